Source: an optimization exercise on an open RTL-to-GDS flow (aim: small area, a short achievable clock period and few clock cycles per item). Production flows keep margins and buffers that such runs may drop.
Where RTL was checked, it was by simulation tests only, not by an equivalence proof against the original.
The runs stand in the order in which they began. Some may have run side by side, so a run need not build on the results above it, and the first need not be the original design.
Some runs may be left out. An edit can pass the tests and still lose a function that they never use.
Function not checked in runs 2 to 6, 12 to 16, 24, 33 and 35: the RTL went through the layout flow alone.
Power and IR drop assume default switching activity.

==> flow/design.v <==
module CPU(
				clk,
			  rst_n,
		   IO_stall,
         awid_m_inf,
       awaddr_m_inf,
       awsize_m_inf,
      awburst_m_inf,
        awlen_m_inf,
      awvalid_m_inf,
      awready_m_inf,
        wdata_m_inf,
        wlast_m_inf,
       wvalid_m_inf,
       wready_m_inf,
          bid_m_inf,
        bresp_m_inf,
       bvalid_m_inf,
       bready_m_inf,
         arid_m_inf,
       araddr_m_inf,
        arlen_m_inf,
       arsize_m_inf,
      arburst_m_inf,
      arvalid_m_inf,
      arready_m_inf, 
          rid_m_inf,
        rdata_m_inf,
        rresp_m_inf,
        rlast_m_inf,
       rvalid_m_inf,
       rready_m_inf 
);
input  wire clk, rst_n;
output reg  IO_stall;
parameter ID_WIDTH = 4, ADDR_WIDTH = 32, DATA_WIDTH = 16, DRAM_NUMBER = 2, WRIT_NUMBER = 1;
output wire [WRIT_NUMBER * ID_WIDTH-1:0]      awid_m_inf;
output wire [WRIT_NUMBER * ADDR_WIDTH-1:0]  awaddr_m_inf;
output wire [WRIT_NUMBER * 3 -1:0]          awsize_m_inf;
output wire [WRIT_NUMBER * 2 -1:0]         awburst_m_inf;
output wire [WRIT_NUMBER * 7 -1:0]           awlen_m_inf;
output wire [WRIT_NUMBER-1:0]              awvalid_m_inf;
input  wire [WRIT_NUMBER-1:0]              awready_m_inf;
output wire [WRIT_NUMBER * DATA_WIDTH-1:0]   wdata_m_inf;
output wire [WRIT_NUMBER-1:0]                wlast_m_inf;
output wire [WRIT_NUMBER-1:0]               wvalid_m_inf;
input  wire [WRIT_NUMBER-1:0]               wready_m_inf;
input  wire [WRIT_NUMBER * ID_WIDTH-1:0]       bid_m_inf;
input  wire [WRIT_NUMBER * 2 -1:0]           bresp_m_inf;
input  wire [WRIT_NUMBER-1:0]               bvalid_m_inf;
output wire [WRIT_NUMBER-1:0]               bready_m_inf;
output wire [DRAM_NUMBER * ID_WIDTH-1:0]      arid_m_inf;
output wire [DRAM_NUMBER * ADDR_WIDTH-1:0]  araddr_m_inf;
output wire [DRAM_NUMBER * 7 -1:0]           arlen_m_inf;
output wire [DRAM_NUMBER * 3 -1:0]          arsize_m_inf;
output wire [DRAM_NUMBER * 2 -1:0]         arburst_m_inf;
output wire [DRAM_NUMBER-1:0]              arvalid_m_inf;
input  wire [DRAM_NUMBER-1:0]              arready_m_inf;
input  wire [DRAM_NUMBER * ID_WIDTH-1:0]       rid_m_inf;
input  wire [DRAM_NUMBER * DATA_WIDTH-1:0]   rdata_m_inf;
input  wire [DRAM_NUMBER * 2 -1:0]           rresp_m_inf;
input  wire [DRAM_NUMBER-1:0]                rlast_m_inf;
input  wire [DRAM_NUMBER-1:0]               rvalid_m_inf;
output wire [DRAM_NUMBER-1:0]               rready_m_inf;
assign awid_m_inf    = 4'd0;
assign awsize_m_inf  = 3'd1;
assign awburst_m_inf = 2'd1;
assign awlen_m_inf   = 7'd0;
assign wlast_m_inf   = 1'b1;       
assign bready_m_inf  = 1'b1;
assign arid_m_inf    = 8'd0;
assign arsize_m_inf  = {3'd1, 3'd1};
assign arburst_m_inf = {2'd1, 2'd1};
reg  [255:0] rfv;
reg  [15:0]  rv;
wire [15:0]  wb_en;                
wire [15:0]  wb_data;
genvar gi;
generate for (gi = 0; gi < 16; gi = gi + 1) begin : g_rf
    always @(posedge clk) if (wb_en[gi]) rfv[16*gi +: 16] <= wb_data;
end endgenerate
always @(posedge clk or negedge rst_n)
    if (!rst_n) rv <= 16'd0;
    else        rv <= rv | wb_en;
reg  [3:0]  ra_idx, rb_idx;
reg  [15:0] ra_val, rb_val;
integer ri;
always @(*) begin
    ra_val = 16'd0;
    rb_val = 16'd0;
    for (ri = 0; ri < 16; ri = ri + 1) begin
        ra_val = ra_val | ({16{(ra_idx == ri[3:0]) & rv[ri]}} & rfv[16*ri +: 16]);
        rb_val = rb_val | ({16{(rb_idx == ri[3:0]) & rv[ri]}} & rfv[16*ri +: 16]);
    end
end
reg         i_arvalid;
reg  [10:0] i_araddr;
reg  [6:0]  i_arlen;
reg         i_rready;
reg  [7:0]  f_rem;         
reg  [7:0]  f_drop;        
reg         f_drain;       
reg  [10:0] f_addr;        
reg  [10:0] nb;            
reg         q0v, q1v;
reg  [15:0] q0, q1;
reg  [10:0] ipc;           
wire [15:0] i_rdata  = rdata_m_inf[31:16];
wire        i_beat   = rvalid_m_inf[1] & i_rready;
assign arlen_m_inf   = {i_arlen, 7'd0};
assign rready_m_inf  = {i_rready, 1'b1};
wire [2:0]  op    = q0[15:13];
wire [3:0]  f_rs  = q0[12:9];
wire [3:0]  f_rt  = q0[8:5];
wire [3:0]  f_rd  = q0[4:1];
wire        f_fn  = q0[0];
wire [4:0]  f_imm = q0[4:0];
wire is_alu  = (op == 3'd0) | (op == 3'd1 & ~f_fn);
wire is_mul  = (op == 3'd1) & f_fn;
wire is_ld   = (op == 3'd2);
wire is_st   = (op == 3'd3);
wire is_br   = (op == 3'd4);
wire is_det  = (op == 3'd7);
wire is_nop  = (op == 3'd5) | (op == 3'd6);
reg  [15:0] busy;
wire bz_rs = busy[f_rs];
wire bz_rt = busy[f_rt];
wire bz_rd = busy[f_rd];
wire        alu_sub = f_fn | (op == 3'd1);
wire [15:0] alu_sum = ra_val + (rb_val ^ {16{alu_sub}}) + {15'd0, alu_sub};
wire        alu_lt  = (ra_val[15] != rb_val[15]) ? ra_val[15] : alu_sum[15];
wire [15:0] alu_res = (op == 3'd1) ? {15'd0, alu_lt} : alu_sum;
wire        br_eq   = (ra_val == rb_val);
wire [10:0] ls_addr = ra_val[10:0] + {{6{f_imm[4]}}, f_imm};
wire [10:0] br_tgt  = ipc + 11'd1 + {{6{f_imm[4]}}, f_imm};
reg  [16:0] ma, mb;
reg  [33:0] ms, mc;
reg  [33:0] mp;
wire [33:0] bs, bc;
booth17 u_mul (.a(ma), .b(mb), .s(bs), .c(bc));
reg         a_v, s_v, p_v;
reg  [1:0]  a_kind, s_kind, p_kind;
reg         a_first, s_first, p_first;
reg  [1:0]  a_sh, s_sh, p_sh;
reg         a_buf, s_buf, p_buf;
reg  [3:0]  a_tag, s_tag, p_tag;
wire        p_mulwb = p_v & (p_kind == 2'd3);    
reg         dt_on;         
reg  [2:0]  dt_ph;         
reg  [5:0]  dt_slot;
reg  [3:0]  dt_cnt;
reg  [3:0]  dt_ra, dt_rb;
reg  [1:0]  dt_kind, dt_sh;
reg         dt_first, dt_ha, dt_hb, dt_buf;
always @(*) begin
    dt_ra = 4'd0; dt_rb = 4'd0; dt_kind = 2'd0; dt_first = 1'b0;
    dt_ha = 1'b0; dt_hb = 1'b0; dt_sh = 2'd0; dt_buf = 1'b0;
    case (dt_slot)
        6'd0: begin dt_ra = 4'd0; dt_rb = 4'd5; dt_kind = 2'd0; dt_first = 1'b1; dt_ha = 1'b0; dt_hb = 1'b0; dt_sh = 2'd0; dt_buf = 1'b0; end
        6'd1: begin dt_ra = 4'd1; dt_rb = 4'd4; dt_kind = 2'd0; dt_first = 1'b0; dt_ha = 1'b0; dt_hb = 1'b0; dt_sh = 2'd0; dt_buf = 1'b0; end
        6'd2: begin dt_ra = 4'd10; dt_rb = 4'd15; dt_kind = 2'd1; dt_first = 1'b1; dt_ha = 1'b0; dt_hb = 1'b0; dt_sh = 2'd0; dt_buf = 1'b0; end
        6'd3: begin dt_ra = 4'd11; dt_rb = 4'd14; dt_kind = 2'd1; dt_first = 1'b0; dt_ha = 1'b0; dt_hb = 1'b0; dt_sh = 2'd0; dt_buf = 1'b0; end
        6'd4: begin dt_ra = 4'd0; dt_rb = 4'd6; dt_kind = 2'd0; dt_first = 1'b1; dt_ha = 1'b0; dt_hb = 1'b0; dt_sh = 2'd0; dt_buf = 1'b1; end
        6'd5: begin dt_ra = 4'd2; dt_rb = 4'd4; dt_kind = 2'd0; dt_first = 1'b0; dt_ha = 1'b0; dt_hb = 1'b0; dt_sh = 2'd0; dt_buf = 1'b1; end
        6'd6: begin dt_ra = 4'd11; dt_rb = 4'd13; dt_kind = 2'd1; dt_first = 1'b1; dt_ha = 1'b0; dt_hb = 1'b0; dt_sh = 2'd0; dt_buf = 1'b1; end
        6'd7: begin dt_ra = 4'd9; dt_rb = 4'd15; dt_kind = 2'd1; dt_first = 1'b0; dt_ha = 1'b0; dt_hb = 1'b0; dt_sh = 2'd0; dt_buf = 1'b1; end
        6'd8: begin dt_ra = 4'd0; dt_rb = 4'd0; dt_kind = 2'd2; dt_first = 1'b0; dt_ha = 1'b0; dt_hb = 1'b0; dt_sh = 2'd0; dt_buf = 1'b0; end
        6'd9: begin dt_ra = 4'd0; dt_rb = 4'd0; dt_kind = 2'd2; dt_first = 1'b0; dt_ha = 1'b1; dt_hb = 1'b0; dt_sh = 2'd1; dt_buf = 1'b0; end
        6'd10: begin dt_ra = 4'd0; dt_rb = 4'd0; dt_kind = 2'd2; dt_first = 1'b0; dt_ha = 1'b0; dt_hb = 1'b1; dt_sh = 2'd1; dt_buf = 1'b0; end
        6'd11: begin dt_ra = 4'd0; dt_rb = 4'd0; dt_kind = 2'd2; dt_first = 1'b0; dt_ha = 1'b1; dt_hb = 1'b1; dt_sh = 2'd2; dt_buf = 1'b0; end
        6'd12: begin dt_ra = 4'd0; dt_rb = 4'd7; dt_kind = 2'd0; dt_first = 1'b1; dt_ha = 1'b0; dt_hb = 1'b0; dt_sh = 2'd0; dt_buf = 1'b0; end
        6'd13: begin dt_ra = 4'd3; dt_rb = 4'd4; dt_kind = 2'd0; dt_first = 1'b0; dt_ha = 1'b0; dt_hb = 1'b0; dt_sh = 2'd0; dt_buf = 1'b0; end
        6'd14: begin dt_ra = 4'd9; dt_rb = 4'd14; dt_kind = 2'd1; dt_first = 1'b1; dt_ha = 1'b0; dt_hb = 1'b0; dt_sh = 2'd0; dt_buf = 1'b0; end
        6'd15: begin dt_ra = 4'd10; dt_rb = 4'd13; dt_kind = 2'd1; dt_first = 1'b0; dt_ha = 1'b0; dt_hb = 1'b0; dt_sh = 2'd0; dt_buf = 1'b0; end
        6'd16: begin dt_ra = 4'd0; dt_rb = 4'd0; dt_kind = 2'd2; dt_first = 1'b0; dt_ha = 1'b0; dt_hb = 1'b0; dt_sh = 2'd0; dt_buf = 1'b1; end
        6'd17: begin dt_ra = 4'd0; dt_rb = 4'd0; dt_kind = 2'd2; dt_first = 1'b0; dt_ha = 1'b1; dt_hb = 1'b0; dt_sh = 2'd1; dt_buf = 1'b1; end
        6'd18: begin dt_ra = 4'd0; dt_rb = 4'd0; dt_kind = 2'd2; dt_first = 1'b0; dt_ha = 1'b0; dt_hb = 1'b1; dt_sh = 2'd1; dt_buf = 1'b1; end
        6'd19: begin dt_ra = 4'd0; dt_rb = 4'd0; dt_kind = 2'd2; dt_first = 1'b0; dt_ha = 1'b1; dt_hb = 1'b1; dt_sh = 2'd2; dt_buf = 1'b1; end
        6'd20: begin dt_ra = 4'd1; dt_rb = 4'd6; dt_kind = 2'd0; dt_first = 1'b1; dt_ha = 1'b0; dt_hb = 1'b0; dt_sh = 2'd0; dt_buf = 1'b1; end
        6'd21: begin dt_ra = 4'd2; dt_rb = 4'd5; dt_kind = 2'd0; dt_first = 1'b0; dt_ha = 1'b0; dt_hb = 1'b0; dt_sh = 2'd0; dt_buf = 1'b1; end
        6'd22: begin dt_ra = 4'd8; dt_rb = 4'd15; dt_kind = 2'd1; dt_first = 1'b1; dt_ha = 1'b0; dt_hb = 1'b0; dt_sh = 2'd0; dt_buf = 1'b1; end
        6'd23: begin dt_ra = 4'd11; dt_rb = 4'd12; dt_kind = 2'd1; dt_first = 1'b0; dt_ha = 1'b0; dt_hb = 1'b0; dt_sh = 2'd0; dt_buf = 1'b1; end
        6'd24: begin dt_ra = 4'd0; dt_rb = 4'd0; dt_kind = 2'd2; dt_first = 1'b0; dt_ha = 1'b0; dt_hb = 1'b0; dt_sh = 2'd0; dt_buf = 1'b0; end
        6'd25: begin dt_ra = 4'd0; dt_rb = 4'd0; dt_kind = 2'd2; dt_first = 1'b0; dt_ha = 1'b1; dt_hb = 1'b0; dt_sh = 2'd1; dt_buf = 1'b0; end
        6'd26: begin dt_ra = 4'd0; dt_rb = 4'd0; dt_kind = 2'd2; dt_first = 1'b0; dt_ha = 1'b0; dt_hb = 1'b1; dt_sh = 2'd1; dt_buf = 1'b0; end
        6'd27: begin dt_ra = 4'd0; dt_rb = 4'd0; dt_kind = 2'd2; dt_first = 1'b0; dt_ha = 1'b1; dt_hb = 1'b1; dt_sh = 2'd2; dt_buf = 1'b0; end
        6'd28: begin dt_ra = 4'd1; dt_rb = 4'd7; dt_kind = 2'd0; dt_first = 1'b1; dt_ha = 1'b0; dt_hb = 1'b0; dt_sh = 2'd0; dt_buf = 1'b0; end
        6'd29: begin dt_ra = 4'd3; dt_rb = 4'd5; dt_kind = 2'd0; dt_first = 1'b0; dt_ha = 1'b0; dt_hb = 1'b0; dt_sh = 2'd0; dt_buf = 1'b0; end
        6'd30: begin dt_ra = 4'd10; dt_rb = 4'd12; dt_kind = 2'd1; dt_first = 1'b1; dt_ha = 1'b0; dt_hb = 1'b0; dt_sh = 2'd0; dt_buf = 1'b0; end
        6'd31: begin dt_ra = 4'd8; dt_rb = 4'd14; dt_kind = 2'd1; dt_first = 1'b0; dt_ha = 1'b0; dt_hb = 1'b0; dt_sh = 2'd0; dt_buf = 1'b0; end
        6'd32: begin dt_ra = 4'd0; dt_rb = 4'd0; dt_kind = 2'd2; dt_first = 1'b0; dt_ha = 1'b0; dt_hb = 1'b0; dt_sh = 2'd0; dt_buf = 1'b1; end
        6'd33: begin dt_ra = 4'd0; dt_rb = 4'd0; dt_kind = 2'd2; dt_first = 1'b0; dt_ha = 1'b1; dt_hb = 1'b0; dt_sh = 2'd1; dt_buf = 1'b1; end
        6'd34: begin dt_ra = 4'd0; dt_rb = 4'd0; dt_kind = 2'd2; dt_first = 1'b0; dt_ha = 1'b0; dt_hb = 1'b1; dt_sh = 2'd1; dt_buf = 1'b1; end
        6'd35: begin dt_ra = 4'd0; dt_rb = 4'd0; dt_kind = 2'd2; dt_first = 1'b0; dt_ha = 1'b1; dt_hb = 1'b1; dt_sh = 2'd2; dt_buf = 1'b1; end
        6'd36: begin dt_ra = 4'd2; dt_rb = 4'd7; dt_kind = 2'd0; dt_first = 1'b1; dt_ha = 1'b0; dt_hb = 1'b0; dt_sh = 2'd0; dt_buf = 1'b1; end
        6'd37: begin dt_ra = 4'd3; dt_rb = 4'd6; dt_kind = 2'd0; dt_first = 1'b0; dt_ha = 1'b0; dt_hb = 1'b0; dt_sh = 2'd0; dt_buf = 1'b1; end
        6'd38: begin dt_ra = 4'd8; dt_rb = 4'd13; dt_kind = 2'd1; dt_first = 1'b1; dt_ha = 1'b0; dt_hb = 1'b0; dt_sh = 2'd0; dt_buf = 1'b1; end
        6'd39: begin dt_ra = 4'd9; dt_rb = 4'd12; dt_kind = 2'd1; dt_first = 1'b0; dt_ha = 1'b0; dt_hb = 1'b0; dt_sh = 2'd0; dt_buf = 1'b1; end
        6'd40: begin dt_ra = 4'd0; dt_rb = 4'd0; dt_kind = 2'd2; dt_first = 1'b0; dt_ha = 1'b0; dt_hb = 1'b0; dt_sh = 2'd0; dt_buf = 1'b0; end
        6'd41: begin dt_ra = 4'd0; dt_rb = 4'd0; dt_kind = 2'd2; dt_first = 1'b0; dt_ha = 1'b1; dt_hb = 1'b0; dt_sh = 2'd1; dt_buf = 1'b0; end
        6'd42: begin dt_ra = 4'd0; dt_rb = 4'd0; dt_kind = 2'd2; dt_first = 1'b0; dt_ha = 1'b0; dt_hb = 1'b1; dt_sh = 2'd1; dt_buf = 1'b0; end
        6'd43: begin dt_ra = 4'd0; dt_rb = 4'd0; dt_kind = 2'd2; dt_first = 1'b0; dt_ha = 1'b1; dt_hb = 1'b1; dt_sh = 2'd2; dt_buf = 1'b0; end
        6'd44: begin dt_ra = 4'd0; dt_rb = 4'd0; dt_kind = 2'd2; dt_first = 1'b0; dt_ha = 1'b0; dt_hb = 1'b0; dt_sh = 2'd0; dt_buf = 1'b1; end
        6'd45: begin dt_ra = 4'd0; dt_rb = 4'd0; dt_kind = 2'd2; dt_first = 1'b0; dt_ha = 1'b1; dt_hb = 1'b0; dt_sh = 2'd1; dt_buf = 1'b1; end
        6'd46: begin dt_ra = 4'd0; dt_rb = 4'd0; dt_kind = 2'd2; dt_first = 1'b0; dt_ha = 1'b0; dt_hb = 1'b1; dt_sh = 2'd1; dt_buf = 1'b1; end
        6'd47: begin dt_ra = 4'd0; dt_rb = 4'd0; dt_kind = 2'd2; dt_first = 1'b0; dt_ha = 1'b1; dt_hb = 1'b1; dt_sh = 2'd2; dt_buf = 1'b1; end
        default: ;
    endcase
end
reg  [32:0] t0, b0, t1, b1;      
reg  [66:0] acc;
wire [32:0] t_sel = dt_buf ? t1 : t0;
wire [32:0] b_sel = dt_buf ? b1 : b0;
wire [16:0] ch_a  = dt_ha ? t_sel[32:16] : {1'b0, t_sel[15:0]};
wire [16:0] ch_b  = dt_hb ? b_sel[32:16] : {1'b0, b_sel[15:0]};
wire dt_issue = dt_on & (dt_ph == 3'd0);
wire [32:0] x_old  = p_buf ? (p_kind[0] ? b1 : t1) : (p_kind[0] ? b0 : t0);
wire [32:0] x_new  = p_first ? mp[32:0] : (x_old - mp[32:0]);
wire [66:0] p_ext  = {{33{mp[33]}}, mp};
reg  [66:0] acc_add;
always @(*) begin
    case (p_sh)
        2'd0:    acc_add = p_ext;
        2'd1:    acc_add = {p_ext[50:0], 16'd0};
        default: acc_add = {p_ext[34:0], 32'd0};
    endcase
    if (dt_ph == 3'd3) acc_add = {58'd0, q0[8:0]};
end
wire [66:0] acc_sum = acc + acc_add;
wire        sat_ok  = (&acc[66:15]) | ~(|acc[66:15]);
wire [15:0] det_res = sat_ok ? acc[15:0] : (acc[66] ? 16'h8000 : 16'h7fff);
reg  [10:0] dm_addr;
reg         d_arvalid;
reg         ld_busy;       
reg  [3:0]  ld_tag;
reg         md_v;          
reg  [15:0] md;
reg  [3:0]  md_tag;
reg         d_awvalid, d_wvalid;
reg  [1:0]  st_ph;         
reg  [15:0] wd;
assign awaddr_m_inf  = {20'd1, dm_addr, 1'b0};
assign arvalid_m_inf = {i_arvalid, d_arvalid};
assign araddr_m_inf  = {20'd1, i_araddr, 1'b0, 20'd1, dm_addr, 1'b0};
assign awvalid_m_inf = d_awvalid;
assign wdata_m_inf   = wd;
assign wvalid_m_inf  = d_wvalid;
wire d_beat = rvalid_m_inf[0];
wire hz_alu = bz_rs | bz_rt | bz_rd | p_mulwb;
wire hz_mul = bz_rs | bz_rt | bz_rd;
wire hz_ld  = bz_rs | bz_rt | ld_busy | md_v;
wire hz_st  = bz_rs | bz_rt | ld_busy;
wire hz_br  = bz_rs | bz_rt;
wire go_alu = q0v & is_alu & ~hz_alu;
wire go_mul = q0v & is_mul & ~hz_mul;
wire go_ld  = q0v & is_ld  & ~hz_ld;
wire go_st  = q0v & is_st  & ~hz_st & (st_ph == 2'd0);
wire go_br  = q0v & is_br  & ~hz_br;
wire go_nop = q0v & is_nop;
wire go_det = q0v & is_det & ~dt_on & (busy == 16'd0);
wire st_done = (st_ph == 2'd3) & bvalid_m_inf;
wire dt_done = dt_on & (dt_ph == 3'd4);
wire pop   = go_alu | go_mul | go_ld | go_br | go_nop | st_done | dt_done;
wire taken = go_br & br_eq & (f_imm != 5'd0);
always @(*) begin
    if (dt_issue) begin ra_idx = dt_ra; rb_idx = dt_rb; end
    else          begin ra_idx = f_rs;  rb_idx = f_rt;  end
end
wire md_wb = md_v & ~p_mulwb & ~go_alu & ~dt_done;
wire [3:0] wb_idx = p_mulwb ? p_tag : go_alu ? f_rd : dt_done ? 4'd0 : md_tag;
wire       wb_any = p_mulwb | go_alu | dt_done | md_wb;
assign wb_data = p_mulwb ? mp[15:0] : go_alu ? alu_res : dt_done ? det_res : md;
generate for (gi = 0; gi < 16; gi = gi + 1) begin : g_we
    assign wb_en[gi] = wb_any & (wb_idx == gi);
end endgenerate
wire [15:0] set_mul = go_mul ? (16'd1 << f_rd) : 16'd0;
wire [15:0] set_ld  = go_ld  ? (16'd1 << f_rt) : 16'd0;
wire [15:0] clr_mul = p_mulwb ? (16'd1 << p_tag) : 16'd0;
wire [15:0] clr_md  = md_wb ? (16'd1 << md_tag) : 16'd0;
always @(posedge clk or negedge rst_n)
    if (!rst_n) busy <= 16'd0;
    else        busy <= (busy & ~clr_mul & ~clr_md) | set_mul | set_ld;
always @(posedge clk or negedge rst_n)
    if (!rst_n) IO_stall <= 1'b1;
    else        IO_stall <= ~pop;
wire [10:0] d0      = br_tgt - f_addr;
wire        in_brst = (f_rem != 8'd0) & ({1'b0, d0} < {4'd0, f_rem});
wire        push    = i_beat & (f_drop == 8'd0);
always @(posedge clk or negedge rst_n) begin
    if (!rst_n) begin
        i_arvalid <= 1'b0;
        i_araddr  <= 11'd0;
        i_arlen   <= 7'd0;
        i_rready  <= 1'b0;
        f_rem     <= 8'd0;
        f_drop    <= 8'd0;
        f_drain   <= 1'b0;
        f_addr    <= 11'd0;
        nb        <= 11'd0;
        q0v       <= 1'b0;
        q1v       <= 1'b0;
        ipc       <= 11'd0;
    end else begin : fetch
        reg [7:0]  rem_n, drop_n;
        reg        q0v_n, q1v_n, drain_n;
        rem_n   = f_rem - {7'd0, i_beat};
        drop_n  = f_drop - {7'd0, i_beat & (f_drop != 8'd0)};
        drain_n = f_drain;
        q0v_n   = q0v;
        q1v_n   = q1v;
        if (i_beat) f_addr <= f_addr + 11'd1;
        if (i_beat & ~f_drain) nb <= f_addr + 11'd1;
        if (taken) begin
            ipc   <= br_tgt;
            q1v_n = 1'b0;
            q0v_n = 1'b0;
            if (in_brst) begin
                if (i_beat) begin
                    if (d0 == 11'd0) begin q0v_n = 1'b1; q0 <= i_rdata; drop_n = 8'd0; end
                    else drop_n = {1'b0, d0[6:0]} - 8'd1;
                end else drop_n = {1'b0, d0[6:0]};
            end else begin
                drop_n  = rem_n;
                drain_n = 1'b1;
                nb      <= br_tgt;
            end
        end else begin
            if (pop) ipc <= ipc + 11'd1;
            if (pop) begin
                if (q1v) begin
                    q0 <= q1; q0v_n = 1'b1;
                    q1v_n = push;
                    if (push) q1 <= i_rdata;
                end else begin
                    q0v_n = push;
                    if (push) q0 <= i_rdata;
                    q1v_n = 1'b0;
                end
            end else if (push) begin
                if (!q0v) begin q0 <= i_rdata; q0v_n = 1'b1; end
                else      begin q1 <= i_rdata; q1v_n = 1'b1; end
            end
        end
        if (i_arvalid & arready_m_inf[1]) i_arvalid <= 1'b0;
        if (rem_n == 8'd0) begin : newburst
            reg [10:0] sa;
            reg [6:0]  ln;
            sa = drain_n ? (taken ? br_tgt : nb) : (i_beat ? f_addr + 11'd1 : nb);
            ln = (sa[10:7] == 4'hf) ? ~sa[6:0] : 7'd127;
            i_arvalid <= 1'b1;
            i_araddr  <= sa;
            i_arlen   <= ln;
            f_addr    <= sa;
            rem_n     = {1'b0, ln} + 8'd1;
            drain_n   = 1'b0;
        end
        f_rem   <= rem_n;
        f_drop  <= drop_n;
        f_drain <= drain_n;
        q0v     <= q0v_n;
        q1v     <= q1v_n;
        i_rready <= (drop_n != 8'd0) | ~(q0v_n & q1v_n);
    end
end
always @(posedge clk) begin
    if (dt_issue) begin
        ma <= (dt_kind == 2'd2) ? ch_a : {ra_val[15], ra_val};
        mb <= (dt_kind == 2'd2) ? ch_b : {rb_val[15], rb_val};
    end else begin
        ma <= {ra_val[15], ra_val};
        mb <= {rb_val[15], rb_val};
    end
    ms <= bs;
    mc <= bc;
    mp <= ms + mc;
    a_kind <= dt_issue ? dt_kind : 2'd3;
    a_first <= dt_first; a_sh <= dt_sh; a_buf <= dt_buf; a_tag <= f_rd;
    s_kind <= a_kind; s_first <= a_first; s_sh <= a_sh; s_buf <= a_buf; s_tag <= a_tag;
    p_kind <= s_kind; p_first <= s_first; p_sh <= s_sh; p_buf <= s_buf; p_tag <= s_tag;
end
always @(posedge clk or negedge rst_n)
    if (!rst_n) begin a_v <= 1'b0; s_v <= 1'b0; p_v <= 1'b0; end
    else        begin a_v <= go_mul | dt_issue; s_v <= a_v; p_v <= s_v; end
always @(posedge clk) begin
    if (p_v & (p_kind[1] == 1'b0)) begin
        case ({p_buf, p_kind[0]})
            2'b00: t0 <= x_new;
            2'b01: b0 <= x_new;
            2'b10: t1 <= x_new;
            2'b11: b1 <= x_new;
        endcase
    end
    if (go_det)                                acc <= 67'd0;
    else if (p_v & (p_kind == 2'd2))           acc <= acc_sum;
    else if (dt_on & (dt_ph == 3'd2) & (dt_cnt != 4'd0))
                                               acc <= {acc[66], acc[66], acc[66:2]};
    else if (dt_on & (dt_ph == 3'd3))          acc <= acc_sum;
end
always @(posedge clk or negedge rst_n) begin
    if (!rst_n) begin
        dt_on   <= 1'b0;
        dt_ph   <= 3'd0;
        dt_slot <= 6'd0;
        dt_cnt  <= 4'd0;
    end else begin
        if (go_det) begin
            dt_on   <= 1'b1;
            dt_ph   <= 3'd0;
            dt_slot <= 6'd0;
        end else if (dt_on) begin
            case (dt_ph)
                3'd0: begin
                    dt_slot <= dt_slot + 6'd1;
                    if (dt_slot == 6'd47) begin dt_ph <= 3'd1; dt_cnt <= 4'd2; end
                end
                3'd1: begin        
                    dt_cnt <= dt_cnt - 4'd1;
                    if (dt_cnt == 4'd0) begin dt_ph <= 3'd2; dt_cnt <= q0[12:9]; end
                end
                3'd2: begin        
                    dt_cnt <= dt_cnt - 4'd1;
                    if (dt_cnt == 4'd0) dt_ph <= 3'd3;
                end
                3'd3: dt_ph <= 3'd4;
                default: begin dt_on <= 1'b0; dt_ph <= 3'd0; end
            endcase
        end
    end
end
always @(posedge clk) begin
    if (go_ld | go_st) dm_addr <= ls_addr;
    if (go_st)         wd <= rb_val;
    if (d_beat)        md <= rdata_m_inf[15:0];
    if (d_beat)        md_tag <= ld_tag;
    if (go_ld)         ld_tag <= f_rt;
end
always @(posedge clk or negedge rst_n) begin
    if (!rst_n) begin
        d_arvalid <= 1'b0;
        ld_busy   <= 1'b0;
        md_v      <= 1'b0;
        d_awvalid <= 1'b0;
        d_wvalid  <= 1'b0;
        st_ph     <= 2'd0;
    end else begin
        if (go_ld) begin d_arvalid <= 1'b1; ld_busy <= 1'b1; end
        else if (d_arvalid & arready_m_inf[0]) d_arvalid <= 1'b0;
        if (d_beat) begin ld_busy <= 1'b0; md_v <= 1'b1; end
        else if (md_wb) md_v <= 1'b0;
        case (st_ph)
            2'd0: if (go_st) begin d_awvalid <= 1'b1; st_ph <= 2'd1; end
            2'd1: if (awready_m_inf) begin d_awvalid <= 1'b0; d_wvalid <= 1'b1; st_ph <= 2'd2; end
            2'd2: if (wready_m_inf) begin d_wvalid <= 1'b0; st_ph <= 2'd3; end
            2'd3: if (bvalid_m_inf) st_ph <= 2'd0;
        endcase
    end
end
endmodule
module booth17 (
    input  wire [16:0] a,
    input  wire [16:0] b,
    output wire [33:0] s,
    output wire [33:0] c
);
wire [17:0] bx = {b[16], b};
wire [18:0] ax = {{2{a[16]}}, a};
wire d0_one = bx[0] ^ 1'b0;
wire d0_two = (bx[1] & ~bx[0] & ~1'b0) | (~bx[1] & bx[0] & 1'b0);
wire d0_neg = bx[1];
wire [18:0] pp0;
assign pp0[0] = (d0_one & ax[0]) ^ d0_neg;
genvar g0;
generate for (g0 = 1; g0 < 19; g0 = g0 + 1) begin : gp0
    assign pp0[g0] = ((d0_one & ax[g0]) | (d0_two & ax[g0-1])) ^ d0_neg;
end endgenerate
wire d1_one = bx[2] ^ bx[1];
wire d1_two = (bx[3] & ~bx[2] & ~bx[1]) | (~bx[3] & bx[2] & bx[1]);
wire d1_neg = bx[3];
wire [18:0] pp1;
assign pp1[0] = (d1_one & ax[0]) ^ d1_neg;
genvar g1;
generate for (g1 = 1; g1 < 19; g1 = g1 + 1) begin : gp1
    assign pp1[g1] = ((d1_one & ax[g1]) | (d1_two & ax[g1-1])) ^ d1_neg;
end endgenerate
wire d2_one = bx[4] ^ bx[3];
wire d2_two = (bx[5] & ~bx[4] & ~bx[3]) | (~bx[5] & bx[4] & bx[3]);
wire d2_neg = bx[5];
wire [18:0] pp2;
assign pp2[0] = (d2_one & ax[0]) ^ d2_neg;
genvar g2;
generate for (g2 = 1; g2 < 19; g2 = g2 + 1) begin : gp2
    assign pp2[g2] = ((d2_one & ax[g2]) | (d2_two & ax[g2-1])) ^ d2_neg;
end endgenerate
wire d3_one = bx[6] ^ bx[5];
wire d3_two = (bx[7] & ~bx[6] & ~bx[5]) | (~bx[7] & bx[6] & bx[5]);
wire d3_neg = bx[7];
wire [18:0] pp3;
assign pp3[0] = (d3_one & ax[0]) ^ d3_neg;
genvar g3;
generate for (g3 = 1; g3 < 19; g3 = g3 + 1) begin : gp3
    assign pp3[g3] = ((d3_one & ax[g3]) | (d3_two & ax[g3-1])) ^ d3_neg;
end endgenerate
wire d4_one = bx[8] ^ bx[7];
wire d4_two = (bx[9] & ~bx[8] & ~bx[7]) | (~bx[9] & bx[8] & bx[7]);
wire d4_neg = bx[9];
wire [18:0] pp4;
assign pp4[0] = (d4_one & ax[0]) ^ d4_neg;
genvar g4;
generate for (g4 = 1; g4 < 19; g4 = g4 + 1) begin : gp4
    assign pp4[g4] = ((d4_one & ax[g4]) | (d4_two & ax[g4-1])) ^ d4_neg;
end endgenerate
wire d5_one = bx[10] ^ bx[9];
wire d5_two = (bx[11] & ~bx[10] & ~bx[9]) | (~bx[11] & bx[10] & bx[9]);
wire d5_neg = bx[11];
wire [18:0] pp5;
assign pp5[0] = (d5_one & ax[0]) ^ d5_neg;
genvar g5;
generate for (g5 = 1; g5 < 19; g5 = g5 + 1) begin : gp5
    assign pp5[g5] = ((d5_one & ax[g5]) | (d5_two & ax[g5-1])) ^ d5_neg;
end endgenerate
wire d6_one = bx[12] ^ bx[11];
wire d6_two = (bx[13] & ~bx[12] & ~bx[11]) | (~bx[13] & bx[12] & bx[11]);
wire d6_neg = bx[13];
wire [18:0] pp6;
assign pp6[0] = (d6_one & ax[0]) ^ d6_neg;
genvar g6;
generate for (g6 = 1; g6 < 19; g6 = g6 + 1) begin : gp6
    assign pp6[g6] = ((d6_one & ax[g6]) | (d6_two & ax[g6-1])) ^ d6_neg;
end endgenerate
wire d7_one = bx[14] ^ bx[13];
wire d7_two = (bx[15] & ~bx[14] & ~bx[13]) | (~bx[15] & bx[14] & bx[13]);
wire d7_neg = bx[15];
wire [18:0] pp7;
assign pp7[0] = (d7_one & ax[0]) ^ d7_neg;
genvar g7;
generate for (g7 = 1; g7 < 19; g7 = g7 + 1) begin : gp7
    assign pp7[g7] = ((d7_one & ax[g7]) | (d7_two & ax[g7-1])) ^ d7_neg;
end endgenerate
wire d8_one = bx[16] ^ bx[15];
wire d8_two = (bx[17] & ~bx[16] & ~bx[15]) | (~bx[17] & bx[16] & bx[15]);
wire d8_neg = bx[17];
wire [18:0] pp8;
assign pp8[0] = (d8_one & ax[0]) ^ d8_neg;
genvar g8;
generate for (g8 = 1; g8 < 19; g8 = g8 + 1) begin : gp8
    assign pp8[g8] = ((d8_one & ax[g8]) | (d8_two & ax[g8-1])) ^ d8_neg;
end endgenerate
wire t1 = pp0[16] ^ pp1[14];
wire t2 = pp0[16] & pp1[14];
wire t3 = pp0[17] ^ pp1[15];
wire t4 = pp0[17] & pp1[15];
wire t5 = ~pp0[18] ^ pp1[16] ^ pp2[14];
wire t6 = (~pp0[18] & pp1[16]) | (~pp0[18] & pp2[14]) | (pp1[16] & pp2[14]);
wire t7 = pp1[17] ^ pp2[15];
wire t8 = pp1[17] & pp2[15];
wire t9 = pp0[10] ^ pp1[8];
wire t10 = pp0[10] & pp1[8];
wire t11 = pp0[11] ^ pp1[9];
wire t12 = pp0[11] & pp1[9];
wire t13 = pp0[12] ^ pp1[10] ^ pp2[8];
wire t14 = (pp0[12] & pp1[10]) | (pp0[12] & pp2[8]) | (pp1[10] & pp2[8]);
wire t15 = pp3[6] ^ pp4[4];
wire t16 = pp3[6] & pp4[4];
wire t17 = pp0[13] ^ pp1[11] ^ pp2[9];
wire t18 = (pp0[13] & pp1[11]) | (pp0[13] & pp2[9]) | (pp1[11] & pp2[9]);
wire t19 = pp3[7] ^ pp4[5];
wire t20 = pp3[7] & pp4[5];
wire t21 = pp0[14] ^ pp1[12] ^ pp2[10];
wire t22 = (pp0[14] & pp1[12]) | (pp0[14] & pp2[10]) | (pp1[12] & pp2[10]);
wire t23 = pp3[8] ^ pp4[6] ^ pp5[4];
wire t24 = (pp3[8] & pp4[6]) | (pp3[8] & pp5[4]) | (pp4[6] & pp5[4]);
wire t25 = pp6[2] ^ pp7[0];
wire t26 = pp6[2] & pp7[0];
wire t27 = pp0[15] ^ pp1[13] ^ pp2[11];
wire t28 = (pp0[15] & pp1[13]) | (pp0[15] & pp2[11]) | (pp1[13] & pp2[11]);
wire t29 = pp3[9] ^ pp4[7] ^ pp5[5];
wire t30 = (pp3[9] & pp4[7]) | (pp3[9] & pp5[5]) | (pp4[7] & pp5[5]);
wire t31 = pp6[3] ^ pp7[1];
wire t32 = pp6[3] & pp7[1];
wire t33 = t1 ^ pp2[12] ^ pp3[10];
wire t34 = (t1 & pp2[12]) | (t1 & pp3[10]) | (pp2[12] & pp3[10]);
wire t35 = pp4[8] ^ pp5[6] ^ pp6[4];
wire t36 = (pp4[8] & pp5[6]) | (pp4[8] & pp6[4]) | (pp5[6] & pp6[4]);
wire t37 = pp7[2] ^ pp8[0] ^ d8_neg;
wire t38 = (pp7[2] & pp8[0]) | (pp7[2] & d8_neg) | (pp8[0] & d8_neg);
wire t39 = t2 ^ t3 ^ pp2[13];
wire t40 = (t2 & t3) | (t2 & pp2[13]) | (t3 & pp2[13]);
wire t41 = pp3[11] ^ pp4[9] ^ pp5[7];
wire t42 = (pp3[11] & pp4[9]) | (pp3[11] & pp5[7]) | (pp4[9] & pp5[7]);
wire t43 = pp6[5] ^ pp7[3] ^ pp8[1];
wire t44 = (pp6[5] & pp7[3]) | (pp6[5] & pp8[1]) | (pp7[3] & pp8[1]);
wire t45 = t4 ^ t5 ^ pp3[12];
wire t46 = (t4 & t5) | (t4 & pp3[12]) | (t5 & pp3[12]);
wire t47 = pp4[10] ^ pp5[8] ^ pp6[6];
wire t48 = (pp4[10] & pp5[8]) | (pp4[10] & pp6[6]) | (pp5[8] & pp6[6]);
wire t49 = pp7[4] ^ pp8[2] ^ 1'b1;
wire t50 = (pp7[4] & pp8[2]) | (pp7[4] & 1'b1) | (pp8[2] & 1'b1);
wire t51 = t6 ^ t7 ^ pp3[13];
wire t52 = (t6 & t7) | (t6 & pp3[13]) | (t7 & pp3[13]);
wire t53 = pp4[11] ^ pp5[9] ^ pp6[7];
wire t54 = (pp4[11] & pp5[9]) | (pp4[11] & pp6[7]) | (pp5[9] & pp6[7]);
wire t55 = pp7[5] ^ pp8[3] ^ 1'b1;
wire t56 = (pp7[5] & pp8[3]) | (pp7[5] & 1'b1) | (pp8[3] & 1'b1);
wire t57 = t8 ^ ~pp1[18] ^ pp2[16];
wire t58 = (t8 & ~pp1[18]) | (t8 & pp2[16]) | (~pp1[18] & pp2[16]);
wire t59 = pp3[14] ^ pp4[12] ^ pp5[10];
wire t60 = (pp3[14] & pp4[12]) | (pp3[14] & pp5[10]) | (pp4[12] & pp5[10]);
wire t61 = pp6[8] ^ pp7[6] ^ pp8[4];
wire t62 = (pp6[8] & pp7[6]) | (pp6[8] & pp8[4]) | (pp7[6] & pp8[4]);
wire t63 = pp2[17] ^ pp3[15] ^ pp4[13];
wire t64 = (pp2[17] & pp3[15]) | (pp2[17] & pp4[13]) | (pp3[15] & pp4[13]);
wire t65 = pp5[11] ^ pp6[9] ^ pp7[7];
wire t66 = (pp5[11] & pp6[9]) | (pp5[11] & pp7[7]) | (pp6[9] & pp7[7]);
wire t67 = pp8[5] ^ 1'b1;
wire t68 = pp8[5] & 1'b1;
wire t69 = ~pp2[18] ^ pp3[16] ^ pp4[14];
wire t70 = (~pp2[18] & pp3[16]) | (~pp2[18] & pp4[14]) | (pp3[16] & pp4[14]);
wire t71 = pp5[12] ^ pp6[10] ^ pp7[8];
wire t72 = (pp5[12] & pp6[10]) | (pp5[12] & pp7[8]) | (pp6[10] & pp7[8]);
wire t73 = pp3[17] ^ pp4[15] ^ pp5[13];
wire t74 = (pp3[17] & pp4[15]) | (pp3[17] & pp5[13]) | (pp4[15] & pp5[13]);
wire t75 = pp6[11] ^ pp7[9];
wire t76 = pp6[11] & pp7[9];
wire t77 = ~pp3[18] ^ pp4[16] ^ pp5[14];
wire t78 = (~pp3[18] & pp4[16]) | (~pp3[18] & pp5[14]) | (pp4[16] & pp5[14]);
wire t79 = pp4[17] ^ pp5[15];
wire t80 = pp4[17] & pp5[15];
wire t81 = pp0[6] ^ pp1[4];
wire t82 = pp0[6] & pp1[4];
wire t83 = pp0[7] ^ pp1[5];
wire t84 = pp0[7] & pp1[5];
wire t85 = pp0[8] ^ pp1[6] ^ pp2[4];
wire t86 = (pp0[8] & pp1[6]) | (pp0[8] & pp2[4]) | (pp1[6] & pp2[4]);
wire t87 = pp3[2] ^ pp4[0];
wire t88 = pp3[2] & pp4[0];
wire t89 = pp0[9] ^ pp1[7] ^ pp2[5];
wire t90 = (pp0[9] & pp1[7]) | (pp0[9] & pp2[5]) | (pp1[7] & pp2[5]);
wire t91 = pp3[3] ^ pp4[1];
wire t92 = pp3[3] & pp4[1];
wire t93 = t9 ^ pp2[6] ^ pp3[4];
wire t94 = (t9 & pp2[6]) | (t9 & pp3[4]) | (pp2[6] & pp3[4]);
wire t95 = pp4[2] ^ pp5[0] ^ d5_neg;
wire t96 = (pp4[2] & pp5[0]) | (pp4[2] & d5_neg) | (pp5[0] & d5_neg);
wire t97 = t10 ^ t11 ^ pp2[7];
wire t98 = (t10 & t11) | (t10 & pp2[7]) | (t11 & pp2[7]);
wire t99 = pp3[5] ^ pp4[3] ^ pp5[1];
wire t100 = (pp3[5] & pp4[3]) | (pp3[5] & pp5[1]) | (pp4[3] & pp5[1]);
wire t101 = t12 ^ t13 ^ t15;
wire t102 = (t12 & t13) | (t12 & t15) | (t13 & t15);
wire t103 = pp5[2] ^ pp6[0] ^ d6_neg;
wire t104 = (pp5[2] & pp6[0]) | (pp5[2] & d6_neg) | (pp6[0] & d6_neg);
wire t105 = t14 ^ t16 ^ t17;
wire t106 = (t14 & t16) | (t14 & t17) | (t16 & t17);
wire t107 = t19 ^ pp5[3] ^ pp6[1];
wire t108 = (t19 & pp5[3]) | (t19 & pp6[1]) | (pp5[3] & pp6[1]);
wire t109 = t18 ^ t20 ^ t21;
wire t110 = (t18 & t20) | (t18 & t21) | (t20 & t21);
wire t111 = t23 ^ t25 ^ d7_neg;
wire t112 = (t23 & t25) | (t23 & d7_neg) | (t25 & d7_neg);
wire t113 = t22 ^ t24 ^ t26;
wire t114 = (t22 & t24) | (t22 & t26) | (t24 & t26);
wire t115 = t27 ^ t29 ^ t31;
wire t116 = (t27 & t29) | (t27 & t31) | (t29 & t31);
wire t117 = t28 ^ t30 ^ t32;
wire t118 = (t28 & t30) | (t28 & t32) | (t30 & t32);
wire t119 = t33 ^ t35 ^ t37;
wire t120 = (t33 & t35) | (t33 & t37) | (t35 & t37);
wire t121 = t34 ^ t36 ^ t38;
wire t122 = (t34 & t36) | (t34 & t38) | (t36 & t38);
wire t123 = t39 ^ t41 ^ t43;
wire t124 = (t39 & t41) | (t39 & t43) | (t41 & t43);
wire t125 = t40 ^ t42 ^ t44;
wire t126 = (t40 & t42) | (t40 & t44) | (t42 & t44);
wire t127 = t45 ^ t47 ^ t49;
wire t128 = (t45 & t47) | (t45 & t49) | (t47 & t49);
wire t129 = t46 ^ t48 ^ t50;
wire t130 = (t46 & t48) | (t46 & t50) | (t48 & t50);
wire t131 = t51 ^ t53 ^ t55;
wire t132 = (t51 & t53) | (t51 & t55) | (t53 & t55);
wire t133 = t52 ^ t54 ^ t56;
wire t134 = (t52 & t54) | (t52 & t56) | (t54 & t56);
wire t135 = t57 ^ t59 ^ t61;
wire t136 = (t57 & t59) | (t57 & t61) | (t59 & t61);
wire t137 = t58 ^ t60 ^ t62;
wire t138 = (t58 & t60) | (t58 & t62) | (t60 & t62);
wire t139 = t63 ^ t65 ^ t67;
wire t140 = (t63 & t65) | (t63 & t67) | (t65 & t67);
wire t141 = t64 ^ t66 ^ t68;
wire t142 = (t64 & t66) | (t64 & t68) | (t66 & t68);
wire t143 = t69 ^ t71 ^ pp8[6];
wire t144 = (t69 & t71) | (t69 & pp8[6]) | (t71 & pp8[6]);
wire t145 = t70 ^ t72 ^ t73;
wire t146 = (t70 & t72) | (t70 & t73) | (t72 & t73);
wire t147 = t75 ^ pp8[7] ^ 1'b1;
wire t148 = (t75 & pp8[7]) | (t75 & 1'b1) | (pp8[7] & 1'b1);
wire t149 = t74 ^ t76 ^ t77;
wire t150 = (t74 & t76) | (t74 & t77) | (t76 & t77);
wire t151 = pp6[12] ^ pp7[10] ^ pp8[8];
wire t152 = (pp6[12] & pp7[10]) | (pp6[12] & pp8[8]) | (pp7[10] & pp8[8]);
wire t153 = t78 ^ t79 ^ pp6[13];
wire t154 = (t78 & t79) | (t78 & pp6[13]) | (t79 & pp6[13]);
wire t155 = pp7[11] ^ pp8[9] ^ 1'b1;
wire t156 = (pp7[11] & pp8[9]) | (pp7[11] & 1'b1) | (pp8[9] & 1'b1);
wire t157 = t80 ^ ~pp4[18] ^ pp5[16];
wire t158 = (t80 & ~pp4[18]) | (t80 & pp5[16]) | (~pp4[18] & pp5[16]);
wire t159 = pp6[14] ^ pp7[12] ^ pp8[10];
wire t160 = (pp6[14] & pp7[12]) | (pp6[14] & pp8[10]) | (pp7[12] & pp8[10]);
wire t161 = pp5[17] ^ pp6[15] ^ pp7[13];
wire t162 = (pp5[17] & pp6[15]) | (pp5[17] & pp7[13]) | (pp6[15] & pp7[13]);
wire t163 = pp8[11] ^ 1'b1;
wire t164 = pp8[11] & 1'b1;
wire t165 = ~pp5[18] ^ pp6[16] ^ pp7[14];
wire t166 = (~pp5[18] & pp6[16]) | (~pp5[18] & pp7[14]) | (pp6[16] & pp7[14]);
wire t167 = pp6[17] ^ pp7[15];
wire t168 = pp6[17] & pp7[15];
wire t169 = pp0[4] ^ pp1[2];
wire t170 = pp0[4] & pp1[2];
wire t171 = pp0[5] ^ pp1[3];
wire t172 = pp0[5] & pp1[3];
wire t173 = t81 ^ pp2[2] ^ pp3[0];
wire t174 = (t81 & pp2[2]) | (t81 & pp3[0]) | (pp2[2] & pp3[0]);
wire t175 = t82 ^ t83 ^ pp2[3];
wire t176 = (t82 & t83) | (t82 & pp2[3]) | (t83 & pp2[3]);
wire t177 = t84 ^ t85 ^ t87;
wire t178 = (t84 & t85) | (t84 & t87) | (t85 & t87);
wire t179 = t86 ^ t88 ^ t89;
wire t180 = (t86 & t88) | (t86 & t89) | (t88 & t89);
wire t181 = t90 ^ t92 ^ t93;
wire t182 = (t90 & t92) | (t90 & t93) | (t92 & t93);
wire t183 = t94 ^ t96 ^ t97;
wire t184 = (t94 & t96) | (t94 & t97) | (t96 & t97);
wire t185 = t98 ^ t100 ^ t101;
wire t186 = (t98 & t100) | (t98 & t101) | (t100 & t101);
wire t187 = t102 ^ t104 ^ t105;
wire t188 = (t102 & t104) | (t102 & t105) | (t104 & t105);
wire t189 = t106 ^ t108 ^ t109;
wire t190 = (t106 & t108) | (t106 & t109) | (t108 & t109);
wire t191 = t110 ^ t112 ^ t113;
wire t192 = (t110 & t112) | (t110 & t113) | (t112 & t113);
wire t193 = t114 ^ t116 ^ t117;
wire t194 = (t114 & t116) | (t114 & t117) | (t116 & t117);
wire t195 = t118 ^ t120 ^ t121;
wire t196 = (t118 & t120) | (t118 & t121) | (t120 & t121);
wire t197 = t122 ^ t124 ^ t125;
wire t198 = (t122 & t124) | (t122 & t125) | (t124 & t125);
wire t199 = t126 ^ t128 ^ t129;
wire t200 = (t126 & t128) | (t126 & t129) | (t128 & t129);
wire t201 = t130 ^ t132 ^ t133;
wire t202 = (t130 & t132) | (t130 & t133) | (t132 & t133);
wire t203 = t134 ^ t136 ^ t137;
wire t204 = (t134 & t136) | (t134 & t137) | (t136 & t137);
wire t205 = t138 ^ t140 ^ t141;
wire t206 = (t138 & t140) | (t138 & t141) | (t140 & t141);
wire t207 = t142 ^ t144 ^ t145;
wire t208 = (t142 & t144) | (t142 & t145) | (t144 & t145);
wire t209 = t146 ^ t148 ^ t149;
wire t210 = (t146 & t148) | (t146 & t149) | (t148 & t149);
wire t211 = t150 ^ t152 ^ t153;
wire t212 = (t150 & t152) | (t150 & t153) | (t152 & t153);
wire t213 = t154 ^ t156 ^ t157;
wire t214 = (t154 & t156) | (t154 & t157) | (t156 & t157);
wire t215 = t158 ^ t160 ^ t161;
wire t216 = (t158 & t160) | (t158 & t161) | (t160 & t161);
wire t217 = t162 ^ t164 ^ t165;
wire t218 = (t162 & t164) | (t162 & t165) | (t164 & t165);
wire t219 = t166 ^ t167 ^ pp8[13];
wire t220 = (t166 & t167) | (t166 & pp8[13]) | (t167 & pp8[13]);
wire t221 = t168 ^ ~pp6[18] ^ pp7[16];
wire t222 = (t168 & ~pp6[18]) | (t168 & pp7[16]) | (~pp6[18] & pp7[16]);
wire t223 = pp7[17] ^ pp8[15];
wire t224 = pp7[17] & pp8[15];
wire t225 = pp0[2] ^ pp1[0];
wire t226 = pp0[2] & pp1[0];
wire t227 = pp0[3] ^ pp1[1];
wire t228 = pp0[3] & pp1[1];
wire t229 = t169 ^ pp2[0] ^ d2_neg;
wire t230 = (t169 & pp2[0]) | (t169 & d2_neg) | (pp2[0] & d2_neg);
wire t231 = t170 ^ t171 ^ pp2[1];
wire t232 = (t170 & t171) | (t170 & pp2[1]) | (t171 & pp2[1]);
wire t233 = t172 ^ t173 ^ d3_neg;
wire t234 = (t172 & t173) | (t172 & d3_neg) | (t173 & d3_neg);
wire t235 = t174 ^ t175 ^ pp3[1];
wire t236 = (t174 & t175) | (t174 & pp3[1]) | (t175 & pp3[1]);
wire t237 = t176 ^ t177 ^ d4_neg;
wire t238 = (t176 & t177) | (t176 & d4_neg) | (t177 & d4_neg);
wire t239 = t178 ^ t179 ^ t91;
wire t240 = (t178 & t179) | (t178 & t91) | (t179 & t91);
wire t241 = t180 ^ t181 ^ t95;
wire t242 = (t180 & t181) | (t180 & t95) | (t181 & t95);
wire t243 = t182 ^ t183 ^ t99;
wire t244 = (t182 & t183) | (t182 & t99) | (t183 & t99);
wire t245 = t184 ^ t185 ^ t103;
wire t246 = (t184 & t185) | (t184 & t103) | (t185 & t103);
wire t247 = t186 ^ t187 ^ t107;
wire t248 = (t186 & t187) | (t186 & t107) | (t187 & t107);
wire t249 = t188 ^ t189 ^ t111;
wire t250 = (t188 & t189) | (t188 & t111) | (t189 & t111);
wire t251 = t190 ^ t191 ^ t115;
wire t252 = (t190 & t191) | (t190 & t115) | (t191 & t115);
wire t253 = t192 ^ t193 ^ t119;
wire t254 = (t192 & t193) | (t192 & t119) | (t193 & t119);
wire t255 = t194 ^ t195 ^ t123;
wire t256 = (t194 & t195) | (t194 & t123) | (t195 & t123);
wire t257 = t196 ^ t197 ^ t127;
wire t258 = (t196 & t197) | (t196 & t127) | (t197 & t127);
wire t259 = t198 ^ t199 ^ t131;
wire t260 = (t198 & t199) | (t198 & t131) | (t199 & t131);
wire t261 = t200 ^ t201 ^ t135;
wire t262 = (t200 & t201) | (t200 & t135) | (t201 & t135);
wire t263 = t202 ^ t203 ^ t139;
wire t264 = (t202 & t203) | (t202 & t139) | (t203 & t139);
wire t265 = t204 ^ t205 ^ t143;
wire t266 = (t204 & t205) | (t204 & t143) | (t205 & t143);
wire t267 = t206 ^ t207 ^ t147;
wire t268 = (t206 & t207) | (t206 & t147) | (t207 & t147);
wire t269 = t208 ^ t209 ^ t151;
wire t270 = (t208 & t209) | (t208 & t151) | (t209 & t151);
wire t271 = t210 ^ t211 ^ t155;
wire t272 = (t210 & t211) | (t210 & t155) | (t211 & t155);
wire t273 = t212 ^ t213 ^ t159;
wire t274 = (t212 & t213) | (t212 & t159) | (t213 & t159);
wire t275 = t214 ^ t215 ^ t163;
wire t276 = (t214 & t215) | (t214 & t163) | (t215 & t163);
wire t277 = t216 ^ t217 ^ pp8[12];
wire t278 = (t216 & t217) | (t216 & pp8[12]) | (t217 & pp8[12]);
wire t279 = t218 ^ t219 ^ 1'b1;
wire t280 = (t218 & t219) | (t218 & 1'b1) | (t219 & 1'b1);
wire t281 = t220 ^ t221 ^ pp8[14];
wire t282 = (t220 & t221) | (t220 & pp8[14]) | (t221 & pp8[14]);
wire t283 = t222 ^ t223 ^ 1'b1;
wire t284 = (t222 & t223) | (t222 & 1'b1) | (t223 & 1'b1);
wire t285 = t224 ^ ~pp7[18] ^ pp8[16];
wire t286 = (t224 & ~pp7[18]) | (t224 & pp8[16]) | (~pp7[18] & pp8[16]);
wire t287 = pp8[17] ^ 1'b1;
wire t288 = pp8[17] & 1'b1;
assign s[0] = pp0[0];
assign c[0] = d0_neg;
assign s[1] = pp0[1];
assign c[1] = 1'b0;
assign s[2] = t225;
assign c[2] = d1_neg;
assign s[3] = t226;
assign c[3] = t227;
assign s[4] = t228;
assign c[4] = t229;
assign s[5] = t230;
assign c[5] = t231;
assign s[6] = t232;
assign c[6] = t233;
assign s[7] = t234;
assign c[7] = t235;
assign s[8] = t236;
assign c[8] = t237;
assign s[9] = t238;
assign c[9] = t239;
assign s[10] = t240;
assign c[10] = t241;
assign s[11] = t242;
assign c[11] = t243;
assign s[12] = t244;
assign c[12] = t245;
assign s[13] = t246;
assign c[13] = t247;
assign s[14] = t248;
assign c[14] = t249;
assign s[15] = t250;
assign c[15] = t251;
assign s[16] = t252;
assign c[16] = t253;
assign s[17] = t254;
assign c[17] = t255;
assign s[18] = t256;
assign c[18] = t257;
assign s[19] = t258;
assign c[19] = t259;
assign s[20] = t260;
assign c[20] = t261;
assign s[21] = t262;
assign c[21] = t263;
assign s[22] = t264;
assign c[22] = t265;
assign s[23] = t266;
assign c[23] = t267;
assign s[24] = t268;
assign c[24] = t269;
assign s[25] = t270;
assign c[25] = t271;
assign s[26] = t272;
assign c[26] = t273;
assign s[27] = t274;
assign c[27] = t275;
assign s[28] = t276;
assign c[28] = t277;
assign s[29] = t278;
assign c[29] = t279;
assign s[30] = t280;
assign c[30] = t281;
assign s[31] = t282;
assign c[31] = t283;
assign s[32] = t284;
assign c[32] = t285;
assign s[33] = t286;
assign c[33] = t287;
endmodule
==> flow/run.sh <==
#!/bin/bash
# synth_recipe.tcl (not shown) runs the flow's synth.tcl, then flattens the netlist and writes it again
# the make line also repeats each setting of config.mk as NAME=value (left out here)
make -C /OpenROAD-flow-scripts/flow DESIGN_CONFIG=/design/flow/config.mk WORK_HOME=/design/flow/orfs CLKGATE_MAP_FILE= SYNTH_SCRIPT=/design/flow/synth_recipe.tcl finish
==> flow/config.mk <==
export PLATFORM = sky130hd
export DESIGN_NAME = CPU
export DESIGN_NICKNAME = CPU
export VERILOG_FILES = /design/flow/design.v
export SDC_FILE = /design/flow/constraint.sdc
export NUM_CORES = 8
export LEC_CHECK = 0
export CAP_MARGIN = 20
export CORE_MARGIN = 2
export CORE_UTILIZATION = 55.0
export SLEW_MARGIN = 20
==> flow/constraint.sdc <==
create_clock -name core_clock -period 10.0 [get_ports {clk}]
set_input_delay 2.0000 -clock core_clock [delete_from_list [all_inputs] [get_ports {clk}]]
set_output_delay 2.0000 -clock core_clock [all_outputs]
set_load 0.01 [all_outputs]
==> out/results.md, run 1 <==
- timing/DRC/antenna clean — run status
- 7 — drt pass-1 iters
- 0 — Finish-stage setup viols
- 0.9937 — global placement routability congestion
- 137000 um — HPWL after detailed placement
- 116 — Site Rows
- 0.1550 — proportion of synthesized flip-flops having asynchronous set or reset
- 1.226 ns — transition time at the pin with the least slew margin
- 0 — number of violations of the max-capacitance limit
- 6100 — drt initial violations
- 0.3267 ns — final hold slack
- 115.5 MHz — fmax
- 0.06 ns — register clock-pin slew on the reported worst setup and hold paths
- 0.1036 sq mm — die area
- 0.09178 — fraction of layout instances using a drive strength above 1
- 194900 um — wire length after detailed routing
- 832 — # clock sinks
- 1 — total number of yosys warnings
- 1.34 ns — worst reg-to-reg setup slack
- inv_1 -> ha_1 -> nand2b_1 -> nor2_1 -> o21ai_1 -> a21o_1 -> buf_4 -> mux2_2 -> and4b_1 -> nand4_1 -> xnor2_1 -> a2111oi_2 -> nand4_4 -> nor3_4 -> o21bai_1 -> a221o_1 -> or4_1 -> or2_1 -> ha_1 -> nand2_1 -> mux2i_1 -> a221o_1 — cell-by-cell trace of the critical path
- 0.5551 — Initial Utilization
- 0 — number of cells upsized or downsized after cts
- 230 — Top Ports
- 91 — number of buffers added by the clock tree synthesis step
- 0 — hold violation count in the final report
- 0.8657 — Final Cycle Share
- 0 — residual overflow from global routing
- 1.343 ns — Worst Slack Setup Final
- 0.3960 — share of the yosys chip area belonging to registers
- 0.3687 — global-route usage over all layers
- 0.05559 sq mm — Netlist Area Pre-Place
- 0.72 ns — insertion delay to the later sink of the worst-skew pair
- 0.1799 — Slew headroom
- 9.334 sq um — mean post-synth cell area
- register to register — Crit Path Class
- 0 — Routed Antenna Nets
- 48050 — total via count in the routed design
- false — RSZ-0062 raised after global routing
- 110 — Synth cell types
- 286000 um — first-pass GRT wire length
- 82 — maximum number of pins on one net before global-route repair
- 321.9 um — overall die height
- 0.1001 sq mm — area of the core
- 3 — Max Buffers Root-to-Sink
- 0 — total of hold buffers inserted after clock tree synthesis
- register to register — HP Class
- 5956 — Syn Inst Count
- 4 — initial antenna violation count
- 8612 — fill cell instance count of the final layout
- 832 — number of flip-flops and latches in the synthesized netlist
- 0.05648 ns — clock tree skew after final layout
- 6.609 — via/cell ratio
- 0 — number of buffers inserted to repair setup after CTS
- 102 — quantity of I/O buffers inserted on ports
- 26.81 um — post-DR wirelength/cell
- nor3_4 — cell with the biggest individual delay on the critical path
- 8.657 ns — shortest clock period the worst path allows after layout
- 1.638 ns — setup slack at placement
- 6297 — number of nets at the end of the flow
- 9.23 ns — Critical Path AT
- clkbuf_16 — library cell used as clock root buffer
- 321.9 um — die width
- register — type of element launching the critical path
- 0 — final max-slew violation count
- 10.58 ns — CP required
- 0 ns — Setup TNS
- done — CTS tree
- edfxtp_1 — most used flip-flop cell after synthesis
- 9.198% — synth-to-layout area growth
- 3 — number of levels the H-tree was split into
- 17 — critical path fanouts, max
- register — type of element capturing the critical path
- 0 — drt drc
- 0.71 ns — slowest stage delay, CP
- 43940 — via count of the first global-routing pass
- 471 — number of enable flip-flop cells after synthesis
-- metrics by stage --
step / cell area (sq um) / util / cells
global route: 60700 / 0.6061 / 7269
detailed placement: 57580 / 0.5750 / 7098
finish: 60710 / 0.6062 / 7271
CTS: 60700 / 0.6061 / 7269
global placement: 57580 / 0.5749 / 7098
floorplan: 55990 / - / 6061
-- cell families (layout without fill, tap and decap cells) --
kind of cell               count (synthesis)  count (layout)  share of synthesized area
xor gates and xnor gates                 248             248                    0.03907
muxes                                    150             150                    0.04224
other                                      2             109                  0.0001351
adders and majority gates                389             389                     0.1006
and+or+nand+nor                         1825            1825                     0.1556
DFF                                      832             832                     0.3960
buffers and inverters                    841             751                    0.06682
AOI/OAI and AO/OA                       1669            1669                     0.1995
-- worst max-delay path, delay by kind of cell (launching register included) --
kind | cells | cell delay, ns
and+or+nand+nor | 9 | 3.15
AOI/OAI and AO/OA | 6 | 2.51
adders and majority gates | 2 | 0.72
DFF | 1 | 0.64
buffers and inverters | 2 | 0.62
muxes | 2 | 0.47
xor gates and xnor gates | 1 | 0.38
-- synthesized netlist by cell type, drive strengths merged (161+ instances only) --
| cell | instances | share of area |
|---|---|---|
| a21oi | 438 | 0.040 |
| buf | 214 | 0.024 |
| clkbuf | 313 | 0.021 |
| dfxtp | 232 | 0.084 |
| edfxtp | 471 | 0.25 |
| ha | 231 | 0.052 |
| inv | 303 | 0.020 |
| nand2 | 590 | 0.040 |
| nand3 | 200 | 0.018 |
| nor2 | 510 | 0.035 |
| o21ai | 348 | 0.031 |
| xnor2 | 161 | 0.025 |
-- final cells by class --
class                           count  area [sq um]  area share
Timing Repair Buffer              266          2253     0.03712
Multi-Input combinational cell   4388         30490      0.5023
Tap cell                         1298          1624     0.02675
Inverter                          314          1179     0.01942
Clock buffer                      117          2445     0.04027
Clock inverter                     54         673.1     0.01109
Antenna cell                        2         5.005  0.00008244
Sequential cell                   832         22040      0.3630
-- sequential cells by signal, indices dropped and copies added, names as in the netlist, 33 cells and up --
signal	cells
ms	34
t0	33
rfv	256
acc	67
b1	33
b0	33
mc	33
mp	34
t1	33
-- placed cells by master (no fill, tap or decap), types with 37 or more instances in the layout --
master	count
nor3_1	62
o21ai_0	336
a21o_1	73
nor4_1	44
mux2i_1	49
dfrtp_1	128
xor2_1	87
and3_1	69
ha_1	231
o211ai_1	56
nor2_1	488
edfxtp_1	471
fa_1	112
nand2b_1	54
dfxtp_1	219
clkbuf_16	91
a31oi_1	45
buf_4	164
nand2_1	589
mux4_2	64
a21oi_1	436
clkdlybuf4s50_1	101
o221ai_1	37
a211oi_1	119
nor2b_1	42
o22ai_1	47
a22oi_1	67
nand4_1	61
xnor2_1	161
nand3_1	200
conb_1	107
a221oi_1	63
mux2_2	37
a311oi_1	52
maj3_1	46
inv_1	303
-- per-layer routing --
layer  wire (um)  vias up  GRT usage
met3       22490      551    0.09922
met4        9632        4     0.1576
li1            -    21540          -
met2       82940     2763     0.5432
met5          22        -          0
met1       79850    23200     0.5108
-- worst paths after layout --
check | end | start | cells past startpoint
setup / recovery | f_rem[4] | dt_slot[1] | 22
hold / removal | p_tag[0] | s_tag[0] | 0
setup reg to reg | f_rem[4] | dt_slot[1] | 22
hold reg to reg | p_tag[0] | s_tag[0] | 0
max in group asynchronous | rv[14] | rst_n | 2
min in group asynchronous | f_drop[2] | rst_n | 1
Testbench counts, summed over its fixed seeds: cycles 47,571, instructions 12,000.
Power of run 1 is not shown: the default activity estimate is doubtful for this run.
==> inputs of run 2 (changes only) <==
--- a/flow/design.v
+++ b/flow/design.v
@@ -108,7 +108,7 @@
 wire [15:0] i_rdata  = rdata_m_inf[31:16];
 wire        i_beat   = rvalid_m_inf[1] & i_rready;
 assign arlen_m_inf   = {i_arlen, 7'd0};
-assign rready_m_inf  = {i_rready, 1'b1};
+assign rready_m_inf  = {i_rready, d_rready};
 wire [2:0]  op    = q0[15:13];
 wire [3:0]  f_rs  = q0[12:9];
 wire [3:0]  f_rt  = q0[8:5];
@@ -149,61 +149,62 @@
 reg  [2:0]  dt_ph;         
 reg  [5:0]  dt_slot;
 reg  [3:0]  dt_cnt;
-reg  [3:0]  dt_ra, dt_rb;
-reg  [1:0]  dt_kind, dt_sh;
-reg         dt_first, dt_ha, dt_hb, dt_buf;
+reg  [3:0]  dt_ra, dt_rb, nx_ra, nx_rb;
+reg  [1:0]  dt_kind, dt_sh, nx_kind, nx_sh;
+reg         dt_first, dt_ha, dt_hb, dt_buf, nx_first, nx_ha, nx_hb, nx_buf;
+wire [5:0]  dt_nslot;        
 always @(*) begin
-    dt_ra = 4'd0; dt_rb = 4'd0; dt_kind = 2'd0; dt_first = 1'b0;
-    dt_ha = 1'b0; dt_hb = 1'b0; dt_sh = 2'd0; dt_buf = 1'b0;
-    case (dt_slot)
-        6'd0: begin dt_ra = 4'd0; dt_rb = 4'd5; dt_kind = 2'd0; dt_first = 1'b1; dt_ha = 1'b0; dt_hb = 1'b0; dt_sh = 2'd0; dt_buf = 1'b0; end
-        6'd1: begin dt_ra = 4'd1; dt_rb = 4'd4; dt_kind = 2'd0; dt_first = 1'b0; dt_ha = 1'b0; dt_hb = 1'b0; dt_sh = 2'd0; dt_buf = 1'b0; end
-        6'd2: begin dt_ra = 4'd10; dt_rb = 4'd15; dt_kind = 2'd1; dt_first = 1'b1; dt_ha = 1'b0; dt_hb = 1'b0; dt_sh = 2'd0; dt_buf = 1'b0; end
-        6'd3: begin dt_ra = 4'd11; dt_rb = 4'd14; dt_kind = 2'd1; dt_first = 1'b0; dt_ha = 1'b0; dt_hb = 1'b0; dt_sh = 2'd0; dt_buf = 1'b0; end
-        6'd4: begin dt_ra = 4'd0; dt_rb = 4'd6; dt_kind = 2'd0; dt_first = 1'b1; dt_ha = 1'b0; dt_hb = 1'b0; dt_sh = 2'd0; dt_buf = 1'b1; end
-        6'd5: begin dt_ra = 4'd2; dt_rb = 4'd4; dt_kind = 2'd0; dt_first = 1'b0; dt_ha = 1'b0; dt_hb = 1'b0; dt_sh = 2'd0; dt_buf = 1'b1; end
-        6'd6: begin dt_ra = 4'd11; dt_rb = 4'd13; dt_kind = 2'd1; dt_first = 1'b1; dt_ha = 1'b0; dt_hb = 1'b0; dt_sh = 2'd0; dt_buf = 1'b1; end
-        6'd7: begin dt_ra = 4'd9; dt_rb = 4'd15; dt_kind = 2'd1; dt_first = 1'b0; dt_ha = 1'b0; dt_hb = 1'b0; dt_sh = 2'd0; dt_buf = 1'b1; end
-        6'd8: begin dt_ra = 4'd0; dt_rb = 4'd0; dt_kind = 2'd2; dt_first = 1'b0; dt_ha = 1'b0; dt_hb = 1'b0; dt_sh = 2'd0; dt_buf = 1'b0; end
-        6'd9: begin dt_ra = 4'd0; dt_rb = 4'd0; dt_kind = 2'd2; dt_first = 1'b0; dt_ha = 1'b1; dt_hb = 1'b0; dt_sh = 2'd1; dt_buf = 1'b0; end
-        6'd10: begin dt_ra = 4'd0; dt_rb = 4'd0; dt_kind = 2'd2; dt_first = 1'b0; dt_ha = 1'b0; dt_hb = 1'b1; dt_sh = 2'd1; dt_buf = 1'b0; end
-        6'd11: begin dt_ra = 4'd0; dt_rb = 4'd0; dt_kind = 2'd2; dt_first = 1'b0; dt_ha = 1'b1; dt_hb = 1'b1; dt_sh = 2'd2; dt_buf = 1'b0; end
-        6'd12: begin dt_ra = 4'd0; dt_rb = 4'd7; dt_kind = 2'd0; dt_first = 1'b1; dt_ha = 1'b0; dt_hb = 1'b0; dt_sh = 2'd0; dt_buf = 1'b0; end
-        6'd13: begin dt_ra = 4'd3; dt_rb = 4'd4; dt_kind = 2'd0; dt_first = 1'b0; dt_ha = 1'b0; dt_hb = 1'b0; dt_sh = 2'd0; dt_buf = 1'b0; end
-        6'd14: begin dt_ra = 4'd9; dt_rb = 4'd14; dt_kind = 2'd1; dt_first = 1'b1; dt_ha = 1'b0; dt_hb = 1'b0; dt_sh = 2'd0; dt_buf = 1'b0; end
-        6'd15: begin dt_ra = 4'd10; dt_rb = 4'd13; dt_kind = 2'd1; dt_first = 1'b0; dt_ha = 1'b0; dt_hb = 1'b0; dt_sh = 2'd0; dt_buf = 1'b0; end
-        6'd16: begin dt_ra = 4'd0; dt_rb = 4'd0; dt_kind = 2'd2; dt_first = 1'b0; dt_ha = 1'b0; dt_hb = 1'b0; dt_sh = 2'd0; dt_buf = 1'b1; end
-        6'd17: begin dt_ra = 4'd0; dt_rb = 4'd0; dt_kind = 2'd2; dt_first = 1'b0; dt_ha = 1'b1; dt_hb = 1'b0; dt_sh = 2'd1; dt_buf = 1'b1; end
-        6'd18: begin dt_ra = 4'd0; dt_rb = 4'd0; dt_kind = 2'd2; dt_first = 1'b0; dt_ha = 1'b0; dt_hb = 1'b1; dt_sh = 2'd1; dt_buf = 1'b1; end
-        6'd19: begin dt_ra = 4'd0; dt_rb = 4'd0; dt_kind = 2'd2; dt_first = 1'b0; dt_ha = 1'b1; dt_hb = 1'b1; dt_sh = 2'd2; dt_buf = 1'b1; end
-        6'd20: begin dt_ra = 4'd1; dt_rb = 4'd6; dt_kind = 2'd0; dt_first = 1'b1; dt_ha = 1'b0; dt_hb = 1'b0; dt_sh = 2'd0; dt_buf = 1'b1; end
-        6'd21: begin dt_ra = 4'd2; dt_rb = 4'd5; dt_kind = 2'd0; dt_first = 1'b0; dt_ha = 1'b0; dt_hb = 1'b0; dt_sh = 2'd0; dt_buf = 1'b1; end
-        6'd22: begin dt_ra = 4'd8; dt_rb = 4'd15; dt_kind = 2'd1; dt_first = 1'b1; dt_ha = 1'b0; dt_hb = 1'b0; dt_sh = 2'd0; dt_buf = 1'b1; end
-        6'd23: begin dt_ra = 4'd11; dt_rb = 4'd12; dt_kind = 2'd1; dt_first = 1'b0; dt_ha = 1'b0; dt_hb = 1'b0; dt_sh = 2'd0; dt_buf = 1'b1; end
-        6'd24: begin dt_ra = 4'd0; dt_rb = 4'd0; dt_kind = 2'd2; dt_first = 1'b0; dt_ha = 1'b0; dt_hb = 1'b0; dt_sh = 2'd0; dt_buf = 1'b0; end
-        6'd25: begin dt_ra = 4'd0; dt_rb = 4'd0; dt_kind = 2'd2; dt_first = 1'b0; dt_ha = 1'b1; dt_hb = 1'b0; dt_sh = 2'd1; dt_buf = 1'b0; end
-        6'd26: begin dt_ra = 4'd0; dt_rb = 4'd0; dt_kind = 2'd2; dt_first = 1'b0; dt_ha = 1'b0; dt_hb = 1'b1; dt_sh = 2'd1; dt_buf = 1'b0; end
-        6'd27: begin dt_ra = 4'd0; dt_rb = 4'd0; dt_kind = 2'd2; dt_first = 1'b0; dt_ha = 1'b1; dt_hb = 1'b1; dt_sh = 2'd2; dt_buf = 1'b0; end
-        6'd28: begin dt_ra = 4'd1; dt_rb = 4'd7; dt_kind = 2'd0; dt_first = 1'b1; dt_ha = 1'b0; dt_hb = 1'b0; dt_sh = 2'd0; dt_buf = 1'b0; end
-        6'd29: begin dt_ra = 4'd3; dt_rb = 4'd5; dt_kind = 2'd0; dt_first = 1'b0; dt_ha = 1'b0; dt_hb = 1'b0; dt_sh = 2'd0; dt_buf = 1'b0; end
-        6'd30: begin dt_ra = 4'd10; dt_rb = 4'd12; dt_kind = 2'd1; dt_first = 1'b1; dt_ha = 1'b0; dt_hb = 1'b0; dt_sh = 2'd0; dt_buf = 1'b0; end
-        6'd31: begin dt_ra = 4'd8; dt_rb = 4'd14; dt_kind = 2'd1; dt_first = 1'b0; dt_ha = 1'b0; dt_hb = 1'b0; dt_sh = 2'd0; dt_buf = 1'b0; end
-        6'd32: begin dt_ra = 4'd0; dt_rb = 4'd0; dt_kind = 2'd2; dt_first = 1'b0; dt_ha = 1'b0; dt_hb = 1'b0; dt_sh = 2'd0; dt_buf = 1'b1; end
-        6'd33: begin dt_ra = 4'd0; dt_rb = 4'd0; dt_kind = 2'd2; dt_first = 1'b0; dt_ha = 1'b1; dt_hb = 1'b0; dt_sh = 2'd1; dt_buf = 1'b1; end
-        6'd34: begin dt_ra = 4'd0; dt_rb = 4'd0; dt_kind = 2'd2; dt_first = 1'b0; dt_ha = 1'b0; dt_hb = 1'b1; dt_sh = 2'd1; dt_buf = 1'b1; end
-        6'd35: begin dt_ra = 4'd0; dt_rb = 4'd0; dt_kind = 2'd2; dt_first = 1'b0; dt_ha = 1'b1; dt_hb = 1'b1; dt_sh = 2'd2; dt_buf = 1'b1; end
-        6'd36: begin dt_ra = 4'd2; dt_rb = 4'd7; dt_kind = 2'd0; dt_first = 1'b1; dt_ha = 1'b0; dt_hb = 1'b0; dt_sh = 2'd0; dt_buf = 1'b1; end
-        6'd37: begin dt_ra = 4'd3; dt_rb = 4'd6; dt_kind = 2'd0; dt_first = 1'b0; dt_ha = 1'b0; dt_hb = 1'b0; dt_sh = 2'd0; dt_buf = 1'b1; end
-        6'd38: begin dt_ra = 4'd8; dt_rb = 4'd13; dt_kind = 2'd1; dt_first = 1'b1; dt_ha = 1'b0; dt_hb = 1'b0; dt_sh = 2'd0; dt_buf = 1'b1; end
-        6'd39: begin dt_ra = 4'd9; dt_rb = 4'd12; dt_kind = 2'd1; dt_first = 1'b0; dt_ha = 1'b0; dt_hb = 1'b0; dt_sh = 2'd0; dt_buf = 1'b1; end
-        6'd40: begin dt_ra = 4'd0; dt_rb = 4'd0; dt_kind = 2'd2; dt_first = 1'b0; dt_ha = 1'b0; dt_hb = 1'b0; dt_sh = 2'd0; dt_buf = 1'b0; end
-        6'd41: begin dt_ra = 4'd0; dt_rb = 4'd0; dt_kind = 2'd2; dt_first = 1'b0; dt_ha = 1'b1; dt_hb = 1'b0; dt_sh = 2'd1; dt_buf = 1'b0; end
-        6'd42: begin dt_ra = 4'd0; dt_rb = 4'd0; dt_kind = 2'd2; dt_first = 1'b0; dt_ha = 1'b0; dt_hb = 1'b1; dt_sh = 2'd1; dt_buf = 1'b0; end
-        6'd43: begin dt_ra = 4'd0; dt_rb = 4'd0; dt_kind = 2'd2; dt_first = 1'b0; dt_ha = 1'b1; dt_hb = 1'b1; dt_sh = 2'd2; dt_buf = 1'b0; end
-        6'd44: begin dt_ra = 4'd0; dt_rb = 4'd0; dt_kind = 2'd2; dt_first = 1'b0; dt_ha = 1'b0; dt_hb = 1'b0; dt_sh = 2'd0; dt_buf = 1'b1; end
-        6'd45: begin dt_ra = 4'd0; dt_rb = 4'd0; dt_kind = 2'd2; dt_first = 1'b0; dt_ha = 1'b1; dt_hb = 1'b0; dt_sh = 2'd1; dt_buf = 1'b1; end
-        6'd46: begin dt_ra = 4'd0; dt_rb = 4'd0; dt_kind = 2'd2; dt_first = 1'b0; dt_ha = 1'b0; dt_hb = 1'b1; dt_sh = 2'd1; dt_buf = 1'b1; end
-        6'd47: begin dt_ra = 4'd0; dt_rb = 4'd0; dt_kind = 2'd2; dt_first = 1'b0; dt_ha = 1'b1; dt_hb = 1'b1; dt_sh = 2'd2; dt_buf = 1'b1; end
+    nx_ra = 4'd0; nx_rb = 4'd0; nx_kind = 2'd0; nx_first = 1'b0;
+    nx_ha = 1'b0; nx_hb = 1'b0; nx_sh = 2'd0; nx_buf = 1'b0;
+    case (dt_nslot)
+        6'd0: begin nx_ra = 4'd0; nx_rb = 4'd5; nx_kind = 2'd0; nx_first = 1'b1; nx_ha = 1'b0; nx_hb = 1'b0; nx_sh = 2'd0; nx_buf = 1'b0; end
+        6'd1: begin nx_ra = 4'd1; nx_rb = 4'd4; nx_kind = 2'd0; nx_first = 1'b0; nx_ha = 1'b0; nx_hb = 1'b0; nx_sh = 2'd0; nx_buf = 1'b0; end
+        6'd2: begin nx_ra = 4'd10; nx_rb = 4'd15; nx_kind = 2'd1; nx_first = 1'b1; nx_ha = 1'b0; nx_hb = 1'b0; nx_sh = 2'd0; nx_buf = 1'b0; end
+        6'd3: begin nx_ra = 4'd11; nx_rb = 4'd14; nx_kind = 2'd1; nx_first = 1'b0; nx_ha = 1'b0; nx_hb = 1'b0; nx_sh = 2'd0; nx_buf = 1'b0; end
+        6'd4: begin nx_ra = 4'd0; nx_rb = 4'd6; nx_kind = 2'd0; nx_first = 1'b1; nx_ha = 1'b0; nx_hb = 1'b0; nx_sh = 2'd0; nx_buf = 1'b1; end
+        6'd5: begin nx_ra = 4'd2; nx_rb = 4'd4; nx_kind = 2'd0; nx_first = 1'b0; nx_ha = 1'b0; nx_hb = 1'b0; nx_sh = 2'd0; nx_buf = 1'b1; end
+        6'd6: begin nx_ra = 4'd11; nx_rb = 4'd13; nx_kind = 2'd1; nx_first = 1'b1; nx_ha = 1'b0; nx_hb = 1'b0; nx_sh = 2'd0; nx_buf = 1'b1; end
+        6'd7: begin nx_ra = 4'd9; nx_rb = 4'd15; nx_kind = 2'd1; nx_first = 1'b0; nx_ha = 1'b0; nx_hb = 1'b0; nx_sh = 2'd0; nx_buf = 1'b1; end
+        6'd8: begin nx_ra = 4'd0; nx_rb = 4'd0; nx_kind = 2'd2; nx_first = 1'b0; nx_ha = 1'b0; nx_hb = 1'b0; nx_sh = 2'd0; nx_buf = 1'b0; end
+        6'd9: begin nx_ra = 4'd0; nx_rb = 4'd0; nx_kind = 2'd2; nx_first = 1'b0; nx_ha = 1'b1; nx_hb = 1'b0; nx_sh = 2'd1; nx_buf = 1'b0; end
+        6'd10: begin nx_ra = 4'd0; nx_rb = 4'd0; nx_kind = 2'd2; nx_first = 1'b0; nx_ha = 1'b0; nx_hb = 1'b1; nx_sh = 2'd1; nx_buf = 1'b0; end
+        6'd11: begin nx_ra = 4'd0; nx_rb = 4'd0; nx_kind = 2'd2; nx_first = 1'b0; nx_ha = 1'b1; nx_hb = 1'b1; nx_sh = 2'd2; nx_buf = 1'b0; end
+        6'd12: begin nx_ra = 4'd0; nx_rb = 4'd7; nx_kind = 2'd0; nx_first = 1'b1; nx_ha = 1'b0; nx_hb = 1'b0; nx_sh = 2'd0; nx_buf = 1'b0; end
+        6'd13: begin nx_ra = 4'd3; nx_rb = 4'd4; nx_kind = 2'd0; nx_first = 1'b0; nx_ha = 1'b0; nx_hb = 1'b0; nx_sh = 2'd0; nx_buf = 1'b0; end
+        6'd14: begin nx_ra = 4'd9; nx_rb = 4'd14; nx_kind = 2'd1; nx_first = 1'b1; nx_ha = 1'b0; nx_hb = 1'b0; nx_sh = 2'd0; nx_buf = 1'b0; end
+        6'd15: begin nx_ra = 4'd10; nx_rb = 4'd13; nx_kind = 2'd1; nx_first = 1'b0; nx_ha = 1'b0; nx_hb = 1'b0; nx_sh = 2'd0; nx_buf = 1'b0; end
+        6'd16: begin nx_ra = 4'd0; nx_rb = 4'd0; nx_kind = 2'd2; nx_first = 1'b0; nx_ha = 1'b0; nx_hb = 1'b0; nx_sh = 2'd0; nx_buf = 1'b1; end
+        6'd17: begin nx_ra = 4'd0; nx_rb = 4'd0; nx_kind = 2'd2; nx_first = 1'b0; nx_ha = 1'b1; nx_hb = 1'b0; nx_sh = 2'd1; nx_buf = 1'b1; end
+        6'd18: begin nx_ra = 4'd0; nx_rb = 4'd0; nx_kind = 2'd2; nx_first = 1'b0; nx_ha = 1'b0; nx_hb = 1'b1; nx_sh = 2'd1; nx_buf = 1'b1; end
+        6'd19: begin nx_ra = 4'd0; nx_rb = 4'd0; nx_kind = 2'd2; nx_first = 1'b0; nx_ha = 1'b1; nx_hb = 1'b1; nx_sh = 2'd2; nx_buf = 1'b1; end
+        6'd20: begin nx_ra = 4'd1; nx_rb = 4'd6; nx_kind = 2'd0; nx_first = 1'b1; nx_ha = 1'b0; nx_hb = 1'b0; nx_sh = 2'd0; nx_buf = 1'b1; end
+        6'd21: begin nx_ra = 4'd2; nx_rb = 4'd5; nx_kind = 2'd0; nx_first = 1'b0; nx_ha = 1'b0; nx_hb = 1'b0; nx_sh = 2'd0; nx_buf = 1'b1; end
+        6'd22: begin nx_ra = 4'd8; nx_rb = 4'd15; nx_kind = 2'd1; nx_first = 1'b1; nx_ha = 1'b0; nx_hb = 1'b0; nx_sh = 2'd0; nx_buf = 1'b1; end
+        6'd23: begin nx_ra = 4'd11; nx_rb = 4'd12; nx_kind = 2'd1; nx_first = 1'b0; nx_ha = 1'b0; nx_hb = 1'b0; nx_sh = 2'd0; nx_buf = 1'b1; end
+        6'd24: begin nx_ra = 4'd0; nx_rb = 4'd0; nx_kind = 2'd2; nx_first = 1'b0; nx_ha = 1'b0; nx_hb = 1'b0; nx_sh = 2'd0; nx_buf = 1'b0; end
+        6'd25: begin nx_ra = 4'd0; nx_rb = 4'd0; nx_kind = 2'd2; nx_first = 1'b0; nx_ha = 1'b1; nx_hb = 1'b0; nx_sh = 2'd1; nx_buf = 1'b0; end
+        6'd26: begin nx_ra = 4'd0; nx_rb = 4'd0; nx_kind = 2'd2; nx_first = 1'b0; nx_ha = 1'b0; nx_hb = 1'b1; nx_sh = 2'd1; nx_buf = 1'b0; end
+        6'd27: begin nx_ra = 4'd0; nx_rb = 4'd0; nx_kind = 2'd2; nx_first = 1'b0; nx_ha = 1'b1; nx_hb = 1'b1; nx_sh = 2'd2; nx_buf = 1'b0; end
+        6'd28: begin nx_ra = 4'd1; nx_rb = 4'd7; nx_kind = 2'd0; nx_first = 1'b1; nx_ha = 1'b0; nx_hb = 1'b0; nx_sh = 2'd0; nx_buf = 1'b0; end
+        6'd29: begin nx_ra = 4'd3; nx_rb = 4'd5; nx_kind = 2'd0; nx_first = 1'b0; nx_ha = 1'b0; nx_hb = 1'b0; nx_sh = 2'd0; nx_buf = 1'b0; end
+        6'd30: begin nx_ra = 4'd10; nx_rb = 4'd12; nx_kind = 2'd1; nx_first = 1'b1; nx_ha = 1'b0; nx_hb = 1'b0; nx_sh = 2'd0; nx_buf = 1'b0; end
+        6'd31: begin nx_ra = 4'd8; nx_rb = 4'd14; nx_kind = 2'd1; nx_first = 1'b0; nx_ha = 1'b0; nx_hb = 1'b0; nx_sh = 2'd0; nx_buf = 1'b0; end
+        6'd32: begin nx_ra = 4'd0; nx_rb = 4'd0; nx_kind = 2'd2; nx_first = 1'b0; nx_ha = 1'b0; nx_hb = 1'b0; nx_sh = 2'd0; nx_buf = 1'b1; end
+        6'd33: begin nx_ra = 4'd0; nx_rb = 4'd0; nx_kind = 2'd2; nx_first = 1'b0; nx_ha = 1'b1; nx_hb = 1'b0; nx_sh = 2'd1; nx_buf = 1'b1; end
+        6'd34: begin nx_ra = 4'd0; nx_rb = 4'd0; nx_kind = 2'd2; nx_first = 1'b0; nx_ha = 1'b0; nx_hb = 1'b1; nx_sh = 2'd1; nx_buf = 1'b1; end
+        6'd35: begin nx_ra = 4'd0; nx_rb = 4'd0; nx_kind = 2'd2; nx_first = 1'b0; nx_ha = 1'b1; nx_hb = 1'b1; nx_sh = 2'd2; nx_buf = 1'b1; end
+        6'd36: begin nx_ra = 4'd2; nx_rb = 4'd7; nx_kind = 2'd0; nx_first = 1'b1; nx_ha = 1'b0; nx_hb = 1'b0; nx_sh = 2'd0; nx_buf = 1'b1; end
+        6'd37: begin nx_ra = 4'd3; nx_rb = 4'd6; nx_kind = 2'd0; nx_first = 1'b0; nx_ha = 1'b0; nx_hb = 1'b0; nx_sh = 2'd0; nx_buf = 1'b1; end
+        6'd38: begin nx_ra = 4'd8; nx_rb = 4'd13; nx_kind = 2'd1; nx_first = 1'b1; nx_ha = 1'b0; nx_hb = 1'b0; nx_sh = 2'd0; nx_buf = 1'b1; end
+        6'd39: begin nx_ra = 4'd9; nx_rb = 4'd12; nx_kind = 2'd1; nx_first = 1'b0; nx_ha = 1'b0; nx_hb = 1'b0; nx_sh = 2'd0; nx_buf = 1'b1; end
+        6'd40: begin nx_ra = 4'd0; nx_rb = 4'd0; nx_kind = 2'd2; nx_first = 1'b0; nx_ha = 1'b0; nx_hb = 1'b0; nx_sh = 2'd0; nx_buf = 1'b0; end
+        6'd41: begin nx_ra = 4'd0; nx_rb = 4'd0; nx_kind = 2'd2; nx_first = 1'b0; nx_ha = 1'b1; nx_hb = 1'b0; nx_sh = 2'd1; nx_buf = 1'b0; end
+        6'd42: begin nx_ra = 4'd0; nx_rb = 4'd0; nx_kind = 2'd2; nx_first = 1'b0; nx_ha = 1'b0; nx_hb = 1'b1; nx_sh = 2'd1; nx_buf = 1'b0; end
+        6'd43: begin nx_ra = 4'd0; nx_rb = 4'd0; nx_kind = 2'd2; nx_first = 1'b0; nx_ha = 1'b1; nx_hb = 1'b1; nx_sh = 2'd2; nx_buf = 1'b0; end
+        6'd44: begin nx_ra = 4'd0; nx_rb = 4'd0; nx_kind = 2'd2; nx_first = 1'b0; nx_ha = 1'b0; nx_hb = 1'b0; nx_sh = 2'd0; nx_buf = 1'b1; end
+        6'd45: begin nx_ra = 4'd0; nx_rb = 4'd0; nx_kind = 2'd2; nx_first = 1'b0; nx_ha = 1'b1; nx_hb = 1'b0; nx_sh = 2'd1; nx_buf = 1'b1; end
+        6'd46: begin nx_ra = 4'd0; nx_rb = 4'd0; nx_kind = 2'd2; nx_first = 1'b0; nx_ha = 1'b0; nx_hb = 1'b1; nx_sh = 2'd1; nx_buf = 1'b1; end
+        6'd47: begin nx_ra = 4'd0; nx_rb = 4'd0; nx_kind = 2'd2; nx_first = 1'b0; nx_ha = 1'b1; nx_hb = 1'b1; nx_sh = 2'd2; nx_buf = 1'b1; end
         default: ;
     endcase
 end
@@ -229,27 +230,31 @@
 wire [66:0] acc_sum = acc + acc_add;
 wire        sat_ok  = (&acc[66:15]) | ~(|acc[66:15]);
 wire [15:0] det_res = sat_ok ? acc[15:0] : (acc[66] ? 16'h8000 : 16'h7fff);
-reg  [10:0] dm_addr;
+reg  [10:0] dm_addr;       
 reg         d_arvalid;
-reg         ld_busy;       
-reg  [3:0]  ld_tag;
+reg         la1_v;         
+reg  [10:0] la1;
+reg  [1:0]  ld_cnt;        
+reg  [3:0]  ld_tag0, ld_tag1;
 reg         md_v;          
 reg  [15:0] md;
 reg  [3:0]  md_tag;
+reg         d_rready;
 reg         d_awvalid, d_wvalid;
 reg  [1:0]  st_ph;         
+reg  [10:0] st_addr;
 reg  [15:0] wd;
-assign awaddr_m_inf  = {20'd1, dm_addr, 1'b0};
+assign awaddr_m_inf  = {20'd1, st_addr, 1'b0};
 assign arvalid_m_inf = {i_arvalid, d_arvalid};
 assign araddr_m_inf  = {20'd1, i_araddr, 1'b0, 20'd1, dm_addr, 1'b0};
 assign awvalid_m_inf = d_awvalid;
 assign wdata_m_inf   = wd;
 assign wvalid_m_inf  = d_wvalid;
-wire d_beat = rvalid_m_inf[0];
+wire d_beat = rvalid_m_inf[0] & d_rready;
 wire hz_alu = bz_rs | bz_rt | bz_rd | p_mulwb;
 wire hz_mul = bz_rs | bz_rt | bz_rd;
-wire hz_ld  = bz_rs | bz_rt | ld_busy | md_v;
-wire hz_st  = bz_rs | bz_rt | ld_busy;
+wire hz_ld  = bz_rs | bz_rt | ld_cnt[1];
+wire hz_st  = bz_rs | bz_rt;
 wire hz_br  = bz_rs | bz_rt;
 wire go_alu = q0v & is_alu & ~hz_alu;
 wire go_mul = q0v & is_mul & ~hz_mul;
@@ -266,10 +271,12 @@
     if (dt_issue) begin ra_idx = dt_ra; rb_idx = dt_rb; end
     else          begin ra_idx = f_rs;  rb_idx = f_rt;  end
 end
-wire md_wb = md_v & ~p_mulwb & ~go_alu & ~dt_done;
-wire [3:0] wb_idx = p_mulwb ? p_tag : go_alu ? f_rd : dt_done ? 4'd0 : md_tag;
-wire       wb_any = p_mulwb | go_alu | dt_done | md_wb;
-assign wb_data = p_mulwb ? mp[15:0] : go_alu ? alu_res : dt_done ? det_res : md;
+wire wb_busy = p_mulwb | go_alu | dt_done;
+wire md_wb   = md_v & ~wb_busy;
+wire rd_wb   = d_beat & ~md_v & ~wb_busy;
+wire [3:0] wb_idx = p_mulwb ? p_tag : go_alu ? f_rd : dt_done ? 4'd0 : md_v ? md_tag : ld_tag0;
+wire       wb_any = wb_busy | md_wb | rd_wb;
+assign wb_data = p_mulwb ? mp[15:0] : go_alu ? alu_res : dt_done ? det_res : md_v ? md : rdata_m_inf[15:0];
 generate for (gi = 0; gi < 16; gi = gi + 1) begin : g_we
     assign wb_en[gi] = wb_any & (wb_idx == gi);
 end endgenerate
@@ -277,15 +284,73 @@
 wire [15:0] set_ld  = go_ld  ? (16'd1 << f_rt) : 16'd0;
 wire [15:0] clr_mul = p_mulwb ? (16'd1 << p_tag) : 16'd0;
 wire [15:0] clr_md  = md_wb ? (16'd1 << md_tag) : 16'd0;
+wire [15:0] clr_rd  = rd_wb ? (16'd1 << ld_tag0) : 16'd0;
 always @(posedge clk or negedge rst_n)
     if (!rst_n) busy <= 16'd0;
-    else        busy <= (busy & ~clr_mul & ~clr_md) | set_mul | set_ld;
+    else        busy <= (busy & ~clr_mul & ~clr_md & ~clr_rd) | set_mul | set_ld;
 always @(posedge clk or negedge rst_n)
     if (!rst_n) IO_stall <= 1'b1;
     else        IO_stall <= ~pop;
-wire [10:0] d0      = br_tgt - f_addr;
-wire        in_brst = (f_rem != 8'd0) & ({1'b0, d0} < {4'd0, f_rem});
-wire        push    = i_beat & (f_drop == 8'd0);
+wire [10:0] d0     = br_tgt - f_addr;
+wire        rem_z  = (f_rem == 8'd0);
+wire        rem_1  = (f_rem == 8'd1);
+wire        drop_z = (f_drop == 8'd0);
+wire        in_brst = ~rem_z & ({1'b0, d0} < {4'd0, f_rem});
+wire        d0_z   = (d0 == 11'd0);
+wire        push   = i_beat & drop_z;
+wire [7:0]  rem_n  = f_rem - {7'd0, i_beat};
+wire        end_n  = rem_z | (rem_1 & i_beat);    
+wire [10:0] f_addr_1 = f_addr + 11'd1;
+reg  [7:0]  nt_drop;
+reg         nt_q0v, nt_q1v, nt_drain, nt_q0_beat, nt_q0_q1, nt_q1_beat;
+reg  [10:0] nt_sa;
+always @(*) begin
+    nt_drop    = f_drop - {7'd0, i_beat & ~drop_z};
+    nt_drain   = f_drain;
+    nt_q0v     = q0v;
+    nt_q1v     = q1v;
+    nt_q0_beat = 1'b0;
+    nt_q0_q1   = 1'b0;
+    nt_q1_beat = 1'b0;
+    if (pop) begin
+        if (q1v) begin nt_q0_q1 = 1'b1; nt_q0v = 1'b1; nt_q1v = push; nt_q1_beat = push; end
+        else     begin nt_q0v = push; nt_q0_beat = push; nt_q1v = 1'b0; end
+    end else if (push) begin
+        if (!q0v) begin nt_q0_beat = 1'b1; nt_q0v = 1'b1; end
+        else      begin nt_q1_beat = 1'b1; nt_q1v = 1'b1; end
+    end
+    nt_sa = f_drain ? nb : (i_beat ? f_addr_1 : nb);
+    if (end_n) nt_drain = 1'b0;
+end
+reg  [7:0]  tk_drop;
+reg         tk_q0v, tk_drain;
+reg  [10:0] tk_sa;
+always @(*) begin
+    tk_q0v   = 1'b0;
+    tk_drain = 1'b0;
+    if (in_brst) begin
+        if (i_beat) begin
+            if (d0_z) begin tk_q0v = 1'b1; tk_drop = 8'd0; end
+            else tk_drop = {1'b0, d0[6:0]} - 8'd1;
+        end else tk_drop = {1'b0, d0[6:0]};
+        tk_sa = i_beat ? f_addr_1 : nb;
+    end else begin
+        tk_drop  = rem_n;
+        tk_drain = ~end_n;
+        tk_sa    = br_tgt;
+    end
+end
+wire [7:0]  drop_n  = taken ? tk_drop : nt_drop;
+wire        drain_n = taken ? tk_drain : nt_drain;
+wire        q0v_n   = taken ? tk_q0v : nt_q0v;
+wire        q1v_n   = taken ? 1'b0 : nt_q1v;
+wire [10:0] sa      = taken ? tk_sa : nt_sa;
+wire [6:0]  sa_len  = (sa[10:7] == 4'hf) ? ~sa[6:0] : 7'd127;
+always @(posedge clk) begin
+    if (taken ? tk_q0v : nt_q0_beat) q0 <= i_rdata;
+    else if (~taken & nt_q0_q1)      q0 <= q1;
+    if (~taken & nt_q1_beat)         q1 <= i_rdata;
+end
 always @(posedge clk or negedge rst_n) begin
     if (!rst_n) begin
         i_arvalid <= 1'b0;
@@ -300,65 +365,27 @@
         q0v       <= 1'b0;
         q1v       <= 1'b0;
         ipc       <= 11'd0;
-    end else begin : fetch
-        reg [7:0]  rem_n, drop_n;
-        reg        q0v_n, q1v_n, drain_n;
-        rem_n   = f_rem - {7'd0, i_beat};
-        drop_n  = f_drop - {7'd0, i_beat & (f_drop != 8'd0)};
-        drain_n = f_drain;
-        q0v_n   = q0v;
-        q1v_n   = q1v;
-        if (i_beat) f_addr <= f_addr + 11'd1;
-        if (i_beat & ~f_drain) nb <= f_addr + 11'd1;
-        if (taken) begin
-            ipc   <= br_tgt;
-            q1v_n = 1'b0;
-            q0v_n = 1'b0;
-            if (in_brst) begin
-                if (i_beat) begin
-                    if (d0 == 11'd0) begin q0v_n = 1'b1; q0 <= i_rdata; drop_n = 8'd0; end
-                    else drop_n = {1'b0, d0[6:0]} - 8'd1;
-                end else drop_n = {1'b0, d0[6:0]};
-            end else begin
-                drop_n  = rem_n;
-                drain_n = 1'b1;
-                nb      <= br_tgt;
-            end
-        end else begin
-            if (pop) ipc <= ipc + 11'd1;
-            if (pop) begin
-                if (q1v) begin
-                    q0 <= q1; q0v_n = 1'b1;
-                    q1v_n = push;
-                    if (push) q1 <= i_rdata;
-                end else begin
-                    q0v_n = push;
-                    if (push) q0 <= i_rdata;
-                    q1v_n = 1'b0;
-                end
-            end else if (push) begin
-                if (!q0v) begin q0 <= i_rdata; q0v_n = 1'b1; end
-                else      begin q1 <= i_rdata; q1v_n = 1'b1; end
-            end
-        end
+    end else begin
+        if (taken)    ipc <= br_tgt;
+        else if (pop) ipc <= ipc + 11'd1;
+        if (taken & ~in_brst)              nb <= br_tgt;
+        else if (i_beat & ~f_drain)        nb <= f_addr_1;
         if (i_arvalid & arready_m_inf[1]) i_arvalid <= 1'b0;
-        if (rem_n == 8'd0) begin : newburst
-            reg [10:0] sa;
-            reg [6:0]  ln;
-            sa = drain_n ? (taken ? br_tgt : nb) : (i_beat ? f_addr + 11'd1 : nb);
-            ln = (sa[10:7] == 4'hf) ? ~sa[6:0] : 7'd127;
+        if (end_n) begin                    
             i_arvalid <= 1'b1;
             i_araddr  <= sa;
-            i_arlen   <= ln;
+            i_arlen   <= sa_len;
             f_addr    <= sa;
-            rem_n     = {1'b0, ln} + 8'd1;
-            drain_n   = 1'b0;
+            f_rem     <= {1'b0, sa_len} + 8'd1;
+            f_drain   <= 1'b0;
+        end else begin
+            if (i_beat) f_addr <= f_addr_1;
+            f_rem   <= rem_n;
+            f_drain <= drain_n;
         end
-        f_rem   <= rem_n;
-        f_drop  <= drop_n;
-        f_drain <= drain_n;
-        q0v     <= q0v_n;
-        q1v     <= q1v_n;
+        f_drop   <= drop_n;
+        q0v      <= q0v_n;
+        q1v      <= q1v_n;
         i_rready <= (drop_n != 8'd0) | ~(q0v_n & q1v_n);
     end
 end
@@ -396,6 +423,13 @@
                                                acc <= {acc[66], acc[66], acc[66:2]};
     else if (dt_on & (dt_ph == 3'd3))          acc <= acc_sum;
 end
+assign dt_nslot = go_det ? 6'd0 : dt_slot + 6'd1;
+always @(posedge clk) begin
+    if (go_det | dt_issue) begin
+        dt_ra <= nx_ra; dt_rb <= nx_rb; dt_kind <= nx_kind; dt_first <= nx_first;
+        dt_ha <= nx_ha; dt_hb <= nx_hb; dt_sh <= nx_sh; dt_buf <= nx_buf;
+    end
+end
 always @(posedge clk or negedge rst_n) begin
     if (!rst_n) begin
         dt_on   <= 1'b0;
@@ -427,30 +461,55 @@
         end
     end
 end
+wire d_arhs = d_arvalid & arready_m_inf[0];
+wire [1:0] ld_cnt_n = ld_cnt + {1'b0, go_ld} - {1'b0, d_beat};
 always @(posedge clk) begin
-    if (go_ld | go_st) dm_addr <= ls_addr;
-    if (go_st)         wd <= rb_val;
-    if (d_beat)        md <= rdata_m_inf[15:0];
-    if (d_beat)        md_tag <= ld_tag;
-    if (go_ld)         ld_tag <= f_rt;
+    if (go_st) st_addr <= ls_addr;
+    if (go_st) wd <= rb_val;
+    if (d_beat & ~rd_wb) begin md <= rdata_m_inf[15:0]; md_tag <= ld_tag0; end
+    if (go_ld & ~la1_v & (~d_arvalid | d_arhs)) dm_addr <= ls_addr;
+    else if (d_arhs & la1_v)                    dm_addr <= la1;
+    if (go_ld & d_arvalid & ~d_arhs)            la1 <= ls_addr;
+    if (d_beat) begin
+        ld_tag0 <= (go_ld & (ld_cnt == 2'd1)) ? f_rt : ld_tag1;
+        ld_tag1 <= f_rt;
+    end else if (go_ld) begin
+        if (ld_cnt == 2'd0) ld_tag0 <= f_rt;
+        else                ld_tag1 <= f_rt;
+    end
 end
 always @(posedge clk or negedge rst_n) begin
     if (!rst_n) begin
         d_arvalid <= 1'b0;
-        ld_busy   <= 1'b0;
+        la1_v     <= 1'b0;
+        ld_cnt    <= 2'd0;
         md_v      <= 1'b0;
+        d_rready  <= 1'b0;
         d_awvalid <= 1'b0;
         d_wvalid  <= 1'b0;
         st_ph     <= 2'd0;
-    end else begin
-        if (go_ld) begin d_arvalid <= 1'b1; ld_busy <= 1'b1; end
-        else if (d_arvalid & arready_m_inf[0]) d_arvalid <= 1'b0;
-        if (d_beat) begin ld_busy <= 1'b0; md_v <= 1'b1; end
-        else if (md_wb) md_v <= 1'b0;
+    end else begin : dport
+        reg md_v_n;
+        if (go_ld) begin
+            if (d_arvalid & ~d_arhs) la1_v <= 1'b1;
+            d_arvalid <= 1'b1;
+        end else if (d_arhs) begin
+            d_arvalid <= la1_v;
+            la1_v     <= 1'b0;
+        end
+        ld_cnt <= ld_cnt_n;
+        md_v_n = (md_v & ~md_wb) | (d_beat & ~rd_wb);
+        md_v     <= md_v_n;
+        d_rready <= ~md_v_n;
         case (st_ph)
             2'd0: if (go_st) begin d_awvalid <= 1'b1; st_ph <= 2'd1; end
-            2'd1: if (awready_m_inf) begin d_awvalid <= 1'b0; d_wvalid <= 1'b1; st_ph <= 2'd2; end
-            2'd2: if (wready_m_inf) begin d_wvalid <= 1'b0; st_ph <= 2'd3; end
+            2'd1: if (awready_m_inf) begin
+                      d_awvalid <= 1'b0; st_ph <= 2'd2;
+                      d_wvalid  <= (ld_cnt_n == 2'd0);
+                  end
+            2'd2: if (d_wvalid) begin
+                      if (wready_m_inf) begin d_wvalid <= 1'b0; st_ph <= 2'd3; end
+                  end else if (ld_cnt_n == 2'd0) d_wvalid <= 1'b1;
             2'd3: if (bvalid_m_inf) st_ph <= 2'd0;
         endcase
     end
--- a/flow/config.mk
+++ b/flow/config.mk
@@ -5,7 +5,9 @@
 export SDC_FILE = /design/flow/constraint.sdc
 export NUM_CORES = 8
 export LEC_CHECK = 0
+export ABC_CLOCK_PERIOD_IN_PS = 2500
 export CAP_MARGIN = 20
 export CORE_MARGIN = 2
 export CORE_UTILIZATION = 55.0
+export SETUP_SLACK_MARGIN = 5
 export SLEW_MARGIN = 20
==> run 2 against run 1 <==
- highest routed layer unchanged
- synthesized cell count grew 1.9%
- wire length increased by 6.8%
- die area grew 3.2%
- register-to-register slack gained 2.6 ns
- flip-flop and latch count rose by 42
- maximum frequency is 43% higher
- via count grew 5.8%
- clock skew fell by 0.0058 ns
- first-iteration DRC count up 4.5%
- non-clock buffer count increased by 294
- core utilization rose by 5.8 points
- setup slack better by 2.6 ns
==> out/results.md, run 2 <==
- 7284 — count of placed standard cells including taps
- 7 — WP buf/inv
- 0.1510 — proportion of synthesized flip-flops having asynchronous set or reset
- 510 — number of enable flip-flop cells after synthesis
- rfv: 256 flops, acc: 67 flops — biggest registers after layout
- 6 — drt pass-1 iters
- 0.05065 ns — clock tree skew after final layout
- 0.05740 sq mm — Netlist Area Pre-Place
- 0.1736 — Slew headroom
- 0 — hold violation count in the final report
- 0.2992 ns — final hold slack
- 0.6061 — Final Cycle Share
- 256 — flip-flop count of the largest register, all copies and words added
- nand2_1, edfxtp_1, nor2_1 — most common library cells after synthesis
- 0.3752 — global-route usage over all layers
- 0.2590 mV — VDD IR max
- or4b_4 -> buf_12 -> buf_16 -> mux2i_4 -> buf_12 -> buf_4 -> buf_6 -> o22ai_1 -> a31oi_1 -> nand2_1 -> xnor2_1 -> ha_1 -> and3_4 -> a31o_4 -> o211ai_1 -> o22ai_2 -> buf_4 -> or3_1 -> a311oi_2 -> a21oi_2 -> buf_6 — cell-by-cell trace of the critical path
- 874 — # clock sinks
- 0 — number of violations of the max-capacitance limit
- 10.43 ns — CP required
- done — CTS tree
- 303400 um — first-pass GRT wire length
- rfv — register with the highest flop count
- 8246 — fill cell instance count of the final layout
- nand2_1 — most frequently used cell type in the post-synthesis netlist
- 26.74 um — post-DR wirelength/cell
- 4 — initial antenna violation count
- 19.79% — synth-to-layout area growth
- 136500 um — HPWL after detailed placement
- 3.939 ns — Worst Slack Setup Final
- 6725 — number of nets at the end of the flow
- 6.49 ns — Critical Path AT
- 0.06 ns — register clock-pin slew on the reported worst setup and hold paths
- 230 — Top Ports
- nand2_1 — most common cell after layout, fill and taps aside
- 8 — critical path fanouts, max
- 0.1070 sq mm — die area
- 3 — number of levels the H-tree was split into
- 0 — final max-slew violation count
- register to register — Crit Path Class
- 47070 — via count of the first global-routing pass
- 0.1809 — fraction of layout instances using a drive strength above 1
- 6377 — drt initial violations
- 0.9470 — global placement routability congestion
- 26.97 nW — leakage power
- edfxtp_1, dfxtp_1, dfrtp_1 — largest cells by area after synthesis
- 0.4053 — share of the yosys chip area belonging to registers
- 0.2668 — proportion of netlist area held by the largest area contributor
- 0.73 ns — insertion delay to the later sink of the worst-skew pair
- 874 — number of flip-flops and latches in the synthesized netlist
- 0 — drt drc
- 208200 um — wire length after detailed routing
- register to register — HP Class
- 0.70 ns — slowest stage delay, CP
- 3 — Max Buffers Root-to-Sink
- 0 — total of hold buffers inserted after clock tree synthesis
- 1 — total number of yosys warnings
- 102 — Synth cell types
- 118 — Site Rows
- clkbuf_16 — library cell used as clock root buffer
- 165.0 MHz — fmax
- 0 — Finish-stage setup viols
- simple AND/OR/NAND/NOR gates — dominant delay contributor by cell family on the critical path
- nand2_1, edfxtp_1, nor2_1, a21oi_1, o21ai_0 — most used cells in the layout excluding fill and tap cells
- true — RSZ-0062 raised after global routing
- 289.3 mW/mm^2 — power per cell area
- 6.061 ns — shortest clock period the worst path allows after layout
- 99 — maximum number of pins on one net before global-route repair
- 2.011 ns — setup slack at placement
- timing/DRC/antenna clean — run status
- 0 — Routed Antenna Nets
- 327.1 um — die width
- 97 — number of buffers added by the clock tree synthesis step
- 7785 — count of placed standard cells in the final layout, fillers left out
- 1.237 ns — transition time at the pin with the least slew margin
- or4b_4 — cell with the biggest individual delay on the critical path
- 9.458 sq um — mean post-synth cell area
- edfxtp_1 — most used flip-flop cell after synthesis
- 103 — quantity of I/O buffers inserted on ports
- register — type of element capturing the critical path
- 327.1 um — overall die height
- 0.5546 — Initial Utilization
- 0 — residual overflow from global routing
- edfxtp_1 — most area-hungry cell type in the Yosys netlist
- 6069 — Syn Inst Count
- 0.1035 sq mm — area of the core
- 6.528 — via/cell ratio
- 0 ns — Setup TNS
- 50820 — total via count in the routed design
- register — type of element launching the critical path
run 2: cell types whose count changed after synthesis, sizes merged, moves of 39 or more:
cell,before,now
nor2,510,444
nand2,590,656
nand3,200,161
o21ai,348,393
edfxtp,471,510
o22ai,47,157
run 2: kinds of logic (layout without fill, tap and decap cells):
kind of cell | after synthesis | count (layout) | synth area share
AND/OR/NAND/NOR | 1807 | 1810 | 0.1488
AO/OA/AOI/OAI | 1683 | 1684 | 0.1858
flip-flops | 874 | 874 | 0.4053
buffers and inverters | 829 | 1055 | 0.06302
adder cells (fa/ha/maj) | 388 | 388 | 0.09726
XOR/XNOR | 263 | 263 | 0.04013
multiplexers | 223 | 223 | 0.05958
other | 2 | 108 | 0.0001308
run 2: final timing paths:
kind	end	slack [ns]	from	cells past startpoint
min reg2reg	s_first	0.30	a_first	0
min in group asynchronous	i_araddr[0]	1.35	rst_n	1
max reg2reg	rfv[93]	3.94	dt_ph[0]	21
max	rfv[93]	3.94	dt_ph[0]	21
min	s_first	0.30	a_first	0
max in group asynchronous	ipc[10]	7.26	rst_n	2
run 2: worst reg2reg max path, cell delays in order (launching register included):
cell and delay (ns):
dfrtp_2 0.43, or4b_4 0.70, buf_12 0.22, buf_16 0.14, mux2i_4 0.18, buf_12 0.16
buf_4 0.16, buf_6 0.17, o22ai_1 0.10, a31oi_1 0.40, nand2_1 0.48, xnor2_1 0.38
ha_1 0.31, and3_4 0.18, a31o_4 0.22, o211ai_1 0.28, o22ai_2 0.15, buf_4 0.15
or3_1 0.32, a311oi_2 0.30, a21oi_2 0.15, buf_6 0.21
run 2: cell type report:
cell class / count / area [sq um] / share of cell area
Antenna cell: 2 / 5.005 / 0.00007279
Clock buffer: 129 / 2768 / 0.04025
Timing Repair Buffer: 560 / 5633 / 0.08192
Inverter: 314 / 1179 / 0.01714
Clock inverter: 52 / 689.4 / 0.01003
Tap cell: 1380 / 1727 / 0.02511
Multi-Input combinational cell: 4474 / 33470 / 0.4868
Sequential cell: 874 / 23290 / 0.3387
run 2: through the flow:
| step | cell area, sq um | utilization | power, mW |
|---|---|---|---|
| after global placement | 59580 | 0.5756 | 14.47 |
| after floorplan | 58130 | - | 11.64 |
| final | 68760 | 0.6644 | 19.89 |
| after CTS | 67420 | 0.6515 | 19.31 |
| after detailed placement | 59590 | 0.5757 | 14.70 |
| after global routing | 68750 | 0.6643 | 21.10 |
run 2: where the power goes:
| part | internal (mW) | switching [mW] |
|---|---|---|
| combinational | 4.28 | 6.47 |
| clock | 2.25 | 1.58 |
| sequential | 4.66 | 0.647 |
run 2: repair_timing:
item,CTS,global route
setup endpoints to repair,757,643
gates cloned,15,4
setup buffers,245,52
gates resized for setup,421,181
pin swaps,107,75
run 2: routing by layer:
layer / global-route usage / wire length, um / vias to the layer above
met5: 0 / 24 / -
met4: 0.1540 / 9983 / 4
met3: 0.08387 / 23540 / 593
met2: 0.5549 / 89930 / 3038
met1: 0.5340 / 84730 / 24660
li1: - / - / 22520
==> inputs of run 3 (changes only) <==
--- a/flow/config.mk
+++ b/flow/config.mk
@@ -5,7 +5,7 @@
 export SDC_FILE = /design/flow/constraint.sdc
 export NUM_CORES = 8
 export LEC_CHECK = 0
-export ABC_CLOCK_PERIOD_IN_PS = 2500
+export ABC_CLOCK_PERIOD_IN_PS = 4000
 export CAP_MARGIN = 20
 export CORE_MARGIN = 2
 export CORE_UTILIZATION = 55.0
==> run 3 against run 2 <==
- total power is the same
- flip-flop and latch count is the same
- count of clock-buffer cells in the layout is the same
- register-to-register slack is essentially flat
- maximum frequency is the same
- wire length is the same
- largest power group unchanged
- highest routed layer unchanged
==> out/results.md, run 3 <==
- timing/DRC/antenna clean — run status
- 208200 um — wire length after detailed routing
- 6.49 ns — Critical Path AT
- 0.540 — Comb power frac
- register — type of element capturing the critical path
- 0 — drt drc
- rfv[93] — Reg-to-Reg End
- true — RSZ-0062 raised after global routing
- 6069 — Syn Inst Count
- 0.9470 — global placement routability congestion
- 327.1 um — die width
- 0.6061 — Final Cycle Share
- 0.1809 — fraction of layout instances using a drive strength above 1
- 2.011 ns — setup slack at placement
- 8.703 mW — Switching Power
- 0.06876 sq mm — finished layout cell area
- 289.3 mW/mm^2 — power per cell area
- done — CTS tree
- 0 — final max-slew violation count
- 0.2590 mV — VDD IR max
- 0.06 ns — register clock-pin slew on the reported worst setup and hold paths
- 0.09726 — Post-Synth Adder-Cell Area
- 0.5546 — Initial Utilization
- 26.74 um — post-DR wirelength/cell
- register to register — Crit Path Class
- 3.939 ns — Worst Slack Setup Final
- edfxtp_1, dfxtp_1, dfrtp_1 — largest cells by area after synthesis
- 0.6644 — Layout Utilization
- simple AND/OR/NAND/NOR gates — dominant delay contributor by cell family on the critical path
- register — type of element launching the critical path
- 0.4375 — switching fraction of total power
- 874 — # clock sinks
- 6.061 ns — shortest clock period the worst path allows after layout
- 103 — quantity of I/O buffers inserted on ports
- 165.0 MHz — fmax
- 0.193 — Clock power frac
- 0.1858 — Synth Area in Compound Gates
- edfxtp_1 — most used flip-flop cell after synthesis
- 510 — number of enable flip-flop cells after synthesis
- 7 — WP buf/inv
- 874 — number of flip-flops and latches in the synthesized netlist
- 0.05065 ns — clock tree skew after final layout
- 21 — cells on worst reg2reg path
- 0.70 ns — slowest stage delay, CP
- 3 — number of levels the H-tree was split into
- 50820 — total via count in the routed design
- 11.19 mW — Internal
- rfv — register with the highest flop count
- 0.73 ns — insertion delay to the later sink of the worst-skew pair
- nand2_1, edfxtp_1, nor2_1 — most common library cells after synthesis
- 0 — Finish-stage setup viols
- 0.1510 — proportion of synthesized flip-flops having asynchronous set or reset
- 6725 — number of nets at the end of the flow
- edfxtp_1 — most area-hungry cell type in the Yosys netlist
- 9.458 sq um — mean post-synth cell area
- 0 — hold violation count in the final report
- 0.05740 sq mm — Netlist Area Pre-Place
- 327.1 um — overall die height
- nand2_1 — most frequently used cell type in the post-synthesis netlist
- 0.1035 sq mm — area of the core
- 26.97 nW — leakage power
- 118 — Site Rows
- 0.1070 sq mm — die area
- 6 — drt pass-1 iters
- 3 — Max Buffers Root-to-Sink
- 0.04013 — area share of xor/xnor cells in the synthesized design
- 1 — total number of yosys warnings
- 256 — flip-flop count of the largest register, all copies and words added
- 19.79% — synth-to-layout area growth
- 303400 um — first-pass GRT wire length
- or4b_4 — cell with the biggest individual delay on the critical path
- 4 — initial antenna violation count
- 6377 — drt initial violations
- rfv: 256 flops, acc: 67 flops — biggest registers after layout
- 0 ns — Setup TNS
- 102 — Synth cell types
- 0.1488 — simple-gate area share of the yosys netlist
- 0 — number of violations of the max-capacitance limit
- 0.267 — sequential share of power
- a_first — source of the worst hold timing path
- 19.89 mW — total power
- compound AO/OA/AOI/OAI gates — largest family of logic cells by synthesized area
- register to register — HP Class
- 0.1736 — Slew headroom
- 10.43 ns — CP required
- clkbuf_16 — library cell used as clock root buffer
- 0 — residual overflow from global routing
- dt_ph[0] — Worst setup startpoint
- nand2_1, edfxtp_1, nor2_1, a21oi_1, o21ai_0 — most used cells in the layout excluding fill and tap cells
- 99 — maximum number of pins on one net before global-route repair
- 0.4053 — share of the yosys chip area belonging to registers
- 3.94 ns — worst reg-to-reg setup slack
- s_first — end point of the most critical hold path
- 6.528 — via/cell ratio
- 0.3752 — global-route usage over all layers
- 0.05957 — post-synthesis mux area share
- 8 — critical path fanouts, max
- or4b_4 -> buf_12 -> buf_16 -> mux2i_4 -> buf_12 -> buf_4 -> buf_6 -> o22ai_1 -> a31oi_1 -> nand2_1 -> xnor2_1 -> ha_1 -> and3_4 -> a31o_4 -> o211ai_1 -> o22ai_2 -> buf_4 -> or3_1 -> a311oi_2 -> a21oi_2 -> buf_6 — cell-by-cell trace of the critical path
- 0.05959 sq mm — Cell Area, Placed
- 1.237 ns — transition time at the pin with the least slew margin
- 136500 um — HPWL after detailed placement
- 0.2668 — proportion of netlist area held by the largest area contributor
- 0 — Routed Antenna Nets
- dt_ph[0] — Reg-to-Reg Start
- 8246 — fill cell instance count of the final layout
- 47070 — via count of the first global-routing pass
- nand2_1 — most common cell after layout, fill and taps aside
- 0 — Hold Path Stages
- 97 — number of buffers added by the clock tree synthesis step
- 230 — Top Ports
-- run 3: cell counts after synthesis --
Identical to the previous run, type by type.
-- run 3: per-stage QoR --
| stage | cells | hold slack (ns) |
|---|---|---|
| after floorplan | 6173 | 0.3096 |
| after global placement | 7284 | 0.3109 |
| after detailed placement | 7284 | 0.3121 |
| after CTS | 7725 | 0.3093 |
| after global routing | 7783 | 0.3229 |
| final | 7785 | 0.2992 |
-- run 3: kinds of logic (layout without fill, tap and decap cells) --
logic type / Yosys count / after routing
other: 2 / 108
AOI/OAI and AO/OA: 1683 / 1684
muxes: 223 / 223
and+or+nand+nor: 1807 / 1810
xor gates and xnor gates: 263 / 263
adders and majority gates: 388 / 388
DFF: 874 / 874
buffers and inverters: 829 / 1055
-- run 3: layout make-up --
cell class	count	area, sq um	share of cell area
timing repair buffer	560	5633	0.08192
multi-input combinational	4474	33470	0.4868
clock inverter	52	689.4	0.01003
clock buffer	129	2768	0.04025
sequential	874	23290	0.3387
tap	1380	1727	0.02511
antenna	2	5.005	0.00007279
inverter	314	1179	0.01714
-- run 3: worst max path at each step --
stage                    end  cells past startpoint  slack (ns)
detailed placement   rfv[14]                     24        2.01
floorplan           rfv[110]                     26        4.79
CTS                  rfv[46]                     27        4.24
global route        rfv[142]                     25        3.88
global placement     rfv[30]                     24        2.02
finish               rfv[93]                     21        3.94
-- run 3: what timing repair did --
| action | CTS | global route |
|---|---|---|
| pin swaps | 107 | 75 |
| hold endpoints to repair | 0 | 0 |
| endpoints found under the setup margin | 757 | 643 |
| hold buffers | 0 | 0 |
| gates cloned | 15 | 4 |
| gates resized for setup | 421 | 181 |
| setup buffers | 245 | 52 |
-- run 3: layer usage --
layer | global-route usage | wire length, um | vias to the layer above
li1 | - | - | 22520
met1 | 0.5340 | 84730 | 24660
met2 | 0.5549 | 89930 | 3038
met3 | 0.08387 | 23540 | 593
met4 | 0.1540 | 9983 | 4
met5 | 0 | 24 | -
-- run 3: power by group through the flow --
stage / Combinational [mW] / Sequential [mW] / Clock (mW)
finish: 10.7 / 5.31 / 3.84
global route: 11.8 / 5.32 / 4.00
CTS: 10.2 / 5.26 / 3.87
detailed placement: 9.36 / 5.34 / 0
global placement: 9.15 / 5.33 / 0
floorplan: 6.66 / 4.98 / 0
==> run 4: too many edits to list; what changed since run 3 <==
flow/design.v: 963 -> 1017 lines; modules unchanged: 1
  CPU: edited, 517 -> 571 lines, shown in part
==> module CPU, changes in run 4, first 53 of 420 lines <==
@@ -73,8 +73,9 @@
 assign arburst_m_inf = {2'd1, 2'd1};
 reg  [255:0] rfv;
 reg  [15:0]  rv;
-wire [15:0]  wb_en;                
-wire [15:0]  wb_data;
+reg  [15:0]  wb_en;                
+reg  [15:0]  wb_data;
+reg  [15:0]  ra_sel, rb_sel, rd_sel;
 genvar gi;
 generate for (gi = 0; gi < 16; gi = gi + 1) begin : g_rf
     always @(posedge clk) if (wb_en[gi]) rfv[16*gi +: 16] <= wb_data;
@@ -82,17 +83,18 @@
 always @(posedge clk or negedge rst_n)
     if (!rst_n) rv <= 16'd0;
     else        rv <= rv | wb_en;
-reg  [3:0]  ra_idx, rb_idx;
-reg  [15:0] ra_val, rb_val;
+reg  [15:0] ra_raw, rb_raw;
 integer ri;
 always @(*) begin
-    ra_val = 16'd0;
-    rb_val = 16'd0;
+    ra_raw = 16'd0;
+    rb_raw = 16'd0;
     for (ri = 0; ri < 16; ri = ri + 1) begin
-        ra_val = ra_val | ({16{(ra_idx == ri[3:0]) & rv[ri]}} & rfv[16*ri +: 16]);
-        rb_val = rb_val | ({16{(rb_idx == ri[3:0]) & rv[ri]}} & rfv[16*ri +: 16]);
+        ra_raw = ra_raw | ({16{ra_sel[ri]}} & rfv[16*ri +: 16]);
+        rb_raw = rb_raw | ({16{rb_sel[ri]}} & rfv[16*ri +: 16]);
     end
 end
+wire [15:0] ra_val = ra_raw & {16{|(ra_sel & rv)}};
+wire [15:0] rb_val = rb_raw & {16{|(rb_sel & rv)}};
 reg         i_arvalid;
 reg  [10:0] i_araddr;
 reg  [6:0]  i_arlen;
@@ -107,10 +109,7 @@
 reg  [10:0] ipc;           
 wire [15:0] i_rdata  = rdata_m_inf[31:16];
 wire        i_beat   = rvalid_m_inf[1] & i_rready;
-assign arlen_m_inf   = {i_arlen, 7'd0};
-assign rready_m_inf  = {i_rready, d_rready};
 wire [2:0]  op    = q0[15:13];
-wire [3:0]  f_rs  = q0[12:9];
 wire [3:0]  f_rt  = q0[8:5];
 wire [3:0]  f_rd  = q0[4:1];
 wire        f_fn  = q0[0];
@@ -123,9 +122,9 @@
 wire is_det  = (op == 3'd7);
 wire is_nop  = (op == 3'd5) | (op == 3'd6);
 reg  [15:0] busy;
-wire bz_rs = busy[f_rs];
--- a/flow/config.mk
+++ b/flow/config.mk
@@ -5,7 +5,6 @@
 export SDC_FILE = /design/flow/constraint.sdc
 export NUM_CORES = 8
 export LEC_CHECK = 0
-export ABC_CLOCK_PERIOD_IN_PS = 4000
 export CAP_MARGIN = 20
 export CORE_MARGIN = 2
 export CORE_UTILIZATION = 55.0
==> run 4 against run 3 <==
- flip-flop and latch count is 79 higher
- core utilization is 2.7 points lower
- count of clock-buffer cells in the layout is 5 higher
- still clean on timing, DRC and antenna
- cell area is 0.78% lower
- setup slack better by 0.42 ns
==> out/results.md, run 4 <==
- timing/DRC/antenna clean — run status
- 26 — cells on worst reg2reg path
- 0.5297 — GR Util met2
- 199900 um — wire length after detailed routing
- 554 — number of enable flip-flop cells after synthesis
- register to register — HP Class
- 8685 — fill cell instance count of the final layout
- 120 — Site Rows
- 14.94% — synth-to-layout area growth
- 95 — maximum number of pins on one net before global-route repair
- 4.36 ns — worst reg-to-reg setup slack
- 0 — total of hold buffers inserted after clock tree synthesis
- register to register — Crit Path Class
- ipc[0] — Reg-to-Reg Start
- register — type of element launching the critical path
- 332.5 um — die width
- 198.9 mW/mm^2 — power per cell area
- 0 — final max-slew violation count
- 103 — quantity of I/O buffers inserted on ports
- 0.72 ns — insertion delay to the later sink of the worst-skew pair
- edfxtp_1 — most common cell after layout, fill and taps aside
- 0 — Finish-stage setup viols
- 6.19 ns — Critical Path AT
- 0.1421 — fraction of layout instances using a drive strength above 1
- 3 — number of levels the H-tree was split into
- edfxtp_1 — most used flip-flop cell after synthesis
- edfxtp_1 — most area-hungry cell type in the Yosys netlist
- 0.5545 — Initial Utilization
- 177.3 MHz — fmax
- 4.359 ns — Worst Slack Setup Final
- 3 — Max Buffers Root-to-Sink
- 133300 um — HPWL after detailed placement
- 0.5641 — Final Cycle Share
- 46760 — via count of the first global-routing pass
- s_tag[2] — end point of the most critical hold path
- 0 — Hold Path Stages
- 103 — number of buffers added by the clock tree synthesis step
- 50280 — total via count in the routed design
- 953 — number of flip-flops and latches in the synthesized netlist
- 230 — Top Ports
- 0.1071 sq mm — area of the core
- edfxtp_1 — most frequently used cell type in the post-synthesis netlist
- 26.01 um — post-DR wirelength/cell
- edfxtp_1, dfxtp_1, dfrtp_1 — largest cells by area after synthesis
- 6610 — number of nets at the end of the flow
- 0.09889 — Slew headroom
- 0.06 ns — register clock-pin slew on the reported worst setup and hold paths
- edfxtp_1, nand2_1, nor2_1 — most common library cells after synthesis
- 6.542 — via/cell ratio
- 0.4264 — share of the yosys chip area belonging to registers
- 0.3519 — global-route usage over all layers
- 5 — critical path fanouts, max
- f_rem[6] — Reg-to-Reg End
- 4 — initial antenna violation count
- 0.06448 — met3 usage
- 0 — hold violation count in the final report
- 0 ns — Setup TNS
- 6 — drt pass-1 iters
- 256 — flip-flop count of the largest register, all copies and words added
- 296000 um — first-pass GRT wire length
- 10.55 ns — CP required
- 953 — # clock sinks
- 0.5114 — met1 track demand over resource in global routing
- rfv — register with the highest flop count
- done — CTS tree
- 0.6373 — Layout Utilization
- met2 — most crowded layer after global routing
- 0.03624 ns — clock tree skew after final layout
- edfxtp_1, nand2_1, nor2_1, a21oi_1, o21ai_0 — most used cells in the layout excluding fill and tap cells
- clkbuf_16 — library cell used as clock root buffer
- rfv: 256 flops, acc: 67 flops, mp: 66 flops — biggest registers after layout
- 0 — number of violations of the max-capacitance limit
- 3.055 ns — setup slack at placement
- 0.3158 ns — final hold slack
- 0 — drt drc
- 0 — Routed Antenna Nets
- 1.352 ns — transition time at the pin with the least slew margin
- 0.2803 — proportion of netlist area held by the largest area contributor
- 0.1911 mV — VDD IR max
- 0 — residual overflow from global routing
- 332.5 um — overall die height
- 6059 — drt initial violations
- 0.06166 sq mm — Cell Area, Placed
- 0.05936 sq mm — Netlist Area Pre-Place
- 5.641 ns — shortest clock period the worst path allows after layout
- 95 — Synth cell types
- register — type of element capturing the critical path
- true — RSZ-0062 raised after global routing
- 1 — total number of yosys warnings
- 0.9308 — global placement routability congestion
- 6069 — Syn Inst Count
- 0.1438 — proportion of synthesized flip-flops having asynchronous set or reset
- a_tag[2] — source of the worst hold timing path
- 0.06822 sq mm — finished layout cell area
- 0.1106 sq mm — die area
- 27.02 nW — leakage power
- 9.780 sq um — mean post-synth cell area
-- run 4: changes by cell type in the layout (fill, tap and decap cells not counted), sizes merged, moves of 44 or more --
cell / delta
a221oi: +92
a22o: +102
a21o: +48
nand2: -104
a211oi: -47
edfxtp: +44
buf: -154
a22oi: +47
o22ai: -107
-- run 4: repair_timing --
action,4_1_cts,5_1_grt
setup buffers,90,44
cloned,13,2
gates resized for setup,218,152
pin swaps,56,60
setup endpoints to repair,315,324
-- run 4: worst max path at each step --
stage / startpoint / endpoint / slack [ns] / depth (start not counted)
global placement: q0[0] / f_rem[6] / 3.17 / 27
floorplan: ipc[1] / rb_sel[12] / 4.60 / 27
finish: ipc[0] / f_rem[6] / 4.36 / 26
global route: ipc[2] / f_rem[6] / 4.15 / 26
detailed placement: q0[0] / f_rem[6] / 3.05 / 27
CTS: ipc[0] / f_rem[6] / 4.49 / 29
-- run 4: area by class of cell --
| cell class | instances | area [sq um] | share of cell area |
|---|---|---|---|
| Tap cell | 1403 | 1755 | 0.02573 |
| Multi-Input combinational cell | 4420 | 32470 | 0.4759 |
| Timing Repair Buffer | 410 | 4011 | 0.05880 |
| Antenna cell | 5 | 12.51 | 0.0001834 |
| Clock buffer | 134 | 2815 | 0.04126 |
| Inverter | 299 | 1129 | 0.01654 |
| Clock inverter | 62 | 704.4 | 0.01033 |
| Sequential cell | 953 | 25330 | 0.3713 |
-- run 4: logic make-up (layout without fill, tap and decap cells) --
kind of cell             Yosys count  after routing  synth area share
other                              2            111         0.0001265
multiplexers                     200            200           0.04899
AO/OA/AOI/OAI                   1832           1832            0.2043
XOR/XNOR                         273            273           0.04028
buffers and inverters            807            905           0.05883
flip-flops                       953            953            0.4264
adder cells (fa/ha/maj)          408            408           0.09836
AND/OR/NAND/NOR                 1594           1601            0.1227
-- run 4: power by group --
group / internal [mW] / switching, mW / leakage [nW]
registers: 4.66 / 0.394 / 8.78
logic: 1.82 / 2.71 / 16.5
clock network: 2.29 / 1.69 / 1.71
-- run 4: worst max-delay path, stage by stage (launching register included) --
cell and delay (ns):
dfrtp_1 0.43, and3_4 0.23, xor2_1 0.14, ha_1 0.41, nand2_1 0.13, o21ai_2 0.18, buf_4 0.14, xor2_2 0.29
ha_1 0.33, o21ai_2 0.09, o21ba_2 0.22, o31ai_4 0.22, a21boi_4 0.24, ha_1 0.24, nor3_1 0.18, nor2_1 0.08
nand2_2 0.15, nand3_4 0.14, mux2i_1 0.15, mux2i_1 0.21, nand2_1 0.15, nor3b_4 0.34, nand2_2 0.11, ha_4 0.18
mux2_2 0.28, o22ai_2 0.14, o21ai_1 0.07
-- run 4: per-layer routing --
layer	wire length, um	part of all wire	vias to the layer above
li1	-	-	22430
met1	83460	0.42	24500
met2	87500	0.44	2871
met3	21070	0.11	473
met4	7848	0.039	4
met5	25	0.00013	-
-- run 4: through the flow --
step                total power, mW  std cells
global placement              8.925       7336
global route                  14.18       7681
finish                        13.57       7686
CTS                           13.28       7635
detailed placement            8.971       7336
floorplan                     7.763       6173
==> inputs of run 5 (changes only) <==
==> flow/flow/run.sh (new file) <==
#!/bin/bash
# Standard layout, with timing repair aiming for a larger setup margin.
set -euo pipefail
bash standard.sh SETUP_SLACK_MARGIN=6.5 finish > standard_flow.log 2>&1
==> flow/standard.sh (new file) <==
#!/bin/bash
# synth_recipe.tcl (not shown) runs the flow's synth.tcl, then flattens the netlist and writes it again
# the make line also repeats each setting of config.mk as NAME=value (left out here)
make -C /OpenROAD-flow-scripts/flow DESIGN_CONFIG=/design/flow/config.mk WORK_HOME=/design/flow/orfs CLKGATE_MAP_FILE= SYNTH_SCRIPT=/design/flow/synth_recipe.tcl "${@:-finish}"
removed: flow/run.sh
==> run 5 against run 4 <==
- sequential power rose by 1%
- still clean
- via count rose by 9.8%
- highest routed layer unchanged
- largest power group is now combinational logic
- largest cell class unchanged
- flip-flop and latch count did not move
==> out/results.md, run 5 <==
- 1 — total number of yosys warnings
- 0 ns — Setup TNS
- true — RSZ-0062 raised after global routing
- 28.51 um — post-DR wirelength/cell
- 0.7469 — Layout Utilization
- 0.334 — sequential share of power
- 0.1106 sq mm — die area
- 3 — number of levels the H-tree was split into
- dfrtp_1 — cell with the biggest individual delay on the critical path
- register to register — HP Class
- 95 — Synth cell types
- 953 — # clock sinks
- 0 — final max-slew violation count
- 0.2022 — Slew headroom
- edfxtp_1, nand2_1, nor2_1 — most common library cells after synthesis
- edfxtp_1, nand2_1, buf_4, nor2_1, a21oi_1 — most used cells in the layout excluding fill and tap cells
- 0.3212 — fraction of layout instances using a drive strength above 1
- 0.3605 — switching fraction of total power
- edfxtp_1 — most used flip-flop cell after synthesis
- rfv — register with the highest flop count
- 0.5778 — GR Util met2
- 0 — number of violations of the max-capacitance limit
- 0.07 ns — register clock-pin slew on the reported worst setup and hold paths
- 103 — quantity of I/O buffers inserted on ports
- 6069 — Syn Inst Count
- 5.720 ns — shortest clock period the worst path allows after layout
- 234300 um — wire length after detailed routing
- 0.1282 — met3 usage
- 0.1071 sq mm — area of the core
- edfxtp_1 — most frequently used cell type in the post-synthesis netlist
- 554 — number of enable flip-flop cells after synthesis
- 0.4264 — share of the yosys chip area belonging to registers
- 7300 — count of placed standard cells including taps
- 55230 — total via count in the routed design
- 6.29 ns — Critical Path AT
- rfv: 256 flops, acc: 67 flops, mp: 66 flops — biggest registers after layout
- 34.72% — synth-to-layout area growth
- 2.900 ns — setup slack at placement
- 0.5545 — Initial Utilization
- 0.1438 — proportion of synthesized flip-flops having asynchronous set or reset
- 0.07996 sq mm — finished layout cell area
- 0.06187 sq mm — Cell Area, Placed
- 0.9233 — global placement routability congestion
- 10 — drt pass-1 iters
- register to register — Crit Path Class
- 6 — initial antenna violation count
- 0.280 — Clock power frac
- 50460 — via count of the first global-routing pass
- 9.780 sq um — mean post-synth cell area
- 0 — hold violation count in the final report
- 0.08717 ns — clock tree skew after final layout
- done — CTS tree
- 191.0 mW/mm^2 — power per cell area
- 0.75 ns — insertion delay to the later sink of the worst-skew pair
- 104 — number of buffers added by the clock tree synthesis step
- 7143 — number of nets at the end of the flow
- 332.5 um — die width
- 133800 um — HPWL after detailed placement
- 4.280 ns — Worst Slack Setup Final
- 1.192 ns — transition time at the pin with the least slew margin
- 0 — Routed Antenna Nets
- timing/DRC/antenna clean — run status
- 0.3970 — global-route usage over all layers
- 5.506 mW — Switching Power
- 6.722 — via/cell ratio
- 256 — flip-flop count of the largest register, all copies and words added
- 0.2257 mV — VDD IR max
- edfxtp_1 — most common cell after layout, fill and taps aside
- 329800 um — first-pass GRT wire length
- 953 — number of flip-flops and latches in the synthesized netlist
- 0 — Finish-stage setup viols
- 0.5575 — met1 track demand over resource in global routing
- register — type of element launching the critical path
- 8217 — count of placed standard cells in the final layout, fillers left out
- register — type of element capturing the critical path
- 0 — total of hold buffers inserted after clock tree synthesis
- 230 — Top Ports
- 7917 — drt initial violations
- clkbuf_16 — library cell used as clock root buffer
- 3 — Max Buffers Root-to-Sink
- 9.767 mW — Internal
- 0.2803 — proportion of netlist area held by the largest area contributor
- edfxtp_1 — most area-hungry cell type in the Yosys netlist
- 174.8 MHz — fmax
- ha_4 -> and3_4 -> xor2_4 -> ha_4 -> a21oi_4 -> o21ai_2 -> buf_4 -> buf_4 -> xor2_4 -> ha_1 -> o21ai_4 -> o21ai_1 -> a2111oi_2 -> a311o_1 -> xnor2_2 -> nand2_2 -> nor4_4 -> and4_4 -> a21oi_4 -> buf_6 -> mux2_4 -> o22a_4 -> or2_4 -> nor2_1 — cell-by-cell trace of the critical path
- 0.42 ns — slowest stage delay, CP
- 120 — Site Rows
- edfxtp_1, dfxtp_1, dfrtp_1 — largest cells by area after synthesis
- 31.67 nW — leakage power
- 4 — critical path fanouts, max
- 10.57 ns — CP required
- 7232 — fill cell instance count of the final layout
- 0 — drt drc
- met2 — most crowded layer after global routing
- 0.05936 sq mm — Netlist Area Pre-Place
- 0.5720 — Final Cycle Share
- 0.386 — Comb power frac
- 0 — residual overflow from global routing
- 95 — maximum number of pins on one net before global-route repair
- 332.5 um — overall die height
==> run 5: routing by layer <==
layer | vias to the layer above | part of all wire
met2 | 3998 | 0.42
met1 | 26840 | 0.38
met5 | - | 0.00083
li1 | 23570 | -
met3 | 807 | 0.15
met4 | 14 | 0.044
==> run 5: cells by family after synthesis <==
kind of cell | after synthesis | share of synthesized area
buffers and inverters | 807 | 0.05883
adders and majority gates | 408 | 0.09836
DFF | 953 | 0.4264
and+or+nand+nor | 1594 | 0.1227
xor gates and xnor gates | 273 | 0.04028
other | 2 | 0.0001265
muxes | 200 | 0.04899
AOI/OAI and AO/OA | 1832 | 0.2043
==> run 5: critical path, delay by kind of cell (launching register included) <==
family | cells | cell delay (ns)
AO/OA/AOI/OAI | 8 | 1.65
XOR/XNOR | 3 | 0.57
adder cells (fa/ha/maj) | 3 | 0.80
buffers and inverters | 3 | 0.45
flip-flops | 1 | 0.42
multiplexers | 1 | 0.30
AND/OR/NAND/NOR | 6 | 1.36
==> run 5: area by class of cell <==
cell class / instances / area (sq um) / share of cell area
inverter: 299 / 1236 / 0.01546
clock inverter: 66 / 982.2 / 0.01228
multi-input combinational: 4434 / 36930 / 0.4618
tap: 1403 / 1755 / 0.02195
clock buffer: 132 / 2854 / 0.03569
timing repair buffer: 928 / 10630 / 0.1330
sequential: 953 / 25570 / 0.3197
antenna: 2 / 5.005 / 0.00006259
==> run 5: per-stage QoR <==
| stage | hold WS [ns] | total power [mW] |
|---|---|---|
| 2_1_floorplan | 0.3096 | 7.851 |
| 3_3_place_gp | 0.3100 | 8.995 |
| 3_5_place_dp | 0.3120 | 9.045 |
| 4_1_cts | 0.3249 | 14.29 |
| 5_1_grt | 0.3299 | 15.87 |
| 6_report | 0.3241 | 15.27 |
==> run 5: final timing paths <==
check / depth (start not counted) / end / slack [ns] / from
setup / recovery: 24 / rb_sel[8] / 4.28 / ipc[1]
hold / removal: 0 / p_kind[0] / 0.32 / s_kind[0]
setup reg to reg: 24 / rb_sel[8] / 4.28 / ipc[1]
hold reg to reg: 0 / p_kind[0] / 0.32 / s_kind[0]
max in group asynchronous: 2 / busy[4] / 7.12 / rst_n
min in group asynchronous: 1 / i_arlen[5] / 1.28 / rst_n
==> run 5: repair_timing <==
item / in CTS / in global routing
pin swaps: 275 / 265
resized for setup: 1197 / 635
setup buffers: 446 / 196
cloned: 57 / 18
setup endpoints to repair: 1122 / 971
==> run 5: power by group through the flow <==
| stage | logic (mW) | registers, mW | clock network (mW) |
|---|---|---|---|
| 2_1_floorplan | 2.92 | 4.93 | 0 |
| 5_1_grt | 6.28 | 5.14 | 4.46 |
| 4_1_cts | 4.93 | 5.07 | 4.29 |
| 3_5_place_dp | 3.92 | 5.12 | 0 |
| 6_report | 5.89 | 5.11 | 4.28 |
| 3_3_place_gp | 3.88 | 5.12 | 0 |
==> inputs of run 6 (changes only) <==
--- a/flow/design.v
+++ b/flow/design.v
@@ -107,11 +107,12 @@
 reg         q0v, q1v;
 reg  [15:0] q0, q1;
 reg  [10:0] ipc;           
+reg         rdr;           
+reg  [10:0] rdr_tgt;
 wire [15:0] i_rdata  = rdata_m_inf[31:16];
 wire        i_beat   = rvalid_m_inf[1] & i_rready;
 wire [2:0]  op    = q0[15:13];
 wire [3:0]  f_rt  = q0[8:5];
-wire [3:0]  f_rd  = q0[4:1];
 wire        f_fn  = q0[0];
 wire [4:0]  f_imm = q0[4:0];
 wire is_alu  = (op == 3'd0) | (op == 3'd1 & ~f_fn);
@@ -126,17 +127,22 @@
 wire bz_rt = |(busy & rb_sel);
 wire bz_rd = |(busy & rd_sel);
 wire        alu_sub = f_fn | (op == 3'd1);
-wire [15:0] alu_sum = ra_val + (rb_val ^ {16{alu_sub}}) + {15'd0, alu_sub};
+wire [15:0] alu_sum;
+ksadd #(16) u_alu (.a(ra_val), .b(rb_val ^ {16{alu_sub}}), .ci(alu_sub), .s(alu_sum));
 wire        alu_lt  = (ra_val[15] != rb_val[15]) ? ra_val[15] : alu_sum[15];
 wire [15:0] alu_res = (op == 3'd1) ? {15'd0, alu_lt} : alu_sum;
 wire        br_eq   = (ra_val == rb_val);
-wire [10:0] ls_addr = ra_val[10:0] + {{6{f_imm[4]}}, f_imm};
+wire [10:0] ls_addr;
+ksadd #(11) u_lsa (.a(ra_val[10:0]), .b({{6{f_imm[4]}}, f_imm}), .ci(1'b0), .s(ls_addr));
 wire [10:0] br_tgt  = ipc + 11'd1 + {{6{f_imm[4]}}, f_imm};
 reg  [16:0] ma, mb;
 reg  [33:0] ms, mc;
 reg  [66:0] mp;
+reg  [32:0] mq;            
 wire [33:0] bs, bc;
 booth17 u_mul (.a(ma), .b(mb), .s(bs), .c(bc));
+wire [33:0] prod;
+ksadd #(34) u_prod (.a(ms), .b(mc), .ci(1'b0), .s(prod));
 reg         a_v, s_v, p_v;
 reg  [1:0]  a_kind, s_kind, p_kind;
 reg         a_first, s_first, p_first;
@@ -241,9 +247,10 @@
 wire [16:0] ch_a  = dt_ha ? t_sel[32:16] : {1'b0, t_sel[15:0]};
 wire [16:0] ch_b  = dt_hb ? b_sel[32:16] : {1'b0, b_sel[15:0]};
 wire dt_issue = dt_on & (dt_ph == 3'd0);
-wire [32:0] x_old  = p_buf ? (p_kind[0] ? b1 : t1) : (p_kind[0] ? b0 : t0);
-wire [32:0] x_new  = p_first ? mp[32:0] : (x_old - mp[32:0]);
-wire [66:0] acc_sum = acc + mp;
+wire [32:0] x_new;
+ksadd #(33) u_minor (.a(mq), .b(~mp[32:0]), .ci(1'b1), .s(x_new));
+wire [66:0] acc_sum;
+ksadd #(67) u_acc (.a(acc), .b(mp), .ci(1'b0), .s(acc_sum));
 wire        sat_ok  = (&acc[66:15]) | ~(|acc[66:15]);
 wire [15:0] det_res = sat_ok ? acc[15:0] : (acc[66] ? 16'h8000 : 16'h7fff);
 reg  [10:0] dm_addr;       
@@ -276,17 +283,20 @@
 wire hz_br  = bz_rs | bz_rt;
 reg  [3:0] rc;
 wire       rc_full = (rc == 4'd15);
-wire       q0ok    = q0v & ~rc_full;
+wire       q0ok    = q0v & ~rc_full & ~rdr;
+wire st_wpend = st_ph[0] | (st_ph == 2'd2);
 wire go_alu = q0ok & is_alu & ~hz_alu;
 wire go_mul = q0ok & is_mul & ~hz_mul;
-wire go_ld  = q0ok & is_ld  & ~hz_ld & ~st_ph[0] & ~(st_ph == 2'd2);    
+wire go_ld  = q0ok & is_ld  & ~hz_ld & ~(st_wpend & (ls_addr == st_addr));
 wire go_st  = q0ok & is_st  & ~hz_st & (st_ph == 2'd0) & (rc == 4'd0);
 wire go_br  = q0ok & is_br  & ~hz_br;
 wire go_nop = q0ok & is_nop;
-wire go_det = q0ok & is_det & ~dt_on & (busy == 16'd0) & ~a_v & ~s_v & ~p_v;
+wire go_det = q0ok & is_det & ~dt_on;
+wire dt_pause = dt_v & (dt_kind != 2'd2) & (bz_rs | bz_rt);
+wire dt_adv   = dt_issue & ~dt_pause;
 wire st_done = (st_ph == 2'd3) & bvalid_m_inf;
 wire dt_early = dt_issue & (dt_slot == 7'd35) & ~((&acc[66:51]) | ~(|acc[66:51]));
-wire dt_done = dt_on & ((dt_ph == 3'd4) | dt_early);
+wire dt_done = dt_on & ((dt_ph == 3'd4) | dt_early) & ~p_mulwb & ~busy[0];
 wire pop   = go_alu | go_mul | go_ld | go_br | go_nop | go_st | dt_done;
 wire taken = go_br & br_eq & (f_imm != 5'd0);
 wire inc   = go_alu | go_mul | go_ld | go_br | go_nop | dt_done;
@@ -298,11 +308,11 @@
 wire [15:0] dec_md   = 16'd1 << md_tag;
 wire [15:0] dec_ld0  = 16'd1 << ld_tag0;
 always @(*) begin
-    if (p_mulwb)     begin wb_en = dec_ptag; wb_data = mp[15:0]; end
-    else if (go_alu) begin wb_en = rd_sel;   wb_data = alu_res;  end
-    else if (dt_done) begin wb_en = 16'd1;   wb_data = det_res;  end
-    else if (md_v)   begin wb_en = md_wb ? dec_md : 16'd0; wb_data = md; end
-    else             begin wb_en = rd_wb ? dec_ld0 : 16'd0; wb_data = rdata_m_inf[15:0]; end
+    if (p_mulwb)      begin wb_en = dec_ptag; wb_data = mp[15:0]; end
+    else if (go_alu)  begin wb_en = rd_sel;   wb_data = alu_res;  end
+    else if (dt_done) begin wb_en = 16'd1;    wb_data = det_res;  end
+    else if (md_v)    begin wb_en = md_wb ? dec_md : 16'd0; wb_data = md; end
+    else              begin wb_en = rd_wb ? dec_ld0 : 16'd0; wb_data = rdata_m_inf[15:0]; end
 end
 wire [15:0] set_mul = go_mul ? rd_sel : 16'd0;
 wire [15:0] set_ld  = go_ld  ? rb_sel : 16'd0;
@@ -320,65 +330,65 @@
         IO_stall <= ~ret;
         rc       <= rc + {3'd0, inc} - {3'd0, ret & (st_ph == 2'd0)};
     end
-wire [10:0] d0     = br_tgt - f_addr;
-wire        rem_z  = (f_rem == 8'd0);
-wire        rem_1  = (f_rem == 8'd1);
-wire        drop_z = (f_drop == 8'd0);
-wire        in_brst = ~rem_z & ({1'b0, d0} < {4'd0, f_rem});
-wire        d0_z   = (d0 == 11'd0);
-wire        push   = i_beat & drop_z;
-wire [7:0]  rem_n  = f_rem - {7'd0, i_beat};
-wire        end_n  = rem_z | (rem_1 & i_beat);    
+wire        rem_z   = (f_rem == 8'd0);
+wire        rem_1   = (f_rem == 8'd1);
+wire        drop_z  = (f_drop == 8'd0);
+wire        push    = i_beat & drop_z;
+wire [7:0]  rem_n   = f_rem - {7'd0, i_beat};
+wire        end_n   = rem_z | (rem_1 & i_beat);    
 wire [10:0] f_addr_1 = f_addr + 11'd1;
-reg  [7:0]  nt_drop;
-reg         nt_q0v, nt_q1v, nt_drain, nt_q0_beat, nt_q0_q1, nt_q1_beat;
-reg  [10:0] nt_sa;
+wire [10:0] ipc_1   = ipc + 11'd1;
+wire [10:0] rd_d    = rdr_tgt - f_addr;
+wire        rd_inb  = ~rem_z & ({1'b0, rd_d} < {4'd0, f_rem});
+wire        rd_q1   = q1v & (rdr_tgt == ipc_1);      
+wire        hold_ar = q0v & is_br;
+reg  [7:0]  drop_n;
+reg         q0v_n, q1v_n, drain_n, q0_beat, q0_q1, q1_beat, new_ar;
+reg  [10:0] sa, ipc_n, nb_n;
 always @(*) begin
-    nt_drop    = f_drop - {7'd0, i_beat & ~drop_z};
-    nt_drain   = f_drain;
-    nt_q0v     = q0v;
-    nt_q1v     = q1v;
-    nt_q0_beat = 1'b0;
-    nt_q0_q1   = 1'b0;
-    nt_q1_beat = 1'b0;
-    if (pop) begin
-        if (q1v) begin nt_q0_q1 = 1'b1; nt_q0v = 1'b1; nt_q1v = push; nt_q1_beat = push; end
-        else     begin nt_q0v = push; nt_q0_beat = push; nt_q1v = 1'b0; end
+    drop_n  = f_drop - {7'd0, i_beat & ~drop_z};
+    drain_n = f_drain;
+    q0v_n   = q0v;
+    q1v_n   = q1v;
+    q0_beat = 1'b0;
+    q0_q1   = 1'b0;
+    q1_beat = 1'b0;
+    ipc_n   = ipc;
+    nb_n    = (i_beat & ~f_drain) ? f_addr_1 : nb;
+    sa      = f_drain ? nb : (i_beat ? f_addr_1 : nb);
+    new_ar  = end_n & ~hold_ar;
+    if (rdr & ~rd_q1) begin
+        q0v_n = 1'b0;
+        q1v_n = 1'b0;
+        ipc_n = rdr_tgt;
+        new_ar = end_n;
+        if (rd_inb) begin
+            if (i_beat) begin
+                if (rd_d == 11'd0) begin q0v_n = 1'b1; q0_beat = 1'b1; drop_n = 8'd0; end
+                else drop_n = {1'b0, rd_d[6:0]} - 8'd1;
+            end else drop_n = {1'b0, rd_d[6:0]};
+        end else begin
+            drop_n  = rem_n;
+            drain_n = 1'b1;
+            nb_n    = rdr_tgt;
+            sa      = rdr_tgt;
+        end
+    end else if (pop | rdr) begin
+        ipc_n = ipc_1;
+        if (q1v) begin q0_q1 = 1'b1; q0v_n = 1'b1; q1v_n = push; q1_beat = push; end
+        else     begin q0v_n = push; q0_beat = push; q1v_n = 1'b0; end
     end else if (push) begin
-        if (!q0v) begin nt_q0_beat = 1'b1; nt_q0v = 1'b1; end
-        else      begin nt_q1_beat = 1'b1; nt_q1v = 1'b1; end
-    end
-    nt_sa = f_drain ? nb : (i_beat ? f_addr_1 : nb);
-    if (end_n) nt_drain = 1'b0;
-end
-reg  [7:0]  tk_drop;
-reg         tk_q0v, tk_drain;
-reg  [10:0] tk_sa;
-always @(*) begin
-    tk_q0v   = 1'b0;
-    tk_drain = 1'b0;
-    if (in_brst) begin
-        if (i_beat) begin
-            if (d0_z) begin tk_q0v = 1'b1; tk_drop = 8'd0; end
-            else tk_drop = {1'b0, d0[6:0]} - 8'd1;
-        end else tk_drop = {1'b0, d0[6:0]};
-        tk_sa = i_beat ? f_addr_1 : nb;
-    end else begin
-        tk_drop  = rem_n;
-        tk_drain = ~end_n;
-        tk_sa    = br_tgt;
+        if (!q0v) begin q0_beat = 1'b1; q0v_n = 1'b1; end
+        else      begin q1_beat = 1'b1; q1v_n = 1'b1; end
     end
+    if (new_ar) drain_n = 1'b0;
 end
-wire [7:0]  drop_n  = taken ? tk_drop : nt_drop;
-wire        drain_n = taken ? tk_drain : nt_drain;
-wire        q0v_n   = taken ? tk_q0v : nt_q0v;
-wire        q1v_n   = taken ? 1'b0 : nt_q1v;
-wire [10:0] sa      = taken ? tk_sa : nt_sa;
 wire [6:0]  sa_len  = (sa[10:7] == 4'hf) ? ~sa[6:0] : 7'd127;
 always @(posedge clk) begin
-    if (taken ? tk_q0v : nt_q0_beat) q0 <= i_rdata;
-    else if (~taken & nt_q0_q1)      q0 <= q1;
-    if (~taken & nt_q1_beat)         q1 <= i_rdata;
+    if (q0_beat)     q0 <= i_rdata;
+    else if (q0_q1)  q0 <= q1;
+    if (q1_beat)     q1 <= i_rdata;
+    if (taken)       rdr_tgt <= br_tgt;
 end
 always @(posedge clk or negedge rst_n) begin
     if (!rst_n) begin
@@ -394,50 +404,46 @@
         q0v       <= 1'b0;
         q1v       <= 1'b0;
         ipc       <= 11'd0;
+        rdr       <= 1'b0;
     end else begin
-        if (taken)    ipc <= br_tgt;
-        else if (pop) ipc <= ipc + 11'd1;
-        if (taken & ~in_brst)              nb <= br_tgt;
-        else if (i_beat & ~f_drain)        nb <= f_addr_1;
+        rdr <= taken;
+        ipc <= ipc_n;
+        nb  <= nb_n;
         if (i_arvalid & arready_m_inf[1]) i_arvalid <= 1'b0;
-        if (end_n) begin                    
+        if (new_ar) begin                   
             i_arvalid <= 1'b1;
             i_araddr  <= sa;
             i_arlen   <= sa_len;
             f_addr    <= sa;
             f_rem     <= {1'b0, sa_len} + 8'd1;
-            f_drain   <= 1'b0;
         end else begin
             if (i_beat) f_addr <= f_addr_1;
             f_rem   <= rem_n;
-            f_drain <= drain_n;
         end
+        f_drain  <= drain_n;
         f_drop   <= drop_n;
         q0v      <= q0v_n;
         q1v      <= q1v_n;
         i_rready <= (drop_n != 8'd0) | ~(q0v_n & q1v_n);
     end
 end
-wire q0_ld_beat = taken ? tk_q0v : nt_q0_beat;
-wire q0_ld_q1   = ~taken & nt_q0_q1;
-wire dt_issue_n = go_det | (dt_issue & (dt_slot != 7'd73) & ~dt_early);
+wire dt_issue_n = go_det | (dt_adv & (dt_slot != 7'd73) & ~dt_early);
 always @(posedge clk) begin
     if (dt_issue_n) begin
         ra_sel <= 16'd1 << nx_ra;
         rb_sel <= 16'd1 << nx_rb;
-    end else if (q0_ld_beat) begin
+    end else if (q0_beat) begin
         ra_sel <= 16'd1 << i_rdata[12:9];
         rb_sel <= 16'd1 << i_rdata[8:5];
-    end else if (q0_ld_q1) begin
+    end else if (q0_q1) begin
         ra_sel <= 16'd1 << q1[12:9];
         rb_sel <= 16'd1 << q1[8:5];
     end
-    if (q0_ld_beat)    rd_sel <= 16'd1 << i_rdata[4:1];
-    else if (q0_ld_q1) rd_sel <= 16'd1 << q1[4:1];
+    if (q0_beat)    rd_sel <= 16'd1 << i_rdata[4:1];
+    else if (q0_q1) rd_sel <= 16'd1 << q1[4:1];
 end
-wire [33:0] prod = ms + mc;
 always @(posedge clk) begin
-    if (dt_issue & (dt_kind == 2'd2)) begin
+    if (dt_adv & (dt_kind == 2'd2)) begin
         ma <= ch_a;
         mb <= ch_b;
     end else begin
@@ -452,16 +458,20 @@
         2'd1:    mp <= {{17{prod[33]}}, prod, 16'd0};
         default: mp <= {prod[33], prod, 32'd0};
     endcase
-    a_kind <= dt_issue ? dt_kind : 2'd3;
-    a_first <= dt_first; a_sh <= dt_sh; a_buf <= dt_buf; a_tag <= f_rd;
+    a_kind  <= dt_adv ? dt_kind : 2'd3;
+    a_first <= dt_adv & dt_first;
+    a_sh    <= dt_adv ? dt_sh : 2'd0;
+    a_buf   <= dt_buf;
+    a_tag   <= q0[4:1];
     s_kind <= a_kind; s_first <= a_first; s_sh <= a_sh; s_buf <= a_buf; s_tag <= a_tag;
     p_kind <= s_kind; p_first <= s_first; p_buf <= s_buf; p_tag <= s_tag;
 end
 always @(posedge clk or negedge rst_n)
     if (!rst_n) begin a_v <= 1'b0; s_v <= 1'b0; p_v <= 1'b0; end
-    else        begin a_v <= go_mul | (dt_issue & dt_v); s_v <= a_v; p_v <= s_v; end
+    else        begin a_v <= go_mul | (dt_adv & dt_v); s_v <= a_v; p_v <= s_v; end
 always @(posedge clk) begin
-    if (p_v & (p_kind[1] == 1'b0)) begin
+    if (p_v & p_first) mq <= mp[32:0];
+    if (p_v & ~p_first & (p_kind[1] == 1'b0)) begin
         case ({p_buf, p_kind[0]})
             2'b00: t0 <= x_new;
             2'b01: b0 <= x_new;
@@ -477,7 +487,7 @@
 end
 assign dt_nslot = go_det ? 7'd0 : dt_slot + 7'd1;
 always @(posedge clk) begin
-    if (go_det | dt_issue) begin
+    if (go_det | dt_adv) begin
         dt_kind <= nx_kind; dt_first <= nx_first;
         dt_ha <= nx_ha; dt_hb <= nx_hb; dt_sh <= nx_sh; dt_buf <= nx_buf; dt_v <= nx_v;
     end
@@ -493,11 +503,12 @@
             dt_on   <= 1'b1;
             dt_ph   <= 3'd0;
             dt_slot <= 7'd0;
-        end else if (dt_early) begin
-            dt_on <= 1'b0;
+        end else if (dt_done) begin
+            dt_on   <= 1'b0;
+            dt_ph   <= 3'd0;
         end else if (dt_on) begin
             case (dt_ph)
-                3'd0: begin
+                3'd0: if (dt_adv) begin
                     dt_slot <= dt_slot + 7'd1;
                     if (dt_slot == 7'd73) begin dt_ph <= 3'd1; dt_cnt <= 4'd2; end
                 end
@@ -510,13 +521,15 @@
                     if (dt_cnt == 4'd0) dt_ph <= 3'd3;
                 end
                 3'd3: dt_ph <= 3'd4;
-                default: begin dt_on <= 1'b0; dt_ph <= 3'd0; end
+                default: ;         
             endcase
         end
     end
 end
 wire d_arhs = d_arvalid & arready_m_inf[0];
 wire [1:0] ld_cnt_n = ld_cnt + {1'b0, go_ld} - {1'b0, d_beat};
+reg  [1:0] st_lw;
+wire [1:0] st_lw_n = st_lw - {1'b0, d_beat & (st_lw != 2'd0)};
 always @(posedge clk) begin
     if (go_st) st_addr <= ls_addr;
     if (go_st) wd <= rb_val;
@@ -542,6 +555,7 @@
         d_awvalid <= 1'b0;
         d_wvalid  <= 1'b0;
         st_ph     <= 2'd0;
+        st_lw     <= 2'd0;
     end else begin : dport
         reg md_v_n;
         if (go_ld) begin
@@ -552,6 +566,7 @@
             la1_v     <= 1'b0;
         end
         ld_cnt <= ld_cnt_n;
+        st_lw  <= go_st ? (ld_cnt - {1'b0, d_beat}) : st_lw_n;
         md_v_n = (md_v & ~md_wb) | (d_beat & ~rd_wb);
         md_v     <= md_v_n;
         d_rready <= ~md_v_n;
@@ -559,16 +574,43 @@
             2'd0: if (go_st) begin d_awvalid <= 1'b1; st_ph <= 2'd1; end
             2'd1: if (awready_m_inf) begin
                       d_awvalid <= 1'b0; st_ph <= 2'd2;
-                      d_wvalid  <= (ld_cnt_n == 2'd0);
+                      d_wvalid  <= (st_lw_n == 2'd0);
                   end
             2'd2: if (d_wvalid) begin
                       if (wready_m_inf) begin d_wvalid <= 1'b0; st_ph <= 2'd3; end
-                  end else if (ld_cnt_n == 2'd0) d_wvalid <= 1'b1;
+                  end else if (st_lw_n == 2'd0) d_wvalid <= 1'b1;
             2'd3: if (bvalid_m_inf) st_ph <= 2'd0;
         endcase
     end
 end
 endmodule
+module ksadd #(parameter W = 16) (
+    input  wire [W-1:0] a,
+    input  wire [W-1:0] b,
+    input  wire         ci,
+    output wire [W-1:0] s
+);
+    localparam L = $clog2(W + 1);
+    wire [W:0] g [0:L];
+    wire [W:0] p [0:L];
+    assign g[0] = {a & b, ci};
+    assign p[0] = {a ^ b, 1'b0};
+    genvar k, j;
+    generate
+        for (k = 0; k < L; k = k + 1) begin : lv
+            for (j = 0; j <= W; j = j + 1) begin : bt
+                if (j >= (1 << k)) begin : cmb
+                    assign g[k+1][j] = g[k][j] | (p[k][j] & g[k][j - (1 << k)]);
+                    assign p[k+1][j] = p[k][j] & p[k][j - (1 << k)];
+                end else begin : pas
+                    assign g[k+1][j] = g[k][j];
+                    assign p[k+1][j] = p[k][j];
+                end
+            end
+        end
+    endgenerate
+    assign s = (a ^ b) ^ g[L][W-1:0];
+endmodule
 module booth17 (
     input  wire [16:0] a,
     input  wire [16:0] b,
==> flow/flow/run.sh (replaced) <==
#!/bin/bash
# Standard layout, with timing repair aiming for a larger setup margin.
set -euo pipefail
bash standard.sh SETUP_SLACK_MARGIN=6 finish > standard_flow.log 2>&1
==> run 6 against run 5 <==
- setup slack improved by 0.23 ns
- wire length decreased by 5.1%
- area after synthesis increased by 1.9%
- critical path depth unchanged
- flip-flop and latch count increased by 47
- core utilization decreased by 6.2 points
- still clean on timing, DRC and antenna
- sequential share of layout area increased by 3.9 points
- clock skew decreased by 0.042 ns
- non-clock buffer count decreased by 278
- register-to-register slack improved by 0.23 ns
- cell area decreased by 6.7%
- hold slack got worse by 0.0013 ns
==> out/results.md, run 6 <==
- edfxtp_1, a21oi_1, nor2_1 — most common library cells after synthesis
- 0.02674 sq mm — sequential cell area
- buf_12 -> a22o_1 -> a221oi_2 -> nand4_1 -> and2_4 -> ha_4 -> inv_2 -> fa_2 -> xnor2_1 -> nor3_1 -> nand3_1 -> a311oi_1 -> nand3_1 -> nor4_4 -> a31oi_4 -> buf_6 -> o31ai_4 -> o32ai_4 -> buf_12 -> buf_12 -> mux2_4 -> mux2i_4 -> nand2b_4 -> nor2_2 — cell-by-cell trace of the critical path
- 320500 um — first-pass GRT wire length
- 7403 — count of placed standard cells including taps
- edfxtp_1 — most area-hungry cell type in the Yosys netlist
- 0.07463 sq mm — finished layout cell area
- 0.1090 sq mm — area of the core
- clkbuf_16 — library cell used as clock root buffer
- 6.586 — via/cell ratio
- 0.72 ns — insertion delay to the later sink of the worst-skew pair
- edfxtp_1, a21oi_1, nand2_1, nor2_1, inv_1 — most used cells in the layout excluding fill and tap cells
- 0.06286 sq mm — Cell Area, Placed
- 109 — Synth cell types
- 0.03364 sq mm — combined area of the multi-input logic cells
- 0.06047 sq mm — Netlist Area Pre-Place
- 52780 — total via count in the routed design
- 5.94 ns — Critical Path AT
- 230 — Top Ports
- edfxtp_1, dfxtp_1, dfrtp_1 — largest cells by area after synthesis
- 1000 — # clock sinks
- register to register — Crit Path Class
- 10.45 ns — CP required
- 0 — hold violation count in the final report
- 0.3821 — global-route usage over all layers
- done — CTS tree
- 0.45 ns — slowest stage delay, CP
- 121 — Site Rows
- 48760 — via count of the first global-routing pass
- 0.1235 — Slew headroom
- 8013 — count of placed standard cells in the final layout, fillers left out
- 6927 — number of nets at the end of the flow
- 9.864 sq um — mean post-synth cell area
- 0.5494 — Final Cycle Share
- 0.5547 — Initial Utilization
- rb_sel[4] — Reg-to-Reg End
- 0 — final max-slew violation count
- 27.74 um — post-DR wirelength/cell
- true — RSZ-0062 raised after global routing
- rfv: 256 flops, acc: 67 flops, mp: 66 flops — biggest registers after layout
- 23.41% — synth-to-layout area growth
- 3 — number of levels the H-tree was split into
- 0.1126 sq mm — die area
- 5 — critical path fanouts, max
- 24 — cells on worst reg2reg path
- 0.9111 — global placement routability congestion
- edfxtp_1 — most common cell after layout, fill and taps aside
- 0.5435 — met1 track demand over resource in global routing
- 0.1958 — fraction of layout instances using a drive strength above 1
- 6 — total number of yosys warnings
- timing/DRC/antenna clean — run status
- 0.1400 — proportion of synthesized flip-flops having asynchronous set or reset
- 0.06 ns — register clock-pin slew on the reported worst setup and hold paths
- 4.51 ns — worst reg-to-reg setup slack
- 182.0 MHz — fmax
- fa_2 — cell with the biggest individual delay on the critical path
- 108 — number of buffers added by the clock tree synthesis step
- 1.310 ns — transition time at the pin with the least slew margin
- 9 — initial antenna violation count
- 0 — Hold Path Stages
- edfxtp_1 — most used flip-flop cell after synthesis
- 1000 — number of flip-flops and latches in the synthesized netlist
- 0 ns — Setup TNS
- 335.6 um — overall die height
- 3 — Max Buffers Root-to-Sink
- 85 — maximum number of pins on one net before global-route repair
- buf_12 — most prevalent standard cell on the critical path
- rfv — register with the highest flop count
- 0 — number of violations of the max-capacitance limit
- 0.04472 ns — clock tree skew after final layout
- 0.4417 — share of the yosys chip area belonging to registers
- 103 — quantity of I/O buffers inserted on ports
- 5.494 ns — shortest clock period the worst path allows after layout
- 256 — flip-flop count of the largest register, all copies and words added
- met1 — most crowded layer after global routing
- 0 — drt drc
- 335.6 um — die width
- ra_sel[6] — Reg-to-Reg Start
- 7132 — drt initial violations
- 0 — Finish-stage setup viols
- register to register — HP Class
- register — type of element launching the critical path
- p_tag[2] — end point of the most critical hold path
- edfxtp_1 — most frequently used cell type in the post-synthesis netlist
- 0.2970 — proportion of netlist area held by the largest area contributor
- register — type of element capturing the critical path
- 8202 — fill cell instance count of the final layout
- 0 — Routed Antenna Nets
- 0 — residual overflow from global routing
- 6130 — Syn Inst Count
- 0.1086 — met3 usage
- 0.5416 — GR Util met2
- 598 — number of enable flip-flop cells after synthesis
- s_tag[2] — source of the worst hold timing path
- 134700 um — HPWL after detailed placement
- 7 — drt pass-1 iters
- 0 — total of hold buffers inserted after clock tree synthesis
- 222200 um — wire length after detailed routing
==> run 6: cell count changes in the layout (fill, tap and decap cells not counted), moves of 45 or more <==
| cell | before | now |
|---|---|---|
| buf_4 | 451 | 275 |
| a21oi_2 | 82 | 30 |
| fa_2 | 51 | 5 |
| dfxtp_1 | 168 | 249 |
| ha_1 | 179 | 234 |
| dlygate4sd2_1 | 55 | 0 |
| xnor2_1 | 133 | 178 |
| a21oi_1 | 322 | 508 |
| dfxtp_4 | 49 | 4 |
| nor2_1 | 396 | 443 |
| clkdlybuf4s50_1 | 39 | 102 |
| inv_1 | 230 | 302 |
==> run 6: timing repair <==
item                                    4_1_cts  5_1_grt
pin swaps                                   138      117
resized for setup                           651      284
buffers inserted                            268       84
endpoints found under the setup margin      931      910
cloned                                       43        5
==> run 6: worst max-delay path by stage <==
stage | start | endpoint | slack (ns) | depth (start not counted)
after floorplan | ra_sel[4] | ra_sel[0] | 5.16 | 21
after global placement | ra_sel[0] | ra_sel[14] | 3.23 | 20
after detailed placement | ra_sel[1] | ra_sel[3] | 3.14 | 23
after CTS | ra_sel[1] | ra_sel[3] | 4.59 | 24
after global routing | ra_sel[1] | ra_sel[11] | 4.28 | 23
final | ra_sel[6] | rb_sel[4] | 4.51 | 24
==> run 6: layout make-up <==
class,instances,area share
clock inverter,53,0.007679
sequential,1000,0.3583
timing repair buffer,650,0.1000
clock buffer,150,0.04178
multi-input combinational,4411,0.4508
inverter,330,0.01752
tap,1414,0.02371
antenna,5,0.0001677
==> run 6: cells by family after synthesis <==
group | count (synthesis) | synth area share
buffers and inverters | 833 | 0.05947
AND/OR/NAND/NOR | 1534 | 0.1166
multiplexers | 154 | 0.03396
adder cells (fa/ha/maj) | 408 | 0.09642
XOR/XNOR | 313 | 0.04687
AO/OA/AOI/OAI | 1886 | 0.2049
other | 2 | 0.0001242
flip-flops | 1000 | 0.4417
==> run 6: worst max-delay path, delay by kind of cell, from the launching register on <==
kind	cells	cell delay, ns
buf+inv	5	0.70
simple gates	8	1.51
xor+xnor	1	0.14
compound gates	6	1.25
flops	1	0.42
mux	2	0.57
fa+ha+maj	2	0.62
==> run 6: stage by stage <==
stage               worst slack [ns]  hold slack, ns  utilization
floorplan                      5.161          0.3096            -
global placement               3.227          0.3101       0.5764
detailed placement             3.141          0.3121       0.5767
CTS                            4.590          0.3245       0.6665
global route                   4.284          0.3289       0.6845
finish                         4.506          0.3229       0.6846
==> run 6: per-layer routing <==
layer,part of all wire,up-vias
li1,-,23130
met1,0.41,25520
met2,0.41,3433
met3,0.13,683
met4,0.053,6
met5,0.00026,-
Power of run 6 is not shown: the default activity estimate is doubtful for this run.
==> inputs of run 7 (changes only) <==
--- a/flow/design.v
+++ b/flow/design.v
@@ -128,12 +128,12 @@
 wire bz_rd = |(busy & rd_sel);
 wire        alu_sub = f_fn | (op == 3'd1);
 wire [15:0] alu_sum;
-ksadd #(16) u_alu (.a(ra_val), .b(rb_val ^ {16{alu_sub}}), .ci(alu_sub), .s(alu_sum));
+ksadd #(16, 5) u_alu (.a(ra_val), .b(rb_val ^ {16{alu_sub}}), .ci(alu_sub), .s(alu_sum));
 wire        alu_lt  = (ra_val[15] != rb_val[15]) ? ra_val[15] : alu_sum[15];
 wire [15:0] alu_res = (op == 3'd1) ? {15'd0, alu_lt} : alu_sum;
 wire        br_eq   = (ra_val == rb_val);
 wire [10:0] ls_addr;
-ksadd #(11) u_lsa (.a(ra_val[10:0]), .b({{6{f_imm[4]}}, f_imm}), .ci(1'b0), .s(ls_addr));
+ksadd #(11, 4) u_lsa (.a(ra_val[10:0]), .b({{6{f_imm[4]}}, f_imm}), .ci(1'b0), .s(ls_addr));
 wire [10:0] br_tgt  = ipc + 11'd1 + {{6{f_imm[4]}}, f_imm};
 reg  [16:0] ma, mb;
 reg  [33:0] ms, mc;
@@ -142,7 +142,7 @@
 wire [33:0] bs, bc;
 booth17 u_mul (.a(ma), .b(mb), .s(bs), .c(bc));
 wire [33:0] prod;
-ksadd #(34) u_prod (.a(ms), .b(mc), .ci(1'b0), .s(prod));
+ksadd #(34, 6) u_prod (.a(ms), .b(mc), .ci(1'b0), .s(prod));
 reg         a_v, s_v, p_v;
 reg  [1:0]  a_kind, s_kind, p_kind;
 reg         a_first, s_first, p_first;
@@ -248,9 +248,9 @@
 wire [16:0] ch_b  = dt_hb ? b_sel[32:16] : {1'b0, b_sel[15:0]};
 wire dt_issue = dt_on & (dt_ph == 3'd0);
 wire [32:0] x_new;
-ksadd #(33) u_minor (.a(mq), .b(~mp[32:0]), .ci(1'b1), .s(x_new));
+ksadd #(33, 6) u_minor (.a(mq), .b(~mp[32:0]), .ci(1'b1), .s(x_new));
 wire [66:0] acc_sum;
-ksadd #(67) u_acc (.a(acc), .b(mp), .ci(1'b0), .s(acc_sum));
+ksadd #(67, 7) u_acc (.a(acc), .b(mp), .ci(1'b0), .s(acc_sum));
 wire        sat_ok  = (&acc[66:15]) | ~(|acc[66:15]);
 wire [15:0] det_res = sat_ok ? acc[15:0] : (acc[66] ? 16'h8000 : 16'h7fff);
 reg  [10:0] dm_addr;       
@@ -584,13 +584,12 @@
     end
 end
 endmodule
-module ksadd #(parameter W = 16) (
+module ksadd #(parameter W = 16, parameter L = 5) (
     input  wire [W-1:0] a,
     input  wire [W-1:0] b,
     input  wire         ci,
     output wire [W-1:0] s
 );
-    localparam L = $clog2(W + 1);
     wire [W:0] g [0:L];
     wire [W:0] p [0:L];
     assign g[0] = {a & b, ci};
==> flow/run.sh (new file) <==
#!/bin/bash
# synth_recipe.tcl (not shown) runs the flow's synth.tcl, then flattens the netlist and writes it again
# the make line also repeats each setting of config.mk as NAME=value (left out here)
make -C /OpenROAD-flow-scripts/flow DESIGN_CONFIG=/design/flow/config.mk WORK_HOME=/design/flow/orfs CLKGATE_MAP_FILE= SYNTH_SCRIPT=/design/flow/synth_recipe.tcl finish
removed: flow/flow/run.sh
removed: flow/standard.sh
==> run 7 against run 6 <==
- non-clock buffer count down 255
- first-iteration DRC count fell by 13%
- via count decreased by 4.8%
- largest cell class unchanged
==> out/results.md, run 7 <==
- 5.83 ns — Critical Path AT
- 121 — Site Rows
- 6 — critical path fanouts, max
- 0 — drt drc
- 0.5398 — Final Cycle Share
- true — RSZ-0062 raised after global routing
- 0.09642 — Post-Synth Adder-Cell Area
- rfv — register with the highest flop count
- 0.04687 — area share of xor/xnor cells in the synthesized design
- 0.1126 sq mm — die area
- 0.1090 sq mm — area of the core
- 0 — Finish-stage setup viols
- 3 — Max Buffers Root-to-Sink
- edfxtp_1 — most frequently used cell type in the post-synthesis netlist
- 0.1166 — simple-gate area share of the yosys netlist
- 0.2970 — proportion of netlist area held by the largest area contributor
- 335.6 um — die width
- 0 — Hold Path Stages
- 0.1244 — fraction of layout instances using a drive strength above 1
- 5.398 ns — shortest clock period the worst path allows after layout
- 0.4417 — share of the yosys chip area belonging to registers
- register — type of element capturing the critical path
- register to register — HP Class
- 256 — flip-flop count of the largest register, all copies and words added
- edfxtp_1 — most common cell after layout, fill and taps aside
- 300000 um — first-pass GRT wire length
- 0.2049 — Synth Area in Compound Gates
- edfxtp_1 — most used flip-flop cell after synthesis
- 185.2 MHz — fmax
- 1000 — number of flip-flops and latches in the synthesized netlist
- edfxtp_1, a21oi_1, nor2_1 — most common library cells after synthesis
- 105 — number of buffers added by the clock tree synthesis step
- 7 — drt pass-1 iters
- 135100 um — HPWL after detailed placement
- 103 — quantity of I/O buffers inserted on ports
- 335.6 um — overall die height
- 8940 — fill cell instance count of the final layout
- 0.1400 — proportion of synthesized flip-flops having asynchronous set or reset
- 0.03396 — post-synthesis mux area share
- 9.864 sq um — mean post-synth cell area
- 598 — number of enable flip-flop cells after synthesis
- done — CTS tree
- 10.43 ns — CP required
- 13.96% — synth-to-layout area growth
- 0 — residual overflow from global routing
- 0 — number of violations of the max-capacitance limit
- 26.53 um — post-DR wirelength/cell
- 24 — cells on worst reg2reg path
- 0.06047 sq mm — Netlist Area Pre-Place
- 0 — hold violation count in the final report
- 0.03957 ns — clock tree skew after final layout
- 0 — Routed Antenna Nets
- 85 — maximum number of pins on one net before global-route repair
- register — type of element launching the critical path
- 0.1527 — Slew headroom
- rfv: 256 flops, acc: 67 flops, mp: 66 flops — biggest registers after layout
- edfxtp_1, dfxtp_1, dfrtp_1 — largest cells by area after synthesis
- 0.02673 sq mm — sequential cell area
- 6 — total number of yosys warnings
- 1000 — # clock sinks
- 1.267 ns — transition time at the pin with the least slew margin
- 230 — Top Ports
- 0.71 ns — insertion delay to the later sink of the worst-skew pair
- 6192 — drt initial violations
- 50230 — total via count in the routed design
- compound AO/OA/AOI/OAI gates — largest family of logic cells by synthesized area
- timing/DRC/antenna clean — run status
- 3 — number of levels the H-tree was split into
- 0 — total of hold buffers inserted after clock tree synthesis
- edfxtp_1 — most area-hungry cell type in the Yosys netlist
- 6.490 — via/cell ratio
- 109 — Synth cell types
- 0.3561 — global-route usage over all layers
- clkbuf_16 — library cell used as clock root buffer
- register to register — Crit Path Class
- 0.9437 — global placement routability congestion
- 0.06 ns — register clock-pin slew on the reported worst setup and hold paths
- 6661 — number of nets at the end of the flow
- 0 ns — Setup TNS
- 0 — final max-slew violation count
- 0.5547 — Initial Utilization
- 6130 — Syn Inst Count
- edfxtp_1, a21oi_1, nand2_1, nor2_1, o21ai_0 — most used cells in the layout excluding fill and tap cells
- 0.03174 sq mm — combined area of the multi-input logic cells
- 45970 — via count of the first global-routing pass
- 7 — initial antenna violation count
- 205300 um — wire length after detailed routing
[run 7: cell counts after synthesis]
Identical to the previous run, type by type.
[run 7: cell families (layout without fill, tap and decap cells)]
family,after synthesis,count (layout)
multiplexers,154,154
XOR/XNOR,313,313
AND/OR/NAND/NOR,1534,1536
AO/OA/AOI/OAI,1886,1886
adder cells (fa/ha/maj),408,408
other,2,107
flip-flops,1000,1000
buffers and inverters,833,921
[run 7: path summary, 6_finish.rpt]
check / from / to / slack [ns]
setup / recovery: ra_sel[0] / ra_sel[6] / 4.60
hold / removal: s_tag[3] / p_tag[3] / 0.33
setup reg to reg: ra_sel[0] / ra_sel[6] / 4.60
hold reg to reg: s_tag[3] / p_tag[3] / 0.33
max in group asynchronous: rst_n / dt_slot[0] / 7.09
min in group asynchronous: rst_n / f_rem[4] / 1.33
[run 7: critical path: stages, from the launching register on]
cell      delay (ns)
edfxtp_1        0.55
a22o_1          0.27
a221oi_1        0.23
nand4_1         0.19
and2_4          0.24
ha_4            0.17
inv_2           0.05
fa_2            0.46
xnor2_2         0.15
nor3_2          0.19
nand3_1         0.09
a311oi_1        0.20
nand3_1         0.16
nor4_4          0.36
a31oi_4         0.14
buf_12          0.17
inv_12          0.05
a41oi_4         0.13
o32ai_4         0.15
buf_12          0.19
buf_12          0.14
mux2_4          0.32
o21ai_4         0.23
nand2b_4        0.23
nor2_1          0.05
[run 7: area by class of cell]
cell class	instances	share of cell area
Inverter	330	0.01821
Sequential cell	1000	0.3879
Tap cell	1414	0.02567
Antenna cell	1	0.00003631
Timing Repair Buffer	395	0.05643
Clock inverter	51	0.008098
Multi-Input combinational cell	4403	0.4606
Clock buffer	145	0.04312
[run 7: per-layer routing]
layer,track usage,routed length (um),vias to the layer above
met5,0,54,-
met4,0.1283,8009,4
met3,0.08674,23830,468
met2,0.5106,85880,2941
met1,0.5220,87570,24310
li1,-,-,22510
[run 7: through the flow]
stage / cell area (sq um) / utilization / setup slack [ns] / cells / hold slack (ns)
after floorplan: 60920 / - / 5.036 / 6234 / 0.3096
after global placement: 62680 / 0.5750 / 3.394 / 7407 / 0.3107
after detailed placement: 62740 / 0.5756 / 3.350 / 7410 / 0.3121
after CTS: 67670 / 0.6208 / 4.684 / 7670 / 0.3269
after global routing: 68910 / 0.6321 / 4.464 / 7738 / 0.3341
final: 68910 / 0.6322 / 4.602 / 7739 / 0.3268
[run 7: timing repair]
item	CTS	global route
cloned	5	0
setup endpoints to repair	597	524
resized for setup	164	145
pin swaps	42	57
buffers inserted	59	66
Testbench counts for the RTL of run 7, summed over its fixed seeds: cycles 38,156, instructions 12,000.
Power of run 7 is not shown: the default activity estimate is doubtful for this run.
==> inputs of run 8 (changes only) <==
--- a/flow/design.v
+++ b/flow/design.v
@@ -122,20 +122,27 @@
 wire is_br   = (op == 3'd4);
 wire is_det  = (op == 3'd7);
 wire is_nop  = (op == 3'd5) | (op == 3'd6);
-reg  [15:0] busy;
-wire bz_rs = |(busy & ra_sel);
-wire bz_rt = |(busy & rb_sel);
-wire bz_rd = |(busy & rd_sel);
-wire        alu_sub = f_fn | (op == 3'd1);
+reg  [15:0] busy, kill;
+wire [15:0] busy_rd = busy & ~kill;
+wire bz_rs  = |(busy_rd & ra_sel);
+wire bz_rt  = |(busy_rd & rb_sel);
+wire bzw_rt = |(busy & rb_sel);
+wire bz_rd  = |(busy & rd_sel);
+reg         x_alu, x_sub, x_slt;
+reg  [15:0] x_rd;
+reg  [16:0] ma, mb;
 wire [15:0] alu_sum;
-ksadd #(16, 5) u_alu (.a(ra_val), .b(rb_val ^ {16{alu_sub}}), .ci(alu_sub), .s(alu_sum));
-wire        alu_lt  = (ra_val[15] != rb_val[15]) ? ra_val[15] : alu_sum[15];
-wire [15:0] alu_res = (op == 3'd1) ? {15'd0, alu_lt} : alu_sum;
+ksadd #(16, 5) u_alu (.a(ma[15:0]), .b(mb[15:0] ^ {16{x_sub}}), .ci(x_sub), .s(alu_sum));
+wire        alu_lt  = (ma[15] != mb[15]) ? ma[15] : alu_sum[15];
+wire [15:0] alu_res = x_slt ? {15'd0, alu_lt} : alu_sum;
+wire        xw_rs   = x_alu & |(x_rd & ra_sel);
+wire        xw_rt   = x_alu & |(x_rd & rb_sel);
+wire [15:0] ra_fwd  = xw_rs ? alu_res : ra_val;
+wire [15:0] rb_fwd  = xw_rt ? alu_res : rb_val;
 wire        br_eq   = (ra_val == rb_val);
 wire [10:0] ls_addr;
 ksadd #(11, 4) u_lsa (.a(ra_val[10:0]), .b({{6{f_imm[4]}}, f_imm}), .ci(1'b0), .s(ls_addr));
 wire [10:0] br_tgt  = ipc + 11'd1 + {{6{f_imm[4]}}, f_imm};
-reg  [16:0] ma, mb;
 reg  [33:0] ms, mc;
 reg  [66:0] mp;
 reg  [32:0] mq;            
@@ -149,7 +156,10 @@
 reg  [1:0]  a_sh, s_sh;
 reg         a_buf, s_buf, p_buf;
 reg  [3:0]  a_tag, s_tag, p_tag;
-wire        p_mulwb = p_v & (p_kind == 2'd3);    
+wire        p_mul   = p_v & (p_kind == 2'd3);    
+wire [15:0] dec_ptag = 16'd1 << p_tag;
+wire        k_mul    = |(dec_ptag & kill);
+wire        p_mulwb = p_mul & ~k_mul;          
 reg         dt_on;         
 reg  [2:0]  dt_ph;         
 reg  [6:0]  dt_slot;
@@ -276,18 +286,19 @@
 assign wdata_m_inf   = wd;
 assign wvalid_m_inf  = d_wvalid;
 wire d_beat = rvalid_m_inf[0] & d_rready;
-wire hz_alu = bz_rs | bz_rt | bz_rd | p_mulwb;
+wire s_mul  = s_v & (s_kind == 2'd3);      
+wire hz_alu = bz_rs | bz_rt | s_mul;
 wire hz_mul = bz_rs | bz_rt | bz_rd;
-wire hz_ld  = bz_rs | bz_rt | ld_cnt[1];
-wire hz_st  = bz_rs | bz_rt;
-wire hz_br  = bz_rs | bz_rt;
+wire hz_ld  = bz_rs | bzw_rt | ld_cnt[1] | xw_rs;
+wire hz_st  = bz_rs | bz_rt | xw_rs;
+wire hz_br  = bz_rs | bz_rt | xw_rs | xw_rt;
 reg  [3:0] rc;
 wire       rc_full = (rc == 4'd15);
 wire       q0ok    = q0v & ~rc_full & ~rdr;
 wire st_wpend = st_ph[0] | (st_ph == 2'd2);
 wire go_alu = q0ok & is_alu & ~hz_alu;
 wire go_mul = q0ok & is_mul & ~hz_mul;
-wire go_ld  = q0ok & is_ld  & ~hz_ld & ~(st_wpend & (ls_addr == st_addr));
+wire go_ld  = q0ok & is_ld  & ~hz_ld;
 wire go_st  = q0ok & is_st  & ~hz_st & (st_ph == 2'd0) & (rc == 4'd0);
 wire go_br  = q0ok & is_br  & ~hz_br;
 wire go_nop = q0ok & is_nop;
@@ -296,32 +307,41 @@
 wire dt_adv   = dt_issue & ~dt_pause;
 wire st_done = (st_ph == 2'd3) & bvalid_m_inf;
 wire dt_early = dt_issue & (dt_slot == 7'd35) & ~((&acc[66:51]) | ~(|acc[66:51]));
-wire dt_done = dt_on & ((dt_ph == 3'd4) | dt_early) & ~p_mulwb & ~busy[0];
+wire dt_done = dt_on & ((dt_ph == 3'd4) | dt_early) & ~p_mulwb & ~busy_rd[0];
 wire pop   = go_alu | go_mul | go_ld | go_br | go_nop | go_st | dt_done;
 wire taken = go_br & br_eq & (f_imm != 5'd0);
 wire inc   = go_alu | go_mul | go_ld | go_br | go_nop | dt_done;
 wire ret   = (st_ph == 2'd0) ? ((rc != 4'd0) | inc) : st_done;
-wire wb_busy = p_mulwb | go_alu | dt_done;
-wire md_wb   = md_v & ~wb_busy;
-wire rd_wb   = d_beat & ~md_v & ~wb_busy;
-wire [15:0] dec_ptag = 16'd1 << p_tag;
 wire [15:0] dec_md   = 16'd1 << md_tag;
 wire [15:0] dec_ld0  = 16'd1 << ld_tag0;
+wire        k_md     = |(dec_md & kill);
+wire        k_ld0    = |(dec_ld0 & kill);
+wire wb_busy = p_mulwb | x_alu | dt_done;
+wire md_wb   = md_v & ~wb_busy & ~k_md;
+wire rd_wb   = d_beat & ~md_v & ~wb_busy & ~k_ld0;
+wire md_kl   = md_v & k_md;
+wire rd_kl   = d_beat & ~md_v & k_ld0;
 always @(*) begin
     if (p_mulwb)      begin wb_en = dec_ptag; wb_data = mp[15:0]; end
-    else if (go_alu)  begin wb_en = rd_sel;   wb_data = alu_res;  end
+    else if (x_alu)   begin wb_en = x_rd;     wb_data = alu_res;  end
     else if (dt_done) begin wb_en = 16'd1;    wb_data = det_res;  end
     else if (md_v)    begin wb_en = md_wb ? dec_md : 16'd0; wb_data = md; end
     else              begin wb_en = rd_wb ? dec_ld0 : 16'd0; wb_data = rdata_m_inf[15:0]; end
 end
 wire [15:0] set_mul = go_mul ? rd_sel : 16'd0;
 wire [15:0] set_ld  = go_ld  ? rb_sel : 16'd0;
-wire [15:0] clr_mul = p_mulwb ? dec_ptag : 16'd0;
-wire [15:0] clr_md  = md_wb ? dec_md : 16'd0;
-wire [15:0] clr_rd  = rd_wb ? dec_ld0 : 16'd0;
+wire [15:0] clr_mul = p_mul ? dec_ptag : 16'd0;
+wire [15:0] clr_md  = (md_wb | md_kl) ? dec_md : 16'd0;
+wire [15:0] clr_rd  = (rd_wb | rd_kl) ? dec_ld0 : 16'd0;
+wire [15:0] set_kl  = go_alu ? (rd_sel & busy & ~clr_mul & ~clr_md & ~clr_rd) : 16'd0;
 always @(posedge clk or negedge rst_n)
-    if (!rst_n) busy <= 16'd0;
-    else        busy <= (busy & ~clr_mul & ~clr_md & ~clr_rd) | set_mul | set_ld;
+    if (!rst_n) begin
+        busy <= 16'd0;
+        kill <= 16'd0;
+    end else begin
+        busy <= (busy & ~clr_mul & ~clr_md & ~clr_rd) | set_mul | set_ld;
+        kill <= ((kill & ~clr_mul & ~clr_md & ~clr_rd) | set_kl) & ~set_mul & ~set_ld;
+    end
 always @(posedge clk or negedge rst_n)
     if (!rst_n) begin
         IO_stall <= 1'b1;
@@ -447,9 +467,12 @@
         ma <= ch_a;
         mb <= ch_b;
     end else begin
-        ma <= {ra_val[15], ra_val};
-        mb <= {rb_val[15], rb_val};
+        ma <= {ra_fwd[15], ra_fwd};
+        mb <= {rb_fwd[15], rb_fwd};
     end
+    x_rd  <= rd_sel;
+    x_sub <= f_fn | (op == 3'd1);
+    x_slt <= (op == 3'd1);
     ms <= bs;
     mc <= bc;
     if (dt_on & (dt_ph == 3'd2)) mp <= {58'd0, q0[8:0]};       
@@ -467,8 +490,8 @@
     p_kind <= s_kind; p_first <= s_first; p_buf <= s_buf; p_tag <= s_tag;
 end
 always @(posedge clk or negedge rst_n)
-    if (!rst_n) begin a_v <= 1'b0; s_v <= 1'b0; p_v <= 1'b0; end
-    else        begin a_v <= go_mul | (dt_adv & dt_v); s_v <= a_v; p_v <= s_v; end
+    if (!rst_n) begin a_v <= 1'b0; s_v <= 1'b0; p_v <= 1'b0; x_alu <= 1'b0; end
+    else        begin a_v <= go_mul | (dt_adv & dt_v); s_v <= a_v; p_v <= s_v; x_alu <= go_alu; end
 always @(posedge clk) begin
     if (p_v & p_first) mq <= mp[32:0];
     if (p_v & ~p_first & (p_kind[1] == 1'b0)) begin
@@ -527,16 +550,20 @@
     end
 end
 wire d_arhs = d_arvalid & arready_m_inf[0];
+reg  d_arq, d_arh, la1_h;
+wire a_free = ~d_arq | d_arhs;
 wire [1:0] ld_cnt_n = ld_cnt + {1'b0, go_ld} - {1'b0, d_beat};
 reg  [1:0] st_lw;
 wire [1:0] st_lw_n = st_lw - {1'b0, d_beat & (st_lw != 2'd0)};
 always @(posedge clk) begin
     if (go_st) st_addr <= ls_addr;
-    if (go_st) wd <= rb_val;
-    if (d_beat & ~rd_wb) begin md <= rdata_m_inf[15:0]; md_tag <= ld_tag0; end
-    if (go_ld & ~la1_v & (~d_arvalid | d_arhs)) dm_addr <= ls_addr;
-    else if (d_arhs & la1_v)                    dm_addr <= la1;
-    if (go_ld & d_arvalid & ~d_arhs)            la1 <= ls_addr;
+    if (go_st) wd <= rb_fwd;
+    if (d_beat & ~rd_wb & ~rd_kl) begin md <= rdata_m_inf[15:0]; md_tag <= ld_tag0; end
+    if (a_free) begin
+        if (la1_v)      dm_addr <= la1;
+        else if (go_ld) dm_addr <= ls_addr;
+    end
+    if (go_ld & ~(a_free & ~la1_v)) la1 <= ls_addr;
     if (d_beat) begin
         ld_tag0 <= (go_ld & (ld_cnt == 2'd1)) ? f_rt : ld_tag1;
         ld_tag1 <= f_rt;
@@ -548,7 +575,10 @@
 always @(posedge clk or negedge rst_n) begin
     if (!rst_n) begin
         d_arvalid <= 1'b0;
+        d_arq     <= 1'b0;
+        d_arh     <= 1'b0;
         la1_v     <= 1'b0;
+        la1_h     <= 1'b0;
         ld_cnt    <= 2'd0;
         md_v      <= 1'b0;
         d_rready  <= 1'b0;
@@ -557,17 +587,27 @@
         st_ph     <= 2'd0;
         st_lw     <= 2'd0;
     end else begin : dport
-        reg md_v_n;
-        if (go_ld) begin
-            if (d_arvalid & ~d_arhs) la1_v <= 1'b1;
-            d_arvalid <= 1'b1;
-        end else if (d_arhs) begin
-            d_arvalid <= la1_v;
-            la1_v     <= 1'b0;
+        reg md_v_n, arq_n, arh_n;
+        if (a_free) begin
+            if (la1_v) begin
+                arq_n = 1'b1; arh_n = la1_h & st_wpend;
+                la1_v <= go_ld; la1_h <= st_wpend;
+            end else if (go_ld) begin
+                arq_n = 1'b1; arh_n = st_wpend;
+            end else begin
+                arq_n = 1'b0; arh_n = 1'b0;
+            end
+        end else begin
+            arq_n = 1'b1; arh_n = d_arh & st_wpend;
+            if (go_ld) begin la1_v <= 1'b1; la1_h <= st_wpend; end
+            else la1_h <= la1_h & st_wpend;
         end
+        d_arq     <= arq_n;
+        d_arh     <= arh_n;
+        d_arvalid <= arq_n & ~arh_n;
         ld_cnt <= ld_cnt_n;
         st_lw  <= go_st ? (ld_cnt - {1'b0, d_beat}) : st_lw_n;
-        md_v_n = (md_v & ~md_wb) | (d_beat & ~rd_wb);
+        md_v_n = (md_v & ~md_wb & ~md_kl) | (d_beat & ~rd_wb & ~rd_kl);
         md_v     <= md_v_n;
         d_rready <= ~md_v_n;
         case (st_ph)
==> run 8 against run 7 <==
- critical path depth decreased by 12
- maximum frequency increased by 10%
- non-clock buffer count decreased by 123
- via count increased by 3.5%
- sequential share of layout area increased by 1.3 points
- register-to-register slack improved by 0.50 ns
- final cell count increased by 2.6%
- critical path type unchanged
- largest cell class unchanged
==> out/results.md, run 8 <==
- rfv[154] — Reg-to-Reg End
- 0.08552 — fraction of layout instances using a drive strength above 1
- 0.1541 — proportion of synthesized flip-flops having asynchronous set or reset
- 598 — number of enable flip-flop cells after synthesis
- 0 — final max-slew violation count
- rfv — register with the highest flop count
- 6.546 — via/cell ratio
- 9 — drt pass-1 iters
- 100 — maximum number of pins on one net before global-route repair
- nor2_1, edfxtp_1, nand2_1, a21oi_1, o21ai_0 — most used cells in the layout excluding fill and tap cells
- 102 — Synth cell types
- 0.9624 — global placement routability congestion
- done — CTS tree
- register — type of element capturing the critical path
- 0.1158 sq mm — die area
- 1038 — number of flip-flops and latches in the synthesized netlist
- 7199 — drt initial violations
- 9544 — fill cell instance count of the final layout
- nor2_1 — most frequently used cell type in the post-synthesis netlist
- 0 — hold violation count in the final report
- 0 — residual overflow from global routing
- 103 — quantity of I/O buffers inserted on ports
- acc[66] — Reg-to-Reg Start
- 0.3572 — global-route usage over all layers
- 0 ns — Setup TNS
- register to register — Crit Path Class
- 0.5537 — Initial Utilization
- 5.10 ns — worst reg-to-reg setup slack
- 51990 — total via count in the routed design
- 6 — total number of yosys warnings
- 2 — initial antenna violation count
- 0 — number of violations of the max-capacitance limit
- 256 — flip-flop count of the largest register, all copies and words added
- 123 — Site Rows
- 340.3 um — die width
- 0 — Ant. Diodes
- 144500 um — HPWL after detailed placement
- 1.127 ns — transition time at the pin with the least slew margin
- 0.06221 sq mm — Netlist Area Pre-Place
- 0.04667 ns — clock tree skew after final layout
- edfxtp_1 — most used flip-flop cell after synthesis
- 0.1123 sq mm — area of the core
- nor2_1 — most common cell after layout, fill and taps aside
- a_buf — source of the worst hold timing path
- clkbuf_16 — library cell used as clock root buffer
- 6772 — number of nets at the end of the flow
- true — RSZ-0062 raised after global routing
- 15 — critical path fanouts, max
- 10.56% — synth-to-layout area growth
- 6393 — Syn Inst Count
- 230 — Top Ports
- 9.731 sq um — mean post-synth cell area
- 204.0 MHz — fmax
- 340.3 um — overall die height
- 5.31 ns — Critical Path AT
- 0.2887 — proportion of netlist area held by the largest area contributor
- rfv: 256 flops, acc: 67 flops, mp: 66 flops — biggest registers after layout
- register to register — HP Class
- register — type of element launching the critical path
- timing/DRC/antenna clean — run status
- nor2_1, edfxtp_1, nand2_1 — most common library cells after synthesis
- s_buf — end point of the most critical hold path
- edfxtp_1, dfxtp_1, dfrtp_1 — largest cells by area after synthesis
- 47540 — via count of the first global-routing pass
- 0.4903 — Final Cycle Share
- 1038 — # clock sinks
- 0 — drt drc
- 4.903 ns — shortest clock period the worst path allows after layout
- 0.74 ns — insertion delay to the later sink of the worst-skew pair
- 0.2485 — Slew headroom
- 0.06 ns — register clock-pin slew on the reported worst setup and hold paths
- 3 — Max Buffers Root-to-Sink
- 0 — Routed Antenna Nets
- 0 — Finish-stage setup viols
- 10.41 ns — CP required
- 0.4431 — share of the yosys chip area belonging to registers
- 12 — cells on worst reg2reg path
- 26.64 um — post-DR wirelength/cell
- 0 — Hold Path Stages
- 312700 um — first-pass GRT wire length
- 3 — number of levels the H-tree was split into
- 110 — number of buffers added by the clock tree synthesis step
- 0 — total of hold buffers inserted after clock tree synthesis
- edfxtp_1 — most area-hungry cell type in the Yosys netlist
- 211600 um — wire length after detailed routing
[run 8: cell count changes in the layout (fill, tap and decap cells not counted), sizes merged, moves of 37 or more]
cell | before | now
buf | 292 | 170
nor2 | 498 | 617
a22oi | 94 | 145
a21oi | 559 | 509
mux2i | 58 | 96
a221oi | 141 | 178
[run 8: cell type report]
cell class | count | area (sq um) | area share
Multi-Input combinational cell | 4597 | 31750 | 0.4616
Sequential cell | 1038 | 27580 | 0.4009
Clock buffer | 153 | 3163 | 0.04599
Timing Repair Buffer | 272 | 2486 | 0.03615
Tap cell | 1500 | 1877 | 0.02729
Inverter | 328 | 1235 | 0.01795
Clock inverter | 55 | 695.7 | 0.01011
[run 8: kinds of logic (layout without fill, tap and decap cells)]
family | after synthesis | in the layout | share of synthesized area
AO/OA/AOI/OAI | 1928 | 1930 | 0.2053
adder cells (fa/ha/maj) | 373 | 373 | 0.08805
XOR/XNOR | 287 | 287 | 0.04099
multiplexers | 177 | 177 | 0.03590
flip-flops | 1038 | 1038 | 0.4431
other | 2 | 106 | 0.0001207
buffers and inverters | 864 | 808 | 0.05941
AND/OR/NAND/NOR | 1724 | 1724 | 0.1271
[run 8: timing repair]
action                     CTS  global route
gates cloned                 1             1
pin swaps                    2             6
setup buffers                3            20
setup endpoints to repair  376           256
resized for setup           16            29
[run 8: layer usage]
| metal | vias to the layer above | GRT usage | routed length [um] |
|---|---|---|---|
| met5 | - | 0 | 56 |
| met4 | 8 | 0.1147 | 7911 |
| met1 | 25150 | 0.5429 | 91940 |
| li1 | 23190 | - | - |
| met2 | 3147 | 0.5094 | 87780 |
| met3 | 491 | 0.07121 | 23880 |
[run 8: how the worst max path moves through the flow]
stage                           from   endpoint
after floorplan           rdr_tgt[0]  ra_sel[0]
after global placement       acc[66]  rb_sel[6]
after detailed placement     acc[66]  rb_sel[6]
after CTS                   p_tag[1]  rb_sel[6]
after global routing        p_tag[0]  rb_sel[6]
final                        acc[66]   rfv[154]
[run 8: through the flow]
stage	std cells	cell area [sq um]	worst slack, ns	hold WS (ns)	utilization
after floorplan	6497	62600	5.013	0.3096	-
after global placement	7709	64380	4.211	0.3104	0.5731
after detailed placement	7709	64380	4.073	0.3121	0.5731
after CTS	7921	68340	4.917	0.3151	0.6083
after global routing	7943	68780	4.963	0.3277	0.6122
final	7943	68780	5.097	0.3146	0.6122
[run 8: critical path: stages, from the launching register on]
cell,delay (ns)
dfxtp_1,0.48
nand4_1,0.15
nor4_2,0.64
nor3b_1,0.20
o221ai_2,0.54
nand2b_1,0.37
and2_0,0.17
buf_4,0.23
nor3b_1,0.47
and2_1,0.22
a211oi_1,0.16
nor2_2,0.59
buf_4,0.35
Testbench counts for the RTL of run 8, summed over its fixed seeds: cycles 38,608, instructions 12,000.
Power of run 8 is not shown: the default activity estimate is doubtful for this run.
==> inputs of run 9 (changes only) <==
==> flow/flow/run.sh (new file) <==
#!/bin/bash
# Standard layout, with timing repair aiming for a larger setup margin.
set -euo pipefail
bash standard.sh SETUP_SLACK_MARGIN=6 finish > standard_flow.log 2>&1
==> flow/standard.sh (new file) <==
#!/bin/bash
# synth_recipe.tcl (not shown) runs the flow's synth.tcl, then flattens the netlist and writes it again
# the make line also repeats each setting of config.mk as NAME=value (left out here)
make -C /OpenROAD-flow-scripts/flow DESIGN_CONFIG=/design/flow/config.mk WORK_HOME=/design/flow/orfs CLKGATE_MAP_FILE= SYNTH_SCRIPT=/design/flow/synth_recipe.tcl "${@:-finish}"
removed: flow/run.sh
==> run 9 against run 8 <==
- non-clock buffer count grew 119
- cell area grew 4.5%
- still clean
- first-iteration DRC count grew 4.6%
- die area is the same
- via count grew 2.4%
- clock skew grew 0.0049 ns
- critical path depth grew 7
- sequential share of layout area shrank 1.7 points
- register-to-register slack gained 0.65 ns
- maximum frequency grew 15%
- final cell count grew 1.7%
- critical endpoint is now rb_sel[1]
==> out/results.md, run 9 <==
- timing/DRC/antenna clean — run status
- 598 — number of enable flip-flop cells after synthesis
- 9188 — fill cell instance count of the final layout
- edfxtp_1 — most common cell after layout, fill and taps aside
- 3.837 ns — setup slack at placement
- register to register — Crit Path Class
- rfv: 256 flops, acc: 67 flops, mp: 66 flops — biggest registers after layout
- 144900 um — HPWL after detailed placement
- 6898 — number of nets at the end of the flow
- 323000 um — first-pass GRT wire length
- 0.1541 — proportion of synthesized flip-flops having asynchronous set or reset
- done — CTS tree
- 123 — Site Rows
- edfxtp_1 — most used flip-flop cell after synthesis
- 219100 um — wire length after detailed routing
- 76 — maximum number of pins on one net before global-route repair
- 0.5484 — met1 track demand over resource in global routing
- 0.09054 — met3 usage
- true — RSZ-0062 raised after global routing
- 15.49% — synth-to-layout area growth
- 0.2887 — proportion of netlist area held by the largest area contributor
- 3 — number of levels the H-tree was split into
- 0 — residual overflow from global routing
- 0.74 ns — insertion delay to the later sink of the worst-skew pair
- clkbuf_16 — library cell used as clock root buffer
- 102 — Synth cell types
- 0.1158 sq mm — die area
- edfxtp_1 — most area-hungry cell type in the Yosys netlist
- 9.731 sq um — mean post-synth cell area
- 8 — drt pass-1 iters
- 1038 — number of flip-flops and latches in the synthesized netlist
- 4.256 ns — shortest clock period the worst path allows after layout
- nor2_1, edfxtp_1, nand2_1 — most common library cells after synthesis
- 6393 — Syn Inst Count
- 0 — number of violations of the max-capacitance limit
- 0 — total of hold buffers inserted after clock tree synthesis
- register to register — HP Class
- 0 — final max-slew violation count
- 0.1123 sq mm — area of the core
- edfxtp_1, nor2_1, nand2_1, a21oi_1 — most used cells in the layout excluding fill and tap cells
- 4.71 ns — Critical Path AT
- 0.06 ns — register clock-pin slew on the reported worst setup and hold paths
- 0.2447 — Slew headroom
- register — type of element launching the critical path
- met1 — most crowded layer after global routing
- 0.5267 — GR Util met2
- 1.133 ns — transition time at the pin with the least slew margin
- 0 — Routed Antenna Nets
- 0.05160 ns — clock tree skew after final layout
- 5.744 ns — Worst Slack Setup Final
- 3 — Max Buffers Root-to-Sink
- 10.46 ns — CP required
- 6 — critical path fanouts, max
- 6.593 — via/cell ratio
- 256 — flip-flop count of the largest register, all copies and words added
- 0 — drt drc
- 0 — Hold Path Stages
- 8 — initial antenna violation count
- 49210 — via count of the first global-routing pass
- 0.3699 — global-route usage over all layers
- 6 — total number of yosys warnings
- 112 — number of buffers added by the clock tree synthesis step
- 27.13 um — post-DR wirelength/cell
- 0 — hold violation count in the final report
- rfv — register with the highest flop count
- 0 ns — Setup TNS
- 0.9886 — global placement routability congestion
- 7530 — drt initial violations
- 0.06221 sq mm — Netlist Area Pre-Place
- 19 — cells on worst reg2reg path
- 1038 — # clock sinks
- 340.3 um — overall die height
- nor2_1 — most frequently used cell type in the post-synthesis netlist
- 0.4431 — share of the yosys chip area belonging to registers
- 0 — Finish-stage setup viols
- 0.4256 — Final Cycle Share
- 103 — quantity of I/O buffers inserted on ports
- register — type of element capturing the critical path
- edfxtp_1, dfxtp_1, dfrtp_1 — largest cells by area after synthesis
- 0.1406 — fraction of layout instances using a drive strength above 1
- 230 — Top Ports
- 235.0 MHz — fmax
- 340.3 um — die width
- 0.5537 — Initial Utilization
- 53250 — total via count in the routed design
==> run 9: cells by family (layout without fill, tap and decap cells) <==
| group | Yosys count | after routing | synth area share |
|---|---|---|---|
| xor gates and xnor gates | 287 | 287 | 0.04099 |
| and+or+nand+nor | 1724 | 1731 | 0.1271 |
| buffers and inverters | 864 | 933 | 0.05941 |
| adders and majority gates | 373 | 373 | 0.08805 |
| DFF | 1038 | 1038 | 0.4431 |
| AOI/OAI and AO/OA | 1928 | 1928 | 0.2053 |
| other | 2 | 109 | 0.0001207 |
| muxes | 177 | 177 | 0.03590 |
==> run 9: metrics by stage <==
stage	hold WS, ns	area (sq um)	cells	util
floorplan	0.3096	62710	6497	-
global route	0.3292	71840	8073	0.6394
finish	0.3260	71850	8076	0.6395
global placement	0.3096	64420	7702	0.5734
detailed placement	0.3128	64430	7703	0.5735
CTS	0.3270	70730	8034	0.6296
==> run 9: worst paths after layout <==
kind	from	endpoint	slack (ns)
max in group asynchronous	rst_n	kill[0]	6.85
worst max register to register	rdr_tgt[1]	rb_sel[1]	5.74
min in group asynchronous	rst_n	i_arlen[5]	1.26
worst max-delay path	rdr_tgt[1]	rb_sel[1]	5.74
worst min-delay path	a_buf	s_buf	0.33
worst min register to register	a_buf	s_buf	0.33
==> run 9: routing by layer <==
metal | vias up | share of wire | wire, um
met2 | 3327 | 0.41 | 90800
met3 | 534 | 0.12 | 27080
li1 | 23490 | - | -
met4 | 4 | 0.040 | 8798
met5 | - | 0.00012 | 27
met1 | 25900 | 0.42 | 92370
==> run 9: worst max-delay path: stages (launching register included) <==
cell	delay, ns
edfxtp_1	0.52
ha_4	0.27
nor2b_4	0.13
o2111ai_2	0.24
nand3_2	0.14
a311oi_2	0.34
nor2_2	0.10
ha_2	0.18
o21bai_4	0.18
o41ai_4	0.34
nand2_2	0.12
o31ai_4	0.22
buf_12	0.16
o211ai_4	0.09
buf_12	0.18
buf_12	0.16
mux2i_4	0.21
a21o_1	0.23
nand2_4	0.12
nor2_1	0.05
==> run 9: repair_timing <==
item,CTS,global route
cloned,12,3
buffers inserted,105,35
pin swaps,63,54
resized for setup,270,188
setup endpoints to repair,851,670
==> run 9: final cells by class <==
cell class | count | area [sq um] | area share
antenna | 3 | 7.507 | 0.0001045
clock inverter | 63 | 745.7 | 0.01038
clock buffer | 151 | 3092 | 0.04303
tap | 1500 | 1877 | 0.02612
multi-input combinational | 4602 | 33270 | 0.4630
inverter | 328 | 1250 | 0.01740
sequential | 1038 | 27610 | 0.3843
timing repair buffer | 391 | 3995 | 0.05561
Power of run 9 is not shown: the default activity estimate is doubtful for this run.
==> run 10: too many edits to list; what changed since run 9 <==
flow/design.v: 1098 -> 1636 lines; modules unchanged: 2
  CPU: edited, 626 -> 634 lines, not shown
  bkadd67: new, 266 lines, shown in part
  bkadd34: new, 133 lines, not shown
  bkadd33: new, 131 lines, not shown
==> module bkadd67 as of run 10, first 51 of 266 lines <==
module bkadd67 (input wire [66:0] a, input wire [66:0] b, input wire ci, output wire [66:0] s);
wire [67:0] g0 = {a & b, ci};
wire [67:0] p0 = {a ^ b, 1'b0};
wire gg1 = g0[1] | (p0[1] & g0[0]);
wire pp1 = p0[1] & p0[0];
wire gg2 = g0[3] | (p0[3] & g0[2]);
wire pp2 = p0[3] & p0[2];
wire gg3 = g0[5] | (p0[5] & g0[4]);
wire pp3 = p0[5] & p0[4];
wire gg4 = g0[7] | (p0[7] & g0[6]);
wire pp4 = p0[7] & p0[6];
wire gg5 = g0[9] | (p0[9] & g0[8]);
wire pp5 = p0[9] & p0[8];
wire gg6 = g0[11] | (p0[11] & g0[10]);
wire pp6 = p0[11] & p0[10];
wire gg7 = g0[13] | (p0[13] & g0[12]);
wire pp7 = p0[13] & p0[12];
wire gg8 = g0[15] | (p0[15] & g0[14]);
wire pp8 = p0[15] & p0[14];
wire gg9 = g0[17] | (p0[17] & g0[16]);
wire pp9 = p0[17] & p0[16];
wire gg10 = g0[19] | (p0[19] & g0[18]);
wire pp10 = p0[19] & p0[18];
wire gg11 = g0[21] | (p0[21] & g0[20]);
wire pp11 = p0[21] & p0[20];
wire gg12 = g0[23] | (p0[23] & g0[22]);
wire pp12 = p0[23] & p0[22];
wire gg13 = g0[25] | (p0[25] & g0[24]);
wire pp13 = p0[25] & p0[24];
wire gg14 = g0[27] | (p0[27] & g0[26]);
wire pp14 = p0[27] & p0[26];
wire gg15 = g0[29] | (p0[29] & g0[28]);
wire pp15 = p0[29] & p0[28];
wire gg16 = g0[31] | (p0[31] & g0[30]);
wire pp16 = p0[31] & p0[30];
wire gg17 = g0[33] | (p0[33] & g0[32]);
wire pp17 = p0[33] & p0[32];
wire gg18 = g0[35] | (p0[35] & g0[34]);
wire pp18 = p0[35] & p0[34];
wire gg19 = g0[37] | (p0[37] & g0[36]);
wire pp19 = p0[37] & p0[36];
wire gg20 = g0[39] | (p0[39] & g0[38]);
wire pp20 = p0[39] & p0[38];
wire gg21 = g0[41] | (p0[41] & g0[40]);
wire pp21 = p0[41] & p0[40];
wire gg22 = g0[43] | (p0[43] & g0[42]);
wire pp22 = p0[43] & p0[42];
wire gg23 = g0[45] | (p0[45] & g0[44]);
wire pp23 = p0[45] & p0[44];
wire gg24 = g0[47] | (p0[47] & g0[46]);
wire pp24 = p0[47] & p0[46];
==> flow/flow/run.sh (replaced) <==
#!/bin/bash
# Standard layout, with timing repair aiming for a larger setup margin.
set -euo pipefail
bash standard.sh SETUP_SLACK_MARGIN=6.5 finish > standard_flow.log 2>&1
==> run 10 against run 9 <==
- core utilization grew 8.8 points
- critical path depth grew 3
- cell area grew 12%
- sequential share of layout area shrank 3.6 points
- maximum frequency grew 4.3%
- flip-flop and latch count grew 12
- setup slack gained 0.18 ns
- die area shrank 0.82%
- register-to-register slack gained 0.18 ns
- critical path type unchanged
- largest cell class unchanged
==> out/results.md, run 10 <==
- 4.079 ns — shortest clock period the worst path allows after layout
- rfv — register with the highest flop count
- true — RSZ-0062 raised after global routing
- 0.4527 — share of the yosys chip area belonging to registers
- 0.1149 sq mm — die area
- 0 — Finish-stage setup viols
- 1050 — number of flip-flops and latches in the synthesized netlist
- register to register — Crit Path Class
- 7927 — drt initial violations
- 1050 — # clock sinks
- 245.1 MHz — fmax
- 9 — initial antenna violation count
- 338.9 um — overall die height
- 0.1110 sq mm — area of the core
- register — type of element capturing the critical path
- 0.04353 ns — clock tree skew after final layout
- 3 — Max Buffers Root-to-Sink
- register to register — HP Class
- compound AO/OA/AOI/OAI gates — dominant delay contributor by cell family on the critical path
- 1.165 ns — transition time at the pin with the least slew margin
- 0.4079 — Final Cycle Share
- 0.7271 — Layout Utilization
- 122 — Site Rows
- 0.06169 sq mm — Netlist Area Pre-Place
- 328300 um — first-pass GRT wire length
- 338.9 um — die width
- edfxtp_1 — most area-hungry cell type in the Yosys netlist
- 22 — number of cells on the critical path
- 0.5559 — Initial Utilization
- 0.9565 — global placement routability congestion
- 0 — number of violations of the max-capacitance limit
- 0 — residual overflow from global routing
- 610 — number of enable flip-flop cells after synthesis
- 28.78 um — post-DR wirelength/cell
- 0 — Routed Antenna Nets
- 3 — number of levels the H-tree was split into
- 101 — Synth cell types
- 0.06 ns — register clock-pin slew on the reported worst setup and hold paths
- 256 — flip-flop count of the largest register, all copies and words added
- 0.3815 — global-route usage over all layers
- 0.3134 ns — final hold slack
- timing/DRC/antenna clean — run status
- 103 — quantity of I/O buffers inserted on ports
- 97 — maximum number of pins on one net before global-route repair
- 0.2969 — proportion of netlist area held by the largest area contributor
- 3 — total number of yosys warnings
- 0 — final max-slew violation count
- 49050 — via count of the first global-routing pass
- 6 — WP buf/inv
- 7092 — number of nets at the end of the flow
- 10.46 ns — CP required
- rfv: 256 flops, acc: 67 flops, mp: 66 flops — biggest registers after layout
- 7 — drt pass-1 iters
- 0.1524 — proportion of synthesized flip-flops having asynchronous set or reset
- 0 — total of hold buffers inserted after clock tree synthesis
- 0 — Hold Path Stages
- 0 — hold violation count in the final report
- 0.39 ns — slowest stage delay, CP
- 4.54 ns — Critical Path AT
- edfxtp_1 — most common cell after layout, fill and taps aside
- 141300 um — HPWL after detailed placement
- 0 — drt drc
- 230 — Top Ports
- clkbuf_16 — library cell used as clock root buffer
- 32.03 nW — leakage power
- 0.08069 sq mm — finished layout cell area
- 0.2236 — Slew headroom
- 3 — critical path fanouts, max
- 0.3317 mV — VDD IR max
- edfxtp_1 — most used flip-flop cell after synthesis
- 113 — number of buffers added by the clock tree synthesis step
- done — CTS tree
- 6065 — Syn Inst Count
- 6.613 — via/cell ratio
- edfxtp_1, nand2_1, nor2_1, buf_4, inv_1 — most used cells in the layout excluding fill and tap cells
- 22 — cells on worst reg2reg path
- edfxtp_1, dfxtp_1, dfrtp_1 — largest cells by area after synthesis
- 30.78% — synth-to-layout area growth
- 235900 um — wire length after detailed routing
- 0 ns — Setup TNS
- register — type of element launching the critical path
- 0.06443 sq mm — Cell Area, Placed
- buf_6 -> buf_12 -> a22o_1 -> a221oi_2 -> nand3_1 -> nor2_4 -> buf_6 -> buf_6 -> buf_6 -> a31oi_4 -> buf_6 -> ha_4 -> a21o_1 -> a21oi_4 -> o21ai_2 -> a21oi_2 -> o21ai_2 -> a21oi_2 -> o21ai_2 -> a21oi_2 -> xnor2_2 -> mux2_2 — cell-by-cell trace of the critical path
- 0.75 ns — insertion delay to the later sink of the worst-skew pair
- 10.17 sq um — mean post-synth cell area
- edfxtp_1 — cell with the biggest individual delay on the critical path
- 4.258 ns — setup slack at placement
- edfxtp_1 — most frequently used cell type in the post-synthesis netlist
- edfxtp_1, nor2_1, nand2_1 — most common library cells after synthesis
- 54220 — total via count in the routed design
- buf_6 — most prevalent standard cell on the critical path
- 328.7 mW/mm^2 — power per cell area
- 5.921 ns — Worst Slack Setup Final
- 0.2823 — fraction of layout instances using a drive strength above 1
## run 10: routing by layer
| layer | global-route usage | share of wire | up-vias | routed length [um] |
|---|---|---|---|---|
| met4 | 0.1702 | 0.059 | 8 | 13940 |
| met1 | 0.5456 | 0.39 | 26440 | 91390 |
| met2 | 0.5489 | 0.42 | 3702 | 99880 |
| li1 | - | - | 23200 | - |
| met5 | 0 | 0.00021 | - | 49 |
| met3 | 0.09264 | 0.13 | 863 | 30660 |
## run 10: per-stage QoR
stage,total power [mW],std cells
2_1_floorplan,14.01,6169
3_3_place_gp,17.96,7381
3_5_place_dp,18.01,7381
4_1_cts,24.33,7935
5_1_grt,27.84,8194
6_report,26.53,8198
## run 10: final timing paths
kind	startpoint	slack, ns	end
hold reg to reg	s_tag[2]	0.31	p_tag[2]
hold / removal	s_tag[2]	0.31	p_tag[2]
setup / recovery	ra_sel[1]	5.92	dm_addr[9]
setup reg to reg	ra_sel[1]	5.92	dm_addr[9]
min in group asynchronous	rst_n	1.23	i_araddr[5]
max in group asynchronous	rst_n	6.99	x_alu
## run 10: final cells by class
cell class	instances	area (sq um)
inverters	389	1496
diodes	4	10.01
repair buffers	818	9084
fillers	7794	30290
well taps	1488	1862
clock buffers	149	3144
flip-flops and latches	1050	28140
multi-input cells	4234	36250
clock inverters	66	693.2
## run 10: what timing repair did
action                                  in CTS  in global routing
endpoints found under the setup margin    1215                910
gates cloned                                40                 28
gates resized for setup                    854                644
setup buffers                              299                230
pin swaps                                  241                337
## run 10: power by group
| part | internal [mW] | switching, mW | leakage [nW] |
|---|---|---|---|
| sequential | 6.03 | 0.871 | 9.82 |
| combinational | 6.34 | 8.93 | 20.3 |
| clock | 2.50 | 1.85 | 1.90 |
## run 10: logic make-up after synthesis
group                      share of synthesized area
muxes                                        0.03683
DFF                                           0.4527
and+or+nand+nor                               0.1232
buffers and inverters                        0.06208
other                                      0.0001217
xor gates and xnor gates                     0.03273
AOI/OAI and AO/OA                             0.1834
adders and majority gates                     0.1090
Testbench counts for the RTL of run 10, summed over its fixed seeds: cycles 38,608, instructions 12,000.
==> inputs of run 11 (changes only) <==
==> flow/flow/run.sh (replaced) <==
#!/bin/bash
# Standard layout, with timing repair aiming for a larger setup margin.
set -euo pipefail
bash standard.sh SETUP_SLACK_MARGIN=6 finish > standard_flow.log 2>&1
==> run 11 against run 10 <==
- count of clock-buffer cells in the layout is 5 lower
- register-to-register slack better by 0.05 ns
- global-route usage is 2.7 points lower
- clock skew is 0.0088 ns higher
- largest power group unchanged
- combinational power is 18% lower
- setup slack better by 0.052 ns
- sequential power hardly changed
- die area stayed put
- area after synthesis stayed put
- flip-flop and latch count stayed put
- clock power hardly changed
- via count is 7.1% lower
- largest cell class unchanged
==> out/results.md, run 11 <==
- 3 — Max Buffers Root-to-Sink
- rdr_imm1 — Reg-to-Reg End
- edfxtp_1, dfxtp_1, dfrtp_1 — largest cells by area after synthesis
- 4.39 ns — Critical Path AT
- 248.3 MHz — fmax
- 103 — quantity of I/O buffers inserted on ports
- 209400 um — wire length after detailed routing
- 0 ns — Setup TNS
- 8975 — fill cell instance count of the final layout
- 12 — cells on worst reg2reg path
- register to register — Crit Path Class
- 46960 — via count of the first global-routing pass
- edfxtp_1 — most area-hungry cell type in the Yosys netlist
- 140100 um — HPWL after detailed placement
- 6640 — number of nets at the end of the flow
- 0.06 ns — register clock-pin slew on the reported worst setup and hold paths
- 27.04 um — post-DR wirelength/cell
- 0.06169 sq mm — Netlist Area Pre-Place
- 0.2969 — proportion of netlist area held by the largest area contributor
- 0.1527 — fraction of layout instances using a drive strength above 1
- 6.507 — via/cell ratio
- rfv — register with the highest flop count
- edfxtp_1 — most frequently used cell type in the post-synthesis netlist
- rfv: 256 flops, acc: 67 flops, mp: 66 flops — biggest registers after layout
- timing/DRC/antenna clean — run status
- 10.36 ns — CP required
- 0.05232 ns — clock tree skew after final layout
- 23.74 mW — total power
- 0.1149 sq mm — die area
- 15.59% — synth-to-layout area growth
- 0.3541 — global-route usage over all layers
- 7743 — count of placed standard cells in the final layout, fillers left out
- 7382 — count of placed standard cells including taps
- 0.1110 sq mm — area of the core
- 4.379 ns — setup slack at placement
- 0.75 ns — insertion delay to the later sink of the worst-skew pair
- rb_sel[0] — Reg-to-Reg Start
- register — type of element launching the critical path
- true — RSZ-0062 raised after global routing
- 0.1612 — Slew headroom
- 0 — final max-slew violation count
- 6065 — Syn Inst Count
- 0 — residual overflow from global routing
- 122 — Site Rows
- 5.973 ns — Worst Slack Setup Final
- 1.249 ns — transition time at the pin with the least slew margin
- 332.9 mW/mm^2 — power per cell area
- 6 — drt pass-1 iters
- 3 — number of levels the H-tree was split into
- clkbuf_16 — library cell used as clock root buffer
- 10.17 sq um — mean post-synth cell area
- 3 — total number of yosys warnings
- 306800 um — first-pass GRT wire length
- done — CTS tree
- 0 — hold violation count in the final report
- 112 — number of buffers added by the clock tree synthesis step
- 0.06405 sq mm — Cell Area, Placed
- 0.9693 — global placement routability congestion
- 8 — initial antenna violation count
- 338.9 um — overall die height
- 6603 — drt initial violations
- 0.1524 — proportion of synthesized flip-flops having asynchronous set or reset
- 1050 — number of flip-flops and latches in the synthesized netlist
- 0.02805 sq mm — sequential cell area
- a_first — source of the worst hold timing path
- 0 — drt drc
- 0 — Hold Path Stages
- 4.027 ns — shortest clock period the worst path allows after layout
- 256 — flip-flop count of the largest register, all copies and words added
- 0 — number of violations of the max-capacitance limit
- 610 — number of enable flip-flop cells after synthesis
- 0.5559 — Initial Utilization
- 5.97 ns — worst reg-to-reg setup slack
- 0.3046 mV — VDD IR max
- 28.17 nW — leakage power
- edfxtp_1, nand2_1, nor2_1, inv_1, a21oi_1 — most used cells in the layout excluding fill and tap cells
- 0.03234 sq mm — combined area of the multi-input logic cells
- 0.07131 sq mm — finished layout cell area
- 50380 — total via count in the routed design
- 24 — critical path fanouts, max
- 101 — Synth cell types
- 338.9 um — die width
- 0 — Finish-stage setup viols
- 0.4527 — share of the yosys chip area belonging to registers
- 0 — Routed Antenna Nets
- s_first — end point of the most critical hold path
- 230 — Top Ports
- 0 — total of hold buffers inserted after clock tree synthesis
- edfxtp_1 — most used flip-flop cell after synthesis
- 92 — maximum number of pins on one net before global-route repair
- 1050 — # clock sinks
- 0.4027 — Final Cycle Share
- register to register — HP Class
- edfxtp_1 — most common cell after layout, fill and taps aside
- register — type of element capturing the critical path
- edfxtp_1, nor2_1, nand2_1 — most common library cells after synthesis
run 11: cell count changes in the layout (fill, tap and decap cells not counted), moves of 59 or more:
cell             before  now
buf_4               426  210
buf_6               124   37
clkdlybuf4s50_1      37  101
dlygate4sd2_1        59    0
buf_12              100   19
nor2_1              433  499
run 11: power breakdown:
part / total [mW] / internal (mW) / switching [mW]
registers: 6.88 / 6.02 / 0.861
clock network: 4.39 / 2.55 / 1.84
logic: 12.5 / 4.66 / 7.81
total: 23.7 / 13.2 / 10.5
run 11: kinds of logic after synthesis:
kind of cell | synth area share
multiplexers | 0.03683
AO/OA/AOI/OAI | 0.1834
adder cells (fa/ha/maj) | 0.1090
flip-flops | 0.4527
buffers and inverters | 0.06208
AND/OR/NAND/NOR | 0.1232
XOR/XNOR | 0.03273
other | 0.0001217
run 11: worst max-delay path, stage by stage (launching register included):
cell and delay, ns:
edfxtp_1 0.40, buf_4 0.46, a22o_1 0.23, a221oi_1 0.04, nand3_1 0.10, nor2_1 0.05, buf_4 0.23, a31oi_1 0.80
xor2_1 0.14, nor4_1 0.32, nand3_1 0.21, nor4_4 0.19, buf_4 0.39
run 11: how the worst max path moves through the flow:
stage	start	endpoint	slack, ns
after floorplan	rvalid_m_inf[1]	ra_sel[0]	5.92
after global placement	rvalid_m_inf[1]	f_rem[4]	4.48
after detailed placement	rvalid_m_inf[1]	f_rem[4]	4.38
after CTS	mb[0]	rfv[44]	5.81
after global routing	q0[1]	rd_d[10]	5.82
final	rb_sel[0]	rdr_imm1	5.97
run 11: what timing repair did:
action,4_1_cts,5_1_grt
gates cloned,5,5
setup buffers,62,73
gates resized for setup,255,241
pin swaps,43,70
endpoints found under the setup margin,861,667
run 11: cell type report:
cell class	count	area share
flip-flops and latches	1050	0.3933
clock inverters	70	0.01151
well taps	1488	0.02611
inverters	389	0.02077
diodes	1	0.00003509
clock buffers	144	0.04309
repair buffers	383	0.05169
multi-input cells	4218	0.4535
run 11: stage by stage:
| step | hold slack (ns) | util |
|---|---|---|
| 2_1_floorplan | 0.3096 | - |
| 3_3_place_gp | 0.3100 | 0.5771 |
| 3_5_place_dp | 0.3121 | 0.5771 |
| 4_1_cts | 0.3258 | 0.6273 |
| 5_1_grt | 0.3303 | 0.6426 |
| 6_report | 0.3261 | 0.6426 |
run 11: routing by layer:
layer  global-route usage  share of wire  vias to the layer above
met2               0.5145           0.43                     2785
li1                     -              -                    22240
met3              0.08171           0.11                      457
met5                    0       0.000081                        -
met1               0.5211           0.42                    24900
met4               0.1179          0.038                        2
==> inputs of run 12 (changes only) <==
--- a/flow/design.v
+++ b/flow/design.v
@@ -144,10 +144,11 @@
 ksadd #(11, 4) u_lsa (.a(ra_val[10:0]), .b({{6{f_imm[4]}}, f_imm}), .ci(1'b0), .s(ls_addr));
 wire [10:0] br_tgt  = ipc + 11'd1 + {{6{f_imm[4]}}, f_imm};
 reg  [33:0] ms, mc;
+reg  [8:0]  bd_one, bd_two, bd_neg;    
 reg  [66:0] mp;
 reg  [32:0] mq;            
 wire [33:0] bs, bc;
-booth17 u_mul (.a(ma), .b(mb), .s(bs), .c(bc));
+booth17e u_mul (.a(ma), .d_one(bd_one), .d_two(bd_two), .d_neg(bd_neg), .s(bs), .c(bc));
 wire [33:0] prod;
 bkadd34 u_prod (.a(ms), .b(mc), .ci(1'b0), .s(prod));
 reg         a_v, s_v, p_v;
@@ -158,8 +159,10 @@
 reg  [3:0]  a_tag, s_tag, p_tag;
 wire        p_mul   = p_v & (p_kind == 2'd3);    
 wire [15:0] dec_ptag = 16'd1 << p_tag;
-wire        k_mul    = |(dec_ptag & kill);
-wire        p_mulwb = p_mul & ~k_mul;          
+wire        p_mulwb = p_mul;                   
+wire [15:0] mul_pend = ((a_v & (a_kind == 2'd3)) ? (16'd1 << a_tag) : 16'd0)
+                     | ((s_v & (s_kind == 2'd3)) ? (16'd1 << s_tag) : 16'd0)
+                     | (p_mul ? dec_ptag : 16'd0);
 reg         dt_on;         
 reg  [2:0]  dt_ph;         
 reg  [6:0]  dt_slot;
@@ -287,19 +290,19 @@
 assign wvalid_m_inf  = d_wvalid;
 wire d_beat = rvalid_m_inf[0] & d_rready;
 wire s_mul  = s_v & (s_kind == 2'd3);      
-wire hz_alu = bz_rs | bz_rt | s_mul;
+wire hz_alu = bz_rs | bz_rt | s_mul | |(mul_pend & rd_sel);
 wire hz_mul = bz_rs | bz_rt | bz_rd;
 wire hz_ld  = bz_rs | bzw_rt | ld_cnt[1] | xw_rs;
 wire hz_st  = bz_rs | bz_rt | xw_rs;
 wire hz_br  = bz_rs | bz_rt | xw_rs | xw_rt;
 reg  [3:0] rc;
-wire       rc_full = (rc == 4'd15);
+reg        rc_full, rc_z;      
 wire       q0ok    = q0v & ~rc_full & ~rdr;
 wire st_wpend = st_ph[0] | (st_ph == 2'd2);
 wire go_alu = q0ok & is_alu & ~hz_alu;
 wire go_mul = q0ok & is_mul & ~hz_mul;
 wire go_ld  = q0ok & is_ld  & ~hz_ld;
-wire go_st  = q0ok & is_st  & ~hz_st & (st_ph == 2'd0) & (rc == 4'd0);
+wire go_st  = q0ok & is_st  & ~hz_st & (st_ph == 2'd0) & rc_z;
 wire go_br  = q0ok & is_br  & ~hz_br;
 wire go_nop = q0ok & is_nop;
 wire go_det = q0ok & is_det & ~dt_on;
@@ -311,7 +314,8 @@
 wire pop   = go_alu | go_mul | go_ld | go_br | go_nop | go_st | dt_done;
 wire taken = go_br & br_eq & (f_imm != 5'd0);
 wire inc   = go_alu | go_mul | go_ld | go_br | go_nop | dt_done;
-wire ret   = (st_ph == 2'd0) ? ((rc != 4'd0) | inc) : st_done;
+wire ret   = (st_ph == 2'd0) ? (~rc_z | inc) : st_done;
+wire [3:0] rc_n = rc + {3'd0, inc} - {3'd0, ret & (st_ph == 2'd0)};
 wire [15:0] dec_md   = 16'd1 << md_tag;
 wire [15:0] dec_ld0  = 16'd1 << ld_tag0;
 wire        k_md     = |(dec_md & kill);
@@ -346,9 +350,13 @@
     if (!rst_n) begin
         IO_stall <= 1'b1;
         rc       <= 4'd0;
+        rc_full  <= 1'b0;
+        rc_z     <= 1'b1;
     end else begin
         IO_stall <= ~ret;
-        rc       <= rc + {3'd0, inc} - {3'd0, ret & (st_ph == 2'd0)};
+        rc       <= rc_n;
+        rc_full  <= (rc_n == 4'd15);
+        rc_z     <= (rc_n == 4'd0);
     end
 wire        rem_z   = (f_rem == 8'd0);
 wire        rem_1   = (f_rem == 8'd1);
@@ -470,13 +478,18 @@
     if (q0_beat)    rd_sel <= 16'd1 << i_rdata[4:1];
     else if (q0_q1) rd_sel <= 16'd1 << q1[4:1];
 end
+wire [8:0] chb_one, chb_two, chb_neg, rbf_one, rbf_two, rbf_neg;
+booth17enc u_enc_ch (.b(ch_b), .d_one(chb_one), .d_two(chb_two), .d_neg(chb_neg));
+booth17enc u_enc_rb (.b({rb_fwd[15], rb_fwd}), .d_one(rbf_one), .d_two(rbf_two), .d_neg(rbf_neg));
 always @(posedge clk) begin
     if (dt_adv & (dt_kind == 2'd2)) begin
         ma <= ch_a;
         mb <= ch_b;
+        bd_one <= chb_one; bd_two <= chb_two; bd_neg <= chb_neg;
     end else begin
         ma <= {ra_fwd[15], ra_fwd};
         mb <= {rb_fwd[15], rb_fwd};
+        bd_one <= rbf_one; bd_two <= rbf_two; bd_neg <= rbf_neg;
     end
     x_rd  <= rd_sel;
     x_sub <= f_fn | (op == 3'd1);
@@ -658,89 +671,90 @@
     endgenerate
     assign s = (a ^ b) ^ g[L][W-1:0];
 endmodule
-module booth17 (
+module booth17e (
     input  wire [16:0] a,
-    input  wire [16:0] b,
+    input  wire [8:0]  d_one,       
+    input  wire [8:0]  d_two,
+    input  wire [8:0]  d_neg,
     output wire [33:0] s,
     output wire [33:0] c
 );
-wire [17:0] bx = {b[16], b};
 wire [18:0] ax = {{2{a[16]}}, a};
-wire d0_one = bx[0] ^ 1'b0;
-wire d0_two = (bx[1] & ~bx[0] & ~1'b0) | (~bx[1] & bx[0] & 1'b0);
-wire d0_neg = bx[1];
+wire d0_one = d_one[0];
+wire d0_two = d_two[0];
+wire d0_neg = d_neg[0];
 wire [18:0] pp0;
 assign pp0[0] = (d0_one & ax[0]) ^ d0_neg;
 genvar g0;
 generate for (g0 = 1; g0 < 19; g0 = g0 + 1) begin : gp0
     assign pp0[g0] = ((d0_one & ax[g0]) | (d0_two & ax[g0-1])) ^ d0_neg;
 end endgenerate
-wire d1_one = bx[2] ^ bx[1];
-wire d1_two = (bx[3] & ~bx[2] & ~bx[1]) | (~bx[3] & bx[2] & bx[1]);
-wire d1_neg = bx[3];
+wire d1_one = d_one[1];
+wire d1_two = d_two[1];
+wire d1_neg = d_neg[1];
 wire [18:0] pp1;
 assign pp1[0] = (d1_one & ax[0]) ^ d1_neg;
 genvar g1;
 generate for (g1 = 1; g1 < 19; g1 = g1 + 1) begin : gp1
     assign pp1[g1] = ((d1_one & ax[g1]) | (d1_two & ax[g1-1])) ^ d1_neg;
 end endgenerate
-wire d2_one = bx[4] ^ bx[3];
-wire d2_two = (bx[5] & ~bx[4] & ~bx[3]) | (~bx[5] & bx[4] & bx[3]);
-wire d2_neg = bx[5];
+wire d2_one = d_one[2];
+wire d2_two = d_two[2];
+wire d2_neg = d_neg[2];
 wire [18:0] pp2;
 assign pp2[0] = (d2_one & ax[0]) ^ d2_neg;
 genvar g2;
 generate for (g2 = 1; g2 < 19; g2 = g2 + 1) begin : gp2
     assign pp2[g2] = ((d2_one & ax[g2]) | (d2_two & ax[g2-1])) ^ d2_neg;
 end endgenerate
-wire d3_one = bx[6] ^ bx[5];
-wire d3_two = (bx[7] & ~bx[6] & ~bx[5]) | (~bx[7] & bx[6] & bx[5]);
-wire d3_neg = bx[7];
+wire d3_one = d_one[3];
+wire d3_two = d_two[3];
+wire d3_neg = d_neg[3];
 wire [18:0] pp3;
 assign pp3[0] = (d3_one & ax[0]) ^ d3_neg;
 genvar g3;
 generate for (g3 = 1; g3 < 19; g3 = g3 + 1) begin : gp3
     assign pp3[g3] = ((d3_one & ax[g3]) | (d3_two & ax[g3-1])) ^ d3_neg;
 end endgenerate
-wire d4_one = bx[8] ^ bx[7];
-wire d4_two = (bx[9] & ~bx[8] & ~bx[7]) | (~bx[9] & bx[8] & bx[7]);
-wire d4_neg = bx[9];
+wire d4_one = d_one[4];
+wire d4_two = d_two[4];
+wire d4_neg = d_neg[4];
 wire [18:0] pp4;
 assign pp4[0] = (d4_one & ax[0]) ^ d4_neg;
 genvar g4;
 generate for (g4 = 1; g4 < 19; g4 = g4 + 1) begin : gp4
     assign pp4[g4] = ((d4_one & ax[g4]) | (d4_two & ax[g4-1])) ^ d4_neg;
 end endgenerate
-wire d5_one = bx[10] ^ bx[9];
-wire d5_two = (bx[11] & ~bx[10] & ~bx[9]) | (~bx[11] & bx[10] & bx[9]);
-wire d5_neg = bx[11];
+wire d5_one = d_one[5];
+wire d5_two = d_two[5];
+wire d5_neg = d_neg[5];
 wire [18:0] pp5;
 assign pp5[0] = (d5_one & ax[0]) ^ d5_neg;
 genvar g5;
 generate for (g5 = 1; g5 < 19; g5 = g5 + 1) begin : gp5
     assign pp5[g5] = ((d5_one & ax[g5]) | (d5_two & ax[g5-1])) ^ d5_neg;
 end endgenerate
-wire d6_one = bx[12] ^ bx[11];
-wire d6_two = (bx[13] & ~bx[12] & ~bx[11]) | (~bx[13] & bx[12] & bx[11]);
-wire d6_neg = bx[13];
+wire d6_one = d_one[6];
+wire d6_two = d_two[6];
+wire d6_neg = d_neg[6];
 wire [18:0] pp6;
 assign pp6[0] = (d6_one & ax[0]) ^ d6_neg;
 genvar g6;
 generate for (g6 = 1; g6 < 19; g6 = g6 + 1) begin : gp6
     assign pp6[g6] = ((d6_one & ax[g6]) | (d6_two & ax[g6-1])) ^ d6_neg;
 end endgenerate
-wire d7_one = bx[14] ^ bx[13];
-wire d7_two = (bx[15] & ~bx[14] & ~bx[13]) | (~bx[15] & bx[14] & bx[13]);
-wire d7_neg = bx[15];
+wire d7_one = d_one[7];
+wire d7_two = d_two[7];
+wire d7_neg = d_neg[7];
 wire [18:0] pp7;
 assign pp7[0] = (d7_one & ax[0]) ^ d7_neg;
 genvar g7;
 generate for (g7 = 1; g7 < 19; g7 = g7 + 1) begin : gp7
     assign pp7[g7] = ((d7_one & ax[g7]) | (d7_two & ax[g7-1])) ^ d7_neg;
 end endgenerate
-wire d8_one = bx[16] ^ bx[15];
-wire d8_two = (bx[17] & ~bx[16] & ~bx[15]) | (~bx[17] & bx[16] & bx[15]);
-wire d8_neg = bx[17];
+wire d8_one = d_one[8];
+wire d8_two = d_two[8];
+wire d8_neg = d_neg[8];
 wire [18:0] pp8;
 assign pp8[0] = (d8_one & ax[0]) ^ d8_neg;
 genvar g8;
@@ -1104,6 +1118,20 @@
 assign s[33] = t286;
 assign c[33] = t287;
 endmodule
+module booth17enc (
+    input  wire [16:0] b,
+    output wire [8:0]  d_one,
+    output wire [8:0]  d_two,
+    output wire [8:0]  d_neg
+);
+wire [18:0] bx = {b[16], b, 1'b0};
+genvar gd;
+generate for (gd = 0; gd < 9; gd = gd + 1) begin : gdig
+    assign d_one[gd] = bx[2*gd+1] ^ bx[2*gd];
+    assign d_two[gd] = (bx[2*gd+2] & ~bx[2*gd+1] & ~bx[2*gd]) | (~bx[2*gd+2] & bx[2*gd+1] & bx[2*gd]);
+    assign d_neg[gd] = bx[2*gd+2];
+end endgenerate
+endmodule
 module bkadd67 (input wire [66:0] a, input wire [66:0] b, input wire ci, output wire [66:0] s);
 wire [67:0] g0 = {a & b, ci};
 wire [67:0] p0 = {a ^ b, 1'b0};
==> flow/flow/run.sh (replaced) <==
#!/bin/bash
# Standard layout, with timing repair aiming for a larger setup margin.
set -euo pipefail
bash standard.sh SETUP_SLACK_MARGIN=6.3 finish > standard_flow.log 2>&1
==> run 12 against run 11 <==
- still clean
- first-iteration DRC count shrank 4.6%
- non-clock buffer count up 168
- flip-flop and latch count rose by 18
- largest cell class unchanged
- highest routed layer unchanged
==> out/results.md, run 12 <==
- 256 — flip-flop count of the largest register, all copies and words added
- 5667 — Syn Inst Count
- register — type of element launching the critical path
- 0.1136 sq mm — die area
- 0.05409 — area share of xor/xnor cells in the synthesized design
- 0 — Ant. Diodes
- 3.874 ns — shortest clock period the worst path allows after layout
- 0.06100 sq mm — Netlist Area Pre-Place
- 0.2503 — Slew headroom
- 103 — quantity of I/O buffers inserted on ports
- 22.03% — synth-to-layout area growth
- 337.0 um — overall die height
- edfxtp_1 — cell with the biggest individual delay on the critical path
- 0 — Routed Antenna Nets
- register to register — HP Class
- 0 ns — Setup TNS
- timing/DRC/antenna clean — run status
- 0.06 ns — register clock-pin slew on the reported worst setup and hold paths
- 46330 — via count of the first global-routing pass
- 0 — number of violations of the max-capacitance limit
- rfv — register with the highest flop count
- 6299 — drt initial violations
- 6.13 ns — worst reg-to-reg setup slack
- 610 — number of enable flip-flop cells after synthesis
- compound AO/OA/AOI/OAI gates — dominant delay contributor by cell family on the critical path
- 49340 — total via count in the routed design
- 28.92 nW — leakage power
- 1.120 ns — transition time at the pin with the least slew margin
- 97 — Synth cell types
- edfxtp_1, inv_1, nand2_1 — most common library cells after synthesis
- 3 — number of levels the H-tree was split into
- 0.03555 — post-synthesis mux area share
- edfxtp_1, inv_1, nand2_1, buf_4, nor2_1 — most used cells in the layout excluding fill and tap cells
- 1068 — number of flip-flops and latches in the synthesized netlist
- 230 — Top Ports
- 139300 um — HPWL after detailed placement
- 4.35 ns — Critical Path AT
- 10.47 ns — CP required
- 216300 um — wire length after detailed routing
- 286.1 mW/mm^2 — power per cell area
- 0.1088 — Post-Synth Adder-Cell Area
- 7598 — count of placed standard cells in the final layout, fillers left out
- 258.2 MHz — fmax
- 28.47 um — post-DR wirelength/cell
- 0.3003 — proportion of netlist area held by the largest area contributor
- edfxtp_1 — most common cell after layout, fill and taps aside
- 0 — final max-slew violation count
- 0 — hold violation count in the final report
- 0.2154 — fraction of layout instances using a drive strength above 1
- 0.1976 mV — VDD IR max
- register to register — Crit Path Class
- edfxtp_1 — most used flip-flop cell after synthesis
- 0.3702 — global-route usage over all layers
- 0.42 ns — slowest stage delay, CP
- 0.5527 — Initial Utilization
- 0 — drt drc
- 0.3874 — Final Cycle Share
- 7057 — count of placed standard cells including taps
- 101 — maximum number of pins on one net before global-route repair
- true — RSZ-0062 raised after global routing
- 310000 um — first-pass GRT wire length
- buf_12 -> a22o_1 -> a221oi_2 -> nand3_1 -> nor2_4 -> buf_6 -> buf_4 -> a31oi_4 -> ha_1 -> a21o_1 -> a21oi_2 -> o21bai_1 -> a21oi_2 -> o21bai_1 -> a21oi_2 -> o21bai_1 -> a21oi_1 -> xnor2_1 -> mux2_4 — cell-by-cell trace of the critical path
- 0.9408 — global placement routability congestion
- 337.0 um — die width
- edfxtp_1, dfxtp_1, dfrtp_1 — largest cells by area after synthesis
- 1068 — # clock sinks
- 116 — number of buffers added by the clock tree synthesis step
- 0.1696 — Synth Area in Compound Gates
- 6 — drt pass-1 iters
- 10.76 sq um — mean post-synth cell area
- 3 — WP buf/inv
- 3 — total number of yosys warnings
- rfv: 256 flops, acc: 67 flops, mp: 66 flops — biggest registers after layout
- 6.494 — via/cell ratio
- 122 — Site Rows
- 0 — residual overflow from global routing
- 3 — Max Buffers Root-to-Sink
- 0.1517 — proportion of synthesized flip-flops having asynchronous set or reset
- 6491 — number of nets at the end of the flow
- 6 — initial antenna violation count
- 0.75 ns — insertion delay to the later sink of the worst-skew pair
- 5 — critical path fanouts, max
- 0.1091 — simple-gate area share of the yosys netlist
- 0.04166 ns — clock tree skew after final layout
- 0.1104 sq mm — area of the core
- edfxtp_1 — most frequently used cell type in the post-synthesis netlist
- 0 — Finish-stage setup viols
- done — CTS tree
- 0.4640 — share of the yosys chip area belonging to registers
- edfxtp_1 — most area-hungry cell type in the Yosys netlist
- clkbuf_16 — library cell used as clock root buffer
- compound AO/OA/AOI/OAI gates — largest family of logic cells by synthesized area
- register — type of element capturing the critical path
## run 12: layer usage
layer  vias to the layer above  wire length [um]  GRT usage
met4                         4             11190     0.1592
li1                      21450                 -          -
met2                      2783             93480     0.5435
met1                     24500             88150     0.5267
met3                       601             23450    0.08357
met5                         -                27          0
## run 12: kinds of logic (layout without fill, tap and decap cells)
group | after synthesis | count (layout)
flip-flops | 1068 | 1068
AO/OA/AOI/OAI | 1473 | 1476
multiplexers | 166 | 166
other | 2 | 106
adder cells (fa/ha/maj) | 427 | 427
XOR/XNOR | 375 | 375
AND/OR/NAND/NOR | 1336 | 1340
buffers and inverters | 820 | 1152
## run 12: area by class of cell
class	count	area, sq um
fill	8435	35930
multi-input combinational	3890	32990
sequential	1068	28480
timing repair buffer	551	5518
clock buffer	145	3124
tap	1488	1862
inverter	379	1465
clock inverter	76	983.4
timing repair inverter	1	11.26
## run 12: path summary, 6_finish.rpt
path	startpoint	end	cells past startpoint
min in group asynchronous	rst_n	i_arvalid	1
max	ra_sel[2]	dm_addr[10]	19
max reg2reg	ra_sel[2]	dm_addr[10]	19
min reg2reg	a_first	s_first	0
min	a_first	s_first	0
max in group asynchronous	rst_n	d_rready	3
## run 12: power breakdown
group	internal [mW]	switching (mW)	total, mW
clock network	2.67	1.92	4.59
logic	4.06	6.30	10.4
registers	5.71	0.632	6.34
total	12.4	8.85	21.3
## run 12: through the flow
step	hold WS, ns	worst slack, ns	instance area, sq um	util	power, mW
3_3_place_gp	0.3112	4.279	63660	0.5769	14.85
3_5_place_dp	0.3121	4.233	63660	0.5769	14.96
6_report	0.3067	6.126	74440	0.6745	21.30
5_1_grt	0.3181	5.980	74440	0.6745	22.48
2_1_floorplan	0.3096	5.842	61880	-	11.77
4_1_cts	0.3077	6.161	71240	0.6455	20.36
## run 12: worst register-to-register path, stage by stage, from the launching register on
cell and delay (ns):
edfxtp_1 0.42, buf_12 0.16, a22o_1 0.22, a221oi_2 0.18
nand3_1 0.16, nor2_4 0.13, buf_6 0.13, buf_4 0.12
a31oi_4 0.06, ha_1 0.41, a21o_1 0.22, a21oi_2 0.19
o21bai_1 0.11, a21oi_2 0.16, o21bai_1 0.12, a21oi_2 0.16
o21bai_1 0.08, a21oi_1 0.15, xnor2_1 0.13, mux2_4 0.28
## run 12: what timing repair did
item	4_1_cts	5_1_grt
gates cloned	15	8
hold buffers	0	0
setup buffers	147	149
setup endpoints to repair	1033	628
resized for setup	430	394
pin swaps	100	197
==> inputs of run 13 (changes only) <==
--- a/flow/config.mk
+++ b/flow/config.mk
@@ -7,6 +7,6 @@
 export LEC_CHECK = 0
 export CAP_MARGIN = 20
 export CORE_MARGIN = 2
-export CORE_UTILIZATION = 55.0
+export CORE_UTILIZATION = 80
 export SETUP_SLACK_MARGIN = 5
 export SLEW_MARGIN = 20
==> run 13 against run 12 <==
- the run now fails in 5_1_grt
- synthesized cell count did not move
- area after synthesis unchanged
==> out/results.md, run 13 <==
- stopped before the end — run status
- 5_1_grt — terminating stage of the flow
- [ERROR GRT-0232] Routing congestion too high. Check the congestion heatmap in the GUI. — First Error
- 0.4640 — share of the yosys chip area belonging to registers
- 97 — Synth cell types
- 1068 — number of flip-flops and latches in the synthesized netlist
- 280.1 um — overall die height
- clkbuf_16 — library cell used as clock root buffer
- 0.1517 — proportion of synthesized flip-flops having asynchronous set or reset
- 0.8058 — Initial Utilization
- 1068 — # clock sinks
- 0 — total of hold buffers inserted after clock tree synthesis
- 10.76 sq um — mean post-synth cell area
- 17 — residual overflow from global routing
- 101 — maximum number of pins on one net before global-route repair
- edfxtp_1 — most used flip-flop cell after synthesis
- edfxtp_1 — most area-hungry cell type in the Yosys netlist
- 1.057 — global placement routability congestion
- 3 — total number of yosys warnings
- 230 — Top Ports
- 139200 um — HPWL after detailed placement
- 280.1 um — die width
- 0.3003 — proportion of netlist area held by the largest area contributor
- 101 — Site Rows
- edfxtp_1 — most frequently used cell type in the post-synthesis netlist
- 3 — Max Buffers Root-to-Sink
- 103 — quantity of I/O buffers inserted on ports
- 3 — number of levels the H-tree was split into
- 5667 — Syn Inst Count
- 0.8044 — global-route usage over all layers
- edfxtp_1, inv_1, nand2_1 — most common library cells after synthesis
- 104 — number of buffers added by the clock tree synthesis step
- 0.06100 sq mm — Netlist Area Pre-Place
- 610 — number of enable flip-flop cells after synthesis
- edfxtp_1, dfxtp_1, dfrtp_1 — largest cells by area after synthesis
## run 13: cell counts after synthesis
No cell type changed its count.
## run 13: worst max-delay path by stage
stage | cells past startpoint | slack, ns | to
floorplan | 9 | 5.84 | ra_sel[0]
global placement | 10 | 4.36 | ra_sel[2]
detailed placement | 10 | 4.23 | ra_sel[2]
CTS | 19 | 6.19 | rd_d[10]
## run 13: routing by layer
layer / overflow / GRT usage
met1: 1 / 0.8062
met2: 4 / 0.9414
met3: 3 / 0.6844
met4: 9 / 0.7766
met5: 0 / 0.4622
## run 13: through the flow
step / utilization / hold slack (ns) / cell area [sq um] / setup slack, ns / std cells
floorplan: - / 0.3096 / 61880 / 5.842 / 5771
CTS: 0.9331 / 0.3247 / 70630 / 6.187 / 6898
detailed placement: 0.8314 / 0.3121 / 62930 / 4.228 / 6537
global placement: 0.8312 / 0.3102 / 62920 / 4.361 / 6537
## run 13: kinds of logic after synthesis
logic type | after synthesis | synth area share
buffers and inverters | 820 | 0.05871
adders and majority gates | 427 | 0.1088
AOI/OAI and AO/OA | 1473 | 0.1696
other | 2 | 0.0001231
and+or+nand+nor | 1336 | 0.1091
DFF | 1068 | 0.4640
muxes | 166 | 0.03555
xor gates and xnor gates | 375 | 0.05409
## run 13: repair_timing
action	in CTS
resized for setup	529
pin swaps	142
cloned	12
endpoints found under the setup margin	1051
setup buffers	151
==> inputs of run 14 (changes only) <==
--- a/flow/config.mk
+++ b/flow/config.mk
@@ -5,8 +5,9 @@
 export SDC_FILE = /design/flow/constraint.sdc
 export NUM_CORES = 8
 export LEC_CHECK = 0
+export ABC_CLOCK_PERIOD_IN_PS = 3000
 export CAP_MARGIN = 20
 export CORE_MARGIN = 2
-export CORE_UTILIZATION = 80
+export CORE_UTILIZATION = 55.0
 export SETUP_SLACK_MARGIN = 5
 export SLEW_MARGIN = 20
==> run 14 against run 13 <==
- now clean on timing, DRC and antenna
- synthesized cell count did not move
- area after synthesis unchanged
==> out/results.md, run 14 <==
- timing/DRC/antenna clean — run status
- 46330 — via count of the first global-routing pass
- 8435 — fill cell instance count of the final layout
- edfxtp_1, inv_1, nand2_1 — most common library cells after synthesis
- 256 — flip-flop count of the largest register, all copies and words added
- 4.35 ns — Critical Path AT
- 6.13 ns — worst reg-to-reg setup slack
- 310000 um — first-pass GRT wire length
- 122 — Site Rows
- 0 — number of violations of the max-capacitance limit
- 3 — number of levels the H-tree was split into
- 337.0 um — overall die height
- 0.3874 — Final Cycle Share
- 3 — total number of yosys warnings
- edfxtp_1 — most frequently used cell type in the post-synthesis netlist
- 0 — residual overflow from global routing
- dm_addr[10] — Reg-to-Reg End
- 286.1 mW/mm^2 — power per cell area
- 0 — hold violation count in the final report
- 1068 — number of flip-flops and latches in the synthesized netlist
- 230 — Top Ports
- register to register — HP Class
- 6299 — drt initial violations
- 0.1976 mV — VDD IR max
- 0.06100 sq mm — Netlist Area Pre-Place
- 4.233 ns — setup slack at placement
- 49340 — total via count in the routed design
- 0.2154 — fraction of layout instances using a drive strength above 1
- done — CTS tree
- 258.2 MHz — fmax
- 0.75 ns — insertion delay to the later sink of the worst-skew pair
- 5 — critical path fanouts, max
- register — type of element capturing the critical path
- 139300 um — HPWL after detailed placement
- 6 — initial antenna violation count
- 0 — Ant. Diodes
- 0.04166 ns — clock tree skew after final layout
- 0.3003 — proportion of netlist area held by the largest area contributor
- 28.47 um — post-DR wirelength/cell
- 97 — Synth cell types
- 0 — drt drc
- 0 — total of hold buffers inserted after clock tree synthesis
- edfxtp_1 — most common cell after layout, fill and taps aside
- 0 — Finish-stage setup viols
- edfxtp_1, dfxtp_1, dfrtp_1 — largest cells by area after synthesis
- clkbuf_16 — library cell used as clock root buffer
- true — RSZ-0062 raised after global routing
- 610 — number of enable flip-flop cells after synthesis
- 0.2503 — Slew headroom
- 0.9408 — global placement routability congestion
- 0.1104 sq mm — area of the core
- 6.494 — via/cell ratio
- 3.874 ns — shortest clock period the worst path allows after layout
- 0.06 ns — register clock-pin slew on the reported worst setup and hold paths
- 0.03299 sq mm — combined area of the multi-input logic cells
- edfxtp_1 — most used flip-flop cell after synthesis
- 0.02848 sq mm — sequential cell area
- dm_addr[10] — destination of the critical timing path
- 0.1136 sq mm — die area
- 1.120 ns — transition time at the pin with the least slew margin
- edfxtp_1, inv_1, nand2_1, buf_4, nor2_1 — most used cells in the layout excluding fill and tap cells
- 6 — drt pass-1 iters
- rfv: 256 flops, acc: 67 flops, mp: 66 flops — biggest registers after layout
- 10.76 sq um — mean post-synth cell area
- 101 — maximum number of pins on one net before global-route repair
- 0.4640 — share of the yosys chip area belonging to registers
- ra_sel[2] — Worst setup startpoint
- 0 — final max-slew violation count
- 0.1517 — proportion of synthesized flip-flops having asynchronous set or reset
- 0 ns — Setup TNS
- 5667 — Syn Inst Count
- 10.47 ns — CP required
- 22.03% — synth-to-layout area growth
- 216300 um — wire length after detailed routing
- register to register — Crit Path Class
- 6491 — number of nets at the end of the flow
- 3 — Max Buffers Root-to-Sink
- ra_sel[2] — Reg-to-Reg Start
- 6.126 ns — Worst Slack Setup Final
- 0.3702 — global-route usage over all layers
- rfv — register with the highest flop count
- edfxtp_1 — most area-hungry cell type in the Yosys netlist
- register — type of element launching the critical path
- 0.5527 — Initial Utilization
- 0 — Routed Antenna Nets
- 28.92 nW — leakage power
- 116 — number of buffers added by the clock tree synthesis step
- 1068 — # clock sinks
- 337.0 um — die width
- 0.6745 — Layout Utilization
- 103 — quantity of I/O buffers inserted on ports
- 19 — cells on worst reg2reg path
run 14: worst min path at each step:
stage	cells after the start	slack (ns)	endpoint	start
after floorplan	0	0.31	p_buf	s_buf
after global placement	0	0.31	s_buf	a_buf
after detailed placement	0	0.31	s_buf	a_buf
after CTS	0	0.31	s_first	a_first
after global routing	0	0.32	s_first	a_first
final	0	0.31	s_first	a_first
run 14: critical path: stages (launching register included):
cell      delay (ns)
edfxtp_1        0.42
buf_12          0.16
a22o_1          0.22
a221oi_2        0.18
nand3_1         0.16
nor2_4          0.13
buf_6           0.13
buf_4           0.12
a31oi_4         0.06
ha_1            0.41
a21o_1          0.22
a21oi_2         0.19
o21bai_1        0.11
a21oi_2         0.16
o21bai_1        0.12
a21oi_2         0.16
o21bai_1        0.08
a21oi_1         0.15
xnor2_1         0.13
mux2_4          0.28
run 14: where the power goes:
part,total [mW],switching [mW],internal [mW]
logic,10.4,6.30,4.06
registers,6.34,0.632,5.71
clock network,4.59,1.92,2.67
run 14: per-stage QoR:
stage               instance area [sq um]  power, mW  hold slack (ns)  cells
floorplan                           61880      11.77           0.3096   5771
global placement                    63660      14.85           0.3112   7057
detailed placement                  63660      14.96           0.3121   7057
CTS                                 71240      20.36           0.3077   7440
global route                        74440      22.48           0.3181   7598
finish                              74440      21.30           0.3067   7598
run 14: logic make-up after synthesis:
group / after synthesis / share of synthesized area
xor+xnor: 375 / 0.05409
buf+inv: 820 / 0.05871
compound gates: 1473 / 0.1696
flops: 1068 / 0.4640
other cells: 2 / 0.0001231
simple gates: 1336 / 0.1091
mux: 166 / 0.03555
fa+ha+maj: 427 / 0.1088
run 14: area by class of cell:
type,count,share of cell area
well taps,1488,0.02501
flip-flops and latches,1068,0.3826
clock inverters,76,0.01321
multi-input cells,3890,0.4433
repair inverters,1,0.0001513
inverters,379,0.01968
clock buffers,145,0.04197
repair buffers,551,0.07413
run 14: timing repair:
item / in CTS / in global routing
setup buffers: 147 / 149
pin swaps: 100 / 197
cloned: 15 / 8
gates resized for setup: 430 / 394
endpoints found under the setup margin: 1033 / 628
run 14: layer usage:
metal  global-route usage  wire [um]  up-vias
met5                    0         27        -
met4               0.1592      11190        4
met3              0.08357      23450      601
met2               0.5435      93480     2783
met1               0.5267      88150    24500
li1                     -          -    21450
==> inputs of run 15 (changes only) <==
--- a/flow/design.v
+++ b/flow/design.v
@@ -96,14 +96,12 @@
 wire [15:0] ra_val = ra_raw & {16{|(ra_sel & rv)}};
 wire [15:0] rb_val = rb_raw & {16{|(rb_sel & rv)}};
 reg         i_arvalid;
-reg  [10:0] i_araddr;
 reg  [6:0]  i_arlen;
 reg         i_rready;
 reg  [7:0]  f_rem;         
 reg  [7:0]  f_drop;        
 reg         f_drain;       
 reg  [10:0] f_addr;        
-reg  [10:0] nb;            
 reg         q0v, q1v;
 reg  [15:0] q0, q1;
 reg  [10:0] ipc;           
@@ -205,51 +203,49 @@
         7'd26: begin nx_ra = 4'd8; nx_rb = 4'd13; nx_kind = 2'd1; nx_first = 1'b1; nx_ha = 1'b0; nx_hb = 1'b0; nx_sh = 2'd0; nx_buf = 1'b1; end
         7'd27: begin nx_ra = 4'd9; nx_rb = 4'd12; nx_kind = 2'd1; nx_first = 1'b0; nx_ha = 1'b0; nx_hb = 1'b0; nx_sh = 2'd0; nx_buf = 1'b1; end
         7'd28: begin nx_ra = 4'd0; nx_rb = 4'd0; nx_kind = 2'd2; nx_first = 1'b0; nx_ha = 1'b1; nx_hb = 1'b1; nx_sh = 2'd2; nx_buf = 1'b0; end
-        7'd29: nx_v = 1'b0;
-        7'd30: nx_v = 1'b0;
+        7'd29: begin nx_ra = 4'd0; nx_rb = 4'd5; nx_kind = 2'd0; nx_first = 1'b1; nx_ha = 1'b0; nx_hb = 1'b0; nx_sh = 2'd0; nx_buf = 1'b0; end
+        7'd30: begin nx_ra = 4'd1; nx_rb = 4'd4; nx_kind = 2'd0; nx_first = 1'b0; nx_ha = 1'b0; nx_hb = 1'b0; nx_sh = 2'd0; nx_buf = 1'b0; end
         7'd31: begin nx_ra = 4'd0; nx_rb = 4'd0; nx_kind = 2'd2; nx_first = 1'b0; nx_ha = 1'b1; nx_hb = 1'b1; nx_sh = 2'd2; nx_buf = 1'b1; end
-        7'd32: begin nx_ra = 4'd0; nx_rb = 4'd5; nx_kind = 2'd0; nx_first = 1'b1; nx_ha = 1'b0; nx_hb = 1'b0; nx_sh = 2'd0; nx_buf = 1'b0; end
-        7'd33: begin nx_ra = 4'd1; nx_rb = 4'd4; nx_kind = 2'd0; nx_first = 1'b0; nx_ha = 1'b0; nx_hb = 1'b0; nx_sh = 2'd0; nx_buf = 1'b0; end
-        7'd34: begin nx_ra = 4'd10; nx_rb = 4'd15; nx_kind = 2'd1; nx_first = 1'b1; nx_ha = 1'b0; nx_hb = 1'b0; nx_sh = 2'd0; nx_buf = 1'b0; end
-        7'd35: begin nx_ra = 4'd11; nx_rb = 4'd14; nx_kind = 2'd1; nx_first = 1'b0; nx_ha = 1'b0; nx_hb = 1'b0; nx_sh = 2'd0; nx_buf = 1'b0; end
-        7'd36: begin nx_ra = 4'd0; nx_rb = 4'd6; nx_kind = 2'd0; nx_first = 1'b1; nx_ha = 1'b0; nx_hb = 1'b0; nx_sh = 2'd0; nx_buf = 1'b1; end
-        7'd37: begin nx_ra = 4'd2; nx_rb = 4'd4; nx_kind = 2'd0; nx_first = 1'b0; nx_ha = 1'b0; nx_hb = 1'b0; nx_sh = 2'd0; nx_buf = 1'b1; end
-        7'd38: begin nx_ra = 4'd11; nx_rb = 4'd13; nx_kind = 2'd1; nx_first = 1'b1; nx_ha = 1'b0; nx_hb = 1'b0; nx_sh = 2'd0; nx_buf = 1'b1; end
-        7'd39: begin nx_ra = 4'd9; nx_rb = 4'd15; nx_kind = 2'd1; nx_first = 1'b0; nx_ha = 1'b0; nx_hb = 1'b0; nx_sh = 2'd0; nx_buf = 1'b1; end
-        7'd40: begin nx_ra = 4'd0; nx_rb = 4'd0; nx_kind = 2'd2; nx_first = 1'b0; nx_ha = 1'b0; nx_hb = 1'b0; nx_sh = 2'd0; nx_buf = 1'b0; end
-        7'd41: begin nx_ra = 4'd0; nx_rb = 4'd0; nx_kind = 2'd2; nx_first = 1'b0; nx_ha = 1'b1; nx_hb = 1'b0; nx_sh = 2'd1; nx_buf = 1'b0; end
-        7'd42: begin nx_ra = 4'd0; nx_rb = 4'd0; nx_kind = 2'd2; nx_first = 1'b0; nx_ha = 1'b0; nx_hb = 1'b1; nx_sh = 2'd1; nx_buf = 1'b0; end
-        7'd43: begin nx_ra = 4'd0; nx_rb = 4'd7; nx_kind = 2'd0; nx_first = 1'b1; nx_ha = 1'b0; nx_hb = 1'b0; nx_sh = 2'd0; nx_buf = 1'b0; end
-        7'd44: begin nx_ra = 4'd3; nx_rb = 4'd4; nx_kind = 2'd0; nx_first = 1'b0; nx_ha = 1'b0; nx_hb = 1'b0; nx_sh = 2'd0; nx_buf = 1'b0; end
-        7'd45: begin nx_ra = 4'd9; nx_rb = 4'd14; nx_kind = 2'd1; nx_first = 1'b1; nx_ha = 1'b0; nx_hb = 1'b0; nx_sh = 2'd0; nx_buf = 1'b0; end
-        7'd46: begin nx_ra = 4'd10; nx_rb = 4'd13; nx_kind = 2'd1; nx_first = 1'b0; nx_ha = 1'b0; nx_hb = 1'b0; nx_sh = 2'd0; nx_buf = 1'b0; end
-        7'd47: begin nx_ra = 4'd0; nx_rb = 4'd0; nx_kind = 2'd2; nx_first = 1'b0; nx_ha = 1'b0; nx_hb = 1'b0; nx_sh = 2'd0; nx_buf = 1'b1; end
-        7'd48: begin nx_ra = 4'd0; nx_rb = 4'd0; nx_kind = 2'd2; nx_first = 1'b0; nx_ha = 1'b1; nx_hb = 1'b0; nx_sh = 2'd1; nx_buf = 1'b1; end
-        7'd49: begin nx_ra = 4'd0; nx_rb = 4'd0; nx_kind = 2'd2; nx_first = 1'b0; nx_ha = 1'b0; nx_hb = 1'b1; nx_sh = 2'd1; nx_buf = 1'b1; end
-        7'd50: begin nx_ra = 4'd1; nx_rb = 4'd6; nx_kind = 2'd0; nx_first = 1'b1; nx_ha = 1'b0; nx_hb = 1'b0; nx_sh = 2'd0; nx_buf = 1'b1; end
-        7'd51: begin nx_ra = 4'd2; nx_rb = 4'd5; nx_kind = 2'd0; nx_first = 1'b0; nx_ha = 1'b0; nx_hb = 1'b0; nx_sh = 2'd0; nx_buf = 1'b1; end
-        7'd52: begin nx_ra = 4'd8; nx_rb = 4'd15; nx_kind = 2'd1; nx_first = 1'b1; nx_ha = 1'b0; nx_hb = 1'b0; nx_sh = 2'd0; nx_buf = 1'b1; end
-        7'd53: begin nx_ra = 4'd11; nx_rb = 4'd12; nx_kind = 2'd1; nx_first = 1'b0; nx_ha = 1'b0; nx_hb = 1'b0; nx_sh = 2'd0; nx_buf = 1'b1; end
-        7'd54: begin nx_ra = 4'd0; nx_rb = 4'd0; nx_kind = 2'd2; nx_first = 1'b0; nx_ha = 1'b0; nx_hb = 1'b0; nx_sh = 2'd0; nx_buf = 1'b0; end
-        7'd55: begin nx_ra = 4'd0; nx_rb = 4'd0; nx_kind = 2'd2; nx_first = 1'b0; nx_ha = 1'b1; nx_hb = 1'b0; nx_sh = 2'd1; nx_buf = 1'b0; end
-        7'd56: begin nx_ra = 4'd0; nx_rb = 4'd0; nx_kind = 2'd2; nx_first = 1'b0; nx_ha = 1'b0; nx_hb = 1'b1; nx_sh = 2'd1; nx_buf = 1'b0; end
-        7'd57: begin nx_ra = 4'd1; nx_rb = 4'd7; nx_kind = 2'd0; nx_first = 1'b1; nx_ha = 1'b0; nx_hb = 1'b0; nx_sh = 2'd0; nx_buf = 1'b0; end
-        7'd58: begin nx_ra = 4'd3; nx_rb = 4'd5; nx_kind = 2'd0; nx_first = 1'b0; nx_ha = 1'b0; nx_hb = 1'b0; nx_sh = 2'd0; nx_buf = 1'b0; end
-        7'd59: begin nx_ra = 4'd10; nx_rb = 4'd12; nx_kind = 2'd1; nx_first = 1'b1; nx_ha = 1'b0; nx_hb = 1'b0; nx_sh = 2'd0; nx_buf = 1'b0; end
-        7'd60: begin nx_ra = 4'd8; nx_rb = 4'd14; nx_kind = 2'd1; nx_first = 1'b0; nx_ha = 1'b0; nx_hb = 1'b0; nx_sh = 2'd0; nx_buf = 1'b0; end
-        7'd61: begin nx_ra = 4'd0; nx_rb = 4'd0; nx_kind = 2'd2; nx_first = 1'b0; nx_ha = 1'b0; nx_hb = 1'b0; nx_sh = 2'd0; nx_buf = 1'b1; end
-        7'd62: begin nx_ra = 4'd0; nx_rb = 4'd0; nx_kind = 2'd2; nx_first = 1'b0; nx_ha = 1'b1; nx_hb = 1'b0; nx_sh = 2'd1; nx_buf = 1'b1; end
-        7'd63: begin nx_ra = 4'd0; nx_rb = 4'd0; nx_kind = 2'd2; nx_first = 1'b0; nx_ha = 1'b0; nx_hb = 1'b1; nx_sh = 2'd1; nx_buf = 1'b1; end
-        7'd64: begin nx_ra = 4'd2; nx_rb = 4'd7; nx_kind = 2'd0; nx_first = 1'b1; nx_ha = 1'b0; nx_hb = 1'b0; nx_sh = 2'd0; nx_buf = 1'b1; end
-        7'd65: begin nx_ra = 4'd3; nx_rb = 4'd6; nx_kind = 2'd0; nx_first = 1'b0; nx_ha = 1'b0; nx_hb = 1'b0; nx_sh = 2'd0; nx_buf = 1'b1; end
-        7'd66: begin nx_ra = 4'd8; nx_rb = 4'd13; nx_kind = 2'd1; nx_first = 1'b1; nx_ha = 1'b0; nx_hb = 1'b0; nx_sh = 2'd0; nx_buf = 1'b1; end
-        7'd67: begin nx_ra = 4'd9; nx_rb = 4'd12; nx_kind = 2'd1; nx_first = 1'b0; nx_ha = 1'b0; nx_hb = 1'b0; nx_sh = 2'd0; nx_buf = 1'b1; end
-        7'd68: begin nx_ra = 4'd0; nx_rb = 4'd0; nx_kind = 2'd2; nx_first = 1'b0; nx_ha = 1'b0; nx_hb = 1'b0; nx_sh = 2'd0; nx_buf = 1'b0; end
-        7'd69: begin nx_ra = 4'd0; nx_rb = 4'd0; nx_kind = 2'd2; nx_first = 1'b0; nx_ha = 1'b1; nx_hb = 1'b0; nx_sh = 2'd1; nx_buf = 1'b0; end
-        7'd70: begin nx_ra = 4'd0; nx_rb = 4'd0; nx_kind = 2'd2; nx_first = 1'b0; nx_ha = 1'b0; nx_hb = 1'b1; nx_sh = 2'd1; nx_buf = 1'b0; end
-        7'd71: begin nx_ra = 4'd0; nx_rb = 4'd0; nx_kind = 2'd2; nx_first = 1'b0; nx_ha = 1'b0; nx_hb = 1'b0; nx_sh = 2'd0; nx_buf = 1'b1; end
-        7'd72: begin nx_ra = 4'd0; nx_rb = 4'd0; nx_kind = 2'd2; nx_first = 1'b0; nx_ha = 1'b1; nx_hb = 1'b0; nx_sh = 2'd1; nx_buf = 1'b1; end
-        7'd73: begin nx_ra = 4'd0; nx_rb = 4'd0; nx_kind = 2'd2; nx_first = 1'b0; nx_ha = 1'b0; nx_hb = 1'b1; nx_sh = 2'd1; nx_buf = 1'b1; end
+        7'd32: begin nx_ra = 4'd10; nx_rb = 4'd15; nx_kind = 2'd1; nx_first = 1'b1; nx_ha = 1'b0; nx_hb = 1'b0; nx_sh = 2'd0; nx_buf = 1'b0; end
+        7'd33: begin nx_ra = 4'd11; nx_rb = 4'd14; nx_kind = 2'd1; nx_first = 1'b0; nx_ha = 1'b0; nx_hb = 1'b0; nx_sh = 2'd0; nx_buf = 1'b0; end
+        7'd34: begin nx_ra = 4'd0; nx_rb = 4'd6; nx_kind = 2'd0; nx_first = 1'b1; nx_ha = 1'b0; nx_hb = 1'b0; nx_sh = 2'd0; nx_buf = 1'b1; end
+        7'd35: begin nx_ra = 4'd2; nx_rb = 4'd4; nx_kind = 2'd0; nx_first = 1'b0; nx_ha = 1'b0; nx_hb = 1'b0; nx_sh = 2'd0; nx_buf = 1'b1; end
+        7'd36: begin nx_ra = 4'd11; nx_rb = 4'd13; nx_kind = 2'd1; nx_first = 1'b1; nx_ha = 1'b0; nx_hb = 1'b0; nx_sh = 2'd0; nx_buf = 1'b1; end
+        7'd37: begin nx_ra = 4'd9; nx_rb = 4'd15; nx_kind = 2'd1; nx_first = 1'b0; nx_ha = 1'b0; nx_hb = 1'b0; nx_sh = 2'd0; nx_buf = 1'b1; end
+        7'd38: begin nx_ra = 4'd0; nx_rb = 4'd0; nx_kind = 2'd2; nx_first = 1'b0; nx_ha = 1'b0; nx_hb = 1'b0; nx_sh = 2'd0; nx_buf = 1'b0; end
+        7'd39: begin nx_ra = 4'd0; nx_rb = 4'd0; nx_kind = 2'd2; nx_first = 1'b0; nx_ha = 1'b1; nx_hb = 1'b0; nx_sh = 2'd1; nx_buf = 1'b0; end
+        7'd40: begin nx_ra = 4'd0; nx_rb = 4'd0; nx_kind = 2'd2; nx_first = 1'b0; nx_ha = 1'b0; nx_hb = 1'b1; nx_sh = 2'd1; nx_buf = 1'b0; end
+        7'd41: begin nx_ra = 4'd0; nx_rb = 4'd7; nx_kind = 2'd0; nx_first = 1'b1; nx_ha = 1'b0; nx_hb = 1'b0; nx_sh = 2'd0; nx_buf = 1'b0; end
+        7'd42: begin nx_ra = 4'd3; nx_rb = 4'd4; nx_kind = 2'd0; nx_first = 1'b0; nx_ha = 1'b0; nx_hb = 1'b0; nx_sh = 2'd0; nx_buf = 1'b0; end
+        7'd43: begin nx_ra = 4'd9; nx_rb = 4'd14; nx_kind = 2'd1; nx_first = 1'b1; nx_ha = 1'b0; nx_hb = 1'b0; nx_sh = 2'd0; nx_buf = 1'b0; end
+        7'd44: begin nx_ra = 4'd10; nx_rb = 4'd13; nx_kind = 2'd1; nx_first = 1'b0; nx_ha = 1'b0; nx_hb = 1'b0; nx_sh = 2'd0; nx_buf = 1'b0; end
+        7'd45: begin nx_ra = 4'd0; nx_rb = 4'd0; nx_kind = 2'd2; nx_first = 1'b0; nx_ha = 1'b0; nx_hb = 1'b0; nx_sh = 2'd0; nx_buf = 1'b1; end
+        7'd46: begin nx_ra = 4'd0; nx_rb = 4'd0; nx_kind = 2'd2; nx_first = 1'b0; nx_ha = 1'b1; nx_hb = 1'b0; nx_sh = 2'd1; nx_buf = 1'b1; end
+        7'd47: begin nx_ra = 4'd0; nx_rb = 4'd0; nx_kind = 2'd2; nx_first = 1'b0; nx_ha = 1'b0; nx_hb = 1'b1; nx_sh = 2'd1; nx_buf = 1'b1; end
+        7'd48: begin nx_ra = 4'd1; nx_rb = 4'd6; nx_kind = 2'd0; nx_first = 1'b1; nx_ha = 1'b0; nx_hb = 1'b0; nx_sh = 2'd0; nx_buf = 1'b1; end
+        7'd49: begin nx_ra = 4'd2; nx_rb = 4'd5; nx_kind = 2'd0; nx_first = 1'b0; nx_ha = 1'b0; nx_hb = 1'b0; nx_sh = 2'd0; nx_buf = 1'b1; end
+        7'd50: begin nx_ra = 4'd8; nx_rb = 4'd15; nx_kind = 2'd1; nx_first = 1'b1; nx_ha = 1'b0; nx_hb = 1'b0; nx_sh = 2'd0; nx_buf = 1'b1; end
+        7'd51: begin nx_ra = 4'd11; nx_rb = 4'd12; nx_kind = 2'd1; nx_first = 1'b0; nx_ha = 1'b0; nx_hb = 1'b0; nx_sh = 2'd0; nx_buf = 1'b1; end
+        7'd52: begin nx_ra = 4'd0; nx_rb = 4'd0; nx_kind = 2'd2; nx_first = 1'b0; nx_ha = 1'b0; nx_hb = 1'b0; nx_sh = 2'd0; nx_buf = 1'b0; end
+        7'd53: begin nx_ra = 4'd0; nx_rb = 4'd0; nx_kind = 2'd2; nx_first = 1'b0; nx_ha = 1'b1; nx_hb = 1'b0; nx_sh = 2'd1; nx_buf = 1'b0; end
+        7'd54: begin nx_ra = 4'd0; nx_rb = 4'd0; nx_kind = 2'd2; nx_first = 1'b0; nx_ha = 1'b0; nx_hb = 1'b1; nx_sh = 2'd1; nx_buf = 1'b0; end
+        7'd55: begin nx_ra = 4'd1; nx_rb = 4'd7; nx_kind = 2'd0; nx_first = 1'b1; nx_ha = 1'b0; nx_hb = 1'b0; nx_sh = 2'd0; nx_buf = 1'b0; end
+        7'd56: begin nx_ra = 4'd3; nx_rb = 4'd5; nx_kind = 2'd0; nx_first = 1'b0; nx_ha = 1'b0; nx_hb = 1'b0; nx_sh = 2'd0; nx_buf = 1'b0; end
+        7'd57: begin nx_ra = 4'd10; nx_rb = 4'd12; nx_kind = 2'd1; nx_first = 1'b1; nx_ha = 1'b0; nx_hb = 1'b0; nx_sh = 2'd0; nx_buf = 1'b0; end
+        7'd58: begin nx_ra = 4'd8; nx_rb = 4'd14; nx_kind = 2'd1; nx_first = 1'b0; nx_ha = 1'b0; nx_hb = 1'b0; nx_sh = 2'd0; nx_buf = 1'b0; end
+        7'd59: begin nx_ra = 4'd0; nx_rb = 4'd0; nx_kind = 2'd2; nx_first = 1'b0; nx_ha = 1'b0; nx_hb = 1'b0; nx_sh = 2'd0; nx_buf = 1'b1; end
+        7'd60: begin nx_ra = 4'd0; nx_rb = 4'd0; nx_kind = 2'd2; nx_first = 1'b0; nx_ha = 1'b1; nx_hb = 1'b0; nx_sh = 2'd1; nx_buf = 1'b1; end
+        7'd61: begin nx_ra = 4'd0; nx_rb = 4'd0; nx_kind = 2'd2; nx_first = 1'b0; nx_ha = 1'b0; nx_hb = 1'b1; nx_sh = 2'd1; nx_buf = 1'b1; end
+        7'd62: begin nx_ra = 4'd2; nx_rb = 4'd7; nx_kind = 2'd0; nx_first = 1'b1; nx_ha = 1'b0; nx_hb = 1'b0; nx_sh = 2'd0; nx_buf = 1'b1; end
+        7'd63: begin nx_ra = 4'd3; nx_rb = 4'd6; nx_kind = 2'd0; nx_first = 1'b0; nx_ha = 1'b0; nx_hb = 1'b0; nx_sh = 2'd0; nx_buf = 1'b1; end
+        7'd64: begin nx_ra = 4'd8; nx_rb = 4'd13; nx_kind = 2'd1; nx_first = 1'b1; nx_ha = 1'b0; nx_hb = 1'b0; nx_sh = 2'd0; nx_buf = 1'b1; end
+        7'd65: begin nx_ra = 4'd9; nx_rb = 4'd12; nx_kind = 2'd1; nx_first = 1'b0; nx_ha = 1'b0; nx_hb = 1'b0; nx_sh = 2'd0; nx_buf = 1'b1; end
+        7'd66: begin nx_ra = 4'd0; nx_rb = 4'd0; nx_kind = 2'd2; nx_first = 1'b0; nx_ha = 1'b0; nx_hb = 1'b0; nx_sh = 2'd0; nx_buf = 1'b0; end
+        7'd67: begin nx_ra = 4'd0; nx_rb = 4'd0; nx_kind = 2'd2; nx_first = 1'b0; nx_ha = 1'b1; nx_hb = 1'b0; nx_sh = 2'd1; nx_buf = 1'b0; end
+        7'd68: begin nx_ra = 4'd0; nx_rb = 4'd0; nx_kind = 2'd2; nx_first = 1'b0; nx_ha = 1'b0; nx_hb = 1'b1; nx_sh = 2'd1; nx_buf = 1'b0; end
+        7'd69: begin nx_ra = 4'd0; nx_rb = 4'd0; nx_kind = 2'd2; nx_first = 1'b0; nx_ha = 1'b0; nx_hb = 1'b0; nx_sh = 2'd0; nx_buf = 1'b1; end
+        7'd70: begin nx_ra = 4'd0; nx_rb = 4'd0; nx_kind = 2'd2; nx_first = 1'b0; nx_ha = 1'b1; nx_hb = 1'b0; nx_sh = 2'd1; nx_buf = 1'b1; end
+        7'd71: begin nx_ra = 4'd0; nx_rb = 4'd0; nx_kind = 2'd2; nx_first = 1'b0; nx_ha = 1'b0; nx_hb = 1'b1; nx_sh = 2'd1; nx_buf = 1'b1; end
         default: ;
     endcase
 end
@@ -282,7 +278,7 @@
 reg  [15:0] wd;
 assign awaddr_m_inf  = {20'd1, st_addr, 1'b0};
 assign arvalid_m_inf = {i_arvalid, d_arvalid};
-assign araddr_m_inf  = {20'd1, i_araddr, 1'b0, 20'd1, dm_addr, 1'b0};
+assign araddr_m_inf  = {20'd1, f_addr, 1'b0, 20'd1, dm_addr, 1'b0};
 assign arlen_m_inf   = {i_arlen, 7'd0};
 assign rready_m_inf  = {i_rready, d_rready};
 assign awvalid_m_inf = d_awvalid;
@@ -380,7 +376,7 @@
 wire        hold_ar = q0v & is_br;
 reg  [7:0]  drop_n;
 reg         q0v_n, q1v_n, drain_n, q0_beat, q0_q1, q1_beat, new_ar;
-reg  [10:0] sa, ipc_n, nb_n;
+reg  [10:0] sa, ipc_n;
 always @(*) begin
     drop_n  = f_drop - {7'd0, i_beat & ~drop_z};
     drain_n = f_drain;
@@ -390,8 +386,7 @@
     q0_q1   = 1'b0;
     q1_beat = 1'b0;
     ipc_n   = ipc;
-    nb_n    = (i_beat & ~f_drain) ? f_addr_1 : nb;
-    sa      = f_drain ? nb : (i_beat ? f_addr_1 : nb);
+    sa      = f_drain ? rdr_tgt : (i_beat ? f_addr_1 : f_addr);
     new_ar  = end_n & ~hold_ar;
     if (rdr & ~rd_q1) begin
         q0v_n = 1'b0;
@@ -406,7 +401,6 @@
         end else begin
             drop_n  = rem_n;
             drain_n = 1'b1;
-            nb_n    = rdr_tgt;
             sa      = rdr_tgt;
         end
     end else if (pop | rdr) begin
@@ -429,14 +423,12 @@
 always @(posedge clk or negedge rst_n) begin
     if (!rst_n) begin
         i_arvalid <= 1'b0;
-        i_araddr  <= 11'd0;
         i_arlen   <= 7'd0;
         i_rready  <= 1'b0;
         f_rem     <= 8'd0;
         f_drop    <= 8'd0;
         f_drain   <= 1'b0;
         f_addr    <= 11'd0;
-        nb        <= 11'd0;
         q0v       <= 1'b0;
         q1v       <= 1'b0;
         ipc       <= 11'd0;
@@ -444,11 +436,9 @@
     end else begin
         rdr <= taken;
         ipc <= ipc_n;
-        nb  <= nb_n;
         if (i_arvalid & arready_m_inf[1]) i_arvalid <= 1'b0;
         if (new_ar) begin                   
             i_arvalid <= 1'b1;
-            i_araddr  <= sa;
             i_arlen   <= sa_len;
             f_addr    <= sa;
             f_rem     <= {1'b0, sa_len} + 8'd1;
@@ -463,7 +453,7 @@
         i_rready <= (drop_n != 8'd0) | ~(q0v_n & q1v_n);
     end
 end
-wire dt_issue_n = go_det | (dt_adv & (dt_slot != 7'd73) & ~dt_early);
+wire dt_issue_n = go_det | (dt_adv & (dt_slot != 7'd71) & ~dt_early);
 always @(posedge clk) begin
     if (dt_issue_n) begin
         ra_sel <= 16'd1 << nx_ra;
@@ -554,7 +544,7 @@
             case (dt_ph)
                 3'd0: if (dt_adv) begin
                     dt_slot <= dt_slot + 7'd1;
-                    if (dt_slot == 7'd73) begin dt_ph <= 3'd1; dt_cnt <= 4'd2; end
+                    if (dt_slot == 7'd71) begin dt_ph <= 3'd1; dt_cnt <= 4'd2; end
                 end
                 3'd1: begin        
                     dt_cnt <= dt_cnt - 4'd1;
==> flow/flow/run.sh (replaced) <==
#!/bin/bash
# Standard layout, with timing repair aiming for a larger setup margin.
set -euo pipefail
bash standard.sh SETUP_SLACK_MARGIN=6 finish > standard_flow.log 2>&1
--- a/flow/config.mk
+++ b/flow/config.mk
@@ -5,7 +5,6 @@
 export SDC_FILE = /design/flow/constraint.sdc
 export NUM_CORES = 8
 export LEC_CHECK = 0
-export ABC_CLOCK_PERIOD_IN_PS = 3000
 export CAP_MARGIN = 20
 export CORE_MARGIN = 2
 export CORE_UTILIZATION = 55.0
==> run 15 against run 14 <==
- still clean on timing, DRC and antenna
- setup slack worse by 0.39 ns
- sequential share of layout area up 1.7 points
- hold slack better by 0.010 ns
- first-iteration DRC count shrank 4.2%
- via count down 5.4%
- non-clock buffer count fell by 137
- wire length is 7.2% lower
- count of clock-buffer cells in the layout increased by 21
- die area shrank 2.7%
- final cell count shrank 5.1%
- cell area decreased by 6.4%
- global-route usage decreased by 1.5 points
- critical path type unchanged
- critical endpoint is now ra_sel[15]
==> out/results.md, run 15 <==
- 0 ns — Setup TNS
- edfxtp_1 — most frequently used cell type in the post-synthesis netlist
- 0.1666 — Synth Area in Compound Gates
- 0.3553 — global-route usage over all layers
- a_sh[0] — source of the worst hold timing path
- 1045 — # clock sinks
- register to register — HP Class
- 0.06 ns — register clock-pin slew on the reported worst setup and hold paths
- register — type of element launching the critical path
- 9 — critical path fanouts, max
- 0.3083 — proportion of netlist area held by the largest area contributor
- 1045 — number of flip-flops and latches in the synthesized netlist
- 0 — Finish-stage setup viols
- 8525 — fill cell instance count of the final layout
- 332.4 um — die width
- 115 — number of buffers added by the clock tree synthesis step
- 4.269 ns — shortest clock period the worst path allows after layout
- 86 — Synth cell types
- 6033 — drt initial violations
- 0.1340 — proportion of synthesized flip-flops having asynchronous set or reset
- 5.73 ns — worst reg-to-reg setup slack
- 0.4673 — share of the yosys chip area belonging to registers
- 0.03922 — post-synthesis mux area share
- 3 — number of levels the H-tree was split into
- 0.03029 sq mm — combined area of the multi-input logic cells
- 44210 — via count of the first global-routing pass
- 0 — Hold Path Stages
- 0 — hold violation count in the final report
- 5493 — Syn Inst Count
- 46690 — total via count in the routed design
- 0.06964 sq mm — finished layout cell area
- 292500 um — first-pass GRT wire length
- 234.3 MHz — fmax
- 0 — Routed Antenna Nets
- 200800 um — wire length after detailed routing
- 0.1105 sq mm — die area
- p_tag[1] — Reg-to-Reg Start
- 17.41% — synth-to-layout area growth
- edfxtp_1 — most used flip-flop cell after synthesis
- 1.194 ns — transition time at the pin with the least slew margin
- 0 — drt drc
- edfxtp_1, dfxtp_1, fa_1 — largest cells by area after synthesis
- 0.09938 — simple-gate area share of the yosys netlist
- 129000 um — HPWL after detailed placement
- 6 — drt pass-1 iters
- 120 — Site Rows
- s_sh[0] — end point of the most critical hold path
- 3 — total number of yosys warnings
- 0.05656 — area share of xor/xnor cells in the synthesized design
- rfv: 256 flops, acc: 67 flops, mp: 66 flops — biggest registers after layout
- 609 — number of enable flip-flop cells after synthesis
- 0.75 ns — insertion delay to the later sink of the worst-skew pair
- 10.80 sq um — mean post-synth cell area
- timing/DRC/antenna clean — run status
- edfxtp_1 — most area-hungry cell type in the Yosys netlist
- true — RSZ-0062 raised after global routing
- compound AO/OA/AOI/OAI gates — largest family of logic cells by synthesized area
- p_tag[1] — Worst setup startpoint
- 14 — cells on worst reg2reg path
- edfxtp_1, inv_1, nand2_1, nor2_1, dfxtp_1 — most used cells in the layout excluding fill and tap cells
- 103 — quantity of I/O buffers inserted on ports
- 0 — number of violations of the max-capacitance limit
- 0.06394 ns — clock tree skew after final layout
- 27.85 um — post-DR wirelength/cell
- 101 — maximum number of pins on one net before global-route repair
- 230 — Top Ports
- 0.1979 — Slew headroom
- 0 — final max-slew violation count
- 332.4 um — overall die height
- 0 — residual overflow from global routing
- rfv — register with the highest flop count
- 6 — initial antenna violation count
- register to register — Crit Path Class
- 0.05931 sq mm — Netlist Area Pre-Place
- 0.5540 — Initial Utilization
- 0.9404 — global placement routability congestion
- edfxtp_1 — most common cell after layout, fill and taps aside
- 0.02783 sq mm — sequential cell area
- 10.51 ns — CP required
- 0.1071 sq mm — area of the core
- 0.1120 — Post-Synth Adder-Cell Area
- 3 — Max Buffers Root-to-Sink
- register — type of element capturing the critical path
- 0.1620 — fraction of layout instances using a drive strength above 1
- 0.06161 sq mm — Cell Area, Placed
- 6.476 — via/cell ratio
- clkbuf_16 — library cell used as clock root buffer
- 0.4269 — Final Cycle Share
- ra_sel[15] — Reg-to-Reg End
- 4.77 ns — Critical Path AT
- edfxtp_1, inv_1, nand2_1 — most common library cells after synthesis
- done — CTS tree
- 256 — flip-flop count of the largest register, all copies and words added
- 6188 — number of nets at the end of the flow
[run 15: cell count changes after synthesis, sizes merged, moves of 14 or more]
cell	previous run	this run
o21ai	216	160
nor4	103	49
nor2	302	354
nand3	99	70
mux2	35	59
dfrtp	160	138
xor2	133	153
a21oi	228	246
and2	29	12
nor2b	39	23
o221ai	15	30
a211oi	80	66
a31oi	95	81
nand4	58	44
[run 15: final cells by class]
cell class              instances  share of cell area
diodes                          2          0.00007187
well taps                    1403             0.02521
clock buffers                 166             0.04745
repair buffers                414             0.06367
flip-flops and latches       1045              0.3996
multi-input cells            3747              0.4350
clock inverters                52            0.008247
inverters                     380             0.02077
[run 15: what timing repair did]
item	in CTS	in global routing
resized for setup	289	212
cloned	19	4
setup buffers	117	54
hold buffers	0	0
setup endpoints to repair	803	598
pin swaps	63	77
[run 15: logic make-up (layout without fill, tap and decap cells)]
family | Yosys count | in the layout
AOI/OAI and AO/OA | 1399 | 1400
xor gates and xnor gates | 383 | 383
adders and majority gates | 427 | 427
buffers and inverters | 812 | 1012
DFF | 1045 | 1045
muxes | 185 | 185
other | 2 | 108
and+or+nand+nor | 1240 | 1246
[run 15: metrics by stage]
stage	setup slack [ns]	hold slack (ns)	util	cells
finish	5.731	0.3171	0.6505	7209
global route	5.660	0.3296	0.6505	7207
CTS	5.757	0.3186	0.6369	7149
detailed placement	4.342	0.3121	0.5755	6795
global placement	4.381	0.3101	0.5755	6795
floorplan	5.912	0.3096	-	5597
[run 15: worst max path at each step]
| stage | end | slack, ns |
|---|---|---|
| finish | ra_sel[15] | 5.73 |
| global route | ra_sel[15] | 5.66 |
| CTS | acc[66] | 5.76 |
| detailed placement | ra_sel[14] | 4.34 |
| global placement | ra_sel[14] | 4.38 |
| floorplan | f_rem[4] | 5.91 |
[run 15: critical path, stage by stage, from the launching register on]
cell and delay (ns):
dfxtp_1 0.57, nand2_1 0.22, nor3_1 0.79, o21ai_0 0.20, nand4_1 0.18, nor4_4 0.07, buf_6 0.13, or3_4 0.40
a221oi_4 0.37, buf_6 0.17, buf_16 0.13, mux2i_4 0.37, mux2i_4 0.17, nand2_2 0.20, nor2_2 0.06
[run 15: metal layers]
metal / GRT usage / vias to the layer above / part of all wire
li1: - / 20390 / -
met1: 0.5134 / 22960 / 0.41
met2: 0.5230 / 2787 / 0.43
met3: 0.07912 / 549 / 0.11
met4: 0.1344 / 6 / 0.045
met5: 0 / - / 0.00020
Power of run 15 is not shown: the default activity estimate is doubtful for this run.
==> inputs of run 16 (changes only) <==
==> flow/flow/run.sh (replaced) <==
#!/bin/bash
# Standard layout, with timing repair aiming for a larger setup margin.
set -euo pipefail
bash standard.sh SETUP_SLACK_MARGIN=6.3 finish > standard_flow.log 2>&1
==> run 16 against run 15 <==
- count of clock-buffer cells in the layout decreased by 28
- cell area increased by 4.2%
- sequential share of layout area shrank 1.6 points
- register-to-register slack improved by 0.03 ns
- setup slack improved by 0.027 ns
- hold slack got worse by 0.022 ns
- core utilization is 2.8 points higher
- critical path type unchanged
- flip-flop and latch count unchanged
==> out/results.md, run 16 <==
- 0.2120 — Slew headroom
- 0.2082 — fraction of layout instances using a drive strength above 1
- 5493 — Syn Inst Count
- 230 — Top Ports
- register — type of element capturing the critical path
- 27.94 um — post-DR wirelength/cell
- 0.06 ns — register clock-pin slew on the reported worst setup and hold paths
- 0.1666 — Synth Area in Compound Gates
- 0.3083 — proportion of netlist area held by the largest area contributor
- edfxtp_1, dfxtp_1, fa_1 — largest cells by area after synthesis
- 0.06180 sq mm — Cell Area, Placed
- 0 — drt drc
- 0.4242 — Final Cycle Share
- 21 — critical path fanouts, max
- 0.09938 — simple-gate area share of the yosys netlist
- 15 — cells on worst reg2reg path
- 129100 um — HPWL after detailed placement
- clkbuf_16 — library cell used as clock root buffer
- 0 — number of violations of the max-capacitance limit
- edfxtp_1, inv_1, nand2_1 — most common library cells after synthesis
- rfv: 256 flops, acc: 67 flops, mp: 66 flops — biggest registers after layout
- 7 — drt pass-1 iters
- edfxtp_1 — most area-hungry cell type in the Yosys netlist
- 0.07258 sq mm — finished layout cell area
- 10.80 sq um — mean post-synth cell area
- 295600 um — first-pass GRT wire length
- edfxtp_1 — most common cell after layout, fill and taps aside
- 0.1071 sq mm — area of the core
- rb_sel[14] — destination of the critical timing path
- 5919 — drt initial violations
- 0 — hold violation count in the final report
- register to register — HP Class
- 3 — number of levels the H-tree was split into
- 0 — Routed Antenna Nets
- 103 — quantity of I/O buffers inserted on ports
- register to register — Crit Path Class
- 114 — number of buffers added by the clock tree synthesis step
- 0.05143 ns — clock tree skew after final layout
- 4.242 ns — shortest clock period the worst path allows after layout
- 6326 — number of nets at the end of the flow
- rfv — register with the highest flop count
- 235.8 MHz — fmax
- rb_sel[3] — Worst setup startpoint
- 86 — Synth cell types
- compound AO/OA/AOI/OAI gates — largest family of logic cells by synthesized area
- 22.38% — synth-to-layout area growth
- 0 — final max-slew violation count
- 0.1105 sq mm — die area
- 1.178 ns — transition time at the pin with the least slew margin
- 0.9495 — global placement routability congestion
- 332.4 um — overall die height
- 0.3586 — global-route usage over all layers
- 0.05656 — area share of xor/xnor cells in the synthesized design
- 1045 — number of flip-flops and latches in the synthesized netlist
- 609 — number of enable flip-flop cells after synthesis
- 0 — residual overflow from global routing
- 4.152 ns — setup slack at placement
- 4 — initial antenna violation count
- 0.5540 — Initial Utilization
- 0.4673 — share of the yosys chip area belonging to registers
- true — RSZ-0062 raised after global routing
- 0 — Finish-stage setup viols
- 0.1340 — proportion of synthesized flip-flops having asynchronous set or reset
- rb_sel[14] — Reg-to-Reg End
- 0.03922 — post-synthesis mux area share
- done — CTS tree
- 94 — maximum number of pins on one net before global-route repair
- s_first — source of the worst hold timing path
- 256 — flip-flop count of the largest register, all copies and words added
- 0 — total of hold buffers inserted after clock tree synthesis
- 8036 — fill cell instance count of the final layout
- 5.76 ns — worst reg-to-reg setup slack
- 5.758 ns — Worst Slack Setup Final
- timing/DRC/antenna clean — run status
- 3 — Max Buffers Root-to-Sink
- 120 — Site Rows
- 3 — total number of yosys warnings
- 6.466 — via/cell ratio
- rb_sel[3] — Reg-to-Reg Start
- 1045 — # clock sinks
- 0 ns — Setup TNS
- 332.4 um — die width
- 44990 — via count of the first global-routing pass
- 47510 — total via count in the routed design
- edfxtp_1 — most frequently used cell type in the post-synthesis netlist
- 0.05931 sq mm — Netlist Area Pre-Place
- 10.48 ns — CP required
- register — type of element launching the critical path
- edfxtp_1 — most used flip-flop cell after synthesis
- 205300 um — wire length after detailed routing
- 4.72 ns — Critical Path AT
- 0.76 ns — insertion delay to the later sink of the worst-skew pair
- 0.1120 — Post-Synth Adder-Cell Area
- edfxtp_1, inv_1, nand2_1, nor2_1, buf_4 — most used cells in the layout excluding fill and tap cells
## run 16: changes by cell type in the layout (fill, tap and decap cells not counted), moves of 10 or more
cell,delta
xnor2_2,+16
dlygate4sd2_1,+10
clkbuf_1,-15
buf_6,+50
buf_12,+23
ha_1,-13
clkdlybuf4s50_1,-11
a31oi_4,+17
xnor2_1,-18
dfxtp_1,-15
buf_4,+54
a31oi_1,-13
## run 16: per-layer routing
| metal | track usage | wire (um) |
|---|---|---|
| met3 | 0.08495 | 23510 |
| met2 | 0.5264 | 88230 |
| met1 | 0.5101 | 84130 |
| met4 | 0.1514 | 9422 |
| met5 | 0 | 0 |
## run 16: per-stage QoR
step	std cells	utilization	hold slack (ns)
finish	7347	0.6780	0.2956
global route	7344	0.6780	0.3095
CTS	7221	0.6543	0.3025
detailed placement	6796	0.5773	0.3121
global placement	6796	0.5772	0.3099
floorplan	5597	-	0.3096
## run 16: how the worst min path moves through the flow
stage,to,depth (start not counted)
2_1_floorplan,p_buf,0
3_3_place_gp,s_buf,0
3_5_place_dp,s_sh[0],0
4_1_cts,p_first,0
5_1_grt,p_first,0
6_report,p_first,0
## run 16: cell families after synthesis
kind of cell	Yosys count
AOI/OAI and AO/OA	1399
and+or+nand+nor	1240
DFF	1045
buffers and inverters	812
adders and majority gates	427
xor gates and xnor gates	383
muxes	185
other	2
## run 16: critical path, stage by stage, from the launching register on
cell      delay (ns)
edfxtp_1        0.36
buf_8           0.28
a22o_1          0.20
a221oi_1        0.05
and4_1          0.27
a21oi_2         0.27
o21bai_1        0.11
a2111o_1        0.51
or3_4           0.43
a221oi_4        0.32
buf_12          0.18
buf_8           0.10
mux2_4          0.32
o21ai_4         0.25
nand2b_4        0.22
nor2_1          0.06
## run 16: layout make-up
cell class | count | area (sq um) | area share
Clock buffer | 138 | 3024 | 0.04166
Tap cell | 1403 | 1755 | 0.02418
Inverter | 380 | 1459 | 0.02010
Timing Repair Buffer | 549 | 6028 | 0.08305
Multi-Input combinational cell | 3750 | 31500 | 0.4340
Antenna cell | 3 | 7.507 | 0.0001034
Sequential cell | 1045 | 27870 | 0.3840
Timing Repair inverter | 1 | 8.758 | 0.0001207
Clock inverter | 78 | 928.4 | 0.01279
## run 16: repair_timing
action,in CTS,in global routing
endpoints found under the setup margin,966,837
gates cloned,22,11
pin swaps,160,187
gates resized for setup,473,323
setup buffers,187,112
Power of run 16 is not shown: the default activity estimate is doubtful for this run.
==> inputs of run 17 (changes only) <==
--- a/flow/design.v
+++ b/flow/design.v
@@ -102,8 +102,8 @@
 reg  [7:0]  f_drop;        
 reg         f_drain;       
 reg  [10:0] f_addr;        
-reg         q0v, q1v;
-reg  [15:0] q0, q1;
+reg         q0v;
+reg  [15:0] q0;
 reg  [10:0] ipc;           
 reg         rdr;           
 reg  [10:0] rdr_tgt;
@@ -162,6 +162,7 @@
                      | ((s_v & (s_kind == 2'd3)) ? (16'd1 << s_tag) : 16'd0)
                      | (p_mul ? dec_ptag : 16'd0);
 reg         dt_on;         
+reg         dt_sat;        
 reg  [2:0]  dt_ph;         
 reg  [6:0]  dt_slot;
 reg  [3:0]  dt_cnt;
@@ -255,11 +256,11 @@
 wire [32:0] b_sel = dt_buf ? b1 : b0;
 wire [16:0] ch_a  = dt_ha ? t_sel[32:16] : {1'b0, t_sel[15:0]};
 wire [16:0] ch_b  = dt_hb ? b_sel[32:16] : {1'b0, b_sel[15:0]};
-wire dt_issue = dt_on & (dt_ph == 3'd0);
+wire dt_issue = dt_on & (dt_ph == 3'd0) & ~dt_sat;
 wire [32:0] x_new;
 bkadd33 u_minor (.a(mq), .b(~mp[32:0]), .ci(1'b1), .s(x_new));
 wire [66:0] acc_sum;
-bkadd67 u_acc (.a(acc), .b(mp), .ci(1'b0), .s(acc_sum));
+ksadd #(67, 7) u_acc (.a(acc), .b(mp), .ci(1'b0), .s(acc_sum));
 wire        sat_ok  = (&acc[66:15]) | ~(|acc[66:15]);
 wire [15:0] det_res = sat_ok ? acc[15:0] : (acc[66] ? 16'h8000 : 16'h7fff);
 reg  [10:0] dm_addr;       
@@ -306,7 +307,7 @@
 wire dt_adv   = dt_issue & ~dt_pause;
 wire st_done = (st_ph == 2'd3) & bvalid_m_inf;
 wire dt_early = dt_issue & (dt_slot == 7'd35) & ~((&acc[66:51]) | ~(|acc[66:51]));
-wire dt_done = dt_on & ((dt_ph == 3'd4) | dt_early) & ~p_mulwb & ~busy_rd[0];
+wire dt_done = dt_on & ((dt_ph == 3'd4) | dt_sat) & ~p_mulwb & ~busy_rd[0];
 wire pop   = go_alu | go_mul | go_ld | go_br | go_nop | go_st | dt_done;
 wire taken = go_br & br_eq & (f_imm != 5'd0);
 wire inc   = go_alu | go_mul | go_ld | go_br | go_nop | dt_done;
@@ -354,6 +355,9 @@
         rc_full  <= (rc_n == 4'd15);
         rc_z     <= (rc_n == 4'd0);
     end
+reg  [15:0] ib0, ib1, ib2, ib3;
+reg  [1:0]  ib_rp;
+reg  [2:0]  ib_cnt;
 wire        rem_z   = (f_rem == 8'd0);
 wire        rem_1   = (f_rem == 8'd1);
 wire        drop_z  = (f_drop == 8'd0);
@@ -361,36 +365,50 @@
 wire [7:0]  rem_n   = f_rem - {7'd0, i_beat};
 wire        end_n   = rem_z | (rem_1 & i_beat);    
 wire [10:0] f_addr_1 = f_addr + 11'd1;
-wire [10:0] ipc_1   = ipc + 11'd1;
 reg  [10:0] rd_d;
-reg         rdr_imm1;
+reg  [4:0]  rdr_k;
 wire        rd_inb  = ~rem_z & ({1'b0, rd_d} < {4'd0, f_rem});
-wire        rd_q1   = q1v & rdr_imm1;
+wire        rd_jmp  = q0v & (rdr_k[4:3] == 2'd0) & (rdr_k[2:0] != 3'd0) & (rdr_k[2:0] <= ib_cnt);
 wire [10:0] tgt_d   = br_tgt - f_addr;
 always @(posedge clk) begin
     if (taken) begin
-        rd_d     <= i_beat ? tgt_d - 11'd1 : tgt_d;
-        rdr_imm1 <= (f_imm == 5'd1);
+        rd_d  <= i_beat ? tgt_d - 11'd1 : tgt_d;
+        rdr_k <= f_imm;
     end
 end
 wire        hold_ar = q0v & is_br;
+wire        q_adv   = (pop & ~rdr) | (rdr & rd_jmp);
+wire [2:0]  adv     = rdr ? rdr_k[2:0] : 3'd1;
+wire [1:0]  rd_idx  = ib_rp + adv[1:0] - 2'd1;
+reg  [15:0] ib_rd;
+always @(*) begin
+    case (rd_idx)
+        2'd0: ib_rd = ib0;
+        2'd1: ib_rd = ib1;
+        2'd2: ib_rd = ib2;
+        default: ib_rd = ib3;
+    endcase
+end
 reg  [7:0]  drop_n;
-reg         q0v_n, q1v_n, drain_n, q0_beat, q0_q1, q1_beat, new_ar;
+reg  [2:0]  cnt_n;
+reg  [1:0]  rp_n;
+reg         q0v_n, drain_n, q0_beat, q0_ib, ib_push, new_ar;
 reg  [10:0] sa, ipc_n;
 always @(*) begin
     drop_n  = f_drop - {7'd0, i_beat & ~drop_z};
     drain_n = f_drain;
     q0v_n   = q0v;
-    q1v_n   = q1v;
+    cnt_n   = ib_cnt;
+    rp_n    = ib_rp;
     q0_beat = 1'b0;
-    q0_q1   = 1'b0;
-    q1_beat = 1'b0;
+    q0_ib   = 1'b0;
+    ib_push = 1'b0;
     ipc_n   = ipc;
     sa      = f_drain ? rdr_tgt : (i_beat ? f_addr_1 : f_addr);
     new_ar  = end_n & ~hold_ar;
-    if (rdr & ~rd_q1) begin
+    if (rdr & ~rd_jmp) begin
         q0v_n = 1'b0;
-        q1v_n = 1'b0;
+        cnt_n = 3'd0;
         ipc_n = rdr_tgt;
         new_ar = end_n;
         if (rd_inb) begin
@@ -403,21 +421,34 @@
             drain_n = 1'b1;
             sa      = rdr_tgt;
         end
-    end else if (pop | rdr) begin
-        ipc_n = ipc_1;
-        if (q1v) begin q0_q1 = 1'b1; q0v_n = 1'b1; q1v_n = push; q1_beat = push; end
-        else     begin q0v_n = push; q0_beat = push; q1v_n = 1'b0; end
+    end else if (q_adv) begin
+        ipc_n = ipc + {8'd0, adv};
+        if (ib_cnt >= adv) begin
+            q0_ib  = 1'b1;
+            q0v_n  = 1'b1;
+            rp_n   = ib_rp + adv[1:0];
+            cnt_n  = ib_cnt - adv + {2'd0, push};
+            ib_push = push;
+        end else begin                       
+            q0v_n  = push;
+            q0_beat = push;
+            cnt_n  = 3'd0;
+        end
     end else if (push) begin
         if (!q0v) begin q0_beat = 1'b1; q0v_n = 1'b1; end
-        else      begin q1_beat = 1'b1; q1v_n = 1'b1; end
+        else      begin ib_push = 1'b1; cnt_n = ib_cnt + 3'd1; end
     end
     if (new_ar) drain_n = 1'b0;
 end
 wire [6:0]  sa_len  = (sa[10:7] == 4'hf) ? ~sa[6:0] : 7'd127;
+wire [1:0]  ib_wp   = ib_rp + ib_cnt[1:0];
 always @(posedge clk) begin
     if (q0_beat)     q0 <= i_rdata;
-    else if (q0_q1)  q0 <= q1;
-    if (q1_beat)     q1 <= i_rdata;
+    else if (q0_ib)  q0 <= ib_rd;
+    if (ib_push & (ib_wp == 2'd0)) ib0 <= i_rdata;
+    if (ib_push & (ib_wp == 2'd1)) ib1 <= i_rdata;
+    if (ib_push & (ib_wp == 2'd2)) ib2 <= i_rdata;
+    if (ib_push & (ib_wp == 2'd3)) ib3 <= i_rdata;
     if (taken)       rdr_tgt <= br_tgt;
 end
 always @(posedge clk or negedge rst_n) begin
@@ -430,7 +461,8 @@
         f_drain   <= 1'b0;
         f_addr    <= 11'd0;
         q0v       <= 1'b0;
-        q1v       <= 1'b0;
+        ib_cnt    <= 3'd0;
+        ib_rp     <= 2'd0;
         ipc       <= 11'd0;
         rdr       <= 1'b0;
     end else begin
@@ -449,11 +481,12 @@
         f_drain  <= drain_n;
         f_drop   <= drop_n;
         q0v      <= q0v_n;
-        q1v      <= q1v_n;
-        i_rready <= (drop_n != 8'd0) | ~(q0v_n & q1v_n);
+        ib_cnt   <= cnt_n;
+        ib_rp    <= rp_n;
+        i_rready <= (drop_n != 8'd0) | ~(q0v_n & (cnt_n == 3'd4));
     end
 end
-wire dt_issue_n = go_det | (dt_adv & (dt_slot != 7'd71) & ~dt_early);
+wire dt_issue_n = go_det | (dt_adv & (dt_slot != 7'd71) & ~dt_done);
 always @(posedge clk) begin
     if (dt_issue_n) begin
         ra_sel <= 16'd1 << nx_ra;
@@ -461,12 +494,12 @@
     end else if (q0_beat) begin
         ra_sel <= 16'd1 << i_rdata[12:9];
         rb_sel <= 16'd1 << i_rdata[8:5];
-    end else if (q0_q1) begin
-        ra_sel <= 16'd1 << q1[12:9];
-        rb_sel <= 16'd1 << q1[8:5];
+    end else if (q0_ib) begin
+        ra_sel <= 16'd1 << ib_rd[12:9];
+        rb_sel <= 16'd1 << ib_rd[8:5];
     end
     if (q0_beat)    rd_sel <= 16'd1 << i_rdata[4:1];
-    else if (q0_q1) rd_sel <= 16'd1 << q1[4:1];
+    else if (q0_ib) rd_sel <= 16'd1 << ib_rd[4:1];
 end
 wire [8:0] chb_one, chb_two, chb_neg, rbf_one, rbf_two, rbf_neg;
 booth17enc u_enc_ch (.b(ch_b), .d_one(chb_one), .d_two(chb_two), .d_neg(chb_neg));
@@ -532,7 +565,9 @@
         dt_ph   <= 3'd0;
         dt_slot <= 7'd0;
         dt_cnt  <= 4'd0;
+        dt_sat  <= 1'b0;
     end else begin
+        dt_sat <= ~go_det & ~dt_done & (dt_sat | dt_early);
         if (go_det) begin
             dt_on   <= 1'b1;
             dt_ph   <= 3'd0;
==> run 17 against run 16 <==
- first-iteration DRC count is 11% higher
- cell area is 5.0% higher
- register-to-register slack better by 0.30 ns
- hold slack better by 0.032 ns
- maximum frequency is 7.5% higher
- global-route usage is 0.19 points higher
- non-clock buffer count is 11 lower
- via count is 8.7% higher
- wire length is 7.0% higher
- count of clock-buffer cells in the layout is 14 higher
- critical path depth is 3 lower
- die area is 6.2% higher
- critical path type unchanged
==> out/results.md, run 17 <==
- 0.3149 — proportion of netlist area held by the largest area contributor
- rd_d[1] — Reg-to-Reg End
- 6.544 — via/cell ratio
- 0.09856 — Post-Synth Adder-Cell Area
- 12 — cells on worst reg2reg path
- register — type of element capturing the critical path
- 0 — number of violations of the max-capacitance limit
- 6.055 ns — Worst Slack Setup Final
- 3 — Max Buffers Root-to-Sink
- 124 — Site Rows
- 4.160 ns — setup slack at placement
- 101 — Synth cell types
- 6741 — number of nets at the end of the flow
- done — CTS tree
- 0.06304 sq mm — Netlist Area Pre-Place
- 4.41 ns — Critical Path AT
- 0.3945 — Final Cycle Share
- 27.84 um — post-DR wirelength/cell
- 1102 — # clock sinks
- 0.07620 sq mm — finished layout cell area
- rfv — register with the highest flop count
- 20.87% — synth-to-layout area growth
- true — RSZ-0062 raised after global routing
- 51630 — total via count in the routed design
- edfxtp_1, nand2_1, inv_1, nor2_1, buf_4 — most used cells in the layout excluding fill and tap cells
- 3 — number of levels the H-tree was split into
- 0 — residual overflow from global routing
- 10.47 ns — CP required
- 0 — total of hold buffers inserted after clock tree synthesis
- edfxtp_1 — most frequently used cell type in the post-synthesis netlist
- 5958 — Syn Inst Count
- 0.1316 — proportion of synthesized flip-flops having asynchronous set or reset
- edfxtp_1 — most used flip-flop cell after synthesis
- timing/DRC/antenna clean — run status
- 0.78 ns — insertion delay to the later sink of the worst-skew pair
- 77 — maximum number of pins on one net before global-route repair
- 0.1173 sq mm — die area
- 118 — number of buffers added by the clock tree synthesis step
- 0.1140 sq mm — area of the core
- 0 — drt drc
- 0.02951 sq mm — sequential cell area
- edfxtp_1, nand2_1, nor2_1 — most common library cells after synthesis
- 0.06553 sq mm — Cell Area, Placed
- 0 — Finish-stage setup viols
- 342.6 um — die width
- edfxtp_1, dfxtp_1, dfrtp_1 — largest cells by area after synthesis
- 3.945 ns — shortest clock period the worst path allows after layout
- 0.4665 — share of the yosys chip area belonging to registers
- 0.1808 — Slew headroom
- 103 — quantity of I/O buffers inserted on ports
- ra_sel[10] — Reg-to-Reg Start
- compound AO/OA/AOI/OAI gates — largest family of logic cells by synthesized area
- 342.6 um — overall die height
- 0 ns — Setup TNS
- 141800 um — HPWL after detailed placement
- edfxtp_1 — most common cell after layout, fill and taps aside
- 0 — hold violation count in the final report
- 0 — Routed Antenna Nets
- register to register — Crit Path Class
- 4 — total number of yosys warnings
- 10.58 sq um — mean post-synth cell area
- 661 — number of enable flip-flop cells after synthesis
- rfv: 256 flops, acc: 67 flops, mp: 66 flops — biggest registers after layout
- 6554 — drt initial violations
- 219700 um — wire length after detailed routing
- clkbuf_16 — library cell used as clock root buffer
- 253.5 MHz — fmax
- 12 — critical path fanouts, max
- 0.06 ns — register clock-pin slew on the reported worst setup and hold paths
- 256 — flip-flop count of the largest register, all copies and words added
- 0.5528 — Initial Utilization
- 1102 — number of flip-flops and latches in the synthesized netlist
- 48550 — via count of the first global-routing pass
- 0.03704 — post-synthesis mux area share
- 6.05 ns — worst reg-to-reg setup slack
- 0.3606 — global-route usage over all layers
- 0.1758 — Synth Area in Compound Gates
- register to register — HP Class
- 7 — initial antenna violation count
- 0 — Ant. Diodes
- 0.03340 sq mm — combined area of the multi-input logic cells
- 8711 — fill cell instance count of the final layout
- 0.1099 — simple-gate area share of the yosys netlist
- 0.05488 — area share of xor/xnor cells in the synthesized design
- edfxtp_1 — most area-hungry cell type in the Yosys netlist
- 230 — Top Ports
- 0 — Hold Path Stages
- 315400 um — first-pass GRT wire length
- 1.223 ns — transition time at the pin with the least slew margin
- ra_sel[10] — Worst setup startpoint
- rd_d[1] — destination of the critical timing path
- 0 — final max-slew violation count
- 0.1970 — fraction of layout instances using a drive strength above 1
- register — type of element launching the critical path
- 7 — drt pass-1 iters
- 0.04292 ns — clock tree skew after final layout
- 0.9649 — global placement routability congestion
==> run 17: cell types whose count changed after synthesis, sizes merged, moves of 27 or more <==
cell,previous run,this run
nor2,354,401
a21oi,246,284
o211ai,62,25
fa,174,145
o21ai,160,260
nand2,364,420
a31oi,81,108
a211oi,66,107
edfxtp,609,661
==> run 17: area by class of cell <==
type                       count  area share
inverter                     385     0.02018
sequential                  1102      0.3873
multi-input combinational   4126      0.4384
clock inverter                73     0.01144
timing repair buffer         538     0.07535
tap                         1512     0.02483
timing repair inverter         1  0.00009852
clock buffer                 152     0.04246
==> run 17: logic make-up (layout without fill, tap and decap cells) <==
family | Yosys count | in the layout
flops | 1102 | 1102
mux | 167 | 167
xor+xnor | 395 | 395
buf+inv | 843 | 1149
simple gates | 1435 | 1444
compound gates | 1604 | 1604
fa+ha+maj | 410 | 410
other cells | 2 | 106
==> run 17: worst min path at each step <==
stage,from,to,slack (ns)
after global placement,s_buf,p_buf,0.31
after detailed placement,s_first,p_first,0.31
after CTS,a_sh[1],s_sh[1],0.33
after floorplan,s_buf,p_buf,0.31
final,a_sh[1],s_sh[1],0.33
after global routing,s_buf,p_buf,0.34
==> run 17: per-stage QoR <==
step | utilization | hold slack [ns] | std cells
CTS | 0.6465 | 0.3288 | 7780
detailed placement | 0.5747 | 0.3121 | 7329
global placement | 0.5746 | 0.3107 | 7329
finish | 0.6682 | 0.3277 | 7889
floorplan | - | 0.3096 | 6062
global route | 0.6682 | 0.3404 | 7889
==> run 17: what timing repair did <==
item,in CTS,in global routing
pin swaps,153,157
endpoints found under the setup margin,1022,695
resized for setup,461,318
buffers inserted,214,93
cloned,12,14
==> run 17: critical path, cell delays in order (launching register included) <==
cell,delay (ns)
edfxtp_1,0.45
buf_12,0.18
buf_4,0.22
a22o_1,0.22
a221oi_1,0.35
a31oi_4,0.24
xor2_1,0.22
nor4_4,0.50
nand4_1,0.45
nor4_4,0.33
buf_12,0.20
buf_12,0.13
buf_16,0.12
==> run 17: per-layer routing <==
| layer | routed length, um | GRT usage | up-vias |
|---|---|---|---|
| li1 | - | - | 22440 |
| met2 | 96350 | 0.5440 | 3109 |
| met3 | 23200 | 0.07358 | 648 |
| met4 | 10780 | 0.1462 | 6 |
| met5 | 39 | 0 | - |
| met1 | 89290 | 0.5099 | 25420 |
Testbench counts for the RTL of run 17, summed over its fixed seeds: cycles 37,599, instructions 12,000.
Power of run 17 is not shown: the default activity estimate is doubtful for this run.
==> inputs of run 18 (changes only) <==
==> flow/flow/run.sh (replaced) <==
#!/bin/bash
# Standard layout, with timing repair aiming for a larger setup margin.
set -euo pipefail
bash standard.sh SETUP_SLACK_MARGIN=6 finish > standard_flow.log 2>&1
==> run 18 against run 17 <==
- still clean
- cell area fell by 4.3%
- area after synthesis did not move
- register-to-register slack got worse by 0.099 ns
- hold slack got worse by 0.0047 ns
- via count fell by 3.3%
- setup slack got worse by 0.099 ns
- die area did not move
- maximum frequency fell by 2.4%
- critical path depth fell by 1
- sequential share of layout area rose by 1.7 points
==> out/results.md, run 18 <==
- timing/DRC/antenna clean — run status
- buf_12 -> buf_4 -> a22o_1 -> a221oi_1 -> a31oi_4 -> xor2_2 -> nor4_4 -> nand4_1 -> nor4_4 -> buf_6 -> buf_12 — cell-by-cell trace of the critical path
- 0.07 ns — register clock-pin slew on the reported worst setup and hold paths
- clkbuf_16 — library cell used as clock root buffer
- 91 — maximum number of pins on one net before global-route repair
- 5958 — Syn Inst Count
- 0.4044 — Final Cycle Share
- 0 — total of hold buffers inserted after clock tree synthesis
- 4 — total number of yosys warnings
- 0.1140 sq mm — area of the core
- 0.53 ns — slowest stage delay, CP
- 11 — cells on worst reg2reg path
- s_sh[1] — end point of the most critical hold path
- 247.3 MHz — fmax
- 1102 — number of flip-flops and latches in the synthesized netlist
- 6 — drt pass-1 iters
- rfv — register with the highest flop count
- 304800 um — first-pass GRT wire length
- 6.466 — via/cell ratio
- 0.9546 — global placement routability congestion
- 0 — number of violations of the max-capacitance limit
- 0 — Routed Antenna Nets
- 119 — number of buffers added by the clock tree synthesis step
- 15.62% — synth-to-layout area growth
- 5.96 ns — worst reg-to-reg setup slack
- 22830 um — met3 layer wire length in the routed design
- done — CTS tree
- 6020 — drt initial violations
- true — RSZ-0062 raised after global routing
- 49940 — total via count in the routed design
- 0.02944 sq mm — sequential cell area
- 0.07288 sq mm — finished layout cell area
- simple AND/OR/NAND/NOR gates — dominant delay contributor by cell family on the critical path
- register — type of element launching the critical path
- edfxtp_1 — most common cell after layout, fill and taps aside
- a_sh[1] — source of the worst hold timing path
- 1.094 ns — transition time at the pin with the least slew margin
- rd_d[6] — Reg-to-Reg End
- register to register — Crit Path Class
- 0 — drt drc
- 101 — Synth cell types
- 0 — hold violation count in the final report
- 0.03210 sq mm — combined area of the multi-input logic cells
- 342.6 um — overall die height
- 3 — Max Buffers Root-to-Sink
- 0.5528 — Initial Utilization
- 10.43 ns — CP required
- 0.3474 — global-route usage over all layers
- 661 — number of enable flip-flop cells after synthesis
- 0.3149 — proportion of netlist area held by the largest area contributor
- 0.06557 sq mm — Cell Area, Placed
- register to register — HP Class
- 7723 — count of placed standard cells in the final layout, fillers left out
- 7342 — count of placed standard cells including taps
- 342.6 um — die width
- 1102 — # clock sinks
- 0 — residual overflow from global routing
- met5 — highest metal used
- 0.05216 ns — clock tree skew after final layout
- edfxtp_1 — most used flip-flop cell after synthesis
- 4 — WP buf/inv
- 211600 um — wire length after detailed routing
- 9114 — fill cell instance count of the final layout
- rfv: 256 flops, acc: 67 flops, mp: 66 flops — biggest registers after layout
- 142300 um — HPWL after detailed placement
- 0.1425 — fraction of layout instances using a drive strength above 1
- edfxtp_1 — most frequently used cell type in the post-synthesis netlist
- 47170 — via count of the first global-routing pass
- edfxtp_1, dfxtp_1, dfrtp_1 — largest cells by area after synthesis
- edfxtp_1, nand2_1, nor2_1 — most common library cells after synthesis
- 0 — final max-slew violation count
- 0 — Finish-stage setup viols
- edfxtp_1, nand2_1, nor2_1, inv_1, dfxtp_1 — most used cells in the layout excluding fill and tap cells
- 0.76 ns — insertion delay to the later sink of the worst-skew pair
- 3 — number of levels the H-tree was split into
- 0 ns — Setup TNS
- 256 — flip-flop count of the largest register, all copies and words added
- 87510 um — sum of routed wire segments on met1
- ra_sel[14] — Reg-to-Reg Start
- 0.1316 — proportion of synthesized flip-flops having asynchronous set or reset
- 4.47 ns — Critical Path AT
- 4.044 ns — shortest clock period the worst path allows after layout
- 0.06304 sq mm — Netlist Area Pre-Place
- 27.39 um — post-DR wirelength/cell
- register — type of element capturing the critical path
- 103 — quantity of I/O buffers inserted on ports
- nor4_4 — cell with the biggest individual delay on the critical path
- 6571 — number of nets at the end of the flow
- 0.1173 sq mm — die area
- 230 — Top Ports
- 0.6391 — Layout Utilization
- 0.2705 — Slew headroom
- 5 — initial antenna violation count
- 91860 um — met2 routed WL
- 0 — Hold Path Stages
- 124 — Site Rows
- 0.4665 — share of the yosys chip area belonging to registers
- 10.58 sq um — mean post-synth cell area
- edfxtp_1 — most area-hungry cell type in the Yosys netlist
- 14 — critical path fanouts, max
run 18: cell families (layout without fill, tap and decap cells):
logic type | Yosys count | in the layout | synth area share
other | 2 | 108 | 0.0001191
xor gates and xnor gates | 395 | 395 | 0.05488
adders and majority gates | 410 | 410 | 0.09856
AOI/OAI and AO/OA | 1604 | 1604 | 0.1759
muxes | 167 | 167 | 0.03704
and+or+nand+nor | 1435 | 1439 | 0.1099
buffers and inverters | 843 | 986 | 0.05724
DFF | 1102 | 1102 | 0.4665
run 18: per-layer routing:
metal	track usage	vias up
met3	0.07768	553
met1	0.4921	24390
met5	0	-
met2	0.5188	2898
li1	-	22080
met4	0.1393	6
run 18: timing repair:
item | in CTS | in global routing
endpoints found under the setup margin | 645 | 563
setup buffers | 60 | 76
pin swaps | 41 | 74
resized for setup | 184 | 205
cloned | 5 | 10
run 18: through the flow:
step / hold WS (ns) / setup WS, ns
final: 0.3230 / 5.956
after detailed placement: 0.3121 / 4.364
after floorplan: 0.3096 / 5.721
after CTS: 0.3220 / 5.999
after global placement: 0.3112 / 4.316
after global routing: 0.3303 / 5.767
run 18: worst register-to-register path, cell delays in order (launching register included):
cell and delay, ns:
edfxtp_1 0.42, buf_12 0.16, buf_4 0.23, a22o_1 0.24
a221oi_1 0.38, a31oi_4 0.22, xor2_2 0.21, nor4_4 0.53
nand4_1 0.52, nor4_4 0.36, buf_6 0.25, buf_12 0.18
run 18: final cells by class:
cell class | count | share of cell area
multi-input cells | 4121 | 0.4405
flip-flops and latches | 1102 | 0.4040
repair buffers | 372 | 0.05268
clock buffers | 140 | 0.04395
well taps | 1512 | 0.02596
inverters | 385 | 0.02041
clock inverters | 88 | 0.01241
repair inverters | 1 | 0.00006867
diodes | 2 | 0.00006867
run 18: worst max path at each step:
stage / startpoint / end / slack [ns] / depth (start not counted)
after floorplan: rvalid_m_inf[1] / ra_sel[0] / 5.72 / 10
after global placement: ms[2] / mp[48] / 4.32 / 13
after detailed placement: ms[2] / mp[48] / 4.36 / 13
after CTS: x_sub / bd_two[0] / 6.00 / 14
after global routing: mp[23] / acc[61] / 5.77 / 12
final: ra_sel[14] / rd_d[6] / 5.96 / 11
Power of run 18 is not shown: the default activity estimate is doubtful for this run.
==> inputs of run 19 (changes only) <==
--- a/flow/design.v
+++ b/flow/design.v
@@ -102,8 +102,8 @@
 reg  [7:0]  f_drop;        
 reg         f_drain;       
 reg  [10:0] f_addr;        
-reg         q0v;
-reg  [15:0] q0;
+reg         q0v, q1v;
+reg  [15:0] q0, q1;
 reg  [10:0] ipc;           
 reg         rdr;           
 reg  [10:0] rdr_tgt;
@@ -135,8 +135,6 @@
 wire [15:0] alu_res = x_slt ? {15'd0, alu_lt} : alu_sum;
 wire        xw_rs   = x_alu & |(x_rd & ra_sel);
 wire        xw_rt   = x_alu & |(x_rd & rb_sel);
-wire [15:0] ra_fwd  = xw_rs ? alu_res : ra_val;
-wire [15:0] rb_fwd  = xw_rt ? alu_res : rb_val;
 wire        br_eq   = (ra_val == rb_val);
 wire [10:0] ls_addr;
 ksadd #(11, 4) u_lsa (.a(ra_val[10:0]), .b({{6{f_imm[4]}}, f_imm}), .ci(1'b0), .s(ls_addr));
@@ -156,6 +154,14 @@
 reg         a_buf, s_buf, p_buf;
 reg  [3:0]  a_tag, s_tag, p_tag;
 wire        p_mul   = p_v & (p_kind == 2'd3);    
+wire [15:0] p_oh    = 16'd1 << p_tag;
+wire [15:0] pmask   = p_mul ? p_oh : 16'd0;
+wire        pw_rs   = p_mul & |(p_oh & ra_sel);
+wire        pw_rt   = p_mul & |(p_oh & rb_sel);
+wire [15:0] ra_fwd  = xw_rs ? alu_res : pw_rs ? mp[15:0] : ra_val;
+wire [15:0] rb_fwd  = xw_rt ? alu_res : pw_rt ? mp[15:0] : rb_val;
+wire bzd_rs = |(busy_rd & ~pmask & ra_sel);
+wire bzd_rt = |(busy_rd & ~pmask & rb_sel);
 wire [15:0] dec_ptag = 16'd1 << p_tag;
 wire        p_mulwb = p_mul;                   
 wire [15:0] mul_pend = ((a_v & (a_kind == 2'd3)) ? (16'd1 << a_tag) : 16'd0)
@@ -287,10 +293,10 @@
 assign wvalid_m_inf  = d_wvalid;
 wire d_beat = rvalid_m_inf[0] & d_rready;
 wire s_mul  = s_v & (s_kind == 2'd3);      
-wire hz_alu = bz_rs | bz_rt | s_mul | |(mul_pend & rd_sel);
-wire hz_mul = bz_rs | bz_rt | bz_rd;
+wire hz_alu = bzd_rs | bzd_rt | s_mul | |(mul_pend & rd_sel);
+wire hz_mul = bzd_rs | bzd_rt | bz_rd;
 wire hz_ld  = bz_rs | bzw_rt | ld_cnt[1] | xw_rs;
-wire hz_st  = bz_rs | bz_rt | xw_rs;
+wire hz_st  = bz_rs | bzd_rt | xw_rs;
 wire hz_br  = bz_rs | bz_rt | xw_rs | xw_rt;
 reg  [3:0] rc;
 reg        rc_full, rc_z;      
@@ -303,7 +309,7 @@
 wire go_br  = q0ok & is_br  & ~hz_br;
 wire go_nop = q0ok & is_nop;
 wire go_det = q0ok & is_det & ~dt_on;
-wire dt_pause = dt_v & (dt_kind != 2'd2) & (bz_rs | bz_rt);
+wire dt_pause = dt_v & (dt_kind != 2'd2) & (bzd_rs | bzd_rt);
 wire dt_adv   = dt_issue & ~dt_pause;
 wire st_done = (st_ph == 2'd3) & bvalid_m_inf;
 wire dt_early = dt_issue & (dt_slot == 7'd35) & ~((&acc[66:51]) | ~(|acc[66:51]));
@@ -355,9 +361,6 @@
         rc_full  <= (rc_n == 4'd15);
         rc_z     <= (rc_n == 4'd0);
     end
-reg  [15:0] ib0, ib1, ib2, ib3;
-reg  [1:0]  ib_rp;
-reg  [2:0]  ib_cnt;
 wire        rem_z   = (f_rem == 8'd0);
 wire        rem_1   = (f_rem == 8'd1);
 wire        drop_z  = (f_drop == 8'd0);
@@ -365,50 +368,36 @@
 wire [7:0]  rem_n   = f_rem - {7'd0, i_beat};
 wire        end_n   = rem_z | (rem_1 & i_beat);    
 wire [10:0] f_addr_1 = f_addr + 11'd1;
+wire [10:0] ipc_1   = ipc + 11'd1;
 reg  [10:0] rd_d;
-reg  [4:0]  rdr_k;
+reg         rdr_imm1;
 wire        rd_inb  = ~rem_z & ({1'b0, rd_d} < {4'd0, f_rem});
-wire        rd_jmp  = q0v & (rdr_k[4:3] == 2'd0) & (rdr_k[2:0] != 3'd0) & (rdr_k[2:0] <= ib_cnt);
+wire        rd_q1   = q1v & rdr_imm1;
 wire [10:0] tgt_d   = br_tgt - f_addr;
 always @(posedge clk) begin
     if (taken) begin
-        rd_d  <= i_beat ? tgt_d - 11'd1 : tgt_d;
-        rdr_k <= f_imm;
+        rd_d     <= i_beat ? tgt_d - 11'd1 : tgt_d;
+        rdr_imm1 <= (f_imm == 5'd1);
     end
 end
 wire        hold_ar = q0v & is_br;
-wire        q_adv   = (pop & ~rdr) | (rdr & rd_jmp);
-wire [2:0]  adv     = rdr ? rdr_k[2:0] : 3'd1;
-wire [1:0]  rd_idx  = ib_rp + adv[1:0] - 2'd1;
-reg  [15:0] ib_rd;
-always @(*) begin
-    case (rd_idx)
-        2'd0: ib_rd = ib0;
-        2'd1: ib_rd = ib1;
-        2'd2: ib_rd = ib2;
-        default: ib_rd = ib3;
-    endcase
-end
 reg  [7:0]  drop_n;
-reg  [2:0]  cnt_n;
-reg  [1:0]  rp_n;
-reg         q0v_n, drain_n, q0_beat, q0_ib, ib_push, new_ar;
+reg         q0v_n, q1v_n, drain_n, q0_beat, q0_q1, q1_beat, new_ar;
 reg  [10:0] sa, ipc_n;
 always @(*) begin
     drop_n  = f_drop - {7'd0, i_beat & ~drop_z};
     drain_n = f_drain;
     q0v_n   = q0v;
-    cnt_n   = ib_cnt;
-    rp_n    = ib_rp;
+    q1v_n   = q1v;
     q0_beat = 1'b0;
-    q0_ib   = 1'b0;
-    ib_push = 1'b0;
+    q0_q1   = 1'b0;
+    q1_beat = 1'b0;
     ipc_n   = ipc;
     sa      = f_drain ? rdr_tgt : (i_beat ? f_addr_1 : f_addr);
     new_ar  = end_n & ~hold_ar;
-    if (rdr & ~rd_jmp) begin
+    if (rdr & ~rd_q1) begin
         q0v_n = 1'b0;
-        cnt_n = 3'd0;
+        q1v_n = 1'b0;
         ipc_n = rdr_tgt;
         new_ar = end_n;
         if (rd_inb) begin
@@ -421,34 +410,21 @@
             drain_n = 1'b1;
             sa      = rdr_tgt;
         end
-    end else if (q_adv) begin
-        ipc_n = ipc + {8'd0, adv};
-        if (ib_cnt >= adv) begin
-            q0_ib  = 1'b1;
-            q0v_n  = 1'b1;
-            rp_n   = ib_rp + adv[1:0];
-            cnt_n  = ib_cnt - adv + {2'd0, push};
-            ib_push = push;
-        end else begin                       
-            q0v_n  = push;
-            q0_beat = push;
-            cnt_n  = 3'd0;
-        end
+    end else if (pop | rdr) begin
+        ipc_n = ipc_1;
+        if (q1v) begin q0_q1 = 1'b1; q0v_n = 1'b1; q1v_n = push; q1_beat = push; end
+        else     begin q0v_n = push; q0_beat = push; q1v_n = 1'b0; end
     end else if (push) begin
         if (!q0v) begin q0_beat = 1'b1; q0v_n = 1'b1; end
-        else      begin ib_push = 1'b1; cnt_n = ib_cnt + 3'd1; end
+        else      begin q1_beat = 1'b1; q1v_n = 1'b1; end
     end
     if (new_ar) drain_n = 1'b0;
 end
 wire [6:0]  sa_len  = (sa[10:7] == 4'hf) ? ~sa[6:0] : 7'd127;
-wire [1:0]  ib_wp   = ib_rp + ib_cnt[1:0];
 always @(posedge clk) begin
     if (q0_beat)     q0 <= i_rdata;
-    else if (q0_ib)  q0 <= ib_rd;
-    if (ib_push & (ib_wp == 2'd0)) ib0 <= i_rdata;
-    if (ib_push & (ib_wp == 2'd1)) ib1 <= i_rdata;
-    if (ib_push & (ib_wp == 2'd2)) ib2 <= i_rdata;
-    if (ib_push & (ib_wp == 2'd3)) ib3 <= i_rdata;
+    else if (q0_q1)  q0 <= q1;
+    if (q1_beat)     q1 <= i_rdata;
     if (taken)       rdr_tgt <= br_tgt;
 end
 always @(posedge clk or negedge rst_n) begin
@@ -461,8 +437,7 @@
         f_drain   <= 1'b0;
         f_addr    <= 11'd0;
         q0v       <= 1'b0;
-        ib_cnt    <= 3'd0;
-        ib_rp     <= 2'd0;
+        q1v       <= 1'b0;
         ipc       <= 11'd0;
         rdr       <= 1'b0;
     end else begin
@@ -481,9 +456,8 @@
         f_drain  <= drain_n;
         f_drop   <= drop_n;
         q0v      <= q0v_n;
-        ib_cnt   <= cnt_n;
-        ib_rp    <= rp_n;
-        i_rready <= (drop_n != 8'd0) | ~(q0v_n & (cnt_n == 3'd4));
+        q1v      <= q1v_n;
+        i_rready <= (drop_n != 8'd0) | ~(q0v_n & q1v_n);
     end
 end
 wire dt_issue_n = go_det | (dt_adv & (dt_slot != 7'd71) & ~dt_done);
@@ -494,12 +468,12 @@
     end else if (q0_beat) begin
         ra_sel <= 16'd1 << i_rdata[12:9];
         rb_sel <= 16'd1 << i_rdata[8:5];
-    end else if (q0_ib) begin
-        ra_sel <= 16'd1 << ib_rd[12:9];
-        rb_sel <= 16'd1 << ib_rd[8:5];
+    end else if (q0_q1) begin
+        ra_sel <= 16'd1 << q1[12:9];
+        rb_sel <= 16'd1 << q1[8:5];
     end
     if (q0_beat)    rd_sel <= 16'd1 << i_rdata[4:1];
-    else if (q0_ib) rd_sel <= 16'd1 << ib_rd[4:1];
+    else if (q0_q1) rd_sel <= 16'd1 << q1[4:1];
 end
 wire [8:0] chb_one, chb_two, chb_neg, rbf_one, rbf_two, rbf_neg;
 booth17enc u_enc_ch (.b(ch_b), .d_one(chb_one), .d_two(chb_two), .d_neg(chb_neg));
==> run 19 against run 18 <==
- wire length rose by 0.33%
- critical endpoint is now dm_addr[10]
- core utilization rose by 0.19 points
- flip-flop and latch count fell by 56
- final cell count fell by 0.89%
- global-route usage rose by 1.5 points
==> out/results.md, run 19 <==
- timing/DRC/antenna clean — run status
- 20 — critical path fanouts, max
- 1046 — # clock sinks
- done — CTS tree
- 0.1105 sq mm — area of the core
- 230 — Top Ports
- 0.4016 — Final Cycle Share
- 4.335 ns — setup slack at placement
- 10.32 sq um — mean post-synth cell area
- 0 — drt drc
- 0.06116 sq mm — Netlist Area Pre-Place
- 7654 — count of placed standard cells in the final layout, fillers left out
- 46880 — via count of the first global-routing pass
- 6609 — drt initial violations
- register — type of element launching the critical path
- 4.50 ns — Critical Path AT
- 8 — drt pass-1 iters
- 0.08822 — met3 usage
- 337.5 um — overall die height
- 1.092 ns — transition time at the pin with the least slew margin
- 0 — residual overflow from global routing
- 306400 um — first-pass GRT wire length
- edfxtp_1, nand2_1, nor2_1 — most common library cells after synthesis
- 5.984 ns — Worst Slack Setup Final
- 0 — Routed Antenna Nets
- 15.83% — synth-to-layout area growth
- 0 ns — Setup TNS
- 3 — Max Buffers Root-to-Sink
- 0 — Finish-stage setup viols
- rfv: 256 flops, acc: 67 flops, mp: 66 flops — biggest registers after layout
- 0.06 ns — register clock-pin slew on the reported worst setup and hold paths
- 256 — flip-flop count of the largest register, all copies and words added
- 0.5534 — Initial Utilization
- register — type of element capturing the critical path
- 140400 um — HPWL after detailed placement
- 0.2628 — Slew headroom
- 4 — total number of yosys warnings
- 0.1348 — proportion of synthesized flip-flops having asynchronous set or reset
- 0.1139 sq mm — die area
- 27.73 um — post-DR wirelength/cell
- 8871 — fill cell instance count of the final layout
- 0.4536 — share of the yosys chip area belonging to registers
- 6.503 — via/cell ratio
- 1046 — number of flip-flops and latches in the synthesized netlist
- edfxtp_1 — most used flip-flop cell after synthesis
- rfv — register with the highest flop count
- 0.3243 ns — final hold slack
- edfxtp_1 — most frequently used cell type in the post-synthesis netlist
- 212200 um — wire length after detailed routing
- edfxtp_1, dfxtp_1, dfrtp_1 — largest cells by area after synthesis
- 0.5261 — GR Util met2
- 10.49 ns — CP required
- 5927 — Syn Inst Count
- edfxtp_1, nand2_1, nor2_1, inv_1, a21oi_1 — most used cells in the layout excluding fill and tap cells
- 6520 — number of nets at the end of the flow
- clkbuf_16 — library cell used as clock root buffer
- 3 — number of levels the H-tree was split into
- edfxtp_1 — most common cell after layout, fill and taps aside
- 0.03182 ns — clock tree skew after final layout
- 107 — Synth cell types
- register to register — HP Class
- 0 — hold violation count in the final report
- 0.5242 — met1 track demand over resource in global routing
- edfxtp_1 — most area-hungry cell type in the Yosys netlist
- 7265 — count of placed standard cells including taps
- 103 — quantity of I/O buffers inserted on ports
- 0.3621 — global-route usage over all layers
- 609 — number of enable flip-flop cells after synthesis
- 0 — number of violations of the max-capacitance limit
- 0.2990 — proportion of netlist area held by the largest area contributor
- 8 — initial antenna violation count
- 337.5 um — die width
- 249.0 MHz — fmax
- register to register — Crit Path Class
- 0.1476 — fraction of layout instances using a drive strength above 1
- 49780 — total via count in the routed design
- true — RSZ-0062 raised after global routing
- 0.9562 — global placement routability congestion
- 0 — final max-slew violation count
- 122 — Site Rows
- met2 — most crowded layer after global routing
- 4.016 ns — shortest clock period the worst path allows after layout
- 0.74 ns — insertion delay to the later sink of the worst-skew pair
- 112 — number of buffers added by the clock tree synthesis step
- 72 — maximum number of pins on one net before global-route repair
- 0 — total of hold buffers inserted after clock tree synthesis
[run 19: final cells by class]
| cell class | instances | area, sq um | area share |
|---|---|---|---|
| flip-flops and latches | 1046 | 27840 | 0.3929 |
| well taps | 1488 | 1862 | 0.02628 |
| clock buffers | 150 | 3138 | 0.04430 |
| clock inverters | 63 | 769.5 | 0.01086 |
| diodes | 1 | 2.502 | 0.00003532 |
| multi-input cells | 4132 | 31900 | 0.4503 |
| inverters | 383 | 1471 | 0.02077 |
| repair buffers | 391 | 3865 | 0.05456 |
[run 19: routing by layer]
layer / up-vias / share of wire
met5: - / 0.00034
met4: 6 / 0.043
met3: 566 / 0.12
met2: 3059 / 0.42
met1: 24330 / 0.42
li1: 21820 / -
[run 19: logic make-up (layout without fill, tap and decap cells)]
family | count (synthesis) | count (layout) | synth area share
other | 2 | 107 | 0.0001228
flip-flops | 1046 | 1046 | 0.4536
multiplexers | 127 | 127 | 0.02858
XOR/XNOR | 402 | 402 | 0.05757
AO/OA/AOI/OAI | 1637 | 1638 | 0.1832
adder cells (fa/ha/maj) | 397 | 397 | 0.09849
buffers and inverters | 855 | 987 | 0.06017
AND/OR/NAND/NOR | 1461 | 1462 | 0.1182
[run 19: per-stage QoR]
stage,util,instance area [sq um]
6_report,0.6410,70840
3_5_place_dp,0.5738,63420
3_3_place_gp,0.5738,63410
4_1_cts,0.6262,69200
5_1_grt,0.6410,70840
2_1_floorplan,-,61720
[run 19: final timing paths]
| path | slack (ns) | cells past startpoint | end | startpoint |
|---|---|---|---|---|
| max | 5.98 | 17 | dm_addr[10] | ra_sel[2] |
| min | 0.32 | 0 | p_first | s_first |
| max reg2reg | 5.98 | 17 | dm_addr[10] | ra_sel[2] |
| min reg2reg | 0.32 | 0 | p_first | s_first |
| max in group asynchronous | 7.49 | 2 | d_arh | rst_n |
| min in group asynchronous | 1.28 | 1 | f_addr[10] | rst_n |
[run 19: worst max-delay path: stages (launching register included)]
cell      delay, ns
edfxtp_1       0.36
buf_4          0.29
a22o_1         0.26
a221oi_1       0.20
and3_1         0.24
a31oi_4        0.15
ha_2           0.25
fa_2           0.35
a21o_1         0.20
a21oi_2        0.19
o21bai_1       0.12
a21oi_2        0.16
o21bai_1       0.11
a21oi_2        0.19
o21bai_1       0.11
a21oi_2        0.19
xnor2_2        0.11
mux2_2         0.27
[run 19: timing repair]
item                       in CTS  in global routing
setup endpoints to repair     798                408
buffers inserted               85                 78
gates resized for setup       243                192
pin swaps                      46                 89
gates cloned                    4                  6
Testbench counts for the RTL of run 19, summed over its fixed seeds: cycles 38,604, instructions 12,000.
Power of run 19 is not shown: the default activity estimate is doubtful for this run.
==> inputs of run 20 (changes only) <==
==> flow/flow/run.sh (replaced) <==
#!/bin/bash
# Standard layout, with timing repair aiming for a larger setup margin.
set -euo pipefail
bash standard.sh SETUP_SLACK_MARGIN=5.75 finish > standard_flow.log 2>&1
==> run 20 against run 19 <==
- still clean on timing, DRC and antenna
- via count shrank 1.2%
- clock skew is 0.029 ns higher
- critical path depth is 9 lower
- cell area fell by 2.7%
- register-to-register slack lost 0.15 ns
==> out/results.md, run 20 <==
- 0.5534 — Initial Utilization
- edfxtp_1 — most used flip-flop cell after synthesis
- edfxtp_1 — most frequently used cell type in the post-synthesis netlist
- 0.75 ns — insertion delay to the later sink of the worst-skew pair
- 337.5 um — die width
- 7 — initial antenna violation count
- register — type of element capturing the critical path
- 6.504 — via/cell ratio
- 1046 — # clock sinks
- done — CTS tree
- 0.2351 — Slew headroom
- 0 — total of hold buffers inserted after clock tree synthesis
- ra_sel[0] — Reg-to-Reg Start
- 3 — number of levels the H-tree was split into
- 12 — critical path fanouts, max
- 12.75% — synth-to-layout area growth
- 0.1832 — Synth Area in Compound Gates
- 8 — drt pass-1 iters
- 0 — Routed Antenna Nets
- 4.202 ns — shortest clock period the worst path allows after layout
- 107 — Synth cell types
- input pin — type of element launching the critical path
- edfxtp_1 — most common cell after layout, fill and taps aside
- 49170 — total via count in the routed design
- timing/DRC/antenna clean — run status
- register to register — HP Class
- 0.1105 sq mm — area of the core
- 122 — Site Rows
- edfxtp_1, nand2_1, nor2_1, inv_1, a21oi_1 — most used cells in the layout excluding fill and tap cells
- 5.83 ns — worst reg-to-reg setup slack
- 0 — hold violation count in the final report
- 0 — Hold Path Stages
- 6424 — number of nets at the end of the flow
- 0.06116 sq mm — Netlist Area Pre-Place
- 1046 — number of flip-flops and latches in the synthesized netlist
- 140000 um — HPWL after detailed placement
- p_buf — end point of the most critical hold path
- 256 — flip-flop count of the largest register, all copies and words added
- 230 — Top Ports
- 109 — number of buffers added by the clock tree synthesis step
- rfv: 256 flops, acc: 67 flops, mp: 66 flops — biggest registers after layout
- 0.3610 — global-route usage over all layers
- clkbuf_16 — library cell used as clock root buffer
- 4.60 ns — Critical Path AT
- true — RSZ-0062 raised after global routing
- 208400 um — wire length after detailed routing
- 83 — maximum number of pins on one net before global-route repair
- 0.4536 — share of the yosys chip area belonging to registers
- 6383 — drt initial violations
- 0.06 ns — register clock-pin slew on the reported worst setup and hold paths
- dm_addr[10] — Reg-to-Reg End
- 0.06062 ns — clock tree skew after final layout
- 337.5 um — overall die height
- 0.1155 — fraction of layout instances using a drive strength above 1
- 0 ns — Setup TNS
- 304700 um — first-pass GRT wire length
- 238.0 MHz — fmax
- 5927 — Syn Inst Count
- 27.56 um — post-DR wirelength/cell
- 1.140 ns — transition time at the pin with the least slew margin
- edfxtp_1, dfxtp_1, dfrtp_1 — largest cells by area after synthesis
- 0 — number of violations of the max-capacitance limit
- 0.4202 — Final Cycle Share
- 0 — final max-slew violation count
- 1.000 — global placement routability congestion
- 0.1139 sq mm — die area
- s_buf — source of the worst hold timing path
- 103 — quantity of I/O buffers inserted on ports
- 3 — Max Buffers Root-to-Sink
- 0.05757 — area share of xor/xnor cells in the synthesized design
- 0 — drt drc
- 10.40 ns — CP required
- 0.02858 — post-synthesis mux area share
- 0.09849 — Post-Synth Adder-Cell Area
- edfxtp_1, nand2_1, nor2_1 — most common library cells after synthesis
- 0.1348 — proportion of synthesized flip-flops having asynchronous set or reset
- 0 — Finish-stage setup viols
- 0.1182 — simple-gate area share of the yosys netlist
- compound AO/OA/AOI/OAI gates — largest family of logic cells by synthesized area
- 10.32 sq um — mean post-synth cell area
- 19 — cells on worst reg2reg path
- 609 — number of enable flip-flop cells after synthesis
- edfxtp_1 — most area-hungry cell type in the Yosys netlist
- 0.2990 — proportion of netlist area held by the largest area contributor
- 4 — total number of yosys warnings
- 46330 — via count of the first global-routing pass
- input pin to register — Crit Path Class
- 0 — residual overflow from global routing
- rfv — register with the highest flop count
## run 20: cell counts after synthesis
No cell type changed its count.
## run 20: kinds of logic (layout without fill, tap and decap cells)
logic type / Yosys count / in the layout
compound gates: 1637 / 1638
xor+xnor: 402 / 402
fa+ha+maj: 397 / 397
buf+inv: 855 / 890
flops: 1046 / 1046
mux: 127 / 127
other cells: 2 / 111
simple gates: 1461 / 1461
## run 20: timing repair
action / in CTS / in global routing
cloned: 0 / 3
hold endpoints to repair: 0 / 0
resized for setup: 129 / 143
setup endpoints to repair: 662 / 275
pin swaps: 28 / 34
setup buffers: 49 / 29
## run 20: area by class of cell
cell class	instances	area, sq um
well taps	1488	1862
fillers	9159	41560
flip-flops and latches	1046	27790
diodes	5	12.51
clock inverters	58	610.6
repair buffers	299	2930
multi-input cells	4131	31290
inverters	383	1453
clock buffers	150	3014
## run 20: how the worst max path moves through the flow
stage	start	endpoint	slack [ns]	depth (start not counted)
final	rvalid_m_inf[0]	rfv[195]	5.80	8
after global routing	ra_sel[8]	dm_addr[10]	5.56	19
after CTS	bd_neg[0]	rfv[64]	5.70	14
after detailed placement	rvalid_m_inf[1]	ra_sel[9]	3.90	11
after global placement	rvalid_m_inf[1]	ra_sel[11]	4.05	11
after floorplan	rvalid_m_inf[1]	f_rem[6]	5.64	15
## run 20: metrics by stage
stage          hold WS (ns)    util  std cells  setup WS (ns)  area (sq um)
2_1_floorplan        0.3096       -       6031          5.645         61600
3_3_place_gp         0.3104  0.5732       7264          4.052         63350
3_5_place_dp         0.3146  0.5732       7264          3.904         63350
4_1_cts              0.3267  0.6155       7521          5.698         68030
5_1_grt              0.3310  0.6239       7555          5.557         68950
6_report             0.3260  0.6240       7560          5.798         68960
## run 20: critical path, cell delays in order
cell and delay (ns):
clkdlybuf4s50_1 0.45, nand2_1 0.37, nor4_4 0.50, nand2_1 0.19, o22ai_1 0.20, a221oi_1 0.14, nor2_4 0.36, buf_4 0.36
## run 20: routing by layer
metal | routed length, um | part of all wire | vias up | GRT usage
met4 | 8787 | 0.042 | 2 | 0.1402
met1 | 86980 | 0.42 | 24100 | 0.5189
met3 | 24460 | 0.12 | 505 | 0.08948
met2 | 88120 | 0.42 | 2924 | 0.5244
met5 | 8 | 0.000038 | - | 0
li1 | - | - | 21640 | -
Power of run 20 is not shown: the default activity estimate is doubtful for this run.
==> inputs of run 21 (changes only) <==
==> flow/flow/run.sh (replaced) <==
#!/bin/bash
# Standard layout, with timing repair aiming for a larger setup margin.
set -euo pipefail
bash standard.sh SETUP_SLACK_MARGIN=5.5 finish > standard_flow.log 2>&1
==> run 21 against run 20 <==
- maximum frequency fell by 7.3%
- via count fell by 0.89%
- hold slack improved by 0.0021 ns
- die area did not move
- sequential share of layout area rose by 0.42 points
- synthesized cell count did not move
- still clean
- critical endpoint is now rc_full
==> out/results.md, run 21 <==
- timing/DRC/antenna clean — run status
- register — type of element launching the critical path
- 0 ns — Setup TNS
- 3 — Max Buffers Root-to-Sink
- 0.52 ns — slowest stage delay, CP
- buf_4 — cell with the biggest individual delay on the critical path
- 11.51% — synth-to-layout area growth
- met5 — highest metal used
- 0 — number of violations of the max-capacitance limit
- 0.74 ns — insertion delay to the later sink of the worst-skew pair
- 0.06820 sq mm — finished layout cell area
- 337.5 um — overall die height
- 0.1105 sq mm — area of the core
- 0.1348 — proportion of synthesized flip-flops having asynchronous set or reset
- 4.532 ns — shortest clock period the worst path allows after layout
- 0.1035 — fraction of layout instances using a drive strength above 1
- 7528 — count of placed standard cells in the final layout, fillers left out
- 0.06116 sq mm — Netlist Area Pre-Place
- 6328 — drt initial violations
- 205700 um — wire length after detailed routing
- edfxtp_1 — most frequently used cell type in the post-synthesis netlist
- 46070 — via count of the first global-routing pass
- 4 — total number of yosys warnings
- 1046 — number of flip-flops and latches in the synthesized netlist
- 337.5 um — die width
- 0 — residual overflow from global routing
- 139200 um — HPWL after detailed placement
- 0.2990 — proportion of netlist area held by the largest area contributor
- 6395 — number of nets at the end of the flow
- 1046 — # clock sinks
- 27.33 um — post-DR wirelength/cell
- 5.17 ns — Critical Path AT
- edfxtp_1, dfxtp_1, dfrtp_1 — largest cells by area after synthesis
- 122 — Site Rows
- register — type of element capturing the critical path
- 0.1139 sq mm — die area
- 76 — maximum number of pins on one net before global-route repair
- 301200 um — first-pass GRT wire length
- 220.6 MHz — fmax
- 5.47 ns — worst reg-to-reg setup slack
- 0.6171 — Layout Utilization
- 256 — flip-flop count of the largest register, all copies and words added
- true — RSZ-0062 raised after global routing
- edfxtp_1, nand2_1, nor2_1 — most common library cells after synthesis
- edfxtp_1, nand2_1, nor2_1, inv_1, a21oi_1 — most used cells in the layout excluding fill and tap cells
- rfv — register with the highest flop count
- 0.5534 — Initial Utilization
- 0 — hold violation count in the final report
- 6 — drt pass-1 iters
- 0.3564 — global-route usage over all layers
- 0.04185 ns — clock tree skew after final layout
- 111 — number of buffers added by the clock tree synthesis step
- 103 — quantity of I/O buffers inserted on ports
- 0.06333 sq mm — Cell Area, Placed
- 1.199 ns — transition time at the pin with the least slew margin
- 7266 — count of placed standard cells including taps
- 0.4532 — Final Cycle Share
- 88150 um — sum of routed wire segments on met1
- 0 — drt drc
- 0.06 ns — register clock-pin slew on the reported worst setup and hold paths
- 0 — final max-slew violation count
- rfv: 256 flops, acc: 67 flops, mp: 66 flops — biggest registers after layout
- 22620 um — met3 layer wire length in the routed design
- clkbuf_16 — library cell used as clock root buffer
- 8 — initial antenna violation count
- 6.473 — via/cell ratio
- 3 — number of levels the H-tree was split into
- edfxtp_1 — most used flip-flop cell after synthesis
- edfxtp_1 — most area-hungry cell type in the Yosys netlist
- 86560 um — met2 routed WL
- 48730 — total via count in the routed design
- 10.32 sq um — mean post-synth cell area
- 0 — Finish-stage setup viols
- 0 — Routed Antenna Nets
- register to register — HP Class
- 10.64 ns — CP required
- buf_4 -> a221oi_1 -> a31oi_4 -> buf_4 -> o31ai_2 -> a21oi_1 -> nor3b_2 -> a21oi_2 -> ha_1 -> inv_1 -> ha_1 -> inv_1 -> fa_1 -> xnor2_2 -> and4_1 — cell-by-cell trace of the critical path
- register to register — Crit Path Class
- done — CTS tree
- 107 — Synth cell types
- 609 — number of enable flip-flop cells after synthesis
- 230 — Top Ports
- 0.9638 — global placement routability congestion
- 0.4536 — share of the yosys chip area belonging to registers
- 0.1907 — Slew headroom
- 0 — total of hold buffers inserted after clock tree synthesis
- 5927 — Syn Inst Count
- 28 — critical path fanouts, max
- edfxtp_1 — most common cell after layout, fill and taps aside
## run 21: cell count changes in the layout (fill, tap and decap cells not counted), moves of 5 or more
cell,delta
o21ai_1,-7
a21oi_1,+6
nand2_1,+8
clkinv_2,+12
dfxtp_1,+8
o21ai_0,+11
dfxtp_2,-5
clkbuf_1,-18
nand2_2,-5
buf_6,-18
## run 21: repair_timing
action | in CTS | in global routing
endpoints found under the setup margin | 412 | 197
cloned | 1 | 0
resized for setup | 71 | 73
pin swaps | 14 | 10
buffers inserted | 29 | 18
## run 21: cells by family (layout without fill, tap and decap cells)
group                      count (synthesis)  in the layout  synth area share
AOI/OAI and AO/OA                       1637           1637            0.1832
xor gates and xnor gates                 402            402           0.05757
adders and majority gates                397            397           0.09849
buffers and inverters                    855            860           0.06017
DFF                                     1046           1046            0.4536
muxes                                    127            127           0.02858
other                                      2            109         0.0001228
and+or+nand+nor                         1461           1462            0.1182
## run 21: worst paths after layout
| check | from | to | cells past startpoint |
|---|---|---|---|
| hold reg to reg | a_sh[0] | s_sh[0] | 0 |
| hold / removal | a_sh[0] | s_sh[0] | 0 |
| setup / recovery | rb_sel[8] | rc_full | 15 |
| setup reg to reg | rb_sel[8] | rc_full | 15 |
| max in group asynchronous | rst_n | dt_ph[1] | 2 |
| min in group asynchronous | rst_n | f_addr[9] | 1 |
## run 21: layout make-up
| type | count | area, sq um |
|---|---|---|
| fillers | 9235 | 42320 |
| multi-input cells | 4131 | 30900 |
| flip-flops and latches | 1046 | 27770 |
| clock buffers | 139 | 3104 |
| repair buffers | 268 | 2492 |
| well taps | 1488 | 1862 |
| inverters | 383 | 1449 |
| clock inverters | 70 | 611.8 |
| diodes | 3 | 7.507 |
## run 21: worst max-delay path: cells and delay by family (launching register included)
| kind | cells | cell delay (ns) |
|---|---|---|
| xor gates and xnor gates | 1 | 0.25 |
| adders and majority gates | 3 | 0.91 |
| AOI/OAI and AO/OA | 5 | 1.12 |
| and+or+nand+nor | 2 | 0.67 |
| DFF | 1 | 0.48 |
| buffers and inverters | 4 | 1.03 |
## run 21: per-layer routing
metal / track usage / vias to the layer above
li1: - / 21590
met1: 0.5222 / 23810
met2: 0.5185 / 2819
met3: 0.07956 / 512
met4: 0.1267 / 2
met5: 0 / -
## run 21: per-stage QoR
step | hold slack, ns | worst slack [ns]
6_report | 0.3282 | 5.468
5_1_grt | 0.3334 | 5.373
4_1_cts | 0.3268 | 5.458
3_5_place_dp | 0.3121 | 3.962
3_3_place_gp | 0.3109 | 4.021
2_1_floorplan | 0.3096 | 5.415
Power of run 21 is not shown: the default activity estimate is doubtful for this run.
==> inputs of run 22 (changes only) <==
==> flow/flow/run.sh (replaced) <==
#!/bin/bash
# Standard layout, with timing repair aiming for a larger setup margin.
set -euo pipefail
bash standard.sh SETUP_SLACK_MARGIN=6 finish > standard_flow.log 2>&1
--- a/flow/config.mk
+++ b/flow/config.mk
@@ -10,3 +10,4 @@
 export CORE_UTILIZATION = 55.0
 export SETUP_SLACK_MARGIN = 5
 export SLEW_MARGIN = 20
+export TNS_END_PERCENT = 10
==> run 22 against run 21 <==
- flip-flop and latch count is the same
- count of clock-buffer cells in the layout grew 7
- cell area grew 1.7%
- core utilization grew 1.0 points
- largest cell class unchanged
- still clean
- highest routed layer unchanged
- sequential share of layout area shrank 0.64 points
- non-clock buffer count grew 28
==> out/results.md, run 22 <==
- edfxtp_1, dfxtp_1, dfrtp_1 — largest cells by area after synthesis
- 138600 um — HPWL after detailed placement
- 3 — Max Buffers Root-to-Sink
- 0.1105 sq mm — area of the core
- register — type of element launching the critical path
- 1046 — number of flip-flops and latches in the synthesized netlist
- 0.73 ns — insertion delay to the later sink of the worst-skew pair
- 0.4251 — Final Cycle Share
- 4.67 ns — Critical Path AT
- 0.9990 — global placement routability congestion
- 0.06116 sq mm — Netlist Area Pre-Place
- 46220 — via count of the first global-routing pass
- 113 — number of buffers added by the clock tree synthesis step
- 303000 um — first-pass GRT wire length
- 256 — flip-flop count of the largest register, all copies and words added
- 6.511 — via/cell ratio
- edfxtp_1 — most area-hungry cell type in the Yosys netlist
- 5927 — Syn Inst Count
- 207700 um — wire length after detailed routing
- 85 — maximum number of pins on one net before global-route repair
- 0 ns — Setup TNS
- edfxtp_1 — most used flip-flop cell after synthesis
- 230 — Top Ports
- 0.1563 — Slew headroom
- 0.5534 — Initial Utilization
- 0 — Routed Antenna Nets
- 9 — drt pass-1 iters
- 3 — initial antenna violation count
- rfv — register with the highest flop count
- timing/DRC/antenna clean — run status
- 0 — final max-slew violation count
- register — type of element capturing the critical path
- 10.42 ns — CP required
- true — RSZ-0062 raised after global routing
- 0.2990 — proportion of netlist area held by the largest area contributor
- 0 — residual overflow from global routing
- 235.3 MHz — fmax
- 27.48 um — post-DR wirelength/cell
- edfxtp_1, nand2_1, nor2_1 — most common library cells after synthesis
- 4 — total number of yosys warnings
- 0 — total of hold buffers inserted after clock tree synthesis
- 6424 — number of nets at the end of the flow
- 337.5 um — overall die height
- 6576 — drt initial violations
- 5.749 ns — Worst Slack Setup Final
- 122 — Site Rows
- 609 — number of enable flip-flop cells after synthesis
- register to register — HP Class
- done — CTS tree
- 107 — Synth cell types
- register to register — Crit Path Class
- 337.5 um — die width
- edfxtp_1 — most frequently used cell type in the post-synthesis netlist
- 0.1208 — fraction of layout instances using a drive strength above 1
- 1046 — # clock sinks
- 0.06 ns — register clock-pin slew on the reported worst setup and hold paths
- 0 — number of violations of the max-capacitance limit
- 0.03405 ns — clock tree skew after final layout
- edfxtp_1, nand2_1, nor2_1, inv_1, a21oi_1 — most used cells in the layout excluding fill and tap cells
- 20 — critical path fanouts, max
- 49220 — total via count in the routed design
- 1.258 ns — transition time at the pin with the least slew margin
- clkbuf_16 — library cell used as clock root buffer
- 3 — number of levels the H-tree was split into
- 13.38% — synth-to-layout area growth
- 0 — Finish-stage setup viols
- 10.32 sq um — mean post-synth cell area
- 0.3592 — global-route usage over all layers
- 4.307 ns — setup slack at placement
- 0.1139 sq mm — die area
- 0 — hold violation count in the final report
- edfxtp_1 — most common cell after layout, fill and taps aside
- 0.1348 — proportion of synthesized flip-flops having asynchronous set or reset
- 103 — quantity of I/O buffers inserted on ports
- 0 — drt drc
- 9240 — fill cell instance count of the final layout
- rfv: 256 flops, acc: 67 flops, mp: 66 flops — biggest registers after layout
- 4.251 ns — shortest clock period the worst path allows after layout
- 0.4536 — share of the yosys chip area belonging to registers
==> run 22: cell count changes in the layout (fill, tap and decap cells not counted), sizes merged, moves of 2 or more <==
cell,before,now
buf,166,190
bufbuf,0,2
bufinv,7,11
clkbuf,139,149
clkinv,54,42
inv,385,391
==> run 22: worst paths after layout <==
check / start / endpoint / slack [ns] / cells past startpoint
max: bd_neg[1] / rfv[224] / 5.75 / 14
min: a_sh[0] / s_sh[0] / 0.33 / 0
max reg2reg: bd_neg[1] / rfv[224] / 5.75 / 14
min reg2reg: a_sh[0] / s_sh[0] / 0.33 / 0
max in group asynchronous: rst_n / rc_full / 7.28 / 2
min in group asynchronous: rst_n / f_rem[3] / 1.40 / 1
==> run 22: kinds of logic (layout without fill, tap and decap cells) <==
family          count (synthesis)  count (layout)  share of synthesized area
simple gates                 1461            1461                     0.1182
flops                        1046            1046                     0.4536
fa+ha+maj                     397             397                    0.09849
xor+xnor                      402             402                    0.05757
buf+inv                       855             894                    0.06017
mux                           127             127                    0.02858
compound gates               1637            1637                     0.1832
other cells                     2             108                  0.0001228
==> run 22: layout make-up <==
cell class | instances | area (sq um) | area share
timing repair buffer | 296 | 2947 | 0.04249
clock buffer | 146 | 3166 | 0.04565
tap | 1488 | 1862 | 0.02685
sequential | 1046 | 27800 | 0.4008
multi-input combinational | 4130 | 31360 | 0.4522
clock inverter | 69 | 752.0 | 0.01084
antenna | 2 | 5.005 | 0.00007217
inverter | 383 | 1460 | 0.02106
==> run 22: per-layer routing <==
metal	track usage	vias to the layer above	wire (um)
met5	0	-	83
met3	0.08466	515	23300
met4	0.1329	2	8174
li1	-	21630	-
met1	0.5224	24090	87810
met2	0.5213	2981	88360
==> run 22: per-stage QoR <==
step                cells  instance area, sq um  hold WS, ns    util
global route         7558                 69340       0.3335  0.6274
detailed placement   7265                 63380       0.3121  0.5735
CTS                  7517                 68460       0.3268  0.6195
finish               7560                 69340       0.3277  0.6275
floorplan            6031                 61640       0.3096       -
global placement     7265                 63380       0.3115  0.5735
==> run 22: critical path, stage by stage, from the launching register on <==
cell and delay, ns:
dfxtp_1 0.34, buf_8 0.23, xor2_1 0.18, ha_1 0.31, and3_1 0.20, a221oi_2 0.31
o21ai_0 0.19, o41ai_2 0.41, o311ai_0 0.19, a21oi_1 0.22, xnor2_1 0.12, maj3_1 0.45
a21oi_4 0.30, a221oi_1 0.14, a21o_2 0.35
==> run 22: timing repair <==
item                                   in CTS  in global routing
resized for setup                         197                 90
setup endpoints to repair                 751                770
gates cloned                                2                  2
pin swaps                                  21                 40
endpoints found under the hold margin       0                  0
setup buffers                              35                 37
Power of run 22 is not shown: the default activity estimate is doubtful for this run.
==> inputs of run 23 (changes only) <==
--- a/flow/config.mk
+++ b/flow/config.mk
@@ -8,6 +8,6 @@
 export CAP_MARGIN = 20
 export CORE_MARGIN = 2
 export CORE_UTILIZATION = 55.0
+export PLACE_DENSITY = 0.5
 export SETUP_SLACK_MARGIN = 5
 export SLEW_MARGIN = 20
-export TNS_END_PERCENT = 10
==> run 23 against run 22 <==
- critical path depth is 3 higher
- critical path type unchanged
- count of clock-buffer cells in the layout is 4 higher
- critical endpoint is now dm_addr[10]
- still clean on timing, DRC and antenna
- synthesized cell count stayed put
- largest cell class unchanged
==> out/results.md, run 23 <==
- 5.984 ns — Worst Slack Setup Final
- compound AO/OA/AOI/OAI gates — dominant delay contributor by cell family on the critical path
- 4.335 ns — setup slack at placement
- 0.4016 — Final Cycle Share
- 46880 — via count of the first global-routing pass
- 4.016 ns — shortest clock period the worst path allows after layout
- edfxtp_1 — most used flip-flop cell after synthesis
- 0 — drt drc
- 0.06342 sq mm — Cell Area, Placed
- 0 — residual overflow from global routing
- 0 — number of violations of the max-capacitance limit
- 140400 um — HPWL after detailed placement
- 49780 — total via count in the routed design
- 6520 — number of nets at the end of the flow
- 1046 — number of flip-flops and latches in the synthesized netlist
- edfxtp_1, nand2_1, nor2_1, inv_1, a21oi_1 — most used cells in the layout excluding fill and tap cells
- 0 — total of hold buffers inserted after clock tree synthesis
- 256 — flip-flop count of the largest register, all copies and words added
- register to register — Crit Path Class
- 10.49 ns — CP required
- 0.06116 sq mm — Netlist Area Pre-Place
- 7265 — count of placed standard cells including taps
- 0.1476 — fraction of layout instances using a drive strength above 1
- register to register — HP Class
- 6.503 — via/cell ratio
- 17 — number of cells on the critical path
- true — RSZ-0062 raised after global routing
- register — type of element launching the critical path
- 72 — maximum number of pins on one net before global-route repair
- 337.5 um — die width
- 230 — Top Ports
- 107 — Synth cell types
- 6609 — drt initial violations
- 10.32 sq um — mean post-synth cell area
- 0.08822 — met3 usage
- 7654 — count of placed standard cells in the final layout, fillers left out
- 337.5 um — overall die height
- 306400 um — first-pass GRT wire length
- 0.9562 — global placement routability congestion
- 17 — cells on worst reg2reg path
- 0.2990 — proportion of netlist area held by the largest area contributor
- 0.5242 — met1 track demand over resource in global routing
- 0.07084 sq mm — finished layout cell area
- clkbuf_16 — library cell used as clock root buffer
- 3 — number of levels the H-tree was split into
- rfv: 256 flops, acc: 67 flops, mp: 66 flops — biggest registers after layout
- 0.06 ns — register clock-pin slew on the reported worst setup and hold paths
- 1.092 ns — transition time at the pin with the least slew margin
- buf_4 -> a22o_1 -> a221oi_1 -> and3_1 -> a31oi_4 -> ha_2 -> fa_2 -> a21o_1 -> a21oi_2 -> o21bai_1 -> a21oi_2 -> o21bai_1 -> a21oi_2 -> o21bai_1 -> a21oi_2 -> xnor2_2 -> mux2_2 — cell-by-cell trace of the critical path
- 122 — Site Rows
- register — type of element capturing the critical path
- 27.73 um — post-DR wirelength/cell
- 112 — number of buffers added by the clock tree synthesis step
- 8 — initial antenna violation count
- 0 — Routed Antenna Nets
- 0.5261 — GR Util met2
- 0.5534 — Initial Utilization
- 0.1348 — proportion of synthesized flip-flops having asynchronous set or reset
- 212200 um — wire length after detailed routing
- edfxtp_1 — most common cell after layout, fill and taps aside
- 0.1105 sq mm — area of the core
- edfxtp_1 — most frequently used cell type in the post-synthesis netlist
- edfxtp_1, nand2_1, nor2_1 — most common library cells after synthesis
- 1046 — # clock sinks
- 0.03182 ns — clock tree skew after final layout
- 0.74 ns — insertion delay to the later sink of the worst-skew pair
- 0.36 ns — slowest stage delay, CP
- 4 — total number of yosys warnings
- rfv — register with the highest flop count
- 0.3621 — global-route usage over all layers
- a21oi_2 — most prevalent standard cell on the critical path
- done — CTS tree
- 15.83% — synth-to-layout area growth
- 0 — final max-slew violation count
- 3 — Max Buffers Root-to-Sink
- timing/DRC/antenna clean — run status
- 249.0 MHz — fmax
- 0 ns — Setup TNS
- 20 — critical path fanouts, max
- 1 — WP buf/inv
- edfxtp_1, dfxtp_1, dfrtp_1 — largest cells by area after synthesis
- 0 — hold violation count in the final report
- met2 — most crowded layer after global routing
- 8 — drt pass-1 iters
- 4.50 ns — Critical Path AT
- 0.1139 sq mm — die area
- 609 — number of enable flip-flop cells after synthesis
- 5927 — Syn Inst Count
- edfxtp_1 — most area-hungry cell type in the Yosys netlist
- 0.2628 — Slew headroom
- edfxtp_1 — cell with the biggest individual delay on the critical path
- 0 — Finish-stage setup viols
- 103 — quantity of I/O buffers inserted on ports
- 0 — Hold Path Stages
- 0.4536 — share of the yosys chip area belonging to registers
[run 23: final timing paths]
kind | endpoint | start | slack, ns
max | dm_addr[10] | ra_sel[2] | 5.98
min | p_first | s_first | 0.32
max reg2reg | dm_addr[10] | ra_sel[2] | 5.98
min reg2reg | p_first | s_first | 0.32
max in group asynchronous | d_arh | rst_n | 7.49
min in group asynchronous | f_addr[10] | rst_n | 1.28
[run 23: metrics by stage]
| step | utilization | hold slack, ns |
|---|---|---|
| after floorplan | - | 0.3096 |
| after global placement | 0.5738 | 0.3101 |
| after detailed placement | 0.5738 | 0.3121 |
| after CTS | 0.6262 | 0.3270 |
| after global routing | 0.6410 | 0.3350 |
| final | 0.6410 | 0.3243 |
[run 23: worst register-to-register path, delay by kind of cell (launching register included)]
family,cells,cell delay (ns)
buffers and inverters,1,0.29
AND/OR/NAND/NOR,1,0.24
XOR/XNOR,1,0.11
AO/OA/AOI/OAI,11,1.90
adder cells (fa/ha/maj),2,0.60
flip-flops,1,0.36
multiplexers,1,0.27
[run 23: area by class of cell]
class	count	area, sq um
Antenna cell	1	2.502
Timing Repair Buffer	391	3865
Fill cell	8871	39670
Clock buffer	150	3138
Tap cell	1488	1862
Sequential cell	1046	27840
Inverter	383	1471
Clock inverter	63	769.5
Multi-Input combinational cell	4132	31900
[run 23: metal layers]
| metal | up-vias | part of all wire |
|---|---|---|
| met5 | - | 0.00034 |
| met4 | 6 | 0.043 |
| met3 | 566 | 0.12 |
| met2 | 3059 | 0.42 |
| met1 | 24330 | 0.42 |
| li1 | 21820 | - |
[run 23: repair_timing]
action                     in CTS  in global routing
setup endpoints to repair     798                408
gates cloned                    4                  6
gates resized for setup       243                192
pin swaps                      46                 89
setup buffers                  85                 78
[run 23: kinds of logic (layout without fill, tap and decap cells)]
kind of cell | count (synthesis) | after routing | synth area share
flip-flops | 1046 | 1046 | 0.4536
adder cells (fa/ha/maj) | 397 | 397 | 0.09849
AO/OA/AOI/OAI | 1637 | 1638 | 0.1832
multiplexers | 127 | 127 | 0.02858
XOR/XNOR | 402 | 402 | 0.05757
AND/OR/NAND/NOR | 1461 | 1462 | 0.1182
buffers and inverters | 855 | 987 | 0.06017
other | 2 | 107 | 0.0001228
Power of run 23 is not shown: the default activity estimate is doubtful for this run.
==> inputs of run 24 (changes only) <==
--- a/flow/design.v
+++ b/flow/design.v
@@ -328,12 +328,12 @@
 wire rd_wb   = d_beat & ~md_v & ~wb_busy & ~k_ld0;
 wire md_kl   = md_v & k_md;
 wire rd_kl   = d_beat & ~md_v & k_ld0;
+wire [15:0] wb_oth  = p_mulwb ? mp[15:0] : dt_done ? det_res : md;
+wire [15:0] wb_en_e = p_mulwb ? dec_ptag : x_alu ? x_rd : dt_done ? 16'd1 : md_wb ? dec_md : 16'd0;
+wire        rd_ok   = d_rready & ~md_v & ~wb_busy & ~k_ld0;
 always @(*) begin
-    if (p_mulwb)      begin wb_en = dec_ptag; wb_data = mp[15:0]; end
-    else if (x_alu)   begin wb_en = x_rd;     wb_data = alu_res;  end
-    else if (dt_done) begin wb_en = 16'd1;    wb_data = det_res;  end
-    else if (md_v)    begin wb_en = md_wb ? dec_md : 16'd0; wb_data = md; end
-    else              begin wb_en = rd_wb ? dec_ld0 : 16'd0; wb_data = rdata_m_inf[15:0]; end
+    wb_data = x_alu ? alu_res : (p_mulwb | dt_done | md_v) ? wb_oth : rdata_m_inf[15:0];
+    wb_en   = wb_en_e | ((rd_ok & rvalid_m_inf[0]) ? dec_ld0 : 16'd0);
 end
 wire [15:0] set_mul = go_mul ? rd_sel : 16'd0;
 wire [15:0] set_ld  = go_ld  ? rb_sel : 16'd0;
@@ -364,9 +364,6 @@
 wire        rem_z   = (f_rem == 8'd0);
 wire        rem_1   = (f_rem == 8'd1);
 wire        drop_z  = (f_drop == 8'd0);
-wire        push    = i_beat & drop_z;
-wire [7:0]  rem_n   = f_rem - {7'd0, i_beat};
-wire        end_n   = rem_z | (rem_1 & i_beat);    
 wire [10:0] f_addr_1 = f_addr + 11'd1;
 wire [10:0] ipc_1   = ipc + 11'd1;
 reg  [10:0] rd_d;
@@ -381,46 +378,105 @@
     end
 end
 wire        hold_ar = q0v & is_br;
-reg  [7:0]  drop_n;
-reg         q0v_n, q1v_n, drain_n, q0_beat, q0_q1, q1_beat, new_ar;
-reg  [10:0] sa, ipc_n;
+wire        push_1  = drop_z;
+wire        push_0  = 1'b0;
+wire [7:0]  rem_n_1 = f_rem - 8'd1;
+wire [7:0]  rem_n_0 = f_rem;
+wire        end_n_1 = rem_z | rem_1;
+wire        end_n_0 = rem_z;
+reg  [7:0]  drop_n_1, drop_n_0;
+reg         q0v_n_1, q1v_n_1, drain_n_1, q0_beat_1, q0_q1_1, q1_beat_1, new_ar_1;
+reg         q0v_n_0, q1v_n_0, drain_n_0, q0_beat_0, q0_q1_0, q1_beat_0, new_ar_0;
+reg  [10:0] sa_1, ipc_n_1, sa_0, ipc_n_0;
 always @(*) begin
-    drop_n  = f_drop - {7'd0, i_beat & ~drop_z};
-    drain_n = f_drain;
-    q0v_n   = q0v;
-    q1v_n   = q1v;
-    q0_beat = 1'b0;
-    q0_q1   = 1'b0;
-    q1_beat = 1'b0;
-    ipc_n   = ipc;
-    sa      = f_drain ? rdr_tgt : (i_beat ? f_addr_1 : f_addr);
-    new_ar  = end_n & ~hold_ar;
+    drop_n_1  = f_drop - {7'd0, 1'b1 & ~drop_z};
+    drain_n_1 = f_drain;
+    q0v_n_1   = q0v;
+    q1v_n_1   = q1v;
+    q0_beat_1 = 1'b0;
+    q0_q1_1   = 1'b0;
+    q1_beat_1 = 1'b0;
+    ipc_n_1   = ipc;
+    sa_1      = f_drain ? rdr_tgt : (1'b1 ? f_addr_1 : f_addr);
+    new_ar_1  = end_n_1 & ~hold_ar;
     if (rdr & ~rd_q1) begin
-        q0v_n = 1'b0;
-        q1v_n = 1'b0;
-        ipc_n = rdr_tgt;
-        new_ar = end_n;
+        q0v_n_1 = 1'b0;
+        q1v_n_1 = 1'b0;
+        ipc_n_1 = rdr_tgt;
+        new_ar_1 = end_n_1;
         if (rd_inb) begin
-            if (i_beat) begin
-                if (rd_d == 11'd0) begin q0v_n = 1'b1; q0_beat = 1'b1; drop_n = 8'd0; end
-                else drop_n = {1'b0, rd_d[6:0]} - 8'd1;
-            end else drop_n = {1'b0, rd_d[6:0]};
+            if (1'b1) begin
+                if (rd_d == 11'd0) begin q0v_n_1 = 1'b1; q0_beat_1 = 1'b1; drop_n_1 = 8'd0; end
+                else drop_n_1 = {1'b0, rd_d[6:0]} - 8'd1;
+            end else drop_n_1 = {1'b0, rd_d[6:0]};
         end else begin
-            drop_n  = rem_n;
-            drain_n = 1'b1;
-            sa      = rdr_tgt;
+            drop_n_1  = rem_n_1;
+            drain_n_1 = 1'b1;
+            sa_1      = rdr_tgt;
         end
     end else if (pop | rdr) begin
-        ipc_n = ipc_1;
-        if (q1v) begin q0_q1 = 1'b1; q0v_n = 1'b1; q1v_n = push; q1_beat = push; end
-        else     begin q0v_n = push; q0_beat = push; q1v_n = 1'b0; end
-    end else if (push) begin
-        if (!q0v) begin q0_beat = 1'b1; q0v_n = 1'b1; end
-        else      begin q1_beat = 1'b1; q1v_n = 1'b1; end
+        ipc_n_1 = ipc_1;
+        if (q1v) begin q0_q1_1 = 1'b1; q0v_n_1 = 1'b1; q1v_n_1 = push_1; q1_beat_1 = push_1; end
+        else     begin q0v_n_1 = push_1; q0_beat_1 = push_1; q1v_n_1 = 1'b0; end
+    end else if (push_1) begin
+        if (!q0v) begin q0_beat_1 = 1'b1; q0v_n_1 = 1'b1; end
+        else      begin q1_beat_1 = 1'b1; q1v_n_1 = 1'b1; end
     end
-    if (new_ar) drain_n = 1'b0;
+    if (new_ar_1) drain_n_1 = 1'b0;
 end
-wire [6:0]  sa_len  = (sa[10:7] == 4'hf) ? ~sa[6:0] : 7'd127;
+always @(*) begin
+    drop_n_0  = f_drop - {7'd0, 1'b0 & ~drop_z};
+    drain_n_0 = f_drain;
+    q0v_n_0   = q0v;
+    q1v_n_0   = q1v;
+    q0_beat_0 = 1'b0;
+    q0_q1_0   = 1'b0;
+    q1_beat_0 = 1'b0;
+    ipc_n_0   = ipc;
+    sa_0      = f_drain ? rdr_tgt : (1'b0 ? f_addr_1 : f_addr);
+    new_ar_0  = end_n_0 & ~hold_ar;
+    if (rdr & ~rd_q1) begin
+        q0v_n_0 = 1'b0;
+        q1v_n_0 = 1'b0;
+        ipc_n_0 = rdr_tgt;
+        new_ar_0 = end_n_0;
+        if (rd_inb) begin
+            if (1'b0) begin
+                if (rd_d == 11'd0) begin q0v_n_0 = 1'b1; q0_beat_0 = 1'b1; drop_n_0 = 8'd0; end
+                else drop_n_0 = {1'b0, rd_d[6:0]} - 8'd1;
+            end else drop_n_0 = {1'b0, rd_d[6:0]};
+        end else begin
+            drop_n_0  = rem_n_0;
+            drain_n_0 = 1'b1;
+            sa_0      = rdr_tgt;
+        end
+    end else if (pop | rdr) begin
+        ipc_n_0 = ipc_1;
+        if (q1v) begin q0_q1_0 = 1'b1; q0v_n_0 = 1'b1; q1v_n_0 = push_0; q1_beat_0 = push_0; end
+        else     begin q0v_n_0 = push_0; q0_beat_0 = push_0; q1v_n_0 = 1'b0; end
+    end else if (push_0) begin
+        if (!q0v) begin q0_beat_0 = 1'b1; q0v_n_0 = 1'b1; end
+        else      begin q1_beat_0 = 1'b1; q1v_n_0 = 1'b1; end
+    end
+    if (new_ar_0) drain_n_0 = 1'b0;
+end
+wire [6:0]  sa_len_1 = (sa_1[10:7] == 4'hf) ? ~sa_1[6:0] : 7'd127;
+wire [6:0]  sa_len_0 = (sa_0[10:7] == 4'hf) ? ~sa_0[6:0] : 7'd127;
+wire        rdy_1    = (drop_n_1 != 8'd0) | ~(q0v_n_1 & q1v_n_1);
+wire        rdy_0    = (drop_n_0 != 8'd0) | ~(q0v_n_0 & q1v_n_0);
+wire [7:0]  drop_n  = i_beat ? drop_n_1  : drop_n_0;
+wire        q0v_n   = i_beat ? q0v_n_1   : q0v_n_0;
+wire        q1v_n   = i_beat ? q1v_n_1   : q1v_n_0;
+wire        drain_n = i_beat ? drain_n_1 : drain_n_0;
+wire        q0_beat = i_beat & q0_beat_1;
+wire        q0_q1   = i_beat ? q0_q1_1   : q0_q1_0;
+wire        q1_beat = i_beat & q1_beat_1;
+wire        new_ar  = i_beat ? new_ar_1  : new_ar_0;
+wire [10:0] sa      = i_beat ? sa_1      : sa_0;
+wire [6:0]  sa_len  = i_beat ? sa_len_1  : sa_len_0;
+wire [10:0] ipc_n   = ipc_n_0;
+wire [7:0]  rem_n   = i_beat ? rem_n_1   : rem_n_0;
+wire        rdy_n   = i_beat ? rdy_1     : rdy_0;
 always @(posedge clk) begin
     if (q0_beat)     q0 <= i_rdata;
     else if (q0_q1)  q0 <= q1;
@@ -457,7 +513,7 @@
         f_drop   <= drop_n;
         q0v      <= q0v_n;
         q1v      <= q1v_n;
-        i_rready <= (drop_n != 8'd0) | ~(q0v_n & q1v_n);
+        i_rready <= rdy_n;
     end
 end
 wire dt_issue_n = go_det | (dt_adv & (dt_slot != 7'd71) & ~dt_done);
--- a/flow/config.mk
+++ b/flow/config.mk
@@ -8,6 +8,5 @@
 export CAP_MARGIN = 20
 export CORE_MARGIN = 2
 export CORE_UTILIZATION = 55.0
-export PLACE_DENSITY = 0.5
 export SETUP_SLACK_MARGIN = 5
 export SLEW_MARGIN = 20
==> run 24 against run 23 <==
- final cell count rose by 3.1%
- count of clock-buffer cells in the layout decreased by 10
- critical path depth decreased by 1
- area after synthesis up 1.7%
- wire length is 3.4% higher
- setup slack lost 0.025 ns
- critical path type unchanged
==> out/results.md, run 24 <==
- edfxtp_1 — most common cell after layout, fill and taps aside
- 1046 — # clock sinks
- 6741 — number of nets at the end of the flow
- rfv: 256 flops, acc: 67 flops, mp: 66 flops — biggest registers after layout
- 0 — final max-slew violation count
- timing/DRC/antenna clean — run status
- 6.576 — via/cell ratio
- register — type of element capturing the critical path
- 0.4406 — switching fraction of total power
- 340.2 um — overall die height
- 4.424 ns — setup slack at placement
- 5 — critical path fanouts, max
- register — type of element launching the critical path
- 0 ns — Setup TNS
- edfxtp_1 — most area-hungry cell type in the Yosys netlist
- 0 — total of hold buffers inserted after clock tree synthesis
- edfxtp_1 — most frequently used cell type in the post-synthesis netlist
- 0 — hold violation count in the final report
- 10.48 ns — CP required
- 0.195 — Clock power frac
- rfv — register with the highest flop count
- 103 — Synth cell types
- 103 — quantity of I/O buffers inserted on ports
- 0.1123 sq mm — area of the core
- 144000 um — HPWL after detailed placement
- 0.1348 — proportion of synthesized flip-flops having asynchronous set or reset
- 256 — flip-flop count of the largest register, all copies and words added
- 0.9782 — global placement routability congestion
- 49100 — via count of the first global-routing pass
- 0.3264 ns — final hold slack
- 0 — number of violations of the max-capacitance limit
- clkbuf_16 — library cell used as clock root buffer
- q0[2] — Reg-to-Reg Start
- 9106 — fill cell instance count of the final layout
- 10.13 sq um — mean post-synth cell area
- 0.06 ns — register clock-pin slew on the reported worst setup and hold paths
- edfxtp_1, dfxtp_1, dfrtp_1 — largest cells by area after synthesis
- 1.152 ns — transition time at the pin with the least slew margin
- 340.2 um — die width
- 0.3696 — global-route usage over all layers
- 0.5535 — Initial Utilization
- 0.78 ns — slowest stage delay, CP
- 0.520 — Comb power frac
- edfxtp_1, nand2_1, a21oi_1, nor2_1, inv_1 — most common library cells after synthesis
- 0.1158 sq mm — die area
- true — RSZ-0062 raised after global routing
- 322.9 mW/mm^2 — power per cell area
- edfxtp_1 — cell with the biggest individual delay on the critical path
- ha_1 -> nor2b_1 -> o21ai_1 -> nand2_1 -> nor2_1 -> nor2_2 -> ha_1 -> a21boi_0 -> o21ai_1 -> a21boi_1 -> o21a_1 -> o21ai_2 -> or4b_4 -> o311ai_2 -> xnor2_1 -> xnor2_1 — cell-by-cell trace of the critical path
- 0.06218 sq mm — Netlist Area Pre-Place
- register to register — Crit Path Class
- 51900 — total via count in the routed design
- 4.52 ns — Critical Path AT
- 0.2941 — proportion of netlist area held by the largest area contributor
- 6814 — drt initial violations
- 247.4 MHz — fmax
- 10.19 mW — Switching Power
- register to register — HP Class
- edfxtp_1, nand2_1, nor2_1, inv_1, a21oi_1 — most used cells in the layout excluding fill and tap cells
- 0 — drt drc
- edfxtp_1 — most used flip-flop cell after synthesis
- q0[2] — Worst setup startpoint
- 1046 — number of flip-flops and latches in the synthesized netlist
- 12.93 mW — Internal
- 123 — Site Rows
- 609 — number of enable flip-flop cells after synthesis
- 27.97 nW — leakage power
- a_sh[1] — source of the worst hold timing path
- 7 — drt pass-1 iters
- 3 — number of levels the H-tree was split into
- 0 — residual overflow from global routing
- 27.79 um — post-DR wirelength/cell
- done — CTS tree
- 88 — maximum number of pins on one net before global-route repair
- 5.959 ns — Worst Slack Setup Final
- 4 — initial antenna violation count
- 0.285 — sequential share of power
- 15.14% — synth-to-layout area growth
- 0.75 ns — insertion delay to the later sink of the worst-skew pair
- 114 — number of buffers added by the clock tree synthesis step
- 0 — Routed Antenna Nets
- 4 — total number of yosys warnings
- 230 — Top Ports
- 4.041 ns — shortest clock period the worst path allows after layout
- 3 — Max Buffers Root-to-Sink
- 0 — Finish-stage setup viols
- 321200 um — first-pass GRT wire length
- 219400 um — wire length after detailed routing
- 0.2267 — Slew headroom
- 0.4041 — Final Cycle Share
- 0.1365 — fraction of layout instances using a drive strength above 1
- 6139 — Syn Inst Count
- 0.2563 mV — VDD IR max
- 0.4462 — share of the yosys chip area belonging to registers
- 0.05649 ns — clock tree skew after final layout
-- run 24: cell types whose count changed after synthesis, moves of 15 or more --
cell,change
nor3_1,+65
xnor2_1,-15
and2_1,+38
a211oi_1,+19
a21o_1,-22
nand2_1,+16
o31ai_1,+22
a21oi_1,+84
-- run 24: area by class of cell --
cell class	instances	area, sq um	share of cell area
tap	1500	1877	0.02621
antenna	4	10.01	0.0001398
inverter	377	1434	0.02003
clock buffer	140	3083	0.04306
multi-input combinational	4350	32680	0.4565
clock inverter	77	909.6	0.01271
timing repair buffer	399	3827	0.05346
sequential	1046	27770	0.3879
-- run 24: per-stage QoR --
step | cell area, sq um | power (mW) | util | cells
after floorplan | 62630 | 13.88 | - | 6243
after global placement | 64550 | 17.70 | 0.5746 | 7506
after detailed placement | 64560 | 17.76 | 0.5747 | 7506
after CTS | 70280 | 22.71 | 0.6256 | 7807
after global routing | 71580 | 24.82 | 0.6372 | 7889
final | 71590 | 23.12 | 0.6373 | 7893
-- run 24: worst max-delay path, delay by kind of cell, from the launching register on --
kind | cells | cell delay [ns]
adder cells (fa/ha/maj) | 2 | 0.72
XOR/XNOR | 2 | 0.31
AO/OA/AOI/OAI | 7 | 1.07
AND/OR/NAND/NOR | 5 | 0.90
flip-flops | 1 | 0.78
-- run 24: final timing paths --
kind	to	slack, ns	cells after the start
hold / removal	s_sh[1]	0.33	0
min in group asynchronous	i_arlen[2]	1.31	1
setup / recovery	rd_d[10]	5.96	16
setup reg to reg	rd_d[10]	5.96	16
hold reg to reg	s_sh[1]	0.33	0
max in group asynchronous	d_arvalid	7.17	2
-- run 24: cell families after synthesis --
kind of cell / after synthesis / share of synthesized area
xor+xnor: 389 / 0.05479
fa+ha+maj: 394 / 0.09634
buf+inv: 853 / 0.05894
simple gates: 1582 / 0.1248
compound gates: 1755 / 0.1918
flops: 1046 / 0.4462
other cells: 2 / 0.0001208
mux: 118 / 0.02704
-- run 24: power groups by stage --
stage | Combinational, mW | Sequential [mW] | Clock (mW)
2_1_floorplan | 7.70 | 6.18 | 0
3_3_place_gp | 11.1 | 6.61 | 0
3_5_place_dp | 11.1 | 6.62 | 0
4_1_cts | 11.6 | 6.54 | 4.53
5_1_grt | 13.5 | 6.64 | 4.71
6_report | 12.0 | 6.59 | 4.51
-- run 24: repair_timing --
action                                  4_1_cts  5_1_grt
pin swaps                                    52       64
setup buffers                                78       75
endpoints found under the setup margin      811      348
cloned                                        6        6
gates resized for setup                     200      145
-- run 24: layer usage --
layer / GRT usage / routed length (um)
met1: 0.5278 / 90260
met2: 0.5423 / 93050
met3: 0.08713 / 25170
met4: 0.1490 / 10880
met5: 0 / 0
==> inputs of run 25 (changes only) <==
==> flow/design.v: back to that of run 19 <==
--- a/flow/config.mk
+++ b/flow/config.mk
@@ -8,5 +8,6 @@
 export CAP_MARGIN = 20
 export CORE_MARGIN = 2
 export CORE_UTILIZATION = 55.0
+export PLACE_DENSITY = 0.8
 export SETUP_SLACK_MARGIN = 5
 export SLEW_MARGIN = 20
==> run 25 against run 24 <==
- count of clock-buffer cells in the layout up 11
- die area down 1.6%
- non-clock buffer count down 11
==> out/results.md, run 25 <==
- timing/DRC/antenna clean — run status
- 0.1348 — proportion of synthesized flip-flops having asynchronous set or reset
- true — RSZ-0062 raised after global routing
- edfxtp_1, dfxtp_1, dfrtp_1 — largest cells by area after synthesis
- 3 — Max Buffers Root-to-Sink
- edfxtp_1, nand2_1, inv_1, nor2_1, a21oi_1 — most used cells in the layout excluding fill and tap cells
- 0.9995 — global placement routability congestion
- 6.792 — via/cell ratio
- 107 — Synth cell types
- register to register — Crit Path Class
- 13 — cells on worst reg2reg path
- 133000 um — HPWL after detailed placement
- 0.07062 sq mm — finished layout cell area
- 0 — hold violation count in the final report
- rd_d[10] — destination of the critical timing path
- done — CTS tree
- 0.76 ns — insertion delay to the later sink of the worst-skew pair
- 0.05757 — area share of xor/xnor cells in the synthesized design
- 302100 um — first-pass GRT wire length
- 4 — total number of yosys warnings
- 0 — Finish-stage setup viols
- 337.5 um — die width
- 0.5534 — Initial Utilization
- 51990 — total via count in the routed design
- 10.37 ns — CP required
- 75 — maximum number of pins on one net before global-route repair
- 0.2990 — proportion of netlist area held by the largest area contributor
- register — type of element launching the critical path
- 337.5 um — overall die height
- 0.1832 — Synth Area in Compound Gates
- rfv: 256 flops, acc: 67 flops, mp: 66 flops — biggest registers after layout
- 5.62 ns — worst reg-to-reg setup slack
- 1046 — # clock sinks
- 0.1139 sq mm — die area
- edfxtp_1 — most used flip-flop cell after synthesis
- 15.47% — synth-to-layout area growth
- 8147 — fill cell instance count of the final layout
- 0 — residual overflow from global routing
- 49200 — via count of the first global-routing pass
- register — type of element capturing the critical path
- 22 — drt pass-1 iters
- 24 — critical path fanouts, max
- 230 — Top Ports
- 0 — Routed Antenna Nets
- 8373 — drt initial violations
- 0.06 ns — register clock-pin slew on the reported worst setup and hold paths
- 256 — flip-flop count of the largest register, all copies and words added
- 609 — number of enable flip-flop cells after synthesis
- 0 — drt drc
- 0 ns — Setup TNS
- 228.5 MHz — fmax
- 0.06325 sq mm — Cell Area, Placed
- 0.1624 — Slew headroom
- 0.06116 sq mm — Netlist Area Pre-Place
- 5927 — Syn Inst Count
- 108 — number of buffers added by the clock tree synthesis step
- 5.624 ns — Worst Slack Setup Final
- edfxtp_1 — most common cell after layout, fill and taps aside
- 0.3511 — global-route usage over all layers
- register to register — HP Class
- 17 — initial antenna violation count
- edfxtp_1 — most area-hungry cell type in the Yosys netlist
- 0.2695 ns — final hold slack
- 0.09849 — Post-Synth Adder-Cell Area
- compound AO/OA/AOI/OAI gates — largest family of logic cells by synthesized area
- 4.74 ns — Critical Path AT
- 27.60 um — post-DR wirelength/cell
- 0.4536 — share of the yosys chip area belonging to registers
- 0.1105 sq mm — area of the core
- 3 — number of levels the H-tree was split into
- edfxtp_1 — most frequently used cell type in the post-synthesis netlist
- rfv — register with the highest flop count
- rb_sel[7] — Reg-to-Reg Start
- rb_sel[7] — Worst setup startpoint
- 122 — Site Rows
- edfxtp_1, nand2_1, nor2_1 — most common library cells after synthesis
- 1046 — number of flip-flops and latches in the synthesized netlist
- 4.275 ns — setup slack at placement
- 0 — number of violations of the max-capacitance limit
- 4.376 ns — shortest clock period the worst path allows after layout
- 6514 — number of nets at the end of the flow
- 211200 um — wire length after detailed routing
- 0.1182 — simple-gate area share of the yosys netlist
- 103 — quantity of I/O buffers inserted on ports
- 10.32 sq um — mean post-synth cell area
- 0 — final max-slew violation count
- rd_d[10] — Reg-to-Reg End
- 0.07208 ns — clock tree skew after final layout
- 0.4376 — Final Cycle Share
- 0.1496 — fraction of layout instances using a drive strength above 1
- 1.256 ns — transition time at the pin with the least slew margin
- 0.02858 — post-synthesis mux area share
- clkbuf_16 — library cell used as clock root buffer
## run 25: changes by cell type in the layout (fill, tap and decap cells not counted), moves of 32 or more
| cell | change |
|---|---|
| nor3_1 | -60 |
| nand2_1 | -34 |
| and2_1 | -32 |
| a21oi_1 | -85 |
| dfxtp_1 | -32 |
## run 25: worst max-delay path: stages, from the launching register on
cell and delay, ns:
edfxtp_1 0.41, buf_6 0.26, a22o_1 0.24, a221oi_1 0.22
nand3_1 0.15, nor2_2 0.13, buf_4 0.34, a31oi_1 0.17
xnor2_1 0.32, nand2_1 0.22, nor4_1 0.24, o2111ai_1 0.52
nor3_4 0.33, buf_4 0.39
## run 25: per-layer routing
layer  vias to the layer above  global-route usage  share of wire
met5                         -            0.009362         0.0034
met4                        30              0.1658          0.064
met3                      1084              0.1190           0.15
met2                      4178              0.5329           0.43
met1                     24870              0.4518           0.35
li1                      21820                   -              -
## run 25: worst min-delay path by stage
| stage | from | endpoint | slack, ns | cells past startpoint |
|---|---|---|---|---|
| after floorplan | s_buf | p_buf | 0.31 | 0 |
| after global placement | a_sh[0] | s_sh[0] | 0.31 | 0 |
| after detailed placement | a_buf | s_buf | 0.31 | 0 |
| after CTS | a_buf | s_buf | 0.27 | 0 |
| after global routing | a_buf | s_buf | 0.29 | 0 |
| final | a_buf | s_buf | 0.27 | 0 |
## run 25: what timing repair did
item | 4_1_cts | 5_1_grt
gates cloned | 5 | 12
pin swaps | 45 | 94
setup buffers | 64 | 105
hold buffers | 0 | 0
setup endpoints to repair | 895 | 496
resized for setup | 245 | 246
## run 25: cell type report
class / count / area (sq um) / area share
tap: 1488 / 1862 / 0.02636
multi-input combinational: 4133 / 32030 / 0.4536
antenna: 10 / 25.02 / 0.0003544
sequential: 1046 / 27860 / 0.3945
timing repair buffer: 388 / 3846 / 0.05446
inverter: 383 / 1463 / 0.02071
clock buffer: 151 / 2934 / 0.04155
clock inverter: 55 / 599.3 / 0.008487
## run 25: cell families after synthesis
group	count (synthesis)
AO/OA/AOI/OAI	1637
AND/OR/NAND/NOR	1461
flip-flops	1046
buffers and inverters	855
XOR/XNOR	402
adder cells (fa/ha/maj)	397
multiplexers	127
other	2
## run 25: stage by stage
step	util	cells
floorplan	-	6031
global placement	0.5722	7251
detailed placement	0.5723	7251
CTS	0.6193	7526
global route	0.6389	7649
finish	0.6390	7654
Testbench counts for the RTL of run 25, summed over its fixed seeds: cycles 38,604, instructions 12,000.
Power of run 25 is not shown: the default activity estimate is doubtful for this run.
==> inputs of run 26 (changes only) <==
--- a/flow/config.mk
+++ b/flow/config.mk
@@ -8,6 +8,6 @@
 export CAP_MARGIN = 20
 export CORE_MARGIN = 2
 export CORE_UTILIZATION = 55.0
-export PLACE_DENSITY = 0.8
+export PLACE_DENSITY = 0.75
 export SETUP_SLACK_MARGIN = 5
 export SLEW_MARGIN = 20
==> run 26 against run 25 <==
- critical path depth grew 3
- final cell count shrank 0.50%
- first-iteration DRC count shrank 8.4%
- clock skew shrank 0.017 ns
- non-clock buffer count shrank 27
- maximum frequency grew 8.2%
- count of clock-buffer cells in the layout shrank 9
- setup slack gained 0.33 ns
- global-route usage shrank 0.17 points
- wire length shrank 2.7%
- via count shrank 2.3%
- area after synthesis is the same
- critical endpoint is now bd_two[7]
- largest cell class unchanged
==> out/results.md, run 26 <==
- rfv — register with the highest flop count
- 0 — Finish-stage setup viols
- 3 — Max Buffers Root-to-Sink
- 247.4 MHz — fmax
- 10.32 sq um — mean post-synth cell area
- 0.1182 — simple-gate area share of the yosys netlist
- 337.5 um — overall die height
- 6486 — number of nets at the end of the flow
- register — type of element capturing the critical path
- 0.3495 — global-route usage over all layers
- 0.4042 — Final Cycle Share
- 0 ns — Setup TNS
- 50800 — total via count in the routed design
- 4.62 ns — Critical Path AT
- 5927 — Syn Inst Count
- edfxtp_1 — most area-hungry cell type in the Yosys netlist
- 4.289 ns — setup slack at placement
- register to register — HP Class
- 0.1348 — proportion of synthesized flip-flops having asynchronous set or reset
- 2 — WP buf/inv
- 107 — Synth cell types
- 0.2370 — Slew headroom
- 0.1469 — fraction of layout instances using a drive strength above 1
- 0.1832 — Synth Area in Compound Gates
- 0 — number of violations of the max-capacitance limit
- 0.39 ns — slowest stage delay, CP
- 0 — total of hold buffers inserted after clock tree synthesis
- buf_12 -> xor2_1 -> ha_1 -> and3_1 -> a221oi_2 -> o21ai_2 -> o41ai_2 -> buf_4 -> o311ai_0 -> a21oi_1 -> xnor2_2 -> xnor2_2 -> nor2_2 -> or3_1 -> o31a_1 -> a311oi_2 — cell-by-cell trace of the critical path
- 7668 — drt initial violations
- edfxtp_1, dfxtp_1, dfrtp_1 — largest cells by area after synthesis
- timing/DRC/antenna clean — run status
- 107 — number of buffers added by the clock tree synthesis step
- 609 — number of enable flip-flop cells after synthesis
- 0 — Routed Antenna Nets
- 0.75 ns — insertion delay to the later sink of the worst-skew pair
- 4 — critical path fanouts, max
- 4 — total number of yosys warnings
- 0.09849 — Post-Synth Adder-Cell Area
- edfxtp_1 — most frequently used cell type in the post-synthesis netlist
- a311oi_2 — cell with the biggest individual delay on the critical path
- 26.99 um — post-DR wirelength/cell
- compound AO/OA/AOI/OAI gates — largest family of logic cells by synthesized area
- compound AO/OA/AOI/OAI gates — dominant delay contributor by cell family on the critical path
- 48000 — via count of the first global-routing pass
- edfxtp_1 — most common cell after layout, fill and taps aside
- 4.042 ns — shortest clock period the worst path allows after layout
- 0 — drt drc
- register to register — Crit Path Class
- edfxtp_1, nand2_1, inv_1, nor2_1, a21oi_1 — most used cells in the layout excluding fill and tap cells
- xnor2_2 — most prevalent standard cell on the critical path
- 337.5 um — die width
- 0.1139 sq mm — die area
- 3 — number of levels the H-tree was split into
- 9 — drt pass-1 iters
- 0.05757 — area share of xor/xnor cells in the synthesized design
- 1046 — number of flip-flops and latches in the synthesized netlist
- 0.06 ns — register clock-pin slew on the reported worst setup and hold paths
- 0.9856 — global placement routability congestion
- edfxtp_1 — most used flip-flop cell after synthesis
- 122 — Site Rows
- 0.06116 sq mm — Netlist Area Pre-Place
- 0.5534 — Initial Utilization
- 256 — flip-flop count of the largest register, all copies and words added
- 0.6370 — Layout Utilization
- 133800 um — HPWL after detailed placement
- 1046 — # clock sinks
- 0.05494 ns — clock tree skew after final layout
- 4 — initial antenna violation count
- 5.958 ns — Worst Slack Setup Final
- 299100 um — first-pass GRT wire length
- 0.2990 — proportion of netlist area held by the largest area contributor
- 0.02858 — post-synthesis mux area share
- 0 — final max-slew violation count
- 1.138 ns — transition time at the pin with the least slew margin
- 90 — maximum number of pins on one net before global-route repair
- 230 — Top Ports
- 0.1105 sq mm — area of the core
- 0.3024 ns — final hold slack
- 0 — hold violation count in the final report
- 10.58 ns — CP required
- 103 — quantity of I/O buffers inserted on ports
- done — CTS tree
- clkbuf_16 — library cell used as clock root buffer
- edfxtp_1, nand2_1, nor2_1 — most common library cells after synthesis
- 8401 — fill cell instance count of the final layout
- 205500 um — wire length after detailed routing
- 0.4536 — share of the yosys chip area belonging to registers
- 6.671 — via/cell ratio
- 15.11% — synth-to-layout area growth
- register — type of element launching the critical path
- true — RSZ-0062 raised after global routing
- 0 — residual overflow from global routing
- rfv: 256 flops, acc: 67 flops, mp: 66 flops — biggest registers after layout
[run 26: cell counts after synthesis]
No cell type changed its count.
[run 26: kinds of logic (layout without fill, tap and decap cells)]
group                    count (synthesis)  after routing
XOR/XNOR                               402            402
other                                    2            107
adder cells (fa/ha/maj)                397            397
multiplexers                           127            127
AO/OA/AOI/OAI                         1637           1639
buffers and inverters                  855            948
flip-flops                            1046           1046
AND/OR/NAND/NOR                       1461           1462
[run 26: final timing paths]
check                      slack, ns         to  cells past startpoint  startpoint
setup reg to reg                5.96  bd_two[7]                     16   bd_neg[1]
hold / removal                  0.30      p_buf                      0       s_buf
setup / recovery                5.96  bd_two[7]                     16   bd_neg[1]
min in group asynchronous       1.38  f_addr[9]                      1       rst_n
max in group asynchronous       7.13        s_v                      2       rst_n
hold reg to reg                 0.30      p_buf                      0       s_buf
[run 26: metrics by stage]
step | area, sq um | instances
after floorplan | 61720 | 6031
after global placement | 63330 | 7262
after detailed placement | 63360 | 7265
after CTS | 68580 | 7531
after global routing | 70400 | 7615
final | 70400 | 7616
[run 26: routing by layer]
| metal | global-route usage | wire (um) | vias up |
|---|---|---|---|
| met5 | 0.009787 | 315 | - |
| met4 | 0.1609 | 10980 | 11 |
| met3 | 0.1100 | 28490 | 759 |
| met2 | 0.5155 | 88350 | 3728 |
| met1 | 0.4697 | 77410 | 24540 |
| li1 | - | - | 21770 |
[run 26: layout make-up]
type,instances,area (sq um),area share
Clock inverter,62,807.0,0.01146
Antenna cell,1,2.502,0.00003554
Clock buffer,142,2940,0.04176
Timing Repair Buffer,361,3465,0.04921
Inverter,383,1460,0.02074
Multi-Input combinational cell,4133,32020,0.4548
Sequential cell,1046,27850,0.3955
Tap cell,1488,1862,0.02644
[run 26: what timing repair did]
item                                    CTS  global route
endpoints found under the setup margin  873           407
cloned                                    4             5
pin swaps                                37            89
buffers inserted                         58            78
gates resized for setup                 223           239
Power of run 26 is not shown: the default activity estimate is doubtful for this run.
==> inputs of run 27 (changes only) <==
--- a/flow/config.mk
+++ b/flow/config.mk
@@ -8,6 +8,6 @@
 export CAP_MARGIN = 20
 export CORE_MARGIN = 2
 export CORE_UTILIZATION = 55.0
-export PLACE_DENSITY = 0.75
+export PLACE_DENSITY = 0.7
 export SETUP_SLACK_MARGIN = 5
 export SLEW_MARGIN = 20
==> run 27 against run 26 <==
- clock skew up 0.00080 ns
- flip-flop and latch count unchanged
- final cell count up 0.22%
- maximum frequency up 0.22%
- first-iteration DRC count down 13%
- via count down 1.0%
- critical path depth down 1
- global-route usage up 0.29 points
- area after synthesis unchanged
- hold slack better by 0.018 ns
- largest cell class unchanged
==> out/results.md, run 27 <==
- clkbuf_16 — library cell used as clock root buffer
- 0.05574 ns — clock tree skew after final layout
- 50270 — total via count in the routed design
- 4.033 ns — shortest clock period the worst path allows after layout
- or4_4 — cell with the biggest individual delay on the critical path
- 0 ns — Setup TNS
- 5.967 ns — Worst Slack Setup Final
- 4 — total number of yosys warnings
- 0.1105 sq mm — area of the core
- rfv: 256 flops, acc: 67 flops, mp: 66 flops — biggest registers after layout
- 0 — number of violations of the max-capacitance limit
- true — RSZ-0062 raised after global routing
- 103 — quantity of I/O buffers inserted on ports
- 6498 — number of nets at the end of the flow
- 0 — Finish-stage setup viols
- 300200 um — first-pass GRT wire length
- 0.1410 — fraction of layout instances using a drive strength above 1
- 0 — final max-slew violation count
- met5 — highest metal used
- 0.2224 — Slew headroom
- 8 — initial antenna violation count
- 0 — total of hold buffers inserted after clock tree synthesis
- 337.5 um — overall die height
- 0.5534 — Initial Utilization
- 4.59 ns — Critical Path AT
- edfxtp_1 — most common cell after layout, fill and taps aside
- 26.93 um — post-DR wirelength/cell
- 0.06 ns — register clock-pin slew on the reported worst setup and hold paths
- 0.61 ns — slowest stage delay, CP
- 230 — Top Ports
- 6.586 — via/cell ratio
- register — type of element capturing the critical path
- 79560 um — sum of routed wire segments on met1
- 1.156 ns — transition time at the pin with the least slew margin
- edfxtp_1, dfxtp_1, dfrtp_1 — largest cells by area after synthesis
- 28520 um — met3 layer wire length in the routed design
- 5.97 ns — worst reg-to-reg setup slack
- register — type of element launching the critical path
- 6693 — drt initial violations
- 91 — maximum number of pins on one net before global-route repair
- 0 — drt drc
- 0 — hold violation count in the final report
- done — CTS tree
- 122 — Site Rows
- 10.32 sq um — mean post-synth cell area
- 0.1139 sq mm — die area
- 0.1348 — proportion of synthesized flip-flops having asynchronous set or reset
- 5927 — Syn Inst Count
- 0.6344 — Layout Utilization
- 135300 um — HPWL after detailed placement
- 3 — number of levels the H-tree was split into
- timing/DRC/antenna clean — run status
- 0.06116 sq mm — Netlist Area Pre-Place
- 87800 um — met2 routed WL
- 256 — flip-flop count of the largest register, all copies and words added
- 0.9847 — global placement routability congestion
- 0.3523 — global-route usage over all layers
- 10.55 ns — CP required
- 107 — Synth cell types
- 4.315 ns — setup slack at placement
- 110 — number of buffers added by the clock tree synthesis step
- edfxtp_1 — most frequently used cell type in the post-synthesis netlist
- 0.2990 — proportion of netlist area held by the largest area contributor
- edfxtp_1 — most used flip-flop cell after synthesis
- 0.74 ns — insertion delay to the later sink of the worst-skew pair
- buf_12 -> a22o_1 -> a221oi_1 -> and3_1 -> a31oi_4 -> buf_12 -> o31ai_4 -> a21oi_2 -> nand4bb_4 -> buf_12 -> mux2_4 -> nand3_2 -> a31oi_4 -> or4_4 -> nor4_4 — cell-by-cell trace of the critical path
- 609 — number of enable flip-flop cells after synthesis
- 1046 — number of flip-flops and latches in the synthesized netlist
- 0 — residual overflow from global routing
- buf_12 — most prevalent standard cell on the critical path
- 1046 — # clock sinks
- 205500 um — wire length after detailed routing
- 14.63% — synth-to-layout area growth
- 0 — Routed Antenna Nets
- register to register — Crit Path Class
- 28 — critical path fanouts, max
- 337.5 um — die width
- register to register — HP Class
- edfxtp_1 — most area-hungry cell type in the Yosys netlist
- 8 — drt pass-1 iters
- 247.9 MHz — fmax
- edfxtp_1, nand2_1, nor2_1 — most common library cells after synthesis
- 0.4536 — share of the yosys chip area belonging to registers
- 47470 — via count of the first global-routing pass
- edfxtp_1, nand2_1, nor2_1, inv_1, a21oi_1 — most used cells in the layout excluding fill and tap cells
- rfv — register with the highest flop count
- 0.4033 — Final Cycle Share
- 3 — Max Buffers Root-to-Sink
run 27: cell counts after synthesis:
No cell type changed its count.
run 27: timing repair:
action | 4_1_cts | 5_1_grt
pin swaps | 45 | 73
resized for setup | 198 | 202
endpoints found under the setup margin | 826 | 580
setup buffers | 77 | 63
hold endpoints to repair | 0 | 0
gates cloned | 5 | 2
run 27: logic make-up after synthesis:
family	count (synthesis)	share of synthesized area
buf+inv	855	0.06017
mux	127	0.02858
xor+xnor	402	0.05757
compound gates	1637	0.1832
fa+ha+maj	397	0.09849
other cells	2	0.0001228
flops	1046	0.4536
simple gates	1461	0.1182
run 27: critical path: cells and delay by family (launching register included):
| kind | cells | cell delay (ns) |
|---|---|---|
| muxes | 1 | 0.34 |
| and+or+nand+nor | 5 | 1.40 |
| AOI/OAI and AO/OA | 6 | 1.12 |
| DFF | 1 | 0.41 |
| buffers and inverters | 3 | 0.53 |
run 27: final timing paths:
path	startpoint	cells past startpoint	to
setup / recovery	rb_sel[5]	15	ra_sel[14]
hold / removal	a_first	0	s_first
setup reg to reg	rb_sel[5]	15	ra_sel[14]
hold reg to reg	a_first	0	s_first
max in group asynchronous	rst_n	2	p_v
min in group asynchronous	rst_n	1	f_addr[10]
run 27: final cells by class:
cell class | count | area [sq um]
Fill cell | 8714 | 40410
Multi-Input combinational cell | 4132 | 31770
Sequential cell | 1046 | 27810
Timing Repair Buffer | 371 | 3528
Clock buffer | 148 | 3037
Tap cell | 1488 | 1862
Inverter | 383 | 1460
Clock inverter | 61 | 623.1
Antenna cell | 4 | 10.01
run 27: layer usage:
layer | global-route usage | vias up
met5 | 0 | -
met4 | 0.1515 | 8
met1 | 0.4882 | 24230
met3 | 0.1036 | 691
met2 | 0.5146 | 3536
li1 | - | 21810
run 27: stage by stage:
step | hold WS (ns) | cells | instance area (sq um)
finish | 0.3206 | 7633 | 70110
global route | 0.3323 | 7629 | 70100
CTS | 0.3223 | 7560 | 68630
detailed placement | 0.3144 | 7269 | 63410
global placement | 0.3117 | 7269 | 63390
floorplan | 0.3096 | 6031 | 61720
Power of run 27 is not shown: the default activity estimate is doubtful for this run.
==> inputs of run 28 (changes only) <==
--- a/flow/config.mk
+++ b/flow/config.mk
@@ -8,6 +8,8 @@
 export CAP_MARGIN = 20
 export CORE_MARGIN = 2
 export CORE_UTILIZATION = 55.0
+export CTS_CLUSTER_DIAMETER = 120
+export CTS_CLUSTER_SIZE = 30
 export PLACE_DENSITY = 0.7
 export SETUP_SLACK_MARGIN = 5
 export SLEW_MARGIN = 20
==> run 28 against run 27 <==
- still clean on timing, DRC and antenna
- cell area is 2.9% lower
- global-route usage down 0.46 points
- core utilization down 1.9 points
- wire length fell by 0.89%
- hold slack improved by 0.019 ns
- clock skew is 0.0052 ns lower
- first-iteration DRC count fell by 0.64%
- critical endpoint is now ra_sel[10]
- largest cell class unchanged
- highest routed layer unchanged
==> out/results.md, run 28 <==
- 0.4536 — share of the yosys chip area belonging to registers
- edfxtp_1, dfxtp_1, dfrtp_1 — largest cells by area after synthesis
- 0 — Finish-stage setup viols
- edfxtp_1, nand2_1, nor2_1 — most common library cells after synthesis
- 246.5 MHz — fmax
- ra_sel[10] — Reg-to-Reg End
- register — type of element capturing the critical path
- 103 — quantity of I/O buffers inserted on ports
- rfv — register with the highest flop count
- 256 — flip-flop count of the largest register, all copies and words added
- 0.64 ns — slowest stage delay, CP
- 0.5534 — Initial Utilization
- 9026 — fill cell instance count of the final layout
- 296300 um — first-pass GRT wire length
- 91 — maximum number of pins on one net before global-route repair
- 10.32 sq um — mean post-synth cell area
- 1.192 ns — transition time at the pin with the least slew margin
- 0.1105 sq mm — area of the core
- edfxtp_1 — most frequently used cell type in the post-synthesis netlist
- 0.05049 ns — clock tree skew after final layout
- 0.3477 — global-route usage over all layers
- 203700 um — wire length after detailed routing
- done — CTS tree
- 43 — number of buffers added by the clock tree synthesis step
- 0 — number of violations of the max-capacitance limit
- 0.06341 sq mm — Cell Area, Placed
- 11.26% — synth-to-layout area growth
- simple AND/OR/NAND/NOR gates — dominant delay contributor by cell family on the critical path
- 49660 — total via count in the routed design
- clkbuf_16 — library cell used as clock root buffer
- 2 — number of levels the H-tree was split into
- edfxtp_1 — most common cell after layout, fill and taps aside
- 27.08 um — post-DR wirelength/cell
- 0.2990 — proportion of netlist area held by the largest area contributor
- 4.315 ns — setup slack at placement
- 5927 — Syn Inst Count
- 0 ns — Setup TNS
- edfxtp_1 — most area-hungry cell type in the Yosys netlist
- 337.5 um — overall die height
- p_tag[1] — Worst setup startpoint
- a_first — source of the worst hold timing path
- 3 — Max Buffers Root-to-Sink
- true — RSZ-0062 raised after global routing
- 4.056 ns — shortest clock period the worst path allows after layout
- 16 — number of cells on the critical path
- 4.58 ns — Critical Path AT
- 0 — hold violation count in the final report
- edfxtp_1 — most used flip-flop cell after synthesis
- 0 — drt drc
- 6.602 — via/cell ratio
- 6 — initial antenna violation count
- 4 — WP buf/inv
- 1046 — # clock sinks
- or4_4 — cell with the biggest individual delay on the critical path
- 1046 — number of flip-flops and latches in the synthesized netlist
- ra_sel[10] — destination of the critical timing path
- 6650 — drt initial violations
- 0.4056 — Final Cycle Share
- 5.94 ns — worst reg-to-reg setup slack
- 0.06116 sq mm — Netlist Area Pre-Place
- 10.52 ns — CP required
- 0.6157 — Layout Utilization
- rfv: 256 flops, acc: 67 flops, mp: 66 flops — biggest registers after layout
- 609 — number of enable flip-flop cells after synthesis
- 0.12 ns — register clock-pin slew on the reported worst setup and hold paths
- 122 — Site Rows
- buf_8 -> buf_4 -> nor4b_4 -> o22ai_1 -> nor2_1 -> nand4_2 -> nor4_4 -> buf_6 -> o21ai_4 -> nand4bb_4 -> buf_12 -> mux2_4 -> nand3_2 -> a31oi_4 -> or4_4 -> nor3b_2 — cell-by-cell trace of the critical path
- 0 — residual overflow from global routing
- 0.06805 sq mm — finished layout cell area
- 0.9847 — global placement routability congestion
- timing/DRC/antenna clean — run status
- register — type of element launching the critical path
- 230 — Top Ports
- 8 — drt pass-1 iters
- 0 — Routed Antenna Nets
- register to register — Crit Path Class
- 0.2003 — Slew headroom
- 16 — cells on worst reg2reg path
- 107 — Synth cell types
- 135300 um — HPWL after detailed placement
- 0 — final max-slew violation count
- 5.944 ns — Worst Slack Setup Final
- 0.1139 sq mm — die area
- 4 — total number of yosys warnings
- 0.70 ns — insertion delay to the later sink of the worst-skew pair
- register to register — HP Class
- edfxtp_1, nand2_1, nor2_1, inv_1, a21oi_1 — most used cells in the layout excluding fill and tap cells
- 46430 — via count of the first global-routing pass
- 0.1278 — fraction of layout instances using a drive strength above 1
- 0.1348 — proportion of synthesized flip-flops having asynchronous set or reset
- 6453 — number of nets at the end of the flow
- 8 — critical path fanouts, max
- 0 — Ant. Diodes
- p_tag[1] — Reg-to-Reg Start
- 337.5 um — die width
## run 28: cell types whose count changed in the layout (fill, tap and decap cells not counted), moves of 6 or more
cell	change
clkbuf_8	-12
bufinv_16	-7
clkinvlp_4	-7
buf_4	+11
buf_6	+6
clkinv_2	-20
clkbuf_16	-65
clkinv_1	-10
## run 28: metal layers
metal	global-route usage	part of all wire	vias up
li1	-	-	21630
met1	0.4909	0.40	24120
met2	0.5150	0.43	3315
met3	0.08925	0.13	591
met4	0.1326	0.045	6
met5	0	0.00028	-
## run 28: final cells by class
cell class | count | area (sq um) | share of cell area
clock buffers | 72 | 1262 | 0.01855
inverters | 383 | 1468 | 0.02157
well taps | 1488 | 1862 | 0.02736
flip-flops and latches | 1046 | 27820 | 0.4088
repair buffers | 392 | 3730 | 0.05481
clock inverters | 8 | 127.6 | 0.001875
multi-input cells | 4133 | 31780 | 0.4671
## run 28: per-stage QoR
stage | instances | hold slack (ns)
after global placement | 7269 | 0.3117
after global routing | 7522 | 0.3497
after detailed placement | 7269 | 0.3144
after floorplan | 6031 | 0.3096
after CTS | 7421 | 0.3419
final | 7522 | 0.3392
## run 28: worst min path at each step
stage	end	cells past startpoint	slack [ns]
2_1_floorplan	p_buf	0	0.31
3_3_place_gp	s_buf	0	0.31
6_report	s_first	0	0.34
4_1_cts	p_buf	0	0.34
3_5_place_dp	s_first	0	0.31
5_1_grt	s_first	0	0.35
## run 28: repair_timing
item                                    in CTS  in global routing
cloned                                       4                  4
pin swaps                                   42                 87
endpoints found under the setup margin     823                605
hold buffers                                 0                  0
setup buffers                               68                 93
resized for setup                          195                208
## run 28: logic make-up (layout without fill, tap and decap cells)
kind of cell,count (synthesis),in the layout,share of synthesized area
adder cells (fa/ha/maj),397,397,0.09849
AND/OR/NAND/NOR,1461,1463,0.1182
multiplexers,127,127,0.02858
AO/OA/AOI/OAI,1637,1638,0.1832
flip-flops,1046,1046,0.4536
other,2,106,0.0001228
buffers and inverters,855,855,0.06017
XOR/XNOR,402,402,0.05757
Power of run 28 is not shown: the default activity estimate is doubtful for this run.
==> inputs of run 29 (changes only) <==
--- a/flow/config.mk
+++ b/flow/config.mk
@@ -9,7 +9,7 @@
 export CORE_MARGIN = 2
 export CORE_UTILIZATION = 55.0
 export CTS_CLUSTER_DIAMETER = 120
-export CTS_CLUSTER_SIZE = 30
+export CTS_CLUSTER_SIZE = 24
 export PLACE_DENSITY = 0.7
 export SETUP_SLACK_MARGIN = 5
 export SLEW_MARGIN = 20
==> run 29 against run 28 <==
- setup slack improved by 0.0036 ns
- hold slack got worse by 0.0040 ns
- first-iteration DRC count rose by 0.38%
- global-route usage barely moved
- non-clock buffer count fell by 27
- sequential share of layout area rose by 0.064 points
- register-to-register slack barely moved
- critical path type unchanged
- critical endpoint unchanged
- largest cell class unchanged
==> out/results.md, run 29 <==
- rfv — register with the highest flop count
- 5927 — Syn Inst Count
- 609 — number of enable flip-flop cells after synthesis
- 230 — Top Ports
- 50 — number of buffers added by the clock tree synthesis step
- 0.3476 — global-route usage over all layers
- s_v — Worst setup startpoint
- 202700 um — wire length after detailed routing
- 10.32 sq um — mean post-synth cell area
- edfxtp_1, nand2_1, nor2_1, inv_1, a21oi_1 — most used cells in the layout excluding fill and tap cells
- register — type of element launching the critical path
- 8 — initial antenna violation count
- 107 — Synth cell types
- edfxtp_1, dfxtp_1, dfrtp_1 — largest cells by area after synthesis
- 135300 um — HPWL after detailed placement
- 9 — drt pass-1 iters
- register to register — Crit Path Class
- 337.5 um — overall die height
- 0 — Routed Antenna Nets
- 0.4053 — Final Cycle Share
- 296100 um — first-pass GRT wire length
- 6.608 — via/cell ratio
- 14 — cells on worst reg2reg path
- 0 — total of hold buffers inserted after clock tree synthesis
- ra_sel[10] — destination of the critical timing path
- rfv: 256 flops, acc: 67 flops, mp: 66 flops — biggest registers after layout
- 0.1348 — proportion of synthesized flip-flops having asynchronous set or reset
- 46460 — via count of the first global-routing pass
- 1046 — number of flip-flops and latches in the synthesized netlist
- 5.95 ns — worst reg-to-reg setup slack
- 0.2129 — Slew headroom
- 1.170 ns — transition time at the pin with the least slew margin
- 10.56 ns — CP required
- 0 — residual overflow from global routing
- 4.61 ns — Critical Path AT
- 0 — Finish-stage setup viols
- 8 — critical path fanouts, max
- 0 — hold violation count in the final report
- 0 — final max-slew violation count
- 0.1253 — fraction of layout instances using a drive strength above 1
- 49610 — total via count in the routed design
- edfxtp_1 — most area-hungry cell type in the Yosys netlist
- register — type of element capturing the critical path
- 6675 — drt initial violations
- 1046 — # clock sinks
- 0.1105 sq mm — area of the core
- timing/DRC/antenna clean — run status
- s_v — Reg-to-Reg Start
- 0 — number of violations of the max-capacitance limit
- 6431 — number of nets at the end of the flow
- register to register — HP Class
- edfxtp_1 — most common cell after layout, fill and taps aside
- edfxtp_1 — most used flip-flop cell after synthesis
- 246.8 MHz — fmax
- edfxtp_1, nand2_1, nor2_1 — most common library cells after synthesis
- clkbuf_16 — library cell used as clock root buffer
- 337.5 um — die width
- true — RSZ-0062 raised after global routing
- 0 ns — Setup TNS
- 3 — Max Buffers Root-to-Sink
- 91 — maximum number of pins on one net before global-route repair
- 0.10 ns — register clock-pin slew on the reported worst setup and hold paths
- 0.06063 ns — clock tree skew after final layout
- 0.2990 — proportion of netlist area held by the largest area contributor
- ra_sel[10] — Reg-to-Reg End
- 0.9847 — global placement routability congestion
- 4.053 ns — shortest clock period the worst path allows after layout
- 0.4536 — share of the yosys chip area belonging to registers
- 4 — total number of yosys warnings
- 0.75 ns — insertion delay to the later sink of the worst-skew pair
- 103 — quantity of I/O buffers inserted on ports
- 256 — flip-flop count of the largest register, all copies and words added
- done — CTS tree
- 27.00 um — post-DR wirelength/cell
- 0.06116 sq mm — Netlist Area Pre-Place
- 0.1139 sq mm — die area
- 0.5534 — Initial Utilization
- 0 — drt drc
- 2 — number of levels the H-tree was split into
- 122 — Site Rows
- 11.09% — synth-to-layout area growth
- edfxtp_1 — most frequently used cell type in the post-synthesis netlist
==> run 29: worst min path at each step <==
| stage | startpoint | endpoint | slack [ns] | depth (start not counted) |
|---|---|---|---|---|
| 2_1_floorplan | s_buf | p_buf | 0.31 | 0 |
| 3_3_place_gp | a_buf | s_buf | 0.31 | 0 |
| 3_5_place_dp | a_first | s_first | 0.31 | 0 |
| 4_1_cts | a_first | s_first | 0.34 | 0 |
| 5_1_grt | a_first | s_first | 0.35 | 0 |
| 6_report | a_first | s_first | 0.34 | 0 |
==> run 29: routing by layer <==
metal	routed length, um	GRT usage
met5	68	0
met1	80070	0.4879
met2	86180	0.5135
met4	9657	0.1390
met3	26720	0.09126
==> run 29: cells by family after synthesis <==
family	share of synthesized area
other	0.0001228
flip-flops	0.4536
AO/OA/AOI/OAI	0.1832
multiplexers	0.02858
buffers and inverters	0.06017
AND/OR/NAND/NOR	0.1182
XOR/XNOR	0.05757
adder cells (fa/ha/maj)	0.09849
==> run 29: worst max-delay path, stage by stage, from the launching register on <==
cell       delay [ns]
dfrtp_1          0.43
nand4_1          0.31
or4_1            0.54
a31oi_1          0.21
a2111oi_0        0.07
and4_2           0.28
o21ai_4          0.20
nand4bb_4        0.16
buf_12           0.17
mux2i_4          0.18
buf_6            0.14
nor2_8           0.25
nor3_1           0.15
or4_4            0.62
nor3b_2          0.19
==> run 29: area by class of cell <==
cell class,count,area [sq um]
inverter,383,1468
clock inverter,6,97.59
fill,9029,42570
antenna,1,2.502
sequential,1046,27820
clock buffer,87,1390
tap,1488,1862
timing repair buffer,365,3491
multi-input combinational,4131,31820
==> run 29: timing repair <==
| action | CTS | global route |
|---|---|---|
| hold endpoints to repair | 0 | 0 |
| gates cloned | 3 | 3 |
| gates resized for setup | 181 | 231 |
| pin swaps | 43 | 80 |
| buffers inserted | 72 | 63 |
| setup endpoints to repair | 813 | 592 |
==> run 29: through the flow <==
step           utilization  hold WS [ns]  worst slack (ns)  instance area (sq um)  std cells
5_1_grt             0.6148        0.3466             5.845                  67940       7506
6_report            0.6148        0.3352             5.947                  67940       7507
3_5_place_dp        0.5737        0.3144             4.315                  63410       7269
2_1_floorplan            -        0.3096             5.693                  61720       6031
4_1_cts             0.5999        0.3371             5.998                  66300       7437
3_3_place_gp        0.5736        0.3117             4.407                  63390       7269
Power of run 29 is not shown: the default activity estimate is doubtful for this run.
==> inputs of run 30 (changes only) <==
--- a/flow/config.mk
+++ b/flow/config.mk
@@ -9,7 +9,7 @@
 export CORE_MARGIN = 2
 export CORE_UTILIZATION = 55.0
 export CTS_CLUSTER_DIAMETER = 120
-export CTS_CLUSTER_SIZE = 24
+export CTS_CLUSTER_SIZE = 20
 export PLACE_DENSITY = 0.7
 export SETUP_SLACK_MARGIN = 5
 export SLEW_MARGIN = 20
==> run 30 against run 29 <==
- still clean on timing, DRC and antenna
- first-iteration DRC count is 2.0% lower
- count of clock-buffer cells in the layout up 16
- clock skew down 0.015 ns
- maximum frequency hardly changed
- largest cell class unchanged
==> out/results.md, run 30 <==
- 4.44 ns — Critical Path AT
- 4.315 ns — setup slack at placement
- 0.5153 — GR Util met2
- 230 — Top Ports
- 46570 — via count of the first global-routing pass
- edfxtp_1, nand2_1, nor2_1, inv_1, a21oi_1 — most used cells in the layout excluding fill and tap cells
- 0.1348 — proportion of synthesized flip-flops having asynchronous set or reset
- rfv: 256 flops, acc: 67 flops, mp: 66 flops — biggest registers after layout
- 4 — total number of yosys warnings
- 0.4887 — met1 track demand over resource in global routing
- 0 — total of hold buffers inserted after clock tree synthesis
- 0.06341 sq mm — Cell Area, Placed
- 0.1105 sq mm — area of the core
- 135300 um — HPWL after detailed placement
- 0 — residual overflow from global routing
- 10.38 ns — CP required
- 0.4054 — Final Cycle Share
- edfxtp_1 — most used flip-flop cell after synthesis
- ra_sel[6] — Worst setup startpoint
- ra_sel[6] — Reg-to-Reg Start
- buf_4 -> a22oi_1 -> nand4_1 -> nor2_1 -> buf_6 -> buf_4 -> buf_4 -> a31oi_2 -> xnor2_2 -> nand2_1 -> nor4_1 -> o2111ai_2 -> nor3_4 -> buf_6 — cell-by-cell trace of the critical path
- 6.603 — via/cell ratio
- edfxtp_1 — most area-hungry cell type in the Yosys netlist
- register — type of element capturing the critical path
- 337.5 um — overall die height
- s_sh[1] — end point of the most critical hold path
- 14 — number of cells on the critical path
- 0.1223 — fraction of layout instances using a drive strength above 1
- 0.09 ns — register clock-pin slew on the reported worst setup and hold paths
- 49590 — total via count in the routed design
- 107 — Synth cell types
- 24 — critical path fanouts, max
- edfxtp_1, dfxtp_1, dfrtp_1 — largest cells by area after synthesis
- 0.74 ns — insertion delay to the later sink of the worst-skew pair
- 0 — number of violations of the max-capacitance limit
- 103 — quantity of I/O buffers inserted on ports
- 0.06116 sq mm — Netlist Area Pre-Place
- 10.32 sq um — mean post-synth cell area
- register — type of element launching the critical path
- met2 — most crowded layer after global routing
- a_sh[1] — source of the worst hold timing path
- 2 — number of levels the H-tree was split into
- 202300 um — wire length after detailed routing
- 337.5 um — die width
- 0 — drt drc
- rfv — register with the highest flop count
- 3 — initial antenna violation count
- 0 — final max-slew violation count
- 11.23% — synth-to-layout area growth
- 609 — number of enable flip-flop cells after synthesis
- 0.4536 — share of the yosys chip area belonging to registers
- 0 — Hold Path Stages
- 0 — Finish-stage setup viols
- 0.04581 ns — clock tree skew after final layout
- 0.06803 sq mm — finished layout cell area
- 122 — Site Rows
- 6423 — number of nets at the end of the flow
- 5.95 ns — worst reg-to-reg setup slack
- 0.2990 — proportion of netlist area held by the largest area contributor
- 5927 — Syn Inst Count
- 3 — Max Buffers Root-to-Sink
- register to register — HP Class
- a31oi_2 — cell with the biggest individual delay on the critical path
- timing/DRC/antenna clean — run status
- 4.054 ns — shortest clock period the worst path allows after layout
- edfxtp_1 — most frequently used cell type in the post-synthesis netlist
- rdr_tgt[8] — Reg-to-Reg End
- edfxtp_1, nand2_1, nor2_1 — most common library cells after synthesis
- 256 — flip-flop count of the largest register, all copies and words added
- 91 — maximum number of pins on one net before global-route repair
- 297000 um — first-pass GRT wire length
- 0 — hold violation count in the final report
- 0.5534 — Initial Utilization
- 5.946 ns — Worst Slack Setup Final
- 246.6 MHz — fmax
- 0.9847 — global placement routability congestion
- register to register — Crit Path Class
- 0 — Routed Antenna Nets
- true — RSZ-0062 raised after global routing
- 0.09407 — met3 usage
- 6544 — drt initial violations
- 0.1407 — Slew headroom
- 0.3481 — global-route usage over all layers
- buffers and inverters — dominant delay contributor by cell family on the critical path
- 1046 — number of flip-flops and latches in the synthesized netlist
- 1046 — # clock sinks
- 14 — cells on worst reg2reg path
- 5 — WP buf/inv
- 9 — drt pass-1 iters
- edfxtp_1 — most common cell after layout, fill and taps aside
- buf_4 — most prevalent standard cell on the critical path
- clkbuf_16 — library cell used as clock root buffer
- 0.1139 sq mm — die area
- 1.281 ns — transition time at the pin with the least slew margin
- 59 — number of buffers added by the clock tree synthesis step
- done — CTS tree
- 0 ns — Setup TNS
- 0.55 ns — slowest stage delay, CP
- 26.93 um — post-DR wirelength/cell
run 30: cell counts after synthesis:
Identical to the previous run, type by type.
run 30: per-layer routing:
metal / wire [um] / up-vias
met4: 9496 / 2
met5: 13 / -
li1: - / 21590
met3: 26060 / 629
met1: 80560 / 24090
met2: 86120 / 3279
run 30: area by class of cell:
| type | count | area, sq um |
|---|---|---|
| diodes | 4 | 10.01 |
| clock buffers | 103 | 1642 |
| clock inverters | 7 | 146.4 |
| fillers | 8986 | 42490 |
| inverters | 383 | 1456 |
| multi-input cells | 4133 | 31810 |
| flip-flops and latches | 1046 | 27810 |
| well taps | 1488 | 1862 |
| repair buffers | 346 | 3288 |
run 30: kinds of logic (layout without fill, tap and decap cells):
logic type | Yosys count | after routing | synth area share
xor+xnor | 402 | 402 | 0.05757
simple gates | 1461 | 1463 | 0.1182
buf+inv | 855 | 839 | 0.06017
compound gates | 1637 | 1638 | 0.1832
mux | 127 | 127 | 0.02858
flops | 1046 | 1046 | 0.4536
other cells | 2 | 110 | 0.0001228
fa+ha+maj | 397 | 397 | 0.09849
run 30: worst max path at each step:
stage | slack, ns | end
3_3_place_gp | 4.41 | ra_sel[9]
5_1_grt | 5.84 | dm_addr[10]
6_report | 5.95 | rdr_tgt[8]
3_5_place_dp | 4.32 | rc_full
4_1_cts | 5.99 | rb_sel[12]
2_1_floorplan | 5.69 | f_rem[6]
run 30: stage by stage:
stage / hold slack, ns / util / instances
6_report: 0.3275 / 0.6156 / 7510
5_1_grt: 0.3449 / 0.6155 / 7506
4_1_cts: 0.3315 / 0.6030 / 7447
3_5_place_dp: 0.3144 / 0.5737 / 7269
3_3_place_gp: 0.3117 / 0.5736 / 7269
2_1_floorplan: 0.3096 / - / 6031
run 30: timing repair:
item,CTS,global route
buffers inserted,63,54
cloned,5,1
pin swaps,42,71
endpoints found under the setup margin,833,618
resized for setup,198,196
Power of run 30 is not shown: the default activity estimate is doubtful for this run.
==> inputs of run 31 (changes only) <==
--- a/flow/config.mk
+++ b/flow/config.mk
@@ -7,9 +7,9 @@
 export LEC_CHECK = 0
 export CAP_MARGIN = 20
 export CORE_MARGIN = 2
-export CORE_UTILIZATION = 55.0
+export CORE_UTILIZATION = 66.0
 export CTS_CLUSTER_DIAMETER = 120
-export CTS_CLUSTER_SIZE = 20
-export PLACE_DENSITY = 0.7
+export CTS_CLUSTER_SIZE = 24
+export PLACE_DENSITY = 0.78
 export SETUP_SLACK_MARGIN = 5
 export SLEW_MARGIN = 20
==> run 31 against run 30 <==
- wire length decreased by 0.96%
- register-to-register slack improved by 0.03 ns
- sequential share of layout area increased by 0.38 points
- critical path type is now input pin to register
- via count increased by 1.9%
- flip-flop and latch count unchanged
==> out/results.md, run 31 <==
- edfxtp_1 — most area-hungry cell type in the Yosys netlist
- 47250 — via count of the first global-routing pass
- 10.37 ns — CP required
- 0 — total of hold buffers inserted after clock tree synthesis
- true — RSZ-0062 raised after global routing
- 6.980 — via/cell ratio
- 11 — critical path fanouts, max
- 0.69 ns — insertion delay to the later sink of the worst-skew pair
- 3 — Max Buffers Root-to-Sink
- edfxtp_1, nand2_1, inv_1, nor2_1, a21oi_1 — most used cells in the layout excluding fill and tap cells
- 5.98 ns — worst reg-to-reg setup slack
- register — type of element capturing the critical path
- 0.1204 — fraction of layout instances using a drive strength above 1
- 0 — hold violation count in the final report
- 308.4 um — overall die height
- timing/DRC/antenna clean — run status
- edfxtp_1 — most frequently used cell type in the post-synthesis netlist
- 0.1348 — proportion of synthesized flip-flops having asynchronous set or reset
- 50550 — total via count in the routed design
- 2 — number of levels the H-tree was split into
- 0.4023 — Final Cycle Share
- 1.174 ns — transition time at the pin with the least slew margin
- done — CTS tree
- 0.6662 — Initial Utilization
- 0.06743 sq mm — finished layout cell area
- 5927 — Syn Inst Count
- input pin to register — Crit Path Class
- 107 — Synth cell types
- 0.10 ns — register clock-pin slew on the reported worst setup and hold paths
- 609 — number of enable flip-flop cells after synthesis
- 0.2123 — Slew headroom
- edfxtp_1 — most common cell after layout, fill and taps aside
- 0 — drt drc
- 230 — Top Ports
- 27.66 um — post-DR wirelength/cell
- 1046 — number of flip-flops and latches in the synthesized netlist
- input pin — type of element launching the critical path
- 7692 — drt initial violations
- 103 — quantity of I/O buffers inserted on ports
- 0 — Hold Path Stages
- 248.5 MHz — fmax
- 10.32 sq um — mean post-synth cell area
- 292100 um — first-pass GRT wire length
- 6409 — number of nets at the end of the flow
- rvalid_m_inf[0] — Worst setup startpoint
- 200300 um — wire length after detailed routing
- edfxtp_1, dfxtp_1, dfrtp_1 — largest cells by area after synthesis
- 0.3300 ns — final hold slack
- 0 — final max-slew violation count
- rfv — register with the highest flop count
- rfv: 256 flops, acc: 67 flops, mp: 66 flops — biggest registers after layout
- 0.2990 — proportion of netlist area held by the largest area contributor
- 111 — Site Rows
- edfxtp_1 — most used flip-flop cell after synthesis
- 4.39 ns — Critical Path AT
- 13 — drt pass-1 iters
- 4.023 ns — shortest clock period the worst path allows after layout
- 5.977 ns — Worst Slack Setup Final
- 0 — residual overflow from global routing
- rdr_tgt[5] — Reg-to-Reg End
- clkbuf_16 — library cell used as clock root buffer
- 132400 um — HPWL after detailed placement
- 15 — cells on worst reg2reg path
- 10.25% — synth-to-layout area growth
- rb_sel[2] — Reg-to-Reg Start
- 4 — total number of yosys warnings
- 308.4 um — die width
- 0.4088 — global-route usage over all layers
- register to register — HP Class
- 1 — initial antenna violation count
- 0.4536 — share of the yosys chip area belonging to registers
- edfxtp_1, nand2_1, nor2_1 — most common library cells after synthesis
- 0.09512 sq mm — die area
- 1.029 — global placement routability congestion
- 1046 — # clock sinks
- 0 — Routed Antenna Nets
- 93 — maximum number of pins on one net before global-route repair
- 0.09180 sq mm — area of the core
- 256 — flip-flop count of the largest register, all copies and words added
- 50 — number of buffers added by the clock tree synthesis step
- 0 ns — Setup TNS
- 0 — number of violations of the max-capacitance limit
- 0.06116 sq mm — Netlist Area Pre-Place
- 4.400 ns — setup slack at placement
- 0.06303 sq mm — Cell Area, Placed
- 0.04766 ns — clock tree skew after final layout
- 0 — Finish-stage setup viols
- s_first — source of the worst hold timing path
- p_first — end point of the most critical hold path
run 31: logic make-up (layout without fill, tap and decap cells):
kind of cell | Yosys count | count (layout) | synth area share
AOI/OAI and AO/OA | 1637 | 1640 | 0.1832
xor gates and xnor gates | 402 | 402 | 0.05757
adders and majority gates | 397 | 397 | 0.09849
buffers and inverters | 855 | 818 | 0.06017
DFF | 1046 | 1046 | 0.4536
muxes | 127 | 127 | 0.02858
other | 2 | 107 | 0.0001228
and+or+nand+nor | 1461 | 1461 | 0.1182
run 31: metrics by stage:
stage,cells,util
final,7241,0.7345
after global routing,7240,0.7345
after detailed placement,7017,0.6865
after CTS,7173,0.7187
after global placement,7017,0.6865
after floorplan,6031,-
run 31: routing by layer:
| metal | share of wire | track usage | vias to the layer above |
|---|---|---|---|
| li1 | - | - | 21560 |
| met1 | 0.37 | 0.5562 | 24310 |
| met2 | 0.43 | 0.6065 | 3865 |
| met3 | 0.15 | 0.1277 | 810 |
| met4 | 0.055 | 0.1742 | 2 |
| met5 | 0.000055 | 0 | - |
run 31: worst max-delay path by stage:
stage	endpoint	slack, ns	cells past startpoint
finish	rfv[223]	5.98	8
global route	dm_addr[10]	5.86	17
CTS	rfv[224]	5.89	14
detailed placement	f_rem[6]	4.40	16
global placement	f_rem[6]	4.47	16
floorplan	f_rem[6]	5.69	15
run 31: cell type report:
class / count / area (sq um)
Clock inverter: 7 / 101.3
Clock buffer: 87 / 1411
Antenna cell: 1 / 2.502
Inverter: 383 / 1471
Timing Repair Buffer: 341 / 3279
Multi-Input combinational cell: 4133 / 31780
Fill cell: 6420 / 24370
Sequential cell: 1046 / 27820
Tap cell: 1243 / 1555
run 31: critical path: stages:
cell	delay, ns
clkdlybuf4s50_1	0.47
nand2_2	0.20
nor4_4	0.38
nand2_1	0.18
o22ai_1	0.25
a22oi_1	0.15
o21ai_4	0.37
buf_4	0.36
run 31: repair_timing:
item | CTS | global route
pin swaps | 32 | 75
endpoints found under the setup margin | 871 | 500
gates resized for setup | 204 | 186
cloned | 4 | 4
setup buffers | 58 | 61
Power of run 31 is not shown: the default activity estimate is doubtful for this run.
==> inputs of run 32 (changes only) <==
--- a/flow/config.mk
+++ b/flow/config.mk
@@ -7,9 +7,9 @@
 export LEC_CHECK = 0
 export CAP_MARGIN = 20
 export CORE_MARGIN = 2
-export CORE_UTILIZATION = 66.0
+export CORE_UTILIZATION = 62.0
 export CTS_CLUSTER_DIAMETER = 120
 export CTS_CLUSTER_SIZE = 24
-export PLACE_DENSITY = 0.78
+export PLACE_DENSITY = 0.75
 export SETUP_SLACK_MARGIN = 5
 export SLEW_MARGIN = 20
==> run 32 against run 31 <==
- synthesized cell count unchanged
- core utilization decreased by 4.3 points
- final cell count is 1.1% higher
- critical path type is now register to register
- global-route usage fell by 2.4 points
- critical endpoint is now bd_two[7]
- maximum frequency rose by 1.1%
- flip-flop and latch count unchanged
- count of clock-buffer cells in the layout is 1 higher
- critical path depth increased by 8
==> out/results.md, run 32 <==
- 1046 — number of flip-flops and latches in the synthesized netlist
- true — RSZ-0062 raised after global routing
- clkbuf_16 — library cell used as clock root buffer
- 256 — flip-flop count of the largest register, all copies and words added
- timing/DRC/antenna clean — run status
- 3.980 ns — shortest clock period the worst path allows after layout
- 2 — number of levels the H-tree was split into
- 7 — initial antenna violation count
- edfxtp_1 — most used flip-flop cell after synthesis
- done — CTS tree
- 1046 — # clock sinks
- 50 — number of buffers added by the clock tree synthesis step
- 0.2990 — proportion of netlist area held by the largest area contributor
- 7366 — fill cell instance count of the final layout
- 0.09813 sq mm — area of the core
- edfxtp_1 — most common cell after layout, fill and taps aside
- 0 — Routed Antenna Nets
- 1.122 ns — transition time at the pin with the least slew margin
- 50080 — total via count in the routed design
- register — type of element launching the critical path
- 107 — Synth cell types
- 0 — final max-slew violation count
- 318.1 um — die width
- 9 — drt pass-1 iters
- 0.1348 — proportion of synthesized flip-flops having asynchronous set or reset
- 201500 um — wire length after detailed routing
- rfv — register with the highest flop count
- 0.6232 — Initial Utilization
- 0.4536 — share of the yosys chip area belonging to registers
- 5927 — Syn Inst Count
- 0.2509 — Slew headroom
- 230 — Top Ports
- a311oi_2 — cell with the biggest individual delay on the critical path
- 0 — number of violations of the max-capacitance limit
- 295200 um — first-pass GRT wire length
- 0.1012 sq mm — die area
- 6445 — number of nets at the end of the flow
- 0.10 ns — register clock-pin slew on the reported worst setup and hold paths
- rfv: 256 flops, acc: 67 flops, mp: 66 flops — biggest registers after layout
- edfxtp_1 — most area-hungry cell type in the Yosys netlist
- 27.53 um — post-DR wirelength/cell
- 318.1 um — overall die height
- xnor2_2 — most prevalent standard cell on the critical path
- 0 — Finish-stage setup viols
- 0.1270 — fraction of layout instances using a drive strength above 1
- register to register — Crit Path Class
- edfxtp_1 — most frequently used cell type in the post-synthesis netlist
- 0 — drt drc
- 10 — critical path fanouts, max
- 0.3845 — global-route usage over all layers
- 134700 um — HPWL after detailed placement
- edfxtp_1, nand2_1, nor2_1 — most common library cells after synthesis
- 0 — residual overflow from global routing
- 115 — Site Rows
- 4 — total number of yosys warnings
- 10.56 ns — CP required
- 6.842 — via/cell ratio
- 0.06116 sq mm — Netlist Area Pre-Place
- 0.70 ns — insertion delay to the later sink of the worst-skew pair
- 103 — quantity of I/O buffers inserted on ports
- register — type of element capturing the critical path
- buf_12 -> xor2_2 -> ha_4 -> and3_1 -> a221oi_2 -> o21ai_2 -> o41ai_2 -> buf_4 -> o311ai_0 -> a21oi_1 -> xnor2_2 -> xnor2_2 -> nor2_1 -> or3_1 -> o31a_1 -> a311oi_2 — cell-by-cell trace of the critical path
- 85 — maximum number of pins on one net before global-route repair
- 251.3 MHz — fmax
- 4.54 ns — Critical Path AT
- 10.88% — synth-to-layout area growth
- 0.3980 — Final Cycle Share
- 0 — hold violation count in the final report
- 3 — Max Buffers Root-to-Sink
- 10.32 sq um — mean post-synth cell area
- 0.9941 — global placement routability congestion
- edfxtp_1, nand2_1, inv_1, nor2_1, a21oi_1 — most used cells in the layout excluding fill and tap cells
- 609 — number of enable flip-flop cells after synthesis
- 0.03744 ns — clock tree skew after final layout
- 7423 — drt initial violations
- register to register — HP Class
- edfxtp_1, dfxtp_1, dfrtp_1 — largest cells by area after synthesis
- 6.02 ns — worst reg-to-reg setup slack
- 47090 — via count of the first global-routing pass
- 0 ns — Setup TNS
- 0.39 ns — slowest stage delay, CP
==> run 32: final timing paths <==
check / from / endpoint / depth (start not counted)
max: bd_neg[0] / bd_two[7] / 16
min: a_first / s_first / 0
max reg2reg: bd_neg[0] / bd_two[7] / 16
min reg2reg: a_first / s_first / 0
max in group asynchronous: rst_n / dt_slot[0] / 2
min in group asynchronous: rst_n / ipc[10] / 1
==> run 32: layout make-up <==
type / count / area (sq um) / share of cell area
flip-flops and latches: 1046 / 27830 / 0.4104
inverters: 383 / 1468 / 0.02164
repair buffers: 379 / 3586 / 0.05288
multi-input cells: 4131 / 31860 / 0.4698
clock buffers: 88 / 1415 / 0.02087
clock inverters: 4 / 45.04 / 0.0006642
well taps: 1287 / 1610 / 0.02375
diodes: 1 / 2.502 / 0.00003690
==> run 32: metal layers <==
metal | up-vias | GRT usage | wire (um)
li1 | 21600 | - | -
met1 | 24190 | 0.5406 | 77320
met2 | 3597 | 0.5669 | 85680
met3 | 694 | 0.1059 | 28160
met4 | 2 | 0.1524 | 10330
met5 | - | 0 | 8
==> run 32: cells by family (layout without fill, tap and decap cells) <==
| kind of cell | after synthesis | after routing | share of synthesized area |
|---|---|---|---|
| compound gates | 1637 | 1638 | 0.1832 |
| simple gates | 1461 | 1461 | 0.1182 |
| flops | 1046 | 1046 | 0.4536 |
| buf+inv | 855 | 854 | 0.06017 |
| xor+xnor | 402 | 402 | 0.05757 |
| fa+ha+maj | 397 | 397 | 0.09849 |
| mux | 127 | 127 | 0.02858 |
| other cells | 2 | 107 | 0.0001228 |
==> run 32: what timing repair did <==
action,CTS,global route
endpoints found under the setup margin,802,444
setup buffers,63,91
pin swaps,34,92
gates cloned,2,4
resized for setup,187,233
hold buffers,0,0
==> run 32: worst max-delay path, delay by kind of cell, from the launching register on <==
kind	cells	cell delay [ns]
XOR/XNOR	3	0.61
adder cells (fa/ha/maj)	1	0.24
buffers and inverters	2	0.33
flip-flops	1	0.37
AND/OR/NAND/NOR	3	0.66
AO/OA/AOI/OAI	7	1.64
==> run 32: through the flow <==
| step | util | hold slack (ns) | instance area (sq um) | setup WS, ns | std cells |
|---|---|---|---|---|---|
| 6_report | 0.6910 | 0.3359 | 67810 | 6.020 | 7319 |
| 5_1_grt | 0.6910 | 0.3393 | 67810 | 5.828 | 7318 |
| 4_1_cts | 0.6725 | 0.3357 | 66000 | 5.944 | 7222 |
| 3_5_place_dp | 0.6434 | 0.3128 | 63140 | 4.397 | 7065 |
| 3_3_place_gp | 0.6433 | 0.3120 | 63130 | 4.492 | 7064 |
| 2_1_floorplan | - | 0.3096 | 61720 | 5.693 | 6031 |
Power of run 32 is not shown: the default activity estimate is doubtful for this run.
==> inputs of run 33 (changes only) <==
--- a/flow/design.v
+++ b/flow/design.v
@@ -102,8 +102,8 @@
 reg  [7:0]  f_drop;        
 reg         f_drain;       
 reg  [10:0] f_addr;        
-reg         q0v, q1v;
-reg  [15:0] q0, q1;
+reg         q0v;
+reg  [15:0] q0;
 reg  [10:0] ipc;           
 reg         rdr;           
 reg  [10:0] rdr_tgt;
@@ -361,6 +361,9 @@
         rc_full  <= (rc_n == 4'd15);
         rc_z     <= (rc_n == 4'd0);
     end
+reg  [15:0] ib0, ib1;
+reg         ib_rp;
+reg  [1:0]  ib_cnt;
 wire        rem_z   = (f_rem == 8'd0);
 wire        rem_1   = (f_rem == 8'd1);
 wire        drop_z  = (f_drop == 8'd0);
@@ -368,36 +371,45 @@
 wire [7:0]  rem_n   = f_rem - {7'd0, i_beat};
 wire        end_n   = rem_z | (rem_1 & i_beat);    
 wire [10:0] f_addr_1 = f_addr + 11'd1;
-wire [10:0] ipc_1   = ipc + 11'd1;
 reg  [10:0] rd_d;
-reg         rdr_imm1;
+reg  [4:0]  rdr_k;
 wire        rd_inb  = ~rem_z & ({1'b0, rd_d} < {4'd0, f_rem});
-wire        rd_q1   = q1v & rdr_imm1;
+wire        rd_jmp  = q0v & (rdr_k[4:2] == 3'd0) & (rdr_k[1:0] != 2'd0) & (rdr_k[1:0] <= ib_cnt);
 wire [10:0] tgt_d   = br_tgt - f_addr;
 always @(posedge clk) begin
     if (taken) begin
-        rd_d     <= i_beat ? tgt_d - 11'd1 : tgt_d;
-        rdr_imm1 <= (f_imm == 5'd1);
+        rd_d  <= i_beat ? tgt_d - 11'd1 : tgt_d;
+        rdr_k <= f_imm;
     end
 end
 wire        hold_ar = q0v & is_br;
+wire        q_adv   = (pop & ~rdr) | (rdr & rd_jmp);
+wire [1:0]  adv     = rdr ? rdr_k[1:0] : 2'd1;
+wire        rd_idx  = ib_rp + adv[0] - 1'b1;
+reg  [15:0] ib_rd;
+always @(*) begin
+    ib_rd = rd_idx ? ib1 : ib0;
+end
 reg  [7:0]  drop_n;
-reg         q0v_n, q1v_n, drain_n, q0_beat, q0_q1, q1_beat, new_ar;
+reg  [1:0]  cnt_n;
+reg         rp_n;
+reg         q0v_n, drain_n, q0_beat, q0_ib, ib_push, new_ar;
 reg  [10:0] sa, ipc_n;
 always @(*) begin
     drop_n  = f_drop - {7'd0, i_beat & ~drop_z};
     drain_n = f_drain;
     q0v_n   = q0v;
-    q1v_n   = q1v;
+    cnt_n   = ib_cnt;
+    rp_n    = ib_rp;
     q0_beat = 1'b0;
-    q0_q1   = 1'b0;
-    q1_beat = 1'b0;
+    q0_ib   = 1'b0;
+    ib_push = 1'b0;
     ipc_n   = ipc;
     sa      = f_drain ? rdr_tgt : (i_beat ? f_addr_1 : f_addr);
     new_ar  = end_n & ~hold_ar;
-    if (rdr & ~rd_q1) begin
+    if (rdr & ~rd_jmp) begin
         q0v_n = 1'b0;
-        q1v_n = 1'b0;
+        cnt_n = 2'd0;
         ipc_n = rdr_tgt;
         new_ar = end_n;
         if (rd_inb) begin
@@ -410,21 +422,32 @@
             drain_n = 1'b1;
             sa      = rdr_tgt;
         end
-    end else if (pop | rdr) begin
-        ipc_n = ipc_1;
-        if (q1v) begin q0_q1 = 1'b1; q0v_n = 1'b1; q1v_n = push; q1_beat = push; end
-        else     begin q0v_n = push; q0_beat = push; q1v_n = 1'b0; end
+    end else if (q_adv) begin
+        ipc_n = ipc + {9'd0, adv};
+        if (ib_cnt >= adv) begin
+            q0_ib  = 1'b1;
+            q0v_n  = 1'b1;
+            rp_n   = ib_rp + adv[0];
+            cnt_n  = ib_cnt - adv + {1'd0, push};
+            ib_push = push;
+        end else begin                       
+            q0v_n  = push;
+            q0_beat = push;
+            cnt_n  = 2'd0;
+        end
     end else if (push) begin
         if (!q0v) begin q0_beat = 1'b1; q0v_n = 1'b1; end
-        else      begin q1_beat = 1'b1; q1v_n = 1'b1; end
+        else      begin ib_push = 1'b1; cnt_n = ib_cnt + 2'd1; end
     end
     if (new_ar) drain_n = 1'b0;
 end
 wire [6:0]  sa_len  = (sa[10:7] == 4'hf) ? ~sa[6:0] : 7'd127;
+wire        ib_wp   = ib_rp + ib_cnt[0];
 always @(posedge clk) begin
     if (q0_beat)     q0 <= i_rdata;
-    else if (q0_q1)  q0 <= q1;
-    if (q1_beat)     q1 <= i_rdata;
+    else if (q0_ib)  q0 <= ib_rd;
+    if (ib_push & ~ib_wp) ib0 <= i_rdata;
+    if (ib_push & ib_wp)  ib1 <= i_rdata;
     if (taken)       rdr_tgt <= br_tgt;
 end
 always @(posedge clk or negedge rst_n) begin
@@ -437,7 +460,8 @@
         f_drain   <= 1'b0;
         f_addr    <= 11'd0;
         q0v       <= 1'b0;
-        q1v       <= 1'b0;
+        ib_cnt    <= 2'd0;
+        ib_rp     <= 1'b0;
         ipc       <= 11'd0;
         rdr       <= 1'b0;
     end else begin
@@ -456,8 +480,9 @@
         f_drain  <= drain_n;
         f_drop   <= drop_n;
         q0v      <= q0v_n;
-        q1v      <= q1v_n;
-        i_rready <= (drop_n != 8'd0) | ~(q0v_n & q1v_n);
+        ib_cnt   <= cnt_n;
+        ib_rp    <= rp_n;
+        i_rready <= (drop_n != 8'd0) | ~(q0v_n & (cnt_n == 2'd2));
     end
 end
 wire dt_issue_n = go_det | (dt_adv & (dt_slot != 7'd71) & ~dt_done);
@@ -468,12 +493,12 @@
     end else if (q0_beat) begin
         ra_sel <= 16'd1 << i_rdata[12:9];
         rb_sel <= 16'd1 << i_rdata[8:5];
-    end else if (q0_q1) begin
-        ra_sel <= 16'd1 << q1[12:9];
-        rb_sel <= 16'd1 << q1[8:5];
+    end else if (q0_ib) begin
+        ra_sel <= 16'd1 << ib_rd[12:9];
+        rb_sel <= 16'd1 << ib_rd[8:5];
     end
     if (q0_beat)    rd_sel <= 16'd1 << i_rdata[4:1];
-    else if (q0_q1) rd_sel <= 16'd1 << q1[4:1];
+    else if (q0_ib) rd_sel <= 16'd1 << ib_rd[4:1];
 end
 wire [8:0] chb_one, chb_two, chb_neg, rbf_one, rbf_two, rbf_neg;
 booth17enc u_enc_ch (.b(ch_b), .d_one(chb_one), .d_two(chb_two), .d_neg(chb_neg));
==> run 33 against run 32 <==
- still clean
- maximum frequency decreased by 2.9%
- final cell count grew 4.2%
- via count up 3.7%
- core utilization increased by 1.5 points
- register-to-register slack worse by 0.12 ns
- clock skew is 0.0036 ns higher
- flip-flop and latch count up 22
- count of clock-buffer cells in the layout fell by 1
- non-clock buffer count grew 44
- critical path depth is 1 higher
- area after synthesis increased by 2.7%
- sequential share of layout area fell by 0.88 points
==> out/results.md, run 33 <==
- 0 — final max-slew violation count
- 244.0 MHz — fmax
- 0.09 ns — register clock-pin slew on the reported worst setup and hold paths
- 0 — Finish-stage setup viols
- 0 ns — Setup TNS
- 10.43 ns — CP required
- 17 — cells on worst reg2reg path
- 0.1003 sq mm — area of the core
- 1068 — number of flip-flops and latches in the synthesized netlist
- timing/DRC/antenna clean — run status
- rfv — register with the highest flop count
- 7969 — drt initial violations
- 0 — number of violations of the max-capacitance limit
- 4 — total number of yosys warnings
- clkbuf_16 — library cell used as clock root buffer
- 0.06520 sq mm — Cell Area, Placed
- 0.1712 — Slew headroom
- 629 — number of enable flip-flop cells after synthesis
- 48470 — via count of the first global-routing pass
- 0.1347 — fraction of layout instances using a drive strength above 1
- edfxtp_1 — most used flip-flop cell after synthesis
- true — RSZ-0062 raised after global routing
- 81 — maximum number of pins on one net before global-route repair
- 0.9973 — global placement routability congestion
- 0.4098 — Final Cycle Share
- 1.239 ns — transition time at the pin with the least slew margin
- 0.06281 sq mm — Netlist Area Pre-Place
- 0 — Routed Antenna Nets
- 12.81% — synth-to-layout area growth
- 214300 um — wire length after detailed routing
- 0.04103 ns — clock tree skew after final layout
- 141200 um — HPWL after detailed placement
- 0.1039 sq mm — die area
- 0 — total of hold buffers inserted after clock tree synthesis
- 0.07085 sq mm — finished layout cell area
- 0.72 ns — insertion delay to the later sink of the worst-skew pair
- 113 — Synth cell types
- 0 — Hold Path Stages
- 0.6263 — Initial Utilization
- 230 — Top Ports
- 4.53 ns — Critical Path AT
- 256 — flip-flop count of the largest register, all copies and words added
- 0.1339 — proportion of synthesized flip-flops having asynchronous set or reset
- 6690 — number of nets at the end of the flow
- 322.3 um — die width
- edfxtp_1 — most area-hungry cell type in the Yosys netlist
- register to register — HP Class
- 0 — drt drc
- 51950 — total via count in the routed design
- 50 — number of buffers added by the clock tree synthesis step
- 0.03331 sq mm — combined area of the multi-input logic cells
- 103 — quantity of I/O buffers inserted on ports
- rfv: 256 flops, acc: 67 flops, mp: 66 flops — biggest registers after layout
- edfxtp_1, dfxtp_1, dfrtp_1 — largest cells by area after synthesis
- 0.02845 sq mm — sequential cell area
- register — type of element capturing the critical path
- 116 — Site Rows
- 4.098 ns — shortest clock period the worst path allows after layout
- 0.4521 — share of the yosys chip area belonging to registers
- 2 — number of levels the H-tree was split into
- 7 — initial antenna violation count
- 0.3997 — global-route usage over all layers
- edfxtp_1 — most common cell after layout, fill and taps aside
- 3 — Max Buffers Root-to-Sink
- edfxtp_1, nand2_1, inv_1, nor2_1, a21oi_1 — most used cells in the layout excluding fill and tap cells
- register — type of element launching the critical path
- 0 — hold violation count in the final report
- 7239 — fill cell instance count of the final layout
- edfxtp_1 — most frequently used cell type in the post-synthesis netlist
- register to register — Crit Path Class
- 6.812 — via/cell ratio
- 1068 — # clock sinks
- 322.3 um — overall die height
- edfxtp_1, nand2_1, nor2_1 — most common library cells after synthesis
- 10.27 sq um — mean post-synth cell area
- 4 — critical path fanouts, max
- 0 — residual overflow from global routing
- 9 — drt pass-1 iters
- 309300 um — first-pass GRT wire length
- 6116 — Syn Inst Count
- 0.3007 — proportion of netlist area held by the largest area contributor
- done — CTS tree
- 28.10 um — post-DR wirelength/cell
## run 33: logic make-up after synthesis
group                      count (synthesis)  share of synthesized area
AOI/OAI and AO/OA                       1707                     0.1847
xor gates and xnor gates                 398                    0.05550
adders and majority gates                404                    0.09745
buffers and inverters                    854                    0.05847
DFF                                     1068                     0.4521
muxes                                    133                    0.02863
other                                      2                  0.0001196
and+or+nand+nor                         1550                     0.1230
## run 33: path summary, 6_finish.rpt
path / startpoint / endpoint / slack, ns
max: mp[1] / b1[32] / 5.90
min: a_sh[1] / s_sh[1] / 0.33
max reg2reg: mp[1] / b1[32] / 5.90
min reg2reg: a_sh[1] / s_sh[1] / 0.33
max in group asynchronous: rst_n / la1_v / 7.17
min in group asynchronous: rst_n / st_ph[1] / 1.35
## run 33: area by class of cell
type / count / area share
clock buffer: 87 / 0.02022
tap: 1357 / 0.02396
sequential: 1068 / 0.4016
timing repair buffer: 423 / 0.06276
multi-input combinational: 4304 / 0.4702
antenna: 3 / 0.0001060
inverter: 381 / 0.02064
clock inverter: 4 / 0.0005651
## run 33: per-stage QoR
step	std cells	setup WS, ns	hold WS, ns	utilization
floorplan	6220	5.527	0.3096	-
global placement	7331	4.484	0.3112	0.6497
detailed placement	7334	4.487	0.3121	0.6501
CTS	7542	5.910	0.3342	0.6879
global route	7624	5.807	0.3382	0.7064
finish	7627	5.902	0.3339	0.7065
## run 33: metal layers
layer | share of wire | vias to the layer above | GRT usage | routed length [um]
met3 | 0.13 | 770 | 0.1001 | 28320
met5 | 0.00016 | - | 0 | 35
met1 | 0.38 | 24980 | 0.5464 | 80930
li1 | - | 22460 | - | -
met2 | 0.42 | 3742 | 0.5825 | 90470
met4 | 0.068 | 6 | 0.2261 | 14600
## run 33: repair_timing
action / in CTS / in global routing
endpoints found under the setup margin: 773 / 558
cloned: 11 / 9
pin swaps: 67 / 79
gates resized for setup: 262 / 227
buffers inserted: 106 / 73
## run 33: critical path, stage by stage, from the launching register on
cell and delay [ns]:
dfxtp_4 0.40, clkinvlp_4 0.10, buf_6 0.13, ha_4 0.20
a21o_1 0.20, a21oi_4 0.16, o211ai_1 0.15, a21oi_2 0.33
o21ai_2 0.13, o41a_1 0.37, a221oi_2 0.34, o21ai_2 0.12
o41ai_2 0.34, nor2_1 0.10, a211oi_2 0.22, fa_2 0.28
xnor2_2 0.09, xnor2_2 0.17
Power of run 33 is not shown: the default activity estimate is doubtful for this run.
==> inputs of run 34 (changes only) <==
==> flow/design.v: back to that of run 19 <==
==> flow/flow/run.sh (replaced) <==
#!/bin/bash
# Standard layout, with timing repair aiming for a larger setup margin.
set -euo pipefail
bash standard.sh SETUP_SLACK_MARGIN=6.2 finish > standard_flow.log 2>&1
==> run 34 against run 33 <==
- setup slack improved by 0.054 ns
- clock skew rose by 0.010 ns
- largest cell class unchanged
- register-to-register slack improved by 0.05 ns
- die area fell by 2.6%
- core utilization rose by 0.73 points
- first-iteration DRC count fell by 2.1%
- still clean
- final cell count fell by 2.8%
==> out/results.md, run 34 <==
- timing/DRC/antenna clean — run status
- 256 — flip-flop count of the largest register, all copies and words added
- 318.1 um — overall die height
- 0.06323 sq mm — Cell Area, Placed
- 107 — Synth cell types
- 7411 — count of placed standard cells in the final layout, fillers left out
- 103 — quantity of I/O buffers inserted on ports
- 0.6232 — Initial Utilization
- 14.54% — synth-to-layout area growth
- 0 — hold violation count in the final report
- 0.1012 sq mm — die area
- 6534 — number of nets at the end of the flow
- 47870 — via count of the first global-routing pass
- 10.52 ns — CP required
- edfxtp_1 — most common cell after layout, fill and taps aside
- true — RSZ-0062 raised after global routing
- edfxtp_1 — most area-hungry cell type in the Yosys netlist
- 28.17 um — post-DR wirelength/cell
- register — type of element capturing the critical path
- edfxtp_1, dfxtp_1, dfrtp_1 — largest cells by area after synthesis
- 0.73 ns — insertion delay to the later sink of the worst-skew pair
- 0.9964 — global placement routability congestion
- 0 — final max-slew violation count
- 0 — number of violations of the max-capacitance limit
- 7059 — count of placed standard cells including taps
- register — type of element launching the critical path
- 609 — number of enable flip-flop cells after synthesis
- 0.2332 — Slew headroom
- 10.32 sq um — mean post-synth cell area
- edfxtp_1, nand2_1, nor2_1 — most common library cells after synthesis
- rfv: 256 flops, acc: 67 flops, mp: 66 flops — biggest registers after layout
- 0 — Routed Antenna Nets
- edfxtp_1 — most frequently used cell type in the post-synthesis netlist
- 115 — Site Rows
- 0.4045 — Final Cycle Share
- 0 — Finish-stage setup viols
- 5927 — Syn Inst Count
- 230 — Top Ports
- rfv — register with the highest flop count
- 0.09813 sq mm — area of the core
- 0.06116 sq mm — Netlist Area Pre-Place
- 6 — initial antenna violation count
- 0.3931 — global-route usage over all layers
- clkbuf_16 — library cell used as clock root buffer
- 0.1348 — proportion of synthesized flip-flops having asynchronous set or reset
- 134100 um — HPWL after detailed placement
- 6938 — fill cell instance count of the final layout
- 300700 um — first-pass GRT wire length
- 208700 um — wire length after detailed routing
- 0.2990 — proportion of netlist area held by the largest area contributor
- 4 — total number of yosys warnings
- 247.2 MHz — fmax
- 6.903 — via/cell ratio
- 0 — total of hold buffers inserted after clock tree synthesis
- 85 — maximum number of pins on one net before global-route repair
- register to register — HP Class
- 50 — number of buffers added by the clock tree synthesis step
- 4.045 ns — shortest clock period the worst path allows after layout
- 4.56 ns — Critical Path AT
- 7804 — drt initial violations
- 0 ns — Setup TNS
- 4.310 ns — setup slack at placement
- done — CTS tree
- 318.1 um — die width
- 0 — residual overflow from global routing
- 5.955 ns — Worst Slack Setup Final
- 1046 — number of flip-flops and latches in the synthesized netlist
- 0.4536 — share of the yosys chip area belonging to registers
- 0.10 ns — register clock-pin slew on the reported worst setup and hold paths
- 1046 — # clock sinks
- 51160 — total via count in the routed design
- 0.1645 — fraction of layout instances using a drive strength above 1
- edfxtp_1 — most used flip-flop cell after synthesis
- 0.07005 sq mm — finished layout cell area
- register to register — Crit Path Class
- 0 — drt drc
- 0.05129 ns — clock tree skew after final layout
- 1.150 ns — transition time at the pin with the least slew margin
- edfxtp_1, nand2_1, inv_1, nor2_1, a21oi_1 — most used cells in the layout excluding fill and tap cells
- 2 — number of levels the H-tree was split into
- 28 — critical path fanouts, max
- 8 — drt pass-1 iters
- 0.03301 sq mm — combined area of the multi-input logic cells
- 3 — Max Buffers Root-to-Sink
- 0.02785 sq mm — sequential cell area
run 34: cell types whose count changed after synthesis, sizes merged, moves of 12 or more:
cell	previous run	this run
edfxtp	629	609
a21oi	377	311
nor3	115	66
nand2	468	456
mux2i	64	47
o21ai	292	274
o22ai	24	39
run 34: per-layer routing:
metal  vias up  track usage  wire (um)
met3       770       0.1273      30540
met4         2       0.1776      11390
met2      3951       0.5674      88530
li1      21800            -          -
met5         -            0         11
met1     24630       0.5419      78260
run 34: worst paths after layout:
check                      startpoint  slack, ns  depth (start not counted)         end
max                         rb_sel[4]       5.96                         16  ra_sel[14]
min                           a_sh[1]       0.34                          0     s_sh[1]
max reg2reg                 rb_sel[4]       5.96                         16  ra_sel[14]
min reg2reg                   a_sh[1]       0.34                          0     s_sh[1]
max in group asynchronous       rst_n       7.23                          2     kill[8]
min in group asynchronous       rst_n       1.38                          1     f_drain
run 34: final cells by class:
class,instances,area share
clock buffer,84,0.01968
clock inverter,8,0.001804
timing repair buffer,461,0.06555
tap,1287,0.02299
antenna,4,0.0001429
sequential,1046,0.3975
multi-input combinational,4138,0.4712
inverter,383,0.02108
run 34: timing repair:
action,in CTS,in global routing
buffers inserted,164,74
gates cloned,6,8
gates resized for setup,372,312
setup endpoints to repair,956,717
pin swaps,119,150
run 34: metrics by stage:
stage | util | hold slack [ns]
2_1_floorplan | - | 0.3096
3_5_place_dp | 0.6444 | 0.3154
3_3_place_gp | 0.6442 | 0.3098
6_report | 0.7138 | 0.3361
5_1_grt | 0.7137 | 0.3439
4_1_cts | 0.6914 | 0.3384
run 34: logic make-up (layout without fill, tap and decap cells):
group                    Yosys count  after routing  synth area share
AO/OA/AOI/OAI                   1637           1638            0.1832
AND/OR/NAND/NOR                 1461           1468            0.1182
flip-flops                      1046           1046            0.4536
buffers and inverters            855            936           0.06017
XOR/XNOR                         402            402           0.05757
adder cells (fa/ha/maj)          397            397           0.09849
multiplexers                     127            127           0.02858
other                              2            110         0.0001228
run 34: worst max-delay path, stage by stage (launching register included):
cell       delay [ns]
edfxtp_1         0.35
buf_4            0.47
a22oi_1          0.13
and3_1           0.25
a31oi_4          0.18
buf_12           0.26
o31ai_4          0.10
a21oi_2          0.25
nand4bb_4        0.18
buf_12           0.18
mux2i_4          0.19
buf_4            0.15
buf_6            0.11
o21ai_2          0.19
a31oi_4          0.15
or4_4            0.53
nor4_4           0.17
Testbench counts for the RTL of run 34, summed over its fixed seeds: cycles 38,604, instructions 12,000.
Power of run 34 is not shown: the default activity estimate is doubtful for this run.
==> inputs of run 35 (changes only) <==
--- a/flow/design.v
+++ b/flow/design.v
@@ -266,7 +266,7 @@
 wire [32:0] x_new;
 bkadd33 u_minor (.a(mq), .b(~mp[32:0]), .ci(1'b1), .s(x_new));
 wire [66:0] acc_sum;
-ksadd #(67, 7) u_acc (.a(acc), .b(mp), .ci(1'b0), .s(acc_sum));
+bkadd67 u_acc (.a(acc), .b(mp), .ci(1'b0), .s(acc_sum));
 wire        sat_ok  = (&acc[66:15]) | ~(|acc[66:15]);
 wire [15:0] det_res = sat_ok ? acc[15:0] : (acc[66] ? 16'h8000 : 16'h7fff);
 reg  [10:0] dm_addr;       
==> flow/flow/run.sh (replaced) <==
#!/bin/bash
# Standard layout, with timing repair aiming for a larger setup margin.
set -euo pipefail
bash standard.sh SETUP_SLACK_MARGIN=6 finish > standard_flow.log 2>&1
==> run 35 against run 34 <==
- first-iteration DRC count is 7.8% lower
- flip-flop and latch count stayed put
- clock skew is 0.017 ns lower
- setup slack worse by 0.20 ns
- via count is 3.6% lower
- global-route usage is 0.26 points higher
- maximum frequency is 4.8% lower
- sequential share of layout area is 1.2 points higher
- area after synthesis is 0.92% lower
- cell area is 3.1% lower
- highest routed layer unchanged
==> out/results.md, run 35 <==
- timing/DRC/antenna clean — run status
- 0.3957 — global-route usage over all layers
- 12.07% — synth-to-layout area growth
- 1.024 — global placement routability congestion
- rfv — register with the highest flop count
- 1.090 ns — transition time at the pin with the least slew margin
- 0 — Hold Path Stages
- true — RSZ-0062 raised after global routing
- 0.6266 — Initial Utilization
- 4 — initial antenna violation count
- 0.10 ns — register clock-pin slew on the reported worst setup and hold paths
- 49320 — total via count in the routed design
- 4.181 ns — setup slack at placement
- 0.1442 — fraction of layout instances using a drive strength above 1
- rfv: 256 flops, acc: 67 flops, mp: 66 flops — biggest registers after layout
- 10.64 sq um — mean post-synth cell area
- 0 — drt drc
- a_buf — source of the worst hold timing path
- 3 — Max Buffers Root-to-Sink
- 205300 um — wire length after detailed routing
- 6.938 — via/cell ratio
- 0 ns — Setup TNS
- register — type of element launching the critical path
- 0 — number of violations of the max-capacitance limit
- 0 — final max-slew violation count
- 5.75 ns — worst reg-to-reg setup slack
- 0.09671 sq mm — area of the core
- 0.4249 — Final Cycle Share
- 9 — critical path fanouts, max
- s_buf — end point of the most critical hold path
- 235.3 MHz — fmax
- register to register — Crit Path Class
- 10.50 ns — CP required
- 0.2732 — Slew headroom
- edfxtp_1 — most common cell after layout, fill and taps aside
- 114 — Site Rows
- 0.06059 sq mm — Netlist Area Pre-Place
- 5694 — Syn Inst Count
- 6276 — number of nets at the end of the flow
- 28.88 um — post-DR wirelength/cell
- 7062 — fill cell instance count of the final layout
- edfxtp_1, nand2_1, inv_1, nor2_1, dfxtp_1 — most used cells in the layout excluding fill and tap cells
- 0.1348 — proportion of synthesized flip-flops having asynchronous set or reset
- 0.3018 — proportion of netlist area held by the largest area contributor
- edfxtp_1, dfxtp_1, fa_1 — largest cells by area after synthesis
- 316.6 um — die width
- clkbuf_16 — library cell used as clock root buffer
- 101 — maximum number of pins on one net before global-route repair
- edfxtp_1 — most frequently used cell type in the post-synthesis netlist
- 0 — total of hold buffers inserted after clock tree synthesis
- 0 — Finish-stage setup viols
- done — CTS tree
- register to register — HP Class
- 316.6 um — overall die height
- p_tag[1] — Reg-to-Reg Start
- rb_sel[1] — Reg-to-Reg End
- 7197 — drt initial violations
- edfxtp_1 — most area-hungry cell type in the Yosys netlist
- edfxtp_1, nand2_1, inv_1 — most common library cells after synthesis
- 0 — residual overflow from global routing
- 46440 — via count of the first global-routing pass
- 50 — number of buffers added by the clock tree synthesis step
- 0.70 ns — insertion delay to the later sink of the worst-skew pair
- 1046 — # clock sinks
- met5 — highest metal used
- 230 — Top Ports
- 0 — Ant. Diodes
- 294600 um — first-pass GRT wire length
- 26940 um — met3 layer wire length in the routed design
- 0 — hold violation count in the final report
- 0.02784 sq mm — sequential cell area
- 0.03183 sq mm — combined area of the multi-input logic cells
- 0.03395 ns — clock tree skew after final layout
- register — type of element capturing the critical path
- 2 — number of levels the H-tree was split into
- 89460 um — met2 routed WL
- 4.75 ns — Critical Path AT
- 0.4579 — share of the yosys chip area belonging to registers
- 5.751 ns — Worst Slack Setup Final
- 1046 — number of flip-flops and latches in the synthesized netlist
- 134500 um — HPWL after detailed placement
- 7 — drt pass-1 iters
- 256 — flip-flop count of the largest register, all copies and words added
- 3 — total number of yosys warnings
- 103 — quantity of I/O buffers inserted on ports
- 76080 um — sum of routed wire segments on met1
- 14 — cells on worst reg2reg path
- 0.1002 sq mm — die area
- 609 — number of enable flip-flop cells after synthesis
- 4.249 ns — shortest clock period the worst path allows after layout
- edfxtp_1 — most used flip-flop cell after synthesis
- 0 — Routed Antenna Nets
- 110 — Synth cell types
run 35: cell types whose count changed after synthesis, sizes merged, moves of 22 or more:
cell	delta
a21oi	-80
a31oi	-22
clkbuf	-24
fa	+32
nand2	-29
nor2	-63
nor3	+26
nor4	+43
o211ai	+28
o21ai	-44
run 35: stage by stage:
step | hold WS, ns | instances | util | instance area, sq um
4_1_cts | 0.3347 | 7022 | 0.6833 | 66080
6_report | 0.3344 | 7108 | 0.7022 | 67910
5_1_grt | 0.3399 | 7108 | 0.7022 | 67910
3_3_place_gp | 0.3106 | 6851 | 0.6489 | 62750
2_1_floorplan | 0.3096 | 5798 | - | 61260
3_5_place_dp | 0.3128 | 6854 | 0.6495 | 62820
run 35: area by class of cell:
class                           count  share of cell area
Clock inverter                      6            0.001364
Sequential cell                  1046              0.4100
Clock buffer                       86             0.02073
Inverter                          368             0.02067
Tap cell                         1276             0.02351
Multi-Input combinational cell   3939              0.4687
Timing Repair Buffer              387             0.05502
run 35: logic make-up (layout without fill, tap and decap cells):
family,count (synthesis),in the layout,share of synthesized area
and+or+nand+nor,1390,1393,0.1133
muxes,160,160,0.03502
xor gates and xnor gates,381,381,0.05530
other,2,106,0.0001239
adders and majority gates,427,427,0.1096
DFF,1046,1046,0.4579
AOI/OAI and AO/OA,1468,1472,0.1701
buffers and inverters,820,847,0.05866
run 35: how the worst max path moves through the flow:
stage / startpoint / end / slack (ns) / cells past startpoint
after floorplan: rvalid_m_inf[1] / ra_sel[0] / 5.85 / 11
after global placement: rvalid_m_inf[0] / rfv[242] / 4.09 / 7
after detailed placement: rvalid_m_inf[0] / rfv[244] / 4.18 / 7
after CTS: mp[6] / acc[66] / 5.91 / 17
after global routing: p_tag[2] / rb_sel[1] / 5.62 / 15
final: p_tag[1] / rb_sel[1] / 5.75 / 14
run 35: per-layer routing:
metal / global-route usage / vias up
met1: 0.5331 / 23920
li1: - / 20930
met2: 0.5912 / 3648
met5: 0 / -
met4: 0.1980 / 6
met3: 0.1091 / 823
run 35: worst max-delay path, stage by stage, from the launching register on:
cell and delay [ns]:
dfxtp_4 0.46, buf_4 0.20, and4b_1 0.45, nand2_1 0.26
o211ai_1 0.17, a21oi_1 0.10, and4_4 0.20, a211oi_2 0.30
o211a_1 0.27, buf_12 0.14, mux2i_4 0.27, buf_4 0.28
nor3_2 0.10, a311o_2 0.51, nor4_2 0.33
run 35: repair_timing:
item | in CTS | in global routing
setup buffers | 71 | 79
endpoints found under the setup margin | 667 | 358
pin swaps | 59 | 79
gates resized for setup | 253 | 228
gates cloned | 5 | 7
Power of run 35 is not shown: the default activity estimate is doubtful for this run.

==> separate check: timing with driven ports <==
The flow's constraints put no driver on any port. The routed layouts listed below were extracted and timed again, unchanged, in two steps. Step 1 sets driving cells, clkbuf_16 on the clock port and buf_2 on the other inputs (assumed; they add their load-dependent delay and slew). Step 2 moves the port delays by t, midway between the first and last clock arrival at a register: inputs arrive t later, outputs are due t later. That takes back most of the time a late clock gives input paths. Slacks: ideal ports / drivers / drivers and shift; pairs: ideal ports / drivers.
run | t (ns) | setup slack, ns | worst register clock-pin slew, ns | worst slew at a driven data input, ns
run 1 | 0.774 | 1.343 / 1.343 / 1.343 | 0.07 / 0.07 | 0.06
run 2 | 0.772 | 3.939 / 3.939 / 3.939 | 0.07 / 0.07 | 0.08
run 3 | 0.772 | 3.939 / 3.939 / 3.939 | 0.07 / 0.07 | 0.08
run 4 | 0.774 | 4.359 / 4.359 / 4.040 | 0.07 / 0.07 | 0.15
run 5 | 0.790 | 4.280 / 4.280 / 4.019 | 0.07 / 0.07 | 0.04
run 6 | 0.768 | 4.506 / 4.506 / 4.506 | 0.07 / 0.07 | 0.09
run 7 | 0.766 | 4.602 / 4.602 / 4.602 | 0.07 / 0.07 | 0.09
run 8 | 0.788 | 5.097 / 5.097 / 4.598 | 0.07 / 0.07 | 0.07
run 9 | 0.798 | 5.744 / 5.744 / 5.114 | 0.07 / 0.07 | 0.08
run 10 | 0.809 | 5.921 / 5.921 / 5.608 | 0.07 / 0.07 | 0.06
run 11 | 0.803 | 5.973 / 5.973 / 5.536 | 0.07 / 0.07 | 0.05
run 12 | 0.814 | 6.126 / 6.126 / 5.566 | 0.07 / 0.07 | 0.04
run 14 | 0.814 | 6.126 / 6.126 / 5.566 | 0.07 / 0.07 | 0.04
run 15 | 0.797 | 5.731 / 5.731 / 5.411 | 0.07 / 0.07 | 0.06
run 16 | 0.809 | 5.758 / 5.758 / 5.479 | 0.07 / 0.07 | 0.04
run 17 | 0.839 | 6.055 / 6.055 / 5.362 | 0.07 / 0.07 | 0.09
run 18 | 0.802 | 5.956 / 5.956 / 5.275 | 0.07 / 0.07 | 0.07
run 19 | 0.786 | 5.984 / 5.984 / 5.303 | 0.07 / 0.07 | 0.10
run 20 | 0.786 | 5.798 / 5.826 / 5.057 | 0.07 / 0.07 | 0.11
run 21 | 0.790 | 5.468 / 5.468 / 4.784 | 0.07 / 0.07 | 0.09
run 22 | 0.800 | 5.749 / 5.749 / 5.332 | 0.07 / 0.07 | 0.10
run 23 | 0.786 | 5.984 / 5.984 / 5.303 | 0.07 / 0.07 | 0.10
run 24 | 0.806 | 5.959 / 5.959 / 5.328 | 0.07 / 0.07 | 0.05
run 25 | 0.794 | 5.624 / 5.624 / 5.238 | 0.08 / 0.08 | 0.18
run 26 | 0.791 | 5.958 / 5.958 / 5.371 | 0.07 / 0.07 | 0.08
run 27 | 0.787 | 5.967 / 5.967 / 5.350 | 0.07 / 0.07 | 0.06
run 28 | 0.756 | 5.944 / 5.944 / 5.376 | 0.12 / 0.12 | 0.06
run 29 | 0.791 | 5.947 / 5.947 / 5.378 | 0.11 / 0.11 | 0.06
run 30 | 0.780 | 5.946 / 5.946 / 5.347 | 0.09 / 0.09 | 0.06
run 31 | 0.736 | 5.977 / 5.984 / 5.288 | 0.11 / 0.11 | 0.05
run 32 | 0.753 | 6.020 / 6.020 / 5.414 | 0.11 / 0.11 | 0.04
run 33 | 0.776 | 5.902 / 5.902 / 5.328 | 0.11 / 0.11 | 0.08
run 34 | 0.788 | 5.955 / 5.955 / 5.483 | 0.11 / 0.11 | 0.04
run 35 | 0.756 | 5.751 / 5.751 / 5.319 | 0.11 / 0.11 | 0.05
After both steps setup and hold are still met in every run listed. The setup slack of run 20, which loses most, moves by +0.028 ns with the drivers and by -0.741 ns with both steps.
